This is an optimization exercise on Yosys and OpenROAD, whose aim is small area, a short achievable clock period and few clock cycles, not a production implementation. Where RTL was checked, it was by simulation tests only, not by an equivalence proof against the original. The runs stand in the order in which they began. Some may have run side by side, so a run need not build on the results above it, and the first need not be the original design. Not every run is shown, and edits may drop behaviour that the tests do not exercise. Only the layout flow was run in runs 2 to 4, 6 to 14, 16 to 22, 31 and 32; the RTL was not checked for function there.

===== design.v =====
`timescale 1ns/1ps
module Sobel_Stream_mux_eOg #(
parameter
    ID                = 0,
    NUM_STAGE         = 1,
    din0_WIDTH       = 32,
    din1_WIDTH       = 32,
    din2_WIDTH       = 32,
    din3_WIDTH         = 32,
    dout_WIDTH            = 32
)(
    input  [7 : 0]     din0,
    input  [7 : 0]     din1,
    input  [7 : 0]     din2,
    input  [1 : 0]    din3,
    output [7 : 0]   dout);
wire [1 : 0]     sel;
wire [7 : 0]         mux_1_0;
wire [7 : 0]         mux_1_1;
wire [7 : 0]         mux_2_0;
assign sel = din3;
assign mux_1_0 = (sel[0] == 0)? din0 : din1;
assign mux_1_1 = din2;
assign mux_2_0 = (sel[1] == 0)? mux_1_0 : mux_1_1;
assign dout = mux_2_0;
endmodule
`timescale 1 ns / 1 ps 
module xFGradientX3x3_0_0_s (
        ap_ready,
        t0_V,
        t2_V,
        m0_V,
        m2_V,
        b0_V,
        b2_V,
        ap_return
);
output   ap_ready;
input  [7:0] t0_V;
input  [7:0] t2_V;
input  [7:0] m0_V;
input  [7:0] m2_V;
input  [7:0] b0_V;
input  [7:0] b2_V;
output  [7:0] ap_return;
wire   [8:0] M00_fu_70_p3;
wire   [8:0] M01_fu_82_p3;
wire   [8:0] lhs_V_fu_94_p1;
wire   [8:0] rhs_V_fu_98_p1;
wire   [8:0] ret_V_fu_102_p2;
wire   [8:0] lhs_V_2_fu_112_p1;
wire   [8:0] rhs_V_2_fu_116_p1;
wire   [8:0] ret_V_2_fu_120_p2;
wire   [9:0] zext_ln69_fu_90_p1;
wire   [9:0] zext_ln68_fu_78_p1;
wire   [9:0] out_pix_7_fu_130_p2;
wire   [10:0] zext_ln70_fu_108_p1;
wire  signed [10:0] sext_ln74_fu_136_p1;
wire   [10:0] out_pix_8_fu_140_p2;
wire   [10:0] zext_ln71_fu_126_p1;
wire   [10:0] out_pix_fu_146_p2;
wire   [2:0] tmp_2_fu_164_p4;
wire   [0:0] tmp_fu_156_p3;
wire   [0:0] xor_ln82_fu_180_p2;
wire   [0:0] icmp_ln86_fu_174_p2;
wire   [0:0] or_ln82_fu_194_p2;
wire   [7:0] select_ln82_fu_186_p3;
wire   [7:0] g_x_V_fu_152_p1;
assign M00_fu_70_p3 = {{m0_V}, {1'd0}};
assign M01_fu_82_p3 = {{m2_V}, {1'd0}};
assign ap_ready = 1'b1;
assign ap_return = ((or_ln82_fu_194_p2[0:0] === 1'b1) ? select_ln82_fu_186_p3 : g_x_V_fu_152_p1);
assign g_x_V_fu_152_p1 = out_pix_fu_146_p2[7:0];
assign icmp_ln86_fu_174_p2 = (($signed(tmp_2_fu_164_p4) > $signed(3'd0)) ? 1'b1 : 1'b0);
assign lhs_V_2_fu_112_p1 = t0_V;
assign lhs_V_fu_94_p1 = t2_V;
assign or_ln82_fu_194_p2 = (tmp_fu_156_p3 | icmp_ln86_fu_174_p2);
assign out_pix_7_fu_130_p2 = (zext_ln69_fu_90_p1 - zext_ln68_fu_78_p1);
assign out_pix_8_fu_140_p2 = ($signed(zext_ln70_fu_108_p1) + $signed(sext_ln74_fu_136_p1));
assign out_pix_fu_146_p2 = (out_pix_8_fu_140_p2 - zext_ln71_fu_126_p1);
assign ret_V_2_fu_120_p2 = (lhs_V_2_fu_112_p1 + rhs_V_2_fu_116_p1);
assign ret_V_fu_102_p2 = (lhs_V_fu_94_p1 + rhs_V_fu_98_p1);
assign rhs_V_2_fu_116_p1 = b0_V;
assign rhs_V_fu_98_p1 = b2_V;
assign select_ln82_fu_186_p3 = ((xor_ln82_fu_180_p2[0:0] === 1'b1) ? 8'd255 : 8'd0);
assign sext_ln74_fu_136_p1 = $signed(out_pix_7_fu_130_p2);
assign tmp_2_fu_164_p4 = {{out_pix_fu_146_p2[10:8]}};
assign tmp_fu_156_p3 = out_pix_fu_146_p2[32'd10];
assign xor_ln82_fu_180_p2 = (tmp_fu_156_p3 ^ 1'd1);
assign zext_ln68_fu_78_p1 = M00_fu_70_p3;
assign zext_ln69_fu_90_p1 = M01_fu_82_p3;
assign zext_ln70_fu_108_p1 = ret_V_fu_102_p2;
assign zext_ln71_fu_126_p1 = ret_V_2_fu_120_p2;
endmodule  
`timescale 1 ns / 1 ps 
module xFGradientY3x3_0_0_s (
        ap_ready,
        t0_V,
        t1_V,
        t2_V,
        b0_V,
        b1_V,
        b2_V,
        ap_return
);
output   ap_ready;
input  [7:0] t0_V;
input  [7:0] t1_V;
input  [7:0] t2_V;
input  [7:0] b0_V;
input  [7:0] b1_V;
input  [7:0] b2_V;
output  [7:0] ap_return;
wire   [8:0] M00_fu_70_p3;
wire   [8:0] M01_fu_82_p3;
wire   [8:0] lhs_V_fu_94_p1;
wire   [8:0] rhs_V_fu_98_p1;
wire   [8:0] ret_V_fu_102_p2;
wire   [8:0] lhs_V_1_fu_112_p1;
wire   [8:0] rhs_V_1_fu_116_p1;
wire   [8:0] ret_V_1_fu_120_p2;
wire   [9:0] zext_ln116_fu_90_p1;
wire   [9:0] zext_ln115_fu_78_p1;
wire   [9:0] out_pix_3_fu_130_p2;
wire   [10:0] zext_ln117_fu_108_p1;
wire  signed [10:0] sext_ln121_fu_136_p1;
wire   [10:0] out_pix_4_fu_140_p2;
wire   [10:0] zext_ln118_fu_126_p1;
wire   [10:0] out_pix_fu_146_p2;
wire   [2:0] tmp_1_fu_164_p4;
wire   [0:0] tmp_fu_156_p3;
wire   [0:0] xor_ln129_fu_180_p2;
wire   [0:0] icmp_ln133_fu_174_p2;
wire   [0:0] or_ln129_fu_194_p2;
wire   [7:0] select_ln129_fu_186_p3;
wire   [7:0] g_y_V_fu_152_p1;
assign M00_fu_70_p3 = {{t1_V}, {1'd0}};
assign M01_fu_82_p3 = {{b1_V}, {1'd0}};
assign ap_ready = 1'b1;
assign ap_return = ((or_ln129_fu_194_p2[0:0] === 1'b1) ? select_ln129_fu_186_p3 : g_y_V_fu_152_p1);
assign g_y_V_fu_152_p1 = out_pix_fu_146_p2[7:0];
assign icmp_ln133_fu_174_p2 = (($signed(tmp_1_fu_164_p4) > $signed(3'd0)) ? 1'b1 : 1'b0);
assign lhs_V_1_fu_112_p1 = t0_V;
assign lhs_V_fu_94_p1 = b0_V;
assign or_ln129_fu_194_p2 = (tmp_fu_156_p3 | icmp_ln133_fu_174_p2);
assign out_pix_3_fu_130_p2 = (zext_ln116_fu_90_p1 - zext_ln115_fu_78_p1);
assign out_pix_4_fu_140_p2 = ($signed(zext_ln117_fu_108_p1) + $signed(sext_ln121_fu_136_p1));
assign out_pix_fu_146_p2 = (out_pix_4_fu_140_p2 - zext_ln118_fu_126_p1);
assign ret_V_1_fu_120_p2 = (lhs_V_1_fu_112_p1 + rhs_V_1_fu_116_p1);
assign ret_V_fu_102_p2 = (lhs_V_fu_94_p1 + rhs_V_fu_98_p1);
assign rhs_V_1_fu_116_p1 = t2_V;
assign rhs_V_fu_98_p1 = b2_V;
assign select_ln129_fu_186_p3 = ((xor_ln129_fu_180_p2[0:0] === 1'b1) ? 8'd255 : 8'd0);
assign sext_ln121_fu_136_p1 = $signed(out_pix_3_fu_130_p2);
assign tmp_1_fu_164_p4 = {{out_pix_fu_146_p2[10:8]}};
assign tmp_fu_156_p3 = out_pix_fu_146_p2[32'd10];
assign xor_ln129_fu_180_p2 = (tmp_fu_156_p3 ^ 1'd1);
assign zext_ln115_fu_78_p1 = M00_fu_70_p3;
assign zext_ln116_fu_90_p1 = M01_fu_82_p3;
assign zext_ln117_fu_108_p1 = ret_V_fu_102_p2;
assign zext_ln118_fu_126_p1 = ret_V_1_fu_120_p2;
endmodule  
`timescale 1 ns / 1 ps 
module xFSobel3x3 (
        ap_ready,
        src_buf1_0_V_read,
        src_buf1_1_V_read,
        src_buf1_2_V_read,
        src_buf2_0_V_read,
        src_buf2_2_V_read,
        src_buf3_0_V_read,
        src_buf3_1_V_read,
        src_buf3_2_V_read,
        ap_return_0,
        ap_return_1
);
output   ap_ready;
input  [7:0] src_buf1_0_V_read;
input  [7:0] src_buf1_1_V_read;
input  [7:0] src_buf1_2_V_read;
input  [7:0] src_buf2_0_V_read;
input  [7:0] src_buf2_2_V_read;
input  [7:0] src_buf3_0_V_read;
input  [7:0] src_buf3_1_V_read;
input  [7:0] src_buf3_2_V_read;
output  [7:0] ap_return_0;
output  [7:0] ap_return_1;
wire    GradientvaluesX_V_wr_xFGradientX3x3_0_0_s_fu_72_ap_ready;
wire   [7:0] GradientvaluesX_V_wr_xFGradientX3x3_0_0_s_fu_72_ap_return;
wire    GradientvaluesY_V_wr_xFGradientY3x3_0_0_s_fu_88_ap_ready;
wire   [7:0] GradientvaluesY_V_wr_xFGradientY3x3_0_0_s_fu_88_ap_return;
xFGradientX3x3_0_0_s GradientvaluesX_V_wr_xFGradientX3x3_0_0_s_fu_72(
    .ap_ready(GradientvaluesX_V_wr_xFGradientX3x3_0_0_s_fu_72_ap_ready),
    .t0_V(src_buf1_0_V_read),
    .t2_V(src_buf1_2_V_read),
    .m0_V(src_buf2_0_V_read),
    .m2_V(src_buf2_2_V_read),
    .b0_V(src_buf3_0_V_read),
    .b2_V(src_buf3_2_V_read),
    .ap_return(GradientvaluesX_V_wr_xFGradientX3x3_0_0_s_fu_72_ap_return)
);
xFGradientY3x3_0_0_s GradientvaluesY_V_wr_xFGradientY3x3_0_0_s_fu_88(
    .ap_ready(GradientvaluesY_V_wr_xFGradientY3x3_0_0_s_fu_88_ap_ready),
    .t0_V(src_buf1_0_V_read),
    .t1_V(src_buf1_1_V_read),
    .t2_V(src_buf1_2_V_read),
    .b0_V(src_buf3_0_V_read),
    .b1_V(src_buf3_1_V_read),
    .b2_V(src_buf3_2_V_read),
    .ap_return(GradientvaluesY_V_wr_xFGradientY3x3_0_0_s_fu_88_ap_return)
);
assign ap_ready = 1'b1;
assign ap_return_0 = GradientvaluesX_V_wr_xFGradientX3x3_0_0_s_fu_72_ap_return;
assign ap_return_1 = GradientvaluesY_V_wr_xFGradientY3x3_0_0_s_fu_88_ap_return;
endmodule  
`timescale 1 ns / 1 ps
module xFSobelFilter3x3_bkb_ram (addr0, ce0, q0, addr1, ce1, d1, we1,  clk);
parameter DWIDTH = 8;
parameter AWIDTH = 6;
parameter MEM_SIZE = 64;
input[AWIDTH-1:0] addr0;
input ce0;
output reg[DWIDTH-1:0] q0;
input[AWIDTH-1:0] addr1;
input ce1;
input[DWIDTH-1:0] d1;
input we1;
input clk;
(* ram_style = "block" *)reg [DWIDTH-1:0] ram[0:MEM_SIZE-1];
always @(posedge clk)  
begin 
    if (ce0) 
    begin
        q0 <= ram[addr0];
    end
end
always @(posedge clk)  
begin 
    if (ce1) 
    begin
        if (we1) 
        begin 
            ram[addr1] <= d1; 
        end 
    end
end
endmodule
`timescale 1 ns / 1 ps
module xFSobelFilter3x3_bkb(
    reset,
    clk,
    address0,
    ce0,
    q0,
    address1,
    ce1,
    we1,
    d1);
parameter DataWidth = 32'd8;
parameter AddressRange = 32'd64;
parameter AddressWidth = 32'd6;
input reset;
input clk;
input[AddressWidth - 1:0] address0;
input ce0;
output[DataWidth - 1:0] q0;
input[AddressWidth - 1:0] address1;
input ce1;
input we1;
input[DataWidth - 1:0] d1;
xFSobelFilter3x3_bkb_ram xFSobelFilter3x3_bkb_ram_U(
    .clk( clk ),
    .addr0( address0 ),
    .ce0( ce0 ),
    .q0( q0 ),
    .addr1( address1 ),
    .ce1( ce1 ),
    .we1( we1 ),
    .d1( d1 ));
endmodule
`timescale 1 ns / 1 ps 
module xFSobelFilter3x3 (
        ap_clk,
        ap_rst,
        ap_start,
        ap_done,
        ap_idle,
        ap_ready,
        p_src_mat_data_V_address0,
        p_src_mat_data_V_ce0,
        p_src_mat_data_V_q0,
        p_dst_matx_data_V_address0,
        p_dst_matx_data_V_ce0,
        p_dst_matx_data_V_we0,
        p_dst_matx_data_V_d0,
        p_dst_maty_data_V_address0,
        p_dst_maty_data_V_ce0,
        p_dst_maty_data_V_we0,
        p_dst_maty_data_V_d0,
        img_height,
        img_width
);
parameter    ap_ST_fsm_state1 = 7'd1;
parameter    ap_ST_fsm_pp0_stage0 = 7'd2;
parameter    ap_ST_fsm_state4 = 7'd4;
parameter    ap_ST_fsm_state5 = 7'd8;
parameter    ap_ST_fsm_pp1_stage0 = 7'd16;
parameter    ap_ST_fsm_state12 = 7'd32;
parameter    ap_ST_fsm_state13 = 7'd64;
input   ap_clk;
input   ap_rst;
input   ap_start;
output   ap_done;
output   ap_idle;
output   ap_ready;
output  [11:0] p_src_mat_data_V_address0;
output   p_src_mat_data_V_ce0;
input  [7:0] p_src_mat_data_V_q0;
output  [11:0] p_dst_matx_data_V_address0;
output   p_dst_matx_data_V_ce0;
output   p_dst_matx_data_V_we0;
output  [7:0] p_dst_matx_data_V_d0;
output  [11:0] p_dst_maty_data_V_address0;
output   p_dst_maty_data_V_ce0;
output   p_dst_maty_data_V_we0;
output  [7:0] p_dst_maty_data_V_d0;
input  [15:0] img_height;
input  [15:0] img_width;
reg ap_done;
reg ap_idle;
reg ap_ready;
reg[11:0] p_src_mat_data_V_address0;
reg p_src_mat_data_V_ce0;
reg[11:0] p_dst_matx_data_V_address0;
reg p_dst_matx_data_V_ce0;
reg p_dst_matx_data_V_we0;
reg[7:0] p_dst_matx_data_V_d0;
reg[11:0] p_dst_maty_data_V_address0;
reg p_dst_maty_data_V_ce0;
reg p_dst_maty_data_V_we0;
reg[7:0] p_dst_maty_data_V_d0;
(* fsm_encoding = "none" *) reg   [6:0] ap_CS_fsm;
wire    ap_CS_fsm_state1;
reg   [15:0] index_assign_reg_293;
reg   [12:0] t_V_reg_304;
reg   [12:0] t_V_3_reg_351;
reg   [7:0] src_buf3_V_0_0_reg_363;
reg   [7:0] src_buf2_0_V_reg_375;
reg   [7:0] src_buf2_0_V_reg_375_pp1_iter4_reg;
wire    ap_block_state6_pp1_stage0_iter0;
wire    ap_block_state7_pp1_stage0_iter1;
wire    ap_block_state8_pp1_stage0_iter2;
wire    ap_block_state9_pp1_stage0_iter3;
wire    ap_block_state10_pp1_stage0_iter4;
wire    ap_block_state11_pp1_stage0_iter5;
wire    ap_block_pp1_stage0_11001;
reg   [7:0] src_buf2_V_0_0_reg_387;
reg   [7:0] src_buf3_0_V_reg_400;
reg   [7:0] src_buf3_0_V_reg_400_pp1_iter4_reg;
reg   [7:0] src_buf1_0_V_reg_413;
reg   [7:0] src_buf1_0_V_reg_413_pp1_iter4_reg;
reg   [7:0] src_buf1_V_0_0_reg_425;
reg  signed [31:0] index_assign_1_reg_438;
reg  signed [31:0] index_assign_1_reg_438_pp1_iter4_reg;
reg   [31:0] write_index_2_reg_449;
wire   [31:0] read_index_2_fu_518_p1;
reg   [31:0] read_index_2_reg_853;
wire   [0:0] icmp_ln316_fu_522_p2;
reg   [0:0] icmp_ln316_reg_858;
wire    ap_CS_fsm_pp0_stage0;
wire    ap_block_state2_pp0_stage0_iter0;
wire    ap_block_state3_pp0_stage0_iter1;
wire    ap_block_pp0_stage0_11001;
wire   [15:0] read_index_fu_527_p2;
reg    ap_enable_reg_pp0_iter0;
wire   [63:0] zext_ln544_fu_533_p1;
reg   [63:0] zext_ln544_reg_867;
wire   [12:0] col_V_fu_543_p2;
wire   [16:0] add_ln326_fu_552_p2;
reg   [16:0] add_ln326_reg_907;
wire    ap_CS_fsm_state4;
wire   [0:0] icmp_ln887_fu_566_p2;
wire    ap_CS_fsm_state5;
wire   [1:0] select_ln879_fu_648_p3;
reg   [1:0] select_ln879_reg_916;
wire   [1:0] select_ln879_2_fu_664_p3;
reg   [1:0] select_ln879_2_reg_921;
wire   [1:0] select_ln879_4_fu_680_p3;
reg   [1:0] select_ln879_4_reg_926;
wire   [0:0] icmp_ln887_1_fu_688_p2;
reg   [0:0] icmp_ln887_1_reg_931;
wire   [1:0] trunc_ln321_fu_693_p1;
reg   [1:0] trunc_ln321_reg_935;
wire   [0:0] icmp_ln887_2_fu_716_p2;
reg   [0:0] icmp_ln887_2_reg_939;
wire    ap_CS_fsm_pp1_stage0;
reg   [0:0] icmp_ln887_2_reg_939_pp1_iter1_reg;
reg   [0:0] icmp_ln887_2_reg_939_pp1_iter2_reg;
reg   [0:0] icmp_ln887_2_reg_939_pp1_iter3_reg;
reg   [0:0] icmp_ln887_2_reg_939_pp1_iter4_reg;
wire   [12:0] col_V_1_fu_721_p2;
reg   [12:0] col_V_1_reg_943;
reg    ap_enable_reg_pp1_iter0;
wire   [63:0] zext_ln544_1_fu_746_p1;
reg   [63:0] zext_ln544_1_reg_953;
wire   [0:0] icmp_ln879_3_fu_756_p2;
reg   [0:0] icmp_ln879_3_reg_960;
reg   [0:0] icmp_ln879_3_reg_960_pp1_iter2_reg;
reg   [0:0] icmp_ln879_3_reg_960_pp1_iter3_reg;
reg   [0:0] icmp_ln879_3_reg_960_pp1_iter4_reg;
wire   [7:0] buf0_V_fu_762_p5;
reg   [7:0] buf0_V_reg_979;
reg    ap_enable_reg_pp1_iter3;
wire   [7:0] buf1_V_fu_773_p5;
reg   [7:0] buf1_V_reg_985;
wire   [7:0] buf2_V_fu_784_p5;
reg   [7:0] buf2_V_reg_991;
reg   [7:0] GradientValuesX_0_V_reg_997;
reg   [7:0] GradientValuesY_0_V_reg_1002;
wire   [7:0] GradientValuesX_0_V_1_xFGradientX3x3_0_0_s_fu_478_ap_return;
reg   [7:0] GradientValuesX_0_V_1_reg_1007;
wire    ap_CS_fsm_state12;
wire   [7:0] GradientValuesY_0_V_1_xFGradientY3x3_0_0_s_fu_494_ap_return;
reg   [7:0] GradientValuesY_0_V_1_reg_1012;
wire   [12:0] select_ln401_fu_821_p3;
reg   [12:0] select_ln401_reg_1017;
wire   [12:0] row_V_fu_829_p2;
reg   [12:0] row_V_reg_1022;
wire   [31:0] grp_fu_510_p2;
wire    ap_CS_fsm_state13;
wire    ap_block_pp0_stage0_subdone;
reg    ap_condition_pp0_exit_iter0_state2;
reg    ap_enable_reg_pp0_iter1;
wire    ap_block_pp1_stage0_subdone;
reg    ap_enable_reg_pp1_iter1;
reg    ap_enable_reg_pp1_iter2;
reg    ap_enable_reg_pp1_iter4;
reg    ap_condition_pp1_exit_iter3_state9;
reg    ap_enable_reg_pp1_iter5;
wire   [5:0] buf_0_V_address0;
reg    buf_0_V_ce0;
wire   [7:0] buf_0_V_q0;
reg   [5:0] buf_0_V_address1;
reg    buf_0_V_ce1;
reg    buf_0_V_we1;
reg   [7:0] buf_0_V_d1;
wire   [5:0] buf_1_V_address0;
reg    buf_1_V_ce0;
wire   [7:0] buf_1_V_q0;
reg   [5:0] buf_1_V_address1;
reg    buf_1_V_ce1;
reg    buf_1_V_we1;
reg   [7:0] buf_1_V_d1;
wire   [5:0] buf_2_V_address0;
reg    buf_2_V_ce0;
wire   [7:0] buf_2_V_q0;
reg   [5:0] buf_2_V_address1;
reg    buf_2_V_ce1;
reg    buf_2_V_we1;
reg   [7:0] buf_2_V_d1;
wire    call_ret_xFSobel3x3_fu_461_ap_ready;
wire   [7:0] call_ret_xFSobel3x3_fu_461_ap_return_0;
wire   [7:0] call_ret_xFSobel3x3_fu_461_ap_return_1;
wire    GradientValuesX_0_V_1_xFGradientX3x3_0_0_s_fu_478_ap_ready;
wire    GradientValuesY_0_V_1_xFGradientY3x3_0_0_s_fu_494_ap_ready;
reg   [31:0] write_index_0_reg_315;
reg   [12:0] t_V_1_reg_327;
reg   [12:0] t_V_2_reg_339;
reg   [12:0] ap_phi_mux_t_V_3_phi_fu_355_p4;
wire    ap_block_pp1_stage0;
reg   [7:0] ap_phi_mux_src_buf3_V_0_0_phi_fu_367_p4;
reg   [7:0] ap_phi_mux_src_buf2_V_0_0_phi_fu_391_p4;
reg   [7:0] ap_phi_mux_src_buf1_V_0_0_phi_fu_429_p4;
reg  signed [31:0] ap_phi_mux_index_assign_1_phi_fu_441_p4;
wire   [31:0] ap_phi_reg_pp1_iter3_write_index_2_reg_449;
wire    ap_block_pp0_stage0;
wire   [63:0] zext_ln621_fu_538_p1;
wire   [63:0] zext_ln621_1_fu_736_p1;
wire   [5:0] buf_0_V_addr_1_gep_fu_207_p3;
wire   [5:0] buf_1_V_addr_1_gep_fu_213_p3;
wire   [5:0] buf_2_V_addr_gep_fu_219_p3;
wire  signed [63:0] sext_ln650_1_fu_803_p1;
wire  signed [63:0] sext_ln650_fu_835_p1;
reg   [1:0] p_01400_0_fu_92;
reg   [1:0] p_01396_0_fu_96;
reg   [1:0] p_01392_0_fu_100;
reg   [31:0] read_index_1_fu_104;
wire   [31:0] read_index_3_fu_730_p2;
reg  signed [31:0] grp_fu_510_p0;
wire   [16:0] zext_ln326_fu_549_p1;
wire   [16:0] zext_ln887_1_fu_562_p1;
wire   [0:0] icmp_ln879_2_fu_596_p2;
wire   [0:0] icmp_ln879_fu_584_p2;
wire   [0:0] icmp_ln879_1_fu_590_p2;
wire   [0:0] xor_ln879_fu_626_p2;
wire   [0:0] and_ln879_fu_632_p2;
wire   [0:0] or_ln879_fu_642_p2;
wire   [1:0] zext_ln879_fu_638_p1;
wire   [1:0] select_ln337_fu_602_p3;
wire   [1:0] select_ln879_1_fu_656_p3;
wire   [1:0] select_ln337_1_fu_610_p3;
wire   [1:0] select_ln879_3_fu_672_p3;
wire   [1:0] select_ln337_2_fu_618_p3;
wire   [15:0] zext_ln887_fu_580_p1;
wire   [15:0] zext_ln887_2_fu_712_p1;
wire   [12:0] row_ind_V_fu_809_p2;
wire   [0:0] icmp_ln879_4_fu_815_p2;
reg   [6:0] ap_NS_fsm;
reg    ap_idle_pp0;
wire    ap_enable_pp0;
reg    ap_idle_pp1;
wire    ap_enable_pp1;
reg    ap_condition_706;
reg    ap_condition_710;
reg    ap_condition_342;
xFSobelFilter3x3_bkb #(
    .DataWidth( 8 ),
    .AddressRange( 64 ),
    .AddressWidth( 6 ))
buf_0_V_U(
    .clk(ap_clk),
    .reset(ap_rst),
    .address0(buf_0_V_address0),
    .ce0(buf_0_V_ce0),
    .q0(buf_0_V_q0),
    .address1(buf_0_V_address1),
    .ce1(buf_0_V_ce1),
    .we1(buf_0_V_we1),
    .d1(buf_0_V_d1)
);
xFSobelFilter3x3_bkb #(
    .DataWidth( 8 ),
    .AddressRange( 64 ),
    .AddressWidth( 6 ))
buf_1_V_U(
    .clk(ap_clk),
    .reset(ap_rst),
    .address0(buf_1_V_address0),
    .ce0(buf_1_V_ce0),
    .q0(buf_1_V_q0),
    .address1(buf_1_V_address1),
    .ce1(buf_1_V_ce1),
    .we1(buf_1_V_we1),
    .d1(buf_1_V_d1)
);
xFSobelFilter3x3_bkb #(
    .DataWidth( 8 ),
    .AddressRange( 64 ),
    .AddressWidth( 6 ))
buf_2_V_U(
    .clk(ap_clk),
    .reset(ap_rst),
    .address0(buf_2_V_address0),
    .ce0(buf_2_V_ce0),
    .q0(buf_2_V_q0),
    .address1(buf_2_V_address1),
    .ce1(buf_2_V_ce1),
    .we1(buf_2_V_we1),
    .d1(buf_2_V_d1)
);
xFSobel3x3 call_ret_xFSobel3x3_fu_461(
    .ap_ready(call_ret_xFSobel3x3_fu_461_ap_ready),
    .src_buf1_0_V_read(ap_phi_mux_src_buf1_V_0_0_phi_fu_429_p4),
    .src_buf1_1_V_read(src_buf1_0_V_reg_413),
    .src_buf1_2_V_read(buf0_V_reg_979),
    .src_buf2_0_V_read(ap_phi_mux_src_buf2_V_0_0_phi_fu_391_p4),
    .src_buf2_2_V_read(buf1_V_reg_985),
    .src_buf3_0_V_read(ap_phi_mux_src_buf3_V_0_0_phi_fu_367_p4),
    .src_buf3_1_V_read(src_buf3_0_V_reg_400),
    .src_buf3_2_V_read(buf2_V_reg_991),
    .ap_return_0(call_ret_xFSobel3x3_fu_461_ap_return_0),
    .ap_return_1(call_ret_xFSobel3x3_fu_461_ap_return_1)
);
xFGradientX3x3_0_0_s GradientValuesX_0_V_1_xFGradientX3x3_0_0_s_fu_478(
    .ap_ready(GradientValuesX_0_V_1_xFGradientX3x3_0_0_s_fu_478_ap_ready),
    .t0_V(src_buf1_V_0_0_reg_425),
    .t2_V(8'd0),
    .m0_V(src_buf2_V_0_0_reg_387),
    .m2_V(8'd0),
    .b0_V(src_buf3_V_0_0_reg_363),
    .b2_V(8'd0),
    .ap_return(GradientValuesX_0_V_1_xFGradientX3x3_0_0_s_fu_478_ap_return)
);
xFGradientY3x3_0_0_s GradientValuesY_0_V_1_xFGradientY3x3_0_0_s_fu_494(
    .ap_ready(GradientValuesY_0_V_1_xFGradientY3x3_0_0_s_fu_494_ap_ready),
    .t0_V(src_buf1_V_0_0_reg_425),
    .t1_V(src_buf1_0_V_reg_413),
    .t2_V(8'd0),
    .b0_V(src_buf3_V_0_0_reg_363),
    .b1_V(src_buf3_0_V_reg_400),
    .b2_V(8'd0),
    .ap_return(GradientValuesY_0_V_1_xFGradientY3x3_0_0_s_fu_494_ap_return)
);
Sobel_Stream_mux_eOg #(
    .ID( 1 ),
    .NUM_STAGE( 1 ),
    .din0_WIDTH( 8 ),
    .din1_WIDTH( 8 ),
    .din2_WIDTH( 8 ),
    .din3_WIDTH( 2 ),
    .dout_WIDTH( 8 ))
Sobel_Stream_mux_eOg_U31(
    .din0(buf_0_V_q0),
    .din1(buf_1_V_q0),
    .din2(buf_2_V_q0),
    .din3(select_ln879_reg_916),
    .dout(buf0_V_fu_762_p5)
);
Sobel_Stream_mux_eOg #(
    .ID( 1 ),
    .NUM_STAGE( 1 ),
    .din0_WIDTH( 8 ),
    .din1_WIDTH( 8 ),
    .din2_WIDTH( 8 ),
    .din3_WIDTH( 2 ),
    .dout_WIDTH( 8 ))
Sobel_Stream_mux_eOg_U32(
    .din0(buf_0_V_q0),
    .din1(buf_1_V_q0),
    .din2(buf_2_V_q0),
    .din3(select_ln879_2_reg_921),
    .dout(buf1_V_fu_773_p5)
);
Sobel_Stream_mux_eOg #(
    .ID( 1 ),
    .NUM_STAGE( 1 ),
    .din0_WIDTH( 8 ),
    .din1_WIDTH( 8 ),
    .din2_WIDTH( 8 ),
    .din3_WIDTH( 2 ),
    .dout_WIDTH( 8 ))
Sobel_Stream_mux_eOg_U33(
    .din0(buf_0_V_q0),
    .din1(buf_1_V_q0),
    .din2(buf_2_V_q0),
    .din3(select_ln879_4_reg_926),
    .dout(buf2_V_fu_784_p5)
);
always @ (posedge ap_clk) begin
    if (ap_rst == 1'b1) begin
        ap_CS_fsm <= ap_ST_fsm_state1;
    end else begin
        ap_CS_fsm <= ap_NS_fsm;
    end
end
always @ (posedge ap_clk) begin
    if (ap_rst == 1'b1) begin
        ap_enable_reg_pp0_iter0 <= 1'b0;
    end else begin
        if (((1'b0 == ap_block_pp0_stage0_subdone) & (1'b1 == ap_CS_fsm_pp0_stage0) & (1'b1 == ap_condition_pp0_exit_iter0_state2))) begin
            ap_enable_reg_pp0_iter0 <= 1'b0;
        end else if (((1'b1 == ap_CS_fsm_state1) & (ap_start == 1'b1))) begin
            ap_enable_reg_pp0_iter0 <= 1'b1;
        end
    end
end
always @ (posedge ap_clk) begin
    if (ap_rst == 1'b1) begin
        ap_enable_reg_pp0_iter1 <= 1'b0;
    end else begin
        if (((1'b0 == ap_block_pp0_stage0_subdone) & (1'b1 == ap_condition_pp0_exit_iter0_state2))) begin
            ap_enable_reg_pp0_iter1 <= (1'b1 ^ ap_condition_pp0_exit_iter0_state2);
        end else if ((1'b0 == ap_block_pp0_stage0_subdone)) begin
            ap_enable_reg_pp0_iter1 <= ap_enable_reg_pp0_iter0;
        end else if (((1'b1 == ap_CS_fsm_state1) & (ap_start == 1'b1))) begin
            ap_enable_reg_pp0_iter1 <= 1'b0;
        end
    end
end
always @ (posedge ap_clk) begin
    if (ap_rst == 1'b1) begin
        ap_enable_reg_pp1_iter0 <= 1'b0;
    end else begin
        if (((1'b0 == ap_block_pp1_stage0_subdone) & (1'b1 == ap_CS_fsm_pp1_stage0) & (icmp_ln887_2_fu_716_p2 == 1'd0))) begin
            ap_enable_reg_pp1_iter0 <= 1'b0;
        end else if (((1'b1 == ap_CS_fsm_state5) & (icmp_ln887_fu_566_p2 == 1'd1))) begin
            ap_enable_reg_pp1_iter0 <= 1'b1;
        end
    end
end
always @ (posedge ap_clk) begin
    if (ap_rst == 1'b1) begin
        ap_enable_reg_pp1_iter1 <= 1'b0;
    end else begin
        if ((1'b0 == ap_block_pp1_stage0_subdone)) begin
            ap_enable_reg_pp1_iter1 <= ap_enable_reg_pp1_iter0;
        end
    end
end
always @ (posedge ap_clk) begin
    if (ap_rst == 1'b1) begin
        ap_enable_reg_pp1_iter2 <= 1'b0;
    end else begin
        if ((1'b0 == ap_block_pp1_stage0_subdone)) begin
            ap_enable_reg_pp1_iter2 <= ap_enable_reg_pp1_iter1;
        end
    end
end
always @ (posedge ap_clk) begin
    if (ap_rst == 1'b1) begin
        ap_enable_reg_pp1_iter3 <= 1'b0;
    end else begin
        if ((1'b0 == ap_block_pp1_stage0_subdone)) begin
            ap_enable_reg_pp1_iter3 <= ap_enable_reg_pp1_iter2;
        end
    end
end
always @ (posedge ap_clk) begin
    if (ap_rst == 1'b1) begin
        ap_enable_reg_pp1_iter4 <= 1'b0;
    end else begin
        if ((1'b0 == ap_block_pp1_stage0_subdone)) begin
            if ((1'b1 == ap_condition_pp1_exit_iter3_state9)) begin
                ap_enable_reg_pp1_iter4 <= ap_enable_reg_pp1_iter2;
            end else if ((1'b1 == 1'b1)) begin
                ap_enable_reg_pp1_iter4 <= ap_enable_reg_pp1_iter3;
            end
        end
    end
end
always @ (posedge ap_clk) begin
    if (ap_rst == 1'b1) begin
        ap_enable_reg_pp1_iter5 <= 1'b0;
    end else begin
        if ((1'b0 == ap_block_pp1_stage0_subdone)) begin
            ap_enable_reg_pp1_iter5 <= ap_enable_reg_pp1_iter4;
        end else if (((1'b1 == ap_CS_fsm_state5) & (icmp_ln887_fu_566_p2 == 1'd1))) begin
            ap_enable_reg_pp1_iter5 <= 1'b0;
        end
    end
end
always @ (posedge ap_clk) begin
    if (((1'b0 == ap_block_pp1_stage0_11001) & (ap_enable_reg_pp1_iter4 == 1'b1) & (icmp_ln887_2_reg_939_pp1_iter3_reg == 1'd1))) begin
        index_assign_1_reg_438 <= write_index_2_reg_449;
    end else if (((1'b1 == ap_CS_fsm_state5) & (icmp_ln887_fu_566_p2 == 1'd1))) begin
        index_assign_1_reg_438 <= write_index_0_reg_315;
    end
end
always @ (posedge ap_clk) begin
    if (((icmp_ln316_fu_522_p2 == 1'd0) & (1'b1 == ap_CS_fsm_pp0_stage0) & (ap_enable_reg_pp0_iter0 == 1'b1) & (1'b0 == ap_block_pp0_stage0_11001))) begin
        index_assign_reg_293 <= read_index_fu_527_p2;
    end else if (((1'b1 == ap_CS_fsm_state1) & (ap_start == 1'b1))) begin
        index_assign_reg_293 <= 16'd0;
    end
end
always @ (posedge ap_clk) begin
    if (((1'b0 == ap_block_pp1_stage0_11001) & (ap_enable_reg_pp1_iter0 == 1'b1) & (1'b1 == ap_CS_fsm_pp1_stage0) & (icmp_ln887_2_fu_716_p2 == 1'd1) & (icmp_ln887_1_reg_931 == 1'd1))) begin
        read_index_1_fu_104 <= read_index_3_fu_730_p2;
    end else if ((1'b1 == ap_CS_fsm_state4)) begin
        read_index_1_fu_104 <= read_index_2_reg_853;
    end
end
always @ (posedge ap_clk) begin
    if (((1'b0 == ap_block_pp1_stage0_11001) & (ap_enable_reg_pp1_iter4 == 1'b1) & (icmp_ln887_2_reg_939_pp1_iter3_reg == 1'd1))) begin
        src_buf1_0_V_reg_413 <= buf0_V_reg_979;
    end else if (((1'b1 == ap_CS_fsm_state5) & (icmp_ln887_fu_566_p2 == 1'd1))) begin
        src_buf1_0_V_reg_413 <= 8'd0;
    end
end
always @ (posedge ap_clk) begin
    if (((1'b0 == ap_block_pp1_stage0_11001) & (ap_enable_reg_pp1_iter5 == 1'b1) & (icmp_ln887_2_reg_939_pp1_iter4_reg == 1'd1))) begin
        src_buf1_V_0_0_reg_425 <= src_buf1_0_V_reg_413_pp1_iter4_reg;
    end else if (((1'b1 == ap_CS_fsm_state5) & (icmp_ln887_fu_566_p2 == 1'd1))) begin
        src_buf1_V_0_0_reg_425 <= 8'd0;
    end
end
always @ (posedge ap_clk) begin
    if (((1'b0 == ap_block_pp1_stage0_11001) & (ap_enable_reg_pp1_iter4 == 1'b1) & (icmp_ln887_2_reg_939_pp1_iter3_reg == 1'd1))) begin
        src_buf2_0_V_reg_375 <= buf1_V_reg_985;
    end else if (((1'b1 == ap_CS_fsm_state5) & (icmp_ln887_fu_566_p2 == 1'd1))) begin
        src_buf2_0_V_reg_375 <= 8'd0;
    end
end
always @ (posedge ap_clk) begin
    if (((1'b0 == ap_block_pp1_stage0_11001) & (ap_enable_reg_pp1_iter5 == 1'b1) & (icmp_ln887_2_reg_939_pp1_iter4_reg == 1'd1))) begin
        src_buf2_V_0_0_reg_387 <= src_buf2_0_V_reg_375_pp1_iter4_reg;
    end else if (((1'b1 == ap_CS_fsm_state5) & (icmp_ln887_fu_566_p2 == 1'd1))) begin
        src_buf2_V_0_0_reg_387 <= 8'd0;
    end
end
always @ (posedge ap_clk) begin
    if (((1'b0 == ap_block_pp1_stage0_11001) & (ap_enable_reg_pp1_iter4 == 1'b1) & (icmp_ln887_2_reg_939_pp1_iter3_reg == 1'd1))) begin
        src_buf3_0_V_reg_400 <= buf2_V_reg_991;
    end else if (((1'b1 == ap_CS_fsm_state5) & (icmp_ln887_fu_566_p2 == 1'd1))) begin
        src_buf3_0_V_reg_400 <= 8'd0;
    end
end
always @ (posedge ap_clk) begin
    if (((1'b0 == ap_block_pp1_stage0_11001) & (ap_enable_reg_pp1_iter5 == 1'b1) & (icmp_ln887_2_reg_939_pp1_iter4_reg == 1'd1))) begin
        src_buf3_V_0_0_reg_363 <= src_buf3_0_V_reg_400_pp1_iter4_reg;
    end else if (((1'b1 == ap_CS_fsm_state5) & (icmp_ln887_fu_566_p2 == 1'd1))) begin
        src_buf3_V_0_0_reg_363 <= 8'd0;
    end
end
always @ (posedge ap_clk) begin
    if ((1'b1 == ap_CS_fsm_state13)) begin
        t_V_1_reg_327 <= select_ln401_reg_1017;
    end else if ((1'b1 == ap_CS_fsm_state4)) begin
        t_V_1_reg_327 <= 13'd2;
    end
end
always @ (posedge ap_clk) begin
    if ((1'b1 == ap_CS_fsm_state13)) begin
        t_V_2_reg_339 <= row_V_reg_1022;
    end else if ((1'b1 == ap_CS_fsm_state4)) begin
        t_V_2_reg_339 <= 13'd1;
    end
end
always @ (posedge ap_clk) begin
    if (((1'b0 == ap_block_pp1_stage0_11001) & (ap_enable_reg_pp1_iter1 == 1'b1) & (1'b1 == ap_CS_fsm_pp1_stage0) & (icmp_ln887_2_reg_939 == 1'd1))) begin
        t_V_3_reg_351 <= col_V_1_reg_943;
    end else if (((1'b1 == ap_CS_fsm_state5) & (icmp_ln887_fu_566_p2 == 1'd1))) begin
        t_V_3_reg_351 <= 13'd0;
    end
end
always @ (posedge ap_clk) begin
    if (((icmp_ln316_fu_522_p2 == 1'd0) & (1'b1 == ap_CS_fsm_pp0_stage0) & (ap_enable_reg_pp0_iter0 == 1'b1) & (1'b0 == ap_block_pp0_stage0_11001))) begin
        t_V_reg_304 <= col_V_fu_543_p2;
    end else if (((1'b1 == ap_CS_fsm_state1) & (ap_start == 1'b1))) begin
        t_V_reg_304 <= 13'd0;
    end
end
always @ (posedge ap_clk) begin
    if ((1'b1 == ap_CS_fsm_state13)) begin
        write_index_0_reg_315 <= grp_fu_510_p2;
    end else if ((1'b1 == ap_CS_fsm_state4)) begin
        write_index_0_reg_315 <= 32'd0;
    end
end
always @ (posedge ap_clk) begin
    if (((1'b0 == ap_block_pp1_stage0_11001) & (ap_enable_reg_pp1_iter3 == 1'b1))) begin
        if (((icmp_ln879_3_reg_960_pp1_iter2_reg == 1'd1) & (icmp_ln887_2_reg_939_pp1_iter2_reg == 1'd1))) begin
            write_index_2_reg_449 <= ap_phi_mux_index_assign_1_phi_fu_441_p4;
        end else if (((icmp_ln887_2_reg_939_pp1_iter2_reg == 1'd1) & (icmp_ln879_3_reg_960_pp1_iter2_reg == 1'd0))) begin
            write_index_2_reg_449 <= grp_fu_510_p2;
        end else if ((1'b1 == 1'b1)) begin
            write_index_2_reg_449 <= ap_phi_reg_pp1_iter3_write_index_2_reg_449;
        end
    end
end
always @ (posedge ap_clk) begin
    if ((1'b1 == ap_CS_fsm_state12)) begin
        GradientValuesX_0_V_1_reg_1007 <= GradientValuesX_0_V_1_xFGradientX3x3_0_0_s_fu_478_ap_return;
        GradientValuesY_0_V_1_reg_1012 <= GradientValuesY_0_V_1_xFGradientY3x3_0_0_s_fu_494_ap_return;
        row_V_reg_1022 <= row_V_fu_829_p2;
        select_ln401_reg_1017 <= select_ln401_fu_821_p3;
    end
end
always @ (posedge ap_clk) begin
    if (((1'b0 == ap_block_pp1_stage0_11001) & (icmp_ln887_2_reg_939_pp1_iter3_reg == 1'd1))) begin
        GradientValuesX_0_V_reg_997 <= call_ret_xFSobel3x3_fu_461_ap_return_0;
        GradientValuesY_0_V_reg_1002 <= call_ret_xFSobel3x3_fu_461_ap_return_1;
    end
end
always @ (posedge ap_clk) begin
    if ((1'b1 == ap_CS_fsm_state4)) begin
        add_ln326_reg_907 <= add_ln326_fu_552_p2;
    end
end
always @ (posedge ap_clk) begin
    if (((1'b0 == ap_block_pp1_stage0_11001) & (ap_enable_reg_pp1_iter3 == 1'b1) & (icmp_ln887_2_reg_939_pp1_iter2_reg == 1'd1))) begin
        buf0_V_reg_979 <= buf0_V_fu_762_p5;
        buf1_V_reg_985 <= buf1_V_fu_773_p5;
        buf2_V_reg_991 <= buf2_V_fu_784_p5;
    end
end
always @ (posedge ap_clk) begin
    if (((1'b0 == ap_block_pp1_stage0_11001) & (ap_enable_reg_pp1_iter0 == 1'b1) & (1'b1 == ap_CS_fsm_pp1_stage0))) begin
        col_V_1_reg_943 <= col_V_1_fu_721_p2;
    end
end
always @ (posedge ap_clk) begin
    if (((1'b1 == ap_CS_fsm_pp0_stage0) & (1'b0 == ap_block_pp0_stage0_11001))) begin
        icmp_ln316_reg_858 <= icmp_ln316_fu_522_p2;
    end
end
always @ (posedge ap_clk) begin
    if (((1'b0 == ap_block_pp1_stage0_11001) & (1'b1 == ap_CS_fsm_pp1_stage0) & (icmp_ln887_2_reg_939 == 1'd1))) begin
        icmp_ln879_3_reg_960 <= icmp_ln879_3_fu_756_p2;
        zext_ln544_1_reg_953[12 : 0] <= zext_ln544_1_fu_746_p1[12 : 0];
    end
end
always @ (posedge ap_clk) begin
    if ((1'b0 == ap_block_pp1_stage0_11001)) begin
        icmp_ln879_3_reg_960_pp1_iter2_reg <= icmp_ln879_3_reg_960;
        icmp_ln879_3_reg_960_pp1_iter3_reg <= icmp_ln879_3_reg_960_pp1_iter2_reg;
        icmp_ln879_3_reg_960_pp1_iter4_reg <= icmp_ln879_3_reg_960_pp1_iter3_reg;
        icmp_ln887_2_reg_939_pp1_iter2_reg <= icmp_ln887_2_reg_939_pp1_iter1_reg;
        icmp_ln887_2_reg_939_pp1_iter3_reg <= icmp_ln887_2_reg_939_pp1_iter2_reg;
        icmp_ln887_2_reg_939_pp1_iter4_reg <= icmp_ln887_2_reg_939_pp1_iter3_reg;
        index_assign_1_reg_438_pp1_iter4_reg <= index_assign_1_reg_438;
        src_buf1_0_V_reg_413_pp1_iter4_reg <= src_buf1_0_V_reg_413;
        src_buf2_0_V_reg_375_pp1_iter4_reg <= src_buf2_0_V_reg_375;
        src_buf3_0_V_reg_400_pp1_iter4_reg <= src_buf3_0_V_reg_400;
    end
end
always @ (posedge ap_clk) begin
    if (((1'b1 == ap_CS_fsm_state5) & (icmp_ln887_fu_566_p2 == 1'd1))) begin
        icmp_ln887_1_reg_931 <= icmp_ln887_1_fu_688_p2;
        p_01392_0_fu_100 <= select_ln879_fu_648_p3;
        p_01396_0_fu_96 <= select_ln879_2_fu_664_p3;
        p_01400_0_fu_92 <= select_ln879_4_fu_680_p3;
        select_ln879_2_reg_921 <= select_ln879_2_fu_664_p3;
        select_ln879_4_reg_926 <= select_ln879_4_fu_680_p3;
        select_ln879_reg_916 <= select_ln879_fu_648_p3;
        trunc_ln321_reg_935 <= trunc_ln321_fu_693_p1;
    end
end
always @ (posedge ap_clk) begin
    if (((1'b0 == ap_block_pp1_stage0_11001) & (1'b1 == ap_CS_fsm_pp1_stage0))) begin
        icmp_ln887_2_reg_939 <= icmp_ln887_2_fu_716_p2;
        icmp_ln887_2_reg_939_pp1_iter1_reg <= icmp_ln887_2_reg_939;
    end
end
always @ (posedge ap_clk) begin
    if (((1'b1 == ap_CS_fsm_state1) & (ap_start == 1'b1))) begin
        read_index_2_reg_853[15 : 0] <= read_index_2_fu_518_p1[15 : 0];
    end
end
always @ (posedge ap_clk) begin
    if (((icmp_ln316_fu_522_p2 == 1'd0) & (1'b1 == ap_CS_fsm_pp0_stage0) & (1'b0 == ap_block_pp0_stage0_11001))) begin
        zext_ln544_reg_867[12 : 0] <= zext_ln544_fu_533_p1[12 : 0];
    end
end
always @ (*) begin
    if ((icmp_ln316_fu_522_p2 == 1'd1)) begin
        ap_condition_pp0_exit_iter0_state2 = 1'b1;
    end else begin
        ap_condition_pp0_exit_iter0_state2 = 1'b0;
    end
end
always @ (*) begin
    if (((ap_enable_reg_pp1_iter2 == 1'b0) & (ap_enable_reg_pp1_iter3 == 1'b1))) begin
        ap_condition_pp1_exit_iter3_state9 = 1'b1;
    end else begin
        ap_condition_pp1_exit_iter3_state9 = 1'b0;
    end
end
always @ (*) begin
    if ((((ap_start == 1'b0) & (1'b1 == ap_CS_fsm_state1)) | ((1'b1 == ap_CS_fsm_state5) & (icmp_ln887_fu_566_p2 == 1'd0)))) begin
        ap_done = 1'b1;
    end else begin
        ap_done = 1'b0;
    end
end
always @ (*) begin
    if (((ap_start == 1'b0) & (1'b1 == ap_CS_fsm_state1))) begin
        ap_idle = 1'b1;
    end else begin
        ap_idle = 1'b0;
    end
end
always @ (*) begin
    if (((ap_enable_reg_pp0_iter1 == 1'b0) & (ap_enable_reg_pp0_iter0 == 1'b0))) begin
        ap_idle_pp0 = 1'b1;
    end else begin
        ap_idle_pp0 = 1'b0;
    end
end
always @ (*) begin
    if (((ap_enable_reg_pp1_iter5 == 1'b0) & (ap_enable_reg_pp1_iter4 == 1'b0) & (ap_enable_reg_pp1_iter2 == 1'b0) & (ap_enable_reg_pp1_iter1 == 1'b0) & (ap_enable_reg_pp1_iter3 == 1'b0) & (ap_enable_reg_pp1_iter0 == 1'b0))) begin
        ap_idle_pp1 = 1'b1;
    end else begin
        ap_idle_pp1 = 1'b0;
    end
end
always @ (*) begin
    if (((1'b0 == ap_block_pp1_stage0) & (ap_enable_reg_pp1_iter4 == 1'b1) & (icmp_ln887_2_reg_939_pp1_iter3_reg == 1'd1))) begin
        ap_phi_mux_index_assign_1_phi_fu_441_p4 = write_index_2_reg_449;
    end else begin
        ap_phi_mux_index_assign_1_phi_fu_441_p4 = index_assign_1_reg_438;
    end
end
always @ (*) begin
    if (((1'b0 == ap_block_pp1_stage0) & (ap_enable_reg_pp1_iter5 == 1'b1) & (icmp_ln887_2_reg_939_pp1_iter4_reg == 1'd1))) begin
        ap_phi_mux_src_buf1_V_0_0_phi_fu_429_p4 = src_buf1_0_V_reg_413_pp1_iter4_reg;
    end else begin
        ap_phi_mux_src_buf1_V_0_0_phi_fu_429_p4 = src_buf1_V_0_0_reg_425;
    end
end
always @ (*) begin
    if (((1'b0 == ap_block_pp1_stage0) & (ap_enable_reg_pp1_iter5 == 1'b1) & (icmp_ln887_2_reg_939_pp1_iter4_reg == 1'd1))) begin
        ap_phi_mux_src_buf2_V_0_0_phi_fu_391_p4 = src_buf2_0_V_reg_375_pp1_iter4_reg;
    end else begin
        ap_phi_mux_src_buf2_V_0_0_phi_fu_391_p4 = src_buf2_V_0_0_reg_387;
    end
end
always @ (*) begin
    if (((1'b0 == ap_block_pp1_stage0) & (ap_enable_reg_pp1_iter5 == 1'b1) & (icmp_ln887_2_reg_939_pp1_iter4_reg == 1'd1))) begin
        ap_phi_mux_src_buf3_V_0_0_phi_fu_367_p4 = src_buf3_0_V_reg_400_pp1_iter4_reg;
    end else begin
        ap_phi_mux_src_buf3_V_0_0_phi_fu_367_p4 = src_buf3_V_0_0_reg_363;
    end
end
always @ (*) begin
    if (((1'b0 == ap_block_pp1_stage0) & (ap_enable_reg_pp1_iter1 == 1'b1) & (1'b1 == ap_CS_fsm_pp1_stage0) & (icmp_ln887_2_reg_939 == 1'd1))) begin
        ap_phi_mux_t_V_3_phi_fu_355_p4 = col_V_1_reg_943;
    end else begin
        ap_phi_mux_t_V_3_phi_fu_355_p4 = t_V_3_reg_351;
    end
end
always @ (*) begin
    if (((1'b1 == ap_CS_fsm_state5) & (icmp_ln887_fu_566_p2 == 1'd0))) begin
        ap_ready = 1'b1;
    end else begin
        ap_ready = 1'b0;
    end
end
always @ (*) begin
    if (((1'b0 == ap_block_pp1_stage0) & (ap_enable_reg_pp1_iter1 == 1'b1) & (1'b1 == ap_CS_fsm_pp1_stage0) & (trunc_ln321_reg_935 == 2'd0) & (icmp_ln887_2_reg_939 == 1'd1) & (icmp_ln887_1_reg_931 == 1'd1))) begin
        buf_0_V_address1 = buf_0_V_addr_1_gep_fu_207_p3;
    end else if (((1'b0 == ap_block_pp1_stage0) & (ap_enable_reg_pp1_iter1 == 1'b1) & (1'b1 == ap_CS_fsm_pp1_stage0) & (select_ln879_4_reg_926 == 2'd0) & (icmp_ln887_2_reg_939 == 1'd1) & (icmp_ln887_1_reg_931 == 1'd0))) begin
        buf_0_V_address1 = zext_ln544_1_fu_746_p1;
    end else if (((1'b0 == ap_block_pp0_stage0) & (1'b1 == ap_CS_fsm_pp0_stage0) & (ap_enable_reg_pp0_iter0 == 1'b1))) begin
        buf_0_V_address1 = zext_ln544_fu_533_p1;
    end else begin
        buf_0_V_address1 = 'bx;
    end
end
always @ (*) begin
    if (((1'b0 == ap_block_pp1_stage0_11001) & (ap_enable_reg_pp1_iter2 == 1'b1))) begin
        buf_0_V_ce0 = 1'b1;
    end else begin
        buf_0_V_ce0 = 1'b0;
    end
end
always @ (*) begin
    if ((((1'b1 == ap_CS_fsm_pp0_stage0) & (ap_enable_reg_pp0_iter0 == 1'b1) & (1'b0 == ap_block_pp0_stage0_11001)) | ((1'b0 == ap_block_pp1_stage0_11001) & (ap_enable_reg_pp1_iter1 == 1'b1) & (1'b1 == ap_CS_fsm_pp1_stage0) & (select_ln879_4_reg_926 == 2'd0) & (icmp_ln887_2_reg_939 == 1'd1) & (icmp_ln887_1_reg_931 == 1'd0)) | ((1'b0 == ap_block_pp1_stage0_11001) & (ap_enable_reg_pp1_iter1 == 1'b1) & (1'b1 == ap_CS_fsm_pp1_stage0) & (trunc_ln321_reg_935 == 2'd0) & (icmp_ln887_2_reg_939 == 1'd1) & (icmp_ln887_1_reg_931 == 1'd1)))) begin
        buf_0_V_ce1 = 1'b1;
    end else begin
        buf_0_V_ce1 = 1'b0;
    end
end
always @ (*) begin
    if (((1'b0 == ap_block_pp1_stage0) & (ap_enable_reg_pp1_iter1 == 1'b1) & (1'b1 == ap_CS_fsm_pp1_stage0) & (trunc_ln321_reg_935 == 2'd0) & (icmp_ln887_2_reg_939 == 1'd1) & (icmp_ln887_1_reg_931 == 1'd1))) begin
        buf_0_V_d1 = p_src_mat_data_V_q0;
    end else if ((((1'b0 == ap_block_pp0_stage0) & (1'b1 == ap_CS_fsm_pp0_stage0) & (ap_enable_reg_pp0_iter0 == 1'b1)) | ((1'b0 == ap_block_pp1_stage0) & (ap_enable_reg_pp1_iter1 == 1'b1) & (1'b1 == ap_CS_fsm_pp1_stage0) & (select_ln879_4_reg_926 == 2'd0) & (icmp_ln887_2_reg_939 == 1'd1) & (icmp_ln887_1_reg_931 == 1'd0)))) begin
        buf_0_V_d1 = 8'd0;
    end else begin
        buf_0_V_d1 = 'bx;
    end
end
always @ (*) begin
    if ((((icmp_ln316_fu_522_p2 == 1'd0) & (1'b1 == ap_CS_fsm_pp0_stage0) & (ap_enable_reg_pp0_iter0 == 1'b1) & (1'b0 == ap_block_pp0_stage0_11001)) | ((1'b0 == ap_block_pp1_stage0_11001) & (ap_enable_reg_pp1_iter1 == 1'b1) & (1'b1 == ap_CS_fsm_pp1_stage0) & (select_ln879_4_reg_926 == 2'd0) & (icmp_ln887_2_reg_939 == 1'd1) & (icmp_ln887_1_reg_931 == 1'd0)) | ((1'b0 == ap_block_pp1_stage0_11001) & (ap_enable_reg_pp1_iter1 == 1'b1) & (1'b1 == ap_CS_fsm_pp1_stage0) & (trunc_ln321_reg_935 == 2'd0) & (icmp_ln887_2_reg_939 == 1'd1) & (icmp_ln887_1_reg_931 == 1'd1)))) begin
        buf_0_V_we1 = 1'b1;
    end else begin
        buf_0_V_we1 = 1'b0;
    end
end
always @ (*) begin
    if (((1'b0 == ap_block_pp1_stage0) & (ap_enable_reg_pp1_iter1 == 1'b1) & (1'b1 == ap_CS_fsm_pp1_stage0) & (trunc_ln321_reg_935 == 2'd1) & (icmp_ln887_2_reg_939 == 1'd1) & (icmp_ln887_1_reg_931 == 1'd1))) begin
        buf_1_V_address1 = buf_1_V_addr_1_gep_fu_213_p3;
    end else if (((1'b0 == ap_block_pp1_stage0) & (ap_enable_reg_pp1_iter1 == 1'b1) & (1'b1 == ap_CS_fsm_pp1_stage0) & (select_ln879_4_reg_926 == 2'd1) & (icmp_ln887_2_reg_939 == 1'd1) & (icmp_ln887_1_reg_931 == 1'd0))) begin
        buf_1_V_address1 = zext_ln544_1_fu_746_p1;
    end else if (((1'b0 == ap_block_pp0_stage0) & (1'b1 == ap_CS_fsm_pp0_stage0) & (ap_enable_reg_pp0_iter1 == 1'b1))) begin
        buf_1_V_address1 = zext_ln544_reg_867;
    end else begin
        buf_1_V_address1 = 'bx;
    end
end
always @ (*) begin
    if (((1'b0 == ap_block_pp1_stage0_11001) & (ap_enable_reg_pp1_iter2 == 1'b1))) begin
        buf_1_V_ce0 = 1'b1;
    end else begin
        buf_1_V_ce0 = 1'b0;
    end
end
always @ (*) begin
    if ((((1'b1 == ap_CS_fsm_pp0_stage0) & (ap_enable_reg_pp0_iter1 == 1'b1) & (1'b0 == ap_block_pp0_stage0_11001)) | ((1'b0 == ap_block_pp1_stage0_11001) & (ap_enable_reg_pp1_iter1 == 1'b1) & (1'b1 == ap_CS_fsm_pp1_stage0) & (select_ln879_4_reg_926 == 2'd1) & (icmp_ln887_2_reg_939 == 1'd1) & (icmp_ln887_1_reg_931 == 1'd0)) | ((1'b0 == ap_block_pp1_stage0_11001) & (ap_enable_reg_pp1_iter1 == 1'b1) & (1'b1 == ap_CS_fsm_pp1_stage0) & (trunc_ln321_reg_935 == 2'd1) & (icmp_ln887_2_reg_939 == 1'd1) & (icmp_ln887_1_reg_931 == 1'd1)))) begin
        buf_1_V_ce1 = 1'b1;
    end else begin
        buf_1_V_ce1 = 1'b0;
    end
end
always @ (*) begin
    if (((1'b0 == ap_block_pp1_stage0) & (ap_enable_reg_pp1_iter1 == 1'b1) & (1'b1 == ap_CS_fsm_pp1_stage0) & (select_ln879_4_reg_926 == 2'd1) & (icmp_ln887_2_reg_939 == 1'd1) & (icmp_ln887_1_reg_931 == 1'd0))) begin
        buf_1_V_d1 = 8'd0;
    end else if ((((1'b0 == ap_block_pp0_stage0) & (1'b1 == ap_CS_fsm_pp0_stage0) & (ap_enable_reg_pp0_iter1 == 1'b1)) | ((1'b0 == ap_block_pp1_stage0) & (ap_enable_reg_pp1_iter1 == 1'b1) & (1'b1 == ap_CS_fsm_pp1_stage0) & (trunc_ln321_reg_935 == 2'd1) & (icmp_ln887_2_reg_939 == 1'd1) & (icmp_ln887_1_reg_931 == 1'd1)))) begin
        buf_1_V_d1 = p_src_mat_data_V_q0;
    end else begin
        buf_1_V_d1 = 'bx;
    end
end
always @ (*) begin
    if ((((icmp_ln316_reg_858 == 1'd0) & (1'b1 == ap_CS_fsm_pp0_stage0) & (ap_enable_reg_pp0_iter1 == 1'b1) & (1'b0 == ap_block_pp0_stage0_11001)) | ((1'b0 == ap_block_pp1_stage0_11001) & (ap_enable_reg_pp1_iter1 == 1'b1) & (1'b1 == ap_CS_fsm_pp1_stage0) & (select_ln879_4_reg_926 == 2'd1) & (icmp_ln887_2_reg_939 == 1'd1) & (icmp_ln887_1_reg_931 == 1'd0)) | ((1'b0 == ap_block_pp1_stage0_11001) & (ap_enable_reg_pp1_iter1 == 1'b1) & (1'b1 == ap_CS_fsm_pp1_stage0) & (trunc_ln321_reg_935 == 2'd1) & (icmp_ln887_2_reg_939 == 1'd1) & (icmp_ln887_1_reg_931 == 1'd1)))) begin
        buf_1_V_we1 = 1'b1;
    end else begin
        buf_1_V_we1 = 1'b0;
    end
end
always @ (*) begin
    if ((1'b1 == ap_condition_342)) begin
        if ((1'b1 == ap_condition_710)) begin
            buf_2_V_address1 = buf_2_V_addr_gep_fu_219_p3;
        end else if ((1'b1 == ap_condition_706)) begin
            buf_2_V_address1 = zext_ln544_1_fu_746_p1;
        end else begin
            buf_2_V_address1 = 'bx;
        end
    end else begin
        buf_2_V_address1 = 'bx;
    end
end
always @ (*) begin
    if (((1'b0 == ap_block_pp1_stage0_11001) & (ap_enable_reg_pp1_iter2 == 1'b1))) begin
        buf_2_V_ce0 = 1'b1;
    end else begin
        buf_2_V_ce0 = 1'b0;
    end
end
always @ (*) begin
    if (((~(select_ln879_4_reg_926 == 2'd1) & ~(select_ln879_4_reg_926 == 2'd0) & (1'b0 == ap_block_pp1_stage0_11001) & (ap_enable_reg_pp1_iter1 == 1'b1) & (1'b1 == ap_CS_fsm_pp1_stage0) & (icmp_ln887_2_reg_939 == 1'd1) & (icmp_ln887_1_reg_931 == 1'd0)) | (~(trunc_ln321_reg_935 == 2'd1) & ~(trunc_ln321_reg_935 == 2'd0) & (1'b0 == ap_block_pp1_stage0_11001) & (ap_enable_reg_pp1_iter1 == 1'b1) & (1'b1 == ap_CS_fsm_pp1_stage0) & (icmp_ln887_2_reg_939 == 1'd1) & (icmp_ln887_1_reg_931 == 1'd1)))) begin
        buf_2_V_ce1 = 1'b1;
    end else begin
        buf_2_V_ce1 = 1'b0;
    end
end
always @ (*) begin
    if ((1'b1 == ap_condition_342)) begin
        if ((1'b1 == ap_condition_710)) begin
            buf_2_V_d1 = p_src_mat_data_V_q0;
        end else if ((1'b1 == ap_condition_706)) begin
            buf_2_V_d1 = 8'd0;
        end else begin
            buf_2_V_d1 = 'bx;
        end
    end else begin
        buf_2_V_d1 = 'bx;
    end
end
always @ (*) begin
    if (((~(select_ln879_4_reg_926 == 2'd1) & ~(select_ln879_4_reg_926 == 2'd0) & (1'b0 == ap_block_pp1_stage0_11001) & (ap_enable_reg_pp1_iter1 == 1'b1) & (1'b1 == ap_CS_fsm_pp1_stage0) & (icmp_ln887_2_reg_939 == 1'd1) & (icmp_ln887_1_reg_931 == 1'd0)) | (~(trunc_ln321_reg_935 == 2'd1) & ~(trunc_ln321_reg_935 == 2'd0) & (1'b0 == ap_block_pp1_stage0_11001) & (ap_enable_reg_pp1_iter1 == 1'b1) & (1'b1 == ap_CS_fsm_pp1_stage0) & (icmp_ln887_2_reg_939 == 1'd1) & (icmp_ln887_1_reg_931 == 1'd1)))) begin
        buf_2_V_we1 = 1'b1;
    end else begin
        buf_2_V_we1 = 1'b0;
    end
end
always @ (*) begin
    if ((1'b1 == ap_CS_fsm_state13)) begin
        grp_fu_510_p0 = index_assign_1_reg_438;
    end else if (((1'b0 == ap_block_pp1_stage0) & (ap_enable_reg_pp1_iter3 == 1'b1))) begin
        grp_fu_510_p0 = ap_phi_mux_index_assign_1_phi_fu_441_p4;
    end else begin
        grp_fu_510_p0 = 'bx;
    end
end
always @ (*) begin
    if ((1'b1 == ap_CS_fsm_state13)) begin
        p_dst_matx_data_V_address0 = sext_ln650_fu_835_p1;
    end else if (((1'b0 == ap_block_pp1_stage0) & (ap_enable_reg_pp1_iter5 == 1'b1))) begin
        p_dst_matx_data_V_address0 = sext_ln650_1_fu_803_p1;
    end else begin
        p_dst_matx_data_V_address0 = 'bx;
    end
end
always @ (*) begin
    if (((1'b1 == ap_CS_fsm_state13) | ((1'b0 == ap_block_pp1_stage0_11001) & (ap_enable_reg_pp1_iter5 == 1'b1)))) begin
        p_dst_matx_data_V_ce0 = 1'b1;
    end else begin
        p_dst_matx_data_V_ce0 = 1'b0;
    end
end
always @ (*) begin
    if ((1'b1 == ap_CS_fsm_state13)) begin
        p_dst_matx_data_V_d0 = GradientValuesX_0_V_1_reg_1007;
    end else if (((1'b0 == ap_block_pp1_stage0) & (ap_enable_reg_pp1_iter5 == 1'b1))) begin
        p_dst_matx_data_V_d0 = GradientValuesX_0_V_reg_997;
    end else begin
        p_dst_matx_data_V_d0 = 'bx;
    end
end
always @ (*) begin
    if (((1'b1 == ap_CS_fsm_state13) | ((1'b0 == ap_block_pp1_stage0_11001) & (ap_enable_reg_pp1_iter5 == 1'b1) & (icmp_ln887_2_reg_939_pp1_iter4_reg == 1'd1) & (icmp_ln879_3_reg_960_pp1_iter4_reg == 1'd0)))) begin
        p_dst_matx_data_V_we0 = 1'b1;
    end else begin
        p_dst_matx_data_V_we0 = 1'b0;
    end
end
always @ (*) begin
    if ((1'b1 == ap_CS_fsm_state13)) begin
        p_dst_maty_data_V_address0 = sext_ln650_fu_835_p1;
    end else if (((1'b0 == ap_block_pp1_stage0) & (ap_enable_reg_pp1_iter5 == 1'b1))) begin
        p_dst_maty_data_V_address0 = sext_ln650_1_fu_803_p1;
    end else begin
        p_dst_maty_data_V_address0 = 'bx;
    end
end
always @ (*) begin
    if (((1'b1 == ap_CS_fsm_state13) | ((1'b0 == ap_block_pp1_stage0_11001) & (ap_enable_reg_pp1_iter5 == 1'b1)))) begin
        p_dst_maty_data_V_ce0 = 1'b1;
    end else begin
        p_dst_maty_data_V_ce0 = 1'b0;
    end
end
always @ (*) begin
    if ((1'b1 == ap_CS_fsm_state13)) begin
        p_dst_maty_data_V_d0 = GradientValuesY_0_V_1_reg_1012;
    end else if (((1'b0 == ap_block_pp1_stage0) & (ap_enable_reg_pp1_iter5 == 1'b1))) begin
        p_dst_maty_data_V_d0 = GradientValuesY_0_V_reg_1002;
    end else begin
        p_dst_maty_data_V_d0 = 'bx;
    end
end
always @ (*) begin
    if (((1'b1 == ap_CS_fsm_state13) | ((1'b0 == ap_block_pp1_stage0_11001) & (ap_enable_reg_pp1_iter5 == 1'b1) & (icmp_ln887_2_reg_939_pp1_iter4_reg == 1'd1) & (icmp_ln879_3_reg_960_pp1_iter4_reg == 1'd0)))) begin
        p_dst_maty_data_V_we0 = 1'b1;
    end else begin
        p_dst_maty_data_V_we0 = 1'b0;
    end
end
always @ (*) begin
    if (((1'b0 == ap_block_pp1_stage0) & (ap_enable_reg_pp1_iter0 == 1'b1) & (1'b1 == ap_CS_fsm_pp1_stage0))) begin
        p_src_mat_data_V_address0 = zext_ln621_1_fu_736_p1;
    end else if (((1'b0 == ap_block_pp0_stage0) & (1'b1 == ap_CS_fsm_pp0_stage0) & (ap_enable_reg_pp0_iter0 == 1'b1))) begin
        p_src_mat_data_V_address0 = zext_ln621_fu_538_p1;
    end else begin
        p_src_mat_data_V_address0 = 'bx;
    end
end
always @ (*) begin
    if ((((1'b1 == ap_CS_fsm_pp0_stage0) & (ap_enable_reg_pp0_iter0 == 1'b1) & (1'b0 == ap_block_pp0_stage0_11001)) | ((1'b0 == ap_block_pp1_stage0_11001) & (ap_enable_reg_pp1_iter0 == 1'b1) & (1'b1 == ap_CS_fsm_pp1_stage0)))) begin
        p_src_mat_data_V_ce0 = 1'b1;
    end else begin
        p_src_mat_data_V_ce0 = 1'b0;
    end
end
always @ (*) begin
    case (ap_CS_fsm)
        ap_ST_fsm_state1 : begin
            if (((1'b1 == ap_CS_fsm_state1) & (ap_start == 1'b1))) begin
                ap_NS_fsm = ap_ST_fsm_pp0_stage0;
            end else begin
                ap_NS_fsm = ap_ST_fsm_state1;
            end
        end
        ap_ST_fsm_pp0_stage0 : begin
            if (~((icmp_ln316_fu_522_p2 == 1'd1) & (1'b0 == ap_block_pp0_stage0_subdone) & (ap_enable_reg_pp0_iter0 == 1'b1))) begin
                ap_NS_fsm = ap_ST_fsm_pp0_stage0;
            end else if (((icmp_ln316_fu_522_p2 == 1'd1) & (1'b0 == ap_block_pp0_stage0_subdone) & (ap_enable_reg_pp0_iter0 == 1'b1))) begin
                ap_NS_fsm = ap_ST_fsm_state4;
            end else begin
                ap_NS_fsm = ap_ST_fsm_pp0_stage0;
            end
        end
        ap_ST_fsm_state4 : begin
            ap_NS_fsm = ap_ST_fsm_state5;
        end
        ap_ST_fsm_state5 : begin
            if (((1'b1 == ap_CS_fsm_state5) & (icmp_ln887_fu_566_p2 == 1'd0))) begin
                ap_NS_fsm = ap_ST_fsm_state1;
            end else begin
                ap_NS_fsm = ap_ST_fsm_pp1_stage0;
            end
        end
        ap_ST_fsm_pp1_stage0 : begin
            if ((~((ap_enable_reg_pp1_iter4 == 1'b0) & (ap_enable_reg_pp1_iter2 == 1'b0) & (1'b0 == ap_block_pp1_stage0_subdone) & (ap_enable_reg_pp1_iter3 == 1'b1)) & ~((ap_enable_reg_pp1_iter4 == 1'b0) & (1'b0 == ap_block_pp1_stage0_subdone) & (ap_enable_reg_pp1_iter5 == 1'b1)))) begin
                ap_NS_fsm = ap_ST_fsm_pp1_stage0;
            end else if ((((ap_enable_reg_pp1_iter4 == 1'b0) & (1'b0 == ap_block_pp1_stage0_subdone) & (ap_enable_reg_pp1_iter5 == 1'b1)) | ((ap_enable_reg_pp1_iter4 == 1'b0) & (ap_enable_reg_pp1_iter2 == 1'b0) & (1'b0 == ap_block_pp1_stage0_subdone) & (ap_enable_reg_pp1_iter3 == 1'b1)))) begin
                ap_NS_fsm = ap_ST_fsm_state12;
            end else begin
                ap_NS_fsm = ap_ST_fsm_pp1_stage0;
            end
        end
        ap_ST_fsm_state12 : begin
            ap_NS_fsm = ap_ST_fsm_state13;
        end
        ap_ST_fsm_state13 : begin
            ap_NS_fsm = ap_ST_fsm_state5;
        end
        default : begin
            ap_NS_fsm = 'bx;
        end
    endcase
end
assign add_ln326_fu_552_p2 = (zext_ln326_fu_549_p1 + 17'd1);
assign and_ln879_fu_632_p2 = (xor_ln879_fu_626_p2 & icmp_ln879_1_fu_590_p2);
assign ap_CS_fsm_pp0_stage0 = ap_CS_fsm[32'd1];
assign ap_CS_fsm_pp1_stage0 = ap_CS_fsm[32'd4];
assign ap_CS_fsm_state1 = ap_CS_fsm[32'd0];
assign ap_CS_fsm_state12 = ap_CS_fsm[32'd5];
assign ap_CS_fsm_state13 = ap_CS_fsm[32'd6];
assign ap_CS_fsm_state4 = ap_CS_fsm[32'd2];
assign ap_CS_fsm_state5 = ap_CS_fsm[32'd3];
assign ap_block_pp0_stage0 = ~(1'b1 == 1'b1);
assign ap_block_pp0_stage0_11001 = ~(1'b1 == 1'b1);
assign ap_block_pp0_stage0_subdone = ~(1'b1 == 1'b1);
assign ap_block_pp1_stage0 = ~(1'b1 == 1'b1);
assign ap_block_pp1_stage0_11001 = ~(1'b1 == 1'b1);
assign ap_block_pp1_stage0_subdone = ~(1'b1 == 1'b1);
assign ap_block_state10_pp1_stage0_iter4 = ~(1'b1 == 1'b1);
assign ap_block_state11_pp1_stage0_iter5 = ~(1'b1 == 1'b1);
assign ap_block_state2_pp0_stage0_iter0 = ~(1'b1 == 1'b1);
assign ap_block_state3_pp0_stage0_iter1 = ~(1'b1 == 1'b1);
assign ap_block_state6_pp1_stage0_iter0 = ~(1'b1 == 1'b1);
assign ap_block_state7_pp1_stage0_iter1 = ~(1'b1 == 1'b1);
assign ap_block_state8_pp1_stage0_iter2 = ~(1'b1 == 1'b1);
assign ap_block_state9_pp1_stage0_iter3 = ~(1'b1 == 1'b1);
always @ (*) begin
    ap_condition_342 = ((1'b0 == ap_block_pp1_stage0) & (ap_enable_reg_pp1_iter1 == 1'b1) & (1'b1 == ap_CS_fsm_pp1_stage0) & (icmp_ln887_2_reg_939 == 1'd1));
end
always @ (*) begin
    ap_condition_706 = (~(select_ln879_4_reg_926 == 2'd1) & ~(select_ln879_4_reg_926 == 2'd0) & (icmp_ln887_1_reg_931 == 1'd0));
end
always @ (*) begin
    ap_condition_710 = (~(trunc_ln321_reg_935 == 2'd1) & ~(trunc_ln321_reg_935 == 2'd0) & (icmp_ln887_1_reg_931 == 1'd1));
end
assign ap_enable_pp0 = (ap_idle_pp0 ^ 1'b1);
assign ap_enable_pp1 = (ap_idle_pp1 ^ 1'b1);
assign ap_phi_reg_pp1_iter3_write_index_2_reg_449 = 'bx;
assign buf_0_V_addr_1_gep_fu_207_p3 = zext_ln544_1_fu_746_p1;
assign buf_0_V_address0 = zext_ln544_1_reg_953;
assign buf_1_V_addr_1_gep_fu_213_p3 = zext_ln544_1_fu_746_p1;
assign buf_1_V_address0 = zext_ln544_1_reg_953;
assign buf_2_V_addr_gep_fu_219_p3 = zext_ln544_1_fu_746_p1;
assign buf_2_V_address0 = zext_ln544_1_reg_953;
assign col_V_1_fu_721_p2 = (ap_phi_mux_t_V_3_phi_fu_355_p4 + 13'd1);
assign col_V_fu_543_p2 = (t_V_reg_304 + 13'd1);
assign grp_fu_510_p2 = ($signed(grp_fu_510_p0) + $signed(32'd1));
assign icmp_ln316_fu_522_p2 = ((index_assign_reg_293 == img_width) ? 1'b1 : 1'b0);
assign icmp_ln879_1_fu_590_p2 = ((t_V_1_reg_327 == 13'd0) ? 1'b1 : 1'b0);
assign icmp_ln879_2_fu_596_p2 = ((t_V_1_reg_327 == 13'd1) ? 1'b1 : 1'b0);
assign icmp_ln879_3_fu_756_p2 = ((t_V_3_reg_351 == 13'd0) ? 1'b1 : 1'b0);
assign icmp_ln879_4_fu_815_p2 = ((row_ind_V_fu_809_p2 == 13'd3) ? 1'b1 : 1'b0);
assign icmp_ln879_fu_584_p2 = ((t_V_1_reg_327 == 13'd2) ? 1'b1 : 1'b0);
assign icmp_ln887_1_fu_688_p2 = ((zext_ln887_fu_580_p1 < img_height) ? 1'b1 : 1'b0);
assign icmp_ln887_2_fu_716_p2 = ((zext_ln887_2_fu_712_p1 < img_width) ? 1'b1 : 1'b0);
assign icmp_ln887_fu_566_p2 = ((zext_ln887_1_fu_562_p1 < add_ln326_reg_907) ? 1'b1 : 1'b0);
assign or_ln879_fu_642_p2 = (icmp_ln879_fu_584_p2 | and_ln879_fu_632_p2);
assign read_index_2_fu_518_p1 = img_width;
assign read_index_3_fu_730_p2 = (32'd1 + read_index_1_fu_104);
assign read_index_fu_527_p2 = (index_assign_reg_293 + 16'd1);
assign row_V_fu_829_p2 = (t_V_2_reg_339 + 13'd1);
assign row_ind_V_fu_809_p2 = (t_V_1_reg_327 + 13'd1);
assign select_ln337_1_fu_610_p3 = ((icmp_ln879_2_fu_596_p2[0:0] === 1'b1) ? 2'd0 : p_01396_0_fu_96);
assign select_ln337_2_fu_618_p3 = ((icmp_ln879_2_fu_596_p2[0:0] === 1'b1) ? 2'd1 : p_01400_0_fu_92);
assign select_ln337_fu_602_p3 = ((icmp_ln879_2_fu_596_p2[0:0] === 1'b1) ? 2'd2 : p_01392_0_fu_100);
assign select_ln401_fu_821_p3 = ((icmp_ln879_4_fu_815_p2[0:0] === 1'b1) ? 13'd0 : row_ind_V_fu_809_p2);
assign select_ln879_1_fu_656_p3 = ((and_ln879_fu_632_p2[0:0] === 1'b1) ? 2'd2 : 2'd1);
assign select_ln879_2_fu_664_p3 = ((or_ln879_fu_642_p2[0:0] === 1'b1) ? select_ln879_1_fu_656_p3 : select_ln337_1_fu_610_p3);
assign select_ln879_3_fu_672_p3 = ((and_ln879_fu_632_p2[0:0] === 1'b1) ? 2'd0 : 2'd2);
assign select_ln879_4_fu_680_p3 = ((or_ln879_fu_642_p2[0:0] === 1'b1) ? select_ln879_3_fu_672_p3 : select_ln337_2_fu_618_p3);
assign select_ln879_fu_648_p3 = ((or_ln879_fu_642_p2[0:0] === 1'b1) ? zext_ln879_fu_638_p1 : select_ln337_fu_602_p3);
assign sext_ln650_1_fu_803_p1 = index_assign_1_reg_438_pp1_iter4_reg;
assign sext_ln650_fu_835_p1 = index_assign_1_reg_438;
assign trunc_ln321_fu_693_p1 = t_V_1_reg_327[1:0];
assign xor_ln879_fu_626_p2 = (icmp_ln879_fu_584_p2 ^ 1'd1);
assign zext_ln326_fu_549_p1 = img_height;
assign zext_ln544_1_fu_746_p1 = t_V_3_reg_351;
assign zext_ln544_fu_533_p1 = t_V_reg_304;
assign zext_ln621_1_fu_736_p1 = read_index_1_fu_104;
assign zext_ln621_fu_538_p1 = index_assign_reg_293;
assign zext_ln879_fu_638_p1 = and_ln879_fu_632_p2;
assign zext_ln887_1_fu_562_p1 = t_V_2_reg_339;
assign zext_ln887_2_fu_712_p1 = ap_phi_mux_t_V_3_phi_fu_355_p4;
assign zext_ln887_fu_580_p1 = t_V_2_reg_339;
always @ (posedge ap_clk) begin
    read_index_2_reg_853[31:16] <= 16'b0000000000000000;
    zext_ln544_reg_867[63:13] <= 51'b000000000000000000000000000000000000000000000000000;
    zext_ln544_1_reg_953[63:13] <= 51'b000000000000000000000000000000000000000000000000000;
end
endmodule  
`timescale 1 ns / 1 ps 
module Sobel (
        ap_clk,
        ap_rst,
        ap_start,
        ap_done,
        ap_idle,
        ap_ready,
        p_src_mat_rows_read,
        p_src_mat_cols_read,
        p_src_mat_data_V_address0,
        p_src_mat_data_V_ce0,
        p_src_mat_data_V_q0,
        p_dst_matx_data_V_address0,
        p_dst_matx_data_V_ce0,
        p_dst_matx_data_V_we0,
        p_dst_matx_data_V_d0,
        p_dst_maty_data_V_address0,
        p_dst_maty_data_V_ce0,
        p_dst_maty_data_V_we0,
        p_dst_maty_data_V_d0
);
parameter    ap_ST_fsm_state1 = 2'd1;
parameter    ap_ST_fsm_state2 = 2'd2;
input   ap_clk;
input   ap_rst;
input   ap_start;
output   ap_done;
output   ap_idle;
output   ap_ready;
input  [31:0] p_src_mat_rows_read;
input  [31:0] p_src_mat_cols_read;
output  [11:0] p_src_mat_data_V_address0;
output   p_src_mat_data_V_ce0;
input  [7:0] p_src_mat_data_V_q0;
output  [11:0] p_dst_matx_data_V_address0;
output   p_dst_matx_data_V_ce0;
output   p_dst_matx_data_V_we0;
output  [7:0] p_dst_matx_data_V_d0;
output  [11:0] p_dst_maty_data_V_address0;
output   p_dst_maty_data_V_ce0;
output   p_dst_maty_data_V_we0;
output  [7:0] p_dst_maty_data_V_d0;
reg ap_done;
reg ap_idle;
reg ap_ready;
(* fsm_encoding = "none" *) reg   [1:0] ap_CS_fsm;
wire    ap_CS_fsm_state1;
wire   [15:0] width_fu_38_p1;
reg   [15:0] width_reg_48;
wire   [15:0] height_fu_43_p1;
reg   [15:0] height_reg_53;
wire    grp_xFSobelFilter3x3_fu_26_ap_start;
wire    grp_xFSobelFilter3x3_fu_26_ap_done;
wire    grp_xFSobelFilter3x3_fu_26_ap_idle;
wire    grp_xFSobelFilter3x3_fu_26_ap_ready;
wire   [11:0] grp_xFSobelFilter3x3_fu_26_p_src_mat_data_V_address0;
wire    grp_xFSobelFilter3x3_fu_26_p_src_mat_data_V_ce0;
wire   [11:0] grp_xFSobelFilter3x3_fu_26_p_dst_matx_data_V_address0;
wire    grp_xFSobelFilter3x3_fu_26_p_dst_matx_data_V_ce0;
wire    grp_xFSobelFilter3x3_fu_26_p_dst_matx_data_V_we0;
wire   [7:0] grp_xFSobelFilter3x3_fu_26_p_dst_matx_data_V_d0;
wire   [11:0] grp_xFSobelFilter3x3_fu_26_p_dst_maty_data_V_address0;
wire    grp_xFSobelFilter3x3_fu_26_p_dst_maty_data_V_ce0;
wire    grp_xFSobelFilter3x3_fu_26_p_dst_maty_data_V_we0;
wire   [7:0] grp_xFSobelFilter3x3_fu_26_p_dst_maty_data_V_d0;
reg    grp_xFSobelFilter3x3_fu_26_ap_start_reg;
wire    ap_CS_fsm_state2;
reg   [1:0] ap_NS_fsm;
xFSobelFilter3x3 grp_xFSobelFilter3x3_fu_26(
    .ap_clk(ap_clk),
    .ap_rst(ap_rst),
    .ap_start(grp_xFSobelFilter3x3_fu_26_ap_start),
    .ap_done(grp_xFSobelFilter3x3_fu_26_ap_done),
    .ap_idle(grp_xFSobelFilter3x3_fu_26_ap_idle),
    .ap_ready(grp_xFSobelFilter3x3_fu_26_ap_ready),
    .p_src_mat_data_V_address0(grp_xFSobelFilter3x3_fu_26_p_src_mat_data_V_address0),
    .p_src_mat_data_V_ce0(grp_xFSobelFilter3x3_fu_26_p_src_mat_data_V_ce0),
    .p_src_mat_data_V_q0(p_src_mat_data_V_q0),
    .p_dst_matx_data_V_address0(grp_xFSobelFilter3x3_fu_26_p_dst_matx_data_V_address0),
    .p_dst_matx_data_V_ce0(grp_xFSobelFilter3x3_fu_26_p_dst_matx_data_V_ce0),
    .p_dst_matx_data_V_we0(grp_xFSobelFilter3x3_fu_26_p_dst_matx_data_V_we0),
    .p_dst_matx_data_V_d0(grp_xFSobelFilter3x3_fu_26_p_dst_matx_data_V_d0),
    .p_dst_maty_data_V_address0(grp_xFSobelFilter3x3_fu_26_p_dst_maty_data_V_address0),
    .p_dst_maty_data_V_ce0(grp_xFSobelFilter3x3_fu_26_p_dst_maty_data_V_ce0),
    .p_dst_maty_data_V_we0(grp_xFSobelFilter3x3_fu_26_p_dst_maty_data_V_we0),
    .p_dst_maty_data_V_d0(grp_xFSobelFilter3x3_fu_26_p_dst_maty_data_V_d0),
    .img_height(height_reg_53),
    .img_width(width_reg_48)
);
always @ (posedge ap_clk) begin
    if (ap_rst == 1'b1) begin
        ap_CS_fsm <= ap_ST_fsm_state1;
    end else begin
        ap_CS_fsm <= ap_NS_fsm;
    end
end
always @ (posedge ap_clk) begin
    if (ap_rst == 1'b1) begin
        grp_xFSobelFilter3x3_fu_26_ap_start_reg <= 1'b0;
    end else begin
        if (((ap_start == 1'b1) & (1'b1 == ap_CS_fsm_state1))) begin
            grp_xFSobelFilter3x3_fu_26_ap_start_reg <= 1'b1;
        end else if ((grp_xFSobelFilter3x3_fu_26_ap_ready == 1'b1)) begin
            grp_xFSobelFilter3x3_fu_26_ap_start_reg <= 1'b0;
        end
    end
end
always @ (posedge ap_clk) begin
    if (((ap_start == 1'b1) & (1'b1 == ap_CS_fsm_state1))) begin
        height_reg_53 <= height_fu_43_p1;
        width_reg_48 <= width_fu_38_p1;
    end
end
always @ (*) begin
    if ((((ap_start == 1'b0) & (1'b1 == ap_CS_fsm_state1)) | ((grp_xFSobelFilter3x3_fu_26_ap_done == 1'b1) & (1'b1 == ap_CS_fsm_state2)))) begin
        ap_done = 1'b1;
    end else begin
        ap_done = 1'b0;
    end
end
always @ (*) begin
    if (((ap_start == 1'b0) & (1'b1 == ap_CS_fsm_state1))) begin
        ap_idle = 1'b1;
    end else begin
        ap_idle = 1'b0;
    end
end
always @ (*) begin
    if (((grp_xFSobelFilter3x3_fu_26_ap_done == 1'b1) & (1'b1 == ap_CS_fsm_state2))) begin
        ap_ready = 1'b1;
    end else begin
        ap_ready = 1'b0;
    end
end
always @ (*) begin
    case (ap_CS_fsm)
        ap_ST_fsm_state1 : begin
            if (((ap_start == 1'b1) & (1'b1 == ap_CS_fsm_state1))) begin
                ap_NS_fsm = ap_ST_fsm_state2;
            end else begin
                ap_NS_fsm = ap_ST_fsm_state1;
            end
        end
        ap_ST_fsm_state2 : begin
            if (((grp_xFSobelFilter3x3_fu_26_ap_done == 1'b1) & (1'b1 == ap_CS_fsm_state2))) begin
                ap_NS_fsm = ap_ST_fsm_state1;
            end else begin
                ap_NS_fsm = ap_ST_fsm_state2;
            end
        end
        default : begin
            ap_NS_fsm = 'bx;
        end
    endcase
end
assign ap_CS_fsm_state1 = ap_CS_fsm[32'd0];
assign ap_CS_fsm_state2 = ap_CS_fsm[32'd1];
assign grp_xFSobelFilter3x3_fu_26_ap_start = grp_xFSobelFilter3x3_fu_26_ap_start_reg;
assign height_fu_43_p1 = p_src_mat_rows_read[15:0];
assign p_dst_matx_data_V_address0 = grp_xFSobelFilter3x3_fu_26_p_dst_matx_data_V_address0;
assign p_dst_matx_data_V_ce0 = grp_xFSobelFilter3x3_fu_26_p_dst_matx_data_V_ce0;
assign p_dst_matx_data_V_d0 = grp_xFSobelFilter3x3_fu_26_p_dst_matx_data_V_d0;
assign p_dst_matx_data_V_we0 = grp_xFSobelFilter3x3_fu_26_p_dst_matx_data_V_we0;
assign p_dst_maty_data_V_address0 = grp_xFSobelFilter3x3_fu_26_p_dst_maty_data_V_address0;
assign p_dst_maty_data_V_ce0 = grp_xFSobelFilter3x3_fu_26_p_dst_maty_data_V_ce0;
assign p_dst_maty_data_V_d0 = grp_xFSobelFilter3x3_fu_26_p_dst_maty_data_V_d0;
assign p_dst_maty_data_V_we0 = grp_xFSobelFilter3x3_fu_26_p_dst_maty_data_V_we0;
assign p_src_mat_data_V_address0 = grp_xFSobelFilter3x3_fu_26_p_src_mat_data_V_address0;
assign p_src_mat_data_V_ce0 = grp_xFSobelFilter3x3_fu_26_p_src_mat_data_V_ce0;
assign width_fu_38_p1 = p_src_mat_cols_read[15:0];
endmodule  

===== run.sh =====
#!/bin/bash
# synth_recipe.tcl (not shown) runs the flow's synth.tcl, then flattens the netlist and writes it again
# the make line also repeats each setting of config.mk as NAME=value (left out here)
make -C /OpenROAD-flow-scripts/flow DESIGN_CONFIG=/design/flow/config.mk WORK_HOME=/design/flow/orfs CLKGATE_MAP_FILE= SYNTH_SCRIPT=/design/flow/synth_recipe.tcl finish

===== config.mk =====
export PLATFORM = sky130hd
export DESIGN_NAME = Sobel
export DESIGN_NICKNAME = Sobel
export VERILOG_FILES = /design/flow/design.v
export SDC_FILE = /design/flow/constraint.sdc
export NUM_CORES = 4
export LEC_CHECK = 0
export CAP_MARGIN = 20
export CORE_MARGIN = 2
export CORE_UTILIZATION = 40
export SLEW_MARGIN = 20

===== constraint.sdc =====
create_clock -name core_clock -period 5.0 [get_ports {ap_clk}]
set_input_delay 1.0000 -clock core_clock [delete_from_list [all_inputs] [get_ports {ap_clk}]]
set_output_delay 1.0000 -clock core_clock [all_outputs]
set_load 0.01 [all_outputs]

==> flow_summary.rst, run 1 <==
.. list-table::
   :header-rows: 1

   * - Metric
     - Value
   * - Global-route usage over all layers
     - 0.182
   * - Final Max Tran Viols
     - 0
   * - Max Fanout on Critical Path
     - 7
   * - Setup Viol. Count Final
     - 0
   * - Total overflow reported by the global router
     - 0
   * - Most frequent CP cell
     - sky130_fd_sc_hd__inv_1
   * - Floorplan die width
     - 458 um
   * - Post-synthesis share of cell area spent on full adders, half adders and majority gates
     - 0.0307
   * - Required time at the endpoint of the critical path
     - 5.56 ns
   * - Clock-pin slew of the registers on the worst-case setup and hold paths
     - 0.06 ns
   * - Area of the mapped netlist
     - 82,600 um^2
   * - Antenna violation net count after detailed routing
     - 0
   * - Buffers on Ports
     - 102
   * - Final critical-path required period
     - 4.77 ns
   * - Upper clock frequency limit
     - 210 MHz
   * - Detailed Routing Iterations Pass 1
     - 5
   * - Floorplan die height
     - 458 um
   * - Tcrit/Tclk final
     - 0.954
   * - Crit path cell chain
     - inv_1 -> ha_1 -> inv_1 -> fa_1 -> a21o_1 -> a21oi_4 -> o21bai_1 -> a21oi_2 -> xnor2_1 -> fa_1 -> inv_1 -> fa_1 -> inv_1 -> ha_1 -> or4_1 -> nor3_1 -> o21ai_1 -> a22oi_4 -> mux2_2
   * - Leading area contributor after synthesis
     - sky130_fd_sc_hd__edfxtp_1
   * - Root cell of the clock tree
     - sky130_fd_sc_hd__clkbuf_16
   * - NumNets Final
     - 5,066
   * - Global-route wire length before repair
     - 285,000 um
   * - Overall die area
     - 210,000 um^2
   * - Max-Cap Viols
     - 0
   * - Accumulated negative setup slack
     - 0 ns
   * - Largest cells by area after synthesis
     - sky130_fd_sc_hd__edfxtp_1, sky130_fd_sc_hd__mux4_2, sky130_fd_sc_hd__ha_1
   * - Effective utilization at floorplan
     - 0.403
   * - Number of warnings printed during yosys synthesis
     - 3
   * - Number of levels the H-tree was split into
     - 4
   * - Wirelength, routed
     - 191,000 um
   * - Clk sink count
     - 1,957
   * - Xor/xnor cell area share of the yosys netlist
     - 0.0173
   * - Final Hold Vio Count
     - 0
   * - Via count of the first global-routing pass
     - 42,995
   * - Hold slack final
     - 0.334 ns
   * - Kind of start point of the critical path
     - register
   * - Num ports
     - 135
   * - HPWL after DPL
     - 125,000 um
   * - Simple-gate share of the synthesized area
     - 0.0529
   * - Hold/Removal Path Class
     - register to register
   * - Largest family of logic cells by synthesized area
     - multiplexers
   * - Max incr delay on CP
     - 0.51 ns
   * - CTS tree
     - done
   * - Placement row count
     - 166
   * - Complex-gate fraction of the synthesized area
     - 0.0309
   * - Gpl congestion
     - 0.816
   * - Share of cells above drive strength 1
     - 0.221
   * - Maximum count of clock buffers along a single path
     - 3
   * - Worst Setup End Kind
     - register
   * - Mean routed wirelength per cell
     - 25.0 um
   * - Critical path arrival
     - 5.33 ns
   * - Core region area
     - 205,000 um^2
   * - Largest clock skew in the final design
     - 0.0553 ns
   * - Outcome
     - finished clean
   * - TritonCTS buffer count
     - 202
   * - Leading register cell type out of synthesis
     - sky130_fd_sc_hd__edfxtp_1
   * - Mux cell area share after synthesis
     - 0.145
   * - Highest-delay cell along the critical path
     - sky130_fd_sc_hd__fa_1
   * - Clk latency of the worst-skew pair
     - 0.82 ns
   * - Detailed router's first-iteration violation count
     - 3,962
   * - Area share of the largest cell type after synthesis
     - 0.690
   * - Pin count of the biggest net entering global routing
     - 81
   * - Final routed DRC violation total
     - 0
   * - Antenna violations before repair
     - 4
   * - Crit Path Category
     - register to register
   * - Synth-to-Final Area Change
     - 14.0%
   * - Avg Inst Size Synth
     - 18.2 um^2
   * - Vias per inst
     - 5.46
   * - Relative slew margins
     - 0.282
   * - Net count after synthesis
     - 4,796
   * - Register area share after synthesis
     - 0.704
   * - Syn Inst Count
     - 4,545
   * - Distinct cell type count after synthesis
     - 87
   * - Share of synthesized registers carrying an async set or reset
     - 0
   * - Flip-flop and latch count after synthesis
     - 1,957
   * - Count of flip-flops with a built-in enable after synthesis
     - 1,897
   * - Worst-margin pin slew
     - 1.08 ns
   * - Overall via count from detail_route
     - 41,890
-- layer usage --
metal / vias to the layer above / track usage / share of wire
li1: 18572 / - / -
met1: 21972 / 0.252 / 0.43
met2: 1070 / 0.297 / 0.49
met3: 274 / 0.0295 / 0.052
met4: 2 / 0.0519 / 0.028
met5: - / 0 / 0.00010
-- worst max-delay path, delay by kind of cell (launching register included) --
family                   cells  cell delay [ns]
AND/OR/NAND/NOR              2             0.63
adder cells (fa/ha/maj)      5             1.72
multiplexers                 1             0.38
buffers and inverters        4             0.22
XOR/XNOR                     1             0.13
AO/OA/AOI/OAI                6             1.04
flip-flops                   1             0.38
-- placed cells by master, fill, tap and decap left out, drive strengths merged, types with 12 or more instances in the layout --
| cell type | count |
|---|---|
| xor2 | 60 |
| buf | 172 |
| a21oi | 118 |
| nor4 | 18 |
| o21ai | 86 |
| and2 | 71 |
| a31oi | 25 |
| and3 | 69 |
| o22ai | 27 |
| nor2b | 34 |
| nand4 | 24 |
| a211oi | 12 |
| nand2 | 199 |
| dfxtp | 60 |
| clkbuf | 256 |
| nor2 | 281 |
| xnor2 | 103 |
| nand3 | 65 |
| nand2b | 24 |
| fa | 44 |
| a21o | 58 |
| mux2i | 53 |
| clkdlybuf4s50 | 102 |
| mux4 | 477 |
| mux2 | 59 |
| clkinv | 80 |
| inv | 172 |
| nor3 | 46 |
| ha | 132 |
| o21a | 12 |
| bufinv | 15 |
| edfxtp | 1897 |
| or2 | 21 |
-- logic make-up (layout without fill, tap and decap cells) --
logic type                 count (synthesis)  in the layout
DFF                                     1957           1957
and+or+nand+nor                          893            893
muxes                                    589            589
AOI/OAI and AO/OA                        398            398
buffers and inverters                    369            804
adders and majority gates                176            176
xor gates and xnor gates                 163            163
other                                      0              2
-- worst paths after layout --
kind                                from  endpoint  slack (ns)  depth (start not counted)
worst max register to register  register  register        0.23                         19
worst max-delay path            register  register        0.23                         19
worst min register to register  register  register        0.33                          0
worst min-delay path            register  register        0.33                          0
-- cells in the mapped netlist, types with 57 or more instances --
library cell	instances
sky130_fd_sc_hd__ha_1	132
sky130_fd_sc_hd__a21oi_1	116
sky130_fd_sc_hd__edfxtp_1	1897
sky130_fd_sc_hd__clkbuf_1	115
sky130_fd_sc_hd__mux4_2	477
sky130_fd_sc_hd__nand3_1	64
sky130_fd_sc_hd__and2_1	71
sky130_fd_sc_hd__inv_1	159
sky130_fd_sc_hd__dfxtp_1	60
sky130_fd_sc_hd__a21o_1	57
sky130_fd_sc_hd__and3_1	68
sky130_fd_sc_hd__nor2_1	281
sky130_fd_sc_hd__nand2_1	198
sky130_fd_sc_hd__xnor2_1	103
sky130_fd_sc_hd__o21ai_0	81
sky130_fd_sc_hd__xor2_1	60
-- timing repair --
action                                 in CTS  in global routing
setup buffers                               1                  2
setup endpoints to repair                  14                 17
endpoints found under the hold margin       0                  0
hold buffers                                0                  0
resized for setup                           6                 24
pin swaps                                   1                  7
-- per-stage QoR --
step | cell area, um^2 | std cells | setup WS, ns | util
after global routing | 94200 | 7668 | -0.0164 | 0.460
after floorplan | 82600 | 4545 | 0.184 | -
after global placement | 87500 | 7294 | -0.0190 | 0.427
final | 94200 | 7670 | 0.230 | 0.460
after CTS | 94100 | 7666 | 0.00497 | 0.459
after detailed placement | 87500 | 7296 | -0.0706 | 0.427
-- area by class of cell --
cell class              count  area (um^2)
clock buffers             256         5440
multi-input cells        2219        23100
repair buffers            274         2510
inverters                 161          604
well taps                2688         3360
fillers                 17370       111000
diodes                      2         5.00
clock inverters           113         1050
flip-flops and latches   1957        58200
Testbench counts, summed over its fixed seeds: cycles 88,217.
Power of run 1 is not shown: the default activity estimate is doubtful for this run.
==> inputs of run 2 (changes only) <==
==> design.v (replaced) <==
`timescale 1 ns / 1 ps
module Sobel (
    input         ap_clk,
    input         ap_rst,
    input         ap_start,
    output        ap_done,
    output        ap_idle,
    output        ap_ready,
    input  [31:0] p_src_mat_rows_read,
    input  [31:0] p_src_mat_cols_read,
    output [11:0] p_src_mat_data_V_address0,
    output        p_src_mat_data_V_ce0,
    input  [7:0]  p_src_mat_data_V_q0,
    output [11:0] p_dst_matx_data_V_address0,
    output        p_dst_matx_data_V_ce0,
    output        p_dst_matx_data_V_we0,
    output [7:0]  p_dst_matx_data_V_d0,
    output [11:0] p_dst_maty_data_V_address0,
    output        p_dst_maty_data_V_ce0,
    output        p_dst_maty_data_V_we0,
    output [7:0]  p_dst_maty_data_V_d0
);
localparam H  = 8;             
localparam LH = 3;             
localparam PW = 4;             
localparam NS = LH + 1;        
reg        busy;               
reg        run;                
reg [6:0]  C;                  
reg [12:0] rem;                
reg        last;               
reg [PW-1:0] lm1;              
reg [PW-1:0] p;                
reg [6:0]  c;                  
reg        flush;              
reg        ovl;                
reg        s0;                 
reg        t0;                 
reg [11:0] rd;                 
reg [11:0] cb;                 
reg        rdce;
wire accept = !busy && ap_start;
wire colend = (p == lm1);
wire [12:0] remn = rem - H;
wire nfull  = (rem >= 2*H + 1);         
wire nlast  = (remn <= H + 1);
wire [4:0] lm1_init = (p_src_mat_rows_read[12:0] <= H + 1) ? p_src_mat_rows_read[PW-1:0] : H + 1;
reg  [PW-1:0] n_p;
reg  [6:0]  n_c;
reg         n_flush, n_ovl, n_s0, n_t0, n_run, n_last;
reg  [12:0] n_rem;
reg  [PW-1:0] n_lm1;
reg  [11:0] n_rd, n_cb;
always @(*) begin
    n_p = p + 1'b1; n_c = c; n_flush = flush; n_ovl = ovl; n_s0 = s0; n_t0 = t0;
    n_run = run; n_last = last; n_rem = rem; n_lm1 = lm1;
    n_rd = rd + C; n_cb = cb;
    if (colend) begin
        n_p = 0;
        if (flush) begin
            if (last) begin
                n_run = 1'b0;
            end else begin
                n_c = 0; n_flush = 1'b0; n_ovl = 1'b0; n_s0 = 1'b0;
                n_rem = remn; n_last = nlast; n_lm1 = nlast ? remn[PW-1:0] : H + 1;
                n_rd = rd - {C, 1'b0};
                n_cb = n_rd;
            end
        end else if (c == C - 1) begin
            if (!last && nfull) begin
                n_c = 0; n_ovl = 1'b1; n_s0 = 1'b0; n_t0 = s0;
                n_rem = remn; n_last = nlast; n_lm1 = H + 1;
                n_rd = rd - {C, 1'b0} + 1'b1;
                n_cb = n_rd;
            end else begin
                n_c = C; n_flush = 1'b1; n_ovl = 1'b0; n_t0 = s0;
                n_rd = cb + 1'b1; n_cb = n_rd;
            end
        end else begin
            n_c = c + 1'b1; n_ovl = 1'b0; n_t0 = s0;
            n_rd = cb + 1'b1; n_cb = n_rd;
        end
    end
end
always @(posedge ap_clk) begin
    if (ap_rst) begin
        busy <= 1'b0;
        run  <= 1'b0;
        rdce <= 1'b0;
    end else if (accept) begin
        busy <= 1'b1;
        run  <= 1'b1;
        rdce <= 1'b1;
    end else begin
        if (ap_done) busy <= 1'b0;
        run  <= run & n_run;
        rdce <= run & n_run & !n_flush & !(n_last && n_p >= n_rem[PW:0]);
    end
end
always @(posedge ap_clk) begin
    if (accept) begin
        C    <= p_src_mat_cols_read[6:0];
        rem  <= p_src_mat_rows_read[12:0];
        last <= (p_src_mat_rows_read[12:0] <= H + 1);
        lm1  <= lm1_init[PW-1:0];
        p    <= 0;
        c    <= 0;
        flush <= 1'b0;
        ovl  <= 1'b0;
        s0   <= 1'b1;
        t0   <= 1'b1;
        rd   <= 12'd0;
        cb   <= 12'd0;
    end else if (run) begin
        C    <= C;
        rem  <= n_rem;
        last <= n_last;
        lm1  <= n_lm1;
        p    <= n_p;
        c    <= n_c;
        flush <= n_flush;
        ovl  <= n_ovl;
        s0   <= n_s0;
        t0   <= n_t0;
        rd   <= n_rd;
        cb   <= n_cb;
    end
end
assign p_src_mat_data_V_address0 = rd;
assign p_src_mat_data_V_ce0      = rdce;
wire m_ocol  = (c != 0) || ovl;
wire m_valid = run && m_ocol && ((p >= 2) || (p == 1 && t0));
wire m_top   = t0 && (p == 1);
wire m_left  = ovl ? (C == 1) : (c == 1);
wire m_right = ovl;
wire m_last  = run && flush && last && colend;
wire [11:0] m_offh = {{(5-LH){1'b0}}, C, {LH{1'b0}}};
wire [11:0] m_off1 = {5'd0, C};
wire [11:0] m_addr = rd + ~(ovl ? m_offh : m_off1);
reg        m1_valid, m1_top, m1_left, m1_right, m1_last;
reg [11:0] m1_addr;
reg        m2_valid, m2_top, m2_left, m2_right, m2_last;
reg [11:0] m2_addr;
reg        ce_d1;
always @(posedge ap_clk) begin
    if (ap_rst) begin
        m1_valid <= 1'b0; m1_last <= 1'b0;
        m2_valid <= 1'b0; m2_last <= 1'b0;
        ce_d1 <= 1'b0;
    end else begin
        m1_valid <= m_valid; m1_last <= m_last;
        m2_valid <= m1_valid; m2_last <= m1_last;
        ce_d1 <= rdce;
    end
end
always @(posedge ap_clk) begin
    m1_top <= m_top; m1_left <= m_left; m1_right <= m_right; m1_addr <= m_addr;
    m2_top <= m1_top; m2_left <= m1_left; m2_right <= m1_right; m2_addr <= m1_addr;
end
wire [PW-1:0] vlen = lm1 - 1'b1;
reg  [NS-1:0] sen;    
always @(posedge ap_clk) begin
    if (vlen[LH]) sen <= {NS{1'b1}};
    else          sen <= {1'b0, vlen[0 +: LH]};
end
reg [7:0] e0, e1, e2, f0, f1, f2, g0, g1, g2;
reg [8*H-1:0] va, vb;
wire [7:0] ca [0:NS];    
wire [7:0] cv [0:NS];    
assign ca[0] = e1;
assign cv[0] = f1;
genvar gi, gj;
generate
    for (gi = 0; gi < NS; gi = gi + 1) begin : seg
        localparam integer LEN  = (gi < LH) ? (1 << gi) : 1;
        localparam integer BASE = (gi < LH) ? ((1 << gi) - 1) : (H - 1);
        always @(posedge ap_clk) begin
            va[8*BASE +: 8] <= ca[gi];
            vb[8*BASE +: 8] <= cv[gi];
        end
        for (gj = 1; gj < LEN; gj = gj + 1) begin : st
            always @(posedge ap_clk) begin
                va[8*(BASE+gj) +: 8] <= va[8*(BASE+gj-1) +: 8];
                vb[8*(BASE+gj) +: 8] <= vb[8*(BASE+gj-1) +: 8];
            end
        end
        assign ca[gi+1] = sen[gi] ? va[8*(BASE+LEN-1) +: 8] : ca[gi];
        assign cv[gi+1] = sen[gi] ? vb[8*(BASE+LEN-1) +: 8] : cv[gi];
    end
endgenerate
always @(posedge ap_clk) begin
    e0 <= ce_d1 ? p_src_mat_data_V_q0 : 8'd0;
    e1 <= e0;
    e2 <= e1;
    f0 <= ca[NS];
    f1 <= f0;
    f2 <= f1;
    g0 <= cv[NS];
    g1 <= g0;
    g2 <= g1;
end
wire [7:0] a0 = m2_left ? 8'd0 : g0;
wire [7:0] a1 = m2_left ? 8'd0 : g1;
wire [7:0] a2 = (m2_left | m2_top) ? 8'd0 : g2;
wire [7:0] b0 = f0;
wire [7:0] b2 = m2_top ? 8'd0 : f2;
wire [7:0] d0 = m2_right ? 8'd0 : e0;
wire [7:0] d1 = m2_right ? 8'd0 : e1;
wire [7:0] d2 = (m2_right | m2_top) ? 8'd0 : e2;
wire [11:0] sxp = {4'd0, d2} + {3'd0, d1, 1'b0} + {4'd0, d0};
wire [11:0] sxm = {4'd0, a2} + {3'd0, a1, 1'b0} + {4'd0, a0};
wire [11:0] syp = {4'd0, a0} + {3'd0, b0, 1'b0} + {4'd0, d0};
wire [11:0] sym = {4'd0, a2} + {3'd0, b2, 1'b0} + {4'd0, d2};
wire [11:0] gx = sxp - sxm;
wire [11:0] gy = syp - sym;
wire [7:0] cx = gx[11] ? 8'd0 : (|gx[10:8]) ? 8'd255 : gx[7:0];
wire [7:0] cy = gy[11] ? 8'd0 : (|gy[10:8]) ? 8'd255 : gy[7:0];
reg [7:0]  ox, oy;
reg [11:0] oa;
reg        owe, odone;
always @(posedge ap_clk) begin
    ox <= cx;
    oy <= cy;
    oa <= m2_addr;
end
always @(posedge ap_clk) begin
    if (ap_rst) begin
        owe   <= 1'b0;
        odone <= 1'b0;
    end else begin
        owe   <= m2_valid;
        odone <= m2_last & !odone;
    end
end
assign p_dst_matx_data_V_address0 = oa;
assign p_dst_matx_data_V_ce0      = owe;
assign p_dst_matx_data_V_we0      = owe;
assign p_dst_matx_data_V_d0       = ox;
assign p_dst_maty_data_V_address0 = oa;
assign p_dst_maty_data_V_ce0      = owe;
assign p_dst_maty_data_V_we0      = owe;
assign p_dst_maty_data_V_d0       = oy;
assign ap_done  = odone;
assign ap_ready = odone;
assign ap_idle  = !busy && !ap_start;
endmodule
==> run 2 against run 1 <==
Compared with the run above: still clean on timing, DRC and antenna; setup slack better by 0.041 ns; die area down 82%; area after synthesis down 82%; wire length down 84%; synthesized cell count down 69%; non-clock buffer count down 168; via count down 77%; core utilization up 1.1 points; flip-flop and latch count down 1637; cell area down 82%; sequential share of layout area down 23 points; cell count down 74%.
==> flow_summary.rst, run 2 <==
.. list-table::
   :header-rows: 1

   * - Metric
     - Value
   * - Maximum count of clock buffers along a single path
     - 3
   * - Count of flip-flops with a built-in enable after synthesis
     - 25
   * - Destination of the worst hold path
     - va[35]
   * - Number of fillers in the final layout
     - 3,460
   * - Share of cells above drive strength 1
     - 0.109
   * - Num ports
     - 135
   * - Core region area
     - 36,300 um^2
   * - Wirelength, routed
     - 30,500 um
   * - HPWL after DPL
     - 22,200 um
   * - Setup slack of the most critical reg-to-reg path
     - 0.27 ns
   * - Effective utilization at floorplan
     - 0.403
   * - Via count of the first global-routing pass
     - 9,877
   * - Antenna diode count
     - 0
   * - Critical path arrival
     - 5.10 ns
   * - Area of the mapped netlist
     - 14,600 um^2
   * - Largest registers
     - va (56), vb (56), rem (13)
   * - Crit Path Category
     - register to register
   * - Buffers on Ports
     - 90
   * - Start of the worst register-to-register path
     - m2_left
   * - Kind of start point of the critical path
     - register
   * - Cell with the most instances after synthesis
     - sky130_fd_sc_hd__dfxtp_1
   * - Area share of the largest cell type after synthesis
     - 0.404
   * - Setup repair after global routing missed its margin
     - no
   * - Tcrit/Tclk final
     - 0.946
   * - Required time at the endpoint of the critical path
     - 5.37 ns
   * - Bufs and invs on worst path
     - 3
   * - Setup Viol. Count Final
     - 0
   * - Global-route usage over all layers
     - 0.164
   * - Worst-margin pin slew
     - 1.03 ns
   * - Distinct cell type count after synthesis
     - 80
   * - TritonCTS buffer count
     - 35
   * - Mean routed wirelength per cell
     - 15.4 um
   * - Overall via count from detail_route
     - 9,778
   * - Depth of the worst register-to-register path
     - 17
   * - Synth-to-Final Area Change
     - 16.8%
   * - Detailed Routing Iterations Pass 1
     - 5
   * - Outcome
     - finished clean
   * - Crit path cell chain
     - nor2_1 -> nand2_1 -> fa_1 -> fa_1 -> inv_1 -> fa_1 -> inv_1 -> ha_1 -> a21o_1 -> a21oi_1 -> nor2b_1 -> o21a_1 -> o41ai_1 -> buf_4 -> mux2i_1 -> o221ai_1 -> a21oi_1
   * - Flip-flop and latch count after synthesis
     - 320
   * - Clock-pin slew of the registers on the worst-case setup and hold paths
     - 0.06 ns
   * - Floorplan die height
     - 195 um
   * - Number of levels the H-tree was split into
     - 2
   * - Leading register cell type out of synthesis
     - sky130_fd_sc_hd__dfxtp_1
   * - Quantity of hold-fixing buffers added after cts
     - 0
   * - Root cell of the clock tree
     - sky130_fd_sc_hd__clkbuf_16
   * - Pin count of the biggest net entering global routing
     - 37
   * - Final Hold Vio Count
     - 0
   * - Final critical-path required period
     - 4.73 ns
   * - Global-route wire length before repair
     - 50,700 um
   * - Post-synth top cells
     - sky130_fd_sc_hd__dfxtp_1, sky130_fd_sc_hd__inv_1, sky130_fd_sc_hd__nand2_1
   * - CTS tree
     - done
   * - Syn Inst Count
     - 1,404
   * - Total overflow reported by the global router
     - 0
   * - Vias per inst
     - 4.95
   * - Placement row count
     - 70
   * - Largest cells by area after synthesis
     - sky130_fd_sc_hd__dfxtp_1, sky130_fd_sc_hd__fa_1, sky130_fd_sc_hd__ha_1
   * - Antenna violation net count after detailed routing
     - 0
   * - Origin of the worst min-delay path
     - va[27]
   * - Hold/Removal Path Class
     - register to register
   * - Max incr delay on CP
     - 0.58 ns
   * - Clk sink count
     - 320
   * - Largest clock skew in the final design
     - 0.0222 ns
   * - Highest-count cells in the layout ignoring fill and taps
     - sky130_fd_sc_hd__dfxtp_1, sky130_fd_sc_hd__inv_1, sky130_fd_sc_hd__clkdlybuf4s50_1
   * - Share of synthesized registers carrying an async set or reset
     - 0
   * - Max-Cap Viols
     - 0
   * - Gpl congestion
     - 0.854
   * - Max Fanout on Critical Path
     - 8
   * - Detailed router's first-iteration violation count
     - 506
   * - Most frequent CP cell
     - sky130_fd_sc_hd__fa_1
   * - Floorplan die width
     - 195 um
   * - Relative slew margins
     - 0.310
   * - Worst Setup End Kind
     - register
   * - Overall die area
     - 38,100 um^2
   * - Final routed DRC violation total
     - 0
   * - Register area share after synthesis
     - 0.455
   * - Register Area
     - 6660 um^2
   * - Leading area contributor after synthesis
     - sky130_fd_sc_hd__dfxtp_1
   * - NumNets Final
     - 1,688
   * - Highest-delay cell along the critical path
     - sky130_fd_sc_hd__fa_1
   * - Accumulated negative setup slack
     - 0 ns
   * - Number of warnings printed during yosys synthesis
     - 1
   * - Cell family with most CP delay
     - adder cells
   * - Most common cell after layout, fill and taps aside
     - sky130_fd_sc_hd__dfxtp_1
   * - Upper clock frequency limit
     - 211 MHz
   * - WHS Path Cells
     - 0
   * - RR Endpoint
     - ox[3]
   * - Avg Inst Size Synth
     - 10.4 um^2
   * - Area of combinational cells with multiple inputs
     - 7070 um^2
   * - Antenna violations before repair
     - 0
   * - Final Max Tran Viols
     - 0
   * - Net count after synthesis
     - 1,610
   * - Clk latency of the worst-skew pair
     - 0.53 ns
## run 2: cell count changes after synthesis, moves of 54 or more
cell / delta
sky130_fd_sc_hd__edfxtp_1: -1872
sky130_fd_sc_hd__buf_2: -54
sky130_fd_sc_hd__clkbuf_1: -82
sky130_fd_sc_hd__dfxtp_1: +235
sky130_fd_sc_hd__nor2_1: -225
sky130_fd_sc_hd__mux4_2: -477
sky130_fd_sc_hd__nand2_1: -117
sky130_fd_sc_hd__and3_1: -58
sky130_fd_sc_hd__a21oi_1: -54
sky130_fd_sc_hd__ha_1: -62
sky130_fd_sc_hd__xnor2_1: -64
## run 2: metrics by stage
step,instances,hold WS [ns],instance area [um^2],utilization,setup WS [ns]
4_1_cts,1977,0.307,17100,0.470,0.0229
3_5_place_dp,1913,0.312,15900,0.437,0.0623
6_report,1977,0.309,17100,0.471,0.271
2_1_floorplan,1404,0.310,14600,-,0.427
3_3_place_gp,1913,0.310,15900,0.437,0.116
5_1_grt,1977,0.312,17100,0.471,0.00998
## run 2: layer usage
metal  GRT usage  vias to the layer above  part of all wire
met5           0                        -                 0
met4      0.0597                        0             0.029
met3      0.0252                       66             0.038
met2       0.280                      190              0.47
met1       0.210                     4623              0.46
li1            -                     4899                 -
## run 2: cell families after synthesis
kind of cell / share of synthesized area
buffers and inverters: 0.0621
DFF: 0.455
adders and majority gates: 0.143
xor gates and xnor gates: 0.0461
AOI/OAI and AO/OA: 0.102
muxes: 0.0608
and+or+nand+nor: 0.131
## run 2: worst max-delay path by stage
| stage | slack, ns | endpoint | depth (start not counted) | startpoint |
|---|---|---|---|---|
| floorplan | 0.43 | ox[0] | 16 | m2_left |
| detailed placement | 0.06 | ox[3] | 16 | m2_top |
| CTS | 0.02 | ox[3] | 16 | m2_top |
| global route | 0.01 | ox[0] | 17 | m2_top |
| global placement | 0.12 | ox[0] | 16 | m2_top |
| finish | 0.27 | ox[3] | 17 | m2_left |
## run 2: what timing repair did
action,in CTS,in global routing
resized for setup,0,2
endpoints found under the setup margin,0,16
setup buffers,0,0
## run 2: layout make-up
cell class / count / area share
multi-input cells: 877 / 0.414
clock buffers: 48 / 0.0596
inverters: 142 / 0.0312
repair buffers: 106 / 0.0598
well taps: 468 / 0.0343
clock inverters: 16 / 0.0109
flip-flops and latches: 320 / 0.390
Power of run 2 is not shown: the default activity estimate is doubtful for this run.
==> inputs of run 3 (changes only) <==
==> design.v (replaced) <==
`timescale 1 ns / 1 ps
module Sobel (
    input         ap_clk,
    input         ap_rst,
    input         ap_start,
    output        ap_done,
    output        ap_idle,
    output        ap_ready,
    input  [31:0] p_src_mat_rows_read,
    input  [31:0] p_src_mat_cols_read,
    output [11:0] p_src_mat_data_V_address0,
    output        p_src_mat_data_V_ce0,
    input  [7:0]  p_src_mat_data_V_q0,
    output [11:0] p_dst_matx_data_V_address0,
    output        p_dst_matx_data_V_ce0,
    output        p_dst_matx_data_V_we0,
    output [7:0]  p_dst_matx_data_V_d0,
    output [11:0] p_dst_maty_data_V_address0,
    output        p_dst_maty_data_V_ce0,
    output        p_dst_maty_data_V_we0,
    output [7:0]  p_dst_maty_data_V_d0
);
localparam LH = 3;             
localparam H  = 1 << LH;       
localparam PW = LH + 1;        
localparam NS = LH + 1;        
wire [12:0] R_in = p_src_mat_rows_read[12:0];
wire [6:0]  C_in = p_src_mat_cols_read[6:0];
reg          busy;             
reg          run;              
reg  [5:0]   cm1;              
reg  [12:0]  rem;              
reg          nfull;            
reg          nlast;            
reg  [PW-1:0] nvlen;           
reg          last;             
reg  [PW-1:0] vlen;            
reg  [PW-1:0] p;               
reg          colend;           
reg  [6:0]   c;                
reg          flush;            
reg          ovl;              
reg          s0;               
reg          t0;               
reg  [11:0]  rd;               
reg  [11:0]  cb;               
reg          rdce;
wire accept  = !busy && ap_start;
wire lastcol = (c[5:0] == cm1) && !c[6];
wire st_new  = colend && (flush ? !last : (lastcol && !last && nfull));   
wire st_fl   = colend && !flush && lastcol && (last || !nfull);            
wire st_col  = colend && !flush && !lastcol;                               
wire st_end  = colend && flush && last;
wire        sel_cb = st_fl || st_col;
wire [11:0] ad_a = sel_cb ? cb : rd;
wire [11:0] ad_b = st_new ? ~{5'd0, cm1, 1'b1} : sel_cb ? 12'd0 : {6'd0, cm1};
wire        ad_ci = !(st_new && flush);
wire [11:0] ad_s = ad_a + ad_b + ad_ci;
wire         n_run    = run && !st_end;
wire         n_flush  = st_fl ? 1'b1 : st_new ? 1'b0 : flush;
wire         n_last   = st_new ? nlast : last;
wire [PW-1:0] n_p     = colend ? {PW{1'b0}} : p + 1'b1;
wire         n_colend = !colend && (p == vlen);
always @(posedge ap_clk) begin
    if (ap_rst) begin
        busy <= 1'b0;
        run  <= 1'b0;
        rdce <= 1'b0;
    end else if (accept) begin
        busy <= 1'b1;
        run  <= 1'b1;
        rdce <= 1'b1;
    end else begin
        if (ap_done) busy <= 1'b0;
        run  <= n_run;
        rdce <= n_run && !n_flush && !(n_last && n_colend);
    end
end
always @(posedge ap_clk) begin
    nfull <= (rem >= 2*H + 1);
    nlast <= (rem <= 2*H + 1);
    nvlen <= (rem <= 2*H + 1) ? rem[PW-1:0] - (H + 1) : H;
    if (accept) begin
        cm1    <= C_in[5:0] - 1'b1;
        rem    <= R_in;
        last   <= (R_in <= H + 1);
        vlen   <= (R_in <= H + 1) ? R_in[PW-1:0] - 1'b1 : H;
        p      <= 0;
        colend <= 1'b0;
        c      <= 0;
        flush  <= 1'b0;
        ovl    <= 1'b0;
        s0     <= 1'b1;
        t0     <= 1'b1;
        rd     <= 12'd0;
        cb     <= 12'd0;
    end else begin
        p      <= n_p;
        colend <= n_colend;
        flush  <= n_flush;
        last   <= n_last;
        if (colend) begin
            rd <= ad_s;
            if (st_new || st_fl || st_col) cb <= ad_s;
        end else begin
            rd <= ad_s;
        end
        if (st_new) begin
            rem  <= rem - H;
            vlen <= nvlen;
            s0   <= 1'b0;
            c    <= 0;
            ovl  <= !flush;
            t0   <= s0;
        end
        if (st_fl || st_col) begin
            c   <= c + 1'b1;
            ovl <= 1'b0;
            t0  <= s0;
        end
    end
end
assign p_src_mat_data_V_address0 = rd;
assign p_src_mat_data_V_ce0      = rdce;
wire m_valid  = run && ((c != 0) || ovl) && ((p >= 2) || (p == 1 && t0));
wire m_top    = t0 && (p == 1);
wire m_left   = ovl ? (cm1 == 0) : (c == 1);
wire m_last   = run && st_end;
wire m_fcol   = t0 ? (p == 1) : (p == 2);
wire m_fstrip = m_left && !t0;
reg m1_valid, m1_top, m1_left, m1_right, m1_last, m1_fcol, m1_fstrip;
reg m2_valid, m2_right, m2_last, m2_fcol, m2_fstrip;
reg m3_valid, m3_right, m3_last, m3_fcol, m3_fstrip;
reg ce_d1;
always @(posedge ap_clk) begin
    if (ap_rst) begin
        m1_valid <= 1'b0; m1_last <= 1'b0;
        m2_valid <= 1'b0; m2_last <= 1'b0;
        m3_valid <= 1'b0; m3_last <= 1'b0;
        ce_d1 <= 1'b0;
    end else begin
        m1_valid <= m_valid;  m1_last <= m_last;
        m2_valid <= m1_valid; m2_last <= m1_last;
        m3_valid <= m2_valid; m3_last <= m2_last;
        ce_d1 <= rdce;
    end
end
always @(posedge ap_clk) begin
    m1_top <= m_top; m1_left <= m_left; m1_right <= ovl; m1_fcol <= m_fcol; m1_fstrip <= m_fstrip;
    m2_right <= m1_right; m2_fcol <= m1_fcol; m2_fstrip <= m1_fstrip;
    m3_right <= m2_right; m3_fcol <= m2_fcol; m3_fstrip <= m2_fstrip;
end
reg  [NS-1:0] sen;
always @(posedge ap_clk) begin
    if (vlen[LH]) sen <= {NS{1'b1}};
    else          sen <= {1'b0, vlen[LH-1:0]};
end
reg [7:0] e0, e1, e2, f0, f1, f2, g0, g1, g2;
reg [8*H-1:0] va, vb;
wire [7:0] ca [0:NS];
wire [7:0] cv [0:NS];
assign ca[0] = e1;
assign cv[0] = f1;
genvar gi, gj;
generate
    for (gi = 0; gi < NS; gi = gi + 1) begin : seg
        localparam integer LEN  = (gi < LH) ? (1 << gi) : 1;
        localparam integer BASE = (gi < LH) ? ((1 << gi) - 1) : (H - 1);
        always @(posedge ap_clk) begin
            va[8*BASE +: 8] <= ca[gi];
            vb[8*BASE +: 8] <= cv[gi];
        end
        for (gj = 1; gj < LEN; gj = gj + 1) begin : st
            always @(posedge ap_clk) begin
                va[8*(BASE+gj) +: 8] <= va[8*(BASE+gj-1) +: 8];
                vb[8*(BASE+gj) +: 8] <= vb[8*(BASE+gj-1) +: 8];
            end
        end
        assign ca[gi+1] = sen[gi] ? va[8*(BASE+LEN-1) +: 8] : ca[gi];
        assign cv[gi+1] = sen[gi] ? vb[8*(BASE+LEN-1) +: 8] : cv[gi];
    end
endgenerate
always @(posedge ap_clk) begin
    e0 <= ce_d1 ? p_src_mat_data_V_q0 : 8'd0;
    e1 <= e0;
    e2 <= (m1_top || m1_right) ? 8'd0 : e1;
    f0 <= ca[NS];
    f1 <= f0;
    f2 <= m1_top ? 8'd0 : f1;
    g0 <= m1_left ? 8'd0 : cv[NS];
    g1 <= g0;
    g2 <= m1_top ? 8'd0 : g1;
end
wire [7:0] d0y = m2_right ? 8'd0 : e0;
reg [9:0] sxp, sxm, syp, sym;
always @(posedge ap_clk) begin
    sxp <= {2'd0, e2} + {1'd0, e1, 1'b0} + {2'd0, e0};
    sxm <= {2'd0, g2} + {1'd0, g1, 1'b0} + {2'd0, g0};
    syp <= {2'd0, g0} + {1'd0, f0, 1'b0} + {2'd0, d0y};
    sym <= {2'd0, g2} + {1'd0, f2, 1'b0} + {2'd0, e2};
end
wire [10:0] gx = {1'b0, sxp} - {1'b0, sxm};
wire [10:0] gy = {1'b0, syp} - {1'b0, sym};
wire [7:0] cx = (gx[10] || m3_right) ? 8'd0 : (|gx[9:8]) ? 8'd255 : gx[7:0];
wire [7:0] cy = gy[10] ? 8'd0 : (|gy[9:8]) ? 8'd255 : gy[7:0];
reg [7:0]  ox, oy;
reg [11:0] oa, wcb;
reg        owe, odone;
wire [11:0] wa_a = (m3_fcol && !m3_fstrip) ? wcb : oa;
wire [11:0] wa_n = wa_a + (m3_fcol ? 12'd0 : {6'd0, cm1}) + 1'b1;
always @(posedge ap_clk) begin
    ox <= cx;
    oy <= cy;
    if (accept) wcb <= 12'hfff;
    else if (m3_valid && m3_fcol) wcb <= wa_n;
    if (m3_valid) oa <= wa_n;
end
always @(posedge ap_clk) begin
    if (ap_rst) begin
        owe   <= 1'b0;
        odone <= 1'b0;
    end else begin
        owe   <= m3_valid;
        odone <= m3_last;
    end
end
assign p_dst_matx_data_V_address0 = oa;
assign p_dst_matx_data_V_ce0      = owe;
assign p_dst_matx_data_V_we0      = owe;
assign p_dst_matx_data_V_d0       = ox;
assign p_dst_maty_data_V_address0 = oa;
assign p_dst_maty_data_V_ce0      = owe;
assign p_dst_maty_data_V_we0      = owe;
assign p_dst_maty_data_V_d0       = oy;
assign ap_done  = odone;
assign ap_ready = odone;
assign ap_idle  = !busy && !ap_start;
endmodule
--- a/config.mk
+++ b/config.mk
@@ -5,7 +5,9 @@
 export SDC_FILE = /design/flow/constraint.sdc
 export NUM_CORES = 4
 export LEC_CHECK = 0
+export ABC_CLOCK_PERIOD_IN_PS = 2500
 export CAP_MARGIN = 20
 export CORE_MARGIN = 2
-export CORE_UTILIZATION = 40
+export CORE_UTILIZATION = 55
+export SETUP_SLACK_MARGIN = 2.5
 export SLEW_MARGIN = 20
==> run 3 against run 2 <==
Compared with the run above: register-to-register slack better by 1.3 ns; global-route usage is 4.3 points higher; flip-flop and latch count is 57 higher; first-iteration DRC count is 34% lower; via count is 1.9% lower; synthesized cell count is 4.0% lower; count of clock-buffer cells in the layout is 3 higher; still clean on timing, DRC and antenna; area after synthesis is 2.9% higher; die area is 25% lower; fmax is 38% higher; highest routed layer unchanged; hold slack better by 0.0094 ns; core utilization is 21 points higher.
==> flow_summary.rst, run 3 <==
.. list-table::
   :header-rows: 1

   * - Metric
     - Value
   * - Met1 GRT Util
     - 0.258
   * - Most common cell after layout, fill and taps aside
     - sky130_fd_sc_hd__dfxtp_1
   * - Final Hold Vio Count
     - 0
   * - Final routed DRC violation total
     - 0
   * - Register area share after synthesis
     - 0.525
   * - Antenna violations before repair
     - 0
   * - Final critical-path required period
     - 3.42 ns
   * - Fin area
     - 18,200 um^2
   * - Global-route usage over all layers
     - 0.207
   * - Number of warnings printed during yosys synthesis
     - 1
   * - Clk latency of the worst-skew pair
     - 0.52 ns
   * - Distinct cell type count after synthesis
     - 71
   * - Net count after synthesis
     - 1,546
   * - Clock-pin slew of the registers on the worst-case setup and hold paths
     - 0.06 ns
   * - Avg Inst Size Synth
     - 11.2 um^2
   * - Largest cells by area after synthesis
     - sky130_fd_sc_hd__dfxtp_1, sky130_fd_sc_hd__ha_1, sky130_fd_sc_hd__edfxtp_1
   * - Placement row count
     - 60
   * - Num ports
     - 135
   * - Crit Path Category
     - register to register
   * - Core region area
     - 26,900 um^2
   * - Outcome
     - finished clean
   * - Setup repair after global routing missed its margin
     - yes
   * - Antenna diode count
     - 0
   * - Floorplan die width
     - 169 um
   * - Detailed Routing Iterations Pass 1
     - 4
   * - Share of synthesized registers carrying an async set or reset
     - 0
   * - Share of cells above drive strength 1
     - 0.172
   * - Leading area contributor after synthesis
     - sky130_fd_sc_hd__dfxtp_1
   * - Tcrit/Tclk final
     - 0.685
   * - Relative slew margins
     - 0.342
   * - Most Crowded Layer GR
     - met2
   * - CTS tree
     - done
   * - GR met2 Demand/Resource
     - 0.371
   * - Maximum count of clock buffers along a single path
     - 3
   * - Area of the mapped netlist
     - 15,000 um^2
   * - Kind of start point of the critical path
     - register
   * - Total overflow reported by the global router
     - 0
   * - Required time at the endpoint of the critical path
     - 5.36 ns
   * - TritonCTS buffer count
     - 40
   * - Depth of the worst register-to-register path
     - 12
   * - Overall via count from detail_route
     - 9,597
   * - Synth-to-Final Area Change
     - 21.1%
   * - Area share of the largest cell type after synthesis
     - 0.455
   * - Pin count of the biggest net entering global routing
     - 52
   * - NumNets Final
     - 1,664
   * - Syn Inst Count
     - 1,348
   * - Max Fanout on Critical Path
     - 6
   * - Vias per inst
     - 5.22
   * - Destination of the worst hold path
     - va[47]
   * - Origin of the worst min-delay path
     - va[39]
   * - Cell area after placement
     - 16,200 um^2
   * - HPWL after DPL
     - 20,000 um
   * - Worst Setup End Kind
     - register
   * - Setup slack of the most critical reg-to-reg path
     - 1.58 ns
   * - Final Max Tran Viols
     - 0
   * - Wirelength, routed
     - 29,300 um
   * - Critical path arrival
     - 3.78 ns
   * - Post-synth top cells
     - sky130_fd_sc_hd__dfxtp_1, sky130_fd_sc_hd__ha_1, sky130_fd_sc_hd__nand2_1
   * - Antenna violation net count after detailed routing
     - 0
   * - Buffers on Ports
     - 89
   * - Number of levels the H-tree was split into
     - 2
   * - Flip-flop and latch count after synthesis
     - 377
   * - Clk sink count
     - 377
   * - Leading register cell type out of synthesis
     - sky130_fd_sc_hd__dfxtp_1
   * - Count of flip-flops with a built-in enable after synthesis
     - 35
   * - Gpl congestion
     - 0.818
   * - Mean routed wirelength per cell
     - 15.9 um
   * - Setup Viol. Count Final
     - 0
   * - Overall die area
     - 28,700 um^2
   * - Start of the worst register-to-register path
     - cm1[3]
   * - Highest-count cells in the layout ignoring fill and taps
     - sky130_fd_sc_hd__dfxtp_1, sky130_fd_sc_hd__ha_1, sky130_fd_sc_hd__nand2_1
   * - Effective utilization at floorplan
     - 0.560
   * - Largest registers
     - va (64), vb (64), rem (13)
   * - Hold/Removal Path Class
     - register to register
   * - Worst-margin pin slew
     - 0.986 ns
   * - Max-Cap Viols
     - 0
   * - Accumulated negative setup slack
     - 0 ns
   * - Met3 track demand over resource
     - 0.0354
   * - Via count of the first global-routing pass
     - 9,715
   * - Detailed router's first-iteration violation count
     - 335
   * - Global-route wire length before repair
     - 47,700 um
   * - Upper clock frequency limit
     - 292 MHz
   * - Number of fillers in the final layout
     - 2,075
   * - RR Endpoint
     - cb[11]
   * - Root cell of the clock tree
     - sky130_fd_sc_hd__clkbuf_16
   * - Cell with the most instances after synthesis
     - sky130_fd_sc_hd__dfxtp_1
   * - Quantity of hold-fixing buffers added after cts
     - 0
   * - WHS Path Cells
     - 0
   * - Largest clock skew in the final design
     - 0.0119 ns
   * - Floorplan die height
     - 169 um
-- run 3: how the worst max path moves through the flow --
stage | start | to | slack (ns) | cells past startpoint
floorplan | cm1[2] | cb[10] | 1.73 | 13
global placement | cm1[2] | cb[11] | 1.18 | 11
detailed placement | cm1[2] | cb[11] | 1.13 | 11
CTS | cm1[3] | rd[10] | 1.58 | 13
global route | cm1[3] | cb[11] | 1.42 | 12
finish | cm1[3] | cb[11] | 1.58 | 12
-- run 3: layout make-up --
| cell class | count | area, um^2 | area share |
|---|---|---|---|
| clock buffers | 51 | 1110 | 0.0611 |
| flip-flops and latches | 377 | 7920 | 0.435 |
| clock inverters | 21 | 255 | 0.0140 |
| inverters | 74 | 278 | 0.0152 |
| repair buffers | 128 | 1240 | 0.0683 |
| well taps | 341 | 427 | 0.0234 |
| multi-input cells | 845 | 6980 | 0.383 |
-- run 3: cell families (layout without fill, tap and decap cells) --
| logic type | count (synthesis) | after routing | share of synthesized area |
|---|---|---|---|
| flops | 377 | 377 | 0.525 |
| simple gates | 347 | 348 | 0.116 |
| compound gates | 213 | 213 | 0.0945 |
| fa+ha+maj | 123 | 123 | 0.121 |
| xor+xnor | 76 | 76 | 0.0443 |
| mux | 85 | 85 | 0.0621 |
| buf+inv | 127 | 274 | 0.0369 |
-- run 3: timing repair --
action | 4_1_cts | 5_1_grt
resized for setup | 42 | 66
buffers inserted | 30 | 7
gates cloned | 1 | 0
setup endpoints to repair | 78 | 78
pin swaps | 20 | 19
-- run 3: metrics by stage --
step / setup WS, ns / util / cells / hold slack [ns]
floorplan: 1.73 / - / 1348 / 0.309
global placement: 1.18 / 0.604 / 1727 / 0.310
detailed placement: 1.13 / 0.604 / 1727 / 0.312
CTS: 1.58 / 0.668 / 1830 / 0.315
global route: 1.42 / 0.678 / 1837 / 0.317
finish: 1.58 / 0.678 / 1837 / 0.318
-- run 3: per-layer routing --
layer  vias to the layer above  part of all wire  routed length (um)
met3                        43             0.032                 932
met4                         0             0.017                 495
met1                      4573              0.45               13300
met5                         -                 0                   0
met2                       136              0.50               14600
li1                       4845                 -                   -
-- run 3: critical path, cell delays in order (launching register included) --
cell and delay [ns]:
sky130_fd_sc_hd__edfxtp_1 0.44, sky130_fd_sc_hd__xor2_1 0.17, sky130_fd_sc_hd__or4_4 0.55, sky130_fd_sc_hd__o21ai_4 0.17, sky130_fd_sc_hd__buf_6 0.16, sky130_fd_sc_hd__mux2_2 0.34
sky130_fd_sc_hd__ha_1 0.29, sky130_fd_sc_hd__nor2_2 0.24, sky130_fd_sc_hd__a21o_1 0.19, sky130_fd_sc_hd__a31oi_4 0.05, sky130_fd_sc_hd__a221oi_4 0.37, sky130_fd_sc_hd__mux2i_1 0.22
sky130_fd_sc_hd__a21oi_1 0.08
Power of run 3 is not shown: the default activity estimate is doubtful for this run.
==> inputs of run 4 (changes only) <==
--- a/config.mk
+++ b/config.mk
@@ -5,7 +5,6 @@
 export SDC_FILE = /design/flow/constraint.sdc
 export NUM_CORES = 4
 export LEC_CHECK = 0
-export ABC_CLOCK_PERIOD_IN_PS = 2500
 export CAP_MARGIN = 20
 export CORE_MARGIN = 2
 export CORE_UTILIZATION = 55
==> run 4 against run 3 <==
Compared with the run above: cell area unchanged; flip-flop and latch count stayed put; die area stayed put; setup slack did not move; non-clock buffer count stayed put; wire length unchanged; count of clock-buffer cells in the layout did not move; clock skew stayed put; register-to-register slack is essentially flat; synthesized cell count did not move; largest cell class unchanged; fmax stayed put; sequential share of layout area unchanged.
==> flow_summary.rst, run 4 <==
.. list-table::
   :header-rows: 1

   * - Metric
     - Value
   * - Outcome
     - finished clean
   * - Effective utilization at floorplan
     - 0.560
   * - TritonCTS buffer count
     - 40
   * - Register area share after synthesis
     - 0.525
   * - Core region area
     - 26,900 um^2
   * - WHS Path Cells
     - 0
   * - Gpl congestion
     - 0.818
   * - Vias per inst
     - 5.22
   * - Floorplan die height
     - 169 um
   * - Post-synth top cells
     - sky130_fd_sc_hd__dfxtp_1, sky130_fd_sc_hd__ha_1, sky130_fd_sc_hd__nand2_1
   * - Synth-to-Final Area Change
     - 21.1%
   * - Critical path arrival
     - 3.78 ns
   * - Area share of the largest cell type after synthesis
     - 0.455
   * - HPWL after DPL
     - 20,000 um
   * - Via count of the first global-routing pass
     - 9,715
   * - Avg Inst Size Synth
     - 11.2 um^2
   * - Buffers on Ports
     - 89
   * - Final critical-path required period
     - 3.42 ns
   * - Antenna violation net count after detailed routing
     - 0
   * - Floorplan die width
     - 169 um
   * - Tcrit/Tclk final
     - 0.685
   * - Num ports
     - 135
   * - Area of the mapped netlist
     - 15,000 um^2
   * - Relative slew margins
     - 0.342
   * - Xor/xnor cell area share of the yosys netlist
     - 0.0443
   * - Share of cells above drive strength 1
     - 0.172
   * - Depth of the worst register-to-register path
     - 12
   * - Wirelength, routed
     - 29,300 um
   * - Largest family of logic cells by synthesized area
     - adder cells
   * - Max-Cap Viols
     - 0
   * - Max Fanout on Critical Path
     - 6
   * - Total overflow reported by the global router
     - 0
   * - Detailed router's first-iteration violation count
     - 335
   * - Quantity of hold-fixing buffers added after cts
     - 0
   * - Highest-count cells in the layout ignoring fill and taps
     - sky130_fd_sc_hd__dfxtp_1, sky130_fd_sc_hd__ha_1, sky130_fd_sc_hd__nand2_1
   * - Setup Viol. Count Final
     - 0
   * - Number of levels the H-tree was split into
     - 2
   * - Most common cell after layout, fill and taps aside
     - sky130_fd_sc_hd__dfxtp_1
   * - Final routed DRC violation total
     - 0
   * - Placement row count
     - 60
   * - Worst Setup End Kind
     - register
   * - Required time at the endpoint of the critical path
     - 5.36 ns
   * - Complex-gate fraction of the synthesized area
     - 0.0945
   * - Share of synthesized registers carrying an async set or reset
     - 0
   * - Final Max Tran Viols
     - 0
   * - Largest clock skew in the final design
     - 0.0119 ns
   * - Mux cell area share after synthesis
     - 0.0621
   * - Detailed Routing Iterations Pass 1
     - 4
   * - Start of the worst register-to-register path
     - cm1[3]
   * - Overall die area
     - 28,700 um^2
   * - Overall via count from detail_route
     - 9,597
   * - Accumulated negative setup slack
     - 0 ns
   * - Worst-margin pin slew
     - 0.986 ns
   * - Cell with the most instances after synthesis
     - sky130_fd_sc_hd__dfxtp_1
   * - CTS tree
     - done
   * - RR Endpoint
     - cb[11]
   * - Simple-gate share of the synthesized area
     - 0.116
   * - Post-synthesis share of cell area spent on full adders, half adders and majority gates
     - 0.121
   * - Hold/Removal Path Class
     - register to register
   * - Clock-pin slew of the registers on the worst-case setup and hold paths
     - 0.06 ns
   * - Antenna violations before repair
     - 0
   * - Root cell of the clock tree
     - sky130_fd_sc_hd__clkbuf_16
   * - Largest cells by area after synthesis
     - sky130_fd_sc_hd__dfxtp_1, sky130_fd_sc_hd__ha_1, sky130_fd_sc_hd__edfxtp_1
   * - Maximum count of clock buffers along a single path
     - 3
   * - Distinct cell type count after synthesis
     - 71
   * - Flip-flop and latch count after synthesis
     - 377
   * - Syn Inst Count
     - 1,348
   * - Net count after synthesis
     - 1,546
   * - Destination of the worst hold path
     - va[47]
   * - Antenna diode count
     - 0
   * - Largest registers
     - va (64), vb (64), rem (13)
   * - Global-route wire length before repair
     - 47,700 um
   * - Mean routed wirelength per cell
     - 15.9 um
   * - Pin count of the biggest net entering global routing
     - 52
   * - Clk sink count
     - 377
   * - Global-route usage over all layers
     - 0.207
   * - Origin of the worst min-delay path
     - va[39]
   * - Clk latency of the worst-skew pair
     - 0.52 ns
   * - Count of flip-flops with a built-in enable after synthesis
     - 35
   * - Upper clock frequency limit
     - 292 MHz
   * - NumNets Final
     - 1,664
   * - Number of warnings printed during yosys synthesis
     - 1
   * - Setup slack of the most critical reg-to-reg path
     - 1.58 ns
   * - Final Hold Vio Count
     - 0
   * - Kind of start point of the critical path
     - register
   * - Leading register cell type out of synthesis
     - sky130_fd_sc_hd__dfxtp_1
   * - Setup repair after global routing missed its margin
     - yes
   * - Crit Path Category
     - register to register
   * - Leading area contributor after synthesis
     - sky130_fd_sc_hd__dfxtp_1
## run 4: cell counts after synthesis
Identical to the previous run, type by type.
## run 4: cells by family after synthesis
| family | count (synthesis) |
|---|---|
| and+or+nand+nor | 347 |
| buffers and inverters | 127 |
| DFF | 377 |
| muxes | 85 |
| adders and majority gates | 123 |
| AOI/OAI and AO/OA | 213 |
| xor gates and xnor gates | 76 |
## run 4: worst max-delay path by stage
stage,endpoint,start,cells after the start,slack [ns]
2_1_floorplan,cb[10],cm1[2],13,1.73
3_3_place_gp,cb[11],cm1[2],11,1.18
3_5_place_dp,cb[11],cm1[2],11,1.13
4_1_cts,rd[10],cm1[3],13,1.58
5_1_grt,cb[11],cm1[3],12,1.42
6_report,cb[11],cm1[3],12,1.58
## run 4: what timing repair did
action | 4_1_cts | 5_1_grt
setup buffers | 30 | 7
gates resized for setup | 42 | 66
pin swaps | 20 | 19
endpoints found under the setup margin | 78 | 78
gates cloned | 1 | 0
## run 4: routing by layer
metal	global-route usage	part of all wire	up-vias
met5	0	0	-
met4	0.0546	0.017	0
met3	0.0354	0.032	43
met2	0.371	0.50	136
met1	0.258	0.45	4573
li1	-	-	4845
## run 4: area by class of cell
class                   instances  area, um^2
fillers                      2075        8660
flip-flops and latches        377        7920
multi-input cells             845        6980
repair buffers                128        1240
clock buffers                  51        1110
well taps                     341         427
inverters                      74         278
clock inverters                21         255
## run 4: critical path: stages (launching register included)
cell	delay [ns]
sky130_fd_sc_hd__edfxtp_1	0.44
sky130_fd_sc_hd__xor2_1	0.17
sky130_fd_sc_hd__or4_4	0.55
sky130_fd_sc_hd__o21ai_4	0.17
sky130_fd_sc_hd__buf_6	0.16
sky130_fd_sc_hd__mux2_2	0.34
sky130_fd_sc_hd__ha_1	0.29
sky130_fd_sc_hd__nor2_2	0.24
sky130_fd_sc_hd__a21o_1	0.19
sky130_fd_sc_hd__a31oi_4	0.05
sky130_fd_sc_hd__a221oi_4	0.37
sky130_fd_sc_hd__mux2i_1	0.22
sky130_fd_sc_hd__a21oi_1	0.08
## run 4: metrics by stage
step	worst slack, ns	cells	cell area, um^2	utilization	hold slack [ns]
floorplan	1.73	1348	15200	-	0.309
global placement	1.18	1727	16200	0.604	0.310
detailed placement	1.13	1727	16200	0.604	0.312
CTS	1.58	1830	18000	0.668	0.315
global route	1.42	1837	18200	0.678	0.317
finish	1.58	1837	18200	0.678	0.318
Power of run 4 is not shown: the default activity estimate is doubtful for this run.
==> inputs of run 5 (changes only) <==
--- a/design.v
+++ b/design.v
@@ -37,7 +37,12 @@
 reg  [PW-1:0] vlen;            
 reg  [PW-1:0] p;               
 reg          colend;           
-reg  [6:0]   c;                
+reg  [5:0]   cr;               
+reg          lastcol;          
+reg          col0, col1;       
+reg          c1;               
+reg          k_col, k_new;     
+reg          k_ci;             
 reg          flush;            
 reg          ovl;              
 reg          s0;               
@@ -46,21 +51,20 @@
 reg  [11:0]  cb;               
 reg          rdce;
 wire accept  = !busy && ap_start;
-wire lastcol = (c[5:0] == cm1) && !c[6];
 wire st_new  = colend && (flush ? !last : (lastcol && !last && nfull));   
 wire st_fl   = colend && !flush && lastcol && (last || !nfull);            
 wire st_col  = colend && !flush && !lastcol;                               
 wire st_end  = colend && flush && last;
-wire        sel_cb = st_fl || st_col;
-wire [11:0] ad_a = sel_cb ? cb : rd;
-wire [11:0] ad_b = st_new ? ~{5'd0, cm1, 1'b1} : sel_cb ? 12'd0 : {6'd0, cm1};
-wire        ad_ci = !(st_new && flush);
-wire [11:0] ad_s = ad_a + ad_b + ad_ci;
+wire [11:0] ad_a = k_col ? cb : rd;
+wire [11:0] ad_b = k_new ? ~{5'd0, cm1, 1'b1} : k_col ? 12'd0 : {6'd0, cm1};
+wire [11:0] ad_s = ad_a + ad_b + k_ci;
 wire         n_run    = run && !st_end;
 wire         n_flush  = st_fl ? 1'b1 : st_new ? 1'b0 : flush;
 wire         n_last   = st_new ? nlast : last;
 wire [PW-1:0] n_p     = colend ? {PW{1'b0}} : p + 1'b1;
 wire         n_colend = !colend && (p == vlen);
+wire         n_kcol   = n_colend && !flush && (!lastcol || last || !nfull);
+wire         n_knew   = n_colend && (flush ? !last : (lastcol && !last && nfull));
 always @(posedge ap_clk) begin
     if (ap_rst) begin
         busy <= 1'b0;
@@ -87,44 +91,56 @@
         vlen   <= (R_in <= H + 1) ? R_in[PW-1:0] - 1'b1 : H;
         p      <= 0;
         colend <= 1'b0;
-        c      <= 0;
         flush  <= 1'b0;
         ovl    <= 1'b0;
         s0     <= 1'b1;
         t0     <= 1'b1;
         rd     <= 12'd0;
         cb     <= 12'd0;
-    end else begin
+        cr     <= C_in[5:0] - 1'b1;
+        lastcol <= (C_in[5:0] == 6'd1);
+        c1     <= (C_in[5:0] == 6'd1);
+        col0   <= 1'b1;
+        col1   <= 1'b0;
+        k_col  <= 1'b0;
+        k_new  <= 1'b0;
+        k_ci   <= 1'b1;
+    end else begin
+        k_col  <= n_kcol;
+        k_new  <= n_knew;
+        k_ci   <= !(n_knew && flush);
         p      <= n_p;
         colend <= n_colend;
         flush  <= n_flush;
         last   <= n_last;
-        if (colend) begin
-            rd <= ad_s;
-            if (st_new || st_fl || st_col) cb <= ad_s;
-        end else begin
-            rd <= ad_s;
-        end
+        rd <= ad_s;
+        if (k_col || k_new) cb <= ad_s;
         if (st_new) begin
             rem  <= rem - H;
             vlen <= nvlen;
             s0   <= 1'b0;
-            c    <= 0;
+            cr   <= cm1;
+            lastcol <= c1;
+            col0 <= 1'b1;
+            col1 <= 1'b0;
             ovl  <= !flush;
             t0   <= s0;
         end
         if (st_fl || st_col) begin
-            c   <= c + 1'b1;
-            ovl <= 1'b0;
-            t0  <= s0;
+            cr   <= cr - 1'b1;
+            lastcol <= (cr == 6'd1);
+            col0 <= 1'b0;
+            col1 <= col0;
+            ovl  <= 1'b0;
+            t0   <= s0;
         end
     end
 end
 assign p_src_mat_data_V_address0 = rd;
 assign p_src_mat_data_V_ce0      = rdce;
-wire m_valid  = run && ((c != 0) || ovl) && ((p >= 2) || (p == 1 && t0));
+wire m_valid  = run && (!col0 || ovl) && ((p >= 2) || (p == 1 && t0));
 wire m_top    = t0 && (p == 1);
-wire m_left   = ovl ? (cm1 == 0) : (c == 1);
+wire m_left   = ovl ? c1 : col1;
 wire m_last   = run && st_end;
 wire m_fcol   = t0 ? (p == 1) : (p == 2);
 wire m_fstrip = m_left && !t0;
==> run 5 against run 4 <==
Compared with the run above: global-route usage down 0.69 points; wire length down 1.1%; core utilization down 1.2 points; clock skew down 0.0024 ns; fmax up 38%; via count down 0.67%; still clean; cell area up 0.72%; flip-flop and latch count up 6; setup slack better by 0.94 ns; highest routed layer is now met5; critical path type unchanged; count of clock-buffer cells in the layout up 1; synthesized cell count up 1.3%; first-iteration DRC count up 7.8%.
==> flow_summary.rst, run 5 <==
.. list-table::
   :header-rows: 1

   * - Metric
     - Value
   * - Crit path cell chain
     - mux2_4 -> fa_2 -> inv_2 -> fa_2 -> nor2b_2 -> o211ai_1 -> nand2_1 -> a221oi_2 -> xor2_1 -> o31ai_1
   * - Start of the worst register-to-register path
     - k_col
   * - Required time at the endpoint of the critical path
     - 5.37 ns
   * - Critical path arrival
     - 2.86 ns
   * - Total overflow reported by the global router
     - 0
   * - Max Fanout on Critical Path
     - 6
   * - Relative slew margins
     - 0.341
   * - Most common cell after layout, fill and taps aside
     - sky130_fd_sc_hd__dfxtp_1
   * - Antenna violations before repair
     - 1
   * - Largest clock skew in the final design
     - 0.00947 ns
   * - Kind of start point of the critical path
     - register
   * - Leading area contributor after synthesis
     - sky130_fd_sc_hd__dfxtp_1
   * - Clk sink count
     - 383
   * - Outcome
     - finished clean
   * - Core Util, Final
     - 0.666
   * - Synth-to-Final Area Change
     - 20.1%
   * - Depth of the worst register-to-register path
     - 10
   * - Leading register cell type out of synthesis
     - sky130_fd_sc_hd__dfxtp_1
   * - Number of fillers in the final layout
     - 2,181
   * - Via count of the first global-routing pass
     - 9,359
   * - Gpl congestion
     - 0.811
   * - Share of synthesized registers carrying an async set or reset
     - 0
   * - Vias per inst
     - 5.03
   * - Max incr delay on CP
     - 0.39 ns
   * - Syn Inst Count
     - 1,366
   * - Floorplan die width
     - 171 um
   * - Number of levels the H-tree was split into
     - 2
   * - Register Area
     - 8130 um^2
   * - Final critical-path required period
     - 2.49 ns
   * - Flip-flop and latch count after synthesis
     - 383
   * - Hold/Removal Path Class
     - register to register
   * - Wirelength, routed
     - 29,000 um
   * - Buffers on Ports
     - 89
   * - Placement row count
     - 61
   * - Detailed router's first-iteration violation count
     - 361
   * - Worst setup path startpoint
     - k_col
   * - Antenna violation net count after detailed routing
     - 0
   * - WHS Path Cells
     - 0
   * - Setup repair after global routing missed its margin
     - yes
   * - Origin of the worst min-delay path
     - va[33]
   * - Mean routed wirelength per cell
     - 15.3 um
   * - NumNets Final
     - 1,685
   * - Highest-count cells in the layout ignoring fill and taps
     - sky130_fd_sc_hd__dfxtp_1, sky130_fd_sc_hd__nor2_1, sky130_fd_sc_hd__ha_1
   * - Crit Path Category
     - register to register
   * - Most frequent CP cell
     - sky130_fd_sc_hd__fa_2
   * - Maximum count of clock buffers along a single path
     - 3
   * - Antenna diode count
     - 0
   * - CTS tree
     - done
   * - Core region area
     - 27,600 um^2
   * - Effective utilization at floorplan
     - 0.554
   * - Highest-delay cell along the critical path
     - sky130_fd_sc_hd__fa_2
   * - Quantity of hold-fixing buffers added after cts
     - 0
   * - Num ports
     - 135
   * - Number of warnings printed during yosys synthesis
     - 1
   * - Largest registers
     - va (64), vb (64), rem (13)
   * - Overall die area
     - 29,100 um^2
   * - Clk latency of the worst-skew pair
     - 0.51 ns
   * - Pin count of the biggest net entering global routing
     - 65
   * - Distinct cell type count after synthesis
     - 65
   * - Detailed Routing Iterations Pass 1
     - 5
   * - TritonCTS buffer count
     - 39
   * - Net count after synthesis
     - 1,564
   * - Smallest setup slack after layout
     - 2.51 ns
   * - Root cell of the clock tree
     - sky130_fd_sc_hd__clkbuf_16
   * - Avg Inst Size Synth
     - 11.2 um^2
   * - Accumulated negative setup slack
     - 0 ns
   * - Count of flip-flops with a built-in enable after synthesis
     - 43
   * - Area of combinational cells with multiple inputs
     - 6860 um^2
   * - Setup Viol. Count Final
     - 0
   * - Final routed DRC violation total
     - 0
   * - Tcrit/Tclk final
     - 0.497
   * - Floorplan die height
     - 171 um
   * - Global-route usage over all layers
     - 0.200
   * - Post-synth top cells
     - sky130_fd_sc_hd__dfxtp_1, sky130_fd_sc_hd__nor2_1, sky130_fd_sc_hd__ha_1
   * - Final Hold Vio Count
     - 0
   * - Worst Setup End Kind
     - register
   * - Upper clock frequency limit
     - 402 MHz
   * - Global-route wire length before repair
     - 46,200 um
   * - Clock-pin slew of the registers on the worst-case setup and hold paths
     - 0.06 ns
   * - Area share of the largest cell type after synthesis
     - 0.446
   * - Worst-margin pin slew
     - 0.987 ns
   * - Final Max Tran Viols
     - 0
   * - Max-Cap Viols
     - 0
   * - Largest cells by area after synthesis
     - sky130_fd_sc_hd__dfxtp_1, sky130_fd_sc_hd__edfxtp_1, sky130_fd_sc_hd__ha_1
   * - HPWL after DPL
     - 20,000 um
   * - Share of cells above drive strength 1
     - 0.170
   * - Register area share after synthesis
     - 0.530
   * - Placement Setup Slack
     - 1.76 ns
   * - Area of the mapped netlist
     - 15,300 um^2
   * - Overall via count from detail_route
     - 9,533
   * - Cell with the most instances after synthesis
     - sky130_fd_sc_hd__dfxtp_1
[run 5: cell types whose count changed after synthesis, sizes merged, moves of 6 or more]
cell / previous run / this run
a21oi: 47 / 70
nor2: 77 / 89
o21ai: 61 / 52
a221oi: 10 / 2
a32oi: 8 / 0
edfxtp: 35 / 43
nor3: 38 / 30
a211oi: 7 / 13
[run 5: area by class of cell]
type	count	share of cell area
well taps	378	0.0258
clock inverters	19	0.0111
flip-flops and latches	383	0.443
multi-input cells	860	0.374
clock buffers	52	0.0638
repair buffers	133	0.0681
inverters	70	0.0143
[run 5: kinds of logic after synthesis]
| group | after synthesis | share of synthesized area |
|---|---|---|
| AO/OA/AOI/OAI | 212 | 0.0885 |
| XOR/XNOR | 81 | 0.0464 |
| adder cells (fa/ha/maj) | 123 | 0.119 |
| buffers and inverters | 123 | 0.0355 |
| flip-flops | 383 | 0.530 |
| multiplexers | 90 | 0.0647 |
| AND/OR/NAND/NOR | 354 | 0.116 |
[run 5: through the flow]
stage	hold WS (ns)	instance area, um^2	instances
after global routing	0.328	18300	1895
after detailed placement	0.312	16400	1784
after global placement	0.310	16400	1784
after floorplan	0.310	15400	1366
final	0.323	18300	1895
after CTS	0.325	18000	1875
[run 5: worst paths after layout]
| path | endpoint | slack [ns] |
|---|---|---|
| worst max-delay path | cb[8] | 2.51 |
| worst min-delay path | va[41] | 0.32 |
| worst max register to register | cb[8] | 2.51 |
| worst min register to register | va[41] | 0.32 |
[run 5: per-layer routing]
layer	global-route usage	vias up	part of all wire
met1	0.247	4457	0.44
met2	0.357	135	0.50
met4	0.0617	2	0.024
met3	0.0322	49	0.031
met5	0	-	0.00038
li1	-	4890	-
[run 5: worst max-delay path: cells and delay by family (launching register included)]
family,cells,cell delay (ns)
flip-flops,1,0.38
adder cells (fa/ha/maj),2,0.60
AO/OA/AOI/OAI,3,0.57
multiplexers,1,0.32
XOR/XNOR,1,0.24
AND/OR/NAND/NOR,2,0.18
buffers and inverters,1,0.07
[run 5: what timing repair did]
action,4_1_cts,5_1_grt
buffers inserted,20,20
setup endpoints to repair,99,63
pin swaps,8,34
gates resized for setup,36,51
Testbench counts for the RTL of run 5, summed over its fixed seeds: cycles 92,522.
Power of run 5 is not shown: the default activity estimate is doubtful for this run.
==> inputs of run 6 (changes only) <==
--- a/design.v
+++ b/design.v
@@ -20,7 +20,7 @@
     output        p_dst_maty_data_V_we0,
     output [7:0]  p_dst_maty_data_V_d0
 );
-localparam LH = 3;             
+localparam LH = 4;             
 localparam H  = 1 << LH;       
 localparam PW = LH + 1;        
 localparam NS = LH + 1;        
@@ -37,6 +37,8 @@
 reg  [PW-1:0] vlen;            
 reg  [PW-1:0] p;               
 reg          colend;           
+reg          cn;               
+reg          r1;               
 reg  [5:0]   cr;               
 reg          lastcol;          
 reg          col0, col1;       
@@ -55,6 +57,7 @@
 wire st_fl   = colend && !flush && lastcol && (last || !nfull);            
 wire st_col  = colend && !flush && !lastcol;                               
 wire st_end  = colend && flush && last;
+wire ext     = flush && last && !r1;
 wire [11:0] ad_a = k_col ? cb : rd;
 wire [11:0] ad_b = k_new ? ~{5'd0, cm1, 1'b1} : k_col ? 12'd0 : {6'd0, cm1};
 wire [11:0] ad_s = ad_a + ad_b + k_ci;
@@ -63,6 +66,7 @@
 wire         n_last   = st_new ? nlast : last;
 wire [PW-1:0] n_p     = colend ? {PW{1'b0}} : p + 1'b1;
 wire         n_colend = !colend && (p == vlen);
+wire         n_cn     = !colend && !cn && (p == vlen);
 wire         n_kcol   = n_colend && !flush && (!lastcol || last || !nfull);
 wire         n_knew   = n_colend && (flush ? !last : (lastcol && !last && nfull));
 always @(posedge ap_clk) begin
@@ -77,18 +81,20 @@
     end else begin
         if (ap_done) busy <= 1'b0;
         run  <= n_run;
-        rdce <= n_run && !n_flush && !(n_last && n_colend);
-    end
-end
-always @(posedge ap_clk) begin
-    nfull <= (rem >= 2*H + 1);
-    nlast <= (rem <= 2*H + 1);
-    nvlen <= (rem <= 2*H + 1) ? rem[PW-1:0] - (H + 1) : H;
+        rdce <= n_run && !n_flush && !(r1 && n_colend);
+    end
+end
+always @(posedge ap_clk) begin
+    nfull <= (rem >= 2*H + 2);
+    nlast <= (rem <= 2*H + 2);
+    nvlen <= (rem <= 2*H + 2) ? rem[PW-1:0] - (H + 2) : H;
     if (accept) begin
         cm1    <= C_in[5:0] - 1'b1;
         rem    <= R_in;
-        last   <= (R_in <= H + 1);
-        vlen   <= (R_in <= H + 1) ? R_in[PW-1:0] - 1'b1 : H;
+        last   <= (R_in <= H + 2);
+        vlen   <= (R_in <= H + 2) ? ((R_in == 13'd1) ? {PW{1'b0}} : R_in[PW-1:0] - 2'd2) : H;
+        r1     <= (R_in == 13'd1);
+        cn     <= 1'b0;
         p      <= 0;
         colend <= 1'b0;
         flush  <= 1'b0;
@@ -110,7 +116,8 @@
         k_new  <= n_knew;
         k_ci   <= !(n_knew && flush);
         p      <= n_p;
-        colend <= n_colend;
+        colend <= ext ? cn : n_colend;
+        cn     <= n_cn;
         flush  <= n_flush;
         last   <= n_last;
         rd <= ad_s;
@@ -138,12 +145,14 @@
 end
 assign p_src_mat_data_V_address0 = rd;
 assign p_src_mat_data_V_ce0      = rdce;
-wire m_valid  = run && (!col0 || ovl) && ((p >= 2) || (p == 1 && t0));
+wire m_bot    = last && !r1 && ((p == 0 && !col0 && !col1) || (flush && colend));
+wire m_valid  = run && (((!col0 || ovl) && ((p >= 2) || (p == 1 && t0))) || m_bot);
 wire m_top    = t0 && (p == 1);
 wire m_left   = ovl ? c1 : col1;
 wire m_last   = run && st_end;
 wire m_fcol   = t0 ? (p == 1) : (p == 2);
 wire m_fstrip = m_left && !t0;
+reg m1_bot, m2_bot;
 reg m1_valid, m1_top, m1_left, m1_right, m1_last, m1_fcol, m1_fstrip;
 reg m2_valid, m2_right, m2_last, m2_fcol, m2_fstrip;
 reg m3_valid, m3_right, m3_last, m3_fcol, m3_fstrip;
@@ -162,6 +171,7 @@
     end
 end
 always @(posedge ap_clk) begin
+    m1_bot <= m_bot; m2_bot <= m1_bot;
     m1_top <= m_top; m1_left <= m_left; m1_right <= ovl; m1_fcol <= m_fcol; m1_fstrip <= m_fstrip;
     m2_right <= m1_right; m2_fcol <= m1_fcol; m2_fstrip <= m1_fstrip;
     m3_right <= m2_right; m3_fcol <= m2_fcol; m3_fstrip <= m2_fstrip;
@@ -207,12 +217,14 @@
     g1 <= g0;
     g2 <= m1_top ? 8'd0 : g1;
 end
+wire [7:0] d0x = m2_bot ? 8'd0 : e0;
+wire [7:0] g0x = m2_bot ? 8'd0 : g0;
 wire [7:0] d0y = m2_right ? 8'd0 : e0;
 reg [9:0] sxp, sxm, syp, sym;
 always @(posedge ap_clk) begin
-    sxp <= {2'd0, e2} + {1'd0, e1, 1'b0} + {2'd0, e0};
-    sxm <= {2'd0, g2} + {1'd0, g1, 1'b0} + {2'd0, g0};
-    syp <= {2'd0, g0} + {1'd0, f0, 1'b0} + {2'd0, d0y};
+    sxp <= {2'd0, e2} + {1'd0, e1, 1'b0} + {2'd0, d0x};
+    sxm <= {2'd0, g2} + {1'd0, g1, 1'b0} + {2'd0, g0x};
+    syp <= m2_bot ? 10'd0 : {2'd0, g0} + {1'd0, f0, 1'b0} + {2'd0, d0y};
     sym <= {2'd0, g2} + {1'd0, f2, 1'b0} + {2'd0, e2};
 end
 wire [10:0] gx = {1'b0, sxp} - {1'b0, sxm};
--- a/config.mk
+++ b/config.mk
@@ -8,5 +8,7 @@
 export CAP_MARGIN = 20
 export CORE_MARGIN = 2
 export CORE_UTILIZATION = 55
+export CTS_CLUSTER_DIAMETER = 60
+export CTS_CLUSTER_SIZE = 24
 export SETUP_SLACK_MARGIN = 2.5
 export SLEW_MARGIN = 20
==> run 6 against run 5 <==
Compared with the run above: global-route usage down 0.64 points; cell count up 15%; cell area up 17%; count of clock-buffer cells in the layout down 13; hold slack worse by 0.0018 ns; critical path depth unchanged.
==> flow_summary.rst, run 6 <==
.. list-table::
   :header-rows: 1

   * - Metric
     - Value
   * - Outcome
     - finished clean
   * - Largest registers
     - va (128), vb (128), rem (13)
   * - Antenna violation net count after detailed routing
     - 0
   * - Area of the mapped netlist
     - 18,500 um^2
   * - Number of levels the H-tree was split into
     - 2
   * - Bufs and invs on worst path
     - 1
   * - Leading area contributor after synthesis
     - sky130_fd_sc_hd__dfxtp_1
   * - Net count after synthesis
     - 1,780
   * - Placement row count
     - 67
   * - Core region area
     - 33,400 um^2
   * - Vias per inst
     - 5.01
   * - Largest cells by area after synthesis
     - sky130_fd_sc_hd__dfxtp_1, sky130_fd_sc_hd__edfxtp_1, sky130_fd_sc_hd__ha_1
   * - Global-route usage over all layers
     - 0.193
   * - Pin count of the biggest net entering global routing
     - 41
   * - Crit Path Category
     - register to register
   * - Share of synthesized registers carrying an async set or reset
     - 0
   * - Highest-count cells in the layout ignoring fill and taps
     - sky130_fd_sc_hd__dfxtp_1, sky130_fd_sc_hd__nor2_1, sky130_fd_sc_hd__nand2_1
   * - Final Hold Vio Count
     - 0
   * - Final critical-path required period
     - 2.59 ns
   * - TritonCTS buffer count
     - 35
   * - Antenna diode count
     - 0
   * - Overall die area
     - 35,100 um^2
   * - Antenna violations before repair
     - 0
   * - Tcrit/Tclk final
     - 0.518
   * - Num ports
     - 135
   * - Buffers on Ports
     - 89
   * - NumNets Final
     - 1,899
   * - Root cell of the clock tree
     - sky130_fd_sc_hd__clkbuf_16
   * - Accumulated negative setup slack
     - 0 ns
   * - Highest-delay cell along the critical path
     - sky130_fd_sc_hd__fa_1
   * - Cell with the most instances after synthesis
     - sky130_fd_sc_hd__dfxtp_1
   * - Cell family with most CP delay
     - compound AO/OA/AOI/OAI gates
   * - Final routed DRC violation total
     - 0
   * - Critical path arrival
     - 3.01 ns
   * - Distinct cell type count after synthesis
     - 60
   * - Floorplan die width
     - 187 um
   * - Worst-margin pin slew
     - 1.14 ns
   * - Register area share after synthesis
     - 0.586
   * - Mean routed wirelength per cell
     - 15.4 um
   * - CTS tree
     - done
   * - Gpl congestion
     - 0.820
   * - Relative slew margins
     - 0.240
   * - HPWL after DPL
     - 22,700 um
   * - Number of warnings printed during yosys synthesis
     - 1
   * - Post-synth top cells
     - sky130_fd_sc_hd__dfxtp_1, sky130_fd_sc_hd__nor2_1, sky130_fd_sc_hd__nand2_1
   * - Setup Viol. Count Final
     - 0
   * - Detailed router's first-iteration violation count
     - 388
   * - Avg Inst Size Synth
     - 11.7 um^2
   * - Required time at the endpoint of the critical path
     - 5.42 ns
   * - Count of flip-flops with a built-in enable after synthesis
     - 46
   * - Clock-pin slew of the registers on the worst-case setup and hold paths
     - 0.09 ns
   * - Global-route wire length before repair
     - 55,300 um
   * - Upper clock frequency limit
     - 386 MHz
   * - Worst Setup End Kind
     - register
   * - Kind of start point of the critical path
     - register
   * - Overall via count from detail_route
     - 10,881
   * - Max-Cap Viols
     - 0
   * - Floorplan die height
     - 187 um
   * - Clk sink count
     - 519
   * - Max incr delay on CP
     - 0.47 ns
   * - Number of fillers in the final layout
     - 2,716
   * - Detailed Routing Iterations Pass 1
     - 4
   * - Crit path cell chain
     - nand2b_4 -> fa_1 -> inv_1 -> ha_2 -> a21o_1 -> a21oi_2 -> o21bai_2 -> a2111oi_2 -> or3_1 -> mux2_4
   * - Setup repair after global routing missed its margin
     - yes
   * - Share of cells above drive strength 1
     - 0.164
   * - Synth-to-Final Area Change
     - 16.4%
   * - Max Fanout on Critical Path
     - 7
   * - Final Max Tran Viols
     - 0
   * - Area share of the largest cell type after synthesis
     - 0.512
   * - Largest clock skew in the final design
     - 0.0156 ns
   * - Hold/Removal Path Class
     - register to register
   * - Total overflow reported by the global router
     - 0
   * - Syn Inst Count
     - 1,584
   * - Via count of the first global-routing pass
     - 11,153
   * - Clk latency of the worst-skew pair
     - 0.53 ns
   * - Most common cell after layout, fill and taps aside
     - sky130_fd_sc_hd__dfxtp_1
   * - Flip-flop and latch count after synthesis
     - 519
   * - Maximum count of clock buffers along a single path
     - 3
   * - Wirelength, routed
     - 33,400 um
   * - Leading register cell type out of synthesis
     - sky130_fd_sc_hd__dfxtp_1
   * - Effective utilization at floorplan
     - 0.555
run 6: worst paths after layout:
check	from	endpoint	slack (ns)	cells past startpoint
hold reg to reg	vb[68]	vb[76]	0.32	0
setup / recovery	m2_right	syp[8]	2.41	10
setup reg to reg	m2_right	syp[8]	2.41	10
hold / removal	vb[68]	vb[76]	0.32	0
run 6: what timing repair did:
action,4_1_cts,5_1_grt
gates cloned,0,0
setup endpoints to repair,88,90
pin swaps,15,35
setup buffers,28,17
hold buffers,0,0
endpoints found under the hold margin,0,0
resized for setup,51,60
run 6: routing by layer:
layer  vias to the layer above  share of wire  GRT usage
li1                       5548              -          -
met1                      5139           0.45      0.247
met2                       144           0.49      0.341
met3                        50          0.028     0.0263
met4                         0          0.026     0.0584
met5                         -              0          0
run 6: final cells by class:
cell class / count / area, um^2 / share of cell area
Timing Repair Buffer: 138 / 1280 / 0.0594
Inverter: 86 / 323 / 0.0150
Clock buffer: 39 / 943 / 0.0438
Tap cell: 448 / 561 / 0.0260
Multi-Input combinational cell: 923 / 7310 / 0.339
Sequential cell: 519 / 10900 / 0.505
Clock inverter: 19 / 238 / 0.0110
run 6: cells by family after synthesis:
group                      share of synthesized area
AOI/OAI and AO/OA                             0.0710
xor gates and xnor gates                      0.0369
adders and majority gates                     0.0968
buffers and inverters                         0.0334
DFF                                            0.586
muxes                                         0.0681
and+or+nand+nor                                0.107
run 6: stage by stage:
stage	hold WS [ns]	cells	utilization	cell area [um^2]	worst slack, ns
after floorplan	0.310	1584	-	18600	2.36
after global placement	0.310	2069	0.592	19700	1.91
after detailed placement	0.312	2069	0.592	19700	1.90
after CTS	0.330	2155	0.636	21200	2.27
after global routing	0.324	2172	0.645	21500	2.28
final	0.322	2172	0.645	21500	2.41
run 6: worst reg2reg max path, cell delays in order (launching register included):
cell and delay [ns]:
sky130_fd_sc_hd__dfxtp_4 0.39, sky130_fd_sc_hd__nand2b_4 0.16, sky130_fd_sc_hd__fa_1 0.47, sky130_fd_sc_hd__inv_1 0.04, sky130_fd_sc_hd__ha_2 0.19, sky130_fd_sc_hd__a21o_1 0.19, sky130_fd_sc_hd__a21oi_2 0.18, sky130_fd_sc_hd__o21bai_2 0.10
sky130_fd_sc_hd__a2111oi_2 0.29, sky130_fd_sc_hd__or3_1 0.18, sky130_fd_sc_hd__mux2_4 0.30
Power of run 6 is not shown: the default activity estimate is doubtful for this run.
==> inputs of run 7 (changes only) <==
--- a/config.mk
+++ b/config.mk
@@ -8,7 +8,5 @@
 export CAP_MARGIN = 20
 export CORE_MARGIN = 2
 export CORE_UTILIZATION = 55
-export CTS_CLUSTER_DIAMETER = 60
-export CTS_CLUSTER_SIZE = 24
 export SETUP_SLACK_MARGIN = 2.5
 export SLEW_MARGIN = 20
==> run 7 against run 6 <==
Compared with the run above: still clean; setup slack worse by 0.011 ns; clock skew down 0.0017 ns; core utilization up 1.7 points; non-clock buffer count unchanged; hold slack worse by 0.0087 ns; global-route usage up 0.51 points; first-iteration DRC count down 0.77%; sequential share of layout area down 1.3 points; flip-flop and latch count unchanged; cell count up 1.7%; count of clock-buffer cells in the layout up 27; cell area up 2.6%; largest cell class unchanged.
==> flow_summary.rst, run 7 <==
.. list-table::
   :header-rows: 1

   * - Metric
     - Value
   * - Outcome
     - finished clean
   * - Flip-flop and latch count after synthesis
     - 519
   * - Detailed Routing Iterations Pass 1
     - 6
   * - Final critical-path required period
     - 2.60 ns
   * - Avg Inst Size Synth
     - 11.7 um^2
   * - Complex-gate fraction of the synthesized area
     - 0.0710
   * - Distinct cell type count after synthesis
     - 60
   * - Tcrit/Tclk final
     - 0.521
   * - Antenna violations before repair
     - 0
   * - Max Fanout on Critical Path
     - 7
   * - Accumulated negative setup slack
     - 0 ns
   * - Synth-to-Final Area Change
     - 19.4%
   * - Area of the mapped netlist
     - 18,500 um^2
   * - Largest clock skew in the final design
     - 0.0139 ns
   * - Num ports
     - 135
   * - Final Max Tran Viols
     - 0
   * - Core region area
     - 33,400 um^2
   * - Xor/xnor cell area share of the yosys netlist
     - 0.0369
   * - Share of cells above drive strength 1
     - 0.181
   * - Cell with the most instances after synthesis
     - sky130_fd_sc_hd__dfxtp_1
   * - Most common cell after layout, fill and taps aside
     - sky130_fd_sc_hd__dfxtp_1
   * - Effective utilization at floorplan
     - 0.555
   * - Worst Setup End Kind
     - register
   * - Total overflow reported by the global router
     - 0
   * - Global-route usage over all layers
     - 0.198
   * - Mux cell area share after synthesis
     - 0.0681
   * - Placement row count
     - 67
   * - Crit Path Category
     - register to register
   * - Number of warnings printed during yosys synthesis
     - 1
   * - Number of fillers in the final layout
     - 2,645
   * - CTS tree
     - done
   * - Overall die area
     - 35,100 um^2
   * - NumNets Final
     - 1,915
   * - Antenna diode count
     - 0
   * - Depth of the worst register-to-register path
     - 10
   * - Upper clock frequency limit
     - 384 MHz
   * - Maximum count of clock buffers along a single path
     - 3
   * - Post-synthesis share of cell area spent on full adders, half adders and majority gates
     - 0.0968
   * - Share of synthesized registers carrying an async set or reset
     - 0
   * - Net count after synthesis
     - 1,780
   * - Post-synth top cells
     - sky130_fd_sc_hd__dfxtp_1, sky130_fd_sc_hd__nor2_1, sky130_fd_sc_hd__nand2_1
   * - Global-route wire length before repair
     - 56,200 um
   * - Clk sink count
     - 519
   * - Antenna violation net count after detailed routing
     - 0
   * - Wirelength, routed
     - 33,800 um
   * - Largest cells by area after synthesis
     - sky130_fd_sc_hd__dfxtp_1, sky130_fd_sc_hd__edfxtp_1, sky130_fd_sc_hd__ha_1
   * - Syn Inst Count
     - 1,584
   * - Gpl congestion
     - 0.820
   * - Register area share after synthesis
     - 0.586
   * - Clk latency of the worst-skew pair
     - 0.58 ns
   * - Area of combinational cells with multiple inputs
     - 7370 um^2
   * - Register Area
     - 10,900 um^2
   * - Setup slack of the most critical reg-to-reg path
     - 2.40 ns
   * - Detailed router's first-iteration violation count
     - 385
   * - Final routed DRC violation total
     - 0
   * - Number of levels the H-tree was split into
     - 2
   * - Required time at the endpoint of the critical path
     - 5.46 ns
   * - Floorplan die height
     - 187 um
   * - Floorplan die width
     - 187 um
   * - Critical path arrival
     - 3.07 ns
   * - Largest registers
     - va (128), vb (128), rem (13)
   * - Overall via count from detail_route
     - 10,938
   * - TritonCTS buffer count
     - 51
   * - Final Hold Vio Count
     - 0
   * - End of the critical path
     - syp[8]
   * - Via count of the first global-routing pass
     - 11,241
   * - Worst-margin pin slew
     - 1.13 ns
   * - Root cell of the clock tree
     - sky130_fd_sc_hd__clkbuf_16
   * - Setup Viol. Count Final
     - 0
   * - Metal-1 WL
     - 15,300 um
   * - Largest family of logic cells by synthesized area
     - simple AND/OR/NAND/NOR gates
   * - Max-Cap Viols
     - 0
   * - Worst setup path startpoint
     - m2_right
   * - RR Endpoint
     - syp[8]
   * - Setup repair after global routing missed its margin
     - yes
   * - Count of flip-flops with a built-in enable after synthesis
     - 46
   * - Buffers on Ports
     - 89
   * - Hold/Removal Path Class
     - register to register
   * - Leading register cell type out of synthesis
     - sky130_fd_sc_hd__dfxtp_1
   * - Leading area contributor after synthesis
     - sky130_fd_sc_hd__dfxtp_1
   * - Pin count of the biggest net entering global routing
     - 41
   * - Highest-count cells in the layout ignoring fill and taps
     - sky130_fd_sc_hd__dfxtp_1, sky130_fd_sc_hd__nor2_1, sky130_fd_sc_hd__nand2_1
   * - HPWL after DPL
     - 22,700 um
   * - Relative slew margins
     - 0.243
   * - Vias per inst
     - 4.95
   * - Total length of routed met2 wires
     - 16,600 um
   * - Highest metal layer with signal wires
     - met4
   * - Simple-gate share of the synthesized area
     - 0.107
   * - Kind of start point of the critical path
     - register
   * - Routed length on met3
     - 1070 um
   * - Mean routed wirelength per cell
     - 15.3 um
   * - Clock-pin slew of the registers on the worst-case setup and hold paths
     - 0.06 ns
   * - Start of the worst register-to-register path
     - m2_right
   * - Area share of the largest cell type after synthesis
     - 0.512
run 7: area by class of cell:
class | count | area share
sequential | 519 | 0.492
multi-input combinational | 923 | 0.334
clock buffer | 66 | 0.0649
timing repair buffer | 138 | 0.0558
tap | 448 | 0.0254
inverter | 86 | 0.0146
clock inverter | 29 | 0.0135
run 7: repair_timing:
item / CTS / global route
pin swaps: 15 / 34
buffers inserted: 28 / 17
resized for setup: 77 / 54
cloned: 0 / 0
setup endpoints to repair: 106 / 54
hold buffers: 0 / 0
run 7: per-stage QoR:
step                      utilization  cells  setup WS, ns  hold WS [ns]  cell area, um^2
after floorplan                     -   1584          2.36         0.310            18600
after global placement          0.592   2069          1.91         0.310            19700
after detailed placement        0.592   2069          1.90         0.312            19700
after CTS                       0.652   2192          2.28         0.315            21800
after global routing            0.662   2209          2.27         0.327            22100
final                           0.662   2209          2.40         0.313            22100
run 7: worst min path at each step:
stage / start / endpoint / slack [ns] / depth (start not counted)
2_1_floorplan: m1_bot / m2_bot / 0.31 / 0
3_3_place_gp: va[85] / va[93] / 0.31 / 0
3_5_place_dp: va[101] / va[109] / 0.31 / 0
4_1_cts: va[103] / va[111] / 0.32 / 0
5_1_grt: va[60] / va[68] / 0.33 / 0
6_report: va[103] / va[111] / 0.31 / 0
run 7: kinds of logic after synthesis:
logic type	after synthesis
xor+xnor	78
buf+inv	142
mux	112
compound gates	205
simple gates	407
fa+ha+maj	121
flops	519
run 7: routing by layer:
layer,track usage,vias up
met5,0,-
met3,0.0319,61
met1,0.248,5120
li1,-,5605
met2,0.347,152
met4,0.0736,0
run 7: worst max-delay path, cell delays in order, from the launching register on:
cell	delay (ns)
sky130_fd_sc_hd__dfxtp_4	0.38
sky130_fd_sc_hd__nand2b_4	0.16
sky130_fd_sc_hd__fa_1	0.47
sky130_fd_sc_hd__inv_1	0.04
sky130_fd_sc_hd__ha_2	0.19
sky130_fd_sc_hd__a21o_1	0.19
sky130_fd_sc_hd__a21oi_2	0.17
sky130_fd_sc_hd__o21bai_2	0.11
sky130_fd_sc_hd__a2111oi_2	0.29
sky130_fd_sc_hd__or3_1	0.18
sky130_fd_sc_hd__mux2_4	0.30
Power of run 7 is not shown: the default activity estimate is doubtful for this run.
==> inputs of run 8 (changes only) <==
==> flow/run.sh (new file) <==
#!/bin/bash
# Standard layout flow; only the cell used to buffer the ports is chosen
# (sky130_fd_sc_hd__buf_1 instead of the tool's default pick).
set -o pipefail
cp standard.sh standard_sh_copy.log
cp config.mk config_orig.log
echo 'export BUFFER_PORTS_ARGS = -buffer_cell sky130_fd_sc_hd__buf_1' >> config.mk
bash standard.sh > standard_run.log 2>&1
==> standard.sh (new file) <==
#!/bin/bash
# synth_recipe.tcl (not shown) runs the flow's synth.tcl, then flattens the netlist and writes it again
# the make line also repeats each setting of config.mk as NAME=value (left out here)
make -C /OpenROAD-flow-scripts/flow DESIGN_CONFIG=/design/flow/config.mk WORK_HOME=/design/flow/orfs CLKGATE_MAP_FILE= SYNTH_SCRIPT=/design/flow/synth_recipe.tcl "${@:-finish}"
--- a/config.mk
+++ b/config.mk
@@ -8,5 +8,8 @@
 export CAP_MARGIN = 20
 export CORE_MARGIN = 2
 export CORE_UTILIZATION = 55
+export CTS_CLUSTER_DIAMETER = 60
+export CTS_CLUSTER_SIZE = 24
 export SETUP_SLACK_MARGIN = 2.5
 export SLEW_MARGIN = 20
+export BUFFER_PORTS_ARGS = -buffer_cell sky130_fd_sc_hd__buf_1
removed: run.sh
==> run 8 against run 7 <==
Compared with the run above: cell count down 2.0%; first-iteration DRC count down 2.1%; register-to-register slack better by 0.06 ns; via count down 1.1%; highest routed layer unchanged.
==> flow_summary.rst, run 8 <==
.. list-table::
   :header-rows: 1

   * - Metric
     - Value
   * - Via count of the first global-routing pass
     - 10,790
   * - Floorplan die height
     - 187 um
   * - Upper clock frequency limit
     - 393 MHz
   * - Max Fanout on Critical Path
     - 6
   * - Core region area
     - 33,400 um^2
   * - Mean routed wirelength per cell
     - 15.3 um
   * - Avg Inst Size Synth
     - 11.7 um^2
   * - Syn Inst Count
     - 1,584
   * - Crit Path Category
     - register to register
   * - Wirelength, routed
     - 33,100 um
   * - CTS tree
     - done
   * - Count of flip-flops with a built-in enable after synthesis
     - 46
   * - Synth-to-Final Area Change
     - 13.4%
   * - Register area share after synthesis
     - 0.586
   * - Total overflow reported by the global router
     - 0
   * - Final Hold Vio Count
     - 0
   * - Overall via count from detail_route
     - 10,816
   * - Kind of start point of the critical path
     - register
   * - Floorplan die width
     - 187 um
   * - Post-synth top cells
     - sky130_fd_sc_hd__dfxtp_1, sky130_fd_sc_hd__nor2_1, sky130_fd_sc_hd__nand2_1
   * - Number of warnings printed during yosys synthesis
     - 1
   * - Antenna violation net count after detailed routing
     - 0
   * - Detailed Routing Iterations Pass 1
     - 5
   * - Most common cell after layout, fill and taps aside
     - sky130_fd_sc_hd__dfxtp_1
   * - Overall die area
     - 35,100 um^2
   * - Clock-pin slew of the registers on the worst-case setup and hold paths
     - 0.09 ns
   * - Area share of the largest cell type after synthesis
     - 0.512
   * - Antenna violations before repair
     - 0
   * - Vias per inst
     - 5.00
   * - Required time at the endpoint of the critical path
     - 5.44 ns
   * - Buffers on Ports
     - 89
   * - Quantity of hold-fixing buffers added after cts
     - 0
   * - Clk sink count
     - 519
   * - Worst-margin pin slew
     - 1.09 ns
   * - Maximum count of clock buffers along a single path
     - 3
   * - Setup repair after global routing missed its margin
     - yes
   * - Antenna diode count
     - 0
   * - Relative slew margins
     - 0.271
   * - Share of synthesized registers carrying an async set or reset
     - 0
   * - Net count after synthesis
     - 1,780
   * - Num ports
     - 135
   * - Area of the mapped netlist
     - 18,500 um^2
   * - RR Endpoint
     - syp[8]
   * - NumNets Final
     - 1,886
   * - TritonCTS buffer count
     - 37
   * - Final routed DRC violation total
     - 0
   * - Depth of the worst register-to-register path
     - 10
   * - Global-route wire length before repair
     - 54,000 um
   * - Final critical-path required period
     - 2.55 ns
   * - Largest clock skew in the final design
     - 0.0172 ns
   * - Worst setup path startpoint
     - m2_right
   * - Distinct cell type count after synthesis
     - 60
   * - Setup Viol. Count Final
     - 0
   * - Largest cells by area after synthesis
     - sky130_fd_sc_hd__dfxtp_1, sky130_fd_sc_hd__edfxtp_1, sky130_fd_sc_hd__ha_1
   * - Share of cells above drive strength 1
     - 0.152
   * - Global-route usage over all layers
     - 0.189
   * - Clk latency of the worst-skew pair
     - 0.54 ns
   * - Leading register cell type out of synthesis
     - sky130_fd_sc_hd__dfxtp_1
   * - Flip-flop and latch count after synthesis
     - 519
   * - Highest-count cells in the layout ignoring fill and taps
     - sky130_fd_sc_hd__dfxtp_1, sky130_fd_sc_hd__nor2_1, sky130_fd_sc_hd__nand2_1
   * - Root cell of the clock tree
     - sky130_fd_sc_hd__clkbuf_16
   * - Max-Cap Viols
     - 0
   * - Effective utilization at floorplan
     - 0.555
   * - Gpl congestion
     - 0.837
   * - Outcome
     - finished clean
   * - Placement row count
     - 67
   * - Cell with the most instances after synthesis
     - sky130_fd_sc_hd__dfxtp_1
   * - Setup slack of the most critical reg-to-reg path
     - 2.45 ns
   * - Final Max Tran Viols
     - 0
   * - Tcrit/Tclk final
     - 0.509
   * - Start of the worst register-to-register path
     - m2_right
   * - Pin count of the biggest net entering global routing
     - 60
   * - WHS Path Cells
     - 0
   * - Hold/Removal Path Class
     - register to register
   * - Accumulated negative setup slack
     - 0 ns
   * - HPWL after DPL
     - 22,800 um
   * - Number of levels the H-tree was split into
     - 2
   * - Leading area contributor after synthesis
     - sky130_fd_sc_hd__dfxtp_1
   * - Worst Setup End Kind
     - register
   * - End of the critical path
     - syp[8]
   * - Critical path arrival
     - 2.99 ns
   * - Largest registers
     - va (128), vb (128), rem (13)
   * - Detailed router's first-iteration violation count
     - 377
## run 8: changes by cell type in the layout (fill, tap and decap cells not counted), moves of 4 or more
cell,before,now
sky130_fd_sc_hd__clkinv_2,8,0
sky130_fd_sc_hd__buf_1,0,89
sky130_fd_sc_hd__inv_6,5,1
sky130_fd_sc_hd__dlygate4sd2_1,36,0
sky130_fd_sc_hd__clkbuf_1,6,2
sky130_fd_sc_hd__ha_4,4,0
sky130_fd_sc_hd__clkinv_8,0,4
sky130_fd_sc_hd__buf_4,47,31
sky130_fd_sc_hd__clkbuf_16,52,41
sky130_fd_sc_hd__clkbuf_8,8,1
sky130_fd_sc_hd__clkdlybuf4s50_1,49,0
sky130_fd_sc_hd__inv_12,0,9
sky130_fd_sc_hd__ha_1,76,82
sky130_fd_sc_hd__bufinv_16,4,0
## run 8: metrics by stage
stage | hold slack, ns | worst slack [ns] | cell area [um^2] | utilization | instances
after floorplan | 0.310 | 2.36 | 18600 | - | 1584
after global placement | 0.310 | 1.87 | 19200 | 0.575 | 2068
after detailed placement | 0.312 | 1.83 | 19200 | 0.575 | 2068
after CTS | 0.329 | 2.30 | 20800 | 0.623 | 2154
after global routing | 0.325 | 2.31 | 21000 | 0.629 | 2164
final | 0.323 | 2.45 | 21000 | 0.629 | 2164
## run 8: cell families (layout without fill, tap and decap cells)
logic type / Yosys count / after routing / synth area share
buf+inv: 142 / 274 / 0.0334
xor+xnor: 78 / 78 / 0.0369
compound gates: 205 / 205 / 0.0710
simple gates: 407 / 407 / 0.107
mux: 112 / 112 / 0.0681
flops: 519 / 519 / 0.586
fa+ha+maj: 121 / 121 / 0.0968
## run 8: how the worst min path moves through the flow
stage / startpoint / endpoint / slack [ns]
floorplan: m1_bot / m2_bot / 0.31
global placement: va[85] / va[93] / 0.31
detailed placement: va[57] / va[65] / 0.31
CTS: va[108] / va[116] / 0.33
global route: vb[86] / vb[94] / 0.32
finish: va[108] / va[116] / 0.32
## run 8: routing by layer
metal  GRT usage  up-vias  share of wire
met5           0        -              0
met4      0.0560        0          0.020
met3      0.0302       40          0.032
met2       0.329      141           0.49
met1       0.244     5106           0.46
li1            -     5529              -
## run 8: area by class of cell
type	instances	area, um^2
Multi-Input combinational cell	923	7270
Fill cell	2760	12400
Timing Repair Buffer	123	594
Tap cell	448	561
Clock buffer	44	1050
Clock inverter	21	302
Inverter	86	325
Sequential cell	519	10900
## run 8: timing repair
item	in CTS	in global routing
resized for setup	39	35
setup buffers	21	10
pin swaps	14	29
setup endpoints to repair	79	44
## run 8: critical path, stage by stage (launching register included)
cell and delay [ns]:
sky130_fd_sc_hd__dfxtp_4 0.38, sky130_fd_sc_hd__nand2b_4 0.15, sky130_fd_sc_hd__fa_1 0.47, sky130_fd_sc_hd__inv_1 0.04, sky130_fd_sc_hd__ha_2 0.19, sky130_fd_sc_hd__a21o_1 0.19, sky130_fd_sc_hd__a21oi_2 0.18, sky130_fd_sc_hd__o21bai_2 0.09
sky130_fd_sc_hd__a2111oi_2 0.29, sky130_fd_sc_hd__or3_1 0.17, sky130_fd_sc_hd__mux2_4 0.29
Power of run 8 is not shown: the default activity estimate is doubtful for this run.
==> inputs of run 9 (changes only) <==
--- a/design.v
+++ b/design.v
@@ -20,10 +20,11 @@
     output        p_dst_maty_data_V_we0,
     output [7:0]  p_dst_maty_data_V_d0
 );
-localparam LH = 4;             
-localparam H  = 1 << LH;       
-localparam PW = LH + 1;        
-localparam NS = LH + 1;        
+localparam H  = 16;            
+localparam PW = $clog2(H + 2);   
+localparam LH = $clog2(H + 1) - 1;   
+localparam XL = H - (1 << LH) + 1;   
+localparam NS = LH + 1;
 wire [12:0] R_in = p_src_mat_rows_read[12:0];
 wire [6:0]  C_in = p_src_mat_cols_read[6:0];
 reg          busy;             
@@ -155,7 +156,7 @@
 reg m1_bot, m2_bot;
 reg m1_valid, m1_top, m1_left, m1_right, m1_last, m1_fcol, m1_fstrip;
 reg m2_valid, m2_right, m2_last, m2_fcol, m2_fstrip;
-reg m3_valid, m3_right, m3_last, m3_fcol, m3_fstrip;
+reg m3_valid, m3_right, m3_last, m3_fcol, m3_wcb;
 reg ce_d1;
 always @(posedge ap_clk) begin
     if (ap_rst) begin
@@ -174,12 +175,12 @@
     m1_bot <= m_bot; m2_bot <= m1_bot;
     m1_top <= m_top; m1_left <= m_left; m1_right <= ovl; m1_fcol <= m_fcol; m1_fstrip <= m_fstrip;
     m2_right <= m1_right; m2_fcol <= m1_fcol; m2_fstrip <= m1_fstrip;
-    m3_right <= m2_right; m3_fcol <= m2_fcol; m3_fstrip <= m2_fstrip;
+    m3_right <= m2_right; m3_fcol <= m2_fcol; m3_wcb <= m2_fcol && !m2_fstrip;
 end
 reg  [NS-1:0] sen;
 always @(posedge ap_clk) begin
-    if (vlen[LH]) sen <= {NS{1'b1}};
-    else          sen <= {1'b0, vlen[LH-1:0]};
+    if (vlen >= (1 << LH)) sen <= {1'b1, vlen[LH-1:0] - XL[LH-1:0]};
+    else                   sen <= {1'b0, vlen[LH-1:0]};
 end
 reg [7:0] e0, e1, e2, f0, f1, f2, g0, g1, g2;
 reg [8*H-1:0] va, vb;
@@ -190,8 +191,8 @@
 genvar gi, gj;
 generate
     for (gi = 0; gi < NS; gi = gi + 1) begin : seg
-        localparam integer LEN  = (gi < LH) ? (1 << gi) : 1;
-        localparam integer BASE = (gi < LH) ? ((1 << gi) - 1) : (H - 1);
+        localparam integer LEN  = (gi < LH) ? (1 << gi) : XL;
+        localparam integer BASE = (gi < LH) ? ((1 << gi) - 1) : ((1 << LH) - 1);
         always @(posedge ap_clk) begin
             va[8*BASE +: 8] <= ca[gi];
             vb[8*BASE +: 8] <= cv[gi];
@@ -219,12 +220,13 @@
 end
 wire [7:0] d0x = m2_bot ? 8'd0 : e0;
 wire [7:0] g0x = m2_bot ? 8'd0 : g0;
-wire [7:0] d0y = m2_right ? 8'd0 : e0;
+wire [7:0] f0x = m2_bot ? 8'd0 : f0;
+wire [7:0] d0y = (m2_right || m2_bot) ? 8'd0 : e0;
 reg [9:0] sxp, sxm, syp, sym;
 always @(posedge ap_clk) begin
     sxp <= {2'd0, e2} + {1'd0, e1, 1'b0} + {2'd0, d0x};
     sxm <= {2'd0, g2} + {1'd0, g1, 1'b0} + {2'd0, g0x};
-    syp <= m2_bot ? 10'd0 : {2'd0, g0} + {1'd0, f0, 1'b0} + {2'd0, d0y};
+    syp <= {2'd0, g0x} + {1'd0, f0x, 1'b0} + {2'd0, d0y};
     sym <= {2'd0, g2} + {1'd0, f2, 1'b0} + {2'd0, e2};
 end
 wire [10:0] gx = {1'b0, sxp} - {1'b0, sxm};
@@ -234,7 +236,7 @@
 reg [7:0]  ox, oy;
 reg [11:0] oa, wcb;
 reg        owe, odone;
-wire [11:0] wa_a = (m3_fcol && !m3_fstrip) ? wcb : oa;
+wire [11:0] wa_a = m3_wcb ? wcb : oa;
 wire [11:0] wa_n = wa_a + (m3_fcol ? 12'd0 : {6'd0, cm1}) + 1'b1;
 always @(posedge ap_clk) begin
     ox <= cx;
==> run 9 against run 8 <==
Compared with the run above: first-iteration DRC count up 35%; via count up 3.3%; cell count up 2.0%; area after synthesis up 1.2%; wire length up 4.4%; non-clock buffer count up 23.
==> flow_summary.rst, run 9 <==
.. list-table::
   :header-rows: 1

   * - Metric
     - Value
   * - Total overflow reported by the global router
     - 0
   * - Outcome
     - finished clean
   * - Number of warnings printed during yosys synthesis
     - 1
   * - Clk sink count
     - 519
   * - Kind of start point of the critical path
     - register
   * - Mean routed wirelength per cell
     - 15.7 um
   * - Area share of the largest cell type after synthesis
     - 0.506
   * - Setup repair after global routing missed its margin
     - yes
   * - Gpl congestion
     - 0.816
   * - Antenna diode count
     - 0
   * - Net count after synthesis
     - 1,804
   * - Overall via count from detail_route
     - 11,169
   * - Crit Path Category
     - register to register
   * - Hold/Removal Path Class
     - register to register
   * - Mux cell area share after synthesis
     - 0.0678
   * - Root cell of the clock tree
     - sky130_fd_sc_hd__clkbuf_16
   * - Global-route wire length before repair
     - 56,300 um
   * - Synth-to-Final Area Change
     - 17.0%
   * - Area of combinational cells with multiple inputs
     - 7910 um^2
   * - Detailed router's first-iteration violation count
     - 508
   * - Antenna violations before repair
     - 0
   * - Setup Viol. Count Final
     - 0
   * - TritonCTS buffer count
     - 38
   * - Core region area
     - 33,500 um^2
   * - Syn Inst Count
     - 1,606
   * - Final Max Tran Viols
     - 0
   * - Floorplan die height
     - 189 um
   * - Global-route usage over all layers
     - 0.196
   * - Avg Inst Size Synth
     - 11.7 um^2
   * - Flip-flop and latch count after synthesis
     - 519
   * - Critical path arrival
     - 3.11 ns
   * - Register Area
     - 10,900 um^2
   * - Simple-gate share of the synthesized area
     - 0.106
   * - Leading area contributor after synthesis
     - sky130_fd_sc_hd__dfxtp_1
   * - Max-Cap Viols
     - 0
   * - CTS tree
     - done
   * - Placement row count
     - 67
   * - Tcrit/Tclk final
     - 0.537
   * - Number of levels the H-tree was split into
     - 2
   * - Post-synthesis share of cell area spent on full adders, half adders and majority gates
     - 0.0970
   * - Largest registers
     - va (128), vb (128), rem (13)
   * - Cell with the most instances after synthesis
     - sky130_fd_sc_hd__dfxtp_1
   * - Distinct cell type count after synthesis
     - 71
   * - Pin count of the biggest net entering global routing
     - 43
   * - Via count of the first global-routing pass
     - 11,140
   * - Area of the mapped netlist
     - 18,700 um^2
   * - Clock-pin slew of the registers on the worst-case setup and hold paths
     - 0.08 ns
   * - Largest clock skew in the final design
     - 0.0194 ns
   * - Leading register cell type out of synthesis
     - sky130_fd_sc_hd__dfxtp_1
   * - Buffers on Ports
     - 89
   * - Upper clock frequency limit
     - 372 MHz
   * - Antenna violation net count after detailed routing
     - 0
   * - Required time at the endpoint of the critical path
     - 5.42 ns
   * - Complex-gate fraction of the synthesized area
     - 0.0756
   * - Xor/xnor cell area share of the yosys netlist
     - 0.0388
   * - Num ports
     - 135
   * - Maximum count of clock buffers along a single path
     - 3
   * - Highest-count cells in the layout ignoring fill and taps
     - sky130_fd_sc_hd__dfxtp_1, sky130_fd_sc_hd__nor2_1, sky130_fd_sc_hd__buf_1
   * - Effective utilization at floorplan
     - 0.558
   * - Max Fanout on Critical Path
     - 6
   * - Register area share after synthesis
     - 0.579
   * - Vias per inst
     - 5.06
   * - Share of cells above drive strength 1
     - 0.196
   * - Share of synthesized registers carrying an async set or reset
     - 0
   * - Wirelength, routed
     - 34,600 um
   * - HPWL after DPL
     - 23,300 um
   * - Clk latency of the worst-skew pair
     - 0.55 ns
   * - Detailed Routing Iterations Pass 1
     - 5
   * - Accumulated negative setup slack
     - 0 ns
   * - NumNets Final
     - 1,930
   * - Floorplan die width
     - 189 um
   * - Count of flip-flops with a built-in enable after synthesis
     - 46
   * - Final critical-path required period
     - 2.69 ns
   * - Worst Setup End Kind
     - register
   * - Largest cells by area after synthesis
     - sky130_fd_sc_hd__dfxtp_1, sky130_fd_sc_hd__edfxtp_1, sky130_fd_sc_hd__ha_1
   * - Worst-margin pin slew
     - 1.11 ns
   * - Overall die area
     - 35,500 um^2
   * - Number of fillers in the final layout
     - 2,650
   * - Most common cell after layout, fill and taps aside
     - sky130_fd_sc_hd__dfxtp_1
   * - Largest family of logic cells by synthesized area
     - simple AND/OR/NAND/NOR gates
   * - Final routed DRC violation total
     - 0
   * - Relative slew margins
     - 0.260
   * - Post-synth top cells
     - sky130_fd_sc_hd__dfxtp_1, sky130_fd_sc_hd__nor2_1, sky130_fd_sc_hd__inv_1
   * - Final Hold Vio Count
     - 0
==> run 9: worst paths after layout <==
kind	depth (start not counted)	start	end	slack, ns
setup / recovery	11	m2_bot	syp[8]	2.31
hold / removal	0	va[71]	va[79]	0.33
setup reg to reg	11	m2_bot	syp[8]	2.31
hold reg to reg	0	va[71]	va[79]	0.33
==> run 9: through the flow <==
stage               hold WS (ns)  instance area [um^2]  worst slack [ns]  utilization  std cells
detailed placement         0.312                 19500              1.90        0.582       2087
floorplan                  0.310                 19000              2.41            -       1606
CTS                        0.327                 21400              2.36        0.638       2184
global route               0.331                 21900              2.17        0.654       2208
finish                     0.326                 21900              2.31        0.654       2208
global placement           0.310                 19500              1.97        0.582       2087
==> run 9: layout make-up <==
type / instances / area share
Timing Repair Buffer: 146 / 0.0383
Clock buffer: 47 / 0.0497
Inverter: 91 / 0.0156
Multi-Input combinational cell: 936 / 0.361
Clock inverter: 21 / 0.0138
Tap cell: 448 / 0.0256
Sequential cell: 519 / 0.496
==> run 9: timing repair <==
action | 4_1_cts | 5_1_grt
buffers inserted | 29 | 23
setup endpoints to repair | 64 | 49
resized for setup | 64 | 78
endpoints found under the hold margin | 0 | 0
pin swaps | 24 | 59
hold buffers | 0 | 0
gates cloned | 0 | 0
==> run 9: per-layer routing <==
layer / track usage / up-vias / routed length (um)
met2: 0.347 / 147 / 17200
met5: 0 / - / 0
met1: 0.249 / 5301 / 15500
met4: 0.0550 / 0 / 779
li1: - / 5663 / -
met3: 0.0305 / 58 / 1130
==> run 9: logic make-up after synthesis <==
family | count (synthesis)
DFF | 519
adders and majority gates | 123
buffers and inverters | 151
and+or+nand+nor | 395
muxes | 113
AOI/OAI and AO/OA | 222
xor gates and xnor gates | 83
==> run 9: worst max-delay path: stages (launching register included) <==
cell and delay, ns:
sky130_fd_sc_hd__dfxtp_4 0.39, sky130_fd_sc_hd__buf_4 0.15, sky130_fd_sc_hd__nor2b_4 0.11, sky130_fd_sc_hd__nor2b_4 0.17
sky130_fd_sc_hd__fa_2 0.47, sky130_fd_sc_hd__ha_4 0.19, sky130_fd_sc_hd__a21o_1 0.16, sky130_fd_sc_hd__a21oi_2 0.16
sky130_fd_sc_hd__nor2b_1 0.07, sky130_fd_sc_hd__o21a_1 0.21, sky130_fd_sc_hd__o41ai_2 0.35, sky130_fd_sc_hd__xnor2_1 0.12
Power of run 9 is not shown: the default activity estimate is doubtful for this run.
==> inputs of run 10 (changes only) <==
--- a/design.v
+++ b/design.v
@@ -20,7 +20,7 @@
     output        p_dst_maty_data_V_we0,
     output [7:0]  p_dst_maty_data_V_d0
 );
-localparam H  = 16;            
+localparam H  = 12;            
 localparam PW = $clog2(H + 2);   
 localparam LH = $clog2(H + 1) - 1;   
 localparam XL = H - (1 << LH) + 1;   
==> run 10 against run 9 <==
Compared with the run above: sequential share of layout area down 2.1 points; fmax down 0.17%; cell count decreased by 7.4%; setup slack lost 0.0047 ns; hold slack got worse by 0.0051 ns; critical path type unchanged; register-to-register slack about the same; still clean.
==> flow_summary.rst, run 10 <==
.. list-table::
   :header-rows: 1

   * - Metric
     - Value
   * - Depth of the worst register-to-register path
     - 13
   * - Flip-flop and latch count after synthesis
     - 451
   * - Largest clock skew in the final design
     - 0.0198 ns
   * - Maximum count of clock buffers along a single path
     - 3
   * - Total overflow reported by the global router
     - 0
   * - TritonCTS buffer count
     - 35
   * - Crit Path Category
     - register to register
   * - Number of warnings printed during yosys synthesis
     - 1
   * - Relative slew margins
     - 0.324
   * - Fin area
     - 20,000 um^2
   * - Worst-margin pin slew
     - 1.01 ns
   * - Leading area contributor after synthesis
     - sky130_fd_sc_hd__dfxtp_1
   * - Max-Cap Viols
     - 0
   * - Clk latency of the worst-skew pair
     - 0.53 ns
   * - Synth-to-Final Area Change
     - 16.4%
   * - Register area share after synthesis
     - 0.552
   * - Highest-count cells in the layout ignoring fill and taps
     - sky130_fd_sc_hd__dfxtp_1, sky130_fd_sc_hd__nor2_1, sky130_fd_sc_hd__buf_1
   * - Required time at the endpoint of the critical path
     - 5.45 ns
   * - Critical path arrival
     - 3.14 ns
   * - Area of combinational cells with multiple inputs
     - 7560 um^2
   * - Antenna violation net count after detailed routing
     - 0
   * - Overall die area
     - 32,700 um^2
   * - Quantity of hold-fixing buffers added after cts
     - 0
   * - Final Hold Vio Count
     - 0
   * - Core region area
     - 30,700 um^2
   * - Setup slack of the most critical reg-to-reg path
     - 2.31 ns
   * - Pin count of the biggest net entering global routing
     - 48
   * - Floorplan die height
     - 181 um
   * - Final routed DRC violation total
     - 0
   * - Placement row count
     - 64
   * - Max Fanout on Critical Path
     - 6
   * - Clk sink count
     - 451
   * - Net count after synthesis
     - 1,704
   * - Avg Inst Size Synth
     - 11.4 um^2
   * - Number of levels the H-tree was split into
     - 2
   * - Setup Viol. Count Final
     - 0
   * - Number of fillers in the final layout
     - 2,441
   * - Share of synthesized registers carrying an async set or reset
     - 0
   * - Largest cells by area after synthesis
     - sky130_fd_sc_hd__dfxtp_1, sky130_fd_sc_hd__edfxtp_1, sky130_fd_sc_hd__ha_1
   * - RR Endpoint
     - syp[7]
   * - Upper clock frequency limit
     - 371 MHz
   * - Via count of the first global-routing pass
     - 10,338
   * - Area of the mapped netlist
     - 17,200 um^2
   * - Area share of the largest cell type after synthesis
     - 0.473
   * - Most common cell after layout, fill and taps aside
     - sky130_fd_sc_hd__dfxtp_1
   * - NumNets Final
     - 1,822
   * - Setup repair after global routing missed its margin
     - yes
   * - CTS tree
     - done
   * - Root cell of the clock tree
     - sky130_fd_sc_hd__clkbuf_16
   * - Start of the worst register-to-register path
     - m2_bot
   * - Distinct cell type count after synthesis
     - 70
   * - Origin of the worst min-delay path
     - vb[35]
   * - Global-route usage over all layers
     - 0.198
   * - Count of flip-flops with a built-in enable after synthesis
     - 45
   * - Gpl congestion
     - 0.816
   * - Wirelength, routed
     - 32,600 um
   * - Cell area after placement
     - 17,900 um^2
   * - Hold/Removal Path Class
     - register to register
   * - Kind of start point of the critical path
     - register
   * - Outcome
     - finished clean
   * - Accumulated negative setup slack
     - 0 ns
   * - Detailed router's first-iteration violation count
     - 462
   * - Largest registers
     - va (96), vb (96), rem (13)
   * - Floorplan die width
     - 181 um
   * - Mean routed wirelength per cell
     - 15.9 um
   * - Leading register cell type out of synthesis
     - sky130_fd_sc_hd__dfxtp_1
   * - Worst setup path startpoint
     - m2_bot
   * - Detailed Routing Iterations Pass 1
     - 5
   * - Destination of the worst hold path
     - vb[43]
   * - Final Max Tran Viols
     - 0
   * - Vias per inst
     - 5.11
   * - Register Area
     - 9500 um^2
   * - Num ports
     - 135
   * - Final critical-path required period
     - 2.69 ns
   * - Antenna violations before repair
     - 0
   * - HPWL after DPL
     - 21,800 um
   * - Cell with the most instances after synthesis
     - sky130_fd_sc_hd__dfxtp_1
   * - Effective utilization at floorplan
     - 0.560
   * - Post-synth top cells
     - sky130_fd_sc_hd__dfxtp_1, sky130_fd_sc_hd__nor2_1, sky130_fd_sc_hd__inv_1
   * - Syn Inst Count
     - 1,505
   * - WHS Path Cells
     - 0
   * - Clock-pin slew of the registers on the worst-case setup and hold paths
     - 0.08 ns
   * - Worst Setup End Kind
     - register
   * - Share of cells above drive strength 1
     - 0.177
   * - Buffers on Ports
     - 89
   * - Global-route wire length before repair
     - 52,900 um
   * - Overall via count from detail_route
     - 10,437
   * - Tcrit/Tclk final
     - 0.538
==> run 10: cell count changes in the layout (fill, tap and decap cells not counted), sizes merged, moves of 8 or more <==
cell and delta:
a31oi +9, buf -10, dfxtp -67, mux2 -16
nand2 -8, o31a +8, xnor2 -8
==> run 10: area by class of cell <==
cell class	instances	share of cell area
Clock inverter	20	0.0156
Clock buffer	41	0.0486
Sequential cell	451	0.475
Inverter	89	0.0167
Tap cell	396	0.0248
Multi-Input combinational cell	907	0.378
Timing Repair Buffer	139	0.0409
Antenna cell	1	0.000125
==> run 10: worst max-delay path, stage by stage, from the launching register on <==
cell	delay, ns
sky130_fd_sc_hd__dfxtp_4	0.40
sky130_fd_sc_hd__nand2b_4	0.15
sky130_fd_sc_hd__or2_4	0.23
sky130_fd_sc_hd__fa_2	0.54
sky130_fd_sc_hd__inv_2	0.05
sky130_fd_sc_hd__ha_4	0.16
sky130_fd_sc_hd__inv_2	0.05
sky130_fd_sc_hd__fa_2	0.20
sky130_fd_sc_hd__inv_2	0.03
sky130_fd_sc_hd__a21o_1	0.16
sky130_fd_sc_hd__a21oi_2	0.18
sky130_fd_sc_hd__o21bai_1	0.11
sky130_fd_sc_hd__a21oi_2	0.21
sky130_fd_sc_hd__xnor2_1	0.16
==> run 10: how the worst max path moves through the flow <==
| stage | cells after the start | endpoint | slack, ns |
|---|---|---|---|
| finish | 13 | syp[7] | 2.31 |
| global route | 13 | syp[7] | 2.23 |
| CTS | 10 | syp[8] | 2.32 |
| detailed placement | 11 | rd[10] | 1.82 |
| global placement | 11 | rd[10] | 1.86 |
| floorplan | 11 | syp[8] | 2.46 |
==> run 10: metal layers <==
layer	wire, um	part of all wire	track usage
met4	815	0.025	0.0603
met2	15800	0.48	0.341
met5	0	0	0
met3	1030	0.032	0.0284
met1	15000	0.46	0.260
==> run 10: cell families (layout without fill, tap and decap cells) <==
kind of cell | after synthesis | in the layout | share of synthesized area
xor gates and xnor gates | 80 | 80 | 0.0408
other | 0 | 1 | 0
and+or+nand+nor | 383 | 383 | 0.112
DFF | 451 | 451 | 0.552
muxes | 100 | 100 | 0.0671
AOI/OAI and AO/OA | 220 | 220 | 0.0845
adders and majority gates | 124 | 124 | 0.106
buffers and inverters | 147 | 289 | 0.0375
==> run 10: timing repair <==
action / in CTS / in global routing
cloned: 1 / 1
pin swaps: 28 / 37
buffers inserted: 31 / 11
setup endpoints to repair: 58 / 54
gates resized for setup: 43 / 55
==> run 10: per-stage QoR <==
stage	hold WS (ns)	setup slack, ns	cells	utilization
2_1_floorplan	0.310	2.46	1505	-
3_3_place_gp	0.309	1.86	1937	0.582
3_5_place_dp	0.312	1.82	1938	0.582
4_1_cts	0.321	2.32	2031	0.639
5_1_grt	0.326	2.23	2043	0.652
6_report	0.321	2.31	2044	0.652
Power of run 10 is not shown: the default activity estimate is doubtful for this run.
==> inputs of run 11 (changes only) <==
--- a/config.mk
+++ b/config.mk
@@ -5,6 +5,7 @@
 export SDC_FILE = /design/flow/constraint.sdc
 export NUM_CORES = 4
 export LEC_CHECK = 0
+export ABC_CLOCK_PERIOD_IN_PS = 1500
 export CAP_MARGIN = 20
 export CORE_MARGIN = 2
 export CORE_UTILIZATION = 55
==> run 11 against run 10 <==
Compared with the run above: cell area is the same; wire length is the same; fmax is the same; first-iteration DRC count is the same; cell count is the same; still clean.
==> flow_summary.rst, run 11 <==
.. list-table::
   :header-rows: 1

   * - Metric
     - Value
   * - Kind of start point of the critical path
     - register
   * - Mean routed wirelength per cell
     - 15.9 um
   * - Maximum count of clock buffers along a single path
     - 3
   * - Wirelength, routed
     - 32,600 um
   * - Worst-margin pin slew
     - 1.01 ns
   * - WHS Path Cells
     - 0
   * - Final routed DRC violation total
     - 0
   * - Overall die area
     - 32,700 um^2
   * - Buffers on Ports
     - 89
   * - Final Max Tran Viols
     - 0
   * - Upper clock frequency limit
     - 371 MHz
   * - RR Endpoint
     - syp[7]
   * - Hold/Removal Path Class
     - register to register
   * - Effective utilization at floorplan
     - 0.560
   * - Gpl congestion
     - 0.816
   * - Total overflow reported by the global router
     - 0
   * - Tcrit/Tclk final
     - 0.538
   * - Detailed Routing Iterations Pass 1
     - 5
   * - Outcome
     - finished clean
   * - Net count after synthesis
     - 1,704
   * - Critical path arrival
     - 3.14 ns
   * - Number of fillers in the final layout
     - 2,441
   * - Largest cells by area after synthesis
     - sky130_fd_sc_hd__dfxtp_1, sky130_fd_sc_hd__edfxtp_1, sky130_fd_sc_hd__ha_1
   * - Share of synthesized registers carrying an async set or reset
     - 0
   * - NumNets Final
     - 1,822
   * - Clock-pin slew of the registers on the worst-case setup and hold paths
     - 0.08 ns
   * - Quantity of hold-fixing buffers added after cts
     - 0
   * - Destination of the worst hold path
     - vb[43]
   * - Max incr delay on CP
     - 0.54 ns
   * - Distinct cell type count after synthesis
     - 70
   * - Max-Cap Viols
     - 0
   * - Post-synth top cells
     - sky130_fd_sc_hd__dfxtp_1, sky130_fd_sc_hd__nor2_1, sky130_fd_sc_hd__inv_1
   * - Overall via count from detail_route
     - 10,437
   * - Root cell of the clock tree
     - sky130_fd_sc_hd__clkbuf_16
   * - Setup repair after global routing missed its margin
     - yes
   * - Antenna violation net count after detailed routing
     - 0
   * - Flip-flop and latch count after synthesis
     - 451
   * - Cell family with most CP delay
     - adder cells
   * - Final critical-path required period
     - 2.69 ns
   * - CTS tree
     - done
   * - Most common cell after layout, fill and taps aside
     - sky130_fd_sc_hd__dfxtp_1
   * - Highest-delay cell along the critical path
     - sky130_fd_sc_hd__fa_2
   * - Max Fanout on Critical Path
     - 6
   * - Register Area
     - 9500 um^2
   * - Crit Path Category
     - register to register
   * - Antenna violations before repair
     - 0
   * - Bufs and invs on worst path
     - 3
   * - Floorplan die height
     - 181 um
   * - Leading register cell type out of synthesis
     - sky130_fd_sc_hd__dfxtp_1
   * - Largest clock skew in the final design
     - 0.0198 ns
   * - Register area share after synthesis
     - 0.552
   * - Accumulated negative setup slack
     - 0 ns
   * - Origin of the worst min-delay path
     - vb[35]
   * - Start of the worst register-to-register path
     - m2_bot
   * - Via count of the first global-routing pass
     - 10,338
   * - Most frequent CP cell
     - sky130_fd_sc_hd__inv_2
   * - Number of levels the H-tree was split into
     - 2
   * - Count of flip-flops with a built-in enable after synthesis
     - 45
   * - Clk sink count
     - 451
   * - Avg Inst Size Synth
     - 11.4 um^2
   * - Setup slack of the most critical reg-to-reg path
     - 2.31 ns
   * - Synth-to-Final Area Change
     - 16.4%
   * - HPWL after DPL
     - 21,800 um
   * - Required time at the endpoint of the critical path
     - 5.45 ns
   * - Leading area contributor after synthesis
     - sky130_fd_sc_hd__dfxtp_1
   * - Cell with the most instances after synthesis
     - sky130_fd_sc_hd__dfxtp_1
   * - Pin count of the biggest net entering global routing
     - 48
   * - Clk latency of the worst-skew pair
     - 0.53 ns
   * - Highest-count cells in the layout ignoring fill and taps
     - sky130_fd_sc_hd__dfxtp_1, sky130_fd_sc_hd__nor2_1, sky130_fd_sc_hd__buf_1
   * - Worst Setup End Kind
     - register
   * - Global-route usage over all layers
     - 0.198
   * - Vias per inst
     - 5.11
   * - Detailed router's first-iteration violation count
     - 462
   * - Share of cells above drive strength 1
     - 0.177
   * - Largest registers
     - va (96), vb (96), rem (13)
   * - Crit path cell chain
     - nand2b_4 -> or2_4 -> fa_2 -> inv_2 -> ha_4 -> inv_2 -> fa_2 -> inv_2 -> a21o_1 -> a21oi_2 -> o21bai_1 -> a21oi_2 -> xnor2_1
   * - Final Hold Vio Count
     - 0
   * - Num ports
     - 135
   * - TritonCTS buffer count
     - 35
   * - Depth of the worst register-to-register path
     - 13
   * - Core region area
     - 30,700 um^2
   * - Relative slew margins
     - 0.324
   * - Floorplan die width
     - 181 um
   * - Area of the mapped netlist
     - 17,200 um^2
   * - Area of combinational cells with multiple inputs
     - 7560 um^2
   * - Global-route wire length before repair
     - 52,900 um
   * - Setup Viol. Count Final
     - 0
   * - Placement row count
     - 64
   * - Number of warnings printed during yosys synthesis
     - 1
   * - Syn Inst Count
     - 1,505
   * - Area share of the largest cell type after synthesis
     - 0.473
## run 11: cell families (layout without fill, tap and decap cells)
kind of cell | Yosys count | after routing | share of synthesized area
simple gates | 383 | 383 | 0.112
other cells | 0 | 1 | 0
mux | 100 | 100 | 0.0671
buf+inv | 147 | 289 | 0.0375
compound gates | 220 | 220 | 0.0845
fa+ha+maj | 124 | 124 | 0.106
xor+xnor | 80 | 80 | 0.0408
flops | 451 | 451 | 0.552
## run 11: cell type report
type	count	area share
sequential	451	0.475
multi-input combinational	907	0.378
clock buffer	41	0.0486
timing repair buffer	139	0.0409
tap	396	0.0248
inverter	89	0.0167
clock inverter	20	0.0156
antenna	1	0.000125
## run 11: worst max path at each step
stage	startpoint	endpoint	cells past startpoint
2_1_floorplan	m2_bot	syp[8]	11
6_report	m2_bot	syp[7]	13
5_1_grt	m2_bot	syp[7]	13
3_3_place_gp	k_new	rd[10]	11
3_5_place_dp	k_new	rd[10]	11
4_1_cts	m2_bot	syp[8]	10
## run 11: timing repair
| action | 4_1_cts | 5_1_grt |
|---|---|---|
| buffers inserted | 31 | 11 |
| pin swaps | 28 | 37 |
| gates cloned | 1 | 1 |
| setup endpoints to repair | 58 | 54 |
| resized for setup | 43 | 55 |
## run 11: stage by stage
step / setup WS, ns / utilization / std cells / cell area [um^2] / hold slack, ns
2_1_floorplan: 2.46 / - / 1505 / 17300 / 0.310
4_1_cts: 2.32 / 0.639 / 2031 / 19600 / 0.321
6_report: 2.31 / 0.652 / 2044 / 20000 / 0.321
3_3_place_gp: 1.86 / 0.582 / 1937 / 17800 / 0.309
5_1_grt: 2.23 / 0.652 / 2043 / 20000 / 0.326
3_5_place_dp: 1.82 / 0.582 / 1938 / 17900 / 0.312
## run 11: routing by layer
layer	vias to the layer above	GRT usage	routed length (um)
li1	5315	-	-
met1	4911	0.260	15000
met2	156	0.341	15800
met3	55	0.0284	1030
met4	0	0.0603	815
met5	-	0	0
## run 11: worst reg2reg max path, cell delays in order, from the launching register on
cell	delay (ns)
sky130_fd_sc_hd__dfxtp_4	0.40
sky130_fd_sc_hd__nand2b_4	0.16
sky130_fd_sc_hd__or2_4	0.23
sky130_fd_sc_hd__fa_2	0.54
sky130_fd_sc_hd__inv_2	0.05
sky130_fd_sc_hd__ha_4	0.16
sky130_fd_sc_hd__inv_2	0.05
sky130_fd_sc_hd__fa_2	0.20
sky130_fd_sc_hd__inv_2	0.03
sky130_fd_sc_hd__a21o_1	0.16
sky130_fd_sc_hd__a21oi_2	0.18
sky130_fd_sc_hd__o21bai_1	0.11
sky130_fd_sc_hd__a21oi_2	0.21
sky130_fd_sc_hd__xnor2_1	0.16
Power of run 11 is not shown: the default activity estimate is doubtful for this run.
==> inputs of run 12 (changes only) <==
--- a/design.v
+++ b/design.v
@@ -153,7 +153,7 @@
 wire m_last   = run && st_end;
 wire m_fcol   = t0 ? (p == 1) : (p == 2);
 wire m_fstrip = m_left && !t0;
-reg m1_bot, m2_bot;
+reg m1_bot, m2_bot, m3_bot;
 reg m1_valid, m1_top, m1_left, m1_right, m1_last, m1_fcol, m1_fstrip;
 reg m2_valid, m2_right, m2_last, m2_fcol, m2_fstrip;
 reg m3_valid, m3_right, m3_last, m3_fcol, m3_wcb;
@@ -175,7 +175,7 @@
     m1_bot <= m_bot; m2_bot <= m1_bot;
     m1_top <= m_top; m1_left <= m_left; m1_right <= ovl; m1_fcol <= m_fcol; m1_fstrip <= m_fstrip;
     m2_right <= m1_right; m2_fcol <= m1_fcol; m2_fstrip <= m1_fstrip;
-    m3_right <= m2_right; m3_fcol <= m2_fcol; m3_wcb <= m2_fcol && !m2_fstrip;
+    m3_right <= m2_right; m3_bot <= m2_bot; m3_fcol <= m2_fcol; m3_wcb <= m2_fcol && !m2_fstrip;
 end
 reg  [NS-1:0] sen;
 always @(posedge ap_clk) begin
@@ -183,6 +183,7 @@
     else                   sen <= {1'b0, vlen[LH-1:0]};
 end
 reg [7:0] e0, e1, e2, f0, f1, f2, g0, g1, g2;
+reg [7:0] e0m, g0m;
 reg [8*H-1:0] va, vb;
 wire [7:0] ca [0:NS];
 wire [7:0] cv [0:NS];
@@ -209,6 +210,8 @@
 endgenerate
 always @(posedge ap_clk) begin
     e0 <= ce_d1 ? p_src_mat_data_V_q0 : 8'd0;
+    e0m <= (ce_d1 && !m1_bot && !m1_right) ? p_src_mat_data_V_q0 : 8'd0;
+    g0m <= (m1_left || m1_bot) ? 8'd0 : cv[NS];
     e1 <= e0;
     e2 <= (m1_top || m1_right) ? 8'd0 : e1;
     f0 <= ca[NS];
@@ -218,19 +221,15 @@
     g1 <= g0;
     g2 <= m1_top ? 8'd0 : g1;
 end
-wire [7:0] d0x = m2_bot ? 8'd0 : e0;
-wire [7:0] g0x = m2_bot ? 8'd0 : g0;
-wire [7:0] f0x = m2_bot ? 8'd0 : f0;
-wire [7:0] d0y = (m2_right || m2_bot) ? 8'd0 : e0;
 reg [9:0] sxp, sxm, syp, sym;
 always @(posedge ap_clk) begin
-    sxp <= {2'd0, e2} + {1'd0, e1, 1'b0} + {2'd0, d0x};
-    sxm <= {2'd0, g2} + {1'd0, g1, 1'b0} + {2'd0, g0x};
-    syp <= {2'd0, g0x} + {1'd0, f0x, 1'b0} + {2'd0, d0y};
+    sxp <= {2'd0, e2} + {1'd0, e1, 1'b0} + {2'd0, e0m};
+    sxm <= {2'd0, g2} + {1'd0, g1, 1'b0} + {2'd0, g0m};
+    syp <= {2'd0, g0} + {1'd0, f0, 1'b0} + {2'd0, e0m};
     sym <= {2'd0, g2} + {1'd0, f2, 1'b0} + {2'd0, e2};
 end
 wire [10:0] gx = {1'b0, sxp} - {1'b0, sxm};
-wire [10:0] gy = {1'b0, syp} - {1'b0, sym};
+wire [10:0] gy = {1'b0, m3_bot ? 10'd0 : syp} - {1'b0, sym};
 wire [7:0] cx = (gx[10] || m3_right) ? 8'd0 : (|gx[9:8]) ? 8'd255 : gx[7:0];
 wire [7:0] cy = gy[10] ? 8'd0 : (|gy[9:8]) ? 8'd255 : gy[7:0];
 reg [7:0]  ox, oy;
--- a/config.mk
+++ b/config.mk
@@ -5,7 +5,6 @@
 export SDC_FILE = /design/flow/constraint.sdc
 export NUM_CORES = 4
 export LEC_CHECK = 0
-export ABC_CLOCK_PERIOD_IN_PS = 1500
 export CAP_MARGIN = 20
 export CORE_MARGIN = 2
 export CORE_UTILIZATION = 55
==> run 12 against run 11 <==
Compared with the run above: count of clock-buffer cells in the layout decreased by 5; global-route usage decreased by 0.50 points; sequential share of layout area increased by 2.5 points; non-clock buffer count decreased by 21; first-iteration DRC count decreased by 6.1%; cell count decreased by 1.9%; area after synthesis increased by 1.2%; die area increased by 1.2%; wire length decreased by 2.9%; critical path depth decreased by 2; cell area decreased by 1.5%; hold slack about the same; largest cell class unchanged; highest routed layer unchanged.
==> flow_summary.rst, run 12 <==
.. list-table::
   :header-rows: 1

   * - Metric
     - Value
   * - Tcrit/Tclk final
     - 0.509
   * - Avg Inst Size Synth
     - 11.7 um^2
   * - Setup repair after global routing missed its margin
     - yes
   * - Critical path arrival
     - 2.82 ns
   * - Mean routed wirelength per cell
     - 15.8 um
   * - Flip-flop and latch count after synthesis
     - 468
   * - Outcome
     - finished clean
   * - Root cell of the clock tree
     - sky130_fd_sc_hd__clkbuf_16
   * - Largest cells by area after synthesis
     - sky130_fd_sc_hd__dfxtp_1, sky130_fd_sc_hd__edfxtp_1, sky130_fd_sc_hd__ha_1
   * - Maximum count of clock buffers along a single path
     - 3
   * - Overall via count from detail_route
     - 10,229
   * - Net count after synthesis
     - 1,681
   * - Worst-margin pin slew
     - 0.921 ns
   * - Cell area after placement
     - 18,000 um^2
   * - Area of the mapped netlist
     - 17,400 um^2
   * - Overall die area
     - 33,100 um^2
   * - Wirelength, routed
     - 31,700 um
   * - Worst Setup End Kind
     - register
   * - Register area share after synthesis
     - 0.565
   * - Pin count of the biggest net entering global routing
     - 52
   * - Detailed router's first-iteration violation count
     - 434
   * - Fin area
     - 19,700 um^2
   * - Placement Setup Slack
     - 1.71 ns
   * - Global-route usage over all layers
     - 0.193
   * - Number of levels the H-tree was split into
     - 2
   * - Leading register cell type out of synthesis
     - sky130_fd_sc_hd__dfxtp_1
   * - Crit Path Category
     - register to register
   * - Max Fanout on Critical Path
     - 3
   * - Smallest setup slack after layout
     - 2.45 ns
   * - CTS tree
     - done
   * - Final Hold Vio Count
     - 0
   * - Core region area
     - 31,300 um^2
   * - Number of warnings printed during yosys synthesis
     - 1
   * - Distinct cell type count after synthesis
     - 68
   * - Count of flip-flops with a built-in enable after synthesis
     - 45
   * - Largest registers
     - va (96), vb (96), rem (13)
   * - Most frequent CP cell
     - sky130_fd_sc_hd__a21o_1
   * - Highest-count cells in the layout ignoring fill and taps
     - sky130_fd_sc_hd__dfxtp_1, sky130_fd_sc_hd__buf_1, sky130_fd_sc_hd__ha_1
   * - Area share of the largest cell type after synthesis
     - 0.487
   * - HPWL after DPL
     - 22,300 um
   * - Synth-to-Final Area Change
     - 13.3%
   * - Share of synthesized registers carrying an async set or reset
     - 0
   * - Clk sink count
     - 468
   * - Final routed DRC violation total
     - 0
   * - Cell family with most CP delay
     - compound AO/OA/AOI/OAI gates
   * - Final critical-path required period
     - 2.55 ns
   * - NumNets Final
     - 1,777
   * - Floorplan die height
     - 182 um
   * - Total overflow reported by the global router
     - 0
   * - Effective utilization at floorplan
     - 0.555
   * - Gpl congestion
     - 0.803
   * - Cell with the most instances after synthesis
     - sky130_fd_sc_hd__dfxtp_1
   * - Total placed cells including tap cells
     - 1,920
   * - Max incr delay on CP
     - 0.46 ns
   * - Relative slew margins
     - 0.385
   * - Hold/Removal Path Class
     - register to register
   * - Floorplan die width
     - 182 um
   * - Quantity of hold-fixing buffers added after cts
     - 0
   * - Max-Cap Viols
     - 0
   * - Vias per inst
     - 5.10
   * - Buffers on Ports
     - 89
   * - Most common cell after layout, fill and taps aside
     - sky130_fd_sc_hd__dfxtp_1
   * - Upper clock frequency limit
     - 393 MHz
   * - Detailed Routing Iterations Pass 1
     - 4
   * - Final Max Tran Viols
     - 0
   * - Placement row count
     - 65
   * - Share of cells above drive strength 1
     - 0.153
   * - Clk latency of the worst-skew pair
     - 0.52 ns
   * - Highest-delay cell along the critical path
     - sky130_fd_sc_hd__edfxtp_1
   * - Setup Viol. Count Final
     - 0
   * - Via count of the first global-routing pass
     - 10,126
   * - Antenna violations before repair
     - 1
   * - Largest clock skew in the final design
     - 0.0163 ns
   * - Post-route insts no fill
     - 2,005
   * - Required time at the endpoint of the critical path
     - 5.27 ns
   * - Post-synth top cells
     - sky130_fd_sc_hd__dfxtp_1, sky130_fd_sc_hd__ha_1, sky130_fd_sc_hd__nor2_1
   * - Syn Inst Count
     - 1,482
   * - Global-route wire length before repair
     - 51,300 um
   * - Accumulated negative setup slack
     - 0 ns
   * - Leading area contributor after synthesis
     - sky130_fd_sc_hd__dfxtp_1
   * - Antenna violation net count after detailed routing
     - 0
   * - Kind of start point of the critical path
     - register
   * - Crit path cell chain
     - buf_6 -> nand2b_4 -> ha_4 -> inv_2 -> fa_2 -> a21o_1 -> a21o_1 -> a211o_1 -> nand3_2 -> xor2_2 -> o2bb2ai_1
   * - TritonCTS buffer count
     - 34
   * - Bufs and invs on worst path
     - 2
   * - Num ports
     - 135
   * - Clock-pin slew of the registers on the worst-case setup and hold paths
     - 0.08 ns
==> run 12: area by class of cell <==
class,instances,area (um^2)
Multi-Input combinational cell,888,7350
Fill cell,2562,11600
Timing Repair Buffer,118,584
Clock buffer,36,880
Inverter,68,255
Sequential cell,468,9840
Tap cell,402,503
Antenna cell,1,2.50
Clock inverter,24,287
==> run 12: cell families (layout without fill, tap and decap cells) <==
logic type / after synthesis / after routing / synth area share
fa+ha+maj: 124 / 124 / 0.105
other cells: 0 / 1 / 0
buf+inv: 126 / 246 / 0.0353
xor+xnor: 75 / 75 / 0.0378
mux: 98 / 98 / 0.0681
flops: 468 / 468 / 0.565
compound gates: 224 / 224 / 0.0816
simple gates: 367 / 367 / 0.107
==> run 12: worst paths after layout <==
| kind | cells after the start | slack (ns) | startpoint | endpoint |
|---|---|---|---|---|
| hold reg to reg | 0 | 0.32 | vb[44] | vb[52] |
| hold / removal | 0 | 0.32 | vb[44] | vb[52] |
| setup / recovery | 11 | 2.45 | cm1[0] | oa[8] |
| setup reg to reg | 11 | 2.45 | cm1[0] | oa[8] |
==> run 12: through the flow <==
| stage | util | hold slack, ns |
|---|---|---|
| after floorplan | - | 0.310 |
| after global placement | 0.573 | 0.310 |
| after detailed placement | 0.573 | 0.312 |
| after CTS | 0.618 | 0.315 |
| after global routing | 0.629 | 0.329 |
| final | 0.629 | 0.321 |
==> run 12: repair_timing <==
action / in CTS / in global routing
resized for setup: 27 / 60
setup buffers: 14 / 10
pin swaps: 13 / 21
setup endpoints to repair: 64 / 49
==> run 12: per-layer routing <==
layer / up-vias / track usage / share of wire
met5: - / 0 / 0
met2: 135 / 0.333 / 0.48
met4: 0 / 0.0592 / 0.025
li1: 5253 / - / -
met1: 4798 / 0.252 / 0.47
met3: 43 / 0.0291 / 0.030
Power of run 12 is not shown: the default activity estimate is doubtful for this run.
==> inputs of run 13 (changes only) <==
--- a/design.v
+++ b/design.v
@@ -30,6 +30,7 @@
 reg          busy;             
 reg          run;              
 reg  [5:0]   cm1;              
+reg  [6:0]   cc;               
 reg  [12:0]  rem;              
 reg          nfull;            
 reg          nlast;            
@@ -44,7 +45,7 @@
 reg          lastcol;          
 reg          col0, col1;       
 reg          c1;               
-reg          k_col, k_new;     
+reg          k_row, k_col, k_new;   
 reg          k_ci;             
 reg          flush;            
 reg          ovl;              
@@ -59,9 +60,10 @@
 wire st_col  = colend && !flush && !lastcol;                               
 wire st_end  = colend && flush && last;
 wire ext     = flush && last && !r1;
-wire [11:0] ad_a = k_col ? cb : rd;
-wire [11:0] ad_b = k_new ? ~{5'd0, cm1, 1'b1} : k_col ? 12'd0 : {6'd0, cm1};
-wire [11:0] ad_s = ad_a + ad_b + k_ci;
+wire [11:0] rd_row = rd + {5'd0, cc};
+wire [11:0] rd_col = cb + 1'b1;
+wire [11:0] rd_str = rd + ~{5'd0, cm1, 1'b1} + k_ci;
+wire [11:0] rd_n   = ({12{k_row}} & rd_row) | ({12{k_col}} & rd_col) | ({12{k_new}} & rd_str);
 wire         n_run    = run && !st_end;
 wire         n_flush  = st_fl ? 1'b1 : st_new ? 1'b0 : flush;
 wire         n_last   = st_new ? nlast : last;
@@ -75,11 +77,20 @@
         busy <= 1'b0;
         run  <= 1'b0;
         rdce <= 1'b0;
+        k_row <= 1'b0;
+        k_col <= 1'b0;
+        k_new <= 1'b0;
     end else if (accept) begin
         busy <= 1'b1;
         run  <= 1'b1;
         rdce <= 1'b1;
-    end else begin
+        k_row <= 1'b1;
+        k_col <= 1'b0;
+        k_new <= 1'b0;
+    end else begin
+        k_row <= n_run && !(ext ? cn : n_colend);
+        k_col <= n_run && n_kcol;
+        k_new <= n_run && n_knew;
         if (ap_done) busy <= 1'b0;
         run  <= n_run;
         rdce <= n_run && !n_flush && !(r1 && n_colend);
@@ -102,27 +113,23 @@
         ovl    <= 1'b0;
         s0     <= 1'b1;
         t0     <= 1'b1;
-        rd     <= 12'd0;
         cb     <= 12'd0;
+        cc     <= C_in;
         cr     <= C_in[5:0] - 1'b1;
         lastcol <= (C_in[5:0] == 6'd1);
         c1     <= (C_in[5:0] == 6'd1);
         col0   <= 1'b1;
         col1   <= 1'b0;
-        k_col  <= 1'b0;
-        k_new  <= 1'b0;
         k_ci   <= 1'b1;
     end else begin
-        k_col  <= n_kcol;
-        k_new  <= n_knew;
         k_ci   <= !(n_knew && flush);
         p      <= n_p;
         colend <= ext ? cn : n_colend;
         cn     <= n_cn;
         flush  <= n_flush;
         last   <= n_last;
-        rd <= ad_s;
-        if (k_col || k_new) cb <= ad_s;
+        if (k_col) cb <= rd_col;
+        if (k_new) cb <= rd_str;
         if (st_new) begin
             rem  <= rem - H;
             vlen <= nvlen;
@@ -144,6 +151,7 @@
         end
     end
 end
+always @(posedge ap_clk) rd <= rd_n;
 assign p_src_mat_data_V_address0 = rd;
 assign p_src_mat_data_V_ce0      = rdce;
 wire m_bot    = last && !r1 && ((p == 0 && !col0 && !col1) || (flush && colend));
@@ -153,10 +161,12 @@
 wire m_last   = run && st_end;
 wire m_fcol   = t0 ? (p == 1) : (p == 2);
 wire m_fstrip = m_left && !t0;
+wire m_first  = m_left && t0 && (p == 1);    
 reg m1_bot, m2_bot, m3_bot;
-reg m1_valid, m1_top, m1_left, m1_right, m1_last, m1_fcol, m1_fstrip;
-reg m2_valid, m2_right, m2_last, m2_fcol, m2_fstrip;
-reg m3_valid, m3_right, m3_last, m3_fcol, m3_wcb;
+reg m1_valid, m1_top, m1_left, m1_right, m1_last, m1_fcol, m1_fstrip, m1_first;
+reg m2_valid, m2_right, m2_last, m2_fcol, m2_fstrip, m2_first;
+reg m3_valid, m3_right, m3_last;
+reg w_row, w_col, w_str, w_hold, w_keep;
 reg ce_d1;
 always @(posedge ap_clk) begin
     if (ap_rst) begin
@@ -173,9 +183,14 @@
 end
 always @(posedge ap_clk) begin
     m1_bot <= m_bot; m2_bot <= m1_bot;
-    m1_top <= m_top; m1_left <= m_left; m1_right <= ovl; m1_fcol <= m_fcol; m1_fstrip <= m_fstrip;
-    m2_right <= m1_right; m2_fcol <= m1_fcol; m2_fstrip <= m1_fstrip;
-    m3_right <= m2_right; m3_bot <= m2_bot; m3_fcol <= m2_fcol; m3_wcb <= m2_fcol && !m2_fstrip;
+    m1_top <= m_top; m1_left <= m_left; m1_right <= ovl; m1_fcol <= m_fcol; m1_fstrip <= m_fstrip; m1_first <= m_first;
+    m2_right <= m1_right; m2_fcol <= m1_fcol; m2_fstrip <= m1_fstrip; m2_first <= m1_first;
+    m3_right <= m2_right; m3_bot <= m2_bot;
+    w_row  <= m2_valid && !m2_fcol;
+    w_col  <= m2_valid && m2_fcol && !m2_fstrip && !m2_first;
+    w_str  <= m2_valid && m2_fcol && m2_fstrip;
+    w_hold <= !m2_valid;
+    w_keep <= !(m2_valid && m2_fcol);
 end
 reg  [NS-1:0] sen;
 always @(posedge ap_clk) begin
@@ -235,14 +250,16 @@
 reg [7:0]  ox, oy;
 reg [11:0] oa, wcb;
 reg        owe, odone;
-wire [11:0] wa_a = m3_wcb ? wcb : oa;
-wire [11:0] wa_n = wa_a + (m3_fcol ? 12'd0 : {6'd0, cm1}) + 1'b1;
+wire [11:0] oa_row = oa + {5'd0, cc};
+wire [11:0] oa_str = oa + 1'b1;
+wire [11:0] oa_col = wcb + 1'b1;
+wire [11:0] oa_n = ({12{w_row}} & oa_row) | ({12{w_col}} & oa_col) | ({12{w_str}} & oa_str) | ({12{w_hold}} & oa);
+wire [11:0] wcb_n = ({12{w_col}} & oa_col) | ({12{w_str}} & oa_str) | ({12{w_keep}} & wcb);
 always @(posedge ap_clk) begin
     ox <= cx;
     oy <= cy;
-    if (accept) wcb <= 12'hfff;
-    else if (m3_valid && m3_fcol) wcb <= wa_n;
-    if (m3_valid) oa <= wa_n;
+    wcb <= wcb_n;
+    oa  <= oa_n;
 end
 always @(posedge ap_clk) begin
     if (ap_rst) begin
==> run 13 against run 12 <==
Compared with the run above: synthesized cell count is 9.9% higher; critical path type unchanged; via count is 9.0% higher; fmax is 0.86% higher; cell count is 9.4% higher; sequential share of layout area is 0.76 points lower; still clean; area after synthesis is 3.5% higher; die area is 3.4% higher; core utilization is 0.14 points higher; non-clock buffer count is 4 lower; clock skew is 0.0075 ns higher; wire length is 8.3% higher; count of clock-buffer cells in the layout is 5 higher.
==> flow_summary.rst, run 13 <==
.. list-table::
   :header-rows: 1

   * - Metric
     - Value
   * - Count of flip-flops with a built-in enable after synthesis
     - 40
   * - Syn Inst Count
     - 1,628
   * - Wirelength, routed
     - 34,300 um
   * - Flip-flop and latch count after synthesis
     - 481
   * - Global-route wire length before repair
     - 55,300 um
   * - Outcome
     - finished clean
   * - Kind of start point of the critical path
     - register
   * - Largest clock skew in the final design
     - 0.0238 ns
   * - Area of the mapped netlist
     - 18,000 um^2
   * - Required time at the endpoint of the critical path
     - 5.45 ns
   * - Most common cell after layout, fill and taps aside
     - sky130_fd_sc_hd__dfxtp_1
   * - Worst-margin pin slew
     - 0.902 ns
   * - Register area share after synthesis
     - 0.557
   * - Cell with the most instances after synthesis
     - sky130_fd_sc_hd__dfxtp_1
   * - Synth-to-Final Area Change
     - 13.4%
   * - Most frequent CP cell
     - sky130_fd_sc_hd__nand2b_4
   * - Total placed cells including tap cells
     - 2,105
   * - Highest-count cells in the layout ignoring fill and taps
     - sky130_fd_sc_hd__dfxtp_1, sky130_fd_sc_hd__nor2_1, sky130_fd_sc_hd__inv_1
   * - Setup repair after global routing missed its margin
     - yes
   * - Highest-delay cell along the critical path
     - sky130_fd_sc_hd__or4_4
   * - Leading area contributor after synthesis
     - sky130_fd_sc_hd__dfxtp_1
   * - Max Fanout on Critical Path
     - 6
   * - Global-route usage over all layers
     - 0.204
   * - Pin count of the biggest net entering global routing
     - 52
   * - Distinct cell type count after synthesis
     - 61
   * - Clk latency of the worst-skew pair
     - 0.54 ns
   * - Share of synthesized registers carrying an async set or reset
     - 0
   * - Number of warnings printed during yosys synthesis
     - 1
   * - Upper clock frequency limit
     - 396 MHz
   * - Number of levels the H-tree was split into
     - 2
   * - Core region area
     - 32,400 um^2
   * - Post-route insts no fill
     - 2,193
   * - Depth of the worst register-to-register path
     - 10
   * - Accumulated negative setup slack
     - 0 ns
   * - Core Util, Final
     - 0.631
   * - HPWL after DPL
     - 24,800 um
   * - Routed length on met3
     - 910 um
   * - Maximum count of clock buffers along a single path
     - 3
   * - Share of cells above drive strength 1
     - 0.110
   * - Relative slew margins
     - 0.397
   * - Buffers on Ports
     - 90
   * - Final Max Tran Viols
     - 0
   * - NumNets Final
     - 1,931
   * - Overall via count from detail_route
     - 11,152
   * - Total length of routed met2 wires
     - 17,000 um
   * - Detailed Routing Iterations Pass 1
     - 4
   * - Metal-1 WL
     - 15,600 um
   * - Leading register cell type out of synthesis
     - sky130_fd_sc_hd__dfxtp_1
   * - Vias per inst
     - 5.09
   * - Avg Inst Size Synth
     - 11.1 um^2
   * - Max-Cap Viols
     - 0
   * - Critical path arrival
     - 2.98 ns
   * - Clock-pin slew of the registers on the worst-case setup and hold paths
     - 0.08 ns
   * - TritonCTS buffer count
     - 37
   * - Tcrit/Tclk final
     - 0.505
   * - Worst Setup End Kind
     - register
   * - Largest cells by area after synthesis
     - sky130_fd_sc_hd__dfxtp_1, sky130_fd_sc_hd__edfxtp_1, sky130_fd_sc_hd__ha_1
   * - Hold/Removal Path Class
     - register to register
   * - Antenna violation net count after detailed routing
     - 0
   * - Detailed router's first-iteration violation count
     - 511
   * - Net count after synthesis
     - 1,835
   * - Placement row count
     - 66
   * - Via count of the first global-routing pass
     - 10,918
   * - Num ports
     - 135
   * - Largest registers
     - va (96), vb (96), rem (13)
   * - Crit Path Category
     - register to register
   * - Crit path cell chain
     - nand2b_4 -> ha_4 -> fa_2 -> nand2b_4 -> a21oi_4 -> o21a_1 -> o21a_2 -> o32ai_2 -> or4_4 -> o31ai_2
   * - Effective utilization at floorplan
     - 0.556
   * - Highest metal layer with signal wires
     - met4
   * - Mean routed wirelength per cell
     - 15.6 um
   * - CTS tree
     - done
   * - Root cell of the clock tree
     - sky130_fd_sc_hd__clkbuf_16
   * - Final Hold Vio Count
     - 0
   * - WHS Path Cells
     - 0
   * - Setup Viol. Count Final
     - 0
   * - Cell area after placement
     - 18,600 um^2
   * - Floorplan die width
     - 185 um
   * - Max incr delay on CP
     - 0.54 ns
   * - Area share of the largest cell type after synthesis
     - 0.491
   * - Fin area
     - 20,400 um^2
   * - Gpl congestion
     - 0.811
   * - Quantity of hold-fixing buffers added after cts
     - 0
   * - Final routed DRC violation total
     - 0
   * - Post-synth top cells
     - sky130_fd_sc_hd__dfxtp_1, sky130_fd_sc_hd__nor2_1, sky130_fd_sc_hd__ha_1
   * - Overall die area
     - 34,200 um^2
   * - Floorplan die height
     - 185 um
   * - Total overflow reported by the global router
     - 0
   * - Final critical-path required period
     - 2.52 ns
   * - Antenna violations before repair
     - 1
   * - Clk sink count
     - 481
run 13: cell count changes in the layout (fill, tap and decap cells not counted), moves of 11 or more:
cell,previous run,this run
sky130_fd_sc_hd__dfxtp_1,413,433
sky130_fd_sc_hd__a21oi_1,47,82
sky130_fd_sc_hd__inv_1,65,93
sky130_fd_sc_hd__mux2_4,31,0
sky130_fd_sc_hd__nor2b_1,49,38
sky130_fd_sc_hd__xor2_1,26,58
sky130_fd_sc_hd__nor2_1,75,109
sky130_fd_sc_hd__xnor2_1,47,60
sky130_fd_sc_hd__o21ai_0,42,54
run 13: repair_timing:
item / in CTS / in global routing
setup buffers: 11 / 11
gates resized for setup: 20 / 59
pin swaps: 11 / 29
endpoints found under the setup margin: 34 / 39
run 13: cells by family after synthesis:
family / after synthesis / synth area share
flops: 481 / 0.557
compound gates: 278 / 0.0961
simple gates: 413 / 0.115
xor+xnor: 119 / 0.0579
fa+ha+maj: 132 / 0.107
buf+inv: 154 / 0.0355
mux: 51 / 0.0311
run 13: per-layer routing:
metal  GRT usage  vias up
met5           0        -
met4      0.0552        0
met3      0.0262       49
met2       0.361      120
met1       0.264     5262
li1            -     5721
run 13: final timing paths:
kind / start / to / slack, ns
worst min-delay path: e0[6] / e1[6] / 0.33
worst max-delay path: m3_bot / oy[4] / 2.48
worst min register to register: e0[6] / e1[6] / 0.33
worst max register to register: m3_bot / oy[4] / 2.48
run 13: final cells by class:
class	count	area (um^2)
multi-input combinational	993	7610
timing repair buffer	114	522
sequential	481	10000
clock inverter	24	333
fill	2722	12000
antenna	1	2.50
tap	442	553
clock buffer	41	993
inverter	97	364
run 13: per-stage QoR:
step           setup slack (ns)  hold slack [ns]
6_report                   2.48            0.327
5_1_grt                    2.38            0.323
4_1_cts                    2.49            0.328
3_5_place_dp               2.20            0.312
3_3_place_gp               2.24            0.310
2_1_floorplan              2.52            0.310
run 13: worst max-delay path: cells and delay by family, from the launching register on:
kind	cells	cell delay, ns
compound gates	5	0.71
fa+ha+maj	2	0.50
flops	1	0.37
simple gates	3	0.86
Power of run 13 is not shown: the default activity estimate is doubtful for this run.
==> inputs of run 14 (changes only) <==
--- a/design.v
+++ b/design.v
@@ -20,7 +20,7 @@
     output        p_dst_maty_data_V_we0,
     output [7:0]  p_dst_maty_data_V_d0
 );
-localparam H  = 12;            
+localparam H  = 16;            
 localparam PW = $clog2(H + 2);   
 localparam LH = $clog2(H + 1) - 1;   
 localparam XL = H - (1 << LH) + 1;   
==> run 14 against run 13 <==
Compared with the run above: flip-flop and latch count rose by 68; cell area is 6.3% higher; register-to-register slack improved by 0.098 ns; area after synthesis grew 8.9%; global-route usage fell by 1.1 points; setup slack improved by 0.098 ns; clock skew is 0.0074 ns lower; first-iteration DRC count down 17%; sequential share of layout area grew 3.4 points; highest routed layer unchanged.
==> flow_summary.rst, run 14 <==
.. list-table::
   :header-rows: 1

   * - Metric
     - Value
   * - Clk sink count
     - 549
   * - Bufs and invs on worst path
     - 1
   * - Largest clock skew in the final design
     - 0.0164 ns
   * - Depth of the worst register-to-register path
     - 7
   * - Final routed DRC violation total
     - 0
   * - Setup slack of the most critical reg-to-reg path
     - 2.57 ns
   * - Pin count of the biggest net entering global routing
     - 34
   * - Met3 track demand over resource
     - 0.0269
   * - Maximum count of clock buffers along a single path
     - 3
   * - Count of flip-flops with a built-in enable after synthesis
     - 41
   * - Area share of the largest cell type after synthesis
     - 0.519
   * - Gpl congestion
     - 0.831
   * - Overall die area
     - 37,100 um^2
   * - Kind of start point of the critical path
     - register
   * - Fin area
     - 21,700 um^2
   * - Distinct cell type count after synthesis
     - 68
   * - Max incr delay on CP
     - 0.51 ns
   * - Buffers on Ports
     - 90
   * - Final Max Tran Viols
     - 0
   * - Tcrit/Tclk final
     - 0.485
   * - Floorplan die width
     - 193 um
   * - Most Crowded Layer GR
     - met2
   * - Smallest setup slack after layout
     - 2.57 ns
   * - Clock-pin slew of the registers on the worst-case setup and hold paths
     - 0.09 ns
   * - Root cell of the clock tree
     - sky130_fd_sc_hd__clkbuf_16
   * - Start of the worst register-to-register path
     - sen[0]
   * - Share of synthesized registers carrying an async set or reset
     - 0
   * - TritonCTS buffer count
     - 37
   * - Post-synth top cells
     - sky130_fd_sc_hd__dfxtp_1, sky130_fd_sc_hd__ha_1, sky130_fd_sc_hd__nor2_1
   * - Placement Setup Slack
     - 2.12 ns
   * - NumNets Final
     - 1,947
   * - Antenna diode count
     - 0
   * - Worst Setup End Kind
     - register
   * - Cell with the most instances after synthesis
     - sky130_fd_sc_hd__dfxtp_1
   * - Relative slew margins
     - 0.483
   * - Highest-count cells in the layout ignoring fill and taps
     - sky130_fd_sc_hd__dfxtp_1, sky130_fd_sc_hd__ha_1, sky130_fd_sc_hd__nor2_1
   * - Outcome
     - finished clean
   * - Setup Viol. Count Final
     - 0
   * - Final Hold Vio Count
     - 0
   * - Number of fillers in the final layout
     - 2,930
   * - Hold/Removal Path Class
     - register to register
   * - Core region area
     - 35,300 um^2
   * - Number of levels the H-tree was split into
     - 2
   * - Placement row count
     - 69
   * - Mux cell area share after synthesis
     - 0.0517
   * - Final critical-path required period
     - 2.43 ns
   * - CTS tree
     - done
   * - Complex-gate fraction of the synthesized area
     - 0.0886
   * - Total overflow reported by the global router
     - 0
   * - Antenna violations before repair
     - 0
   * - Cell area after placement
     - 20,300 um^2
   * - Net count after synthesis
     - 1,864
   * - Critical path arrival
     - 2.85 ns
   * - Most frequent CP cell
     - sky130_fd_sc_hd__mux2_2
   * - End of the critical path
     - g0[2]
   * - Met1 GRT Util
     - 0.259
   * - Synth-to-Final Area Change
     - 10.8%
   * - Leading area contributor after synthesis
     - sky130_fd_sc_hd__dfxtp_1
   * - Largest cells by area after synthesis
     - sky130_fd_sc_hd__dfxtp_1, sky130_fd_sc_hd__edfxtp_1, sky130_fd_sc_hd__ha_1
   * - Simple-gate share of the synthesized area
     - 0.0920
   * - HPWL after DPL
     - 25,200 um
   * - Vias per inst
     - 5.10
   * - Detailed router's first-iteration violation count
     - 426
   * - Effective utilization at floorplan
     - 0.555
   * - Hold slack final
     - 0.323 ns
   * - Floorplan die height
     - 193 um
   * - Num ports
     - 135
   * - Detailed Routing Iterations Pass 1
     - 4
   * - Area of the mapped netlist
     - 19,600 um^2
   * - Mean routed wirelength per cell
     - 15.6 um
   * - Antenna violation net count after detailed routing
     - 0
   * - Number of warnings printed during yosys synthesis
     - 1
   * - Upper clock frequency limit
     - 412 MHz
   * - Share of cells above drive strength 1
     - 0.107
   * - Crit path cell chain
     - buf_4 -> mux2_4 -> mux2_2 -> mux2_2 -> mux2_2 -> mux2i_1 -> nor2_1
   * - Cell family with most CP delay
     - multiplexers
   * - Most common cell after layout, fill and taps aside
     - sky130_fd_sc_hd__dfxtp_1
   * - Crit Path Category
     - register to register
   * - Register area share after synthesis
     - 0.582
   * - Critical Path Stages
     - 7
   * - Leading register cell type out of synthesis
     - sky130_fd_sc_hd__dfxtp_1
   * - RR Endpoint
     - g0[2]
   * - Highest-delay cell along the critical path
     - sky130_fd_sc_hd__dfxtp_4
   * - Post-synthesis share of cell area spent on full adders, half adders and majority gates
     - 0.0978
   * - Required time at the endpoint of the critical path
     - 5.42 ns
   * - Setup repair after global routing missed its margin
     - yes
   * - Clk latency of the worst-skew pair
     - 0.55 ns
   * - Worst setup path startpoint
     - sen[0]
   * - Avg Inst Size Synth
     - 11.8 um^2
   * - Accumulated negative setup slack
     - 0 ns
   * - Worst-margin pin slew
     - 0.775 ns
   * - Flip-flop and latch count after synthesis
     - 549
   * - Global-route usage over all layers
     - 0.193
   * - Largest registers
     - va (128), vb (128), rem (13)
   * - Via count of the first global-routing pass
     - 11,043
   * - Global-route wire length before repair
     - 56,500 um
   * - Max-Cap Viols
     - 0
   * - Overall via count from detail_route
     - 11,365
   * - Xor/xnor cell area share of the yosys netlist
     - 0.0568
   * - Largest family of logic cells by synthesized area
     - adder cells
   * - Wirelength, routed
     - 34,800 um
   * - Syn Inst Count
     - 1,658
   * - GR met2 Demand/Resource
     - 0.330
   * - Max Fanout on Critical Path
     - 12
## run 14: changes by cell type after synthesis, moves of 12 or more
cell	change
sky130_fd_sc_hd__dfxtp_1	+67
sky130_fd_sc_hd__a21oi_1	-21
sky130_fd_sc_hd__mux2_2	+17
sky130_fd_sc_hd__nand2b_1	-17
sky130_fd_sc_hd__mux2_4	+16
sky130_fd_sc_hd__nor2_1	-16
sky130_fd_sc_hd__nor3_1	-13
sky130_fd_sc_hd__inv_1	-12
## run 14: logic make-up after synthesis
| group | after synthesis |
|---|---|
| compound gates | 266 |
| xor+xnor | 127 |
| fa+ha+maj | 131 |
| buf+inv | 140 |
| flops | 549 |
| mux | 86 |
| simple gates | 359 |
## run 14: worst reg2reg max path, stage by stage (launching register included)
cell	delay (ns)
sky130_fd_sc_hd__dfxtp_4	0.51
sky130_fd_sc_hd__buf_4	0.23
sky130_fd_sc_hd__mux2_4	0.32
sky130_fd_sc_hd__mux2_2	0.27
sky130_fd_sc_hd__mux2_2	0.27
sky130_fd_sc_hd__mux2_2	0.27
sky130_fd_sc_hd__mux2i_1	0.35
sky130_fd_sc_hd__nor2_1	0.09
## run 14: per-layer routing
| metal | share of wire | vias up |
|---|---|---|
| met5 | 0 | - |
| met4 | 0.018 | 0 |
| met3 | 0.030 | 48 |
| met2 | 0.48 | 133 |
| met1 | 0.47 | 5351 |
| li1 | - | 5833 |
## run 14: worst min-delay path by stage
stage	start	to	depth (start not counted)
after floorplan	e0[0]	e1[0]	0
after global placement	va[75]	va[83]	0
after detailed placement	va[69]	va[77]	0
after CTS	va[44]	va[52]	0
after global routing	va[44]	va[52]	0
final	va[44]	va[52]	0
## run 14: final cells by class
class | count | area [um^2] | share of cell area
multi-input cells | 969 | 7690 | 0.354
well taps | 461 | 577 | 0.0266
repair buffers | 101 | 420 | 0.0194
flip-flops and latches | 549 | 11400 | 0.526
inverters | 83 | 312 | 0.0144
clock buffers | 40 | 980 | 0.0451
clock inverters | 25 | 307 | 0.0141
## run 14: what timing repair did
action | in CTS | in global routing
setup endpoints to repair | 38 | 35
buffers inserted | 1 | 4
resized for setup | 11 | 27
pin swaps | 0 | 8
hold buffers | 0 | 0
## run 14: metrics by stage
stage	util	cells
6_report	0.615	2228
5_1_grt	0.615	2228
4_1_cts	0.611	2224
3_5_place_dp	0.574	2158
3_3_place_gp	0.574	2158
2_1_floorplan	-	1658
Power of run 14 is not shown: the default activity estimate is doubtful for this run.
==> inputs of run 15 (changes only) <==
--- a/design.v
+++ b/design.v
@@ -21,8 +21,8 @@
     output [7:0]  p_dst_maty_data_V_d0
 );
 localparam H  = 16;            
-localparam PW = $clog2(H + 2);   
-localparam LH = $clog2(H + 1) - 1;   
+localparam PW = (H <= 14) ? 4 : (H <= 30) ? 5 : 6;   
+localparam LH = (H < 16) ? 3 : (H < 32) ? 4 : 5;   
 localparam XL = H - (1 << LH) + 1;   
 localparam NS = LH + 1;
 wire [12:0] R_in = p_src_mat_rows_read[12:0];
==> run 15 against run 14 <==
Compared with the run above: register-to-register slack hardly changed; setup slack stayed put; sequential share of layout area stayed put; cell count stayed put; global-route usage stayed put; hold slack stayed put; area after synthesis stayed put.
==> flow_summary.rst, run 15 <==
.. list-table::
   :header-rows: 1

   * - Metric
     - Value
   * - Outcome
     - finished clean
   * - Worst Setup End Kind
     - register
   * - Critical path arrival
     - 2.85 ns
   * - Global-route wire length before repair
     - 56,500 um
   * - Max-Cap Viols
     - 0
   * - Placement row count
     - 69
   * - Wirelength, routed
     - 34,800 um
   * - Bufs and invs on worst path
     - 1
   * - Crit Path Category
     - register to register
   * - Antenna violation net count after detailed routing
     - 0
   * - Setup repair after global routing missed its margin
     - yes
   * - Floorplan die height
     - 193 um
   * - WHS Path Cells
     - 0
   * - Crit path cell chain
     - buf_4 -> mux2_4 -> mux2_2 -> mux2_2 -> mux2_2 -> mux2i_1 -> nor2_1
   * - Pin count of the biggest net entering global routing
     - 34
   * - Leading register cell type out of synthesis
     - sky130_fd_sc_hd__dfxtp_1
   * - Overall die area
     - 37,100 um^2
   * - Post-synth top cells
     - sky130_fd_sc_hd__dfxtp_1, sky130_fd_sc_hd__ha_1, sky130_fd_sc_hd__nor2_1
   * - Gpl congestion
     - 0.831
   * - Cell family with most CP delay
     - multiplexers
   * - Clk sink count
     - 549
   * - Number of warnings printed during yosys synthesis
     - 1
   * - TritonCTS buffer count
     - 37
   * - CTS tree
     - done
   * - Relative slew margins
     - 0.483
   * - Final routed DRC violation total
     - 0
   * - Accumulated negative setup slack
     - 0 ns
   * - Max incr delay on CP
     - 0.51 ns
   * - Highest-delay cell along the critical path
     - sky130_fd_sc_hd__dfxtp_4
   * - Maximum count of clock buffers along a single path
     - 3
   * - Avg Inst Size Synth
     - 11.8 um^2
   * - Antenna violations before repair
     - 0
   * - Cell with the most instances after synthesis
     - sky130_fd_sc_hd__dfxtp_1
   * - Upper clock frequency limit
     - 412 MHz
   * - Area of the mapped netlist
     - 19,600 um^2
   * - Required time at the endpoint of the critical path
     - 5.42 ns
   * - Largest cells by area after synthesis
     - sky130_fd_sc_hd__dfxtp_1, sky130_fd_sc_hd__edfxtp_1, sky130_fd_sc_hd__ha_1
   * - Setup Viol. Count Final
     - 0
   * - Count of flip-flops with a built-in enable after synthesis
     - 41
   * - Final critical-path required period
     - 2.43 ns
   * - Number of levels the H-tree was split into
     - 2
   * - Largest registers
     - va (128), vb (128), rem (13)
   * - Via count of the first global-routing pass
     - 11,043
   * - Hold/Removal Path Class
     - register to register
   * - Core region area
     - 35,300 um^2
   * - Synth-to-Final Area Change
     - 10.8%
   * - Detailed Routing Iterations Pass 1
     - 4
   * - Vias per inst
     - 5.10
   * - Overall via count from detail_route
     - 11,365
   * - Register area share after synthesis
     - 0.582
   * - Max Fanout on Critical Path
     - 12
   * - Area share of the largest cell type after synthesis
     - 0.519
   * - NumNets Final
     - 1,947
   * - Num ports
     - 135
   * - Tcrit/Tclk final
     - 0.485
   * - Critical Path Stages
     - 7
   * - Global-route usage over all layers
     - 0.193
   * - Depth of the worst register-to-register path
     - 7
   * - Detailed router's first-iteration violation count
     - 426
   * - Kind of start point of the critical path
     - register
   * - Leading area contributor after synthesis
     - sky130_fd_sc_hd__dfxtp_1
   * - Total overflow reported by the global router
     - 0
   * - Largest clock skew in the final design
     - 0.0164 ns
   * - Clk latency of the worst-skew pair
     - 0.55 ns
   * - Root cell of the clock tree
     - sky130_fd_sc_hd__clkbuf_16
   * - Worst-margin pin slew
     - 0.775 ns
   * - Buffers on Ports
     - 90
   * - Final Hold Vio Count
     - 0
   * - Antenna diode count
     - 0
   * - Syn Inst Count
     - 1,658
   * - Quantity of hold-fixing buffers added after cts
     - 0
   * - Share of cells above drive strength 1
     - 0.107
   * - HPWL after DPL
     - 25,200 um
   * - Net count after synthesis
     - 1,864
   * - Most common cell after layout, fill and taps aside
     - sky130_fd_sc_hd__dfxtp_1
   * - Clock-pin slew of the registers on the worst-case setup and hold paths
     - 0.09 ns
   * - Distinct cell type count after synthesis
     - 68
   * - Mean routed wirelength per cell
     - 15.6 um
   * - Effective utilization at floorplan
     - 0.555
   * - Floorplan die width
     - 193 um
   * - Flip-flop and latch count after synthesis
     - 549
   * - Highest-count cells in the layout ignoring fill and taps
     - sky130_fd_sc_hd__dfxtp_1, sky130_fd_sc_hd__ha_1, sky130_fd_sc_hd__nor2_1
   * - Final Max Tran Viols
     - 0
   * - Most frequent CP cell
     - sky130_fd_sc_hd__mux2_2
   * - Share of synthesized registers carrying an async set or reset
     - 0
[run 15: cell counts after synthesis]
No cell type changed its count.
[run 15: layer usage]
layer	up-vias	global-route usage	wire length, um
met5	-	0	0
met4	0	0.0461	614
met3	48	0.0269	1050
met2	133	0.330	16700
met1	5351	0.259	16500
li1	5833	-	-
[run 15: logic make-up after synthesis]
group	after synthesis	synth area share
xor gates and xnor gates	127	0.0568
buffers and inverters	140	0.0312
DFF	549	0.582
muxes	86	0.0517
AOI/OAI and AO/OA	266	0.0886
adders and majority gates	131	0.0978
and+or+nand+nor	359	0.0920
[run 15: per-stage QoR]
step                      cell area [um^2]  hold slack (ns)  setup WS (ns)  utilization  std cells
after floorplan                      19600            0.310           2.52            -       1658
after global placement               20300            0.310           2.12        0.574       2158
after detailed placement             20300            0.312           2.12        0.574       2158
after CTS                            21600            0.323           2.50        0.611       2224
after global routing                 21700            0.327           2.43        0.615       2228
final                                21700            0.323           2.57        0.615       2228
[run 15: worst paths after layout]
check,start,endpoint,slack (ns)
hold reg to reg,va[44],va[52],0.32
setup / recovery,sen[0],g0[2],2.57
setup reg to reg,sen[0],g0[2],2.57
hold / removal,va[44],va[52],0.32
[run 15: area by class of cell]
| cell class | instances | area, um^2 |
|---|---|---|
| flip-flops and latches | 549 | 11400 |
| multi-input cells | 969 | 7690 |
| well taps | 461 | 577 |
| clock inverters | 25 | 307 |
| inverters | 83 | 312 |
| repair buffers | 101 | 420 |
| fillers | 2930 | 13600 |
| clock buffers | 40 | 980 |
[run 15: what timing repair did]
item,4_1_cts,5_1_grt
setup endpoints to repair,38,35
pin swaps,0,8
gates resized for setup,11,27
setup buffers,1,4
Testbench counts for the RTL of run 15, summed over its fixed seeds: cycles 82,208.
Power of run 15 is not shown: the default activity estimate is doubtful for this run.
==> inputs of run 16 (changes only) <==
--- a/design.v
+++ b/design.v
@@ -244,9 +244,9 @@
     sym <= {2'd0, g2} + {1'd0, f2, 1'b0} + {2'd0, e2};
 end
 wire [10:0] gx = {1'b0, sxp} - {1'b0, sxm};
-wire [10:0] gy = {1'b0, m3_bot ? 10'd0 : syp} - {1'b0, sym};
+wire [10:0] gy = {1'b0, syp} - {1'b0, sym};
 wire [7:0] cx = (gx[10] || m3_right) ? 8'd0 : (|gx[9:8]) ? 8'd255 : gx[7:0];
-wire [7:0] cy = gy[10] ? 8'd0 : (|gy[9:8]) ? 8'd255 : gy[7:0];
+wire [7:0] cy = (gy[10] || m3_bot) ? 8'd0 : (|gy[9:8]) ? 8'd255 : gy[7:0];
 reg [7:0]  ox, oy;
 reg [11:0] oa, wcb;
 reg        owe, odone;
==> run 16 against run 15 <==
Compared with the run above: critical path type unchanged; largest cell class unchanged; flip-flop and latch count unchanged; setup slack better by 0.025 ns; non-clock buffer count down 7; first-iteration DRC count down 4.5%.
==> flow_summary.rst, run 16 <==
.. list-table::
   :header-rows: 1

   * - Metric
     - Value
   * - Register area share after synthesis
     - 0.581
   * - Floorplan die height
     - 193 um
   * - Origin of the worst min-delay path
     - vb[75]
   * - Setup slack of the most critical reg-to-reg path
     - 2.60 ns
   * - Number of fillers in the final layout
     - 2,909
   * - Buffers on Ports
     - 90
   * - Metal-1 WL
     - 16,900 um
   * - Largest cells by area after synthesis
     - sky130_fd_sc_hd__dfxtp_1, sky130_fd_sc_hd__edfxtp_1, sky130_fd_sc_hd__ha_1
   * - Synth-to-Final Area Change
     - 10.7%
   * - Largest registers
     - va (128), vb (128), rem (13)
   * - Effective utilization at floorplan
     - 0.555
   * - Floorplan die width
     - 193 um
   * - Crit Path Category
     - register to register
   * - Highest metal layer with signal wires
     - met5
   * - Critical path arrival
     - 2.87 ns
   * - Worst setup path startpoint
     - e0m[2]
   * - Area of the mapped netlist
     - 19,600 um^2
   * - Antenna diode count
     - 0
   * - TritonCTS buffer count
     - 38
   * - Routed length on met3
     - 1230 um
   * - Fin area
     - 21,700 um^2
   * - Global-route wire length before repair
     - 58,200 um
   * - Pin count of the biggest net entering global routing
     - 32
   * - Clk sink count
     - 549
   * - Highest-count cells in the layout ignoring fill and taps
     - sky130_fd_sc_hd__dfxtp_1, sky130_fd_sc_hd__nor2_1, sky130_fd_sc_hd__nand2_1
   * - Outcome
     - finished clean
   * - Upper clock frequency limit
     - 416 MHz
   * - Overall via count from detail_route
     - 11,635
   * - Tcrit/Tclk final
     - 0.480
   * - CTS tree
     - done
   * - Antenna violation net count after detailed routing
     - 0
   * - Root cell of the clock tree
     - sky130_fd_sc_hd__clkbuf_16
   * - Syn Inst Count
     - 1,684
   * - Antenna violations before repair
     - 1
   * - Worst Setup End Kind
     - register
   * - HPWL after DPL
     - 26,400 um
   * - Setup Viol. Count Final
     - 0
   * - Leading area contributor after synthesis
     - sky130_fd_sc_hd__dfxtp_1
   * - Clock-pin slew of the registers on the worst-case setup and hold paths
     - 0.09 ns
   * - Setup repair after global routing missed its margin
     - yes
   * - Maximum count of clock buffers along a single path
     - 3
   * - Wirelength, routed
     - 36,900 um
   * - Count of flip-flops with a built-in enable after synthesis
     - 41
   * - Most common cell after layout, fill and taps aside
     - sky130_fd_sc_hd__dfxtp_1
   * - Hold/Removal Path Class
     - register to register
   * - Detailed Routing Iterations Pass 1
     - 5
   * - Vias per inst
     - 5.18
   * - WHS Path Cells
     - 0
   * - Post-synth top cells
     - sky130_fd_sc_hd__dfxtp_1, sky130_fd_sc_hd__nor2_1, sky130_fd_sc_hd__ha_1, sky130_fd_sc_hd__nand2_1, sky130_fd_sc_hd__inv_1
   * - Placement row count
     - 69
   * - Max-Cap Viols
     - 0
   * - Core Util, Final
     - 0.614
   * - Mean routed wirelength per cell
     - 16.4 um
   * - Detailed router's first-iteration violation count
     - 407
   * - Share of cells above drive strength 1
     - 0.0975
   * - Start of the worst register-to-register path
     - e0m[2]
   * - Destination of the worst hold path
     - vb[83]
   * - Worst-margin pin slew
     - 1.11 ns
   * - Total overflow reported by the global router
     - 0
   * - Leading register cell type out of synthesis
     - sky130_fd_sc_hd__dfxtp_1
   * - Distinct cell type count after synthesis
     - 60
   * - Depth of the worst register-to-register path
     - 7
   * - Final critical-path required period
     - 2.40 ns
   * - Final Max Tran Viols
     - 0
   * - Largest clock skew in the final design
     - 0.0145 ns
   * - Flip-flop and latch count after synthesis
     - 549
   * - Cell with the most instances after synthesis
     - sky130_fd_sc_hd__dfxtp_1
   * - Gpl congestion
     - 0.808
   * - NumNets Final
     - 1,965
   * - Num ports
     - 135
   * - Relative slew margins
     - 0.261
   * - Kind of start point of the critical path
     - register
   * - Final Hold Vio Count
     - 0
   * - Accumulated negative setup slack
     - 0 ns
   * - Via count of the first global-routing pass
     - 11,199
   * - Number of levels the H-tree was split into
     - 2
   * - Avg Inst Size Synth
     - 11.7 um^2
   * - Share of synthesized registers carrying an async set or reset
     - 0
   * - Overall die area
     - 37,200 um^2
   * - Net count after synthesis
     - 1,890
   * - Post-CTS Repair Setup Buffers
     - 0
   * - RR Endpoint
     - syp[8]
   * - Final routed DRC violation total
     - 0
   * - Area share of the largest cell type after synthesis
     - 0.518
   * - Number of warnings printed during yosys synthesis
     - 1
   * - Core region area
     - 35,400 um^2
   * - Clk latency of the worst-skew pair
     - 0.55 ns
   * - Total length of routed met2 wires
     - 17,700 um
   * - Global-route usage over all layers
     - 0.200
   * - Required time at the endpoint of the critical path
     - 5.47 ns
   * - Max Fanout on Critical Path
     - 2
   * - Cell area after placement
     - 20,300 um^2
## run 16: critical path: stages (launching register included)
cell,delay [ns]
sky130_fd_sc_hd__dfxtp_1,0.42
sky130_fd_sc_hd__fa_1,0.46
sky130_fd_sc_hd__ha_1,0.30
sky130_fd_sc_hd__a21o_1,0.17
sky130_fd_sc_hd__a21oi_1,0.26
sky130_fd_sc_hd__o21ai_0,0.23
sky130_fd_sc_hd__o41ai_2,0.31
sky130_fd_sc_hd__xnor2_1,0.18
## run 16: per-layer routing
metal | up-vias | GRT usage
met1 | 5494 | 0.263
li1 | 5881 | -
met5 | - | 0
met4 | 2 | 0.0688
met3 | 63 | 0.0322
met2 | 195 | 0.338
## run 16: logic make-up (layout without fill, tap and decap cells)
logic type | after synthesis | in the layout | synth area share
xor+xnor | 121 | 121 | 0.0540
fa+ha+maj | 131 | 131 | 0.0976
buf+inv | 143 | 244 | 0.0316
flops | 549 | 549 | 0.581
compound gates | 272 | 272 | 0.0909
simple gates | 383 | 383 | 0.0943
mux | 85 | 85 | 0.0510
## run 16: metrics by stage
stage | cells | worst slack (ns) | hold WS (ns)
6_report | 2246 | 2.60 | 0.321
5_1_grt | 2246 | 2.47 | 0.328
4_1_cts | 2246 | 2.50 | 0.325
3_5_place_dp | 2180 | 2.20 | 0.312
3_3_place_gp | 2180 | 2.26 | 0.309
2_1_floorplan | 1684 | 2.71 | 0.310
## run 16: what timing repair did
action                     4_1_cts  5_1_grt
hold buffers                     0        0
gates resized for setup          4       25
pin swaps                        0        3
setup endpoints to repair       10       32
## run 16: worst max path at each step
| stage | end | slack, ns | depth (start not counted) |
|---|---|---|---|
| floorplan | last | 2.71 | 4 |
| global placement | vlen[2] | 2.26 | 8 |
| detailed placement | vlen[1] | 2.20 | 8 |
| CTS | oy[5] | 2.50 | 9 |
| global route | rd[8] | 2.47 | 8 |
| finish | syp[8] | 2.60 | 7 |
## run 16: area by class of cell
cell class	count	area (um^2)	share of cell area
well taps	461	577	0.0265
repair buffers	94	368	0.0169
flip-flops and latches	549	11400	0.525
clock inverters	23	332	0.0153
multi-input cells	992	7710	0.354
clock buffers	43	1030	0.0475
inverters	84	315	0.0145
Power of run 16 is not shown: the default activity estimate is doubtful for this run.
==> inputs of run 17 (changes only) <==
--- a/design.v
+++ b/design.v
@@ -20,11 +20,9 @@
     output        p_dst_maty_data_V_we0,
     output [7:0]  p_dst_maty_data_V_d0
 );
-localparam H  = 16;            
-localparam PW = (H <= 14) ? 4 : (H <= 30) ? 5 : 6;   
-localparam LH = (H < 16) ? 3 : (H < 32) ? 4 : 5;   
-localparam XL = H - (1 << LH) + 1;   
-localparam NS = LH + 1;
+localparam NS = 4;             
+localparam H  = 1 << NS;       
+localparam PW = NS + 1;        
 wire [12:0] R_in = p_src_mat_rows_read[12:0];
 wire [6:0]  C_in = p_src_mat_cols_read[6:0];
 reg          busy;             
@@ -41,6 +39,7 @@
 reg          colend;           
 reg          cn;               
 reg          r1;               
+reg          bub;              
 reg  [5:0]   cr;               
 reg          lastcol;          
 reg          col0, col1;       
@@ -59,7 +58,7 @@
 wire st_fl   = colend && !flush && lastcol && (last || !nfull);            
 wire st_col  = colend && !flush && !lastcol;                               
 wire st_end  = colend && flush && last;
-wire ext     = flush && last && !r1;
+wire ext     = flush && last && !bub;
 wire [11:0] rd_row = rd + {5'd0, cc};
 wire [11:0] rd_col = cb + 1'b1;
 wire [11:0] rd_str = rd + ~{5'd0, cm1, 1'b1} + k_ci;
@@ -93,7 +92,7 @@
         k_new <= n_run && n_knew;
         if (ap_done) busy <= 1'b0;
         run  <= n_run;
-        rdce <= n_run && !n_flush && !(r1 && n_colend);
+        rdce <= n_run && !n_flush && !(bub && (n_p[1] || (r1 && n_p[0])));
     end
 end
 always @(posedge ap_clk) begin
@@ -104,8 +103,9 @@
         cm1    <= C_in[5:0] - 1'b1;
         rem    <= R_in;
         last   <= (R_in <= H + 2);
-        vlen   <= (R_in <= H + 2) ? ((R_in == 13'd1) ? {PW{1'b0}} : R_in[PW-1:0] - 2'd2) : H;
+        vlen   <= (R_in <= H + 2) ? ((R_in <= 13'd2) ? 1'b1 : R_in[PW-1:0] - 2'd2) : H;
         r1     <= (R_in == 13'd1);
+        bub    <= (R_in <= 13'd2);
         cn     <= 1'b0;
         p      <= 0;
         colend <= 1'b0;
@@ -154,8 +154,8 @@
 always @(posedge ap_clk) rd <= rd_n;
 assign p_src_mat_data_V_address0 = rd;
 assign p_src_mat_data_V_ce0      = rdce;
-wire m_bot    = last && !r1 && ((p == 0 && !col0 && !col1) || (flush && colend));
-wire m_valid  = run && (((!col0 || ovl) && ((p >= 2) || (p == 1 && t0))) || m_bot);
+wire m_bot    = last && !bub && ((p == 0 && !col0 && !col1) || (flush && colend));
+wire m_valid  = run && (((!col0 || ovl) && ((p >= 2) || (p == 1 && t0)) && !(r1 && p[1])) || m_bot);
 wire m_top    = t0 && (p == 1);
 wire m_left   = ovl ? c1 : col1;
 wire m_last   = run && st_end;
@@ -193,22 +193,20 @@
     w_keep <= !(m2_valid && m2_fcol);
 end
 reg  [NS-1:0] sen;
-always @(posedge ap_clk) begin
-    if (vlen >= (1 << LH)) sen <= {1'b1, vlen[LH-1:0] - XL[LH-1:0]};
-    else                   sen <= {1'b0, vlen[LH-1:0]};
-end
+wire [PW-1:0] vlen1 = vlen - 1'b1;
+always @(posedge ap_clk) sen <= vlen1[NS-1:0];
 reg [7:0] e0, e1, e2, f0, f1, f2, g0, g1, g2;
 reg [7:0] e0m, g0m;
 reg [8*H-1:0] va, vb;
 wire [7:0] ca [0:NS];
 wire [7:0] cv [0:NS];
-assign ca[0] = e1;
-assign cv[0] = f1;
+assign ca[0] = va[7:0];
+assign cv[0] = vb[7:0];
 genvar gi, gj;
 generate
     for (gi = 0; gi < NS; gi = gi + 1) begin : seg
-        localparam integer LEN  = (gi < LH) ? (1 << gi) : XL;
-        localparam integer BASE = (gi < LH) ? ((1 << gi) - 1) : ((1 << LH) - 1);
+        localparam integer LEN  = 1 << gi;
+        localparam integer BASE = 1 << gi;
         always @(posedge ap_clk) begin
             va[8*BASE +: 8] <= ca[gi];
             vb[8*BASE +: 8] <= cv[gi];
@@ -223,6 +221,10 @@
         assign cv[gi+1] = sen[gi] ? vb[8*(BASE+LEN-1) +: 8] : cv[gi];
     end
 endgenerate
+always @(posedge ap_clk) begin
+    va[7:0] <= e1;
+    vb[7:0] <= f1;
+end
 always @(posedge ap_clk) begin
     e0 <= ce_d1 ? p_src_mat_data_V_q0 : 8'd0;
     e0m <= (ce_d1 && !m1_bot && !m1_right) ? p_src_mat_data_V_q0 : 8'd0;
==> run 17 against run 16 <==
Compared with the run above: count of clock-buffer cells in the layout fell by 1; wire length fell by 4.3%; critical endpoint is now oy[0]; flip-flop and latch count did not move; still clean; setup slack improved by 0.0049 ns; global-route usage fell by 0.42 points.
==> flow_summary.rst, run 17 <==
.. list-table::
   :header-rows: 1

   * - Metric
     - Value
   * - Highest-delay cell along the critical path
     - sky130_fd_sc_hd__a2111oi_4
   * - Upper clock frequency limit
     - 417 MHz
   * - Share of cells above drive strength 1
     - 0.0892
   * - HPWL after DPL
     - 25,200 um
   * - Setup repair after global routing missed its margin
     - yes
   * - Tcrit/Tclk final
     - 0.479
   * - Vias per inst
     - 5.10
   * - Root cell of the clock tree
     - sky130_fd_sc_hd__clkbuf_16
   * - Max Fanout on Critical Path
     - 3
   * - Distinct cell type count after synthesis
     - 65
   * - Leading area contributor after synthesis
     - sky130_fd_sc_hd__dfxtp_1
   * - Clock-pin slew of the registers on the worst-case setup and hold paths
     - 0.09 ns
   * - Placement row count
     - 69
   * - Net count after synthesis
     - 1,869
   * - Post-route insts no fill
     - 2,234
   * - Cell with the most instances after synthesis
     - sky130_fd_sc_hd__dfxtp_1
   * - Worst-margin pin slew
     - 1.08 ns
   * - Wirelength, routed
     - 35,300 um
   * - Antenna violations before repair
     - 2
   * - Post-synth top cells
     - sky130_fd_sc_hd__dfxtp_1, sky130_fd_sc_hd__nor2_1, sky130_fd_sc_hd__nand2_1
   * - Gpl congestion
     - 0.837
   * - Critical path arrival
     - 2.85 ns
   * - WHS Path Cells
     - 0
   * - Kind of start point of the critical path
     - register
   * - Detailed Routing Iterations Pass 1
     - 5
   * - Total placed cells including tap cells
     - 2,167
   * - RR Endpoint
     - oy[0]
   * - Overall die area
     - 37,000 um^2
   * - NumNets Final
     - 1,954
   * - Hold slack final
     - 0.313 ns
   * - Count of flip-flops with a built-in enable after synthesis
     - 42
   * - Clk latency of the worst-skew pair
     - 0.56 ns
   * - Number of levels the H-tree was split into
     - 2
   * - Final critical-path required period
     - 2.40 ns
   * - Clk sink count
     - 549
   * - Global-route usage over all layers
     - 0.196
   * - Destination of the worst hold path
     - vb[93]
   * - Origin of the worst min-delay path
     - vb[85]
   * - Syn Inst Count
     - 1,663
   * - Final routed DRC violation total
     - 0
   * - Num ports
     - 135
   * - Total overflow reported by the global router
     - 0
   * - Largest clock skew in the final design
     - 0.0263 ns
   * - Hold/Removal Path Class
     - register to register
   * - Worst Setup End Kind
     - register
   * - Crit path cell chain
     - inv_1 -> ha_2 -> fa_2 -> nand2b_4 -> a21o_1 -> and3_1 -> a2111oi_4 -> buf_4 -> nand3_1 -> and2_1
   * - Most common cell after layout, fill and taps aside
     - sky130_fd_sc_hd__dfxtp_1
   * - Number of warnings printed during yosys synthesis
     - 1
   * - Accumulated negative setup slack
     - 0 ns
   * - Final Hold Vio Count
     - 0
   * - Floorplan die width
     - 192 um
   * - Depth of the worst register-to-register path
     - 10
   * - Global-route wire length before repair
     - 57,000 um
   * - Area share of the largest cell type after synthesis
     - 0.520
   * - Area of the mapped netlist
     - 19,500 um^2
   * - Setup slack of the most critical reg-to-reg path
     - 2.60 ns
   * - Floorplan die height
     - 192 um
   * - TritonCTS buffer count
     - 38
   * - Buffers on Ports
     - 90
   * - Setup Viol. Count Final
     - 0
   * - Core region area
     - 35,300 um^2
   * - Largest cells by area after synthesis
     - sky130_fd_sc_hd__dfxtp_1, sky130_fd_sc_hd__edfxtp_1, sky130_fd_sc_hd__ha_1
   * - Required time at the endpoint of the critical path
     - 5.45 ns
   * - Antenna violation net count after detailed routing
     - 0
   * - Relative slew margins
     - 0.277
   * - Overall via count from detail_route
     - 11,389
   * - Maximum count of clock buffers along a single path
     - 3
   * - Max incr delay on CP
     - 0.43 ns
   * - Max-Cap Viols
     - 0
   * - Via count of the first global-routing pass
     - 11,051
   * - Highest-count cells in the layout ignoring fill and taps
     - sky130_fd_sc_hd__dfxtp_1, sky130_fd_sc_hd__nor2_1, sky130_fd_sc_hd__nand2_1
   * - Crit Path Category
     - register to register
   * - Share of synthesized registers carrying an async set or reset
     - 0
   * - Flip-flop and latch count after synthesis
     - 549
   * - Avg Inst Size Synth
     - 11.7 um^2
   * - Leading register cell type out of synthesis
     - sky130_fd_sc_hd__dfxtp_1
   * - Register area share after synthesis
     - 0.584
   * - Effective utilization at floorplan
     - 0.553
   * - Detailed router's first-iteration violation count
     - 526
   * - Pin count of the biggest net entering global routing
     - 62
   * - Mean routed wirelength per cell
     - 15.8 um
   * - Synth-to-Final Area Change
     - 10.1%
   * - Largest registers
     - va (128), vb (128), rem (13)
   * - Start of the worst register-to-register path
     - syp[0]
   * - CTS tree
     - done
   * - Outcome
     - finished clean
   * - Final Max Tran Viols
     - 0
-- run 17: cell types whose count changed after synthesis, sizes merged, moves of 4 or more --
cell | before | now
a2111oi | 1 | 5
nand2 | 94 | 100
clkbuf | 32 | 27
a211oi | 27 | 17
nor4b | 2 | 6
nor3 | 29 | 38
mux2 | 72 | 59
nand3 | 32 | 25
nand2b | 17 | 21
-- run 17: cells by family (layout without fill, tap and decap cells) --
kind of cell / count (synthesis) / after routing / share of synthesized area
flops: 549 / 549 / 0.584
simple gates: 392 / 392 / 0.0970
compound gates: 265 / 265 / 0.0907
buf+inv: 135 / 244 / 0.0335
fa+ha+maj: 131 / 131 / 0.0981
xor+xnor: 120 / 120 / 0.0538
mux: 71 / 71 / 0.0428
other cells: 0 / 1 / 0
-- run 17: final cells by class --
type                            instances  area (um^2)
Fill cell                            2906        13800
Sequential cell                       549        11400
Multi-Input combinational cell        979         7550
Clock buffer                           42          997
Tap cell                              461          577
Timing Repair Buffer                   97          390
Inverter                               83          314
Clock inverter                         22          268
Antenna cell                            1         2.50
-- run 17: worst max-delay path by stage --
stage	startpoint	endpoint	slack (ns)
5_1_grt	syp[0]	oy[2]	2.49
3_3_place_gp	ap_start	rdce	1.92
6_report	syp[0]	oy[0]	2.60
4_1_cts	rd[0]	rd[10]	2.52
3_5_place_dp	ap_start	rdce	1.80
2_1_floorplan	ap_start	cr[0]	2.59
-- run 17: worst max-delay path: cells and delay by family, from the launching register on --
family / cells / cell delay, ns
buffers and inverters: 2 / 0.23
and+or+nand+nor: 4 / 0.57
AOI/OAI and AO/OA: 2 / 0.64
DFF: 1 / 0.32
adders and majority gates: 2 / 0.55
-- run 17: metal layers --
layer  share of wire  track usage
met1            0.47        0.262
met2            0.47        0.327
met3           0.035       0.0344
met4           0.025       0.0584
met5         0.00045            0
-- run 17: stage by stage --
step           worst slack (ns)   util  area, um^2
3_3_place_gp               1.92  0.571       20100
6_report                   2.60  0.609       21500
2_1_floorplan              2.59      -       19500
5_1_grt                    2.49  0.609       21500
4_1_cts                    2.52  0.607       21400
3_5_place_dp               1.80  0.571       20100
-- run 17: repair_timing --
action                                 CTS  global route
resized for setup                        4            20
hold buffers                             0             0
pin swaps                                2             5
setup buffers                            0             2
setup endpoints to repair               11            28
endpoints found under the hold margin    0             0
Power of run 17 is not shown: the default activity estimate is doubtful for this run.
==> inputs of run 18 (changes only) <==
--- a/config.mk
+++ b/config.mk
@@ -8,8 +8,8 @@
 export CAP_MARGIN = 20
 export CORE_MARGIN = 2
 export CORE_UTILIZATION = 55
-export CTS_CLUSTER_DIAMETER = 60
-export CTS_CLUSTER_SIZE = 24
+export CTS_CLUSTER_DIAMETER = 80
+export CTS_CLUSTER_SIZE = 32
 export SETUP_SLACK_MARGIN = 2.5
 export SLEW_MARGIN = 20
 export BUFFER_PORTS_ARGS = -buffer_cell sky130_fd_sc_hd__buf_1
==> run 18 against run 17 <==
Compared with the run above: critical path depth fell by 1; via count fell by 0.97%; synthesized cell count did not move; first-iteration DRC count fell by 1.9%; critical path type unchanged.
==> flow_summary.rst, run 18 <==
.. list-table::
   :header-rows: 1

   * - Metric
     - Value
   * - Max Fanout on Critical Path
     - 6
   * - Antenna violations before repair
     - 2
   * - Upper clock frequency limit
     - 418 MHz
   * - Avg Inst Size Synth
     - 11.7 um^2
   * - Outcome
     - finished clean
   * - Vias per inst
     - 5.11
   * - Number of levels the H-tree was split into
     - 1
   * - Overall die area
     - 37,000 um^2
   * - Crit Path Category
     - register to register
   * - Overall via count from detail_route
     - 11,278
   * - Hold slack final
     - 0.328 ns
   * - Max incr delay on CP
     - 0.40 ns
   * - NumNets Final
     - 1,941
   * - Detailed Routing Iterations Pass 1
     - 5
   * - Total overflow reported by the global router
     - 0
   * - Start of the worst register-to-register path
     - sxp[0]
   * - Leading register cell type out of synthesis
     - sky130_fd_sc_hd__dfxtp_1
   * - Syn Inst Count
     - 1,663
   * - Clk latency of the worst-skew pair
     - 0.57 ns
   * - Mean routed wirelength per cell
     - 15.8 um
   * - Most common cell after layout, fill and taps aside
     - sky130_fd_sc_hd__dfxtp_1
   * - Core Util, Final
     - 0.595
   * - Leading area contributor after synthesis
     - sky130_fd_sc_hd__dfxtp_1
   * - Clock-pin slew of the registers on the worst-case setup and hold paths
     - 0.11 ns
   * - Worst setup path startpoint
     - sxp[0]
   * - Antenna violation net count after detailed routing
     - 0
   * - Cell with the most instances after synthesis
     - sky130_fd_sc_hd__dfxtp_1
   * - Effective utilization at floorplan
     - 0.553
   * - Kind of start point of the critical path
     - register
   * - Total length of routed met2 wires
     - 16,500 um
   * - Cell family with most CP delay
     - compound AO/OA/AOI/OAI gates
   * - Hold/Removal Path Class
     - register to register
   * - CTS tree
     - done
   * - HPWL after DPL
     - 25,200 um
   * - Buffers on Ports
     - 90
   * - Final routed DRC violation total
     - 0
   * - Setup repair after global routing missed its margin
     - no
   * - Root cell of the clock tree
     - sky130_fd_sc_hd__clkbuf_16
   * - Smallest setup slack after layout
     - 2.61 ns
   * - Global-route usage over all layers
     - 0.192
   * - Maximum count of clock buffers along a single path
     - 3
   * - Metal-1 WL
     - 16,500 um
   * - Relative slew margins
     - 0.279
   * - Largest cells by area after synthesis
     - sky130_fd_sc_hd__dfxtp_1, sky130_fd_sc_hd__edfxtp_1, sky130_fd_sc_hd__ha_1
   * - Post-synth top cells
     - sky130_fd_sc_hd__dfxtp_1, sky130_fd_sc_hd__nor2_1, sky130_fd_sc_hd__nand2_1
   * - Floorplan die width
     - 192 um
   * - Final Hold Vio Count
     - 0
   * - Worst-margin pin slew
     - 1.08 ns
   * - Gpl congestion
     - 0.837
   * - Net count after synthesis
     - 1,869
   * - Clk sink count
     - 549
   * - Distinct cell type count after synthesis
     - 65
   * - Worst Setup End Kind
     - register
   * - Bufs and invs on worst path
     - 1
   * - Share of synthesized registers carrying an async set or reset
     - 0
   * - Share of cells above drive strength 1
     - 0.0796
   * - Origin of the worst min-delay path
     - vb[36]
   * - Area of the mapped netlist
     - 19,500 um^2
   * - Core region area
     - 35,300 um^2
   * - Crit path cell chain
     - inv_1 -> ha_1 -> fa_1 -> nand2b_1 -> a21o_1 -> and3_1 -> a2111oi_4 -> nand2_2 -> o21a_1
   * - Setup Viol. Count Final
     - 0
   * - TritonCTS buffer count
     - 23
   * - Largest clock skew in the final design
     - 0.0151 ns
   * - Final Max Tran Viols
     - 0
   * - Final critical-path required period
     - 2.39 ns
   * - Count of flip-flops with a built-in enable after synthesis
     - 42
   * - Synth-to-Final Area Change
     - 7.55%
   * - Global-route wire length before repair
     - 56,100 um
   * - Via count of the first global-routing pass
     - 10,863
   * - Wirelength, routed
     - 34,900 um
   * - Register area share after synthesis
     - 0.584
   * - Pin count of the biggest net entering global routing
     - 62
   * - Tcrit/Tclk final
     - 0.478
   * - Critical path arrival
     - 2.86 ns
   * - Placement Setup Slack
     - 1.80 ns
   * - Highest-count cells in the layout ignoring fill and taps
     - sky130_fd_sc_hd__dfxtp_1, sky130_fd_sc_hd__nor2_1, sky130_fd_sc_hd__nand2_1
   * - Area share of the largest cell type after synthesis
     - 0.520
   * - Accumulated negative setup slack
     - 0 ns
   * - Max-Cap Viols
     - 0
   * - Routed length on met3
     - 1180 um
   * - Num ports
     - 135
   * - Highest-delay cell along the critical path
     - sky130_fd_sc_hd__fa_1
   * - Number of fillers in the final layout
     - 2,951
   * - Placement row count
     - 69
   * - Quantity of hold-fixing buffers added after cts
     - 0
   * - Highest metal layer with signal wires
     - met5
   * - Detailed router's first-iteration violation count
     - 516
   * - Required time at the endpoint of the critical path
     - 5.47 ns
   * - Flip-flop and latch count after synthesis
     - 549
   * - Number of warnings printed during yosys synthesis
     - 1
   * - Floorplan die height
     - 192 um
   * - Largest registers
     - va (128), vb (128), rem (13)
==> run 18: cell counts after synthesis <==
No cell type changed its count.
==> run 18: layout make-up <==
class | count | area (um^2) | area share
Antenna cell | 1 | 2.50 | 0.000119
Clock buffer | 27 | 621 | 0.0295
Clock inverter | 9 | 108 | 0.00512
Inverter | 83 | 314 | 0.0149
Multi-Input combinational cell | 979 | 7560 | 0.360
Sequential cell | 549 | 11400 | 0.544
Tap cell | 461 | 577 | 0.0275
Timing Repair Buffer | 99 | 405 | 0.0193
==> run 18: layer usage <==
| metal | up-vias | GRT usage |
|---|---|---|
| li1 | 5790 | - |
| met1 | 5300 | 0.260 |
| met2 | 145 | 0.325 |
| met3 | 41 | 0.0271 |
| met4 | 2 | 0.0437 |
| met5 | - | 0 |
==> run 18: cells by family after synthesis <==
group | Yosys count | share of synthesized area
buffers and inverters | 135 | 0.0335
adder cells (fa/ha/maj) | 131 | 0.0981
AO/OA/AOI/OAI | 265 | 0.0907
flip-flops | 549 | 0.584
multiplexers | 71 | 0.0428
XOR/XNOR | 120 | 0.0538
AND/OR/NAND/NOR | 392 | 0.0970
==> run 18: per-stage QoR <==
step	instance area (um^2)	cells
finish	21000	2208
global route	21000	2207
CTS	20900	2203
detailed placement	20100	2167
global placement	20100	2167
floorplan	19500	1663
==> run 18: worst paths after layout <==
kind	depth (start not counted)	slack, ns	endpoint
worst min register to register	0	0.33	vb[44]
worst min-delay path	0	0.33	vb[44]
worst max-delay path	9	2.61	ox[7]
worst max register to register	9	2.61	ox[7]
==> run 18: timing repair <==
| action | CTS | global route |
|---|---|---|
| hold endpoints to repair | 0 | 0 |
| cloned | 0 | 0 |
| pin swaps | 2 | 8 |
| endpoints found under the setup margin | 12 | 33 |
| resized for setup | 4 | 27 |
| buffers inserted | 0 | 4 |
Power of run 18 is not shown: the default activity estimate is doubtful for this run.
==> inputs of run 19 (changes only) <==
--- a/config.mk
+++ b/config.mk
@@ -7,7 +7,7 @@
 export LEC_CHECK = 0
 export CAP_MARGIN = 20
 export CORE_MARGIN = 2
-export CORE_UTILIZATION = 55
+export CORE_UTILIZATION = 70
 export CTS_CLUSTER_DIAMETER = 80
 export CTS_CLUSTER_SIZE = 32
 export SETUP_SLACK_MARGIN = 2.5
==> run 19 against run 18 <==
Compared with the run above: core utilization grew 16 points; cell area fell by 1.3%; area after synthesis is the same; count of clock-buffer cells in the layout shrank 2.
==> flow_summary.rst, run 19 <==
.. list-table::
   :header-rows: 1

   * - Metric
     - Value
   * - Area of the mapped netlist
     - 19,500 um^2
   * - RR Endpoint
     - sxp[8]
   * - Share of cells above drive strength 1
     - 0.0720
   * - Mean routed wirelength per cell
     - 16.2 um
   * - Cell area after placement
     - 20,000 um^2
   * - Global-route usage over all layers
     - 0.237
   * - Effective utilization at floorplan
     - 0.707
   * - Total placed cells including tap cells
     - 2,082
   * - WHS Path Cells
     - 0
   * - Highest-delay cell along the critical path
     - sky130_fd_sc_hd__buf_1
   * - Area share of the largest cell type after synthesis
     - 0.520
   * - Hold slack final
     - 0.313 ns
   * - Crit path cell chain
     - buf_1 -> nor2_1 -> buf_1
   * - Post-route insts no fill
     - 2,115
   * - Final Hold Vio Count
     - 0
   * - Largest cells by area after synthesis
     - sky130_fd_sc_hd__dfxtp_1, sky130_fd_sc_hd__edfxtp_1, sky130_fd_sc_hd__ha_1
   * - Root cell of the clock tree
     - sky130_fd_sc_hd__clkbuf_16
   * - Leading register cell type out of synthesis
     - sky130_fd_sc_hd__dfxtp_1
   * - Avg Inst Size Synth
     - 11.7 um^2
   * - Setup slack of the most critical reg-to-reg path
     - 2.60 ns
   * - Register area share after synthesis
     - 0.584
   * - Upper clock frequency limit
     - 415 MHz
   * - Cell family with most CP delay
     - buffers and inverters
   * - Number of warnings printed during yosys synthesis
     - 1
   * - Core region area
     - 27,600 um^2
   * - Max incr delay on CP
     - 0.17 ns
   * - Final Max Tran Viols
     - 0
   * - Number of fillers in the final layout
     - 1,935
   * - Max Fanout on Critical Path
     - 2
   * - Outcome
     - finished clean
   * - Clk sink count
     - 549
   * - Leading area contributor after synthesis
     - sky130_fd_sc_hd__dfxtp_1
   * - Largest clock skew in the final design
     - 0.0243 ns
   * - Most frequent CP cell
     - sky130_fd_sc_hd__buf_1
   * - Relative slew margins
     - 0.268
   * - Pin count of the biggest net entering global routing
     - 36
   * - Clk latency of the worst-skew pair
     - 0.56 ns
   * - Share of synthesized registers carrying an async set or reset
     - 0
   * - Final critical-path required period
     - 2.41 ns
   * - Flip-flop and latch count after synthesis
     - 549
   * - HPWL after DPL
     - 25,000 um
   * - Maximum count of clock buffers along a single path
     - 3
   * - Number of levels the H-tree was split into
     - 1
   * - Accumulated negative setup slack
     - 0 ns
   * - Max-Cap Viols
     - 0
   * - Depth of the worst register-to-register path
     - 7
   * - Clock-pin slew of the registers on the worst-case setup and hold paths
     - 0.11 ns
   * - Detailed Routing Iterations Pass 1
     - 5
   * - Final routed DRC violation total
     - 0
   * - Fin area
     - 20,700 um^2
   * - Most common cell after layout, fill and taps aside
     - sky130_fd_sc_hd__dfxtp_1
   * - Critical path arrival
     - 1.41 ns
   * - Post-synth top cells
     - sky130_fd_sc_hd__dfxtp_1, sky130_fd_sc_hd__nor2_1, sky130_fd_sc_hd__nand2_1
   * - Antenna violations before repair
     - 2
   * - Crit Path Category
     - primary input to output pin
   * - Required time at the endpoint of the critical path
     - 4.00 ns
   * - Overall die area
     - 29,300 um^2
   * - Cell with the most instances after synthesis
     - sky130_fd_sc_hd__dfxtp_1
   * - Buffers on Ports
     - 90
   * - Tcrit/Tclk final
     - 0.482
   * - Syn Inst Count
     - 1,663
   * - Overall via count from detail_route
     - 11,434
   * - Num ports
     - 135
   * - Start of the worst register-to-register path
     - e1[1]
   * - Setup repair after global routing missed its margin
     - no
   * - Worst Setup End Kind
     - output pin
   * - Net count after synthesis
     - 1,869
   * - Worst-margin pin slew
     - 1.10 ns
   * - Bufs and invs on worst path
     - 2
   * - Hold/Removal Path Class
     - register to register
   * - Vias per inst
     - 5.41
   * - Floorplan die height
     - 171 um
   * - Count of flip-flops with a built-in enable after synthesis
     - 42
   * - NumNets Final
     - 1,937
   * - CTS tree
     - done
   * - Floorplan die width
     - 171 um
   * - Destination of the worst hold path
     - va[61]
   * - Gpl congestion
     - 0.863
   * - Total overflow reported by the global router
     - 0
   * - Origin of the worst min-delay path
     - va[53]
   * - Detailed router's first-iteration violation count
     - 720
   * - TritonCTS buffer count
     - 21
   * - Synth-to-Final Area Change
     - 6.13%
   * - Kind of start point of the critical path
     - primary input
   * - Distinct cell type count after synthesis
     - 65
   * - Highest-count cells in the layout ignoring fill and taps
     - sky130_fd_sc_hd__dfxtp_1, sky130_fd_sc_hd__nor2_1, sky130_fd_sc_hd__nand2_1
   * - Wirelength, routed
     - 34,300 um
   * - Antenna violation net count after detailed routing
     - 0
   * - Largest registers
     - va (128), vb (128), rem (13)
   * - Quantity of hold-fixing buffers added after cts
     - 0
   * - Via count of the first global-routing pass
     - 11,154
   * - Setup Viol. Count Final
     - 0
   * - Global-route wire length before repair
     - 55,100 um
   * - Placement row count
     - 61
-- run 19: cell families after synthesis --
kind of cell,count (synthesis),share of synthesized area
AOI/OAI and AO/OA,265,0.0907
muxes,71,0.0428
adders and majority gates,131,0.0981
xor gates and xnor gates,120,0.0538
and+or+nand+nor,392,0.0970
buffers and inverters,135,0.0335
DFF,549,0.584
-- run 19: through the flow --
step | util | worst slack, ns
after floorplan | - | 2.59
after global placement | 0.725 | 2.31
after detailed placement | 0.725 | 2.27
after CTS | 0.746 | 2.46
after global routing | 0.750 | 2.49
final | 0.750 | 2.59
-- run 19: layout make-up --
type,instances,area [um^2],share of cell area
clock buffers,25,551,0.0266
multi-input cells,979,7550,0.364
clock inverters,3,37.5,0.00181
repair buffers,97,390,0.0188
diodes,1,2.50,0.000121
inverters,83,315,0.0152
flip-flops and latches,549,11400,0.551
well taps,378,473,0.0228
-- run 19: metal layers --
layer / GRT usage / vias to the layer above / wire length [um]
met4: 0.0685 / 2 / 924
met2: 0.417 / 217 / 16900
met3: 0.0349 / 57 / 1280
li1: - / 5763 / -
met5: 0 / - / 13
met1: 0.303 / 5395 / 15200
-- run 19: worst max path at each step --
stage | from | endpoint | slack (ns) | cells past startpoint
CTS | rd[0] | rd[10] | 2.46 | 8
floorplan | ap_start | cr[0] | 2.59 | 5
finish | ap_start | ap_idle | 2.59 | 3
global placement | ap_start | rem[12] | 2.31 | 6
detailed placement | ap_start | rem[7] | 2.27 | 6
global route | oa[0] | oa[10] | 2.49 | 8
-- run 19: repair_timing --
action / in CTS / in global routing
resized for setup: 3 / 23
endpoints found under the hold margin: 0 / 0
pin swaps: 1 / 8
buffers inserted: 0 / 4
cloned: 0 / 0
endpoints found under the setup margin: 33 / 32
Power of run 19 is not shown: the default activity estimate is doubtful for this run.
==> inputs of run 20 (changes only) <==
--- a/config.mk
+++ b/config.mk
@@ -7,9 +7,9 @@
 export LEC_CHECK = 0
 export CAP_MARGIN = 20
 export CORE_MARGIN = 2
-export CORE_UTILIZATION = 70
-export CTS_CLUSTER_DIAMETER = 80
-export CTS_CLUSTER_SIZE = 32
+export CORE_UTILIZATION = 55
+export CTS_CLUSTER_DIAMETER = 70
+export CTS_CLUSTER_SIZE = 28
 export SETUP_SLACK_MARGIN = 2.5
 export SLEW_MARGIN = 20
 export BUFFER_PORTS_ARGS = -buffer_cell sky130_fd_sc_hd__buf_1
==> run 20 against run 19 <==
Compared with the run above: still clean on timing, DRC and antenna; count of clock-buffer cells in the layout increased by 15; first-iteration DRC count decreased by 28%; cell area is 3.8% higher; global-route usage shrank 4.2 points; synthesized cell count unchanged; critical path type is now register to register; highest routed layer unchanged.
==> flow_summary.rst, run 20 <==
.. list-table::
   :header-rows: 1

   * - Metric
     - Value
   * - Crit path cell chain
     - inv_1 -> ha_2 -> fa_2 -> nand2b_4 -> a21o_1 -> and3_1 -> a2111oi_4 -> buf_4 -> nand3_1 -> and2_1
   * - Global-route wire length before repair
     - 56,900 um
   * - Bufs and invs on worst path
     - 2
   * - Setup slack of the most critical reg-to-reg path
     - 2.60 ns
   * - Core region area
     - 35,300 um^2
   * - Mean routed wirelength per cell
     - 15.8 um
   * - Area of the mapped netlist
     - 19,500 um^2
   * - Hold/Removal Path Class
     - register to register
   * - Total overflow reported by the global router
     - 0
   * - Via count of the first global-routing pass
     - 11,049
   * - Complex-gate fraction of the synthesized area
     - 0.0907
   * - Antenna violation net count after detailed routing
     - 0
   * - Global-route usage over all layers
     - 0.195
   * - Critical Path Stages
     - 10
   * - Floorplan die height
     - 192 um
   * - Largest registers
     - va (128), vb (128), rem (13)
   * - Pin count of the biggest net entering global routing
     - 62
   * - Area share of the largest cell type after synthesis
     - 0.520
   * - Syn Inst Count
     - 1,663
   * - Accumulated negative setup slack
     - 0 ns
   * - RR Endpoint
     - oy[0]
   * - Final critical-path required period
     - 2.40 ns
   * - Final routed DRC violation total
     - 0
   * - Start of the worst register-to-register path
     - syp[0]
   * - Register area share after synthesis
     - 0.584
   * - Mux cell area share after synthesis
     - 0.0428
   * - Max incr delay on CP
     - 0.42 ns
   * - Xor/xnor cell area share of the yosys netlist
     - 0.0538
   * - Highest-count cells in the layout ignoring fill and taps
     - sky130_fd_sc_hd__dfxtp_1, sky130_fd_sc_hd__nor2_1, sky130_fd_sc_hd__nand2_1
   * - Number of fillers in the final layout
     - 2,885
   * - Distinct cell type count after synthesis
     - 65
   * - Upper clock frequency limit
     - 417 MHz
   * - Detailed Routing Iterations Pass 1
     - 5
   * - Clk latency of the worst-skew pair
     - 0.53 ns
   * - Net count after synthesis
     - 1,869
   * - Overall via count from detail_route
     - 11,356
   * - Critical path arrival
     - 2.83 ns
   * - Highest-delay cell along the critical path
     - sky130_fd_sc_hd__a2111oi_4
   * - Clk sink count
     - 549
   * - Outcome
     - finished clean
   * - Kind of start point of the critical path
     - register
   * - Crit Path Category
     - register to register
   * - Max-Cap Viols
     - 0
   * - Leading area contributor after synthesis
     - sky130_fd_sc_hd__dfxtp_1
   * - HPWL after DPL
     - 25,200 um
   * - Synth-to-Final Area Change
     - 10.2%
   * - Post-synth top cells
     - sky130_fd_sc_hd__dfxtp_1, sky130_fd_sc_hd__nor2_1, sky130_fd_sc_hd__nand2_1
   * - Flip-flop and latch count after synthesis
     - 549
   * - Setup Viol. Count Final
     - 0
   * - Buffers on Ports
     - 90
   * - Number of levels the H-tree was split into
     - 2
   * - Worst setup path startpoint
     - syp[0]
   * - Effective utilization at floorplan
     - 0.553
   * - Clock-pin slew of the registers on the worst-case setup and hold paths
     - 0.10 ns
   * - Most common cell after layout, fill and taps aside
     - sky130_fd_sc_hd__dfxtp_1
   * - Required time at the endpoint of the critical path
     - 5.43 ns
   * - Maximum count of clock buffers along a single path
     - 3
   * - Max Fanout on Critical Path
     - 3
   * - WHS Path Cells
     - 0
   * - Simple-gate share of the synthesized area
     - 0.0970
   * - Detailed router's first-iteration violation count
     - 518
   * - Largest clock skew in the final design
     - 0.0195 ns
   * - Vias per inst
     - 5.09
   * - CTS tree
     - done
   * - Share of cells above drive strength 1
     - 0.0894
   * - Quantity of hold-fixing buffers added after cts
     - 0
   * - Largest cells by area after synthesis
     - sky130_fd_sc_hd__dfxtp_1, sky130_fd_sc_hd__edfxtp_1, sky130_fd_sc_hd__ha_1
   * - Gpl congestion
     - 0.837
   * - Depth of the worst register-to-register path
     - 10
   * - Cell with the most instances after synthesis
     - sky130_fd_sc_hd__dfxtp_1
   * - Count of flip-flops with a built-in enable after synthesis
     - 42
   * - Avg Inst Size Synth
     - 11.7 um^2
   * - Largest family of logic cells by synthesized area
     - adder cells
   * - Number of warnings printed during yosys synthesis
     - 1
   * - Share of synthesized registers carrying an async set or reset
     - 0
   * - Tcrit/Tclk final
     - 0.480
   * - Overall die area
     - 37,000 um^2
   * - Antenna violations before repair
     - 2
   * - End of the critical path
     - oy[0]
   * - Post-synthesis share of cell area spent on full adders, half adders and majority gates
     - 0.0981
   * - Relative slew margins
     - 0.279
   * - Num ports
     - 135
   * - Worst-margin pin slew
     - 1.08 ns
   * - Floorplan die width
     - 192 um
   * - Placement row count
     - 69
   * - Root cell of the clock tree
     - sky130_fd_sc_hd__clkbuf_16
   * - Leading register cell type out of synthesis
     - sky130_fd_sc_hd__dfxtp_1
   * - TritonCTS buffer count
     - 34
   * - Final Max Tran Viols
     - 0
   * - Worst Setup End Kind
     - register
   * - Final Hold Vio Count
     - 0
   * - NumNets Final
     - 1,950
   * - Cell family with most CP delay
     - compound AO/OA/AOI/OAI gates
   * - Setup repair after global routing missed its margin
     - yes
   * - Wirelength, routed
     - 35,300 um
==> run 20: cell types whose count changed in the layout (fill, tap and decap cells not counted), moves of 3 or more <==
| cell | before | now |
|---|---|---|
| sky130_fd_sc_hd__clkinv_8 | 0 | 3 |
| sky130_fd_sc_hd__clkbuf_16 | 21 | 38 |
| sky130_fd_sc_hd__inv_12 | 0 | 4 |
| sky130_fd_sc_hd__clkbuf_1 | 3 | 0 |
==> run 20: layout make-up <==
cell class                      count  area [um^2]  share of cell area
Clock inverter                     20          284              0.0132
Sequential cell                   549        11400               0.531
Antenna cell                        1         2.50            0.000116
Clock buffer                       40          978              0.0455
Tap cell                          461          577              0.0268
Timing Repair Buffer               97          390              0.0181
Inverter                           83          314              0.0146
Multi-Input combinational cell    979         7560               0.351
==> run 20: what timing repair did <==
item | 4_1_cts | 5_1_grt
endpoints found under the setup margin | 11 | 30
buffers inserted | 0 | 2
pin swaps | 1 | 6
resized for setup | 5 | 21
==> run 20: worst reg2reg max path, cell delays in order (launching register included) <==
cell	delay, ns
sky130_fd_sc_hd__dfxtp_1	0.32
sky130_fd_sc_hd__inv_1	0.04
sky130_fd_sc_hd__ha_2	0.19
sky130_fd_sc_hd__fa_2	0.36
sky130_fd_sc_hd__nand2b_4	0.15
sky130_fd_sc_hd__a21o_1	0.21
sky130_fd_sc_hd__and3_1	0.20
sky130_fd_sc_hd__a2111oi_4	0.42
sky130_fd_sc_hd__buf_4	0.19
sky130_fd_sc_hd__nand3_1	0.07
sky130_fd_sc_hd__and2_1	0.15
==> run 20: worst min-delay path by stage <==
stage            start  endpoint  slack [ns]
2_1_floorplan    e0[0]     e1[0]        0.31
3_3_place_gp     e0[4]     e1[4]        0.31
3_5_place_dp   va[112]   va[120]        0.31
4_1_cts         vb[54]    vb[62]        0.31
5_1_grt         vb[54]    vb[62]        0.32
6_report        vb[85]    vb[93]        0.32
==> run 20: stage by stage <==
stage                     utilization  instances  instance area (um^2)  hold slack, ns  worst slack [ns]
after floorplan                     -       1663                 19500           0.310              2.59
after global placement          0.571       2167                 20100           0.311              1.92
after detailed placement        0.571       2167                 20100           0.312              1.80
after CTS                       0.607       2227                 21400           0.311              2.50
after global routing            0.609       2229                 21500           0.317              2.48
final                           0.609       2230                 21500           0.315              2.60
==> run 20: layer usage <==
layer	wire, um	vias to the layer above	GRT usage
li1	-	5822	-
met3	1240	55	0.0322
met5	16	-	0
met4	774	2	0.0511
met1	16500	5319	0.261
met2	16700	158	0.329
==> run 20: logic make-up (layout without fill, tap and decap cells) <==
group	Yosys count	in the layout
AO/OA/AOI/OAI	265	265
XOR/XNOR	120	120
adder cells (fa/ha/maj)	131	131
buffers and inverters	135	240
flip-flops	549	549
multiplexers	71	71
other	0	1
AND/OR/NAND/NOR	392	392
Power of run 20 is not shown: the default activity estimate is doubtful for this run.
==> inputs of run 21 (changes only) <==
--- a/config.mk
+++ b/config.mk
@@ -8,8 +8,8 @@
 export CAP_MARGIN = 20
 export CORE_MARGIN = 2
 export CORE_UTILIZATION = 55
-export CTS_CLUSTER_DIAMETER = 70
-export CTS_CLUSTER_SIZE = 28
-export SETUP_SLACK_MARGIN = 2.5
+export CTS_CLUSTER_DIAMETER = 80
+export CTS_CLUSTER_SIZE = 32
+export SETUP_SLACK_MARGIN = 2.7
 export SLEW_MARGIN = 20
 export BUFFER_PORTS_ARGS = -buffer_cell sky130_fd_sc_hd__buf_1
==> run 21 against run 20 <==
Compared with the run above: fmax is 1.5% higher; count of clock-buffer cells in the layout decreased by 14; critical path depth stayed put; wire length increased by 1.8%; flip-flop and latch count is the same; setup slack improved by 0.035 ns; first-iteration DRC count decreased by 7.9%; register-to-register slack better by 0.04 ns; via count increased by 0.29%; clock skew up 0.0022 ns; still clean on timing, DRC and antenna; cell count barely moved.
==> flow_summary.rst, run 21 <==
.. list-table::
   :header-rows: 1

   * - Metric
     - Value
   * - Number of fillers in the final layout
     - 2,921
   * - Setup Viol. Count Final
     - 0
   * - Gpl congestion
     - 0.834
   * - Setup repair after global routing missed its margin
     - yes
   * - Overall via count from detail_route
     - 11,389
   * - Global-route usage over all layers
     - 0.194
   * - Total overflow reported by the global router
     - 0
   * - Maximum count of clock buffers along a single path
     - 3
   * - Most common cell after layout, fill and taps aside
     - sky130_fd_sc_hd__dfxtp_1
   * - Share of cells above drive strength 1
     - 0.131
   * - Depth of the worst register-to-register path
     - 10
   * - Synth-to-Final Area Change
     - 10.2%
   * - Final Hold Vio Count
     - 0
   * - Clk latency of the worst-skew pair
     - 0.56 ns
   * - TritonCTS buffer count
     - 24
   * - Floorplan die width
     - 192 um
   * - Effective utilization at floorplan
     - 0.553
   * - Origin of the worst min-delay path
     - e0[0]
   * - Avg Inst Size Synth
     - 11.7 um^2
   * - Net count after synthesis
     - 1,869
   * - NumNets Final
     - 1,963
   * - HPWL after DPL
     - 25,700 um
   * - Flip-flop and latch count after synthesis
     - 549
   * - Outcome
     - finished clean
   * - WHS Path Cells
     - 0
   * - Count of flip-flops with a built-in enable after synthesis
     - 42
   * - Setup slack of the most critical reg-to-reg path
     - 2.63 ns
   * - Buffers on Ports
     - 90
   * - Core region area
     - 35,300 um^2
   * - Area share of the largest cell type after synthesis
     - 0.520
   * - Wirelength, routed
     - 35,900 um
   * - Upper clock frequency limit
     - 423 MHz
   * - Overall die area
     - 37,000 um^2
   * - Max Fanout on Critical Path
     - 3
   * - Tcrit/Tclk final
     - 0.473
   * - Leading register cell type out of synthesis
     - sky130_fd_sc_hd__dfxtp_1
   * - Floorplan die height
     - 192 um
   * - Largest cells by area after synthesis
     - sky130_fd_sc_hd__dfxtp_1, sky130_fd_sc_hd__edfxtp_1, sky130_fd_sc_hd__ha_1
   * - Final routed DRC violation total
     - 0
   * - Antenna violations before repair
     - 0
   * - Area of the mapped netlist
     - 19,500 um^2
   * - Clock-pin slew of the registers on the worst-case setup and hold paths
     - 0.11 ns
   * - Worst-margin pin slew
     - 1.07 ns
   * - Placement row count
     - 69
   * - Vias per inst
     - 5.11
   * - Leading area contributor after synthesis
     - sky130_fd_sc_hd__dfxtp_1
   * - Destination of the worst hold path
     - e1[0]
   * - Antenna violation net count after detailed routing
     - 0
   * - Detailed Routing Iterations Pass 1
     - 4
   * - Distinct cell type count after synthesis
     - 65
   * - Max incr delay on CP
     - 0.39 ns
   * - Relative slew margins
     - 0.284
   * - Largest clock skew in the final design
     - 0.0217 ns
   * - Crit Path Category
     - register to register
   * - Worst Setup End Kind
     - register
   * - Clk sink count
     - 549
   * - Accumulated negative setup slack
     - 0 ns
   * - Global-route wire length before repair
     - 57,100 um
   * - Root cell of the clock tree
     - sky130_fd_sc_hd__clkbuf_16
   * - Num ports
     - 135
   * - Cell with the most instances after synthesis
     - sky130_fd_sc_hd__dfxtp_1
   * - Number of levels the H-tree was split into
     - 1
   * - Mean routed wirelength per cell
     - 16.1 um
   * - Highest-count cells in the layout ignoring fill and taps
     - sky130_fd_sc_hd__dfxtp_1, sky130_fd_sc_hd__nor2_1, sky130_fd_sc_hd__nand2_1
   * - Pin count of the biggest net entering global routing
     - 62
   * - Register area share after synthesis
     - 0.584
   * - CTS tree
     - done
   * - Via count of the first global-routing pass
     - 11,187
   * - Syn Inst Count
     - 1,663
   * - Post-synth top cells
     - sky130_fd_sc_hd__dfxtp_1, sky130_fd_sc_hd__nor2_1, sky130_fd_sc_hd__nand2_1
   * - Final critical-path required period
     - 2.37 ns
   * - Required time at the endpoint of the critical path
     - 5.46 ns
   * - Number of warnings printed during yosys synthesis
     - 1
   * - Detailed router's first-iteration violation count
     - 477
   * - Share of synthesized registers carrying an async set or reset
     - 0
   * - Start of the worst register-to-register path
     - sxp[0]
   * - Crit path cell chain
     - inv_2 -> ha_4 -> fa_2 -> nand2b_4 -> a21o_1 -> and3_4 -> a2111oi_4 -> buf_4 -> nand3_2 -> and2_4
   * - Hold/Removal Path Class
     - register to register
   * - Largest registers
     - va (128), vb (128), rem (13)
   * - Kind of start point of the critical path
     - register
   * - Max-Cap Viols
     - 0
   * - Highest-delay cell along the critical path
     - sky130_fd_sc_hd__fa_2
   * - RR Endpoint
     - ox[0]
   * - Final Max Tran Viols
     - 0
   * - Critical path arrival
     - 2.83 ns
## run 21: cell count changes in the layout (fill, tap and decap cells not counted), moves of 10 or more
cell | before | now
sky130_fd_sc_hd__buf_4 | 7 | 29
sky130_fd_sc_hd__dfxtp_2 | 5 | 22
sky130_fd_sc_hd__a21oi_1 | 55 | 45
sky130_fd_sc_hd__clkbuf_16 | 38 | 25
sky130_fd_sc_hd__dfxtp_1 | 502 | 479
## run 21: area by class of cell
| type | instances | area, um^2 | area share |
|---|---|---|---|
| clock buffers | 26 | 629 | 0.0292 |
| diodes | 1 | 2.50 | 0.000116 |
| inverters | 83 | 318 | 0.0148 |
| flip-flops and latches | 549 | 11500 | 0.533 |
| repair buffers | 120 | 586 | 0.0272 |
| well taps | 461 | 577 | 0.0268 |
| clock inverters | 10 | 155 | 0.00721 |
| multi-input cells | 979 | 7790 | 0.362 |
## run 21: cells by family (layout without fill, tap and decap cells)
group / Yosys count / in the layout / share of synthesized area
compound gates: 265 / 265 / 0.0907
xor+xnor: 120 / 120 / 0.0538
fa+ha+maj: 131 / 131 / 0.0981
buf+inv: 135 / 239 / 0.0335
flops: 549 / 549 / 0.584
mux: 71 / 71 / 0.0428
other cells: 0 / 1 / 0
simple gates: 392 / 392 / 0.0970
## run 21: worst max-delay path by stage
| stage | startpoint | endpoint | slack [ns] | cells after the start |
|---|---|---|---|---|
| 4_1_cts | ap_start | rdce | 2.64 | 7 |
| 5_1_grt | sxp[0] | ox[0] | 2.55 | 10 |
| 3_5_place_dp | ap_start | rdce | 1.72 | 7 |
| 2_1_floorplan | ap_start | cr[0] | 2.70 | 5 |
| 3_3_place_gp | ap_start | rdce | 1.88 | 7 |
| 6_report | sxp[0] | ox[0] | 2.63 | 10 |
## run 21: repair_timing
action | 4_1_cts | 5_1_grt
hold buffers | 0 | 0
setup endpoints to repair | 59 | 62
buffers inserted | 9 | 17
resized for setup | 63 | 64
pin swaps | 24 | 63
## run 21: metrics by stage
step / util / instances / hold WS, ns / cell area [um^2] / setup WS [ns]
2_1_floorplan: - / 1663 / 0.310 / 19500 / 2.70
3_3_place_gp: 0.571 / 2166 / 0.310 / 20100 / 1.88
3_5_place_dp: 0.571 / 2166 / 0.312 / 20100 / 1.72
4_1_cts: 0.599 / 2211 / 0.334 / 21200 / 2.64
5_1_grt: 0.609 / 2228 / 0.337 / 21500 / 2.55
6_report: 0.609 / 2229 / 0.332 / 21500 / 2.63
## run 21: critical path, delay by kind of cell, from the launching register on
kind	cells	cell delay [ns]
buffers and inverters	2	0.23
adders and majority gates	2	0.54
and+or+nand+nor	4	0.57
DFF	1	0.34
AOI/OAI and AO/OA	2	0.58
## run 21: metal layers
| layer | wire [um] | global-route usage |
|---|---|---|
| met1 | 16800 | 0.253 |
| met2 | 17500 | 0.346 |
| met3 | 959 | 0.0225 |
| met4 | 633 | 0.0440 |
| met5 | 0 | 0 |
Power of run 21 is not shown: the default activity estimate is doubtful for this run.
==> inputs of run 22 (changes only) <==
--- a/design.v
+++ b/design.v
@@ -96,16 +96,20 @@
     end
 end
 always @(posedge ap_clk) begin
+    cm1 <= C_in[5:0] - 1'b1;
+    cc  <= C_in;
+    c1  <= (C_in[5:0] == 6'd1);
+    r1  <= (R_in == 13'd1);
+    bub <= (R_in <= 13'd2);
+end
+always @(posedge ap_clk) begin
     nfull <= (rem >= 2*H + 2);
     nlast <= (rem <= 2*H + 2);
     nvlen <= (rem <= 2*H + 2) ? rem[PW-1:0] - (H + 2) : H;
     if (accept) begin
-        cm1    <= C_in[5:0] - 1'b1;
         rem    <= R_in;
         last   <= (R_in <= H + 2);
         vlen   <= (R_in <= H + 2) ? ((R_in <= 13'd2) ? 1'b1 : R_in[PW-1:0] - 2'd2) : H;
-        r1     <= (R_in == 13'd1);
-        bub    <= (R_in <= 13'd2);
         cn     <= 1'b0;
         p      <= 0;
         colend <= 1'b0;
@@ -114,10 +118,8 @@
         s0     <= 1'b1;
         t0     <= 1'b1;
         cb     <= 12'd0;
-        cc     <= C_in;
         cr     <= C_in[5:0] - 1'b1;
         lastcol <= (C_in[5:0] == 6'd1);
-        c1     <= (C_in[5:0] == 6'd1);
         col0   <= 1'b1;
         col1   <= 1'b0;
         k_ci   <= 1'b1;
--- a/config.mk
+++ b/config.mk
@@ -10,6 +10,6 @@
 export CORE_UTILIZATION = 55
 export CTS_CLUSTER_DIAMETER = 80
 export CTS_CLUSTER_SIZE = 32
-export SETUP_SLACK_MARGIN = 2.7
+export SETUP_SLACK_MARGIN = 2.5
 export SLEW_MARGIN = 20
 export BUFFER_PORTS_ARGS = -buffer_cell sky130_fd_sc_hd__buf_1
==> run 22 against run 21 <==
Compared with the run above: die area decreased by 1.0%; core utilization shrank 0.40 points; fmax fell by 0.35%; wire length shrank 2.2%; highest routed layer unchanged; sequential share of layout area is 0.57 points higher; still clean; setup slack got worse by 0.0082 ns; register-to-register slack barely moved; cell count down 1.1%; hold slack lost 0.0057 ns.
==> flow_summary.rst, run 22 <==
.. list-table::
   :header-rows: 1

   * - Metric
     - Value
   * - Setup slack of the most critical reg-to-reg path
     - 2.63 ns
   * - Antenna violations before repair
     - 0
   * - Num ports
     - 135
   * - Clk sink count
     - 549
   * - Placement row count
     - 68
   * - NumNets Final
     - 1,943
   * - Outcome
     - finished clean
   * - Kind of start point of the critical path
     - register
   * - Effective utilization at floorplan
     - 0.560
   * - Final Max Tran Viols
     - 0
   * - Upper clock frequency limit
     - 421 MHz
   * - Final Hold Vio Count
     - 0
   * - Maximum count of clock buffers along a single path
     - 3
   * - Global-route wire length before repair
     - 56,800 um
   * - Gpl congestion
     - 0.829
   * - Core region area
     - 34,500 um^2
   * - Largest registers
     - va (128), vb (128), rem (13)
   * - Tcrit/Tclk final
     - 0.475
   * - Start of the worst register-to-register path
     - g2[1]
   * - Net count after synthesis
     - 1,871
   * - Pin count of the biggest net entering global routing
     - 40
   * - Largest clock skew in the final design
     - 0.0260 ns
   * - Overall die area
     - 36,700 um^2
   * - Leading register cell type out of synthesis
     - sky130_fd_sc_hd__dfxtp_1
   * - TritonCTS buffer count
     - 25
   * - Required time at the endpoint of the critical path
     - 5.46 ns
   * - Crit Path Category
     - register to register
   * - Via count of the first global-routing pass
     - 11,028
   * - Wirelength, routed
     - 35,200 um
   * - Area of the mapped netlist
     - 19,300 um^2
   * - Relative slew margins
     - 0.272
   * - Hold/Removal Path Class
     - register to register
   * - Worst setup path startpoint
     - g2[1]
   * - Flip-flop and latch count after synthesis
     - 549
   * - Floorplan die width
     - 192 um
   * - Worst-margin pin slew
     - 1.09 ns
   * - Setup Viol. Count Final
     - 0
   * - Syn Inst Count
     - 1,665
   * - Synth-to-Final Area Change
     - 8.15%
   * - Distinct cell type count after synthesis
     - 65
   * - Register area share after synthesis
     - 0.582
   * - Origin of the worst min-delay path
     - e0[3]
   * - Post-synth top cells
     - sky130_fd_sc_hd__dfxtp_1, sky130_fd_sc_hd__nor2_1, sky130_fd_sc_hd__nand2_1
   * - Final routed DRC violation total
     - 0
   * - Buffers on Ports
     - 90
   * - Avg Inst Size Synth
     - 11.6 um^2
   * - Vias per inst
     - 5.13
   * - Global-route usage over all layers
     - 0.195
   * - HPWL after DPL
     - 25,600 um
   * - Number of fillers in the final layout
     - 2,986
   * - Detailed Routing Iterations Pass 1
     - 6
   * - Number of warnings printed during yosys synthesis
     - 1
   * - Floorplan die height
     - 192 um
   * - Antenna violation net count after detailed routing
     - 0
   * - Setup repair after global routing missed its margin
     - no
   * - Number of levels the H-tree was split into
     - 1
   * - Critical path arrival
     - 2.83 ns
   * - CTS tree
     - done
   * - Detailed router's first-iteration violation count
     - 466
   * - Max Fanout on Critical Path
     - 2
   * - Total overflow reported by the global router
     - 0
   * - Share of cells above drive strength 1
     - 0.0726
   * - Largest cells by area after synthesis
     - sky130_fd_sc_hd__dfxtp_1, sky130_fd_sc_hd__ha_1, sky130_fd_sc_hd__edfxtp_1
   * - Highest-count cells in the layout ignoring fill and taps
     - sky130_fd_sc_hd__dfxtp_1, sky130_fd_sc_hd__nor2_1, sky130_fd_sc_hd__nand2_1
   * - Max-Cap Viols
     - 0
   * - Cell with the most instances after synthesis
     - sky130_fd_sc_hd__dfxtp_1
   * - Area share of the largest cell type after synthesis
     - 0.541
   * - Accumulated negative setup slack
     - 0 ns
   * - Mean routed wirelength per cell
     - 16.0 um
   * - Leading area contributor after synthesis
     - sky130_fd_sc_hd__dfxtp_1
   * - Clk latency of the worst-skew pair
     - 0.57 ns
   * - Antenna diode count
     - 0
   * - Root cell of the clock tree
     - sky130_fd_sc_hd__clkbuf_16
   * - Clock-pin slew of the registers on the worst-case setup and hold paths
     - 0.11 ns
   * - Share of synthesized registers carrying an async set or reset
     - 0
   * - Most common cell after layout, fill and taps aside
     - sky130_fd_sc_hd__dfxtp_1
   * - Final critical-path required period
     - 2.37 ns
   * - Count of flip-flops with a built-in enable after synthesis
     - 26
   * - Overall via count from detail_route
     - 11,313
   * - Worst Setup End Kind
     - register
[run 22: cell count changes after synthesis, moves of 4 or more]
cell / change
sky130_fd_sc_hd__xnor2_1: +5
sky130_fd_sc_hd__dfxtp_1: +16
sky130_fd_sc_hd__nor3_1: -6
sky130_fd_sc_hd__and2_1: +4
sky130_fd_sc_hd__inv_1: +7
sky130_fd_sc_hd__edfxtp_1: -16
sky130_fd_sc_hd__a211oi_1: +5
sky130_fd_sc_hd__o221ai_1: -4
[run 22: final timing paths]
| path | to | cells past startpoint |
|---|---|---|
| worst max register to register | sxm[9] | 8 |
| worst max-delay path | sxm[9] | 8 |
| worst min-delay path | e1[3] | 0 |
| worst min register to register | e1[3] | 0 |
[run 22: through the flow]
step / std cells / util / setup slack, ns / hold WS (ns) / area (um^2)
2_1_floorplan: 1665 / - / 2.65 / 0.310 / 19300
3_3_place_gp: 2163 / 0.577 / 2.11 / 0.310 / 19900
3_5_place_dp: 2163 / 0.577 / 2.08 / 0.312 / 19900
4_1_cts: 2202 / 0.603 / 2.54 / 0.329 / 20800
5_1_grt: 2204 / 0.605 / 2.46 / 0.327 / 20900
6_report: 2204 / 0.605 / 2.63 / 0.326 / 20900
[run 22: layer usage]
layer	track usage	part of all wire	up-vias
met4	0.0411	0.018	0
met5	0	0	-
met3	0.0228	0.031	43
li1	-	-	5753
met1	0.256	0.46	5349
met2	0.345	0.49	168
[run 22: final cells by class]
cell class                      count  area (um^2)  area share
Inverter                           91          342      0.0163
Sequential cell                   549        11300       0.538
Multi-Input combinational cell    973         7500       0.359
Timing Repair Buffer               97          394      0.0188
Clock buffer                       27          633      0.0303
Clock inverter                     12          220      0.0105
Tap cell                          455          569      0.0272
[run 22: critical path, stage by stage (launching register included)]
cell and delay (ns):
sky130_fd_sc_hd__dfxtp_1 0.40, sky130_fd_sc_hd__fa_1 0.43, sky130_fd_sc_hd__ha_1 0.24, sky130_fd_sc_hd__fa_1 0.41, sky130_fd_sc_hd__a21o_1 0.20, sky130_fd_sc_hd__a21oi_2 0.19, sky130_fd_sc_hd__o21bai_1 0.11, sky130_fd_sc_hd__a21oi_2 0.18
sky130_fd_sc_hd__o21ai_0 0.10
[run 22: timing repair]
item | 4_1_cts | 5_1_grt
buffers inserted | 0 | 2
pin swaps | 0 | 3
setup endpoints to repair | 18 | 31
resized for setup | 6 | 20
hold buffers | 0 | 0
[run 22: cells by family after synthesis]
family,synth area share
buffers and inverters,0.0353
xor gates and xnor gates,0.0557
and+or+nand+nor,0.0967
DFF,0.582
adders and majority gates,0.0991
AOI/OAI and AO/OA,0.0899
muxes,0.0415
Power of run 22 is not shown: the default activity estimate is doubtful for this run.
==> inputs of run 23 (changes only) <==
--- a/design.v
+++ b/design.v
@@ -25,14 +25,16 @@
 localparam PW = NS + 1;        
 wire [12:0] R_in = p_src_mat_rows_read[12:0];
 wire [6:0]  C_in = p_src_mat_cols_read[6:0];
+wire [12:0] R_m3  = R_in - 2'd3;
+wire [7:0]  kc_in = (R_in <= 13'd2) ? 8'd0 : R_m3[NS +: 8];
+wire [PW-1:0] vll_in = (R_in <= 13'd2) ? 1'b1 : {1'b0, R_m3[NS-1:0]} + 1'b1;
 reg          busy;             
 reg          run;              
 reg  [5:0]   cm1;              
 reg  [6:0]   cc;               
-reg  [12:0]  rem;              
+reg  [7:0]   kc;               
+reg  [PW-1:0] vll;             
 reg          nfull;            
-reg          nlast;            
-reg  [PW-1:0] nvlen;           
 reg          last;             
 reg  [PW-1:0] vlen;            
 reg  [PW-1:0] p;               
@@ -65,7 +67,7 @@
 wire [11:0] rd_n   = ({12{k_row}} & rd_row) | ({12{k_col}} & rd_col) | ({12{k_new}} & rd_str);
 wire         n_run    = run && !st_end;
 wire         n_flush  = st_fl ? 1'b1 : st_new ? 1'b0 : flush;
-wire         n_last   = st_new ? nlast : last;
+wire         n_last   = st_new ? (kc == 8'd1) : last;
 wire [PW-1:0] n_p     = colend ? {PW{1'b0}} : p + 1'b1;
 wire         n_colend = !colend && (p == vlen);
 wire         n_cn     = !colend && !cn && (p == vlen);
@@ -101,15 +103,14 @@
     c1  <= (C_in[5:0] == 6'd1);
     r1  <= (R_in == 13'd1);
     bub <= (R_in <= 13'd2);
-end
-always @(posedge ap_clk) begin
-    nfull <= (rem >= 2*H + 2);
-    nlast <= (rem <= 2*H + 2);
-    nvlen <= (rem <= 2*H + 2) ? rem[PW-1:0] - (H + 2) : H;
+    vll <= vll_in;
+end
+always @(posedge ap_clk) begin
+    nfull <= (kc != 8'd1) || vll[NS];
     if (accept) begin
-        rem    <= R_in;
-        last   <= (R_in <= H + 2);
-        vlen   <= (R_in <= H + 2) ? ((R_in <= 13'd2) ? 1'b1 : R_in[PW-1:0] - 2'd2) : H;
+        kc     <= kc_in;
+        last   <= (kc_in == 8'd0);
+        vlen   <= (kc_in == 8'd0) ? vll_in : H;
         cn     <= 1'b0;
         p      <= 0;
         colend <= 1'b0;
@@ -133,8 +134,8 @@
         if (k_col) cb <= rd_col;
         if (k_new) cb <= rd_str;
         if (st_new) begin
-            rem  <= rem - H;
-            vlen <= nvlen;
+            kc   <= kc - 1'b1;
+            vlen <= (kc == 8'd1) ? vll : H;
             s0   <= 1'b0;
             cr   <= cm1;
             lastcol <= c1;
==> run 23 against run 22 <==
Compared with the run above: fmax is 2.4% lower; wire length increased by 0.61%; clock skew rose by 0.0023 ns; sequential share of layout area shrank 1.0 points; area after synthesis fell by 0.91%; setup slack worse by 0.057 ns; cell area rose by 0.41%; cell count fell by 1.0%; register-to-register slack got worse by 0.06 ns; non-clock buffer count increased by 1; critical endpoint is now oy[3].
==> flow_summary.rst, run 23 <==
.. list-table::
   :header-rows: 1

   * - Metric
     - Value
   * - Leading area contributor after synthesis
     - sky130_fd_sc_hd__dfxtp_1
   * - Clock-pin slew of the registers on the worst-case setup and hold paths
     - 0.12 ns
   * - CTS tree
     - done
   * - Antenna violations before repair
     - 2
   * - Maximum count of clock buffers along a single path
     - 3
   * - Setup repair after global routing missed its margin
     - yes
   * - Critical path arrival
     - 2.91 ns
   * - Required time at the endpoint of the critical path
     - 5.47 ns
   * - Final critical-path required period
     - 2.43 ns
   * - Total overflow reported by the global router
     - 0
   * - Global-route wire length before repair
     - 57,500 um
   * - Antenna violation net count after detailed routing
     - 0
   * - Pin count of the biggest net entering global routing
     - 39
   * - Area of the mapped netlist
     - 19,200 um^2
   * - Core region area
     - 34,500 um^2
   * - Global-route usage over all layers
     - 0.197
   * - Number of warnings printed during yosys synthesis
     - 1
   * - Overall via count from detail_route
     - 11,259
   * - Worst-margin pin slew
     - 1.07 ns
   * - Hold/Removal Path Class
     - register to register
   * - Effective utilization at floorplan
     - 0.556
   * - Floorplan die height
     - 191 um
   * - Register area share after synthesis
     - 0.578
   * - Via count of the first global-routing pass
     - 11,125
   * - Floorplan die width
     - 191 um
   * - Largest registers
     - va (128), vb (128)
   * - Area share of the largest cell type after synthesis
     - 0.545
   * - Final Hold Vio Count
     - 0
   * - Worst Setup End Kind
     - register
   * - Accumulated negative setup slack
     - 0 ns
   * - Setup Viol. Count Final
     - 0
   * - Avg Inst Size Synth
     - 11.7 um^2
   * - Root cell of the clock tree
     - sky130_fd_sc_hd__clkbuf_16
   * - Share of synthesized registers carrying an async set or reset
     - 0
   * - Number of levels the H-tree was split into
     - 1
   * - Wirelength, routed
     - 35,400 um
   * - Largest clock skew in the final design
     - 0.0283 ns
   * - Net count after synthesis
     - 1,850
   * - Overall die area
     - 36,300 um^2
   * - Detailed router's first-iteration violation count
     - 512
   * - Gpl congestion
     - 0.844
   * - Synth-to-Final Area Change
     - 9.59%
   * - HPWL after DPL
     - 25,400 um
   * - Outcome
     - finished clean
   * - Distinct cell type count after synthesis
     - 72
   * - Mean routed wirelength per cell
     - 16.2 um
   * - Highest-count cells in the layout ignoring fill and taps
     - sky130_fd_sc_hd__dfxtp_1, sky130_fd_sc_hd__ha_1, sky130_fd_sc_hd__nor2_1, sky130_fd_sc_hd__buf_1, sky130_fd_sc_hd__nand2_1
   * - Vias per inst
     - 5.16
   * - Clk latency of the worst-skew pair
     - 0.57 ns
   * - Tcrit/Tclk final
     - 0.486
   * - Flip-flop and latch count after synthesis
     - 543
   * - Clk sink count
     - 543
   * - Syn Inst Count
     - 1,642
   * - Final Max Tran Viols
     - 0
   * - Count of flip-flops with a built-in enable after synthesis
     - 21
   * - Kind of start point of the critical path
     - register
   * - Most common cell after layout, fill and taps aside
     - sky130_fd_sc_hd__dfxtp_1
   * - NumNets Final
     - 1,923
   * - Final routed DRC violation total
     - 0
   * - Max-Cap Viols
     - 0
   * - Max Fanout on Critical Path
     - 8
   * - Num ports
     - 135
   * - Share of cells above drive strength 1
     - 0.0951
   * - Quantity of hold-fixing buffers added after cts
     - 0
   * - Largest cells by area after synthesis
     - sky130_fd_sc_hd__dfxtp_1, sky130_fd_sc_hd__ha_1, sky130_fd_sc_hd__fa_1
   * - Relative slew margins
     - 0.285
   * - Upper clock frequency limit
     - 411 MHz
   * - Detailed Routing Iterations Pass 1
     - 5
   * - TritonCTS buffer count
     - 25
   * - Post-synth top cells
     - sky130_fd_sc_hd__dfxtp_1, sky130_fd_sc_hd__ha_1, sky130_fd_sc_hd__nor2_1
   * - Buffers on Ports
     - 90
   * - Crit Path Category
     - register to register
   * - Cell with the most instances after synthesis
     - sky130_fd_sc_hd__dfxtp_1
   * - Leading register cell type out of synthesis
     - sky130_fd_sc_hd__dfxtp_1
   * - Placement row count
     - 68
run 23: changes by cell type after synthesis, moves of 11 or more:
cell	change
sky130_fd_sc_hd__nand2_1	-19
sky130_fd_sc_hd__mux2_2	+14
sky130_fd_sc_hd__o22ai_1	+11
sky130_fd_sc_hd__inv_1	-12
sky130_fd_sc_hd__mux2_4	-14
sky130_fd_sc_hd__xor2_1	+13
sky130_fd_sc_hd__nor2b_1	+11
run 23: cell families after synthesis:
logic type / synth area share
and+or+nand+nor: 0.0988
muxes: 0.0397
DFF: 0.578
AOI/OAI and AO/OA: 0.0911
adders and majority gates: 0.101
buffers and inverters: 0.0300
xor gates and xnor gates: 0.0608
run 23: worst paths after layout:
check / slack (ns) / to / startpoint / cells after the start
max: 2.57 / oy[3] / syp[0] / 9
min: 0.33 / e1[6] / e0[6] / 0
max reg2reg: 2.57 / oy[3] / syp[0] / 9
min reg2reg: 0.33 / e1[6] / e0[6] / 0
run 23: critical path: stages (launching register included):
cell and delay [ns]:
sky130_fd_sc_hd__dfxtp_1 0.32, sky130_fd_sc_hd__inv_1 0.04, sky130_fd_sc_hd__ha_1 0.22, sky130_fd_sc_hd__fa_1 0.44, sky130_fd_sc_hd__nor2b_2 0.16, sky130_fd_sc_hd__o31a_1 0.24, sky130_fd_sc_hd__o21ai_4 0.12, sky130_fd_sc_hd__a2111oi_4 0.44
sky130_fd_sc_hd__nor2_4 0.14, sky130_fd_sc_hd__o31ai_2 0.25
run 23: through the flow:
stage / cell area (um^2) / setup WS [ns] / util / hold WS (ns) / cells
2_1_floorplan: 19200 / 2.18 / - / 0.310 / 1642
3_3_place_gp: 19800 / 1.85 / 0.575 / 0.309 / 2138
3_5_place_dp: 19800 / 1.75 / 0.575 / 0.312 / 2138
4_1_cts: 20800 / 2.43 / 0.603 / 0.335 / 2175
5_1_grt: 21000 / 2.40 / 0.609 / 0.339 / 2180
6_report: 21000 / 2.57 / 0.609 / 0.331 / 2182
run 23: final cells by class:
class	instances	area [um^2]
inverters	78	294
multi-input cells	969	7810
clock inverters	10	183
well taps	455	569
flip-flops and latches	543	11100
clock buffers	27	654
diodes	2	5.00
fillers	2877	13500
repair buffers	98	399
run 23: timing repair:
| item | CTS | global route |
|---|---|---|
| pin swaps | 1 | 12 |
| buffers inserted | 0 | 5 |
| endpoints found under the setup margin | 37 | 35 |
| gates resized for setup | 27 | 35 |
run 23: metal layers:
metal / track usage / vias up / part of all wire
met5: 0 / - / 0
met4: 0.0405 / 0 / 0.017
met3: 0.0239 / 35 / 0.031
met2: 0.339 / 162 / 0.48
met1: 0.267 / 5320 / 0.48
li1: - / 5742 / -
Testbench counts for the RTL of run 23, summed over its fixed seeds: cycles 82,208.
Power of run 23 is not shown: the default activity estimate is doubtful for this run.
==> inputs of run 24 (changes only) <==
--- a/config.mk
+++ b/config.mk
@@ -10,6 +10,6 @@
 export CORE_UTILIZATION = 55
 export CTS_CLUSTER_DIAMETER = 80
 export CTS_CLUSTER_SIZE = 32
-export SETUP_SLACK_MARGIN = 2.5
+export SETUP_SLACK_MARGIN = 2.7
 export SLEW_MARGIN = 20
 export BUFFER_PORTS_ARGS = -buffer_cell sky130_fd_sc_hd__buf_1
==> run 24 against run 23 <==
Compared with the run above: synthesized cell count is the same; critical path depth shrank 1; register-to-register slack gained 0.07 ns; cell area grew 2.5%; area after synthesis is the same; non-clock buffer count grew 23; sequential share of layout area shrank 1.0 points; hold slack lost 0.0080 ns; count of clock-buffer cells in the layout shrank 1.
==> flow_summary.rst, run 24 <==
.. list-table::
   :header-rows: 1

   * - Metric
     - Value
   * - Outcome
     - finished clean
   * - Highest-delay cell along the critical path
     - sky130_fd_sc_hd__fa_2
   * - Largest registers
     - va (128), vb (128)
   * - Final Hold Vio Count
     - 0
   * - Number of warnings printed during yosys synthesis
     - 1
   * - Detailed router's first-iteration violation count
     - 458
   * - Highest-count cells in the layout ignoring fill and taps
     - sky130_fd_sc_hd__dfxtp_1, sky130_fd_sc_hd__nor2_1, sky130_fd_sc_hd__ha_1
   * - Max Fanout on Critical Path
     - 2
   * - Clk sink count
     - 543
   * - Syn Inst Count
     - 1,642
   * - Complex-gate fraction of the synthesized area
     - 0.0911
   * - HPWL after DPL
     - 25,300 um
   * - Area of the mapped netlist
     - 19,200 um^2
   * - Max-Cap Viols
     - 0
   * - Crit Path Category
     - register to register
   * - Global-route usage over all layers
     - 0.198
   * - Core region area
     - 34,500 um^2
   * - Root cell of the clock tree
     - sky130_fd_sc_hd__clkbuf_16
   * - Pin count of the biggest net entering global routing
     - 39
   * - Buffers on Ports
     - 90
   * - Num ports
     - 135
   * - Xor/xnor cell area share of the yosys netlist
     - 0.0608
   * - Cell with the most instances after synthesis
     - sky130_fd_sc_hd__dfxtp_1
   * - Number of levels the H-tree was split into
     - 1
   * - Count of flip-flops with a built-in enable after synthesis
     - 21
   * - Upper clock frequency limit
     - 424 MHz
   * - Avg Inst Size Synth
     - 11.7 um^2
   * - Global-route wire length before repair
     - 57,800 um
   * - Overall die area
     - 36,300 um^2
   * - Largest clock skew in the final design
     - 0.0320 ns
   * - Simple-gate share of the synthesized area
     - 0.0988
   * - Max incr delay on CP
     - 0.55 ns
   * - Wirelength, routed
     - 35,800 um
   * - Flip-flop and latch count after synthesis
     - 543
   * - Setup Viol. Count Final
     - 0
   * - Critical path arrival
     - 2.82 ns
   * - Mean routed wirelength per cell
     - 16.2 um
   * - Final critical-path required period
     - 2.36 ns
   * - CTS tree
     - done
   * - Post-synth top cells
     - sky130_fd_sc_hd__dfxtp_1, sky130_fd_sc_hd__ha_1, sky130_fd_sc_hd__nor2_1
   * - Tcrit/Tclk final
     - 0.472
   * - Cell family with most CP delay
     - compound AO/OA/AOI/OAI gates
   * - Effective utilization at floorplan
     - 0.556
   * - Distinct cell type count after synthesis
     - 72
   * - Final Max Tran Viols
     - 0
   * - Floorplan die width
     - 191 um
   * - Leading area contributor after synthesis
     - sky130_fd_sc_hd__dfxtp_1
   * - TritonCTS buffer count
     - 25
   * - Area share of the largest cell type after synthesis
     - 0.545
   * - Total overflow reported by the global router
     - 0
   * - Relative slew margins
     - 0.269
   * - Placement row count
     - 68
   * - Number of fillers in the final layout
     - 2,783
   * - Clock-pin slew of the registers on the worst-case setup and hold paths
     - 0.11 ns
   * - Worst Setup End Kind
     - register
   * - Antenna violations before repair
     - 1
   * - Core Util, Final
     - 0.624
   * - Setup repair after global routing missed its margin
     - yes
   * - Mux cell area share after synthesis
     - 0.0397
   * - Worst-margin pin slew
     - 1.10 ns
   * - Accumulated negative setup slack
     - 0 ns
   * - Synth-to-Final Area Change
     - 12.3%
   * - Bufs and invs on worst path
     - 0
   * - Maximum count of clock buffers along a single path
     - 3
   * - NumNets Final
     - 1,946
   * - Antenna violation net count after detailed routing
     - 0
   * - Detailed Routing Iterations Pass 1
     - 6
   * - Register Area
     - 11,100 um^2
   * - Required time at the endpoint of the critical path
     - 5.46 ns
   * - Quantity of hold-fixing buffers added after cts
     - 0
   * - Via count of the first global-routing pass
     - 11,124
   * - Crit path cell chain
     - fa_2 -> ha_1 -> a21o_1 -> a21oi_2 -> nor2b_1 -> o21a_1 -> o41a_1 -> xor2_1
   * - Share of synthesized registers carrying an async set or reset
     - 0
   * - Setup slack of the most critical reg-to-reg path
     - 2.64 ns
   * - Area of combinational cells with multiple inputs
     - 8050 um^2
   * - Share of cells above drive strength 1
     - 0.148
   * - Net count after synthesis
     - 1,850
   * - Largest cells by area after synthesis
     - sky130_fd_sc_hd__dfxtp_1, sky130_fd_sc_hd__ha_1, sky130_fd_sc_hd__fa_1
   * - Register area share after synthesis
     - 0.578
   * - Post-synthesis share of cell area spent on full adders, half adders and majority gates
     - 0.101
   * - Gpl congestion
     - 0.829
   * - Kind of start point of the critical path
     - register
   * - Clk latency of the worst-skew pair
     - 0.58 ns
   * - Vias per inst
     - 5.14
   * - Largest family of logic cells by synthesized area
     - adder cells
   * - Overall via count from detail_route
     - 11,345
   * - Leading register cell type out of synthesis
     - sky130_fd_sc_hd__dfxtp_1
   * - Hold/Removal Path Class
     - register to register
   * - Floorplan die height
     - 191 um
   * - Final routed DRC violation total
     - 0
   * - Most common cell after layout, fill and taps aside
     - sky130_fd_sc_hd__dfxtp_1
[run 24: cell count changes in the layout (fill, tap and decap cells not counted), sizes merged]
cell    change
inv         +1
clkinv      +3
diode       -1
buf        +22
[run 24: through the flow]
stage	setup WS, ns	std cells	cell area (um^2)	hold slack (ns)
floorplan	2.18	1642	19200	0.310
global placement	1.93	2138	19800	0.310
detailed placement	1.91	2138	19800	0.312
CTS	2.60	2192	21100	0.323
global route	2.53	2206	21500	0.324
finish	2.64	2207	21500	0.323
[run 24: final timing paths]
path,startpoint,endpoint,cells after the start
hold / removal,vb[47],vb[55],0
hold reg to reg,vb[47],vb[55],0
setup / recovery,f0[1],syp[8],8
setup reg to reg,f0[1],syp[8],8
[run 24: layout make-up]
type,instances,share of cell area
clock inverters,14,0.00930
repair buffers,121,0.0287
multi-input cells,969,0.374
clock buffers,26,0.0302
diodes,1,0.000116
well taps,455,0.0265
flip-flops and latches,543,0.518
inverters,78,0.0137
[run 24: kinds of logic (layout without fill, tap and decap cells)]
kind of cell	Yosys count	in the layout
other	0	1
AOI/OAI and AO/OA	257	257
buffers and inverters	130	239
xor gates and xnor gates	133	133
adders and majority gates	133	133
and+or+nand+nor	377	377
muxes	69	69
DFF	543	543
[run 24: layer usage]
| layer | vias to the layer above | part of all wire | global-route usage |
|---|---|---|---|
| met2 | 168 | 0.47 | 0.335 |
| met4 | 0 | 0.017 | 0.0453 |
| li1 | 5795 | - | - |
| met5 | - | 0 | 0 |
| met1 | 5344 | 0.48 | 0.270 |
| met3 | 38 | 0.038 | 0.0285 |
[run 24: what timing repair did]
action / CTS / global route
resized for setup: 92 / 69
pin swaps: 28 / 49
setup buffers: 14 / 14
endpoints found under the setup margin: 82 / 53
Power of run 24 is not shown: the default activity estimate is doubtful for this run.
==> inputs of run 25 (changes only) <==
--- a/config.mk
+++ b/config.mk
@@ -7,7 +7,7 @@
 export LEC_CHECK = 0
 export CAP_MARGIN = 20
 export CORE_MARGIN = 2
-export CORE_UTILIZATION = 55
+export CORE_UTILIZATION = 70
 export CTS_CLUSTER_DIAMETER = 80
 export CTS_CLUSTER_SIZE = 32
 export SETUP_SLACK_MARGIN = 2.7
==> run 25 against run 24 <==
Compared with the run above: still clean; first-iteration DRC count rose by 46%; clock skew fell by 0.011 ns; sequential share of layout area rose by 0.80 points; critical path depth did not move; highest routed layer is now met5.
==> flow_summary.rst, run 25 <==
.. list-table::
   :header-rows: 1

   * - Metric
     - Value
   * - Final routed DRC violation total
     - 0
   * - Core region area
     - 27,000 um^2
   * - Syn Inst Count
     - 1,642
   * - Crit Path Category
     - register to register
   * - Via count of the first global-routing pass
     - 11,404
   * - Required time at the endpoint of the critical path
     - 5.45 ns
   * - Area share of the largest cell type after synthesis
     - 0.545
   * - Synth-to-Final Area Change
     - 10.6%
   * - Buffers on Ports
     - 90
   * - Worst Setup End Kind
     - register
   * - Detailed router's first-iteration violation count
     - 669
   * - Relative slew margins
     - 0.280
   * - RR Endpoint
     - sxp[8]
   * - Share of synthesized registers carrying an async set or reset
     - 0
   * - Antenna violation net count after detailed routing
     - 0
   * - Depth of the worst register-to-register path
     - 8
   * - Most common cell after layout, fill and taps aside
     - sky130_fd_sc_hd__dfxtp_1
   * - Final Max Tran Viols
     - 0
   * - Tcrit/Tclk final
     - 0.476
   * - Largest clock skew in the final design
     - 0.0206 ns
   * - Vias per inst
     - 5.55
   * - Global-route wire length before repair
     - 56,600 um
   * - Antenna violations before repair
     - 2
   * - Highest-count cells in the layout ignoring fill and taps
     - sky130_fd_sc_hd__dfxtp_1, sky130_fd_sc_hd__ha_1, sky130_fd_sc_hd__nor2_1
   * - Setup repair after global routing missed its margin
     - yes
   * - Origin of the worst min-delay path
     - va[84]
   * - Register area share after synthesis
     - 0.578
   * - Max-Cap Viols
     - 0
   * - NumNets Final
     - 1,960
   * - Overall die area
     - 28,700 um^2
   * - Floorplan die height
     - 169 um
   * - TritonCTS buffer count
     - 21
   * - Leading area contributor after synthesis
     - sky130_fd_sc_hd__dfxtp_1
   * - Global-route usage over all layers
     - 0.245
   * - Clock-pin slew of the registers on the worst-case setup and hold paths
     - 0.12 ns
   * - Kind of start point of the critical path
     - register
   * - Area of the mapped netlist
     - 19,200 um^2
   * - Total overflow reported by the global router
     - 0
   * - Effective utilization at floorplan
     - 0.711
   * - Destination of the worst hold path
     - va[92]
   * - Largest registers
     - va (128), vb (128)
   * - Hold/Removal Path Class
     - register to register
   * - Pin count of the biggest net entering global routing
     - 39
   * - Upper clock frequency limit
     - 420 MHz
   * - Number of warnings printed during yosys synthesis
     - 1
   * - Floorplan die width
     - 169 um
   * - Root cell of the clock tree
     - sky130_fd_sc_hd__clkbuf_16
   * - Final critical-path required period
     - 2.38 ns
   * - Setup slack of the most critical reg-to-reg path
     - 2.62 ns
   * - Leading register cell type out of synthesis
     - sky130_fd_sc_hd__dfxtp_1
   * - Setup Viol. Count Final
     - 0
   * - Net count after synthesis
     - 1,850
   * - Cell area after placement
     - 19,700 um^2
   * - Detailed Routing Iterations Pass 1
     - 8
   * - Clk sink count
     - 543
   * - Final Hold Vio Count
     - 0
   * - HPWL after DPL
     - 24,600 um
   * - Maximum count of clock buffers along a single path
     - 3
   * - Accumulated negative setup slack
     - 0 ns
   * - Mean routed wirelength per cell
     - 17.1 um
   * - Fin area
     - 21,200 um^2
   * - Overall via count from detail_route
     - 11,639
   * - Critical path arrival
     - 2.83 ns
   * - Flip-flop and latch count after synthesis
     - 543
   * - Num ports
     - 135
   * - Count of flip-flops with a built-in enable after synthesis
     - 21
   * - Distinct cell type count after synthesis
     - 72
   * - Max Fanout on Critical Path
     - 2
   * - WHS Path Cells
     - 0
   * - CTS tree
     - done
   * - Wirelength, routed
     - 36,000 um
   * - Placement row count
     - 60
   * - Share of cells above drive strength 1
     - 0.146
   * - Cell with the most instances after synthesis
     - sky130_fd_sc_hd__dfxtp_1
   * - Worst-margin pin slew
     - 1.08 ns
   * - Start of the worst register-to-register path
     - e2[2]
   * - Outcome
     - finished clean
   * - Number of fillers in the final layout
     - 1,718
   * - Post-synth top cells
     - sky130_fd_sc_hd__dfxtp_1, sky130_fd_sc_hd__ha_1, sky130_fd_sc_hd__nor2_1
   * - Number of levels the H-tree was split into
     - 1
   * - Clk latency of the worst-skew pair
     - 0.55 ns
   * - Avg Inst Size Synth
     - 11.7 um^2
   * - Gpl congestion
     - 0.879
   * - Largest cells by area after synthesis
     - sky130_fd_sc_hd__dfxtp_1, sky130_fd_sc_hd__ha_1, sky130_fd_sc_hd__fa_1
[run 25: how the worst max path moves through the flow]
stage | to | start
2_1_floorplan | vlen[3] | p_src_mat_rows_read[3]
3_3_place_gp | vlen[3] | p_src_mat_rows_read[0]
3_5_place_dp | kc[6] | p_src_mat_rows_read[0]
4_1_cts | sxp[8] | e0m[2]
5_1_grt | sxm[8] | g1[1]
6_report | sxp[8] | e2[2]
[run 25: cell families (layout without fill, tap and decap cells)]
kind of cell,count (synthesis),count (layout),share of synthesized area
simple gates,377,377,0.0988
flops,543,543,0.578
other cells,0,1,0
mux,69,69,0.0397
buf+inv,130,244,0.0300
fa+ha+maj,133,133,0.101
xor+xnor,133,133,0.0608
compound gates,257,257,0.0911
[run 25: per-stage QoR]
step | cells | hold WS (ns) | utilization | setup WS (ns)
floorplan | 1642 | 0.310 | - | 2.18
global placement | 2022 | 0.311 | 0.730 | 1.96
detailed placement | 2022 | 0.312 | 0.730 | 1.91
CTS | 2071 | 0.333 | 0.769 | 2.65
global route | 2097 | 0.342 | 0.786 | 2.54
finish | 2098 | 0.330 | 0.786 | 2.62
[run 25: worst max-delay path: stages (launching register included)]
cell and delay, ns:
sky130_fd_sc_hd__dfxtp_2 0.36, sky130_fd_sc_hd__fa_1 0.57, sky130_fd_sc_hd__ha_1 0.24, sky130_fd_sc_hd__a21o_1 0.17, sky130_fd_sc_hd__a21oi_2 0.17, sky130_fd_sc_hd__nor2b_1 0.07, sky130_fd_sc_hd__o21a_1 0.19, sky130_fd_sc_hd__o41a_1 0.32
sky130_fd_sc_hd__xor2_1 0.20
[run 25: metal layers]
layer	up-vias	wire length [um]	track usage
met3	69	1310	0.0329
met1	5533	15900	0.321
met4	2	958	0.0665
met2	218	17700	0.428
li1	5817	-	-
met5	-	12	0
[run 25: layout make-up]
cell class	instances	area [um^2]	area share
repair buffers	139	754	0.0356
flip-flops and latches	543	11100	0.526
clock buffers	24	558	0.0263
clock inverters	3	36.3	0.00171
inverters	78	294	0.0139
diodes	1	2.50	0.000118
multi-input cells	969	7980	0.377
well taps	341	427	0.0201
[run 25: repair_timing]
| item | CTS | global route |
|---|---|---|
| hold buffers | 0 | 0 |
| pin swaps | 27 | 59 |
| buffers inserted | 22 | 26 |
| setup endpoints to repair | 74 | 53 |
| gates resized for setup | 79 | 70 |
Power of run 25 is not shown: the default activity estimate is doubtful for this run.
==> inputs of run 26 (changes only) <==
--- a/config.mk
+++ b/config.mk
@@ -7,9 +7,9 @@
 export LEC_CHECK = 0
 export CAP_MARGIN = 20
 export CORE_MARGIN = 2
-export CORE_UTILIZATION = 70
+export CORE_UTILIZATION = 55
 export CTS_CLUSTER_DIAMETER = 80
 export CTS_CLUSTER_SIZE = 32
-export SETUP_SLACK_MARGIN = 2.7
+export SETUP_SLACK_MARGIN = 2.9
 export SLEW_MARGIN = 20
 export BUFFER_PORTS_ARGS = -buffer_cell sky130_fd_sc_hd__buf_1
==> run 26 against run 25 <==
Compared with the run above: setup slack lost 0.013 ns; cell area grew 7.4%; critical path type unchanged; global-route usage shrank 4.1 points; critical endpoint is now sxp[7]; synthesized cell count is the same; clock skew grew 0.0060 ns; critical path depth is the same; count of clock-buffer cells in the layout grew 3; first-iteration DRC count shrank 28%; sequential share of layout area shrank 3.2 points.
==> flow_summary.rst, run 26 <==
.. list-table::
   :header-rows: 1

   * - Metric
     - Value
   * - Avg Inst Size Synth
     - 11.7 um^2
   * - Share of cells above drive strength 1
     - 0.247
   * - Post-synth top cells
     - sky130_fd_sc_hd__dfxtp_1, sky130_fd_sc_hd__ha_1, sky130_fd_sc_hd__nor2_1
   * - Max Fanout on Critical Path
     - 2
   * - Largest cells by area after synthesis
     - sky130_fd_sc_hd__dfxtp_1, sky130_fd_sc_hd__ha_1, sky130_fd_sc_hd__fa_1
   * - Largest clock skew in the final design
     - 0.0267 ns
   * - Critical path arrival
     - 2.90 ns
   * - Mean routed wirelength per cell
     - 16.4 um
   * - Overall via count from detail_route
     - 11,671
   * - Buffers on Ports
     - 90
   * - Syn Inst Count
     - 1,642
   * - Highest-count cells in the layout ignoring fill and taps
     - sky130_fd_sc_hd__dfxtp_1, sky130_fd_sc_hd__nor2_1, sky130_fd_sc_hd__nand2_1
   * - TritonCTS buffer count
     - 25
   * - Detailed router's first-iteration violation count
     - 479
   * - Final Hold Vio Count
     - 0
   * - Area of the mapped netlist
     - 19,200 um^2
   * - Number of warnings printed during yosys synthesis
     - 1
   * - Clk latency of the worst-skew pair
     - 0.59 ns
   * - Antenna violation net count after detailed routing
     - 0
   * - Num ports
     - 135
   * - RR Endpoint
     - sxp[7]
   * - Global-route wire length before repair
     - 59,100 um
   * - HPWL after DPL
     - 25,400 um
   * - Gpl congestion
     - 0.818
   * - Leading area contributor after synthesis
     - sky130_fd_sc_hd__dfxtp_1
   * - Wirelength, routed
     - 37,000 um
   * - Kind of start point of the critical path
     - register
   * - Hold/Removal Path Class
     - register to register
   * - Setup repair after global routing missed its margin
     - yes
   * - Global-route usage over all layers
     - 0.204
   * - Antenna violations before repair
     - 0
   * - Destination of the worst hold path
     - vb[85]
   * - Upper clock frequency limit
     - 418 MHz
   * - Pin count of the biggest net entering global routing
     - 39
   * - Count of flip-flops with a built-in enable after synthesis
     - 21
   * - Final routed DRC violation total
     - 0
   * - Number of levels the H-tree was split into
     - 1
   * - NumNets Final
     - 1,995
   * - Start of the worst register-to-register path
     - e2[1]
   * - Worst-margin pin slew
     - 1.16 ns
   * - Setup Viol. Count Final
     - 0
   * - CTS tree
     - done
   * - Floorplan die width
     - 191 um
   * - Via count of the first global-routing pass
     - 11,303
   * - Origin of the worst min-delay path
     - vb[77]
   * - Antenna diode count
     - 0
   * - Clock-pin slew of the registers on the worst-case setup and hold paths
     - 0.11 ns
   * - Synth-to-Final Area Change
     - 18.7%
   * - Detailed Routing Iterations Pass 1
     - 5
   * - Root cell of the clock tree
     - sky130_fd_sc_hd__clkbuf_16
   * - Final critical-path required period
     - 2.39 ns
   * - Vias per inst
     - 5.18
   * - Net count after synthesis
     - 1,850
   * - Accumulated negative setup slack
     - 0 ns
   * - Clk sink count
     - 543
   * - Outcome
     - finished clean
   * - Floorplan die height
     - 191 um
   * - Total overflow reported by the global router
     - 0
   * - Placement row count
     - 68
   * - Required time at the endpoint of the critical path
     - 5.51 ns
   * - Leading register cell type out of synthesis
     - sky130_fd_sc_hd__dfxtp_1
   * - Max-Cap Viols
     - 0
   * - Final Max Tran Viols
     - 0
   * - Distinct cell type count after synthesis
     - 72
   * - Most common cell after layout, fill and taps aside
     - sky130_fd_sc_hd__dfxtp_1
   * - Maximum count of clock buffers along a single path
     - 3
   * - Tcrit/Tclk final
     - 0.478
   * - Number of fillers in the final layout
     - 2,672
   * - Worst Setup End Kind
     - register
   * - Core region area
     - 34,500 um^2
   * - Crit Path Category
     - register to register
   * - WHS Path Cells
     - 0
   * - Register area share after synthesis
     - 0.578
   * - Effective utilization at floorplan
     - 0.556
   * - Flip-flop and latch count after synthesis
     - 543
   * - Share of synthesized registers carrying an async set or reset
     - 0
   * - Cell with the most instances after synthesis
     - sky130_fd_sc_hd__dfxtp_1
   * - Area share of the largest cell type after synthesis
     - 0.545
   * - Overall die area
     - 36,300 um^2
   * - Relative slew margins
     - 0.223
   * - Setup slack of the most critical reg-to-reg path
     - 2.61 ns
   * - Largest registers
     - va (128), vb (128)
   * - Depth of the worst register-to-register path
     - 8
-- run 26: cell counts after synthesis --
No cell type changed its count.
-- run 26: cell type report --
type                            instances  area [um^2]  share of cell area
Sequential cell                       543        11200               0.494
Multi-Input combinational cell        969         8420               0.370
Timing Repair Buffer                  170         1340              0.0589
Clock buffer                           27          654              0.0288
Tap cell                              455          569              0.0250
Inverter                               78          298              0.0131
Clock inverter                         13          234              0.0103
-- run 26: worst max-delay path by stage --
stage                                start  endpoint  slack [ns]  cells past startpoint
finish                               e2[1]    sxp[7]        2.61                      8
global placement    p_src_mat_rows_read[0]   vlen[3]        1.95                      7
detailed placement  p_src_mat_rows_read[0]     kc[6]        1.89                      8
floorplan           p_src_mat_rows_read[3]   vlen[3]        2.18                      7
global route                         e2[1]    sxp[7]        2.52                      8
CTS                                  e1[1]    sxp[8]        2.65                      8
-- run 26: cells by family (layout without fill, tap and decap cells) --
group           Yosys count  in the layout  share of synthesized area
compound gates          257            257                     0.0911
fa+ha+maj               133            133                      0.101
flops                   543            543                      0.578
simple gates            377            377                     0.0988
buf+inv                 130            288                     0.0300
xor+xnor                133            133                     0.0608
mux                      69             69                     0.0397
-- run 26: per-layer routing --
metal | part of all wire | track usage | vias to the layer above
li1 | - | - | 5910
met1 | 0.46 | 0.273 | 5560
met2 | 0.49 | 0.356 | 157
met3 | 0.028 | 0.0226 | 44
met4 | 0.018 | 0.0411 | 0
met5 | 0 | 0 | -
-- run 26: metrics by stage --
| stage | setup slack [ns] | utilization | area (um^2) | std cells | hold slack (ns) |
|---|---|---|---|---|---|
| 6_report | 2.61 | 0.660 | 22700 | 2255 | 0.326 |
| 5_1_grt | 2.52 | 0.660 | 22700 | 2255 | 0.336 |
| 4_1_cts | 2.65 | 0.640 | 22000 | 2229 | 0.333 |
| 3_5_place_dp | 1.89 | 0.580 | 20000 | 2139 | 0.312 |
| 3_3_place_gp | 1.95 | 0.580 | 20000 | 2139 | 0.310 |
| 2_1_floorplan | 2.18 | - | 19300 | 1642 | 0.310 |
-- run 26: critical path, cell delays in order (launching register included) --
cell and delay, ns:
sky130_fd_sc_hd__dfxtp_4 0.37, sky130_fd_sc_hd__fa_2 0.48, sky130_fd_sc_hd__ha_4 0.19, sky130_fd_sc_hd__fa_2 0.39
sky130_fd_sc_hd__a21o_1 0.20, sky130_fd_sc_hd__a21oi_2 0.18, sky130_fd_sc_hd__o21bai_1 0.11, sky130_fd_sc_hd__a21oi_2 0.24
sky130_fd_sc_hd__xnor2_2 0.15
-- run 26: what timing repair did --
action                     in CTS  in global routing
resized for setup             239                102
hold buffers                    0                  0
pin swaps                      68                 63
setup buffers                  50                 26
setup endpoints to repair     134                133
Power of run 26 is not shown: the default activity estimate is doubtful for this run.
==> inputs of run 27 (changes only) <==
--- a/design.v
+++ b/design.v
@@ -27,13 +27,11 @@
 wire [6:0]  C_in = p_src_mat_cols_read[6:0];
 wire [12:0] R_m3  = R_in - 2'd3;
 wire [7:0]  kc_in = (R_in <= 13'd2) ? 8'd0 : R_m3[NS +: 8];
-wire [PW-1:0] vll_in = (R_in <= 13'd2) ? 1'b1 : {1'b0, R_m3[NS-1:0]} + 1'b1;
+wire [PW-1:0] vll = (R_in <= 13'd2) ? 1'b1 : {1'b0, R_m3[NS-1:0]} + 1'b1;
 reg          busy;             
 reg          run;              
-reg  [5:0]   cm1;              
 reg  [6:0]   cc;               
 reg  [7:0]   kc;               
-reg  [PW-1:0] vll;             
 reg          nfull;            
 reg          last;             
 reg  [PW-1:0] vlen;            
@@ -47,7 +45,7 @@
 reg          col0, col1;       
 reg          c1;               
 reg          k_row, k_col, k_new;   
-reg          k_ci;             
+reg          k_ov;             
 reg          flush;            
 reg          ovl;              
 reg          s0;               
@@ -63,8 +61,9 @@
 wire ext     = flush && last && !bub;
 wire [11:0] rd_row = rd + {5'd0, cc};
 wire [11:0] rd_col = cb + 1'b1;
-wire [11:0] rd_str = rd + ~{5'd0, cm1, 1'b1} + k_ci;
-wire [11:0] rd_n   = ({12{k_row}} & rd_row) | ({12{k_col}} & rd_col) | ({12{k_new}} & rd_str);
+wire [11:0] rd_n   = ({12{k_row}} & rd_row) | ({12{k_col || (k_new && k_ov)}} & rd_col) |
+                     ({12{k_new && !k_ov}} & cb);
+wire        cap    = (p == H - 1) && !last && (flush || (lastcol && nfull));
 wire         n_run    = run && !st_end;
 wire         n_flush  = st_fl ? 1'b1 : st_new ? 1'b0 : flush;
 wire         n_last   = st_new ? (kc == 8'd1) : last;
@@ -98,19 +97,17 @@
     end
 end
 always @(posedge ap_clk) begin
-    cm1 <= C_in[5:0] - 1'b1;
     cc  <= C_in;
     c1  <= (C_in[5:0] == 6'd1);
     r1  <= (R_in == 13'd1);
     bub <= (R_in <= 13'd2);
-    vll <= vll_in;
 end
 always @(posedge ap_clk) begin
     nfull <= (kc != 8'd1) || vll[NS];
     if (accept) begin
         kc     <= kc_in;
         last   <= (kc_in == 8'd0);
-        vlen   <= (kc_in == 8'd0) ? vll_in : H;
+        vlen   <= (kc_in == 8'd0) ? vll : H;
         cn     <= 1'b0;
         p      <= 0;
         colend <= 1'b0;
@@ -123,21 +120,21 @@
         lastcol <= (C_in[5:0] == 6'd1);
         col0   <= 1'b1;
         col1   <= 1'b0;
-        k_ci   <= 1'b1;
-    end else begin
-        k_ci   <= !(n_knew && flush);
+        k_ov   <= 1'b1;
+    end else begin
+        k_ov   <= !flush;
         p      <= n_p;
         colend <= ext ? cn : n_colend;
         cn     <= n_cn;
         flush  <= n_flush;
         last   <= n_last;
-        if (k_col) cb <= rd_col;
-        if (k_new) cb <= rd_str;
+        if (k_col || (k_new && k_ov)) cb <= rd_col;
+        else if (cap) cb <= rd;
         if (st_new) begin
             kc   <= kc - 1'b1;
             vlen <= (kc == 8'd1) ? vll : H;
             s0   <= 1'b0;
-            cr   <= cm1;
+            cr   <= C_in[5:0] - 1'b1;
             lastcol <= c1;
             col0 <= 1'b1;
             col1 <= 1'b0;
--- a/config.mk
+++ b/config.mk
@@ -10,6 +10,6 @@
 export CORE_UTILIZATION = 55
 export CTS_CLUSTER_DIAMETER = 80
 export CTS_CLUSTER_SIZE = 32
-export SETUP_SLACK_MARGIN = 2.9
+export SETUP_SLACK_MARGIN = 2.7
 export SLEW_MARGIN = 20
 export BUFFER_PORTS_ARGS = -buffer_cell sky130_fd_sc_hd__buf_1
==> run 27 against run 26 <==
Compared with the run above: clock skew down 0.0063 ns; cell count is 5.6% lower; synthesized cell count fell by 4.6%; non-clock buffer count fell by 50; critical path depth unchanged; cell area is 9.3% lower; hold slack worse by 0.015 ns; setup slack improved by 0.038 ns; via count fell by 7.0%; critical path type unchanged.
==> flow_summary.rst, run 27 <==
.. list-table::
   :header-rows: 1

   * - Metric
     - Value
   * - Required time at the endpoint of the critical path
     - 5.44 ns
   * - Overall die area
     - 35,200 um^2
   * - Number of levels the H-tree was split into
     - 1
   * - Floorplan die width
     - 188 um
   * - Largest registers
     - va (128), vb (128)
   * - Vias per inst
     - 5.10
   * - Floorplan die height
     - 188 um
   * - Worst Setup End Kind
     - register
   * - Final Max Tran Viols
     - 0
   * - Global-route usage over all layers
     - 0.192
   * - TritonCTS buffer count
     - 25
   * - Final critical-path required period
     - 2.35 ns
   * - Clock-pin slew of the registers on the worst-case setup and hold paths
     - 0.11 ns
   * - Via count of the first global-routing pass
     - 10,713
   * - Distinct cell type count after synthesis
     - 74
   * - Net count after synthesis
     - 1,767
   * - Relative slew margins
     - 0.447
   * - Core region area
     - 33,400 um^2
   * - Wirelength, routed
     - 33,700 um
   * - Highest-count cells in the layout ignoring fill and taps
     - sky130_fd_sc_hd__dfxtp_1, sky130_fd_sc_hd__buf_1, sky130_fd_sc_hd__ha_1
   * - Avg Inst Size Synth
     - 11.8 um^2
   * - Fin area
     - 20,600 um^2
   * - Antenna violations before repair
     - 1
   * - Num ports
     - 135
   * - Cell area after placement
     - 19,300 um^2
   * - Clk latency of the worst-skew pair
     - 0.56 ns
   * - Final routed DRC violation total
     - 0
   * - Crit Path Category
     - register to register
   * - CTS tree
     - done
   * - Overall via count from detail_route
     - 10,859
   * - Register area share after synthesis
     - 0.586
   * - Leading register cell type out of synthesis
     - sky130_fd_sc_hd__dfxtp_1
   * - Setup Viol. Count Final
     - 0
   * - Critical path arrival
     - 2.79 ns
   * - Detailed router's first-iteration violation count
     - 442
   * - Share of cells above drive strength 1
     - 0.138
   * - Placement Setup Slack
     - 1.82 ns
   * - WHS Path Cells
     - 0
   * - Origin of the worst min-delay path
     - vb[46]
   * - RR Endpoint
     - sym[8]
   * - Placement row count
     - 67
   * - Synth-to-Final Area Change
     - 11.3%
   * - Outcome
     - finished clean
   * - Start of the worst register-to-register path
     - f2[1]
   * - Cell with the most instances after synthesis
     - sky130_fd_sc_hd__dfxtp_1
   * - Max Fanout on Critical Path
     - 2
   * - Largest clock skew in the final design
     - 0.0204 ns
   * - Pin count of the biggest net entering global routing
     - 33
   * - Count of flip-flops with a built-in enable after synthesis
     - 21
   * - Share of synthesized registers carrying an async set or reset
     - 0
   * - Upper clock frequency limit
     - 425 MHz
   * - Maximum count of clock buffers along a single path
     - 3
   * - Number of warnings printed during yosys synthesis
     - 1
   * - Hold/Removal Path Class
     - register to register
   * - Clk sink count
     - 532
   * - Global-route wire length before repair
     - 55,000 um
   * - Post-synth top cells
     - sky130_fd_sc_hd__dfxtp_1, sky130_fd_sc_hd__a21oi_1, sky130_fd_sc_hd__ha_1
   * - Effective utilization at floorplan
     - 0.556
   * - Kind of start point of the critical path
     - register
   * - Setup slack of the most critical reg-to-reg path
     - 2.65 ns
   * - Area of the mapped netlist
     - 18,500 um^2
   * - Tcrit/Tclk final
     - 0.471
   * - Worst-margin pin slew
     - 0.819 ns
   * - Leading area contributor after synthesis
     - sky130_fd_sc_hd__dfxtp_1
   * - Number of fillers in the final layout
     - 2,822
   * - NumNets Final
     - 1,869
   * - Quantity of hold-fixing buffers added after cts
     - 0
   * - Destination of the worst hold path
     - vb[54]
   * - Antenna violation net count after detailed routing
     - 0
   * - Mean routed wirelength per cell
     - 15.8 um
   * - Most common cell after layout, fill and taps aside
     - sky130_fd_sc_hd__dfxtp_1
   * - Accumulated negative setup slack
     - 0 ns
   * - Area share of the largest cell type after synthesis
     - 0.552
   * - Depth of the worst register-to-register path
     - 8
   * - Detailed Routing Iterations Pass 1
     - 5
   * - Syn Inst Count
     - 1,566
   * - Gpl congestion
     - 0.829
   * - Max-Cap Viols
     - 0
   * - Core Util, Final
     - 0.619
   * - Final Hold Vio Count
     - 0
   * - Largest cells by area after synthesis
     - sky130_fd_sc_hd__dfxtp_1, sky130_fd_sc_hd__ha_1, sky130_fd_sc_hd__fa_1
   * - Root cell of the clock tree
     - sky130_fd_sc_hd__clkbuf_16
   * - HPWL after DPL
     - 23,900 um
   * - Total overflow reported by the global router
     - 0
   * - Flip-flop and latch count after synthesis
     - 532
   * - Smallest setup slack after layout
     - 2.65 ns
   * - Setup repair after global routing missed its margin
     - yes
   * - Buffers on Ports
     - 90
==> run 27: logic make-up (layout without fill, tap and decap cells) <==
logic type               after synthesis  count (layout)  share of synthesized area
adder cells (fa/ha/maj)              126             126                     0.0996
flip-flops                           532             532                      0.586
AO/OA/AOI/OAI                        263             263                     0.0895
XOR/XNOR                             103             103                     0.0487
buffers and inverters                116             229                     0.0313
AND/OR/NAND/NOR                      357             357                     0.0990
multiplexers                          69              69                     0.0463
other                                  0               1                          0
==> run 27: final cells by class <==
| cell class | count | area, um^2 | area share |
|---|---|---|---|
| sequential | 532 | 10900 | 0.529 |
| multi-input combinational | 918 | 7460 | 0.362 |
| clock buffer | 25 | 626 | 0.0303 |
| timing repair buffer | 120 | 591 | 0.0286 |
| tap | 448 | 561 | 0.0272 |
| inverter | 71 | 279 | 0.0135 |
| clock inverter | 13 | 206 | 0.0100 |
| antenna | 1 | 2.50 | 0.000121 |
==> run 27: metrics by stage <==
| stage | hold slack [ns] | instances |
|---|---|---|
| 6_report | 0.312 | 2128 |
| 5_1_grt | 0.314 | 2127 |
| 4_1_cts | 0.316 | 2115 |
| 3_5_place_dp | 0.312 | 2066 |
| 3_3_place_gp | 0.310 | 2066 |
| 2_1_floorplan | 0.310 | 1566 |
==> run 27: worst max-delay path by stage <==
stage / cells after the start / end / startpoint
CTS: 8 / sym[8] / e2[2]
global route: 8 / sym[8] / f2[1]
global placement: 8 / vlen[0] / p_src_mat_rows_read[2]
finish: 8 / sym[8] / f2[1]
floorplan: 7 / vlen[0] / p_src_mat_rows_read[2]
detailed placement: 9 / vlen[1] / p_src_mat_rows_read[2]
==> run 27: repair_timing <==
action                     in CTS  in global routing
resized for setup              49                 66
pin swaps                      13                 54
setup buffers                  11                 12
setup endpoints to repair      64                 75
==> run 27: routing by layer <==
layer  GRT usage  part of all wire  up-vias
li1            -                 -     5531
met1       0.254              0.46     5171
met2       0.338              0.49      127
met3      0.0266             0.030       30
met4      0.0354             0.015        0
met5           0                 0        -
==> run 27: critical path: stages (launching register included) <==
cell                      delay (ns)
sky130_fd_sc_hd__dfxtp_2        0.34
sky130_fd_sc_hd__fa_1           0.55
sky130_fd_sc_hd__ha_1           0.23
sky130_fd_sc_hd__a21o_1         0.17
sky130_fd_sc_hd__a21oi_2        0.19
sky130_fd_sc_hd__nor2b_1        0.07
sky130_fd_sc_hd__o21a_1         0.21
sky130_fd_sc_hd__o41ai_2        0.33
sky130_fd_sc_hd__xnor2_1        0.15
Testbench counts for the RTL of run 27, summed over its fixed seeds: cycles 82,208.
Power of run 27 is not shown: the default activity estimate is doubtful for this run.
==> inputs of run 28 (changes only) <==
--- a/config.mk
+++ b/config.mk
@@ -10,6 +10,6 @@
 export CORE_UTILIZATION = 55
 export CTS_CLUSTER_DIAMETER = 80
 export CTS_CLUSTER_SIZE = 32
-export SETUP_SLACK_MARGIN = 2.7
+export SETUP_SLACK_MARGIN = 2.6
 export SLEW_MARGIN = 20
 export BUFFER_PORTS_ARGS = -buffer_cell sky130_fd_sc_hd__buf_1
==> run 28 against run 27 <==
Compared with the run above: cell count down 0.94%; count of clock-buffer cells in the layout is the same; critical path depth unchanged; clock skew up 0.0026 ns; non-clock buffer count is 16 lower.
==> flow_summary.rst, run 28 <==
.. list-table::
   :header-rows: 1

   * - Metric
     - Value
   * - Setup Viol. Count Final
     - 0
   * - Number of fillers in the final layout
     - 2,768
   * - Detailed Routing Iterations Pass 1
     - 4
   * - Register Area
     - 10,900 um^2
   * - Share of synthesized registers carrying an async set or reset
     - 0
   * - Pin count of the biggest net entering global routing
     - 33
   * - Final Hold Vio Count
     - 0
   * - Via count of the first global-routing pass
     - 10,555
   * - Core Util, Final
     - 0.606
   * - Quantity of hold-fixing buffers added after cts
     - 0
   * - Num ports
     - 135
   * - Net count after synthesis
     - 1,767
   * - Critical path arrival
     - 2.82 ns
   * - Global-route usage over all layers
     - 0.188
   * - Post-synth top cells
     - sky130_fd_sc_hd__dfxtp_1, sky130_fd_sc_hd__a21oi_1, sky130_fd_sc_hd__ha_1
   * - Syn Inst Count
     - 1,566
   * - Setup repair after global routing missed its margin
     - yes
   * - Number of levels the H-tree was split into
     - 1
   * - Outcome
     - finished clean
   * - Accumulated negative setup slack
     - 0 ns
   * - WHS Path Cells
     - 0
   * - Largest clock skew in the final design
     - 0.0229 ns
   * - Vias per inst
     - 5.10
   * - NumNets Final
     - 1,851
   * - Leading area contributor after synthesis
     - sky130_fd_sc_hd__dfxtp_1
   * - Tcrit/Tclk final
     - 0.474
   * - Required time at the endpoint of the critical path
     - 5.45 ns
   * - Wirelength, routed
     - 33,300 um
   * - Number of warnings printed during yosys synthesis
     - 1
   * - Detailed router's first-iteration violation count
     - 448
   * - Worst Setup End Kind
     - register
   * - Placement row count
     - 67
   * - Flip-flop and latch count after synthesis
     - 532
   * - Avg Inst Size Synth
     - 11.8 um^2
   * - Core region area
     - 33,400 um^2
   * - Leading register cell type out of synthesis
     - sky130_fd_sc_hd__dfxtp_1
   * - Clk latency of the worst-skew pair
     - 0.56 ns
   * - Hold/Removal Path Class
     - register to register
   * - Cell with the most instances after synthesis
     - sky130_fd_sc_hd__dfxtp_1
   * - Gpl congestion
     - 0.859
   * - Start of the worst register-to-register path
     - e1[1]
   * - Floorplan die width
     - 188 um
   * - Max-Cap Viols
     - 0
   * - Overall via count from detail_route
     - 10,756
   * - Origin of the worst min-delay path
     - e0[3]
   * - Depth of the worst register-to-register path
     - 8
   * - Destination of the worst hold path
     - e1[3]
   * - Setup slack of the most critical reg-to-reg path
     - 2.63 ns
   * - Synth-to-Final Area Change
     - 9.07%
   * - Root cell of the clock tree
     - sky130_fd_sc_hd__clkbuf_16
   * - Area share of the largest cell type after synthesis
     - 0.552
   * - Relative slew margins
     - 0.457
   * - Global-route wire length before repair
     - 53,800 um
   * - Highest-count cells in the layout ignoring fill and taps
     - sky130_fd_sc_hd__dfxtp_1, sky130_fd_sc_hd__buf_1, sky130_fd_sc_hd__ha_1
   * - Largest registers
     - va (128), vb (128)
   * - Register area share after synthesis
     - 0.586
   * - Largest cells by area after synthesis
     - sky130_fd_sc_hd__dfxtp_1, sky130_fd_sc_hd__ha_1, sky130_fd_sc_hd__fa_1
   * - RR Endpoint
     - sxp[8]
   * - Antenna violation net count after detailed routing
     - 0
   * - Overall die area
     - 35,200 um^2
   * - CTS tree
     - done
   * - Upper clock frequency limit
     - 422 MHz
   * - Final critical-path required period
     - 2.37 ns
   * - Final routed DRC violation total
     - 0
   * - TritonCTS buffer count
     - 23
   * - Crit Path Category
     - register to register
   * - Most common cell after layout, fill and taps aside
     - sky130_fd_sc_hd__dfxtp_1
   * - Distinct cell type count after synthesis
     - 74
   * - Buffers on Ports
     - 90
   * - Floorplan die height
     - 188 um
   * - Hold slack final
     - 0.317 ns
   * - Kind of start point of the critical path
     - register
   * - Worst-margin pin slew
     - 0.814 ns
   * - Final Max Tran Viols
     - 0
   * - Clk sink count
     - 532
   * - Mean routed wirelength per cell
     - 15.8 um
   * - Total overflow reported by the global router
     - 0
   * - Area of the mapped netlist
     - 18,500 um^2
   * - Area of combinational cells with multiple inputs
     - 7330 um^2
   * - Antenna violations before repair
     - 1
   * - Share of cells above drive strength 1
     - 0.105
   * - Max Fanout on Critical Path
     - 3
   * - Maximum count of clock buffers along a single path
     - 3
   * - Count of flip-flops with a built-in enable after synthesis
     - 21
   * - HPWL after DPL
     - 23,900 um
   * - Clock-pin slew of the registers on the worst-case setup and hold paths
     - 0.11 ns
   * - Effective utilization at floorplan
     - 0.556
==> run 28: cell counts after synthesis <==
Identical to the previous run, type by type.
==> run 28: cell type report <==
type,count,area share
repair buffers,104,0.0221
clock inverters,9,0.00631
diodes,1,0.000124
flip-flops and latches,532,0.538
well taps,448,0.0277
multi-input cells,918,0.362
inverters,71,0.0138
clock buffers,25,0.0293
==> run 28: per-stage QoR <==
| stage | instance area, um^2 | std cells | setup WS (ns) |
|---|---|---|---|
| floorplan | 18600 | 1566 | 2.53 |
| global placement | 19200 | 2066 | 1.87 |
| detailed placement | 19200 | 2066 | 1.85 |
| CTS | 20100 | 2102 | 2.60 |
| global route | 20200 | 2107 | 2.53 |
| finish | 20200 | 2108 | 2.63 |
==> run 28: layer usage <==
metal / wire length [um] / share of wire / track usage / vias to the layer above
met4: 488 / 0.015 / 0.0376 / 0
met3: 1170 / 0.035 / 0.0279 / 36
li1: - / - / - / 5487
met5: 0 / 0 / 0 / -
met1: 15700 / 0.47 / 0.248 / 5108
met2: 16000 / 0.48 / 0.331 / 125
==> run 28: worst max path at each step <==
stage,from,end,slack (ns),depth (start not counted)
2_1_floorplan,p_src_mat_rows_read[2],vlen[0],2.53,7
3_3_place_gp,p_src_mat_rows_read[2],vlen[0],1.87,8
3_5_place_dp,p_src_mat_rows_read[2],vlen[0],1.85,8
4_1_cts,f0[1],syp[8],2.60,8
5_1_grt,e1[1],sxp[8],2.53,8
6_report,e1[1],sxp[8],2.63,8
==> run 28: repair_timing <==
action                                  in CTS  in global routing
buffers inserted                             2                  5
endpoints found under the hold margin        0                  0
gates resized for setup                     23                 42
pin swaps                                    5                 24
endpoints found under the setup margin      38                 42
==> run 28: critical path, stage by stage, from the launching register on <==
cell and delay, ns:
sky130_fd_sc_hd__dfxtp_4 0.38, sky130_fd_sc_hd__fa_1 0.50, sky130_fd_sc_hd__ha_1 0.31, sky130_fd_sc_hd__a21o_1 0.17, sky130_fd_sc_hd__a21oi_2 0.14, sky130_fd_sc_hd__nor2b_1 0.07, sky130_fd_sc_hd__o21a_1 0.18, sky130_fd_sc_hd__o41a_1 0.35
sky130_fd_sc_hd__xor2_2 0.17
==> run 28: cells by family (layout without fill, tap and decap cells) <==
| kind of cell | after synthesis | after routing | share of synthesized area |
|---|---|---|---|
| simple gates | 357 | 357 | 0.0990 |
| flops | 532 | 532 | 0.586 |
| fa+ha+maj | 126 | 126 | 0.0996 |
| other cells | 0 | 1 | 0 |
| buf+inv | 116 | 209 | 0.0313 |
| compound gates | 263 | 263 | 0.0895 |
| mux | 69 | 69 | 0.0463 |
| xor+xnor | 103 | 103 | 0.0487 |
Power of run 28 is not shown: the default activity estimate is doubtful for this run.
==> inputs of run 29 (changes only) <==
--- a/config.mk
+++ b/config.mk
@@ -7,7 +7,7 @@
 export LEC_CHECK = 0
 export CAP_MARGIN = 20
 export CORE_MARGIN = 2
-export CORE_UTILIZATION = 55
+export CORE_UTILIZATION = 45
 export CTS_CLUSTER_DIAMETER = 80
 export CTS_CLUSTER_SIZE = 32
 export SETUP_SLACK_MARGIN = 2.6
==> run 29 against run 28 <==
Compared with the run above: critical path depth stayed put; die area is 22% higher; synthesized cell count stayed put; highest routed layer unchanged; critical endpoint unchanged.
==> flow_summary.rst, run 29 <==
.. list-table::
   :header-rows: 1

   * - Metric
     - Value
   * - Largest registers
     - va (128), vb (128)
   * - Post-synthesis share of cell area spent on full adders, half adders and majority gates
     - 0.0996
   * - Placement row count
     - 74
   * - HPWL after DPL
     - 23,800 um
   * - CTS tree
     - done
   * - TritonCTS buffer count
     - 25
   * - Floorplan die width
     - 207 um
   * - Global-route wire length before repair
     - 53,300 um
   * - Share of synthesized registers carrying an async set or reset
     - 0
   * - Final Max Tran Viols
     - 0
   * - Avg Inst Size Synth
     - 11.8 um^2
   * - Maximum count of clock buffers along a single path
     - 3
   * - Overall via count from detail_route
     - 10,844
   * - Net count after synthesis
     - 1,767
   * - Global-route usage over all layers
     - 0.155
   * - Total overflow reported by the global router
     - 0
   * - Number of levels the H-tree was split into
     - 1
   * - Buffers on Ports
     - 90
   * - NumNets Final
     - 1,856
   * - Detailed Routing Iterations Pass 1
     - 5
   * - Antenna violations before repair
     - 0
   * - Wirelength, routed
     - 33,100 um
   * - Overall die area
     - 42,800 um^2
   * - Register area share after synthesis
     - 0.586
   * - Highest-count cells in the layout ignoring fill and taps
     - sky130_fd_sc_hd__dfxtp_1, sky130_fd_sc_hd__buf_1, sky130_fd_sc_hd__ha_1
   * - Gpl congestion
     - 0.809
   * - Antenna violation net count after detailed routing
     - 0
   * - Antenna diode count
     - 0
   * - Floorplan die height
     - 207 um
   * - Via count of the first global-routing pass
     - 10,564
   * - Upper clock frequency limit
     - 421 MHz
   * - Crit Path Category
     - register to register
   * - Worst-margin pin slew
     - 0.861 ns
   * - Outcome
     - finished clean
   * - Synth-to-Final Area Change
     - 10.5%
   * - Hold/Removal Path Class
     - register to register
   * - Cell with the most instances after synthesis
     - sky130_fd_sc_hd__dfxtp_1
   * - Area of the mapped netlist
     - 18,500 um^2
   * - Largest clock skew in the final design
     - 0.0222 ns
   * - Area share of the largest cell type after synthesis
     - 0.552
   * - Share of cells above drive strength 1
     - 0.110
   * - Flip-flop and latch count after synthesis
     - 532
   * - Required time at the endpoint of the critical path
     - 5.46 ns
   * - Root cell of the clock tree
     - sky130_fd_sc_hd__clkbuf_16
   * - Post-synth top cells
     - sky130_fd_sc_hd__dfxtp_1, sky130_fd_sc_hd__a21oi_1, sky130_fd_sc_hd__ha_1
   * - Quantity of hold-fixing buffers added after cts
     - 0
   * - Critical path arrival
     - 2.83 ns
   * - Final routed DRC violation total
     - 0
   * - Worst Setup End Kind
     - register
   * - Clk latency of the worst-skew pair
     - 0.58 ns
   * - Simple-gate share of the synthesized area
     - 0.0990
   * - Largest family of logic cells by synthesized area
     - adder cells
   * - Core region area
     - 40,700 um^2
   * - Setup Viol. Count Final
     - 0
   * - Relative slew margins
     - 0.425
   * - Leading area contributor after synthesis
     - sky130_fd_sc_hd__dfxtp_1
   * - Number of fillers in the final layout
     - 3,629
   * - Number of warnings printed during yosys synthesis
     - 1
   * - Mean routed wirelength per cell
     - 15.0 um
   * - Detailed router's first-iteration violation count
     - 498
   * - Final Hold Vio Count
     - 0
   * - Accumulated negative setup slack
     - 0 ns
   * - Xor/xnor cell area share of the yosys netlist
     - 0.0487
   * - Syn Inst Count
     - 1,566
   * - Num ports
     - 135
   * - Distinct cell type count after synthesis
     - 74
   * - Most common cell after layout, fill and taps aside
     - sky130_fd_sc_hd__dfxtp_1
   * - Count of flip-flops with a built-in enable after synthesis
     - 21
   * - Mux cell area share after synthesis
     - 0.0463
   * - Tcrit/Tclk final
     - 0.475
   * - Vias per inst
     - 4.92
   * - Setup repair after global routing missed its margin
     - yes
   * - Kind of start point of the critical path
     - register
   * - Effective utilization at floorplan
     - 0.455
   * - Largest cells by area after synthesis
     - sky130_fd_sc_hd__dfxtp_1, sky130_fd_sc_hd__ha_1, sky130_fd_sc_hd__fa_1
   * - Max Fanout on Critical Path
     - 2
   * - Clock-pin slew of the registers on the worst-case setup and hold paths
     - 0.11 ns
   * - Max-Cap Viols
     - 0
   * - Leading register cell type out of synthesis
     - sky130_fd_sc_hd__dfxtp_1
   * - Pin count of the biggest net entering global routing
     - 34
   * - Complex-gate fraction of the synthesized area
     - 0.0895
   * - Final critical-path required period
     - 2.37 ns
   * - Clk sink count
     - 532
run 29: worst max-delay path: stages, from the launching register on:
cell,delay (ns)
sky130_fd_sc_hd__dfxtp_4,0.38
sky130_fd_sc_hd__fa_1,0.55
sky130_fd_sc_hd__ha_1,0.23
sky130_fd_sc_hd__a21o_1,0.18
sky130_fd_sc_hd__a21oi_2,0.16
sky130_fd_sc_hd__nor2b_1,0.06
sky130_fd_sc_hd__o21a_1,0.20
sky130_fd_sc_hd__o41a_1,0.33
sky130_fd_sc_hd__xor2_1,0.16
run 29: per-stage QoR:
step | cells | util | cell area (um^2) | setup WS, ns | hold WS [ns]
finish | 2202 | 0.503 | 20500 | 2.63 | 0.315
CTS | 2193 | 0.498 | 20300 | 2.60 | 0.320
global placement | 2148 | 0.474 | 19300 | 1.85 | 0.310
floorplan | 1566 | - | 18600 | 2.53 | 0.310
global route | 2202 | 0.503 | 20500 | 2.51 | 0.316
detailed placement | 2148 | 0.474 | 19300 | 1.83 | 0.312
run 29: layer usage:
metal / routed length [um] / track usage / up-vias
met3: 958 / 0.0220 / 43
li1: - / - / 5514
met4: 666 / 0.0370 / 0
met5: 0 / 0 / -
met1: 16400 / 0.220 / 5151
met2: 15100 / 0.251 / 136
run 29: cells by family after synthesis:
| group | Yosys count |
|---|---|
| buf+inv | 116 |
| flops | 532 |
| xor+xnor | 103 |
| simple gates | 357 |
| fa+ha+maj | 126 |
| compound gates | 263 |
| mux | 69 |
run 29: what timing repair did:
action                     CTS  global route
setup endpoints to repair   43            50
setup buffers                3             9
gates resized for setup     26            41
pin swaps                    7            23
run 29: path summary, 6_finish.rpt:
check | startpoint | endpoint | slack, ns | cells past startpoint
setup / recovery | e1[1] | sxp[8] | 2.63 | 8
hold / removal | va[110] | va[118] | 0.32 | 0
setup reg to reg | e1[1] | sxp[8] | 2.63 | 8
hold reg to reg | va[110] | va[118] | 0.32 | 0
run 29: area by class of cell:
cell class / instances / area, um^2 / share of cell area
repair buffers: 107 / 483 / 0.0236
clock inverters: 12 / 194 / 0.00947
well taps: 532 / 666 / 0.0325
flip-flops and latches: 532 / 10900 / 0.532
clock buffers: 30 / 674 / 0.0329
multi-input cells: 918 / 7300 / 0.356
inverters: 71 / 279 / 0.0136
Power of run 29 is not shown: the default activity estimate is doubtful for this run.
==> inputs of run 30 (changes only) <==
--- a/config.mk
+++ b/config.mk
@@ -7,9 +7,9 @@
 export LEC_CHECK = 0
 export CAP_MARGIN = 20
 export CORE_MARGIN = 2
-export CORE_UTILIZATION = 45
+export CORE_UTILIZATION = 55
 export CTS_CLUSTER_DIAMETER = 80
 export CTS_CLUSTER_SIZE = 32
-export SETUP_SLACK_MARGIN = 2.6
+export SETUP_SLACK_MARGIN = 2.65
 export SLEW_MARGIN = 20
 export BUFFER_PORTS_ARGS = -buffer_cell sky130_fd_sc_hd__buf_1
==> run 30 against run 29 <==
Compared with the run above: register-to-register slack better by 0.02 ns; die area is 18% lower; flip-flop and latch count stayed put; fmax is 0.75% higher; hold slack better by 0.015 ns; cell area is 0.49% lower; clock skew is 0.0046 ns higher; cell count is 4.0% lower; non-clock buffer count is 3 higher; wire length is 0.44% lower; count of clock-buffer cells in the layout is 7 lower; setup slack better by 0.018 ns; critical path type unchanged; highest routed layer unchanged.
==> flow_summary.rst, run 30 <==
.. list-table::
   :header-rows: 1

   * - Metric
     - Value
   * - Outcome
     - finished clean
   * - Antenna violations before repair
     - 1
   * - Routed length on met3
     - 1120 um
   * - Via count of the first global-routing pass
     - 10,747
   * - Largest cells by area after synthesis
     - sky130_fd_sc_hd__dfxtp_1, sky130_fd_sc_hd__ha_1, sky130_fd_sc_hd__fa_1
   * - Distinct cell type count after synthesis
     - 74
   * - Mean routed wirelength per cell
     - 15.6 um
   * - Smallest setup slack after layout
     - 2.64 ns
   * - Hold slack final
     - 0.330 ns
   * - Vias per inst
     - 5.08
   * - Gpl congestion
     - 0.838
   * - Clock-pin slew of the registers on the worst-case setup and hold paths
     - 0.11 ns
   * - Worst Setup End Kind
     - register
   * - Pin count of the biggest net entering global routing
     - 33
   * - Placement row count
     - 67
   * - Root cell of the clock tree
     - sky130_fd_sc_hd__clkbuf_16
   * - Area share of the largest cell type after synthesis
     - 0.552
   * - Final Hold Vio Count
     - 0
   * - Final critical-path required period
     - 2.36 ns
   * - Placement Setup Slack
     - 1.82 ns
   * - Total overflow reported by the global router
     - 0
   * - Largest clock skew in the final design
     - 0.0268 ns
   * - Number of levels the H-tree was split into
     - 1
   * - HPWL after DPL
     - 23,700 um
   * - Wirelength, routed
     - 33,000 um
   * - Detailed Routing Iterations Pass 1
     - 4
   * - NumNets Final
     - 1,857
   * - Worst-margin pin slew
     - 0.828 ns
   * - Synth-to-Final Area Change
     - 9.95%
   * - Post-synth top cells
     - sky130_fd_sc_hd__dfxtp_1, sky130_fd_sc_hd__a21oi_1, sky130_fd_sc_hd__ha_1
   * - Count of flip-flops with a built-in enable after synthesis
     - 21
   * - Upper clock frequency limit
     - 424 MHz
   * - Net count after synthesis
     - 1,767
   * - Share of cells above drive strength 1
     - 0.125
   * - Final routed DRC violation total
     - 0
   * - Clk latency of the worst-skew pair
     - 0.56 ns
   * - Final Max Tran Viols
     - 0
   * - Overall via count from detail_route
     - 10,735
   * - Number of fillers in the final layout
     - 2,812
   * - Relative slew margins
     - 0.447
   * - Floorplan die height
     - 188 um
   * - Tcrit/Tclk final
     - 0.471
   * - Crit Path Category
     - register to register
   * - Flip-flop and latch count after synthesis
     - 532
   * - Antenna violation net count after detailed routing
     - 0
   * - Leading area contributor after synthesis
     - sky130_fd_sc_hd__dfxtp_1
   * - Avg Inst Size Synth
     - 11.8 um^2
   * - Detailed router's first-iteration violation count
     - 393
   * - Critical path arrival
     - 2.81 ns
   * - Buffers on Ports
     - 90
   * - Area of the mapped netlist
     - 18,500 um^2
   * - CTS tree
     - done
   * - Floorplan die width
     - 188 um
   * - Max-Cap Viols
     - 0
   * - TritonCTS buffer count
     - 23
   * - Metal-1 WL
     - 15,700 um
   * - Cell with the most instances after synthesis
     - sky130_fd_sc_hd__dfxtp_1
   * - Global-route usage over all layers
     - 0.190
   * - Num ports
     - 135
   * - Max Fanout on Critical Path
     - 2
   * - Highest-count cells in the layout ignoring fill and taps
     - sky130_fd_sc_hd__dfxtp_1, sky130_fd_sc_hd__buf_1, sky130_fd_sc_hd__nor2_1, sky130_fd_sc_hd__ha_1, sky130_fd_sc_hd__a21oi_1
   * - Total length of routed met2 wires
     - 15,600 um
   * - Global-route wire length before repair
     - 54,500 um
   * - Area of combinational cells with multiple inputs
     - 7410 um^2
   * - Largest registers
     - va (128), vb (128)
   * - Leading register cell type out of synthesis
     - sky130_fd_sc_hd__dfxtp_1
   * - Most common cell after layout, fill and taps aside
     - sky130_fd_sc_hd__dfxtp_1
   * - Highest metal layer with signal wires
     - met4
   * - Setup Viol. Count Final
     - 0
   * - Maximum count of clock buffers along a single path
     - 3
   * - Syn Inst Count
     - 1,566
   * - Share of synthesized registers carrying an async set or reset
     - 0
   * - Overall die area
     - 35,200 um^2
   * - Clk sink count
     - 532
   * - Accumulated negative setup slack
     - 0 ns
   * - Hold/Removal Path Class
     - register to register
   * - Kind of start point of the critical path
     - register
   * - Required time at the endpoint of the critical path
     - 5.45 ns
   * - Setup repair after global routing missed its margin
     - yes
   * - Register Area
     - 10,900 um^2
   * - Effective utilization at floorplan
     - 0.556
   * - Number of warnings printed during yosys synthesis
     - 1
   * - Core region area
     - 33,400 um^2
   * - Register area share after synthesis
     - 0.586
run 30: cell counts after synthesis:
Identical to the previous run, type by type.
run 30: layer usage:
metal	track usage	vias up
met2	0.329	122
met3	0.0275	35
met1	0.254	5077
met4	0.0406	0
li1	-	5501
met5	0	-
run 30: layout make-up:
class / instances / share of cell area
Inverter: 71 / 0.0137
Timing Repair Buffer: 110 / 0.0254
Multi-Input combinational cell: 918 / 0.364
Clock buffer: 23 / 0.0282
Tap cell: 448 / 0.0275
Antenna cell: 1 / 0.000123
Sequential cell: 532 / 0.534
Clock inverter: 12 / 0.00712
run 30: critical path, cell delays in order, from the launching register on:
cell and delay [ns]:
sky130_fd_sc_hd__dfxtp_4 0.37, sky130_fd_sc_hd__fa_1 0.56, sky130_fd_sc_hd__ha_1 0.23, sky130_fd_sc_hd__a21o_1 0.18, sky130_fd_sc_hd__a21oi_2 0.17, sky130_fd_sc_hd__nor2b_1 0.07
sky130_fd_sc_hd__o21a_1 0.18, sky130_fd_sc_hd__o41a_1 0.33, sky130_fd_sc_hd__xor2_1 0.16
run 30: worst paths after layout:
kind	slack (ns)	cells past startpoint	start	to
worst max-delay path	2.64	8	e1[1]	sxp[8]
worst min-delay path	0.33	0	vb[54]	vb[62]
worst max register to register	2.64	8	e1[1]	sxp[8]
worst min register to register	0.33	0	vb[54]	vb[62]
run 30: cell families after synthesis:
group	after synthesis	share of synthesized area
and+or+nand+nor	357	0.0990
DFF	532	0.586
buffers and inverters	116	0.0313
muxes	69	0.0463
adders and majority gates	126	0.0996
xor gates and xnor gates	103	0.0487
AOI/OAI and AO/OA	263	0.0895
run 30: timing repair:
item | 4_1_cts | 5_1_grt
gates cloned | 0 | 0
endpoints found under the setup margin | 53 | 56
buffers inserted | 4 | 11
pin swaps | 8 | 34
hold buffers | 0 | 0
endpoints found under the hold margin | 0 | 0
gates resized for setup | 35 | 61
run 30: metrics by stage:
stage | util | std cells | cell area, um^2
2_1_floorplan | - | 1566 | 18600
3_3_place_gp | 0.577 | 2064 | 19200
3_5_place_dp | 0.577 | 2064 | 19200
4_1_cts | 0.602 | 2103 | 20100
5_1_grt | 0.611 | 2114 | 20400
6_report | 0.611 | 2115 | 20400
Power of run 30 is not shown: the default activity estimate is doubtful for this run.
==> inputs of run 31 (changes only) <==
--- a/design.v
+++ b/design.v
@@ -52,7 +52,6 @@
 reg          t0;               
 reg  [11:0]  rd;               
 reg  [11:0]  cb;               
-reg          rdce;
 wire accept  = !busy && ap_start;
 wire st_new  = colend && (flush ? !last : (lastcol && !last && nfull));   
 wire st_fl   = colend && !flush && lastcol && (last || !nfull);            
@@ -76,14 +75,12 @@
     if (ap_rst) begin
         busy <= 1'b0;
         run  <= 1'b0;
-        rdce <= 1'b0;
         k_row <= 1'b0;
         k_col <= 1'b0;
         k_new <= 1'b0;
     end else if (accept) begin
         busy <= 1'b1;
         run  <= 1'b1;
-        rdce <= 1'b1;
         k_row <= 1'b1;
         k_col <= 1'b0;
         k_new <= 1'b0;
@@ -93,7 +90,6 @@
         k_new <= n_run && n_knew;
         if (ap_done) busy <= 1'b0;
         run  <= n_run;
-        rdce <= n_run && !n_flush && !(bub && (n_p[1] || (r1 && n_p[0])));
     end
 end
 always @(posedge ap_clk) begin
@@ -153,9 +149,11 @@
 end
 always @(posedge ap_clk) rd <= rd_n;
 assign p_src_mat_data_V_address0 = rd;
-assign p_src_mat_data_V_ce0      = rdce;
-wire m_bot    = last && !bub && ((p == 0 && !col0 && !col1) || (flush && colend));
-wire m_valid  = run && (((!col0 || ovl) && ((p >= 2) || (p == 1 && t0)) && !(r1 && p[1])) || m_bot);
+assign p_src_mat_data_V_ce0      = run;
+wire m_botw   = last && !bub && ((p == 0 && !col0 && !col1) || (flush && colend));
+wire m_bot    = m_botw || (bub && (r1 ? (p == 1) : (p == 2)));
+wire m_right  = ovl || (flush && p != 0);
+wire m_valid  = run && (((!col0 || ovl) && ((p >= 2) || (p == 1 && t0)) && !(r1 && p[1])) || m_botw);
 wire m_top    = t0 && (p == 1);
 wire m_left   = ovl ? c1 : col1;
 wire m_last   = run && st_end;
@@ -167,23 +165,20 @@
 reg m2_valid, m2_right, m2_last, m2_fcol, m2_fstrip, m2_first;
 reg m3_valid, m3_right, m3_last;
 reg w_row, w_col, w_str, w_hold, w_keep;
-reg ce_d1;
 always @(posedge ap_clk) begin
     if (ap_rst) begin
         m1_valid <= 1'b0; m1_last <= 1'b0;
         m2_valid <= 1'b0; m2_last <= 1'b0;
         m3_valid <= 1'b0; m3_last <= 1'b0;
-        ce_d1 <= 1'b0;
     end else begin
         m1_valid <= m_valid;  m1_last <= m_last;
         m2_valid <= m1_valid; m2_last <= m1_last;
         m3_valid <= m2_valid; m3_last <= m2_last;
-        ce_d1 <= rdce;
     end
 end
 always @(posedge ap_clk) begin
     m1_bot <= m_bot; m2_bot <= m1_bot;
-    m1_top <= m_top; m1_left <= m_left; m1_right <= ovl; m1_fcol <= m_fcol; m1_fstrip <= m_fstrip; m1_first <= m_first;
+    m1_top <= m_top; m1_left <= m_left; m1_right <= m_right; m1_fcol <= m_fcol; m1_fstrip <= m_fstrip; m1_first <= m_first;
     m2_right <= m1_right; m2_fcol <= m1_fcol; m2_fstrip <= m1_fstrip; m2_first <= m1_first;
     m3_right <= m2_right; m3_bot <= m2_bot;
     w_row  <= m2_valid && !m2_fcol;
@@ -226,8 +221,8 @@
     vb[7:0] <= f1;
 end
 always @(posedge ap_clk) begin
-    e0 <= ce_d1 ? p_src_mat_data_V_q0 : 8'd0;
-    e0m <= (ce_d1 && !m1_bot && !m1_right) ? p_src_mat_data_V_q0 : 8'd0;
+    e0 <= p_src_mat_data_V_q0;
+    e0m <= (m1_bot || m1_right) ? 8'd0 : p_src_mat_data_V_q0;
     g0m <= (m1_left || m1_bot) ? 8'd0 : cv[NS];
     e1 <= e0;
     e2 <= (m1_top || m1_right) ? 8'd0 : e1;
==> run 31 against run 30 <==
Compared with the run above: still clean on timing, DRC and antenna; clock skew about the same; setup slack lost 0.024 ns; critical path depth rose by 2; flip-flop and latch count decreased by 2; fmax shrank 1.0%; wire length rose by 0.70%; global-route usage decreased by 0.26 points; sequential share of layout area decreased by 0.31 points; die area shrank 0.73%; count of clock-buffer cells in the layout grew 2; register-to-register slack got worse by 0.02 ns; critical path type is now primary input to register.
==> flow_summary.rst, run 31 <==
.. list-table::
   :header-rows: 1

   * - Metric
     - Value
   * - Post-route insts no fill
     - 2,150
   * - Worst Setup End Kind
     - register
   * - Bufs and invs on worst path
     - 2
   * - Net count after synthesis
     - 1,800
   * - Number of warnings printed during yosys synthesis
     - 1
   * - Share of synthesized registers carrying an async set or reset
     - 0
   * - Critical path arrival
     - 2.68 ns
   * - HPWL after DPL
     - 23,400 um
   * - Core region area
     - 32,800 um^2
   * - Max Fanout on Critical Path
     - 5
   * - Effective utilization at floorplan
     - 0.561
   * - Cell with the most instances after synthesis
     - sky130_fd_sc_hd__dfxtp_1
   * - Synth-to-Final Area Change
     - 11.0%
   * - Mean routed wirelength per cell
     - 15.4 um
   * - Leading register cell type out of synthesis
     - sky130_fd_sc_hd__dfxtp_1
   * - Register area share after synthesis
     - 0.588
   * - Max incr delay on CP
     - 0.37 ns
   * - Required time at the endpoint of the critical path
     - 5.30 ns
   * - Placement row count
     - 66
   * - Detailed router's first-iteration violation count
     - 454
   * - Kind of start point of the critical path
     - primary input
   * - CTS tree
     - done
   * - Max-Cap Viols
     - 0
   * - Num ports
     - 135
   * - Count of flip-flops with a built-in enable after synthesis
     - 21
   * - Via count of the first global-routing pass
     - 10,492
   * - Crit path cell chain
     - buf_12 -> inv_6 -> ha_4 -> a211o_4 -> or3b_4 -> a21oi_2 -> o221ai_2 -> nor2b_4 -> o21ai_4 -> nand2_1
   * - Detailed Routing Iterations Pass 1
     - 4
   * - Worst setup path startpoint
     - p_src_mat_rows_read[2]
   * - Clock-pin slew of the registers on the worst-case setup and hold paths
     - 0.11 ns
   * - Setup Viol. Count Final
     - 0
   * - Post-synth top cells
     - sky130_fd_sc_hd__dfxtp_1, sky130_fd_sc_hd__a21oi_1, sky130_fd_sc_hd__inv_1, sky130_fd_sc_hd__nor2_1, sky130_fd_sc_hd__ha_1
   * - Largest registers
     - va (128), vb (128)
   * - Tcrit/Tclk final
     - 0.476
   * - Clk sink count
     - 530
   * - Highest-delay cell along the critical path
     - sky130_fd_sc_hd__or3b_4
   * - Overall die area
     - 34,900 um^2
   * - Vias per inst
     - 5.11
   * - Largest cells by area after synthesis
     - sky130_fd_sc_hd__dfxtp_1, sky130_fd_sc_hd__ha_1, sky130_fd_sc_hd__fa_1
   * - Buffers on Ports
     - 90
   * - Crit Path Category
     - primary input to register
   * - Total overflow reported by the global router
     - 0
   * - Area of the mapped netlist
     - 18,400 um^2
   * - Total placed cells including tap cells
     - 2,083
   * - WHS Path Cells
     - 0
   * - Global-route usage over all layers
     - 0.188
   * - Depth of the worst register-to-register path
     - 10
   * - Final Hold Vio Count
     - 0
   * - Highest-count cells in the layout ignoring fill and taps
     - sky130_fd_sc_hd__dfxtp_1, sky130_fd_sc_hd__nor2_1, sky130_fd_sc_hd__inv_1
   * - Avg Inst Size Synth
     - 11.5 um^2
   * - Most common cell after layout, fill and taps aside
     - sky130_fd_sc_hd__dfxtp_1
   * - Global-route wire length before repair
     - 53,700 um
   * - Floorplan die height
     - 187 um
   * - Syn Inst Count
     - 1,599
   * - Floorplan die width
     - 187 um
   * - Wirelength, routed
     - 33,200 um
   * - TritonCTS buffer count
     - 22
   * - Share of cells above drive strength 1
     - 0.124
   * - Area share of the largest cell type after synthesis
     - 0.554
   * - Setup slack of the most critical reg-to-reg path
     - 2.62 ns
   * - Root cell of the clock tree
     - sky130_fd_sc_hd__clkbuf_16
   * - Flip-flop and latch count after synthesis
     - 530
   * - Leading area contributor after synthesis
     - sky130_fd_sc_hd__dfxtp_1
   * - Final critical-path required period
     - 2.38 ns
   * - Origin of the worst min-delay path
     - va[68]
   * - Number of levels the H-tree was split into
     - 1
   * - Worst-margin pin slew
     - 0.730 ns
   * - Critical Path Stages
     - 10
   * - Final Max Tran Viols
     - 0
   * - Antenna violation net count after detailed routing
     - 0
   * - Outcome
     - finished clean
   * - Relative slew margins
     - 0.511
   * - Start of the worst register-to-register path
     - sxm[1]
   * - Cell family with most CP delay
     - compound AO/OA/AOI/OAI gates
   * - Upper clock frequency limit
     - 420 MHz
   * - Distinct cell type count after synthesis
     - 74
   * - Number of fillers in the final layout
     - 2,730
   * - Accumulated negative setup slack
     - 0 ns
   * - Clk latency of the worst-skew pair
     - 0.56 ns
   * - Pin count of the biggest net entering global routing
     - 34
   * - Setup repair after global routing missed its margin
     - yes
   * - NumNets Final
     - 1,900
   * - Maximum count of clock buffers along a single path
     - 3
   * - Antenna violations before repair
     - 0
   * - Gpl congestion
     - 0.816
   * - Final routed DRC violation total
     - 0
   * - Largest clock skew in the final design
     - 0.0264 ns
   * - Overall via count from detail_route
     - 10,976
   * - Hold/Removal Path Class
     - register to register
## run 31: cell count changes after synthesis, sizes merged, moves of 6 or more
cell / previous run / this run
nand3: 23 / 31
nand2: 62 / 74
clkbuf: 19 / 27
o21a: 8 / 14
and2: 28 / 19
xnor2: 54 / 46
mux2: 56 / 41
o21ai: 54 / 61
nor2: 83 / 92
or3: 5 / 12
inv: 70 / 92
## run 31: per-layer routing
metal / GRT usage / vias to the layer above / routed length [um]
met5: 0 / - / 0
met4: 0.0437 / 0 / 586
met3: 0.0214 / 38 / 945
met2: 0.321 / 135 / 15900
met1: 0.256 / 5205 / 15800
li1: - / 5598 / -
## run 31: kinds of logic (layout without fill, tap and decap cells)
family | Yosys count | in the layout | synth area share
xor gates and xnor gates | 100 | 100 | 0.0476
AOI/OAI and AO/OA | 278 | 278 | 0.0958
muxes | 55 | 55 | 0.0327
other | 0 | 1 | 0
DFF | 530 | 530 | 0.588
and+or+nand+nor | 365 | 365 | 0.100
buffers and inverters | 145 | 253 | 0.0354
adders and majority gates | 126 | 126 | 0.100
## run 31: metrics by stage
stage               area [um^2]   util  hold WS [ns]  setup slack [ns]
floorplan                 18400      -         0.310              2.10
global placement          19000  0.581         0.310              1.72
detailed placement        19000  0.581         0.312              1.67
CTS                       20000  0.609         0.333              2.61
global route              20400  0.623         0.336              2.52
finish                    20400  0.623         0.328              2.62
## run 31: area by class of cell
cell class / count / area, um^2 / share of cell area
antenna: 1 / 2.50 / 0.000122
sequential: 530 / 10900 / 0.531
tap: 442 / 553 / 0.0271
clock inverter: 7 / 92.6 / 0.00453
inverter: 92 / 350 / 0.0171
clock buffer: 25 / 593 / 0.0290
timing repair buffer: 129 / 709 / 0.0347
multi-input combinational: 924 / 7270 / 0.356
## run 31: final timing paths
check                           endpoint
worst min-delay path              va[76]
worst max register to register     ox[4]
worst max-delay path             vlen[4]
worst min register to register    va[76]
## run 31: timing repair
item | in CTS | in global routing
buffers inserted | 16 | 18
setup endpoints to repair | 54 | 57
pin swaps | 25 | 43
resized for setup | 45 | 87
hold endpoints to repair | 0 | 0
cloned | 0 | 0
hold buffers | 0 | 0
Power of run 31 is not shown: the default activity estimate is doubtful for this run.
==> inputs of run 32 (changes only) <==
--- a/config.mk
+++ b/config.mk
@@ -10,6 +10,7 @@
 export CORE_UTILIZATION = 55
 export CTS_CLUSTER_DIAMETER = 80
 export CTS_CLUSTER_SIZE = 32
+export PLACE_DENSITY = 0.8
 export SETUP_SLACK_MARGIN = 2.65
 export SLEW_MARGIN = 20
 export BUFFER_PORTS_ARGS = -buffer_cell sky130_fd_sc_hd__buf_1
==> run 32 against run 31 <==
Compared with the run above: still clean on timing, DRC and antenna; global-route usage hardly changed; area after synthesis is the same; wire length increased by 0.70%.
==> flow_summary.rst, run 32 <==
.. list-table::
   :header-rows: 1

   * - Metric
     - Value
   * - Outcome
     - finished clean
   * - Gpl congestion
     - 0.890
   * - Crit Path Category
     - register to register
   * - Largest registers
     - va (128), vb (128)
   * - Final routed DRC violation total
     - 0
   * - Kind of start point of the critical path
     - register
   * - Mux cell area share after synthesis
     - 0.0327
   * - Worst-margin pin slew
     - 1.09 ns
   * - Max Fanout on Critical Path
     - 2
   * - Pin count of the biggest net entering global routing
     - 34
   * - Core region area
     - 32,800 um^2
   * - Detailed Routing Iterations Pass 1
     - 5
   * - Placement row count
     - 66
   * - Complex-gate fraction of the synthesized area
     - 0.0958
   * - Antenna violation net count after detailed routing
     - 0
   * - Global-route wire length before repair
     - 54,900 um
   * - Largest cells by area after synthesis
     - sky130_fd_sc_hd__dfxtp_1, sky130_fd_sc_hd__ha_1, sky130_fd_sc_hd__fa_1
   * - Final Max Tran Viols
     - 0
   * - Largest clock skew in the final design
     - 0.0283 ns
   * - Accumulated negative setup slack
     - 0 ns
   * - Placement Setup Slack
     - 1.64 ns
   * - Cell area after placement
     - 19,000 um^2
   * - Simple-gate share of the synthesized area
     - 0.100
   * - Fin area
     - 20,300 um^2
   * - Largest family of logic cells by synthesized area
     - adder cells
   * - Number of fillers in the final layout
     - 2,491
   * - Share of cells above drive strength 1
     - 0.118
   * - Mean routed wirelength per cell
     - 15.6 um
   * - Leading area contributor after synthesis
     - sky130_fd_sc_hd__dfxtp_1
   * - Hold/Removal Path Class
     - register to register
   * - Overall die area
     - 34,900 um^2
   * - Post-synthesis share of cell area spent on full adders, half adders and majority gates
     - 0.100
   * - Setup repair after global routing missed its margin
     - yes
   * - CTS tree
     - done
   * - Syn Inst Count
     - 1,599
   * - Synth-to-Final Area Change
     - 10.3%
   * - Floorplan die height
     - 187 um
   * - Total placed cells including tap cells
     - 2,080
   * - Tcrit/Tclk final
     - 0.483
   * - Number of warnings printed during yosys synthesis
     - 1
   * - Maximum count of clock buffers along a single path
     - 3
   * - TritonCTS buffer count
     - 21
   * - Max-Cap Viols
     - 0
   * - Floorplan die width
     - 187 um
   * - Avg Inst Size Synth
     - 11.5 um^2
   * - Required time at the endpoint of the critical path
     - 5.49 ns
   * - Detailed router's first-iteration violation count
     - 655
   * - Global-route usage over all layers
     - 0.187
   * - Cell with the most instances after synthesis
     - sky130_fd_sc_hd__dfxtp_1
   * - Smallest setup slack after layout
     - 2.58 ns
   * - Antenna violations before repair
     - 0
   * - Area of the mapped netlist
     - 18,400 um^2
   * - Highest-count cells in the layout ignoring fill and taps
     - sky130_fd_sc_hd__dfxtp_1, sky130_fd_sc_hd__nor2_1, sky130_fd_sc_hd__inv_1
   * - Most common cell after layout, fill and taps aside
     - sky130_fd_sc_hd__dfxtp_1
   * - Clk sink count
     - 530
   * - Buffers on Ports
     - 90
   * - Register area share after synthesis
     - 0.588
   * - Final critical-path required period
     - 2.42 ns
   * - Worst Setup End Kind
     - register
   * - Relative slew margins
     - 0.270
   * - Count of flip-flops with a built-in enable after synthesis
     - 21
   * - Upper clock frequency limit
     - 414 MHz
   * - HPWL after DPL
     - 23,100 um
   * - Num ports
     - 135
   * - Area share of the largest cell type after synthesis
     - 0.554
   * - Leading register cell type out of synthesis
     - sky130_fd_sc_hd__dfxtp_1
   * - Flip-flop and latch count after synthesis
     - 530
   * - Vias per inst
     - 5.29
   * - Post-synth top cells
     - sky130_fd_sc_hd__dfxtp_1, sky130_fd_sc_hd__a21oi_1, sky130_fd_sc_hd__inv_1, sky130_fd_sc_hd__nor2_1, sky130_fd_sc_hd__ha_1
   * - Clock-pin slew of the registers on the worst-case setup and hold paths
     - 0.11 ns
   * - Number of levels the H-tree was split into
     - 1
   * - Total overflow reported by the global router
     - 0
   * - Clk latency of the worst-skew pair
     - 0.56 ns
   * - Setup Viol. Count Final
     - 0
   * - NumNets Final
     - 1,893
   * - Distinct cell type count after synthesis
     - 74
   * - Critical path arrival
     - 2.90 ns
   * - Root cell of the clock tree
     - sky130_fd_sc_hd__clkbuf_16
   * - Overall via count from detail_route
     - 11,332
   * - Post-route insts no fill
     - 2,144
   * - Net count after synthesis
     - 1,800
   * - Xor/xnor cell area share of the yosys netlist
     - 0.0476
   * - Share of synthesized registers carrying an async set or reset
     - 0
   * - Wirelength, routed
     - 33,400 um
   * - Via count of the first global-routing pass
     - 11,265
   * - Final Hold Vio Count
     - 0
   * - Effective utilization at floorplan
     - 0.561
run 32: cell count changes in the layout (fill, tap and decap cells not counted), sizes merged:
cell      previous run  this run
buf                128       122
clkinv               2         1
clkinvlp             1         2
run 32: through the flow:
stage          hold WS [ns]   util
2_1_floorplan         0.310      -
3_3_place_gp          0.310  0.580
3_5_place_dp          0.312  0.580
4_1_cts               0.333  0.607
5_1_grt               0.338  0.619
6_report              0.330  0.619
run 32: routing by layer:
| layer | vias up | routed length [um] | global-route usage |
|---|---|---|---|
| met2 | 229 | 16400 | 0.329 |
| met4 | 0 | 808 | 0.0534 |
| met5 | - | 0 | 0 |
| met1 | 5461 | 15100 | 0.243 |
| met3 | 53 | 1160 | 0.0231 |
| li1 | 5589 | - | - |
run 32: worst paths after layout:
kind	from	end	slack (ns)	cells past startpoint
hold / removal	vb[98]	vb[106]	0.33	0
setup reg to reg	e1[0]	sxp[9]	2.58	11
hold reg to reg	vb[98]	vb[106]	0.33	0
setup / recovery	e1[0]	sxp[9]	2.58	11
run 32: what timing repair did:
item | in CTS | in global routing
hold buffers | 0 | 0
resized for setup | 60 | 70
pin swaps | 21 | 34
buffers inserted | 13 | 18
setup endpoints to repair | 53 | 47
run 32: cells by family (layout without fill, tap and decap cells):
kind of cell	Yosys count	after routing
xor gates and xnor gates	100	100
other	0	1
adders and majority gates	126	126
AOI/OAI and AO/OA	278	278
DFF	530	530
buffers and inverters	145	247
muxes	55	55
and+or+nand+nor	365	365
run 32: worst max-delay path, stage by stage (launching register included):
cell	delay, ns
sky130_fd_sc_hd__dfxtp_4	0.37
sky130_fd_sc_hd__fa_1	0.54
sky130_fd_sc_hd__ha_2	0.20
sky130_fd_sc_hd__inv_2	0.04
sky130_fd_sc_hd__fa_2	0.36
sky130_fd_sc_hd__nor2b_2	0.13
sky130_fd_sc_hd__o21ai_2	0.08
sky130_fd_sc_hd__a21boi_2	0.20
sky130_fd_sc_hd__o21ai_1	0.09
sky130_fd_sc_hd__nand2b_1	0.11
sky130_fd_sc_hd__a21o_1	0.12
sky130_fd_sc_hd__a21o_1	0.12
run 32: area by class of cell:
type	count	area [um^2]	share of cell area
sequential	530	10900	0.535
multi-input combinational	924	7270	0.358
timing repair buffer	123	648	0.0319
tap	442	553	0.0272
clock buffer	25	551	0.0271
inverter	92	348	0.0171
clock inverter	7	66.3	0.00327
antenna	1	2.50	0.000123
Power of run 32 is not shown: the default activity estimate is doubtful for this run.
==> inputs of run 33 (changes only) <==
==> design.v: back to that of run 27 <==
==> run 33 against run 32 <==
Compared with the run above: setup slack better by 0.088 ns; largest cell class unchanged; die area increased by 0.73%; global-route usage decreased by 0.36 points; first-iteration DRC count is 17% lower; still clean on timing, DRC and antenna; sequential share of layout area barely moved; critical path depth fell by 2; via count is 3.1% lower; cell count fell by 1.4%; clock skew decreased by 0.0037 ns; area after synthesis rose by 0.75%.
==> flow_summary.rst, run 33 <==
.. list-table::
   :header-rows: 1

   * - Metric
     - Value
   * - Routed length on met3
     - 1160 um
   * - Mean routed wirelength per cell
     - 15.6 um
   * - Upper clock frequency limit
     - 429 MHz
   * - Worst Setup End Kind
     - register
   * - Worst-margin pin slew
     - 1.14 ns
   * - Final Hold Vio Count
     - 0
   * - Floorplan die height
     - 188 um
   * - Largest family of logic cells by synthesized area
     - adder cells
   * - Count of flip-flops with a built-in enable after synthesis
     - 21
   * - Post-synth top cells
     - sky130_fd_sc_hd__dfxtp_1, sky130_fd_sc_hd__a21oi_1, sky130_fd_sc_hd__ha_1
   * - Flip-flop and latch count after synthesis
     - 532
   * - Antenna violation net count after detailed routing
     - 0
   * - Setup Viol. Count Final
     - 0
   * - Largest cells by area after synthesis
     - sky130_fd_sc_hd__dfxtp_1, sky130_fd_sc_hd__ha_1, sky130_fd_sc_hd__fa_1
   * - Largest clock skew in the final design
     - 0.0246 ns
   * - Accumulated negative setup slack
     - 0 ns
   * - Antenna violations before repair
     - 0
   * - Clk sink count
     - 532
   * - Vias per inst
     - 5.19
   * - Crit Path Category
     - register to register
   * - Critical path arrival
     - 2.76 ns
   * - CTS tree
     - done
   * - Complex-gate fraction of the synthesized area
     - 0.0895
   * - Origin of the worst min-delay path
     - vb[87]
   * - Tcrit/Tclk final
     - 0.466
   * - Leading register cell type out of synthesis
     - sky130_fd_sc_hd__dfxtp_1
   * - Wirelength, routed
     - 32,900 um
   * - Number of levels the H-tree was split into
     - 1
   * - Quantity of hold-fixing buffers added after cts
     - 0
   * - Global-route wire length before repair
     - 53,700 um
   * - Number of warnings printed during yosys synthesis
     - 1
   * - Max Fanout on Critical Path
     - 3
   * - Destination of the worst hold path
     - vb[95]
   * - Clock-pin slew of the registers on the worst-case setup and hold paths
     - 0.11 ns
   * - Via count of the first global-routing pass
     - 11,016
   * - Required time at the endpoint of the critical path
     - 5.43 ns
   * - Start of the worst register-to-register path
     - sym[4]
   * - Total overflow reported by the global router
     - 0
   * - Setup repair after global routing missed its margin
     - yes
   * - Simple-gate share of the synthesized area
     - 0.0990
   * - Register area share after synthesis
     - 0.586
   * - Detailed router's first-iteration violation count
     - 544
   * - Highest-count cells in the layout ignoring fill and taps
     - sky130_fd_sc_hd__dfxtp_1, sky130_fd_sc_hd__buf_1, sky130_fd_sc_hd__a21oi_1, sky130_fd_sc_hd__ha_1, sky130_fd_sc_hd__nor2_1
   * - Clk latency of the worst-skew pair
     - 0.56 ns
   * - Total length of routed met2 wires
     - 15,800 um
   * - Maximum count of clock buffers along a single path
     - 3
   * - Smallest setup slack after layout
     - 2.67 ns
   * - TritonCTS buffer count
     - 23
   * - Setup slack of the most critical reg-to-reg path
     - 2.67 ns
   * - Final routed DRC violation total
     - 0
   * - Overall die area
     - 35,200 um^2
   * - Pin count of the biggest net entering global routing
     - 34
   * - Max-Cap Viols
     - 0
   * - Distinct cell type count after synthesis
     - 74
   * - Share of synthesized registers carrying an async set or reset
     - 0
   * - NumNets Final
     - 1,855
   * - Most common cell after layout, fill and taps aside
     - sky130_fd_sc_hd__dfxtp_1
   * - Xor/xnor cell area share of the yosys netlist
     - 0.0487
   * - Leading area contributor after synthesis
     - sky130_fd_sc_hd__dfxtp_1
   * - Highest metal layer with signal wires
     - met4
   * - Global-route usage over all layers
     - 0.183
   * - WHS Path Cells
     - 0
   * - Post-synthesis share of cell area spent on full adders, half adders and majority gates
     - 0.0996
   * - Area share of the largest cell type after synthesis
     - 0.552
   * - Core region area
     - 33,400 um^2
   * - Placement row count
     - 67
   * - Depth of the worst register-to-register path
     - 9
   * - Buffers on Ports
     - 90
   * - Overall via count from detail_route
     - 10,977
   * - Largest registers
     - va (128), vb (128)
   * - Kind of start point of the critical path
     - register
   * - RR Endpoint
     - oy[0]
   * - Synth-to-Final Area Change
     - 9.72%
   * - Num ports
     - 135
   * - Outcome
     - finished clean
   * - Net count after synthesis
     - 1,767
   * - Relative slew margins
     - 0.236
   * - Area of the mapped netlist
     - 18,500 um^2
   * - Detailed Routing Iterations Pass 1
     - 5
   * - Final Max Tran Viols
     - 0
   * - Gpl congestion
     - 0.866
   * - Root cell of the clock tree
     - sky130_fd_sc_hd__clkbuf_16
   * - Final critical-path required period
     - 2.33 ns
   * - Hold slack final
     - 0.310 ns
   * - Avg Inst Size Synth
     - 11.8 um^2
   * - Share of cells above drive strength 1
     - 0.118
   * - Effective utilization at floorplan
     - 0.556
   * - Placement Setup Slack
     - 1.81 ns
   * - Cell with the most instances after synthesis
     - sky130_fd_sc_hd__dfxtp_1
   * - Mux cell area share after synthesis
     - 0.0463
   * - Antenna diode count
     - 0
   * - Floorplan die width
     - 188 um
   * - HPWL after DPL
     - 23,100 um
   * - Hold/Removal Path Class
     - register to register
   * - Syn Inst Count
     - 1,566
   * - Metal-1 WL
     - 15,300 um
-- run 33: changes by cell type after synthesis, sizes merged, moves of 6 or more --
cell	delta
nand3	-8
nand2	-12
xnor2	+8
mux2	+15
o21a	-6
or3	-7
nor2	-9
clkbuf	-8
and2	+9
inv	-22
o21ai	-7
-- run 33: layout make-up --
| class | instances | area [um^2] |
|---|---|---|
| repair buffers | 108 | 494 |
| multi-input cells | 918 | 7370 |
| fillers | 2618 | 13000 |
| well taps | 448 | 561 |
| inverters | 71 | 279 |
| clock buffers | 28 | 624 |
| clock inverters | 8 | 126 |
| flip-flops and latches | 532 | 10900 |
-- run 33: how the worst max path moves through the flow --
stage / slack [ns] / depth (start not counted) / start / to
3_5_place_dp: 1.81 / 8 / p_src_mat_rows_read[2] / vlen[0]
3_3_place_gp: 1.86 / 8 / p_src_mat_rows_read[2] / vlen[0]
6_report: 2.67 / 9 / sym[4] / oy[0]
4_1_cts: 2.65 / 3 / ap_start / ap_idle
5_1_grt: 2.59 / 8 / e1[1] / sxp[8]
2_1_floorplan: 2.53 / 7 / p_src_mat_rows_read[2] / vlen[0]
-- run 33: timing repair --
| item | 4_1_cts | 5_1_grt |
|---|---|---|
| setup endpoints to repair | 48 | 53 |
| buffers inserted | 3 | 13 |
| gates resized for setup | 26 | 60 |
| pin swaps | 6 | 38 |
-- run 33: worst max-delay path, stage by stage (launching register included) --
cell	delay [ns]
sky130_fd_sc_hd__dfxtp_1	0.33
sky130_fd_sc_hd__inv_1	0.05
sky130_fd_sc_hd__ha_1	0.21
sky130_fd_sc_hd__or4_4	0.55
sky130_fd_sc_hd__o22a_1	0.23
sky130_fd_sc_hd__buf_6	0.13
sky130_fd_sc_hd__o31a_1	0.30
sky130_fd_sc_hd__a2bb2oi_4	0.19
sky130_fd_sc_hd__buf_4	0.16
sky130_fd_sc_hd__a21oi_1	0.06
-- run 33: logic make-up (layout without fill, tap and decap cells) --
logic type,after synthesis,in the layout
AO/OA/AOI/OAI,263,263
AND/OR/NAND/NOR,357,357
multiplexers,69,69
flip-flops,532,532
adder cells (fa/ha/maj),126,126
XOR/XNOR,103,103
buffers and inverters,116,215
-- run 33: per-layer routing --
layer,vias to the layer above,global-route usage
met2,194,0.314
met4,0,0.0457
met3,40,0.0223
li1,5493,-
met5,-,0
met1,5250,0.248
-- run 33: metrics by stage --
stage	instance area [um^2]	util	std cells
2_1_floorplan	18600	-	1566
3_3_place_gp	19200	0.576	2061
3_5_place_dp	19200	0.576	2061
4_1_cts	20100	0.602	2100
5_1_grt	20300	0.610	2113
6_report	20300	0.610	2113
Testbench counts for the RTL of run 33, summed over its fixed seeds: cycles 82,208.
Power of run 33 is not shown: the default activity estimate is doubtful for this run.
==> inputs of run 34 (changes only) <==
--- a/config.mk
+++ b/config.mk
@@ -10,7 +10,7 @@
 export CORE_UTILIZATION = 55
 export CTS_CLUSTER_DIAMETER = 80
 export CTS_CLUSTER_SIZE = 32
-export PLACE_DENSITY = 0.8
+export PLACE_DENSITY = 0.9
 export SETUP_SLACK_MARGIN = 2.65
 export SLEW_MARGIN = 20
 export BUFFER_PORTS_ARGS = -buffer_cell sky130_fd_sc_hd__buf_1
==> run 34 against run 33 <==
Compared with the run above: still clean; area after synthesis stayed put; sequential share of layout area is 0.36 points higher; cell area is 0.74% lower; wire length rose by 4.6%; core utilization down 0.45 points; register-to-register slack got worse by 0.09 ns; clock skew is essentially flat.
==> flow_summary.rst, run 34 <==
.. list-table::
   :header-rows: 1

   * - Metric
     - Value
   * - Mean routed wirelength per cell
     - 16.3 um
   * - Max-Cap Viols
     - 0
   * - Area of the mapped netlist
     - 18,500 um^2
   * - Number of fillers in the final layout
     - 2,551
   * - Area share of the largest cell type after synthesis
     - 0.552
   * - Final Max Tran Viols
     - 0
   * - Wirelength, routed
     - 34,400 um
   * - Count of flip-flops with a built-in enable after synthesis
     - 21
   * - Global-route wire length before repair
     - 56,100 um
   * - Tcrit/Tclk final
     - 0.484
   * - Register area share after synthesis
     - 0.586
   * - Floorplan die width
     - 188 um
   * - Floorplan die height
     - 188 um
   * - Antenna violation net count after detailed routing
     - 0
   * - Placement row count
     - 67
   * - Core region area
     - 33,400 um^2
   * - Worst-margin pin slew
     - 1.12 ns
   * - Accumulated negative setup slack
     - 0 ns
   * - Root cell of the clock tree
     - sky130_fd_sc_hd__clkbuf_16
   * - Clock-pin slew of the registers on the worst-case setup and hold paths
     - 0.11 ns
   * - Clk latency of the worst-skew pair
     - 0.55 ns
   * - Gpl congestion
     - 0.916
   * - Final critical-path required period
     - 2.42 ns
   * - Vias per inst
     - 5.36
   * - Antenna diode count
     - 0
   * - WHS Path Cells
     - 0
   * - Required time at the endpoint of the critical path
     - 5.45 ns
   * - Cell with the most instances after synthesis
     - sky130_fd_sc_hd__dfxtp_1
   * - Depth of the worst register-to-register path
     - 8
   * - Net count after synthesis
     - 1,767
   * - Detailed Routing Iterations Pass 1
     - 5
   * - Most common cell after layout, fill and taps aside
     - sky130_fd_sc_hd__dfxtp_1
   * - Start of the worst register-to-register path
     - e0m[2]
   * - Flip-flop and latch count after synthesis
     - 532
   * - Total overflow reported by the global router
     - 0
   * - Largest clock skew in the final design
     - 0.0251 ns
   * - Kind of start point of the critical path
     - register
   * - Num ports
     - 135
   * - Setup slack of the most critical reg-to-reg path
     - 2.58 ns
   * - TritonCTS buffer count
     - 21
   * - Max Fanout on Critical Path
     - 2
   * - Upper clock frequency limit
     - 413 MHz
   * - Relative slew margins
     - 0.251
   * - Crit Path Category
     - register to register
   * - RR Endpoint
     - sxp[8]
   * - Via count of the first global-routing pass
     - 11,398
   * - Synth-to-Final Area Change
     - 8.91%
   * - NumNets Final
     - 1,854
   * - Highest-count cells in the layout ignoring fill and taps
     - sky130_fd_sc_hd__dfxtp_1, sky130_fd_sc_hd__buf_1, sky130_fd_sc_hd__ha_1
   * - Overall die area
     - 35,200 um^2
   * - CTS tree
     - done
   * - Distinct cell type count after synthesis
     - 74
   * - Setup repair after global routing missed its margin
     - yes
   * - Worst Setup End Kind
     - register
   * - HPWL after DPL
     - 23,700 um
   * - Largest cells by area after synthesis
     - sky130_fd_sc_hd__dfxtp_1, sky130_fd_sc_hd__ha_1, sky130_fd_sc_hd__fa_1
   * - Area of combinational cells with multiple inputs
     - 7380 um^2
   * - Pin count of the biggest net entering global routing
     - 34
   * - Syn Inst Count
     - 1,566
   * - Number of levels the H-tree was split into
     - 1
   * - Leading area contributor after synthesis
     - sky130_fd_sc_hd__dfxtp_1
   * - Clk sink count
     - 532
   * - Avg Inst Size Synth
     - 11.8 um^2
   * - Leading register cell type out of synthesis
     - sky130_fd_sc_hd__dfxtp_1
   * - Effective utilization at floorplan
     - 0.556
   * - Hold/Removal Path Class
     - register to register
   * - Largest registers
     - va (128), vb (128)
   * - Destination of the worst hold path
     - va[94]
   * - Share of cells above drive strength 1
     - 0.110
   * - Overall via count from detail_route
     - 11,298
   * - Antenna violations before repair
     - 1
   * - Quantity of hold-fixing buffers added after cts
     - 0
   * - Number of warnings printed during yosys synthesis
     - 1
   * - Setup Viol. Count Final
     - 0
   * - Final Hold Vio Count
     - 0
   * - Share of synthesized registers carrying an async set or reset
     - 0
   * - Detailed router's first-iteration violation count
     - 641
   * - Register Area
     - 10,900 um^2
   * - Outcome
     - finished clean
   * - Buffers on Ports
     - 90
   * - Maximum count of clock buffers along a single path
     - 3
   * - Worst setup path startpoint
     - e0m[2]
   * - Final routed DRC violation total
     - 0
   * - Post-synth top cells
     - sky130_fd_sc_hd__dfxtp_1, sky130_fd_sc_hd__a21oi_1, sky130_fd_sc_hd__ha_1
   * - Global-route usage over all layers
     - 0.192
   * - Critical path arrival
     - 2.87 ns
   * - Origin of the worst min-delay path
     - va[86]
-- run 34: how the worst max path moves through the flow --
stage | endpoint | slack, ns | depth (start not counted)
floorplan | vlen[0] | 2.53 | 7
global placement | vlen[0] | 1.89 | 8
detailed placement | vlen[0] | 1.81 | 8
CTS | sxm[9] | 2.62 | 8
global route | syp[8] | 2.50 | 8
finish | sxp[8] | 2.58 | 8
-- run 34: cell type report --
class / count / area share
Inverter: 71 / 0.0138
Clock inverter: 5 / 0.00254
Multi-Input combinational cell: 918 / 0.365
Tap cell: 448 / 0.0278
Sequential cell: 532 / 0.539
Timing Repair Buffer: 109 / 0.0251
Clock buffer: 23 / 0.0264
-- run 34: critical path, stage by stage (launching register included) --
cell and delay (ns):
sky130_fd_sc_hd__dfxtp_4 0.38, sky130_fd_sc_hd__fa_1 0.50, sky130_fd_sc_hd__ha_1 0.32, sky130_fd_sc_hd__a21o_1 0.20, sky130_fd_sc_hd__a21oi_2 0.19, sky130_fd_sc_hd__nor2b_1 0.08
sky130_fd_sc_hd__o21a_1 0.19, sky130_fd_sc_hd__o41a_1 0.32, sky130_fd_sc_hd__xor2_1 0.15
-- run 34: logic make-up after synthesis --
kind of cell,share of synthesized area
compound gates,0.0895
xor+xnor,0.0487
fa+ha+maj,0.0996
buf+inv,0.0313
flops,0.586
mux,0.0463
simple gates,0.0990
-- run 34: timing repair --
item                       4_1_cts  5_1_grt
gates resized for setup         31       45
pin swaps                        7       32
setup endpoints to repair       54       48
setup buffers                    6       11
-- run 34: per-layer routing --
layer | up-vias | track usage | part of all wire
li1 | 5490 | - | -
met1 | 5479 | 0.250 | 0.45
met2 | 266 | 0.342 | 0.49
met3 | 63 | 0.0221 | 0.039
met4 | 0 | 0.0463 | 0.023
met5 | - | 0 | 0
-- run 34: stage by stage --
step | worst slack (ns) | cells | cell area (um^2) | utilization | hold slack, ns
floorplan | 2.53 | 1566 | 18600 | - | 0.310
CTS | 2.62 | 2095 | 20000 | 0.598 | 0.325
detailed placement | 1.81 | 2061 | 19200 | 0.576 | 0.312
finish | 2.58 | 2106 | 20200 | 0.605 | 0.311
global placement | 1.89 | 2061 | 19200 | 0.576 | 0.310
global route | 2.50 | 2106 | 20200 | 0.605 | 0.331
Power of run 34 is not shown: the default activity estimate is doubtful for this run.

==> separate check: timing with driven ports <==
The flow's constraints put no driver on any port. The routed layouts listed below were extracted and timed again, unchanged, in two steps.
Step 1, drivers: a clkbuf_16 drives ap_clk and a buf_2 each remaining input, both assumed.
Step 2, shift: input delay + t, output delay - t, t = (earliest + latest rising clock arrival at the registers) / 2. This alone moves slack from input paths to output paths.
a / b / c = no drivers / after step 1 / after step 2; a / b = the first two.
| run | t, ns | slack for setup (ns) | slew at the worst register clock pin (ns) | cell pins on the clock port's net |
|---|---|---|---|---|
| run 1 | 0.885 | 0.230 / 0.184 / 0.230 | 0.07 / 0.07 | 1 |
| run 2 | 0.571 | 0.271 / 0.271 / 0.271 | 0.06 / 0.06 | 1 |
| run 3 | 0.565 | 1.576 / 1.576 / 1.576 | 0.06 / 0.06 | 1 |
| run 4 | 0.565 | 1.576 / 1.576 / 1.576 | 0.06 / 0.06 | 1 |
| run 5 | 0.561 | 2.513 / 2.510 / 2.053 | 0.06 / 0.06 | 1 |
| run 6 | 0.572 | 2.409 / 2.409 / 2.104 | 0.09 / 0.09 | 1 |
| run 7 | 0.624 | 2.397 / 2.397 / 2.066 | 0.07 / 0.07 | 1 |
| run 8 | 0.587 | 2.454 / 2.454 / 2.153 | 0.09 / 0.09 | 1 |
| run 9 | 0.592 | 2.313 / 2.313 / 2.313 | 0.09 / 0.09 | 1 |
| run 10 | 0.572 | 2.308 / 2.308 / 2.180 | 0.09 / 0.09 | 1 |
| run 11 | 0.572 | 2.308 / 2.308 / 2.180 | 0.09 / 0.09 | 1 |
| run 12 | 0.567 | 2.454 / 2.454 / 2.259 | 0.09 / 0.09 | 1 |
| run 13 | 0.580 | 2.475 / 2.475 / 2.220 | 0.09 / 0.09 | 1 |
| run 14 | 0.596 | 2.573 / 2.573 / 2.235 | 0.09 / 0.09 | 1 |
| run 15 | 0.596 | 2.573 / 2.573 / 2.235 | 0.09 / 0.09 | 1 |
| run 16 | 0.597 | 2.598 / 2.598 / 2.232 | 0.09 / 0.09 | 1 |
| run 17 | 0.595 | 2.603 / 2.603 / 2.149 | 0.09 / 0.09 | 1 |
| run 18 | 0.613 | 2.608 / 2.582 / 2.173 | 0.12 / 0.12 | 1 |
| run 19 | 0.597 | 2.589 / 2.567 / 2.302 | 0.12 / 0.12 | 1 |
| run 20 | 0.577 | 2.600 / 2.600 / 2.161 | 0.10 / 0.10 | 1 |
| run 21 | 0.605 | 2.635 / 2.635 / 2.172 | 0.11 / 0.11 | 1 |
| run 22 | 0.613 | 2.627 / 2.613 / 2.149 | 0.11 / 0.11 | 1 |
| run 23 | 0.611 | 2.569 / 2.569 / 1.994 | 0.12 / 0.12 | 1 |
| run 24 | 0.614 | 2.640 / 2.640 / 2.076 | 0.12 / 0.12 | 1 |
| run 25 | 0.591 | 2.621 / 2.621 / 2.091 | 0.12 / 0.12 | 1 |
| run 26 | 0.630 | 2.608 / 2.608 / 2.072 | 0.12 / 0.12 | 1 |
| run 27 | 0.607 | 2.646 / 2.646 / 2.124 | 0.11 / 0.11 | 1 |
| run 28 | 0.597 | 2.628 / 2.609 / 2.126 | 0.11 / 0.11 | 1 |
| run 29 | 0.623 | 2.625 / 2.625 / 2.116 | 0.12 / 0.12 | 1 |
| run 30 | 0.605 | 2.643 / 2.630 / 2.135 | 0.11 / 0.11 | 1 |
| run 31 | 0.600 | 2.619 / 2.608 / 2.008 | 0.11 / 0.11 | 1 |
| run 32 | 0.599 | 2.584 / 2.584 / 2.076 | 0.12 / 0.12 | 1 |
| run 33 | 0.597 | 2.672 / 2.652 / 2.151 | 0.12 / 0.12 | 1 |
| run 34 | 0.588 | 2.578 / 2.578 / 2.160 | 0.12 / 0.12 | 1 |
After both steps every run listed still meets setup and hold. The setup slack of run 31, which loses most, moves by -0.011 ns with the drivers and by -0.611 ns with both steps.
